Background: an optimization exercise with open tools, aiming at small area. Do not read the settings as production practice. At most, simulation tests tie the RTL to the original design; equivalence was not proved. Order is by start time. A run may have started before the one above it ended, and the first run may already hold edits. Not every run is shown, and edits may drop behaviour that the tests do not exercise. The RTL of runs 6 to 9, 14 and 15 was laid out without a check of its function.

[design/flow/design.v]
`timescale 1ns / 1ps
module globalCounter(count,clk,rst);
input clk;
input rst;
output [4:0]count;
parameter limit = 21;
reg [4:0]countReg;
always@(posedge clk)
begin
	if(rst)
		countReg <= 0;
	else if(countReg == limit)
		countReg <= 0;
	else
		countReg <= countReg + 1;
end
assign count = countReg;
endmodule
`timescale 1ns / 1ps
module synchronizer(count,
							a11,a12,a13,a14,
							a21,a22,a23,a24,a25,
							a31,a32,a33,a34,a35,a36,
							a41,a42,a43,a44,a45,a46,a47,
								 a52,a53,a54,a55,a56,a57,a58,
									  a63,a64,a65,a66,a67,a68,
										   a74,a75,a76,a77,a78,
												 a85,a86,a87,a88,
							iL1,iL2,iL3,iL4,iL5,iL6,iL7);
input [4:0]count;
input [7:0] a11,a12,a13,a14,
				a21,a22,a23,a24,a25,
				a31,a32,a33,a34,a35,a36,
				a41,a42,a43,a44,a45,a46,a47,
					 a52,a53,a54,a55,a56,a57,a58,
						  a63,a64,a65,a66,a67,a68,
								a74,a75,a76,a77,a78,
									 a85,a86,a87,a88;
output [7:0]iL1,iL2,iL3,iL4,iL5,iL6,iL7;
reg [7:0]iL1Reg;
reg [7:0]iL2Reg;
reg [7:0]iL3Reg;
reg [7:0]iL4Reg;
reg [7:0]iL5Reg;
reg [7:0]iL6Reg;
reg [7:0]iL7Reg;
always@ (*)
begin
	case(count)
	0 : begin
			iL1Reg <= 0;
			iL2Reg <= 0;
			iL3Reg <= 0;
			iL4Reg <= a11;
			iL5Reg <= 0;
			iL6Reg <= 0;
			iL7Reg <= 0;
		  end
	1 : begin
			iL1Reg <= 0;
			iL2Reg <= 0;
			iL3Reg <= 0;
			iL4Reg <= 0;
			iL5Reg <= 0;
			iL6Reg <= 0;
			iL7Reg <= 0;
		  end
	2 : begin
			iL1Reg <= 0;
			iL2Reg <= 0;
			iL3Reg <= a21;
			iL4Reg <= 0;
			iL5Reg <= a12;
			iL6Reg <= 0;
			iL7Reg <= 0;
		  end
	3 : begin
			iL1Reg <= 0;
			iL2Reg <= 0;
			iL3Reg <= 0;
			iL4Reg <= a22;
			iL5Reg <= 0;
			iL6Reg <= 0;
			iL7Reg <= 0;
		  end
	4 : begin
			iL1Reg <= 0;
			iL2Reg <= a31;
			iL3Reg <= 0;
			iL4Reg <= 0;
			iL5Reg <= 0;
			iL6Reg <= a13;
			iL7Reg <= 0;
		  end
	5 : begin
			iL1Reg <= 0;
			iL2Reg <= 0;
			iL3Reg <= a32;
			iL4Reg <= 0;
			iL5Reg <= a23;
			iL6Reg <= 0;
			iL7Reg <= 0;
		  end
	6 : begin
			iL1Reg <= a41;
			iL2Reg <= 0;
			iL3Reg <= 0;
			iL4Reg <= a33;
			iL5Reg <= 0;
			iL6Reg <= 0;
			iL7Reg <= a14;
		  end
	7 : begin
			iL1Reg <= 0;
			iL2Reg <= a42;
			iL3Reg <= 0;
			iL4Reg <= 0;
			iL5Reg <= 0;
			iL6Reg <= a24;
			iL7Reg <= 0;
		  end
	8 : begin
			iL1Reg <= 0;
			iL2Reg <= 0;
			iL3Reg <= a43;
			iL4Reg <= 0;
			iL5Reg <= a34;
			iL6Reg <= 0;
			iL7Reg <= 0;
		  end
	9 : begin
			iL1Reg <= a52;
			iL2Reg <= 0;
			iL3Reg <= 0;
			iL4Reg <= a44;
			iL5Reg <= 0;
			iL6Reg <= 0;
			iL7Reg <= a25;
		  end
	10 : begin
			iL1Reg <= 0;
			iL2Reg <= a53;
			iL3Reg <= 0;
			iL4Reg <= 0;
			iL5Reg <= 0;
			iL6Reg <= a35;
			iL7Reg <= 0;
		  end
	11 : begin
			iL1Reg <= 0;
			iL2Reg <= 0;
			iL3Reg <= a54;
			iL4Reg <= 0;
			iL5Reg <= a45;
			iL6Reg <= 0;
			iL7Reg <= 0;
		  end
	12 : begin
			iL1Reg <= a63;
			iL2Reg <= 0;
			iL3Reg <= 0;
			iL4Reg <= a55;
			iL5Reg <= 0;
			iL6Reg <= 0;
			iL7Reg <= a36;
		  end
	13 : begin
			iL1Reg <= 0;
			iL2Reg <= a64;
			iL3Reg <= 0;
			iL4Reg <= 0;
			iL5Reg <= 0;
			iL6Reg <= a46;
			iL7Reg <= 0;
		  end
	14 : begin
			iL1Reg <= 0;
			iL2Reg <= 0;
			iL3Reg <= a65;
			iL4Reg <= 0;
			iL5Reg <= a56;
			iL6Reg <= 0;
			iL7Reg <= 0;
		  end
	15 : begin
			iL1Reg <= a74;
			iL2Reg <= 0;
			iL3Reg <= 0;
			iL4Reg <= a66;
			iL5Reg <= 0;
			iL6Reg <= 0;
			iL7Reg <= a47;
		  end
	16 : begin
			iL1Reg <= 0;
			iL2Reg <= a75;
			iL3Reg <= 0;
			iL4Reg <= 0;
			iL5Reg <= 0;
			iL6Reg <= a57;
			iL7Reg <= 0;
		  end
	17 : begin
			iL1Reg <= 0;
			iL2Reg <= 0;
			iL3Reg <= a76;
			iL4Reg <= 0;
			iL5Reg <= a67;
			iL6Reg <= 0;
			iL7Reg <= 0;
		  end
	18 : begin
			iL1Reg <= a85;
			iL2Reg <= 0;
			iL3Reg <= 0;
			iL4Reg <= a77;
			iL5Reg <= 0;
			iL6Reg <= 0;
			iL7Reg <= a58;
		  end
	19 : begin
			iL1Reg <= 0;
			iL2Reg <= a86;
			iL3Reg <= 0;
			iL4Reg <= 0;
			iL5Reg <= 0;
			iL6Reg <= a68;
			iL7Reg <= 0;
		  end
	20 : begin
			iL1Reg <= 0;
			iL2Reg <= 0;
			iL3Reg <= a87;
			iL4Reg <= 0;
			iL5Reg <= a78;
			iL6Reg <= 0;
			iL7Reg <= 0;
		  end
	21 : begin
			iL1Reg <= 0;
			iL2Reg <= 0;
			iL3Reg <= 0;
			iL4Reg <= a88;
			iL5Reg <= 0;
			iL6Reg <= 0;
			iL7Reg <= 0;
		  end
	default : begin
			iL1Reg <= 0;
			iL2Reg <= 0;
			iL3Reg <= 0;
			iL4Reg <= 0;
			iL5Reg <= 0;
			iL6Reg <= 0;
			iL7Reg <= 0;
		  end
	endcase
end
assign iL1 = iL1Reg;		  
assign iL2 = iL2Reg;
assign iL3 = iL3Reg;
assign iL4 = iL4Reg;
assign iL5 = iL5Reg;
assign iL6 = iL6Reg;
assign iL7 = iL7Reg;
endmodule
`timescale 1ns / 1ps
module vertexCell(clk,
						x,y,z,
						zOut,rst);
parameter SZ = 8;
parameter mSZ = 16;
input clk;
input rst;
input [SZ-1:0]x,y,z;
output [SZ-1:0]zOut;
reg [SZ-1:0]zReg;
wire [SZ-1:0]c,mS;
wire [mSZ-1:0]m;
assign m = x*y;
assign mS = m[7:0];
assign c = z + mS;	 
always@(posedge clk)
begin
if(rst)
zReg <= 0;
else
zReg <= c;
end
assign zOut = zReg;
endmodule
`timescale 1ns / 1ps
module edgeCell(clk,
					 x,y,z,
					 xOut,zOut,rst);
parameter SZ = 8;
parameter mSZ = 16;
input clk;
input rst;
input [SZ-1:0]x,y,z;
output [SZ-1:0]xOut,zOut;
reg [SZ-1:0]xReg;
reg [SZ-1:0]zReg;
wire [SZ-1:0]c,mS;
wire [mSZ-1:0]m;
assign m = x*y;
assign mS = m[7:0];
assign c = z + mS;	 
always@(posedge clk)
begin
if(rst)
begin
xReg <= 0;
zReg <= 0;
end
else
begin
xReg <= x;
zReg <= c;
end
end
assign xOut = xReg;
assign zOut = zReg;
endmodule
`timescale 1ns / 1ps
module basicCell(clk,
					  x,y,z,
					  xOut,yOut,zOut,rst);
parameter SZ = 8;
parameter mSZ = 16;
input clk;
input rst;
input [SZ-1:0]x,y,z;
output [SZ-1:0]xOut,yOut,zOut;
reg [SZ-1:0]xReg;
reg [SZ-1:0]yReg;
reg [SZ-1:0]zReg;
wire [SZ-1:0]c,mS;
wire [mSZ-1:0]m;
assign m = x*y;
assign mS = m[7:0];
assign c = z + mS;	 
always@(posedge clk)
begin
if(rst)
begin
xReg <= 0;
yReg <= 0;
zReg <= 0;
end
else
begin
xReg <= x;
yReg <= y;
zReg <= c;
end
end
assign xOut = xReg;
assign yOut = yReg;
assign zOut = zReg;
endmodule
`timescale 1ns / 1ps
module negCell(clk,
					x,
					xOut,zOut,rst);
parameter SZ = 8;
input clk;
input rst;
input [SZ-1:0]x;
output [SZ-1:0]xOut,zOut;
reg [SZ-1:0]xReg;
reg [SZ-1:0]zReg;
wire [SZ-1:0]neg;
wire [SZ-1:0]c;
assign neg[0] = ~x[0];
assign neg[1] = ~x[1];
assign neg[2] = ~x[2];
assign neg[3] = ~x[3];
assign neg[4] = ~x[4];
assign neg[5] = ~x[5];
assign neg[6] = ~x[6];
assign neg[7] = ~x[7];
assign c = neg + 8'b00000001;
always@(posedge clk)
begin
	if(rst)
	begin
		xReg <= 0;
		zReg <= 0;
	end
	else
	begin
		xReg <= x;
		zReg <= c;
	end
end
assign xOut = xReg;
assign zOut = zReg;
endmodule
`timescale 1ns / 1ps
module circularCell(clk,
						  x,
						  xInv,xOut,rst);
parameter SZ = 8;
input clk;
input rst;
input [SZ-1:0]x;
output [SZ-1:0]xInv;
output [SZ-1:0]xOut;
reg [SZ-1:0]xReg;
reg [SZ-1:0]xInvReg;
wire [SZ-1:0]I;
assign I = x;
always @(posedge clk)
begin
	if(rst)
	begin
		xReg <= 0;
		xInvReg <= 0;
	end
	else
	begin
		xReg <= x;
		xInvReg <= I;
	end
end
assign xInv = xInvReg;
assign xOut = xReg;
endmodule
`timescale 1ns / 1ps
module systolicArray(iL1,iL2,iL3,iL4,iL5,iL6,iL7,
							lL1,lL2,lL3,
							uL1,uL2,uL3,uL4,
							clk,rst);
parameter iSZ = 8;
parameter oSZ = 16;
input clk;
input rst;
input [iSZ-1:0]iL1,iL2,iL3,iL4,iL5,iL6,iL7;
output [iSZ-1:0]lL1,lL2,lL3;
output [iSZ-1:0]uL1,uL2,uL3,uL4;
wire [iSZ-1:0] x1,x2,x3,x4,x5,x6,x7,x8,x9;
wire [iSZ-1:0] y1,y2,y3,y4,y5,y6,y7,y8,y9,y10,y11;
wire [iSZ-1:0] yInv,pass;
wire [iSZ-1:0] z1,z2,z3,z4,z5,z6,z7,z8,z9;
wire [iSZ-1:0] u2W,u3W,u4W;
vertexCell v1(clk,x1,y1,iL4,z1,rst);
vertexCell v2(clk,iL1,y11,8'b00000000,y3,rst);
edgeCell   e1(clk,y3,x7,iL2,y2,z4,rst);
edgeCell   e2(clk,y2,x4,iL3,y1,z2,rst);
edgeCell	  e3(clk,x2,y4,iL5,x1,z3,rst);
edgeCell   e4(clk,x3,y7,iL6,x2,z6,rst);
edgeCell   e6(clk,y10,z4,8'b00000000,y11,y6,rst);
edgeCell   e7(clk,yInv,z7,8'b00000000,y10,y9,rst);
basicCell b1(clk,x5,y5,z1,x4,y4,z5,rst);
basicCell b2(clk,x8,y6,z2,x7,y5,z7,rst);
basicCell b3(clk,x6,y8,z3,x5,y7,z8,rst);
basicCell b4(clk,x9,y9,z5,x8,y8,z9,rst);
negCell n1(clk,z8,u2W,x9,rst);
negCell n2(clk,z6,u3W,x6,rst);
negCell n3(clk,iL7,u4W,x3,rst);
circularCell c1(clk,z9,yInv,pass,rst);
assign lL1 = y3;
assign lL2 = y6;
assign lL3 = y9;
assign uL1 = pass;
assign uL2 = u2W;
assign uL3 = u3W;
assign uL4 = u4W;
endmodule
`timescale 1ns / 1ps
module luFactorizer(clk,rst,
							a11,a12,a13,a14,
							a21,a22,a23,a24,a25,
							a31,a32,a33,a34,a35,a36,
							a41,a42,a43,a44,a45,a46,a47,
								 a52,a53,a54,a55,a56,a57,a58,
									  a63,a64,a65,a66,a67,a68,
										   a74,a75,a76,a77,a78,
												 a85,a86,a87,a88,
							lL1,lL2,lL3,
							uL1,uL2,uL3,uL4);
parameter iSZ = 8;
input clk;
input rst;
input [iSZ-1:0] a11,a12,a13,a14,
					 a21,a22,a23,a24,a25,
					 a31,a32,a33,a34,a35,a36,
					 a41,a42,a43,a44,a45,a46,a47,
						  a52,a53,a54,a55,a56,a57,a58,
								a63,a64,a65,a66,a67,a68,
									 a74,a75,a76,a77,a78,
										  a85,a86,a87,a88;
output [iSZ-1:0]lL1,lL2,lL3;
output [iSZ-1:0]uL1,uL2,uL3,uL4;
wire [4:0]count;
wire [iSZ-1:0]iL1,iL2,iL3,iL4,iL5,iL6,iL7;
globalCounter g1(count,clk,rst);
synchronizer s1(count,
						a11,a12,a13,a14,
						a21,a22,a23,a24,a25,
						a31,a32,a33,a34,a35,a36,
						a41,a42,a43,a44,a45,a46,a47,
							 a52,a53,a54,a55,a56,a57,a58,
								  a63,a64,a65,a66,a67,a68,
									   a74,a75,a76,a77,a78,
											 a85,a86,a87,a88,
						iL1,iL2,iL3,iL4,iL5,iL6,iL7);
systolicArray a1(iL1,iL2,iL3,iL4,iL5,iL6,iL7,
							lL1,lL2,lL3,
							uL1,uL2,uL3,uL4,
							clk,rst);
endmodule
[design/flow/run.sh]
#!/bin/bash
# synth_recipe.tcl (not shown) runs the flow's synth.tcl, then flattens the netlist and writes it again
# the make line also repeats each setting of config.mk as NAME=value (left out here)
make -C /OpenROAD-flow-scripts/flow DESIGN_CONFIG=/design/flow/config.mk WORK_HOME=/design/flow/orfs CLKGATE_MAP_FILE= SYNTH_SCRIPT=/design/flow/synth_recipe.tcl finish
[design/flow/config.mk]
export PLATFORM = sky130hd
export DESIGN_NAME = luFactorizer
export DESIGN_NICKNAME = luFactorizer
export VERILOG_FILES = /design/flow/design.v
export SDC_FILE = /design/flow/constraint.sdc
export NUM_CORES = 4
export LEC_CHECK = 0
export CAP_MARGIN = 20
export CORE_MARGIN = 2
export CORE_UTILIZATION = 40
export SLEW_MARGIN = 20
[design/flow/constraint.sdc]
create_clock -name core_clock -period 8.0 [get_ports {clk}]
set_input_delay 1.6000 -clock core_clock [delete_from_list [all_inputs] [get_ports {clk}]]
set_output_delay 1.6000 -clock core_clock [all_outputs]
set_load 0.01 [all_outputs]
==> out/qor.yml, run 1 <==
worst_setup_path:
  cp_max_fo: 8
  worstPathArrival_ns: 6.45
  start_kind: "input port"
  critPathCaptureType: "register"
  required_ns: 8.47
  cp_num_buf_inv: 3
  cpMaxStageDelayCell: "fa_1"
  critPathTopFamily: "adder cells"
  crit_chain: "clkdlybuf4s50_1, a222oi_1, o21ai_0, and2_1, fa_1, fa_1, ha_1, inv_1, fa_1, inv_1, ha_1, nor2b_1, o21ai_0, nand2b_1, xnor2_1, xnor3_1, nor2b_1, mux2_4"
  critPathMaxStageDelay_ns: 0.47
  critPathKind: "in2reg"
  critPathMostFrequentCell: "fa_1"
final_layout:
  area.growth.synth_to_final_pct: 27.7
  layout-drive-gt1-share_pct: 3.01
  n_fill_cell: 4827
  fin_area_sq_um: 27300
  multi_input_area_sq_um: 14400
  fin_nets: 3492
  seqCellArea_sq_um: 5330
sta:
  final.setup.worst_slack_ns: 2.02
  setup_tns_ns: 0
  fin_crit_sh_pct: 74.8
  setup_viol: 0
  final_hold_viol_count: 0
  rsz0062_at_grt: "false"
  fmax_ghz: 0.167
  slew_violations: 0
  fin_crit_ns: 5.98
  worst_pin_slew_ns: 1.03
  fin_worst_skew_ns: 0.0222
  slew_headroom_pct: 31.3
yosys:
  syn_nets: 3104
  synth_area_sq_um: 21400
  ys_ff_latch: 266
  synth-edff-count: 0
  ys_async_sr_fraction_pct: 0
  yosysSeqAreaShare_pct: 24.9
  ys_warn_count: 7
  syn_avg_cell_area_sq_um: 9.12
  syn_inst: 2343
  netlist-cell-type-count: 44
  ys.flop_type: "dfxtp_1"
cts:
  clk_pin_slew_ns: 0.06
  clock_latency_ns: 0.58
  cts_num_sinks: 266
  cts_setup_buffers: 0
  cts_tree: "built"
  cts-root-buf: "clkbuf_16"
  cts_buffer_depth: 3
  ctsHoldBuffers: 0
  cts_resized: 0
  numCtsBuffers: 30
  cts.htree.levels: 1
global_routing:
  grt_pass1_vias: 18400
  grt_usage_pct: 24.6
  grt_max_degree: 144
  grt-ovfl-total: 0
  antenna_found_initial: 4
  grt_pass1_wl_um: 108000
routing:
  routed_via_density: 4.97
  postRouteAntennaNets: 0
  drtPass1Iterations: 9
  vias: 17100
  drtIter0Drc: 1101
  wirelength_um: 68000
  drc_errors: 0
  post_drt_wl_per_cell_um: 19.7
floorplanning:
  dieArea_sq_um: 55300
  rows: 84
  num_io_pins: 410
  die_h_um: 235
  core-area_sq_um: 52700
  die_w_um: 235
  initial_core_util_pct: 40.6
place:
  gp_routability_congestion: 0.922
  hpwl_um: 54300
  place_ws_ns: 1.45
  placed_cell_area_sq_um: 26200
  place.port_buffers: 409
run_status:
  status: "no timing/DRC/antenna violations"
job:
  cap_viol_max_count: 0
worst_hold_path:
  hold_class: "reg2reg"
-- cells in the final DEF, fill, tap and decap left out, drive strengths merged, types with 6 or more instances in the layout --
cell type / Yosys / layout
a21o: 24 / 24
dfxtp: 266 / 266
nor3: 6 / 6
xor2: 58 / 58
fa: 198 / 198
and2: 195 / 195
nand2: 257 / 257
clkbuf: 56 / 41
a222oi: 69 / 69
nor2b: 194 / 194
xnor2: 165 / 165
nand2b: 12 / 12
inv: 361 / 362
clkdlybuf4s50: 0 / 408
buf: 15 / 18
and3: 12 / 12
nor2: 92 / 92
nand3: 20 / 20
ha: 209 / 209
clkinvlp: 0 / 6
o21ai: 10 / 10
a22oi: 62 / 62
a21oi: 31 / 31
-- worst reg2reg max path: cells and delay by family (launching register included) --
kind,cells,cell delay [ns]
adders and majority gates,4,1.74
and+or+nand+nor,5,1.51
AOI/OAI and AO/OA,3,0.87
DFF,1,0.73
xor gates and xnor gates,2,0.55
muxes,1,0.26
buffers and inverters,1,0.06
-- cell usage after synthesis, types with 2 or more instances --
| master | n | area share, % |
|---|---|---|
| and4bb_2 | 2 | 0.12 |
| and2_1 | 195 | 5.7 |
| clkbuf_1 | 56 | 0.98 |
| o21a_1 | 4 | 0.14 |
| a21o_1 | 24 | 0.84 |
| o21ai_1 | 4 | 0.094 |
| or2_2 | 2 | 0.059 |
| inv_1 | 361 | 6.3 |
| fa_1 | 198 | 19 |
| xnor3_1 | 2 | 0.21 |
| a21oi_1 | 31 | 0.73 |
| xor2_1 | 58 | 2.4 |
| ha_1 | 209 | 12 |
| nand2b_1 | 12 | 0.35 |
| a222oi_1 | 69 | 3.2 |
| nand3_1 | 20 | 0.47 |
| buf_4 | 4 | 0.14 |
| nor3_1 | 6 | 0.14 |
| dfxtp_1 | 266 | 25 |
| xnor2_1 | 165 | 6.8 |
| nand4bb_1 | 2 | 0.11 |
| a22oi_1 | 62 | 2.2 |
| nor2_1 | 92 | 1.6 |
| and3_1 | 12 | 0.35 |
| nor3b_1 | 4 | 0.14 |
| buf_2 | 5 | 0.12 |
| nor2b_1 | 194 | 5.7 |
| o21ai_0 | 6 | 0.14 |
| a31oi_1 | 2 | 0.059 |
| nand2_1 | 257 | 4.5 |
| buf_1 | 5 | 0.088 |
| a22o_1 | 2 | 0.082 |
-- final timing paths --
check,startpoint,end,slack (ns),depth (start not counted)
max,a74[0],a1.v2.zReg[7]$_SDFF_PP0_,2.02,18
min reg2reg,a1.b4.zReg[5]$_SDFF_PP0_,a1.c1.xInvReg[5]$_SDFF_PP0_,0.44,1
max reg2reg,g1.countReg[2]$_SDFF_PP0_,a1.v2.zReg[7]$_SDFF_PP0_,2.18,16
min,a1.b4.zReg[5]$_SDFF_PP0_,a1.c1.xInvReg[5]$_SDFF_PP0_,0.44,1
-- logic make-up after synthesis --
kind of cell	after synthesis	share of synthesized area, %
AND/OR/NAND/NOR	804	19.5
buffers and inverters	432	7.72
adder cells (fa/ha/maj)	407	30.8
flip-flops	266	24.9
XOR/XNOR	225	9.35
AO/OA/AOI/OAI	208	7.67
multiplexers	1	0.0702
-- area by class of cell --
| class | instances | area share, % |
|---|---|---|
| multi-input combinational | 1645 | 52.8 |
| sequential | 266 | 19.5 |
| timing repair buffer | 427 | 15.5 |
| inverter | 361 | 4.97 |
| tap | 688 | 3.15 |
| clock buffer | 40 | 3.15 |
| clock inverter | 16 | 0.834 |
| antenna | 4 | 0.0367 |
-- metal layers --
layer	track usage, %	part of all wire, %	vias up
met3	2.57	5.1	82
li1	-	-	8180
met1	33.9	46	8346
met5	0	0	-
met2	41.7	47	514
met4	5.35	1.9	0
-- per-stage QoR --
stage	utilization [%]	hold slack, ns	instances
after floorplan	-	0.414	2343
after global placement	49.7	0.428	3387
after detailed placement	49.7	0.425	3387
after CTS	51.8	0.446	3443
after global routing	51.8	0.460	3447
final	51.8	0.441	3447
Power of run 1 is not shown: the default activity estimate is doubtful for this run.
==> inputs of run 2 (changes only) <==
==> design/flow/design.v (replaced) <==
`timescale 1ns / 1ps
module globalCounter(count,clk,rst);
input clk;
input rst;
output [4:0]count;
parameter limit = 21;
reg [4:0]countReg;
always@(posedge clk)
begin
	if(rst)
		countReg <= 0;
	else if(countReg == limit)
		countReg <= 0;
	else
		countReg <= countReg + 1;
end
assign count = countReg;
endmodule
module luFactorizer(clk,rst,a11,a12,a13,a14,a21,a22,a23,a24,a25,a31,a32,a33,a34,a35,a36,a41,a42,a43,a44,a45,a46,a47,a52,a53,a54,a55,a56,a57,a58,a63,a64,a65,a66,a67,a68,a74,a75,a76,a77,a78,a85,a86,a87,a88,lL1,lL2,lL3,uL1,uL2,uL3,uL4);
input clk;
input rst;
input [7:0] a11,a12,a13,a14,a21,a22,a23,a24,a25,a31,a32,a33,a34,a35,a36,a41,a42,a43,a44,a45,a46,a47,a52,a53,a54,a55,a56,a57,a58,a63,a64,a65,a66,a67,a68,a74,a75,a76,a77,a78,a85,a86,a87,a88;
output [7:0] lL1,lL2,lL3,uL1,uL2,uL3,uL4;
wire [4:0] count;
reg first;
globalCounter g1(count,clk,rst);
always @(posedge clk) first <= rst;
wire [5:0] st = {first,count};
reg [7:0] ACC1;
reg [7:0] ACC2;
reg [7:0] ACC3;
reg [7:0] ACC4;
reg [7:0] H7;
reg [7:0] HY3;
reg [7:0] HY6;
reg [7:0] HY9;
reg [7:0] HZ6;
reg [7:0] HZ8;
reg [7:0] HZ9;
reg [7:0] U1_x,U1_y,U1_z; reg U1_s;
always @* begin
  U1_x = HZ8; U1_y = HY9; U1_z = ACC1; U1_s = 1;
  case (st)
    6'd0: begin U1_x = HZ6; U1_y = HY6; end
    6'd7: begin U1_x = HZ6; U1_y = HY6; end
    6'd9: begin U1_x = H7; U1_y = HY3; U1_z = a44; end
    6'd10: begin U1_x = HZ6; U1_y = HY6; end
    6'd12: begin U1_x = H7; U1_y = HY3; U1_z = a55; end
    6'd13: begin U1_x = HZ6; U1_y = HY6; end
    6'd15: begin U1_x = H7; U1_y = HY3; U1_z = a66; end
    6'd16: begin U1_x = HZ6; U1_y = HY6; end
    6'd18: begin U1_x = H7; U1_y = HY3; U1_z = a77; end
    6'd19: begin U1_x = HZ6; U1_y = HY6; end
    6'd21: begin U1_x = H7; U1_y = HY3; U1_z = a88; end
    default: ;
  endcase
end
wire [7:0] U1_p = U1_x * U1_y;
wire [7:0] U1_o = U1_z - U1_p;
reg [7:0] U2_x,U2_y,U2_z; reg U2_s;
always @* begin
  U2_x = HZ9; U2_y = ACC2; U2_z = 8'd0; U2_s = 1;
  case (st)
    6'd0: begin U2_s = 0; end
    6'd4: begin U2_s = 0; end
    6'd6: begin U2_x = HZ8; U2_y = HY6; U2_z = ACC2; end
    6'd7: begin U2_s = 0; end
    6'd8: begin U2_x = HY3; U2_y = HZ6; U2_z = a43; end
    6'd9: begin U2_x = HZ8; U2_y = HY6; U2_z = ACC2; end
    6'd10: begin U2_s = 0; end
    6'd11: begin U2_x = HY3; U2_y = HZ6; U2_z = a54; end
    6'd12: begin U2_x = HZ8; U2_y = HY6; U2_z = ACC2; end
    6'd13: begin U2_s = 0; end
    6'd14: begin U2_x = HY3; U2_y = HZ6; U2_z = a65; end
    6'd15: begin U2_x = HZ8; U2_y = HY6; U2_z = ACC2; end
    6'd16: begin U2_s = 0; end
    6'd17: begin U2_x = HY3; U2_y = HZ6; U2_z = a76; end
    6'd18: begin U2_x = HZ8; U2_y = HY6; U2_z = ACC2; end
    6'd19: begin U2_s = 0; end
    6'd20: begin U2_x = HY3; U2_y = HZ6; U2_z = a87; end
    6'd21: begin U2_x = HZ8; U2_y = HY6; U2_z = ACC2; end
    default: ;
  endcase
end
wire [7:0] U2_p = U2_x * U2_y;
wire [7:0] U2_o = U2_z + (U2_p ^ {8{U2_s}}) + {7'd0,U2_s};
reg [7:0] U3_x,U3_y,U3_z; reg U3_s;
always @* begin
  U3_x = H7; U3_y = HY9; U3_z = ACC3; U3_s = 1;
  case (st)
    6'd6: begin U3_x = HZ6; end
    6'd7: begin U3_z = a24; end
    6'd8: begin U3_y = HY6; U3_z = a34; end
    6'd9: begin U3_x = HZ6; end
    6'd10: begin U3_z = a35; end
    6'd11: begin U3_y = HY6; U3_z = a45; end
    6'd12: begin U3_x = HZ6; end
    6'd13: begin U3_z = a46; end
    6'd14: begin U3_y = HY6; U3_z = a56; end
    6'd15: begin U3_x = HZ6; end
    6'd16: begin U3_z = a57; end
    6'd17: begin U3_y = HY6; U3_z = a67; end
    6'd18: begin U3_x = HZ6; end
    6'd19: begin U3_z = a68; end
    6'd20: begin U3_y = HY6; U3_z = a78; end
    6'd21: begin U3_x = HZ6; end
    default: ;
  endcase
end
wire [7:0] U3_p = U3_x * U3_y;
wire [7:0] U3_o = U3_z - U3_p;
reg [7:0] U4_x,U4_y,U4_z; reg U4_s;
always @* begin
  U4_x = HZ9; U4_y = ACC4; U4_z = 8'd0; U4_s = 0;
  case (st)
    6'd6: begin U4_x = a41; U4_y = HZ9; end
    6'd7: begin U4_x = HY3; U4_y = HZ8; U4_z = a42; U4_s = 1; end
    6'd9: begin U4_x = a52; U4_y = HZ9; end
    6'd10: begin U4_x = HY3; U4_y = HZ8; U4_z = a53; U4_s = 1; end
    6'd12: begin U4_x = a63; U4_y = HZ9; end
    6'd13: begin U4_x = HY3; U4_y = HZ8; U4_z = a64; U4_s = 1; end
    6'd15: begin U4_x = a74; U4_y = HZ9; end
    6'd16: begin U4_x = HY3; U4_y = HZ8; U4_z = a75; U4_s = 1; end
    6'd18: begin U4_x = a85; U4_y = HZ9; end
    6'd19: begin U4_x = HY3; U4_y = HZ8; U4_z = a86; U4_s = 1; end
    default: ;
  endcase
end
wire [7:0] U4_p = U4_x * U4_y;
wire [7:0] U4_o = U4_z + (U4_p ^ {8{U4_s}}) + {7'd0,U4_s};
always @(posedge clk) begin
  case (st)
    6'd2: ACC1 <= HY3;
    6'd3: ACC1 <= a22;
    6'd4: ACC1 <= ACC1;
    6'd6: ACC1 <= a33;
    6'b100000: ACC1 <= 8'd0;
    default: ACC1 <= U1_o;
  endcase
end
always @(posedge clk) begin
  case (st)
    6'd2: ACC2 <= a21;
    6'd3: ACC2 <= ACC2;
    6'd5: ACC2 <= a32;
    default: ACC2 <= U2_o;
  endcase
end
always @(posedge clk) begin
  case (st)
    6'd2: ACC3 <= a12;
    6'd3: ACC3 <= ACC3;
    6'd4: ACC3 <= a13;
    6'd5: ACC3 <= a23;
    default: ACC3 <= U3_o;
  endcase
end
always @(posedge clk) begin
  case (st)
    6'd4: ACC4 <= a31;
    default: ACC4 <= U4_o;
  endcase
end
always @(posedge clk) begin
  case (st)
    6'd6: H7 <= a14;
    6'd9: H7 <= a25;
    6'd12: H7 <= a36;
    6'd15: H7 <= a47;
    6'd18: H7 <= a58;
    default: H7 <= H7;
  endcase
end
always @(posedge clk) begin
  case (st)
    6'd0: HY3 <= a11;
    6'd6: HY3 <= U4_o;
    6'd9: HY3 <= U4_o;
    6'd12: HY3 <= U4_o;
    6'd15: HY3 <= U4_o;
    6'd18: HY3 <= U4_o;
    6'b100000: HY3 <= a11;
    default: HY3 <= HY3;
  endcase
end
always @(posedge clk) begin
  case (st)
    6'd5: HY6 <= U4_o;
    6'd8: HY6 <= U4_o;
    6'd11: HY6 <= U4_o;
    6'd14: HY6 <= U4_o;
    6'd17: HY6 <= U4_o;
    6'd20: HY6 <= U4_o;
    default: HY6 <= HY6;
  endcase
end
always @(posedge clk) begin
  case (st)
    6'd0: HY9 <= U2_o;
    6'd4: HY9 <= U2_o;
    6'd7: HY9 <= U2_o;
    6'd10: HY9 <= U2_o;
    6'd13: HY9 <= U2_o;
    6'd16: HY9 <= U2_o;
    6'd19: HY9 <= U2_o;
    6'b100000: HY9 <= 8'd0;
    default: HY9 <= HY9;
  endcase
end
always @(posedge clk) begin
  case (st)
    6'd5: HZ6 <= ACC3;
    6'd8: HZ6 <= ACC3;
    6'd11: HZ6 <= ACC3;
    6'd14: HZ6 <= ACC3;
    6'd17: HZ6 <= ACC3;
    6'd20: HZ6 <= ACC3;
    default: HZ6 <= HZ6;
  endcase
end
always @(posedge clk) begin
  case (st)
    6'd0: HZ8 <= ACC3;
    6'd4: HZ8 <= ACC3;
    6'd7: HZ8 <= ACC3;
    6'd10: HZ8 <= ACC3;
    6'd13: HZ8 <= ACC3;
    6'd16: HZ8 <= ACC3;
    6'd19: HZ8 <= ACC3;
    6'b100000: HZ8 <= 8'd0;
    default: HZ8 <= HZ8;
  endcase
end
always @(posedge clk) begin
  case (st)
    6'd2: HZ9 <= ACC1;
    6'd3: HZ9 <= ACC1;
    6'd6: HZ9 <= ACC1;
    6'd9: HZ9 <= ACC1;
    6'd12: HZ9 <= ACC1;
    6'd15: HZ9 <= ACC1;
    6'd18: HZ9 <= ACC1;
    6'd21: HZ9 <= ACC1;
    default: HZ9 <= HZ9;
  endcase
end
reg [7:0] lL1_r;
always @* begin
  case (st)
    6'd7, 6'd10, 6'd13, 6'd16, 6'd19: lL1_r = HY3;
    default: lL1_r = 8'd0;
  endcase
end
assign lL1 = lL1_r;
reg [7:0] lL2_r;
always @* begin
  case (st)
    6'd6, 6'd9, 6'd12, 6'd15, 6'd18, 6'd21: lL2_r = HY6;
    default: lL2_r = 8'd0;
  endcase
end
assign lL2 = lL2_r;
reg [7:0] lL3_r;
always @* begin
  case (st)
    6'd1, 6'd5, 6'd8, 6'd11, 6'd14, 6'd17, 6'd20: lL3_r = HY9;
    default: lL3_r = 8'd0;
  endcase
end
assign lL3 = lL3_r;
reg [7:0] uL1_r;
always @* begin
  case (st)
    6'd0, 6'd3, 6'd4, 6'd7, 6'd10, 6'd13, 6'd16, 6'd19: uL1_r = HZ9;
    default: uL1_r = 8'd0;
  endcase
end
assign uL1 = uL1_r;
reg [7:0] uL2_r;
always @* begin
  case (st)
    6'd1, 6'd5, 6'd8, 6'd11, 6'd14, 6'd17, 6'd20: uL2_r = HZ8;
    default: uL2_r = 8'd0;
  endcase
end
assign uL2 = uL2_r;
reg [7:0] uL3_r;
always @* begin
  case (st)
    6'd6, 6'd9, 6'd12, 6'd15, 6'd18, 6'd21: uL3_r = HZ6;
    default: uL3_r = 8'd0;
  endcase
end
assign uL3 = uL3_r;
reg [7:0] uL4_r;
always @* begin
  case (st)
    6'd7, 6'd10, 6'd13, 6'd16, 6'd19: uL4_r = H7;
    default: uL4_r = 8'd0;
  endcase
end
assign uL4 = uL4_r;
endmodule
==> run 2 against run 1 <==
Against the previous run:
- setup slack lost 1.6 ns
- global-route usage grew 8.0 points
- clock skew shrank 0.011 ns
- synthesized cell count shrank 43%
- sequential share of layout area shrank 3.5 points
- synthesized area shrank 44%
- critical endpoint is now HY3[7]$_DFFE_PP_
- largest cell class unchanged
==> out/qor.yml, run 2 <==
worst_setup_path:
  critPathTopFamily: "adder cells"
  required_ns: 8.11
  regToRegSetupSlack_ns: 0.42
  critPathMaxStageDelay_ns: 0.76
  critPathKind: "reg2reg"
  start_kind: "register"
  critPathMostFrequentCell: "fa_1"
  startpoint: "g1.countReg[3]$_SDFF_PP0_"
  cpMaxStageDelayCell: "a211oi_1"
  r2r_cells: 21
  cp_num_buf_inv: 2
  cp.depth: 21
  crit_chain: "mux2_1, a32oi_2, nand2_1, and2_1, a211oi_1, nor2_1, fa_1, inv_1, fa_1, fa_1, fa_1, inv_1, ha_1, a21oi_1, xnor2_1, xnor2_1, xnor2_1, xnor3_1, xnor2_2, xnor2_2, mux2_2"
  worst_r2r_endpoint: "HY3[7]$_DFFE_PP_"
  r2r-start: "g1.countReg[3]$_SDFF_PP0_"
  worstPathArrival_ns: 7.69
  cp_max_fo: 17
  critPathCaptureType: "register"
  crit_end: "HY3[7]$_DFFE_PP_"
yosys:
  synth_area_sq_um: 11900
  synth_top_family_by_area: "compound AO/OA/AOI/OAI gates"
  synth.most_common_cell: "nor2_1"
  yosysSeqAreaShare_pct: 22.6
  synth-edff-count: 80
  ys_ff_latch: 94
  ys.flop_type: "edfxtp_1"
  yosys.area.top_type: "edfxtp_1"
  ys_warn_count: 2
  synthTopCellsByArea: "edfxtp_1 20%, fa_1 9.8%, ha_1 9.3%"
  synth_compound_area_share_pct: 23.5
  synth_xor_area_share_pct: 8.04
  ys_async_sr_fraction_pct: 0
  syn_avg_cell_area_sq_um: 8.91
  synth_mux_area_share_pct: 2.02
  syn_inst: 1335
  yosys-top-cells-count: "121 x nor2_1, 111 x inv_1, 99 x a22oi_1, 99 x nand2_1, 88 x ha_1"
  synth-simple-area-share_pct: 18.4
  synth_top_area_share_pct: 20.2
  syn_nets: 1835
  synth_fa_ha_area_share_pct: 19.0
  netlist-cell-type-count: 89
final_layout:
  layout-drive-gt1-share_pct: 6.97
  seqCellArea_sq_um: 2680
  n_antenna_cell: 0
  multi_input_area_sq_um: 8460
  finalNonFillerCells: 2111
  layout_commonest_cell: "clkdlybuf4s50_1"
  fin_nets: 2216
  area.growth.synth_to_final_pct: 40.5
  mostFrequentLayoutCells: "409 x clkdlybuf4s50_1, 121 x nor2_1, 111 x inv_1"
  n_fill_cell: 2753
place:
  dp.cells: 2095
  hpwl_um: 42900
  place.port_buffers: 409
  gp_routability_congestion: 0.955
floorplanning:
  initial_core_util_pct: 40.3
  core-area_sq_um: 29500
  num_io_pins: 410
  dieArea_sq_um: 31100
  die_w_um: 176
  rows: 63
  die_h_um: 176
cts:
  cts_resized: 0
  cts-root-buf: "clkbuf_16"
  cts_buffer_depth: 2
  clk_pin_slew_ns: 0.07
  cts_setup_buffers: 0
  cts.htree.levels: 3
  cts_num_sinks: 94
  cts_tree: "built"
  clock_latency_ns: 0.36
  ctsHoldBuffers: 0
  numCtsBuffers: 9
global_routing:
  grt_pass1_vias: 12100
  antenna_found_initial: 1
  grt_usage_pct: 32.6
  grt_pass1_wl_um: 75100
  grt_max_degree: 30
  grt-ovfl-total: 0
routing:
  drc_errors: 0
  wirelength_um: 51700
  post_drt_wl_per_cell_um: 24.5
  vias: 12100
  drtPass1Iterations: 5
  postRouteAntennaNets: 0
  routed_via_density: 5.72
  drtIter0Drc: 1017
job:
  cap_viol_max_count: 0
sta:
  fin_worst_skew_ns: 0.0114
  fin_crit_sh_pct: 94.7
  fmax_ghz: 0.132
  fin_crit_ns: 7.58
  worst_pin_slew_ns: 1.00
  slew_headroom_pct: 33.3
  setup_tns_ns: 0
  final_hold_viol_count: 0
  rsz0062_at_grt: "false"
  slew_violations: 0
  setup_viol: 0
worst_hold_path:
  hold_class: "reg2reg"
run_status:
  status: "no timing/DRC/antenna violations"
-- run 2: cell types whose count changed after synthesis, sizes merged, moves of 121 or more --
cell,change
nand2,-158
inv,-250
dfxtp,-252
nor2b,-177
fa,-140
ha,-121
-- run 2: worst register-to-register path: cells and delay by family, from the launching register on --
kind | cells | cell delay (ns)
simple gates | 3 | 0.71
buf+inv | 2 | 0.11
compound gates | 3 | 1.69
fa+ha+maj | 5 | 2.16
xor+xnor | 6 | 1.22
mux | 2 | 0.69
flops | 1 | 0.74
-- run 2: through the flow --
step | setup slack, ns | instance area [sq um] | hold slack [ns] | utilization [%]
final | 0.420 | 16700 | 0.462 | 56.7
after global routing | 0.0939 | 16700 | 0.478 | 56.7
after CTS | 0.505 | 16700 | 0.465 | 56.7
after detailed placement | 0.526 | 16400 | 0.447 | 55.7
after global placement | 0.644 | 16400 | 0.428 | 55.7
after floorplan | 1.40 | 11900 | 0.421 | -
-- run 2: layer usage --
| layer | up-vias | track usage [%] | part of all wire (%) |
|---|---|---|---|
| li1 | 5591 | - | - |
| met1 | 5848 | 41.3 | 41 |
| met2 | 561 | 56.7 | 49 |
| met3 | 69 | 4.82 | 6.8 |
| met4 | 2 | 11.1 | 3.2 |
| met5 | - | 0 | 0.019 |
-- run 2: layout make-up --
class                           instances  area share [%]
Multi-Input combinational cell       1052            50.6
Timing Repair Buffer                  447            26.2
Sequential cell                        94            16.0
Tap cell                              390            2.92
Inverter                              112            2.52
Clock buffer                           11            1.45
Clock inverter                          5           0.247
-- run 2: logic make-up after synthesis --
| kind of cell | after synthesis |
|---|---|
| AO/OA/AOI/OAI | 361 |
| XOR/XNOR | 98 |
| adder cells (fa/ha/maj) | 146 |
| buffers and inverters | 189 |
| flip-flops | 94 |
| multiplexers | 23 |
| AND/OR/NAND/NOR | 424 |
-- run 2: worst min-delay path by stage --
stage,from,to,slack [ns],cells past startpoint
final,ACC3[3]$_DFFE_PP_,HZ6[3]$_DFFE_PP_,0.46,0
after global routing,ACC3[3]$_DFFE_PP_,HZ6[3]$_DFFE_PP_,0.48,0
after CTS,ACC3[3]$_DFFE_PP_,HZ6[3]$_DFFE_PP_,0.46,0
after detailed placement,ACC3[3]$_DFFE_PP_,HZ6[3]$_DFFE_PP_,0.45,0
after global placement,ACC3[3]$_DFFE_PP_,HZ6[3]$_DFFE_PP_,0.43,0
after floorplan,ACC1[0]$_DFFE_PN_,HZ9[0]$_DFFE_PP_,0.42,0
Power of run 2 is not shown: the default activity estimate is doubtful for this run.
==> inputs of run 3 (changes only) <==
==> design/flow/flow/run.sh (new file) <==
#!/bin/bash
set -euo pipefail
cd "$(dirname "$0")/.."
bash standard.sh BUFFER_PORTS_ARGS="-buffer_cell sky130_fd_sc_hd__buf_1" finish > make_finish.log 2>&1
==> design/flow/standard.sh (new file) <==
#!/bin/bash
# synth_recipe.tcl (not shown) runs the flow's synth.tcl, then flattens the netlist and writes it again
# the make line also repeats each setting of config.mk as NAME=value (left out here)
make -C /OpenROAD-flow-scripts/flow DESIGN_CONFIG=/design/flow/config.mk WORK_HOME=/design/flow/orfs CLKGATE_MAP_FILE= SYNTH_SCRIPT=/design/flow/synth_recipe.tcl "${@:-finish}"
removed: design/flow/run.sh
==> run 3 against run 2 <==
Against the previous run:
- setup slack better by 0.36 ns
- count of clock-buffer cells in the layout decreased by 1
- flip-flop and latch count did not move
- critical endpoint unchanged
- largest cell class unchanged
==> out/qor.yml, run 3 <==
yosys:
  ys_warn_count: 2
  syn_avg_cell_area_sq_um: 8.91
  yosys-top-cells-count: "121 x nor2_1, 111 x inv_1, 99 x a22oi_1, 99 x nand2_1, 88 x ha_1"
  ys_async_sr_fraction_pct: 0
  syn_nets: 1835
  netlist-cell-type-count: 89
  synthTopCellsByArea: "edfxtp_1 20%, fa_1 9.8%, ha_1 9.3%"
  ys_ff_latch: 94
  yosys.area.top_type: "edfxtp_1"
  synth-edff-count: 80
  synth.most_common_cell: "nor2_1"
  ys.flop_type: "edfxtp_1"
  syn_inst: 1335
  synth_area_sq_um: 11900
  synth_top_area_share_pct: 20.2
  yosysSeqAreaShare_pct: 22.6
routing:
  post_drt_wl_per_cell_um: 23.7
  drc_errors: 0
  drtPass1Iterations: 7
  wirelength_um: 50200
  postRouteAntennaNets: 0
  routed_via_density: 5.80
  drtIter0Drc: 1209
  vias: 12200
worst_setup_path:
  required_ns: 8.12
  crit_chain: "nor4b_4, o21ai_1, nand2_1, and2_1, a211oi_1, nor2_1, fa_1, inv_1, fa_1, fa_1, fa_1, inv_1, ha_1, a21oi_1, xnor2_1, xnor2_1, xnor2_1, xnor3_1, xnor2_2, xnor2_2, mux2_2"
  worstPathArrival_ns: 7.33
  r2r_cells: 21
  critPathMaxStageDelay_ns: 0.87
  critPathTopFamily: "adder cells"
  cpMaxStageDelayCell: "dfxtp_1"
  start_kind: "register"
  r2r-start: "g1.countReg[2]$_SDFF_PP0_"
  regToRegSetupSlack_ns: 0.78
  critPathKind: "reg2reg"
  cp_num_buf_inv: 2
  critPathCaptureType: "register"
  critPathMostFrequentCell: "fa_1"
  cp_max_fo: 21
  worst_r2r_endpoint: "HY3[7]$_DFFE_PP_"
floorplanning:
  initial_core_util_pct: 40.3
  die_w_um: 176
  die_h_um: 176
  dieArea_sq_um: 31100
  num_io_pins: 410
  core-area_sq_um: 29500
  rows: 63
final_layout:
  area.growth.synth_to_final_pct: 19.2
  fin_area_sq_um: 14200
  layout_commonest_cell: "buf_1"
  mostFrequentLayoutCells: "409 x buf_1, 121 x nor2_1, 111 x inv_1"
  fin_nets: 2217
  layout-drive-gt1-share_pct: 6.97
  n_fill_cell: 2974
cts:
  cts_tree: "built"
  cts_buffer_depth: 2
  ctsHoldBuffers: 0
  cts_num_sinks: 94
  cts-root-buf: "clkbuf_16"
  cts_resized: 0
  numCtsBuffers: 9
  cts_setup_buffers: 0
  clock_latency_ns: 0.37
  cts.htree.levels: 3
  clk_pin_slew_ns: 0.07
global_routing:
  grt_pass1_vias: 11800
  antenna_found_initial: 1
  grt_usage_pct: 31.7
  grt_pass1_wl_um: 73100
  grt_max_degree: 32
  grt-ovfl-total: 0
sta:
  setup_tns_ns: 0
  final_hold_viol_count: 0
  rsz0062_at_grt: "false"
  final.setup.worst_slack_ns: 0.784
  setup_viol: 0
  fin_crit_sh_pct: 90.2
  slew_headroom_pct: 34.8
  worst_pin_slew_ns: 0.972
  fin_crit_ns: 7.22
  fin_worst_skew_ns: 0.0112
  slew_violations: 0
  fmax_ghz: 0.139
worst_hold_path:
  whs_path_depth: 0
  min_to: "HZ6[3]$_DFFE_PP_"
  min_from: "ACC3[3]$_DFFE_PP_"
  hold_class: "reg2reg"
place:
  gp_routability_congestion: 0.980
  hpwl_um: 41300
  place_ws_ns: 0.930
  place.port_buffers: 409
  placed_cell_area_sq_um: 13900
run_status:
  status: "no timing/DRC/antenna violations"
job:
  cap_viol_max_count: 0
==> run 3: cell count changes in the layout (fill, tap and decap cells not counted), sizes merged <==
| cell | delta |
|---|---|
| clkinv | +1 |
| bufinv | +1 |
| clkbuf | -1 |
| clkinvlp | -1 |
| clkdlybuf4s50 | -409 |
| diode | +1 |
| buf | +410 |
==> run 3: metrics by stage <==
step | hold WS [ns] | utilization, % | std cells
floorplan | 0.421 | - | 1335
global placement | 0.433 | 47.1 | 2096
detailed placement | 0.451 | 47.1 | 2096
CTS | 0.468 | 48.1 | 2112
global route | 0.490 | 48.1 | 2113
finish | 0.465 | 48.1 | 2113
==> run 3: final cells by class <==
cell class | count | area [sq um] | share of cell area [%]
antenna | 1 | 2.50 | 0.0176
multi-input combinational | 1052 | 8460 | 59.7
inverter | 112 | 420 | 2.96
timing repair buffer | 448 | 1830 | 12.9
sequential | 94 | 2680 | 18.9
clock buffer | 10 | 229 | 1.61
tap | 390 | 488 | 3.44
clock inverter | 6 | 70.1 | 0.494
==> run 3: logic make-up (layout without fill, tap and decap cells) <==
logic type | count (synthesis) | after routing | synth area share [%]
xor gates and xnor gates | 98 | 98 | 8.04
buffers and inverters | 189 | 576 | 6.50
adders and majority gates | 146 | 146 | 19.0
other | 0 | 1 | 0
muxes | 23 | 23 | 2.02
AOI/OAI and AO/OA | 361 | 361 | 23.5
and+or+nand+nor | 424 | 424 | 18.4
DFF | 94 | 94 | 22.6
==> run 3: how the worst max path moves through the flow <==
| stage | start | to | slack [ns] | depth (start not counted) |
|---|---|---|---|---|
| 2_1_floorplan | a74[0] | HY3[7]$_DFFE_PP_ | 1.40 | 21 |
| 3_3_place_gp | a74[0] | HY3[7]$_DFFE_PP_ | 0.99 | 22 |
| 3_5_place_dp | g1.countReg[2]$_SDFF_PP0_ | HY3[7]$_DFFE_PP_ | 0.93 | 21 |
| 4_1_cts | g1.countReg[2]$_SDFF_PP0_ | HY3[7]$_DFFE_PP_ | 0.90 | 21 |
| 5_1_grt | g1.countReg[2]$_SDFF_PP0_ | HY3[7]$_DFFE_PP_ | 0.31 | 21 |
| 6_report | g1.countReg[2]$_SDFF_PP0_ | HY3[7]$_DFFE_PP_ | 0.78 | 21 |
==> run 3: layer usage <==
layer	up-vias	global-route usage (%)	routed length, um
met5	-	0	0
li1	5600	-	-
met1	5853	41.6	20700
met2	699	53.5	24000
met3	97	2.86	3330
met4	0	13.7	2140
==> run 3: worst reg2reg max path, cell delays in order, from the launching register on <==
cell,delay (ns)
dfxtp_1,0.87
nor4b_4,0.17
o21ai_1,0.57
nand2_1,0.28
and2_1,0.28
a211oi_1,0.67
nor2_1,0.14
fa_1,0.43
inv_1,0.08
fa_1,0.43
fa_1,0.50
fa_1,0.49
inv_1,0.04
ha_1,0.30
a21oi_1,0.18
xnor2_1,0.17
xnor2_1,0.16
xnor2_1,0.14
xnor3_1,0.46
xnor2_2,0.18
xnor2_2,0.16
mux2_2,0.27
Power of run 3 is not shown: the default activity estimate is doubtful for this run.
==> inputs of run 4 (changes only) <==
==> design/flow/design.v (replaced) <==
`timescale 1ns / 1ps
module globalCounter(count,clk,rst);
input clk;
input rst;
output [4:0]count;
parameter limit = 21;
reg [4:0]countReg;
always@(posedge clk)
begin
	if(rst)
		countReg <= 0;
	else if(countReg == limit)
		countReg <= 0;
	else
		countReg <= countReg + 1;
end
assign count = countReg;
endmodule
module luFactorizer(clk,rst,a11,a12,a13,a14,a21,a22,a23,a24,a25,a31,a32,a33,a34,a35,a36,a41,a42,a43,a44,a45,a46,a47,a52,a53,a54,a55,a56,a57,a58,a63,a64,a65,a66,a67,a68,a74,a75,a76,a77,a78,a85,a86,a87,a88,lL1,lL2,lL3,uL1,uL2,uL3,uL4);
input clk;
input rst;
input [7:0] a11,a12,a13,a14,a21,a22,a23,a24,a25,a31,a32,a33,a34,a35,a36,a41,a42,a43,a44,a45,a46,a47,a52,a53,a54,a55,a56,a57,a58,a63,a64,a65,a66,a67,a68,a74,a75,a76,a77,a78,a85,a86,a87,a88;
output [7:0] lL1,lL2,lL3,uL1,uL2,uL3,uL4;
wire [4:0] count;
reg first;
globalCounter g1(count,clk,rst);
always @(posedge clk) first <= rst;
wire [5:0] st = {first,count};
wire s0 = (st == 6'd0) | (st == 6'd10) | (st == 6'd13) | (st == 6'd16) | (st == 6'd19) | (st == 6'd7);
wire s1 = (st == 6'd1) | (st == 6'd11) | (st == 6'd14) | (st == 6'd17) | (st == 6'd20) | (st == 6'd5) | (st == 6'd8);
wire s2 = (st == 6'd12) | (st == 6'd15) | (st == 6'd18) | (st == 6'd21) | (st == 6'd9);
wire s3 = (st == 6'd0) | (st == 6'd1) | (st == 6'd10) | (st == 6'd11) | (st == 6'd13) | (st == 6'd14) | (st == 6'd16) | (st == 6'd17) | (st == 6'd19) | (st == 6'd20) | (st == 6'd5) | (st == 6'd7) | (st == 6'd8);
wire s4 = (st == 6'd9);
wire s5 = (st == 6'd12);
wire s6 = (st == 6'd15);
wire s7 = (st == 6'd18);
wire s8 = (st == 6'd21);
wire s9 = (st == 6'd0) | (st == 6'd10) | (st == 6'd13) | (st == 6'd16) | (st == 6'd19) | (st == 6'd4) | (st == 6'd7);
wire s10 = (st == 6'd12) | (st == 6'd15) | (st == 6'd18) | (st == 6'd21) | (st == 6'd6) | (st == 6'd9);
wire s11 = (st == 6'd11) | (st == 6'd14) | (st == 6'd17) | (st == 6'd20) | (st == 6'd8);
wire s12 = (st == 6'd8);
wire s13 = (st == 6'd11);
wire s14 = (st == 6'd14);
wire s15 = (st == 6'd17);
wire s16 = (st == 6'd20);
wire s17 = (st == 6'd11) | (st == 6'd12) | (st == 6'd14) | (st == 6'd15) | (st == 6'd17) | (st == 6'd18) | (st == 6'd20) | (st == 6'd21) | (st == 6'd6) | (st == 6'd8) | (st == 6'd9);
wire s18 = (st == 6'd10) | (st == 6'd11) | (st == 6'd13) | (st == 6'd14) | (st == 6'd16) | (st == 6'd17) | (st == 6'd19) | (st == 6'd20) | (st == 6'd7) | (st == 6'd8);
wire s19 = (st == 6'd10) | (st == 6'd12) | (st == 6'd13) | (st == 6'd15) | (st == 6'd16) | (st == 6'd18) | (st == 6'd19) | (st == 6'd21) | (st == 6'd6) | (st == 6'd7) | (st == 6'd9);
wire s20 = (st == 6'd7);
wire s21 = (st == 6'd10);
wire s22 = (st == 6'd13);
wire s23 = (st == 6'd16);
wire s24 = (st == 6'd19);
wire s25 = (st == 6'd11) | (st == 6'd14) | (st == 6'd17) | (st == 6'd20) | (st == 6'd5) | (st == 6'd8);
wire s26 = (st == 6'd6);
wire s27 = (st == 6'd10) | (st == 6'd13) | (st == 6'd16) | (st == 6'd19) | (st == 6'd7);
wire s28 = (st == 6'd12) | (st == 6'd15) | (st == 6'd18) | (st == 6'd6) | (st == 6'd9);
wire s29 = (st == 6'd0) | (st == 6'd1) | (st == 6'd10) | (st == 6'd11) | (st == 6'd12) | (st == 6'd13) | (st == 6'd14) | (st == 6'd15) | (st == 6'd16) | (st == 6'd17) | (st == 6'd18) | (st == 6'd19) | (st == 6'd20) | (st == 6'd21) | (st == 6'd5) | (st == 6'd7) | (st == 6'd8) | (st == 6'd9);
wire s30 = (st == 6'd2);
wire s31 = (st == 6'd3);
wire s32 = (st == 6'd0) | (st == 6'b100000) | (st == 6'd1) | (st == 6'd10) | (st == 6'd11) | (st == 6'd12) | (st == 6'd13) | (st == 6'd14) | (st == 6'd15) | (st == 6'd16) | (st == 6'd17) | (st == 6'd18) | (st == 6'd19) | (st == 6'd2) | (st == 6'd20) | (st == 6'd21) | (st == 6'd3) | (st == 6'd5) | (st == 6'd6) | (st == 6'd7) | (st == 6'd8) | (st == 6'd9);
wire s33 = (st == 6'd5);
wire s34 = (st == 6'd11) | (st == 6'd12) | (st == 6'd14) | (st == 6'd15) | (st == 6'd17) | (st == 6'd18) | (st == 6'd2) | (st == 6'd20) | (st == 6'd21) | (st == 6'd5) | (st == 6'd6) | (st == 6'd8) | (st == 6'd9);
wire s35 = (st == 6'd4);
wire s36 = (st == 6'd10) | (st == 6'd11) | (st == 6'd12) | (st == 6'd13) | (st == 6'd14) | (st == 6'd15) | (st == 6'd16) | (st == 6'd17) | (st == 6'd18) | (st == 6'd19) | (st == 6'd20) | (st == 6'd21) | (st == 6'd6) | (st == 6'd7) | (st == 6'd8) | (st == 6'd9);
wire s37 = (st == 6'd10) | (st == 6'd11) | (st == 6'd12) | (st == 6'd13) | (st == 6'd14) | (st == 6'd15) | (st == 6'd16) | (st == 6'd17) | (st == 6'd18) | (st == 6'd19) | (st == 6'd2) | (st == 6'd20) | (st == 6'd21) | (st == 6'd4) | (st == 6'd5) | (st == 6'd6) | (st == 6'd7) | (st == 6'd8) | (st == 6'd9);
wire s38 = (st == 6'd10) | (st == 6'd13) | (st == 6'd16) | (st == 6'd19) | (st == 6'd4) | (st == 6'd7);
wire s39 = (st == 6'd0) | (st == 6'b100000);
wire s40 = (st == 6'd0) | (st == 6'b100000) | (st == 6'd12) | (st == 6'd15) | (st == 6'd18) | (st == 6'd6) | (st == 6'd9);
wire s41 = (st == 6'd0) | (st == 6'b100000) | (st == 6'd10) | (st == 6'd13) | (st == 6'd16) | (st == 6'd19) | (st == 6'd4) | (st == 6'd7);
wire s42 = (st == 6'd12) | (st == 6'd15) | (st == 6'd18) | (st == 6'd2) | (st == 6'd21) | (st == 6'd3) | (st == 6'd6) | (st == 6'd9);
wire s43 = (st == 6'd0) | (st == 6'd10) | (st == 6'd13) | (st == 6'd16) | (st == 6'd19) | (st == 6'd3) | (st == 6'd4) | (st == 6'd7);
reg [7:0] ACC1;
reg [7:0] ACC2;
reg [7:0] ACC3;
reg [7:0] ACC4;
reg [7:0] H7;
reg [7:0] HY3;
reg [7:0] HY6;
reg [7:0] HY9;
reg [7:0] HZ6;
reg [7:0] HZ8;
reg [7:0] HZ9;
wire [7:0] U1_x = ({8{s0}} & HZ6) | ({8{s1}} & HZ8) | ({8{s2}} & H7);
wire [7:0] U1_y = ({8{s0}} & HY6) | ({8{s1}} & HY9) | ({8{s2}} & HY3);
wire [7:0] U1_zi = ({8{s3}} & ~ACC1) | ({8{s4}} & ~a44) | ({8{s5}} & ~a55) | ({8{s6}} & ~a66) | ({8{s7}} & ~a77) | ({8{s8}} & ~a88);
wire U1_n = 1'b1;
wire [7:0] U1_r;
wire U1_w1 = (U1_x[0] & U1_y[0]) ^ U1_zi[0]; wire U1_w2 = (U1_x[0] & U1_y[0]) & U1_zi[0];
assign U1_r[0] = U1_w1;
wire U1_w3 = (U1_x[0] & U1_y[1]) ^ (U1_x[1] & U1_y[0]) ^ U1_zi[1]; wire U1_w4 = ((U1_x[0] & U1_y[1]) & (U1_x[1] & U1_y[0])) | ((U1_x[0] & U1_y[1]) & U1_zi[1]) | ((U1_x[1] & U1_y[0]) & U1_zi[1]);
wire U1_w5 = U1_w2 ^ U1_w3; wire U1_w6 = U1_w2 & U1_w3;
assign U1_r[1] = U1_w5;
wire U1_w7 = (U1_x[0] & U1_y[2]) ^ (U1_x[1] & U1_y[1]) ^ (U1_x[2] & U1_y[0]); wire U1_w8 = ((U1_x[0] & U1_y[2]) & (U1_x[1] & U1_y[1])) | ((U1_x[0] & U1_y[2]) & (U1_x[2] & U1_y[0])) | ((U1_x[1] & U1_y[1]) & (U1_x[2] & U1_y[0]));
wire U1_w9 = U1_zi[2] ^ U1_w4 ^ U1_w6; wire U1_w10 = (U1_zi[2] & U1_w4) | (U1_zi[2] & U1_w6) | (U1_w4 & U1_w6);
wire U1_w11 = U1_w7 ^ U1_w9; wire U1_w12 = U1_w7 & U1_w9;
assign U1_r[2] = U1_w11;
wire U1_w13 = (U1_x[0] & U1_y[3]) ^ (U1_x[1] & U1_y[2]) ^ (U1_x[2] & U1_y[1]); wire U1_w14 = ((U1_x[0] & U1_y[3]) & (U1_x[1] & U1_y[2])) | ((U1_x[0] & U1_y[3]) & (U1_x[2] & U1_y[1])) | ((U1_x[1] & U1_y[2]) & (U1_x[2] & U1_y[1]));
wire U1_w15 = (U1_x[3] & U1_y[0]) ^ U1_zi[3] ^ U1_w8; wire U1_w16 = ((U1_x[3] & U1_y[0]) & U1_zi[3]) | ((U1_x[3] & U1_y[0]) & U1_w8) | (U1_zi[3] & U1_w8);
wire U1_w17 = U1_w10 ^ U1_w12 ^ U1_w13; wire U1_w18 = (U1_w10 & U1_w12) | (U1_w10 & U1_w13) | (U1_w12 & U1_w13);
wire U1_w19 = U1_w15 ^ U1_w17; wire U1_w20 = U1_w15 & U1_w17;
assign U1_r[3] = U1_w19;
wire U1_w21 = (U1_x[0] & U1_y[4]) ^ (U1_x[1] & U1_y[3]) ^ (U1_x[2] & U1_y[2]); wire U1_w22 = ((U1_x[0] & U1_y[4]) & (U1_x[1] & U1_y[3])) | ((U1_x[0] & U1_y[4]) & (U1_x[2] & U1_y[2])) | ((U1_x[1] & U1_y[3]) & (U1_x[2] & U1_y[2]));
wire U1_w23 = (U1_x[3] & U1_y[1]) ^ (U1_x[4] & U1_y[0]) ^ U1_zi[4]; wire U1_w24 = ((U1_x[3] & U1_y[1]) & (U1_x[4] & U1_y[0])) | ((U1_x[3] & U1_y[1]) & U1_zi[4]) | ((U1_x[4] & U1_y[0]) & U1_zi[4]);
wire U1_w25 = U1_w14 ^ U1_w16 ^ U1_w18; wire U1_w26 = (U1_w14 & U1_w16) | (U1_w14 & U1_w18) | (U1_w16 & U1_w18);
wire U1_w27 = U1_w20 ^ U1_w21 ^ U1_w23; wire U1_w28 = (U1_w20 & U1_w21) | (U1_w20 & U1_w23) | (U1_w21 & U1_w23);
wire U1_w29 = U1_w25 ^ U1_w27; wire U1_w30 = U1_w25 & U1_w27;
assign U1_r[4] = U1_w29;
wire U1_w31 = (U1_x[0] & U1_y[5]) ^ (U1_x[1] & U1_y[4]) ^ (U1_x[2] & U1_y[3]); wire U1_w32 = ((U1_x[0] & U1_y[5]) & (U1_x[1] & U1_y[4])) | ((U1_x[0] & U1_y[5]) & (U1_x[2] & U1_y[3])) | ((U1_x[1] & U1_y[4]) & (U1_x[2] & U1_y[3]));
wire U1_w33 = (U1_x[3] & U1_y[2]) ^ (U1_x[4] & U1_y[1]) ^ (U1_x[5] & U1_y[0]); wire U1_w34 = ((U1_x[3] & U1_y[2]) & (U1_x[4] & U1_y[1])) | ((U1_x[3] & U1_y[2]) & (U1_x[5] & U1_y[0])) | ((U1_x[4] & U1_y[1]) & (U1_x[5] & U1_y[0]));
wire U1_w35 = U1_zi[5] ^ U1_w22 ^ U1_w24; wire U1_w36 = (U1_zi[5] & U1_w22) | (U1_zi[5] & U1_w24) | (U1_w22 & U1_w24);
wire U1_w37 = U1_w26 ^ U1_w28 ^ U1_w30; wire U1_w38 = (U1_w26 & U1_w28) | (U1_w26 & U1_w30) | (U1_w28 & U1_w30);
wire U1_w39 = U1_w31 ^ U1_w33 ^ U1_w35; wire U1_w40 = (U1_w31 & U1_w33) | (U1_w31 & U1_w35) | (U1_w33 & U1_w35);
wire U1_w41 = U1_w37 ^ U1_w39; wire U1_w42 = U1_w37 & U1_w39;
assign U1_r[5] = U1_w41;
wire U1_w43 = (U1_x[0] & U1_y[6]) ^ (U1_x[1] & U1_y[5]) ^ (U1_x[2] & U1_y[4]); wire U1_w44 = ((U1_x[0] & U1_y[6]) & (U1_x[1] & U1_y[5])) | ((U1_x[0] & U1_y[6]) & (U1_x[2] & U1_y[4])) | ((U1_x[1] & U1_y[5]) & (U1_x[2] & U1_y[4]));
wire U1_w45 = (U1_x[3] & U1_y[3]) ^ (U1_x[4] & U1_y[2]) ^ (U1_x[5] & U1_y[1]); wire U1_w46 = ((U1_x[3] & U1_y[3]) & (U1_x[4] & U1_y[2])) | ((U1_x[3] & U1_y[3]) & (U1_x[5] & U1_y[1])) | ((U1_x[4] & U1_y[2]) & (U1_x[5] & U1_y[1]));
wire U1_w47 = (U1_x[6] & U1_y[0]) ^ U1_zi[6] ^ U1_w32; wire U1_w48 = ((U1_x[6] & U1_y[0]) & U1_zi[6]) | ((U1_x[6] & U1_y[0]) & U1_w32) | (U1_zi[6] & U1_w32);
wire U1_w49 = U1_w34 ^ U1_w36 ^ U1_w38; wire U1_w50 = (U1_w34 & U1_w36) | (U1_w34 & U1_w38) | (U1_w36 & U1_w38);
wire U1_w51 = U1_w40 ^ U1_w42 ^ U1_w43; wire U1_w52 = (U1_w40 & U1_w42) | (U1_w40 & U1_w43) | (U1_w42 & U1_w43);
wire U1_w53 = U1_w45 ^ U1_w47 ^ U1_w49; wire U1_w54 = (U1_w45 & U1_w47) | (U1_w45 & U1_w49) | (U1_w47 & U1_w49);
wire U1_w55 = U1_w51 ^ U1_w53; wire U1_w56 = U1_w51 & U1_w53;
assign U1_r[6] = U1_w55;
assign U1_r[7] = (U1_x[0] & U1_y[7]) ^ (U1_x[1] & U1_y[6]) ^ (U1_x[2] & U1_y[5]) ^ (U1_x[3] & U1_y[4]) ^ (U1_x[4] & U1_y[3]) ^ (U1_x[5] & U1_y[2]) ^ (U1_x[6] & U1_y[1]) ^ (U1_x[7] & U1_y[0]) ^ U1_zi[7] ^ U1_w44 ^ U1_w46 ^ U1_w48 ^ U1_w50 ^ U1_w52 ^ U1_w54 ^ U1_w56;
wire [7:0] U1_o = U1_r ^ {8{U1_n}};
wire [7:0] U2_x = ({8{s9}} & HZ9) | ({8{s10}} & HZ8) | ({8{s11}} & HY3);
wire [7:0] U2_y = ({8{s9}} & ACC2) | ({8{s10}} & HY6) | ({8{s11}} & HZ6);
wire [7:0] U2_zi = ({8{s10}} & ~ACC2) | ({8{s12}} & ~a43) | ({8{s13}} & ~a54) | ({8{s14}} & ~a65) | ({8{s15}} & ~a76) | ({8{s16}} & ~a87);
wire U2_n = s17;
wire [7:0] U2_r;
wire U2_w1 = (U2_x[0] & U2_y[0]) ^ U2_zi[0]; wire U2_w2 = (U2_x[0] & U2_y[0]) & U2_zi[0];
assign U2_r[0] = U2_w1;
wire U2_w3 = (U2_x[0] & U2_y[1]) ^ (U2_x[1] & U2_y[0]) ^ U2_zi[1]; wire U2_w4 = ((U2_x[0] & U2_y[1]) & (U2_x[1] & U2_y[0])) | ((U2_x[0] & U2_y[1]) & U2_zi[1]) | ((U2_x[1] & U2_y[0]) & U2_zi[1]);
wire U2_w5 = U2_w2 ^ U2_w3; wire U2_w6 = U2_w2 & U2_w3;
assign U2_r[1] = U2_w5;
wire U2_w7 = (U2_x[0] & U2_y[2]) ^ (U2_x[1] & U2_y[1]) ^ (U2_x[2] & U2_y[0]); wire U2_w8 = ((U2_x[0] & U2_y[2]) & (U2_x[1] & U2_y[1])) | ((U2_x[0] & U2_y[2]) & (U2_x[2] & U2_y[0])) | ((U2_x[1] & U2_y[1]) & (U2_x[2] & U2_y[0]));
wire U2_w9 = U2_zi[2] ^ U2_w4 ^ U2_w6; wire U2_w10 = (U2_zi[2] & U2_w4) | (U2_zi[2] & U2_w6) | (U2_w4 & U2_w6);
wire U2_w11 = U2_w7 ^ U2_w9; wire U2_w12 = U2_w7 & U2_w9;
assign U2_r[2] = U2_w11;
wire U2_w13 = (U2_x[0] & U2_y[3]) ^ (U2_x[1] & U2_y[2]) ^ (U2_x[2] & U2_y[1]); wire U2_w14 = ((U2_x[0] & U2_y[3]) & (U2_x[1] & U2_y[2])) | ((U2_x[0] & U2_y[3]) & (U2_x[2] & U2_y[1])) | ((U2_x[1] & U2_y[2]) & (U2_x[2] & U2_y[1]));
wire U2_w15 = (U2_x[3] & U2_y[0]) ^ U2_zi[3] ^ U2_w8; wire U2_w16 = ((U2_x[3] & U2_y[0]) & U2_zi[3]) | ((U2_x[3] & U2_y[0]) & U2_w8) | (U2_zi[3] & U2_w8);
wire U2_w17 = U2_w10 ^ U2_w12 ^ U2_w13; wire U2_w18 = (U2_w10 & U2_w12) | (U2_w10 & U2_w13) | (U2_w12 & U2_w13);
wire U2_w19 = U2_w15 ^ U2_w17; wire U2_w20 = U2_w15 & U2_w17;
assign U2_r[3] = U2_w19;
wire U2_w21 = (U2_x[0] & U2_y[4]) ^ (U2_x[1] & U2_y[3]) ^ (U2_x[2] & U2_y[2]); wire U2_w22 = ((U2_x[0] & U2_y[4]) & (U2_x[1] & U2_y[3])) | ((U2_x[0] & U2_y[4]) & (U2_x[2] & U2_y[2])) | ((U2_x[1] & U2_y[3]) & (U2_x[2] & U2_y[2]));
wire U2_w23 = (U2_x[3] & U2_y[1]) ^ (U2_x[4] & U2_y[0]) ^ U2_zi[4]; wire U2_w24 = ((U2_x[3] & U2_y[1]) & (U2_x[4] & U2_y[0])) | ((U2_x[3] & U2_y[1]) & U2_zi[4]) | ((U2_x[4] & U2_y[0]) & U2_zi[4]);
wire U2_w25 = U2_w14 ^ U2_w16 ^ U2_w18; wire U2_w26 = (U2_w14 & U2_w16) | (U2_w14 & U2_w18) | (U2_w16 & U2_w18);
wire U2_w27 = U2_w20 ^ U2_w21 ^ U2_w23; wire U2_w28 = (U2_w20 & U2_w21) | (U2_w20 & U2_w23) | (U2_w21 & U2_w23);
wire U2_w29 = U2_w25 ^ U2_w27; wire U2_w30 = U2_w25 & U2_w27;
assign U2_r[4] = U2_w29;
wire U2_w31 = (U2_x[0] & U2_y[5]) ^ (U2_x[1] & U2_y[4]) ^ (U2_x[2] & U2_y[3]); wire U2_w32 = ((U2_x[0] & U2_y[5]) & (U2_x[1] & U2_y[4])) | ((U2_x[0] & U2_y[5]) & (U2_x[2] & U2_y[3])) | ((U2_x[1] & U2_y[4]) & (U2_x[2] & U2_y[3]));
wire U2_w33 = (U2_x[3] & U2_y[2]) ^ (U2_x[4] & U2_y[1]) ^ (U2_x[5] & U2_y[0]); wire U2_w34 = ((U2_x[3] & U2_y[2]) & (U2_x[4] & U2_y[1])) | ((U2_x[3] & U2_y[2]) & (U2_x[5] & U2_y[0])) | ((U2_x[4] & U2_y[1]) & (U2_x[5] & U2_y[0]));
wire U2_w35 = U2_zi[5] ^ U2_w22 ^ U2_w24; wire U2_w36 = (U2_zi[5] & U2_w22) | (U2_zi[5] & U2_w24) | (U2_w22 & U2_w24);
wire U2_w37 = U2_w26 ^ U2_w28 ^ U2_w30; wire U2_w38 = (U2_w26 & U2_w28) | (U2_w26 & U2_w30) | (U2_w28 & U2_w30);
wire U2_w39 = U2_w31 ^ U2_w33 ^ U2_w35; wire U2_w40 = (U2_w31 & U2_w33) | (U2_w31 & U2_w35) | (U2_w33 & U2_w35);
wire U2_w41 = U2_w37 ^ U2_w39; wire U2_w42 = U2_w37 & U2_w39;
assign U2_r[5] = U2_w41;
wire U2_w43 = (U2_x[0] & U2_y[6]) ^ (U2_x[1] & U2_y[5]) ^ (U2_x[2] & U2_y[4]); wire U2_w44 = ((U2_x[0] & U2_y[6]) & (U2_x[1] & U2_y[5])) | ((U2_x[0] & U2_y[6]) & (U2_x[2] & U2_y[4])) | ((U2_x[1] & U2_y[5]) & (U2_x[2] & U2_y[4]));
wire U2_w45 = (U2_x[3] & U2_y[3]) ^ (U2_x[4] & U2_y[2]) ^ (U2_x[5] & U2_y[1]); wire U2_w46 = ((U2_x[3] & U2_y[3]) & (U2_x[4] & U2_y[2])) | ((U2_x[3] & U2_y[3]) & (U2_x[5] & U2_y[1])) | ((U2_x[4] & U2_y[2]) & (U2_x[5] & U2_y[1]));
wire U2_w47 = (U2_x[6] & U2_y[0]) ^ U2_zi[6] ^ U2_w32; wire U2_w48 = ((U2_x[6] & U2_y[0]) & U2_zi[6]) | ((U2_x[6] & U2_y[0]) & U2_w32) | (U2_zi[6] & U2_w32);
wire U2_w49 = U2_w34 ^ U2_w36 ^ U2_w38; wire U2_w50 = (U2_w34 & U2_w36) | (U2_w34 & U2_w38) | (U2_w36 & U2_w38);
wire U2_w51 = U2_w40 ^ U2_w42 ^ U2_w43; wire U2_w52 = (U2_w40 & U2_w42) | (U2_w40 & U2_w43) | (U2_w42 & U2_w43);
wire U2_w53 = U2_w45 ^ U2_w47 ^ U2_w49; wire U2_w54 = (U2_w45 & U2_w47) | (U2_w45 & U2_w49) | (U2_w47 & U2_w49);
wire U2_w55 = U2_w51 ^ U2_w53; wire U2_w56 = U2_w51 & U2_w53;
assign U2_r[6] = U2_w55;
assign U2_r[7] = (U2_x[0] & U2_y[7]) ^ (U2_x[1] & U2_y[6]) ^ (U2_x[2] & U2_y[5]) ^ (U2_x[3] & U2_y[4]) ^ (U2_x[4] & U2_y[3]) ^ (U2_x[5] & U2_y[2]) ^ (U2_x[6] & U2_y[1]) ^ (U2_x[7] & U2_y[0]) ^ U2_zi[7] ^ U2_w44 ^ U2_w46 ^ U2_w48 ^ U2_w50 ^ U2_w52 ^ U2_w54 ^ U2_w56;
wire [7:0] U2_o = U2_r ^ {8{U2_n}};
wire [7:0] U3_x = ({8{s10}} & HZ6) | ({8{s18}} & H7);
wire [7:0] U3_y = ({8{s19}} & HY9) | ({8{s11}} & HY6);
wire [7:0] U3_zi = ({8{s10}} & ~ACC3) | ({8{s20}} & ~a24) | ({8{s12}} & ~a34) | ({8{s21}} & ~a35) | ({8{s13}} & ~a45) | ({8{s22}} & ~a46) | ({8{s14}} & ~a56) | ({8{s23}} & ~a57) | ({8{s15}} & ~a67) | ({8{s24}} & ~a68) | ({8{s16}} & ~a78);
wire U3_n = 1'b1;
wire [7:0] U3_r;
wire U3_w1 = (U3_x[0] & U3_y[0]) ^ U3_zi[0]; wire U3_w2 = (U3_x[0] & U3_y[0]) & U3_zi[0];
assign U3_r[0] = U3_w1;
wire U3_w3 = (U3_x[0] & U3_y[1]) ^ (U3_x[1] & U3_y[0]) ^ U3_zi[1]; wire U3_w4 = ((U3_x[0] & U3_y[1]) & (U3_x[1] & U3_y[0])) | ((U3_x[0] & U3_y[1]) & U3_zi[1]) | ((U3_x[1] & U3_y[0]) & U3_zi[1]);
wire U3_w5 = U3_w2 ^ U3_w3; wire U3_w6 = U3_w2 & U3_w3;
assign U3_r[1] = U3_w5;
wire U3_w7 = (U3_x[0] & U3_y[2]) ^ (U3_x[1] & U3_y[1]) ^ (U3_x[2] & U3_y[0]); wire U3_w8 = ((U3_x[0] & U3_y[2]) & (U3_x[1] & U3_y[1])) | ((U3_x[0] & U3_y[2]) & (U3_x[2] & U3_y[0])) | ((U3_x[1] & U3_y[1]) & (U3_x[2] & U3_y[0]));
wire U3_w9 = U3_zi[2] ^ U3_w4 ^ U3_w6; wire U3_w10 = (U3_zi[2] & U3_w4) | (U3_zi[2] & U3_w6) | (U3_w4 & U3_w6);
wire U3_w11 = U3_w7 ^ U3_w9; wire U3_w12 = U3_w7 & U3_w9;
assign U3_r[2] = U3_w11;
wire U3_w13 = (U3_x[0] & U3_y[3]) ^ (U3_x[1] & U3_y[2]) ^ (U3_x[2] & U3_y[1]); wire U3_w14 = ((U3_x[0] & U3_y[3]) & (U3_x[1] & U3_y[2])) | ((U3_x[0] & U3_y[3]) & (U3_x[2] & U3_y[1])) | ((U3_x[1] & U3_y[2]) & (U3_x[2] & U3_y[1]));
wire U3_w15 = (U3_x[3] & U3_y[0]) ^ U3_zi[3] ^ U3_w8; wire U3_w16 = ((U3_x[3] & U3_y[0]) & U3_zi[3]) | ((U3_x[3] & U3_y[0]) & U3_w8) | (U3_zi[3] & U3_w8);
wire U3_w17 = U3_w10 ^ U3_w12 ^ U3_w13; wire U3_w18 = (U3_w10 & U3_w12) | (U3_w10 & U3_w13) | (U3_w12 & U3_w13);
wire U3_w19 = U3_w15 ^ U3_w17; wire U3_w20 = U3_w15 & U3_w17;
assign U3_r[3] = U3_w19;
wire U3_w21 = (U3_x[0] & U3_y[4]) ^ (U3_x[1] & U3_y[3]) ^ (U3_x[2] & U3_y[2]); wire U3_w22 = ((U3_x[0] & U3_y[4]) & (U3_x[1] & U3_y[3])) | ((U3_x[0] & U3_y[4]) & (U3_x[2] & U3_y[2])) | ((U3_x[1] & U3_y[3]) & (U3_x[2] & U3_y[2]));
wire U3_w23 = (U3_x[3] & U3_y[1]) ^ (U3_x[4] & U3_y[0]) ^ U3_zi[4]; wire U3_w24 = ((U3_x[3] & U3_y[1]) & (U3_x[4] & U3_y[0])) | ((U3_x[3] & U3_y[1]) & U3_zi[4]) | ((U3_x[4] & U3_y[0]) & U3_zi[4]);
wire U3_w25 = U3_w14 ^ U3_w16 ^ U3_w18; wire U3_w26 = (U3_w14 & U3_w16) | (U3_w14 & U3_w18) | (U3_w16 & U3_w18);
wire U3_w27 = U3_w20 ^ U3_w21 ^ U3_w23; wire U3_w28 = (U3_w20 & U3_w21) | (U3_w20 & U3_w23) | (U3_w21 & U3_w23);
wire U3_w29 = U3_w25 ^ U3_w27; wire U3_w30 = U3_w25 & U3_w27;
assign U3_r[4] = U3_w29;
wire U3_w31 = (U3_x[0] & U3_y[5]) ^ (U3_x[1] & U3_y[4]) ^ (U3_x[2] & U3_y[3]); wire U3_w32 = ((U3_x[0] & U3_y[5]) & (U3_x[1] & U3_y[4])) | ((U3_x[0] & U3_y[5]) & (U3_x[2] & U3_y[3])) | ((U3_x[1] & U3_y[4]) & (U3_x[2] & U3_y[3]));
wire U3_w33 = (U3_x[3] & U3_y[2]) ^ (U3_x[4] & U3_y[1]) ^ (U3_x[5] & U3_y[0]); wire U3_w34 = ((U3_x[3] & U3_y[2]) & (U3_x[4] & U3_y[1])) | ((U3_x[3] & U3_y[2]) & (U3_x[5] & U3_y[0])) | ((U3_x[4] & U3_y[1]) & (U3_x[5] & U3_y[0]));
wire U3_w35 = U3_zi[5] ^ U3_w22 ^ U3_w24; wire U3_w36 = (U3_zi[5] & U3_w22) | (U3_zi[5] & U3_w24) | (U3_w22 & U3_w24);
wire U3_w37 = U3_w26 ^ U3_w28 ^ U3_w30; wire U3_w38 = (U3_w26 & U3_w28) | (U3_w26 & U3_w30) | (U3_w28 & U3_w30);
wire U3_w39 = U3_w31 ^ U3_w33 ^ U3_w35; wire U3_w40 = (U3_w31 & U3_w33) | (U3_w31 & U3_w35) | (U3_w33 & U3_w35);
wire U3_w41 = U3_w37 ^ U3_w39; wire U3_w42 = U3_w37 & U3_w39;
assign U3_r[5] = U3_w41;
wire U3_w43 = (U3_x[0] & U3_y[6]) ^ (U3_x[1] & U3_y[5]) ^ (U3_x[2] & U3_y[4]); wire U3_w44 = ((U3_x[0] & U3_y[6]) & (U3_x[1] & U3_y[5])) | ((U3_x[0] & U3_y[6]) & (U3_x[2] & U3_y[4])) | ((U3_x[1] & U3_y[5]) & (U3_x[2] & U3_y[4]));
wire U3_w45 = (U3_x[3] & U3_y[3]) ^ (U3_x[4] & U3_y[2]) ^ (U3_x[5] & U3_y[1]); wire U3_w46 = ((U3_x[3] & U3_y[3]) & (U3_x[4] & U3_y[2])) | ((U3_x[3] & U3_y[3]) & (U3_x[5] & U3_y[1])) | ((U3_x[4] & U3_y[2]) & (U3_x[5] & U3_y[1]));
wire U3_w47 = (U3_x[6] & U3_y[0]) ^ U3_zi[6] ^ U3_w32; wire U3_w48 = ((U3_x[6] & U3_y[0]) & U3_zi[6]) | ((U3_x[6] & U3_y[0]) & U3_w32) | (U3_zi[6] & U3_w32);
wire U3_w49 = U3_w34 ^ U3_w36 ^ U3_w38; wire U3_w50 = (U3_w34 & U3_w36) | (U3_w34 & U3_w38) | (U3_w36 & U3_w38);
wire U3_w51 = U3_w40 ^ U3_w42 ^ U3_w43; wire U3_w52 = (U3_w40 & U3_w42) | (U3_w40 & U3_w43) | (U3_w42 & U3_w43);
wire U3_w53 = U3_w45 ^ U3_w47 ^ U3_w49; wire U3_w54 = (U3_w45 & U3_w47) | (U3_w45 & U3_w49) | (U3_w47 & U3_w49);
wire U3_w55 = U3_w51 ^ U3_w53; wire U3_w56 = U3_w51 & U3_w53;
assign U3_r[6] = U3_w55;
assign U3_r[7] = (U3_x[0] & U3_y[7]) ^ (U3_x[1] & U3_y[6]) ^ (U3_x[2] & U3_y[5]) ^ (U3_x[3] & U3_y[4]) ^ (U3_x[4] & U3_y[3]) ^ (U3_x[5] & U3_y[2]) ^ (U3_x[6] & U3_y[1]) ^ (U3_x[7] & U3_y[0]) ^ U3_zi[7] ^ U3_w44 ^ U3_w46 ^ U3_w48 ^ U3_w50 ^ U3_w52 ^ U3_w54 ^ U3_w56;
wire [7:0] U3_o = U3_r ^ {8{U3_n}};
wire [7:0] U4_x = ({8{s25}} & HZ9) | ({8{s26}} & a41) | ({8{s27}} & HY3) | ({8{s4}} & a52) | ({8{s5}} & a63) | ({8{s6}} & a74) | ({8{s7}} & a85);
wire [7:0] U4_y = ({8{s25}} & ACC4) | ({8{s28}} & HZ9) | ({8{s27}} & HZ8);
wire [7:0] U4_zi = ({8{s20}} & ~a42) | ({8{s21}} & ~a53) | ({8{s22}} & ~a64) | ({8{s23}} & ~a75) | ({8{s24}} & ~a86);
wire U4_n = s27;
wire [7:0] U4_r;
wire U4_w1 = (U4_x[0] & U4_y[0]) ^ U4_zi[0]; wire U4_w2 = (U4_x[0] & U4_y[0]) & U4_zi[0];
assign U4_r[0] = U4_w1;
wire U4_w3 = (U4_x[0] & U4_y[1]) ^ (U4_x[1] & U4_y[0]) ^ U4_zi[1]; wire U4_w4 = ((U4_x[0] & U4_y[1]) & (U4_x[1] & U4_y[0])) | ((U4_x[0] & U4_y[1]) & U4_zi[1]) | ((U4_x[1] & U4_y[0]) & U4_zi[1]);
wire U4_w5 = U4_w2 ^ U4_w3; wire U4_w6 = U4_w2 & U4_w3;
assign U4_r[1] = U4_w5;
wire U4_w7 = (U4_x[0] & U4_y[2]) ^ (U4_x[1] & U4_y[1]) ^ (U4_x[2] & U4_y[0]); wire U4_w8 = ((U4_x[0] & U4_y[2]) & (U4_x[1] & U4_y[1])) | ((U4_x[0] & U4_y[2]) & (U4_x[2] & U4_y[0])) | ((U4_x[1] & U4_y[1]) & (U4_x[2] & U4_y[0]));
wire U4_w9 = U4_zi[2] ^ U4_w4 ^ U4_w6; wire U4_w10 = (U4_zi[2] & U4_w4) | (U4_zi[2] & U4_w6) | (U4_w4 & U4_w6);
wire U4_w11 = U4_w7 ^ U4_w9; wire U4_w12 = U4_w7 & U4_w9;
assign U4_r[2] = U4_w11;
wire U4_w13 = (U4_x[0] & U4_y[3]) ^ (U4_x[1] & U4_y[2]) ^ (U4_x[2] & U4_y[1]); wire U4_w14 = ((U4_x[0] & U4_y[3]) & (U4_x[1] & U4_y[2])) | ((U4_x[0] & U4_y[3]) & (U4_x[2] & U4_y[1])) | ((U4_x[1] & U4_y[2]) & (U4_x[2] & U4_y[1]));
wire U4_w15 = (U4_x[3] & U4_y[0]) ^ U4_zi[3] ^ U4_w8; wire U4_w16 = ((U4_x[3] & U4_y[0]) & U4_zi[3]) | ((U4_x[3] & U4_y[0]) & U4_w8) | (U4_zi[3] & U4_w8);
wire U4_w17 = U4_w10 ^ U4_w12 ^ U4_w13; wire U4_w18 = (U4_w10 & U4_w12) | (U4_w10 & U4_w13) | (U4_w12 & U4_w13);
wire U4_w19 = U4_w15 ^ U4_w17; wire U4_w20 = U4_w15 & U4_w17;
assign U4_r[3] = U4_w19;
wire U4_w21 = (U4_x[0] & U4_y[4]) ^ (U4_x[1] & U4_y[3]) ^ (U4_x[2] & U4_y[2]); wire U4_w22 = ((U4_x[0] & U4_y[4]) & (U4_x[1] & U4_y[3])) | ((U4_x[0] & U4_y[4]) & (U4_x[2] & U4_y[2])) | ((U4_x[1] & U4_y[3]) & (U4_x[2] & U4_y[2]));
wire U4_w23 = (U4_x[3] & U4_y[1]) ^ (U4_x[4] & U4_y[0]) ^ U4_zi[4]; wire U4_w24 = ((U4_x[3] & U4_y[1]) & (U4_x[4] & U4_y[0])) | ((U4_x[3] & U4_y[1]) & U4_zi[4]) | ((U4_x[4] & U4_y[0]) & U4_zi[4]);
wire U4_w25 = U4_w14 ^ U4_w16 ^ U4_w18; wire U4_w26 = (U4_w14 & U4_w16) | (U4_w14 & U4_w18) | (U4_w16 & U4_w18);
wire U4_w27 = U4_w20 ^ U4_w21 ^ U4_w23; wire U4_w28 = (U4_w20 & U4_w21) | (U4_w20 & U4_w23) | (U4_w21 & U4_w23);
wire U4_w29 = U4_w25 ^ U4_w27; wire U4_w30 = U4_w25 & U4_w27;
assign U4_r[4] = U4_w29;
wire U4_w31 = (U4_x[0] & U4_y[5]) ^ (U4_x[1] & U4_y[4]) ^ (U4_x[2] & U4_y[3]); wire U4_w32 = ((U4_x[0] & U4_y[5]) & (U4_x[1] & U4_y[4])) | ((U4_x[0] & U4_y[5]) & (U4_x[2] & U4_y[3])) | ((U4_x[1] & U4_y[4]) & (U4_x[2] & U4_y[3]));
wire U4_w33 = (U4_x[3] & U4_y[2]) ^ (U4_x[4] & U4_y[1]) ^ (U4_x[5] & U4_y[0]); wire U4_w34 = ((U4_x[3] & U4_y[2]) & (U4_x[4] & U4_y[1])) | ((U4_x[3] & U4_y[2]) & (U4_x[5] & U4_y[0])) | ((U4_x[4] & U4_y[1]) & (U4_x[5] & U4_y[0]));
wire U4_w35 = U4_zi[5] ^ U4_w22 ^ U4_w24; wire U4_w36 = (U4_zi[5] & U4_w22) | (U4_zi[5] & U4_w24) | (U4_w22 & U4_w24);
wire U4_w37 = U4_w26 ^ U4_w28 ^ U4_w30; wire U4_w38 = (U4_w26 & U4_w28) | (U4_w26 & U4_w30) | (U4_w28 & U4_w30);
wire U4_w39 = U4_w31 ^ U4_w33 ^ U4_w35; wire U4_w40 = (U4_w31 & U4_w33) | (U4_w31 & U4_w35) | (U4_w33 & U4_w35);
wire U4_w41 = U4_w37 ^ U4_w39; wire U4_w42 = U4_w37 & U4_w39;
assign U4_r[5] = U4_w41;
wire U4_w43 = (U4_x[0] & U4_y[6]) ^ (U4_x[1] & U4_y[5]) ^ (U4_x[2] & U4_y[4]); wire U4_w44 = ((U4_x[0] & U4_y[6]) & (U4_x[1] & U4_y[5])) | ((U4_x[0] & U4_y[6]) & (U4_x[2] & U4_y[4])) | ((U4_x[1] & U4_y[5]) & (U4_x[2] & U4_y[4]));
wire U4_w45 = (U4_x[3] & U4_y[3]) ^ (U4_x[4] & U4_y[2]) ^ (U4_x[5] & U4_y[1]); wire U4_w46 = ((U4_x[3] & U4_y[3]) & (U4_x[4] & U4_y[2])) | ((U4_x[3] & U4_y[3]) & (U4_x[5] & U4_y[1])) | ((U4_x[4] & U4_y[2]) & (U4_x[5] & U4_y[1]));
wire U4_w47 = (U4_x[6] & U4_y[0]) ^ U4_zi[6] ^ U4_w32; wire U4_w48 = ((U4_x[6] & U4_y[0]) & U4_zi[6]) | ((U4_x[6] & U4_y[0]) & U4_w32) | (U4_zi[6] & U4_w32);
wire U4_w49 = U4_w34 ^ U4_w36 ^ U4_w38; wire U4_w50 = (U4_w34 & U4_w36) | (U4_w34 & U4_w38) | (U4_w36 & U4_w38);
wire U4_w51 = U4_w40 ^ U4_w42 ^ U4_w43; wire U4_w52 = (U4_w40 & U4_w42) | (U4_w40 & U4_w43) | (U4_w42 & U4_w43);
wire U4_w53 = U4_w45 ^ U4_w47 ^ U4_w49; wire U4_w54 = (U4_w45 & U4_w47) | (U4_w45 & U4_w49) | (U4_w47 & U4_w49);
wire U4_w55 = U4_w51 ^ U4_w53; wire U4_w56 = U4_w51 & U4_w53;
assign U4_r[6] = U4_w55;
assign U4_r[7] = (U4_x[0] & U4_y[7]) ^ (U4_x[1] & U4_y[6]) ^ (U4_x[2] & U4_y[5]) ^ (U4_x[3] & U4_y[4]) ^ (U4_x[4] & U4_y[3]) ^ (U4_x[5] & U4_y[2]) ^ (U4_x[6] & U4_y[1]) ^ (U4_x[7] & U4_y[0]) ^ U4_zi[7] ^ U4_w44 ^ U4_w46 ^ U4_w48 ^ U4_w50 ^ U4_w52 ^ U4_w54 ^ U4_w56;
wire [7:0] U4_o = U4_r ^ {8{U4_n}};
wire [7:0] ACC1_d = ({8{s29}} & U1_o) | ({8{s30}} & HY3) | ({8{s31}} & a22) | ({8{s26}} & a33);
wire ACC1_en = s32;
always @(posedge clk) if (ACC1_en) ACC1 <= ACC1_d;
wire [7:0] ACC2_d = ({8{s30}} & a21) | ({8{s33}} & a32) | ({8{s17}} & U2_o);
wire ACC2_en = s34;
always @(posedge clk) if (ACC2_en) ACC2 <= ACC2_d;
wire [7:0] ACC3_d = ({8{s30}} & a12) | ({8{s35}} & a13) | ({8{s33}} & a23) | ({8{s36}} & U3_o);
wire ACC3_en = s37;
always @(posedge clk) if (ACC3_en) ACC3 <= ACC3_d;
wire [7:0] ACC4_d = ({8{s35}} & a31) | ({8{s27}} & U4_o);
wire ACC4_en = s38;
always @(posedge clk) if (ACC4_en) ACC4 <= ACC4_d;
wire [7:0] H7_d = ({8{s26}} & a14) | ({8{s4}} & a25) | ({8{s5}} & a36) | ({8{s6}} & a47) | ({8{s7}} & a58);
wire H7_en = s28;
always @(posedge clk) if (H7_en) H7 <= H7_d;
wire [7:0] HY3_d = ({8{s39}} & a11) | ({8{s28}} & U4_o);
wire HY3_en = s40;
always @(posedge clk) if (HY3_en) HY3 <= HY3_d;
wire [7:0] HY6_d = ({8{s25}} & U4_o);
wire HY6_en = s25;
always @(posedge clk) if (HY6_en) HY6 <= HY6_d;
wire [7:0] HY9_d = ({8{s9}} & U2_o);
wire HY9_en = s41;
always @(posedge clk) if (HY9_en) HY9 <= HY9_d;
wire [7:0] HZ6_d = ({8{s25}} & ACC3);
wire HZ6_en = s25;
always @(posedge clk) if (HZ6_en) HZ6 <= HZ6_d;
wire [7:0] HZ8_d = ({8{s9}} & ACC3);
wire HZ8_en = s41;
always @(posedge clk) if (HZ8_en) HZ8 <= HZ8_d;
wire [7:0] HZ9_d = ({8{s42}} & ACC1);
wire HZ9_en = s42;
always @(posedge clk) if (HZ9_en) HZ9 <= HZ9_d;
wire [7:0] lL1_w = ({8{s27}} & HY3);
assign lL1 = lL1_w;
wire [7:0] lL2_w = ({8{s10}} & HY6);
assign lL2 = lL2_w;
wire [7:0] lL3_w = ({8{s1}} & HY9);
assign lL3 = lL3_w;
wire [7:0] uL1_w = ({8{s43}} & HZ9);
assign uL1 = uL1_w;
wire [7:0] uL2_w = ({8{s1}} & HZ8);
assign uL2 = uL2_w;
wire [7:0] uL3_w = ({8{s10}} & HZ6);
assign uL3 = uL3_w;
wire [7:0] uL4_w = ({8{s27}} & H7);
assign uL4 = uL4_w;
endmodule
==> run 4 against run 3 <==
Against the previous run:
- now fails the layout checks on negative setup slack
- sequential share of layout area grew 0.65 points
- non-clock buffer count grew 126
- final area about the same
==> out/qor.yml, run 4 <==
yosys:
  syn_avg_cell_area_sq_um: 8.92
  ys.flop_type: "edfxtp_1"
  yosysSeqAreaShare_pct: 26.0
  netlist-cell-type-count: 59
  synth.most_common_cell: "nor2_1"
  syn_nets: 1676
  ys_async_sr_fraction_pct: 0
  synth-edff-count: 88
  ys_warn_count: 2
  synth_top_area_share_pct: 24.9
  synthTopCellsByArea: "edfxtp_1 25%, fa_1 16%, nor2_1 6.2%"
  yosys.area.top_type: "edfxtp_1"
  synth_area_sq_um: 10600
  ys_ff_latch: 94
  syn_inst: 1190
  yosys-top-cells-count: "174 x nor2_1, 132 x inv_1, 88 x edfxtp_1"
final_layout:
  fin_nets: 2196
  area.growth.synth_to_final_pct: 33.4
  fin_util_pct: 54.4
  seqCellArea_sq_um: 2770
  finalNonFillerCells: 2050
  n_fill_cell: 2491
  layout_commonest_cell: "buf_1"
  n_antenna_cell: 0
  mostFrequentLayoutCells: "409 x buf_1, 171 x nor2_1, 159 x buf_4"
  multi_input_area_sq_um: 7350
  layout-drive-gt1-share_pct: 16.8
job:
  cap_viol_max_count: 0
worst_setup_path:
  start_kind: "register"
  worstPathArrival_ns: 8.35
  critPathMostFrequentCell: "ha_2"
  regToRegSetupSlack_ns: -0.12
  cpMaxStageDelayCell: "fa_1"
  required_ns: 8.23
  cp_max_fo: 14
  critPathKind: "reg2reg"
  critPathCaptureType: "register"
  critPathMaxStageDelay_ns: 0.50
cts:
  cts_tree: "built"
  numCtsBuffers: 9
  ctsHoldBuffers: 0
  clk_pin_slew_ns: 0.09
  clock_latency_ns: 0.37
  cts.htree.levels: 3
  cts_buffer_depth: 2
  cts_num_sinks: 94
  cts-root-buf: "clkbuf_16"
global_routing:
  grt_max_degree: 26
  grt-ovfl-total: 0
  grt_pass1_wl_um: 69000
  grt_pass1_vias: 12000
  grt_usage_pct: 32.7
  antenna_found_initial: 1
run_status:
  failed_checks: "negative setup slack"
  status: "finished with violations"
routing:
  wirelength_um: 46700
  drc_errors: 0
  drtIter0Drc: 1360
  vias: 11800
  postRouteAntennaNets: 0
  post_drt_wl_per_cell_um: 22.8
  routed_via_density: 5.73
  drtPass1Iterations: 9
place:
  place.port_buffers: 409
  gp_routability_congestion: 0.982
  dp.cells: 2017
  hpwl_um: 39000
sta:
  slew_headroom_pct: 42.1
  fmax_ghz: 0.123
  fin_worst_skew_ns: 0.0145
  fin_crit_sh_pct: 101
  slew_violations: 0
  fin_crit_ns: 8.12
  setup_viol: 4
  hold_slack_ns: 0.551
  worst_pin_slew_ns: 0.862
  final_hold_viol_count: 0
  rsz0062_at_grt: "true"
  final.setup.worst_slack_ns: -0.119
floorplanning:
  dieArea_sq_um: 27900
  num_io_pins: 410
  core-area_sq_um: 26100
  rows: 59
  initial_core_util_pct: 40.7
  die_w_um: 167
  die_h_um: 167
worst_hold_path:
  hold_class: "reg2reg"
[run 4: metal layers]
| layer | GRT usage (%) | share of wire, % | vias up |
|---|---|---|---|
| li1 | - | - | 5320 |
| met3 | 6.15 | 8.8 | 100 |
| met2 | 55.2 | 48 | 689 |
| met1 | 41.7 | 39 | 5644 |
| met5 | 0 | 0 | - |
| met4 | 12.0 | 3.9 | 0 |
[run 4: final timing paths]
check,depth (start not counted),startpoint,to
max,36,g1.countReg[0]$_SDFF_PP0_,HY3[7]$_DFFE_PP_
min,1,ACC1[0]$_DFFE_PP_,HZ9[0]$_DFFE_PN_
max reg2reg,36,g1.countReg[0]$_SDFF_PP0_,HY3[7]$_DFFE_PP_
min reg2reg,1,ACC1[0]$_DFFE_PP_,HZ9[0]$_DFFE_PN_
[run 4: logic make-up after synthesis]
logic type	synth area share, %
buf+inv	7.45
fa+ha+maj	21.5
compound gates	20.1
simple gates	19.2
flops	26.0
xor+xnor	5.40
mux	0.389
[run 4: through the flow]
step / TNS [ns] / area (sq um) / setup WS (ns)
after floorplan: -0.0562 / 10700 / -0.0451
after detailed placement: -1.44 / 13500 / -0.306
after global routing: -1.90 / 14200 / -0.418
final: -0.294 / 14200 / -0.119
after CTS: -0.107 / 13900 / -0.0779
after global placement: -0.800 / 13500 / -0.237
[run 4: cell type report]
cell class	count	area share, %
sequential	94	19.6
clock buffer	9	1.59
multi-input combinational	897	51.9
tap	335	2.96
inverter	134	3.59
clock inverter	7	0.556
timing repair buffer	574	19.9
[run 4: worst max-delay path: cells and delay by family (launching register included)]
kind | cells | cell delay, ns
adders and majority gates | 14 | 4.49
muxes | 1 | 0.29
AOI/OAI and AO/OA | 3 | 0.73
DFF | 1 | 0.37
and+or+nand+nor | 3 | 0.36
buffers and inverters | 9 | 0.77
xor gates and xnor gates | 6 | 0.98
[run 4: timing repair]
| item | in CTS | in global routing |
|---|---|---|
| endpoints found under the setup margin | 6 | 7 |
| setup buffers | 3 | 14 |
| pin swaps | 4 | 43 |
| gates cloned | 0 | 0 |
| resized for setup | 5 | 48 |
Power of run 4 is not shown: the default activity estimate is doubtful for this run.
==> inputs of run 5 (changes only) <==
==> design/flow/design.v (replaced) <==
`timescale 1ns / 1ps
module globalCounter(count,clk,rst);
input clk;
input rst;
output [4:0]count;
parameter limit = 21;
reg [4:0]countReg;
always@(posedge clk)
begin
	if(rst)
		countReg <= 0;
	else if(countReg == limit)
		countReg <= 0;
	else
		countReg <= countReg + 1;
end
assign count = countReg;
endmodule
module luFactorizer(clk,rst,a11,a12,a13,a14,a21,a22,a23,a24,a25,a31,a32,a33,a34,a35,a36,a41,a42,a43,a44,a45,a46,a47,a52,a53,a54,a55,a56,a57,a58,a63,a64,a65,a66,a67,a68,a74,a75,a76,a77,a78,a85,a86,a87,a88,lL1,lL2,lL3,uL1,uL2,uL3,uL4);
input clk;
input rst;
input [7:0] a11,a12,a13,a14,a21,a22,a23,a24,a25,a31,a32,a33,a34,a35,a36,a41,a42,a43,a44,a45,a46,a47,a52,a53,a54,a55,a56,a57,a58,a63,a64,a65,a66,a67,a68,a74,a75,a76,a77,a78,a85,a86,a87,a88;
output [7:0] lL1,lL2,lL3,uL1,uL2,uL3,uL4;
wire [4:0] count;
reg first;
globalCounter g1(count,clk,rst);
always @(posedge clk) first <= rst;
wire [5:0] st = {first,count};
wire s0 = (st == 6'd0) | (st == 6'd10) | (st == 6'd13) | (st == 6'd16) | (st == 6'd19) | (st == 6'd7);
wire s1 = (st == 6'd1) | (st == 6'd11) | (st == 6'd14) | (st == 6'd17) | (st == 6'd20) | (st == 6'd5) | (st == 6'd8);
wire s2 = (st == 6'd12) | (st == 6'd15) | (st == 6'd18) | (st == 6'd21) | (st == 6'd9);
wire s3 = (st == 6'd0) | (st == 6'd1) | (st == 6'd10) | (st == 6'd11) | (st == 6'd13) | (st == 6'd14) | (st == 6'd16) | (st == 6'd17) | (st == 6'd19) | (st == 6'd20) | (st == 6'd4) | (st == 6'd5) | (st == 6'd7) | (st == 6'd8);
wire s4 = (st == 6'd9);
wire s5 = (st == 6'd12);
wire s6 = (st == 6'd15);
wire s7 = (st == 6'd18);
wire s8 = (st == 6'd21);
wire s9 = (st == 6'd2);
wire s10 = (st == 6'd3);
wire s11 = (st == 6'd6);
wire s12 = (st == 6'b100000);
wire s13 = (st == 6'd0) | (st == 6'd10) | (st == 6'd13) | (st == 6'd16) | (st == 6'd19) | (st == 6'd4) | (st == 6'd7);
wire s14 = (st == 6'd12) | (st == 6'd15) | (st == 6'd18) | (st == 6'd21) | (st == 6'd6) | (st == 6'd9);
wire s15 = (st == 6'd11) | (st == 6'd14) | (st == 6'd17) | (st == 6'd20) | (st == 6'd8);
wire s16 = (st == 6'd12) | (st == 6'd15) | (st == 6'd18) | (st == 6'd21) | (st == 6'd3) | (st == 6'd6) | (st == 6'd9);
wire s17 = (st == 6'd8);
wire s18 = (st == 6'd11);
wire s19 = (st == 6'd14);
wire s20 = (st == 6'd17);
wire s21 = (st == 6'd20);
wire s22 = (st == 6'd5);
wire s23 = (st == 6'd11) | (st == 6'd12) | (st == 6'd14) | (st == 6'd15) | (st == 6'd17) | (st == 6'd18) | (st == 6'd2) | (st == 6'd20) | (st == 6'd21) | (st == 6'd3) | (st == 6'd5) | (st == 6'd6) | (st == 6'd8) | (st == 6'd9);
wire s24 = (st == 6'd10) | (st == 6'd11) | (st == 6'd13) | (st == 6'd14) | (st == 6'd16) | (st == 6'd17) | (st == 6'd19) | (st == 6'd20) | (st == 6'd7) | (st == 6'd8);
wire s25 = (st == 6'd10) | (st == 6'd12) | (st == 6'd13) | (st == 6'd15) | (st == 6'd16) | (st == 6'd18) | (st == 6'd19) | (st == 6'd21) | (st == 6'd6) | (st == 6'd7) | (st == 6'd9);
wire s26 = (st == 6'd7);
wire s27 = (st == 6'd10);
wire s28 = (st == 6'd13);
wire s29 = (st == 6'd16);
wire s30 = (st == 6'd19);
wire s31 = (st == 6'd4);
wire s32 = (st == 6'd11) | (st == 6'd14) | (st == 6'd17) | (st == 6'd20) | (st == 6'd5) | (st == 6'd8);
wire s33 = (st == 6'd10) | (st == 6'd13) | (st == 6'd16) | (st == 6'd19) | (st == 6'd7);
wire s34 = (st == 6'd12) | (st == 6'd15) | (st == 6'd18) | (st == 6'd6) | (st == 6'd9);
wire s35 = (st == 6'd0) | (st == 6'b100000);
wire s36 = (st == 6'd0) | (st == 6'b100000) | (st == 6'd1) | (st == 6'd10) | (st == 6'd11) | (st == 6'd12) | (st == 6'd13) | (st == 6'd14) | (st == 6'd15) | (st == 6'd16) | (st == 6'd17) | (st == 6'd18) | (st == 6'd19) | (st == 6'd2) | (st == 6'd20) | (st == 6'd21) | (st == 6'd3) | (st == 6'd4) | (st == 6'd5) | (st == 6'd6) | (st == 6'd7) | (st == 6'd8) | (st == 6'd9);
wire s37 = (st == 6'd10) | (st == 6'd13) | (st == 6'd16) | (st == 6'd19) | (st == 6'd4) | (st == 6'd7);
wire s38 = (st == 6'd10) | (st == 6'd11) | (st == 6'd12) | (st == 6'd13) | (st == 6'd14) | (st == 6'd15) | (st == 6'd16) | (st == 6'd17) | (st == 6'd18) | (st == 6'd19) | (st == 6'd2) | (st == 6'd20) | (st == 6'd21) | (st == 6'd3) | (st == 6'd4) | (st == 6'd5) | (st == 6'd6) | (st == 6'd7) | (st == 6'd8) | (st == 6'd9);
wire s39 = (st == 6'd0) | (st == 6'b100000) | (st == 6'd12) | (st == 6'd15) | (st == 6'd18) | (st == 6'd6) | (st == 6'd9);
wire s40 = (st == 6'd0) | (st == 6'b100000) | (st == 6'd10) | (st == 6'd13) | (st == 6'd16) | (st == 6'd19) | (st == 6'd4) | (st == 6'd7);
wire s41 = (st == 6'd12) | (st == 6'd15) | (st == 6'd18) | (st == 6'd2) | (st == 6'd21) | (st == 6'd3) | (st == 6'd6) | (st == 6'd9);
wire s42 = (st == 6'd0) | (st == 6'd10) | (st == 6'd13) | (st == 6'd16) | (st == 6'd19) | (st == 6'd3) | (st == 6'd4) | (st == 6'd7);
reg [7:0] ACC1;
reg [7:0] ACC2;
reg [7:0] ACC3;
reg [7:0] H7;
reg [7:0] HY3;
reg [7:0] HY6;
reg [7:0] HY9;
reg [7:0] HZ6;
reg [7:0] HZ8;
reg [7:0] HZ9;
wire [7:0] U1_x = ({8{s0}} & HZ6) | ({8{s1}} & HZ8) | ({8{s2}} & H7);
wire [7:0] U1_y = ({8{s0}} & HY6) | ({8{s1}} & HY9) | ({8{s2}} & HY3);
wire [7:0] U1_zi = ({8{s3}} & ~ACC1) | ({8{s4}} & ~a44) | ({8{s5}} & ~a55) | ({8{s6}} & ~a66) | ({8{s7}} & ~a77) | ({8{s8}} & ~a88) | ({8{s9}} & ~HY3) | ({8{s10}} & ~a22) | ({8{s11}} & ~a33) | ({8{s12}} & 8'hff);
wire U1_n = 1'b1;
wire [7:0] U1_r;
wire U1_w1 = U1_zi[0] ^ (U1_x[0] & U1_y[0]); wire U1_w2 = U1_zi[0] & (U1_x[0] & U1_y[0]);
assign U1_r[0] = U1_w1;
wire U1_w3 = U1_zi[1] ^ (U1_x[0] & U1_y[1]) ^ (U1_x[1] & U1_y[0]); wire U1_w4 = (U1_zi[1] & (U1_x[0] & U1_y[1])) | (U1_zi[1] & (U1_x[1] & U1_y[0])) | ((U1_x[0] & U1_y[1]) & (U1_x[1] & U1_y[0]));
wire U1_w5 = U1_w2 ^ U1_w3; wire U1_w6 = U1_w2 & U1_w3;
assign U1_r[1] = U1_w5;
wire U1_w7 = U1_zi[2] ^ (U1_x[0] & U1_y[2]) ^ (U1_x[1] & U1_y[1]); wire U1_w8 = (U1_zi[2] & (U1_x[0] & U1_y[2])) | (U1_zi[2] & (U1_x[1] & U1_y[1])) | ((U1_x[0] & U1_y[2]) & (U1_x[1] & U1_y[1]));
wire U1_w9 = (U1_x[2] & U1_y[0]) ^ U1_w4 ^ U1_w7; wire U1_w10 = ((U1_x[2] & U1_y[0]) & U1_w4) | ((U1_x[2] & U1_y[0]) & U1_w7) | (U1_w4 & U1_w7);
wire U1_w11 = U1_w6 ^ U1_w9; wire U1_w12 = U1_w6 & U1_w9;
assign U1_r[2] = U1_w11;
wire U1_w13 = U1_zi[3] ^ (U1_x[0] & U1_y[3]) ^ (U1_x[1] & U1_y[2]); wire U1_w14 = (U1_zi[3] & (U1_x[0] & U1_y[3])) | (U1_zi[3] & (U1_x[1] & U1_y[2])) | ((U1_x[0] & U1_y[3]) & (U1_x[1] & U1_y[2]));
wire U1_w15 = (U1_x[2] & U1_y[1]) ^ (U1_x[3] & U1_y[0]) ^ U1_w8; wire U1_w16 = ((U1_x[2] & U1_y[1]) & (U1_x[3] & U1_y[0])) | ((U1_x[2] & U1_y[1]) & U1_w8) | ((U1_x[3] & U1_y[0]) & U1_w8);
wire U1_w17 = U1_w13 ^ U1_w10 ^ U1_w15; wire U1_w18 = (U1_w13 & U1_w10) | (U1_w13 & U1_w15) | (U1_w10 & U1_w15);
wire U1_w19 = U1_w12 ^ U1_w17; wire U1_w20 = U1_w12 & U1_w17;
assign U1_r[3] = U1_w19;
wire U1_w21 = U1_zi[4] ^ (U1_x[0] & U1_y[4]) ^ (U1_x[1] & U1_y[3]); wire U1_w22 = (U1_zi[4] & (U1_x[0] & U1_y[4])) | (U1_zi[4] & (U1_x[1] & U1_y[3])) | ((U1_x[0] & U1_y[4]) & (U1_x[1] & U1_y[3]));
wire U1_w23 = (U1_x[2] & U1_y[2]) ^ (U1_x[3] & U1_y[1]) ^ (U1_x[4] & U1_y[0]); wire U1_w24 = ((U1_x[2] & U1_y[2]) & (U1_x[3] & U1_y[1])) | ((U1_x[2] & U1_y[2]) & (U1_x[4] & U1_y[0])) | ((U1_x[3] & U1_y[1]) & (U1_x[4] & U1_y[0]));
wire U1_w25 = U1_w14 ^ U1_w21 ^ U1_w23; wire U1_w26 = (U1_w14 & U1_w21) | (U1_w14 & U1_w23) | (U1_w21 & U1_w23);
wire U1_w27 = U1_w16 ^ U1_w25 ^ U1_w18; wire U1_w28 = (U1_w16 & U1_w25) | (U1_w16 & U1_w18) | (U1_w25 & U1_w18);
wire U1_w29 = U1_w20 ^ U1_w27; wire U1_w30 = U1_w20 & U1_w27;
assign U1_r[4] = U1_w29;
wire U1_w31 = U1_zi[5] ^ (U1_x[0] & U1_y[5]) ^ (U1_x[1] & U1_y[4]); wire U1_w32 = (U1_zi[5] & (U1_x[0] & U1_y[5])) | (U1_zi[5] & (U1_x[1] & U1_y[4])) | ((U1_x[0] & U1_y[5]) & (U1_x[1] & U1_y[4]));
wire U1_w33 = (U1_x[2] & U1_y[3]) ^ (U1_x[3] & U1_y[2]) ^ (U1_x[4] & U1_y[1]); wire U1_w34 = ((U1_x[2] & U1_y[3]) & (U1_x[3] & U1_y[2])) | ((U1_x[2] & U1_y[3]) & (U1_x[4] & U1_y[1])) | ((U1_x[3] & U1_y[2]) & (U1_x[4] & U1_y[1]));
wire U1_w35 = (U1_x[5] & U1_y[0]) ^ U1_w22 ^ U1_w24; wire U1_w36 = ((U1_x[5] & U1_y[0]) & U1_w22) | ((U1_x[5] & U1_y[0]) & U1_w24) | (U1_w22 & U1_w24);
wire U1_w37 = U1_w31 ^ U1_w33 ^ U1_w26; wire U1_w38 = (U1_w31 & U1_w33) | (U1_w31 & U1_w26) | (U1_w33 & U1_w26);
wire U1_w39 = U1_w35 ^ U1_w37 ^ U1_w28; wire U1_w40 = (U1_w35 & U1_w37) | (U1_w35 & U1_w28) | (U1_w37 & U1_w28);
wire U1_w41 = U1_w30 ^ U1_w39; wire U1_w42 = U1_w30 & U1_w39;
assign U1_r[5] = U1_w41;
wire U1_w43 = U1_zi[6] ^ (U1_x[0] & U1_y[6]) ^ (U1_x[1] & U1_y[5]); wire U1_w44 = (U1_zi[6] & (U1_x[0] & U1_y[6])) | (U1_zi[6] & (U1_x[1] & U1_y[5])) | ((U1_x[0] & U1_y[6]) & (U1_x[1] & U1_y[5]));
wire U1_w45 = (U1_x[2] & U1_y[4]) ^ (U1_x[3] & U1_y[3]) ^ (U1_x[4] & U1_y[2]); wire U1_w46 = ((U1_x[2] & U1_y[4]) & (U1_x[3] & U1_y[3])) | ((U1_x[2] & U1_y[4]) & (U1_x[4] & U1_y[2])) | ((U1_x[3] & U1_y[3]) & (U1_x[4] & U1_y[2]));
wire U1_w47 = (U1_x[5] & U1_y[1]) ^ (U1_x[6] & U1_y[0]) ^ U1_w32; wire U1_w48 = ((U1_x[5] & U1_y[1]) & (U1_x[6] & U1_y[0])) | ((U1_x[5] & U1_y[1]) & U1_w32) | ((U1_x[6] & U1_y[0]) & U1_w32);
wire U1_w49 = U1_w34 ^ U1_w43 ^ U1_w45; wire U1_w50 = (U1_w34 & U1_w43) | (U1_w34 & U1_w45) | (U1_w43 & U1_w45);
wire U1_w51 = U1_w36 ^ U1_w47 ^ U1_w49; wire U1_w52 = (U1_w36 & U1_w47) | (U1_w36 & U1_w49) | (U1_w47 & U1_w49);
wire U1_w53 = U1_w38 ^ U1_w51 ^ U1_w40; wire U1_w54 = (U1_w38 & U1_w51) | (U1_w38 & U1_w40) | (U1_w51 & U1_w40);
wire U1_w55 = U1_w42 ^ U1_w53; wire U1_w56 = U1_w42 & U1_w53;
assign U1_r[6] = U1_w55;
wire U1_w57 = U1_zi[7] ^ (U1_x[0] & U1_y[7]) ^ (U1_x[1] & U1_y[6]);
wire U1_w58 = (U1_x[2] & U1_y[5]) ^ (U1_x[3] & U1_y[4]) ^ (U1_x[4] & U1_y[3]);
wire U1_w59 = (U1_x[5] & U1_y[2]) ^ (U1_x[6] & U1_y[1]) ^ (U1_x[7] & U1_y[0]);
wire U1_w60 = U1_w44 ^ U1_w46 ^ U1_w57;
wire U1_w61 = U1_w58 ^ U1_w59 ^ U1_w48;
wire U1_w62 = U1_w50 ^ U1_w60 ^ U1_w61;
wire U1_w63 = U1_w52 ^ U1_w62 ^ U1_w54;
wire U1_w64 = U1_w56 ^ U1_w63;
assign U1_r[7] = U1_w64;
wire [7:0] U1_o = U1_r ^ {8{U1_n}};
wire [7:0] U2_x = ({8{s13}} & HZ9) | ({8{s14}} & HZ8) | ({8{s15}} & HY3);
wire [7:0] U2_y = ({8{s13}} & ACC2) | ({8{s14}} & HY6) | ({8{s15}} & HZ6);
wire [7:0] U2_zi = ({8{s16}} & ~ACC2) | ({8{s17}} & ~a43) | ({8{s18}} & ~a54) | ({8{s19}} & ~a65) | ({8{s20}} & ~a76) | ({8{s21}} & ~a87) | ({8{s9}} & ~a21) | ({8{s22}} & ~a32);
wire U2_n = s23;
wire [7:0] U2_r;
wire U2_w1 = U2_zi[0] ^ (U2_x[0] & U2_y[0]); wire U2_w2 = U2_zi[0] & (U2_x[0] & U2_y[0]);
assign U2_r[0] = U2_w1;
wire U2_w3 = U2_zi[1] ^ (U2_x[0] & U2_y[1]) ^ (U2_x[1] & U2_y[0]); wire U2_w4 = (U2_zi[1] & (U2_x[0] & U2_y[1])) | (U2_zi[1] & (U2_x[1] & U2_y[0])) | ((U2_x[0] & U2_y[1]) & (U2_x[1] & U2_y[0]));
wire U2_w5 = U2_w2 ^ U2_w3; wire U2_w6 = U2_w2 & U2_w3;
assign U2_r[1] = U2_w5;
wire U2_w7 = U2_zi[2] ^ (U2_x[0] & U2_y[2]) ^ (U2_x[1] & U2_y[1]); wire U2_w8 = (U2_zi[2] & (U2_x[0] & U2_y[2])) | (U2_zi[2] & (U2_x[1] & U2_y[1])) | ((U2_x[0] & U2_y[2]) & (U2_x[1] & U2_y[1]));
wire U2_w9 = (U2_x[2] & U2_y[0]) ^ U2_w4 ^ U2_w7; wire U2_w10 = ((U2_x[2] & U2_y[0]) & U2_w4) | ((U2_x[2] & U2_y[0]) & U2_w7) | (U2_w4 & U2_w7);
wire U2_w11 = U2_w6 ^ U2_w9; wire U2_w12 = U2_w6 & U2_w9;
assign U2_r[2] = U2_w11;
wire U2_w13 = U2_zi[3] ^ (U2_x[0] & U2_y[3]) ^ (U2_x[1] & U2_y[2]); wire U2_w14 = (U2_zi[3] & (U2_x[0] & U2_y[3])) | (U2_zi[3] & (U2_x[1] & U2_y[2])) | ((U2_x[0] & U2_y[3]) & (U2_x[1] & U2_y[2]));
wire U2_w15 = (U2_x[2] & U2_y[1]) ^ (U2_x[3] & U2_y[0]) ^ U2_w8; wire U2_w16 = ((U2_x[2] & U2_y[1]) & (U2_x[3] & U2_y[0])) | ((U2_x[2] & U2_y[1]) & U2_w8) | ((U2_x[3] & U2_y[0]) & U2_w8);
wire U2_w17 = U2_w13 ^ U2_w10 ^ U2_w15; wire U2_w18 = (U2_w13 & U2_w10) | (U2_w13 & U2_w15) | (U2_w10 & U2_w15);
wire U2_w19 = U2_w12 ^ U2_w17; wire U2_w20 = U2_w12 & U2_w17;
assign U2_r[3] = U2_w19;
wire U2_w21 = U2_zi[4] ^ (U2_x[0] & U2_y[4]) ^ (U2_x[1] & U2_y[3]); wire U2_w22 = (U2_zi[4] & (U2_x[0] & U2_y[4])) | (U2_zi[4] & (U2_x[1] & U2_y[3])) | ((U2_x[0] & U2_y[4]) & (U2_x[1] & U2_y[3]));
wire U2_w23 = (U2_x[2] & U2_y[2]) ^ (U2_x[3] & U2_y[1]) ^ (U2_x[4] & U2_y[0]); wire U2_w24 = ((U2_x[2] & U2_y[2]) & (U2_x[3] & U2_y[1])) | ((U2_x[2] & U2_y[2]) & (U2_x[4] & U2_y[0])) | ((U2_x[3] & U2_y[1]) & (U2_x[4] & U2_y[0]));
wire U2_w25 = U2_w14 ^ U2_w21 ^ U2_w23; wire U2_w26 = (U2_w14 & U2_w21) | (U2_w14 & U2_w23) | (U2_w21 & U2_w23);
wire U2_w27 = U2_w16 ^ U2_w25 ^ U2_w18; wire U2_w28 = (U2_w16 & U2_w25) | (U2_w16 & U2_w18) | (U2_w25 & U2_w18);
wire U2_w29 = U2_w20 ^ U2_w27; wire U2_w30 = U2_w20 & U2_w27;
assign U2_r[4] = U2_w29;
wire U2_w31 = U2_zi[5] ^ (U2_x[0] & U2_y[5]) ^ (U2_x[1] & U2_y[4]); wire U2_w32 = (U2_zi[5] & (U2_x[0] & U2_y[5])) | (U2_zi[5] & (U2_x[1] & U2_y[4])) | ((U2_x[0] & U2_y[5]) & (U2_x[1] & U2_y[4]));
wire U2_w33 = (U2_x[2] & U2_y[3]) ^ (U2_x[3] & U2_y[2]) ^ (U2_x[4] & U2_y[1]); wire U2_w34 = ((U2_x[2] & U2_y[3]) & (U2_x[3] & U2_y[2])) | ((U2_x[2] & U2_y[3]) & (U2_x[4] & U2_y[1])) | ((U2_x[3] & U2_y[2]) & (U2_x[4] & U2_y[1]));
wire U2_w35 = (U2_x[5] & U2_y[0]) ^ U2_w22 ^ U2_w24; wire U2_w36 = ((U2_x[5] & U2_y[0]) & U2_w22) | ((U2_x[5] & U2_y[0]) & U2_w24) | (U2_w22 & U2_w24);
wire U2_w37 = U2_w31 ^ U2_w33 ^ U2_w26; wire U2_w38 = (U2_w31 & U2_w33) | (U2_w31 & U2_w26) | (U2_w33 & U2_w26);
wire U2_w39 = U2_w35 ^ U2_w37 ^ U2_w28; wire U2_w40 = (U2_w35 & U2_w37) | (U2_w35 & U2_w28) | (U2_w37 & U2_w28);
wire U2_w41 = U2_w30 ^ U2_w39; wire U2_w42 = U2_w30 & U2_w39;
assign U2_r[5] = U2_w41;
wire U2_w43 = U2_zi[6] ^ (U2_x[0] & U2_y[6]) ^ (U2_x[1] & U2_y[5]); wire U2_w44 = (U2_zi[6] & (U2_x[0] & U2_y[6])) | (U2_zi[6] & (U2_x[1] & U2_y[5])) | ((U2_x[0] & U2_y[6]) & (U2_x[1] & U2_y[5]));
wire U2_w45 = (U2_x[2] & U2_y[4]) ^ (U2_x[3] & U2_y[3]) ^ (U2_x[4] & U2_y[2]); wire U2_w46 = ((U2_x[2] & U2_y[4]) & (U2_x[3] & U2_y[3])) | ((U2_x[2] & U2_y[4]) & (U2_x[4] & U2_y[2])) | ((U2_x[3] & U2_y[3]) & (U2_x[4] & U2_y[2]));
wire U2_w47 = (U2_x[5] & U2_y[1]) ^ (U2_x[6] & U2_y[0]) ^ U2_w32; wire U2_w48 = ((U2_x[5] & U2_y[1]) & (U2_x[6] & U2_y[0])) | ((U2_x[5] & U2_y[1]) & U2_w32) | ((U2_x[6] & U2_y[0]) & U2_w32);
wire U2_w49 = U2_w34 ^ U2_w43 ^ U2_w45; wire U2_w50 = (U2_w34 & U2_w43) | (U2_w34 & U2_w45) | (U2_w43 & U2_w45);
wire U2_w51 = U2_w36 ^ U2_w47 ^ U2_w49; wire U2_w52 = (U2_w36 & U2_w47) | (U2_w36 & U2_w49) | (U2_w47 & U2_w49);
wire U2_w53 = U2_w38 ^ U2_w51 ^ U2_w40; wire U2_w54 = (U2_w38 & U2_w51) | (U2_w38 & U2_w40) | (U2_w51 & U2_w40);
wire U2_w55 = U2_w42 ^ U2_w53; wire U2_w56 = U2_w42 & U2_w53;
assign U2_r[6] = U2_w55;
wire U2_w57 = U2_zi[7] ^ (U2_x[0] & U2_y[7]) ^ (U2_x[1] & U2_y[6]);
wire U2_w58 = (U2_x[2] & U2_y[5]) ^ (U2_x[3] & U2_y[4]) ^ (U2_x[4] & U2_y[3]);
wire U2_w59 = (U2_x[5] & U2_y[2]) ^ (U2_x[6] & U2_y[1]) ^ (U2_x[7] & U2_y[0]);
wire U2_w60 = U2_w44 ^ U2_w46 ^ U2_w57;
wire U2_w61 = U2_w58 ^ U2_w59 ^ U2_w48;
wire U2_w62 = U2_w50 ^ U2_w60 ^ U2_w61;
wire U2_w63 = U2_w52 ^ U2_w62 ^ U2_w54;
wire U2_w64 = U2_w56 ^ U2_w63;
assign U2_r[7] = U2_w64;
wire [7:0] U2_o = U2_r ^ {8{U2_n}};
wire [7:0] U3_x = ({8{s14}} & HZ6) | ({8{s24}} & H7);
wire [7:0] U3_y = ({8{s25}} & HY9) | ({8{s15}} & HY6);
wire [7:0] U3_zi = ({8{s16}} & ~ACC3) | ({8{s26}} & ~a24) | ({8{s17}} & ~a34) | ({8{s27}} & ~a35) | ({8{s18}} & ~a45) | ({8{s28}} & ~a46) | ({8{s19}} & ~a56) | ({8{s29}} & ~a57) | ({8{s20}} & ~a67) | ({8{s30}} & ~a68) | ({8{s21}} & ~a78) | ({8{s9}} & ~a12) | ({8{s31}} & ~a13) | ({8{s22}} & ~a23);
wire U3_n = 1'b1;
wire [7:0] U3_r;
wire U3_w1 = U3_zi[0] ^ (U3_x[0] & U3_y[0]); wire U3_w2 = U3_zi[0] & (U3_x[0] & U3_y[0]);
assign U3_r[0] = U3_w1;
wire U3_w3 = U3_zi[1] ^ (U3_x[0] & U3_y[1]) ^ (U3_x[1] & U3_y[0]); wire U3_w4 = (U3_zi[1] & (U3_x[0] & U3_y[1])) | (U3_zi[1] & (U3_x[1] & U3_y[0])) | ((U3_x[0] & U3_y[1]) & (U3_x[1] & U3_y[0]));
wire U3_w5 = U3_w2 ^ U3_w3; wire U3_w6 = U3_w2 & U3_w3;
assign U3_r[1] = U3_w5;
wire U3_w7 = U3_zi[2] ^ (U3_x[0] & U3_y[2]) ^ (U3_x[1] & U3_y[1]); wire U3_w8 = (U3_zi[2] & (U3_x[0] & U3_y[2])) | (U3_zi[2] & (U3_x[1] & U3_y[1])) | ((U3_x[0] & U3_y[2]) & (U3_x[1] & U3_y[1]));
wire U3_w9 = (U3_x[2] & U3_y[0]) ^ U3_w4 ^ U3_w7; wire U3_w10 = ((U3_x[2] & U3_y[0]) & U3_w4) | ((U3_x[2] & U3_y[0]) & U3_w7) | (U3_w4 & U3_w7);
wire U3_w11 = U3_w6 ^ U3_w9; wire U3_w12 = U3_w6 & U3_w9;
assign U3_r[2] = U3_w11;
wire U3_w13 = U3_zi[3] ^ (U3_x[0] & U3_y[3]) ^ (U3_x[1] & U3_y[2]); wire U3_w14 = (U3_zi[3] & (U3_x[0] & U3_y[3])) | (U3_zi[3] & (U3_x[1] & U3_y[2])) | ((U3_x[0] & U3_y[3]) & (U3_x[1] & U3_y[2]));
wire U3_w15 = (U3_x[2] & U3_y[1]) ^ (U3_x[3] & U3_y[0]) ^ U3_w8; wire U3_w16 = ((U3_x[2] & U3_y[1]) & (U3_x[3] & U3_y[0])) | ((U3_x[2] & U3_y[1]) & U3_w8) | ((U3_x[3] & U3_y[0]) & U3_w8);
wire U3_w17 = U3_w13 ^ U3_w10 ^ U3_w15; wire U3_w18 = (U3_w13 & U3_w10) | (U3_w13 & U3_w15) | (U3_w10 & U3_w15);
wire U3_w19 = U3_w12 ^ U3_w17; wire U3_w20 = U3_w12 & U3_w17;
assign U3_r[3] = U3_w19;
wire U3_w21 = U3_zi[4] ^ (U3_x[0] & U3_y[4]) ^ (U3_x[1] & U3_y[3]); wire U3_w22 = (U3_zi[4] & (U3_x[0] & U3_y[4])) | (U3_zi[4] & (U3_x[1] & U3_y[3])) | ((U3_x[0] & U3_y[4]) & (U3_x[1] & U3_y[3]));
wire U3_w23 = (U3_x[2] & U3_y[2]) ^ (U3_x[3] & U3_y[1]) ^ (U3_x[4] & U3_y[0]); wire U3_w24 = ((U3_x[2] & U3_y[2]) & (U3_x[3] & U3_y[1])) | ((U3_x[2] & U3_y[2]) & (U3_x[4] & U3_y[0])) | ((U3_x[3] & U3_y[1]) & (U3_x[4] & U3_y[0]));
wire U3_w25 = U3_w14 ^ U3_w21 ^ U3_w23; wire U3_w26 = (U3_w14 & U3_w21) | (U3_w14 & U3_w23) | (U3_w21 & U3_w23);
wire U3_w27 = U3_w16 ^ U3_w25 ^ U3_w18; wire U3_w28 = (U3_w16 & U3_w25) | (U3_w16 & U3_w18) | (U3_w25 & U3_w18);
wire U3_w29 = U3_w20 ^ U3_w27; wire U3_w30 = U3_w20 & U3_w27;
assign U3_r[4] = U3_w29;
wire U3_w31 = U3_zi[5] ^ (U3_x[0] & U3_y[5]) ^ (U3_x[1] & U3_y[4]); wire U3_w32 = (U3_zi[5] & (U3_x[0] & U3_y[5])) | (U3_zi[5] & (U3_x[1] & U3_y[4])) | ((U3_x[0] & U3_y[5]) & (U3_x[1] & U3_y[4]));
wire U3_w33 = (U3_x[2] & U3_y[3]) ^ (U3_x[3] & U3_y[2]) ^ (U3_x[4] & U3_y[1]); wire U3_w34 = ((U3_x[2] & U3_y[3]) & (U3_x[3] & U3_y[2])) | ((U3_x[2] & U3_y[3]) & (U3_x[4] & U3_y[1])) | ((U3_x[3] & U3_y[2]) & (U3_x[4] & U3_y[1]));
wire U3_w35 = (U3_x[5] & U3_y[0]) ^ U3_w22 ^ U3_w24; wire U3_w36 = ((U3_x[5] & U3_y[0]) & U3_w22) | ((U3_x[5] & U3_y[0]) & U3_w24) | (U3_w22 & U3_w24);
wire U3_w37 = U3_w31 ^ U3_w33 ^ U3_w26; wire U3_w38 = (U3_w31 & U3_w33) | (U3_w31 & U3_w26) | (U3_w33 & U3_w26);
wire U3_w39 = U3_w35 ^ U3_w37 ^ U3_w28; wire U3_w40 = (U3_w35 & U3_w37) | (U3_w35 & U3_w28) | (U3_w37 & U3_w28);
wire U3_w41 = U3_w30 ^ U3_w39; wire U3_w42 = U3_w30 & U3_w39;
assign U3_r[5] = U3_w41;
wire U3_w43 = U3_zi[6] ^ (U3_x[0] & U3_y[6]) ^ (U3_x[1] & U3_y[5]); wire U3_w44 = (U3_zi[6] & (U3_x[0] & U3_y[6])) | (U3_zi[6] & (U3_x[1] & U3_y[5])) | ((U3_x[0] & U3_y[6]) & (U3_x[1] & U3_y[5]));
wire U3_w45 = (U3_x[2] & U3_y[4]) ^ (U3_x[3] & U3_y[3]) ^ (U3_x[4] & U3_y[2]); wire U3_w46 = ((U3_x[2] & U3_y[4]) & (U3_x[3] & U3_y[3])) | ((U3_x[2] & U3_y[4]) & (U3_x[4] & U3_y[2])) | ((U3_x[3] & U3_y[3]) & (U3_x[4] & U3_y[2]));
wire U3_w47 = (U3_x[5] & U3_y[1]) ^ (U3_x[6] & U3_y[0]) ^ U3_w32; wire U3_w48 = ((U3_x[5] & U3_y[1]) & (U3_x[6] & U3_y[0])) | ((U3_x[5] & U3_y[1]) & U3_w32) | ((U3_x[6] & U3_y[0]) & U3_w32);
wire U3_w49 = U3_w34 ^ U3_w43 ^ U3_w45; wire U3_w50 = (U3_w34 & U3_w43) | (U3_w34 & U3_w45) | (U3_w43 & U3_w45);
wire U3_w51 = U3_w36 ^ U3_w47 ^ U3_w49; wire U3_w52 = (U3_w36 & U3_w47) | (U3_w36 & U3_w49) | (U3_w47 & U3_w49);
wire U3_w53 = U3_w38 ^ U3_w51 ^ U3_w40; wire U3_w54 = (U3_w38 & U3_w51) | (U3_w38 & U3_w40) | (U3_w51 & U3_w40);
wire U3_w55 = U3_w42 ^ U3_w53; wire U3_w56 = U3_w42 & U3_w53;
assign U3_r[6] = U3_w55;
wire U3_w57 = U3_zi[7] ^ (U3_x[0] & U3_y[7]) ^ (U3_x[1] & U3_y[6]);
wire U3_w58 = (U3_x[2] & U3_y[5]) ^ (U3_x[3] & U3_y[4]) ^ (U3_x[4] & U3_y[3]);
wire U3_w59 = (U3_x[5] & U3_y[2]) ^ (U3_x[6] & U3_y[1]) ^ (U3_x[7] & U3_y[0]);
wire U3_w60 = U3_w44 ^ U3_w46 ^ U3_w57;
wire U3_w61 = U3_w58 ^ U3_w59 ^ U3_w48;
wire U3_w62 = U3_w50 ^ U3_w60 ^ U3_w61;
wire U3_w63 = U3_w52 ^ U3_w62 ^ U3_w54;
wire U3_w64 = U3_w56 ^ U3_w63;
assign U3_r[7] = U3_w64;
wire [7:0] U3_o = U3_r ^ {8{U3_n}};
wire [7:0] U4_x = ({8{s32}} & HZ9) | ({8{s11}} & a41) | ({8{s33}} & HY3) | ({8{s4}} & a52) | ({8{s5}} & a63) | ({8{s6}} & a74) | ({8{s7}} & a85);
wire [7:0] U4_y = ({8{s32}} & ACC2) | ({8{s34}} & HZ9) | ({8{s33}} & HZ8);
wire [7:0] U4_zi = ({8{s26}} & ~a42) | ({8{s27}} & ~a53) | ({8{s28}} & ~a64) | ({8{s29}} & ~a75) | ({8{s30}} & ~a86) | ({8{s31}} & a31) | ({8{s35}} & a11);
wire U4_n = s33;
wire [7:0] U4_r;
wire U4_w1 = U4_zi[0] ^ (U4_x[0] & U4_y[0]); wire U4_w2 = U4_zi[0] & (U4_x[0] & U4_y[0]);
assign U4_r[0] = U4_w1;
wire U4_w3 = U4_zi[1] ^ (U4_x[0] & U4_y[1]) ^ (U4_x[1] & U4_y[0]); wire U4_w4 = (U4_zi[1] & (U4_x[0] & U4_y[1])) | (U4_zi[1] & (U4_x[1] & U4_y[0])) | ((U4_x[0] & U4_y[1]) & (U4_x[1] & U4_y[0]));
wire U4_w5 = U4_w2 ^ U4_w3; wire U4_w6 = U4_w2 & U4_w3;
assign U4_r[1] = U4_w5;
wire U4_w7 = U4_zi[2] ^ (U4_x[0] & U4_y[2]) ^ (U4_x[1] & U4_y[1]); wire U4_w8 = (U4_zi[2] & (U4_x[0] & U4_y[2])) | (U4_zi[2] & (U4_x[1] & U4_y[1])) | ((U4_x[0] & U4_y[2]) & (U4_x[1] & U4_y[1]));
wire U4_w9 = (U4_x[2] & U4_y[0]) ^ U4_w4 ^ U4_w7; wire U4_w10 = ((U4_x[2] & U4_y[0]) & U4_w4) | ((U4_x[2] & U4_y[0]) & U4_w7) | (U4_w4 & U4_w7);
wire U4_w11 = U4_w6 ^ U4_w9; wire U4_w12 = U4_w6 & U4_w9;
assign U4_r[2] = U4_w11;
wire U4_w13 = U4_zi[3] ^ (U4_x[0] & U4_y[3]) ^ (U4_x[1] & U4_y[2]); wire U4_w14 = (U4_zi[3] & (U4_x[0] & U4_y[3])) | (U4_zi[3] & (U4_x[1] & U4_y[2])) | ((U4_x[0] & U4_y[3]) & (U4_x[1] & U4_y[2]));
wire U4_w15 = (U4_x[2] & U4_y[1]) ^ (U4_x[3] & U4_y[0]) ^ U4_w8; wire U4_w16 = ((U4_x[2] & U4_y[1]) & (U4_x[3] & U4_y[0])) | ((U4_x[2] & U4_y[1]) & U4_w8) | ((U4_x[3] & U4_y[0]) & U4_w8);
wire U4_w17 = U4_w13 ^ U4_w10 ^ U4_w15; wire U4_w18 = (U4_w13 & U4_w10) | (U4_w13 & U4_w15) | (U4_w10 & U4_w15);
wire U4_w19 = U4_w12 ^ U4_w17; wire U4_w20 = U4_w12 & U4_w17;
assign U4_r[3] = U4_w19;
wire U4_w21 = U4_zi[4] ^ (U4_x[0] & U4_y[4]) ^ (U4_x[1] & U4_y[3]); wire U4_w22 = (U4_zi[4] & (U4_x[0] & U4_y[4])) | (U4_zi[4] & (U4_x[1] & U4_y[3])) | ((U4_x[0] & U4_y[4]) & (U4_x[1] & U4_y[3]));
wire U4_w23 = (U4_x[2] & U4_y[2]) ^ (U4_x[3] & U4_y[1]) ^ (U4_x[4] & U4_y[0]); wire U4_w24 = ((U4_x[2] & U4_y[2]) & (U4_x[3] & U4_y[1])) | ((U4_x[2] & U4_y[2]) & (U4_x[4] & U4_y[0])) | ((U4_x[3] & U4_y[1]) & (U4_x[4] & U4_y[0]));
wire U4_w25 = U4_w14 ^ U4_w21 ^ U4_w23; wire U4_w26 = (U4_w14 & U4_w21) | (U4_w14 & U4_w23) | (U4_w21 & U4_w23);
wire U4_w27 = U4_w16 ^ U4_w25 ^ U4_w18; wire U4_w28 = (U4_w16 & U4_w25) | (U4_w16 & U4_w18) | (U4_w25 & U4_w18);
wire U4_w29 = U4_w20 ^ U4_w27; wire U4_w30 = U4_w20 & U4_w27;
assign U4_r[4] = U4_w29;
wire U4_w31 = U4_zi[5] ^ (U4_x[0] & U4_y[5]) ^ (U4_x[1] & U4_y[4]); wire U4_w32 = (U4_zi[5] & (U4_x[0] & U4_y[5])) | (U4_zi[5] & (U4_x[1] & U4_y[4])) | ((U4_x[0] & U4_y[5]) & (U4_x[1] & U4_y[4]));
wire U4_w33 = (U4_x[2] & U4_y[3]) ^ (U4_x[3] & U4_y[2]) ^ (U4_x[4] & U4_y[1]); wire U4_w34 = ((U4_x[2] & U4_y[3]) & (U4_x[3] & U4_y[2])) | ((U4_x[2] & U4_y[3]) & (U4_x[4] & U4_y[1])) | ((U4_x[3] & U4_y[2]) & (U4_x[4] & U4_y[1]));
wire U4_w35 = (U4_x[5] & U4_y[0]) ^ U4_w22 ^ U4_w24; wire U4_w36 = ((U4_x[5] & U4_y[0]) & U4_w22) | ((U4_x[5] & U4_y[0]) & U4_w24) | (U4_w22 & U4_w24);
wire U4_w37 = U4_w31 ^ U4_w33 ^ U4_w26; wire U4_w38 = (U4_w31 & U4_w33) | (U4_w31 & U4_w26) | (U4_w33 & U4_w26);
wire U4_w39 = U4_w35 ^ U4_w37 ^ U4_w28; wire U4_w40 = (U4_w35 & U4_w37) | (U4_w35 & U4_w28) | (U4_w37 & U4_w28);
wire U4_w41 = U4_w30 ^ U4_w39; wire U4_w42 = U4_w30 & U4_w39;
assign U4_r[5] = U4_w41;
wire U4_w43 = U4_zi[6] ^ (U4_x[0] & U4_y[6]) ^ (U4_x[1] & U4_y[5]); wire U4_w44 = (U4_zi[6] & (U4_x[0] & U4_y[6])) | (U4_zi[6] & (U4_x[1] & U4_y[5])) | ((U4_x[0] & U4_y[6]) & (U4_x[1] & U4_y[5]));
wire U4_w45 = (U4_x[2] & U4_y[4]) ^ (U4_x[3] & U4_y[3]) ^ (U4_x[4] & U4_y[2]); wire U4_w46 = ((U4_x[2] & U4_y[4]) & (U4_x[3] & U4_y[3])) | ((U4_x[2] & U4_y[4]) & (U4_x[4] & U4_y[2])) | ((U4_x[3] & U4_y[3]) & (U4_x[4] & U4_y[2]));
wire U4_w47 = (U4_x[5] & U4_y[1]) ^ (U4_x[6] & U4_y[0]) ^ U4_w32; wire U4_w48 = ((U4_x[5] & U4_y[1]) & (U4_x[6] & U4_y[0])) | ((U4_x[5] & U4_y[1]) & U4_w32) | ((U4_x[6] & U4_y[0]) & U4_w32);
wire U4_w49 = U4_w34 ^ U4_w43 ^ U4_w45; wire U4_w50 = (U4_w34 & U4_w43) | (U4_w34 & U4_w45) | (U4_w43 & U4_w45);
wire U4_w51 = U4_w36 ^ U4_w47 ^ U4_w49; wire U4_w52 = (U4_w36 & U4_w47) | (U4_w36 & U4_w49) | (U4_w47 & U4_w49);
wire U4_w53 = U4_w38 ^ U4_w51 ^ U4_w40; wire U4_w54 = (U4_w38 & U4_w51) | (U4_w38 & U4_w40) | (U4_w51 & U4_w40);
wire U4_w55 = U4_w42 ^ U4_w53; wire U4_w56 = U4_w42 & U4_w53;
assign U4_r[6] = U4_w55;
wire U4_w57 = U4_zi[7] ^ (U4_x[0] & U4_y[7]) ^ (U4_x[1] & U4_y[6]);
wire U4_w58 = (U4_x[2] & U4_y[5]) ^ (U4_x[3] & U4_y[4]) ^ (U4_x[4] & U4_y[3]);
wire U4_w59 = (U4_x[5] & U4_y[2]) ^ (U4_x[6] & U4_y[1]) ^ (U4_x[7] & U4_y[0]);
wire U4_w60 = U4_w44 ^ U4_w46 ^ U4_w57;
wire U4_w61 = U4_w58 ^ U4_w59 ^ U4_w48;
wire U4_w62 = U4_w50 ^ U4_w60 ^ U4_w61;
wire U4_w63 = U4_w52 ^ U4_w62 ^ U4_w54;
wire U4_w64 = U4_w56 ^ U4_w63;
assign U4_r[7] = U4_w64;
wire [7:0] U4_o = U4_r ^ {8{U4_n}};
wire [7:0] ACC1_d = ({8{s36}} & U1_o);
always @(posedge clk) ACC1 <= U1_o;
wire [7:0] ACC2_d = ({8{s23}} & U2_o) | ({8{s37}} & U4_o);
wire ACC2_en = s38;
always @(posedge clk) if (ACC2_en) ACC2 <= ACC2_d;
wire [7:0] ACC3_d = ({8{s38}} & U3_o);
always @(posedge clk) ACC3 <= U3_o;
wire [7:0] H7_d = ({8{s11}} & a14) | ({8{s4}} & a25) | ({8{s5}} & a36) | ({8{s6}} & a47) | ({8{s7}} & a58);
wire H7_en = s34;
always @(posedge clk) if (H7_en) H7 <= H7_d;
wire [7:0] HY3_d = ({8{s39}} & U4_o);
wire HY3_en = s39;
always @(posedge clk) if (HY3_en) HY3 <= HY3_d;
wire [7:0] HY6_d = ({8{s32}} & U4_o);
wire HY6_en = s32;
always @(posedge clk) if (HY6_en) HY6 <= HY6_d;
wire [7:0] HY9_d = ({8{s40}} & U2_o);
wire HY9_en = s40;
always @(posedge clk) if (HY9_en) HY9 <= HY9_d;
wire [7:0] HZ6_d = ({8{s32}} & ACC3);
wire HZ6_en = s32;
always @(posedge clk) if (HZ6_en) HZ6 <= HZ6_d;
wire [7:0] HZ8_d = ({8{s13}} & ACC3);
wire HZ8_en = s40;
always @(posedge clk) if (HZ8_en) HZ8 <= HZ8_d;
wire [7:0] HZ9_d = ({8{s41}} & ACC1);
wire HZ9_en = s41;
always @(posedge clk) if (HZ9_en) HZ9 <= HZ9_d;
wire [7:0] lL1_w = ({8{s33}} & HY3);
assign lL1 = lL1_w;
wire [7:0] lL2_w = ({8{s14}} & HY6);
assign lL2 = lL2_w;
wire [7:0] lL3_w = ({8{s1}} & HY9);
assign lL3 = lL3_w;
wire [7:0] uL1_w = ({8{s42}} & HZ9);
assign uL1 = uL1_w;
wire [7:0] uL2_w = ({8{s1}} & HZ8);
assign uL2 = uL2_w;
wire [7:0] uL3_w = ({8{s14}} & HZ6);
assign uL3 = uL3_w;
wire [7:0] uL4_w = ({8{s33}} & H7);
assign uL4 = uL4_w;
endmodule
==> run 5 against run 4 <==
Against the previous run:
- the run now finishes clean
- non-clock buffer count fell by 108
- largest cell class unchanged
- critical endpoint is now HY6[7]$_DFFE_PN_
- synthesized area decreased by 3.6%
- highest routed layer unchanged
- count of clock-buffer cells in the layout unchanged
- core utilization is 4.0 points lower
- synthesized cell count is 0.17% lower
- flip-flop and latch count decreased by 8
- setup slack better by 0.79 ns
- hold slack worse by 0.060 ns
==> out/qor.yml, run 5 <==
sta:
  setup_tns_ns: 0
  slew_violations: 0
  setup_viol: 0
  fmax_ghz: 0.137
  rsz0062_at_grt: "false"
  final_hold_viol_count: 0
  slew_headroom_pct: 37.0
  worst_pin_slew_ns: 0.945
  fin_crit_sh_pct: 91.5
  fin_crit_ns: 7.32
  fin_worst_skew_ns: 0.0102
routing:
  drtIter0Drc: 1490
  wirelength_um: 48400
  postRouteAntennaNets: 0
  routed_via_density: 6.00
  drtPass1Iterations: 7
  drc_errors: 0
  post_drt_wl_per_cell_um: 25.0
  vias: 11600
yosys:
  synth_top_area_share_pct: 18.8
  syn_inst: 1188
  yosysSeqAreaShare_pct: 23.1
  synth_mux_area_share_pct: 0.440
  yosys.area.top_type: "edfxtp_1"
  yosys-top-cells-count: "136 x nor2_1, 106 x inv_1, 101 x nand2_1"
  synth_fa_ha_area_share_pct: 21.3
  ys_async_sr_fraction_pct: 0
  synth-edff-count: 64
  syn_nets: 1666
  netlist-cell-type-count: 59
  synthTopCellsByArea: "edfxtp_1 19%, fa_1 16%, o22ai_1 6.0%"
  synth_top_family_by_area: "adder cells"
  synth.most_common_cell: "nor2_1"
  ys.flop_type: "edfxtp_1"
  synth_compound_area_share_pct: 21.2
  ys_ff_latch: 86
  synth_xor_area_share_pct: 6.28
  ys_warn_count: 2
  synth-simple-area-share_pct: 21.2
  syn_avg_cell_area_sq_um: 8.62
  synth_area_sq_um: 10200
global_routing:
  grt-ovfl-total: 0
  grt_pass1_vias: 11300
  grt_pass1_wl_um: 69100
  grt_usage_pct: 35.6
  grt_max_degree: 31
  antenna_found_initial: 0
worst_setup_path:
  required_ns: 8.22
  startpoint: "g1.countReg[2]$_SDFF_PP0_"
  crit_end: "HY6[7]$_DFFE_PN_"
  regToRegSetupSlack_ns: 0.68
  critPathMostFrequentCell: "fa_1"
  r2r-start: "g1.countReg[2]$_SDFF_PP0_"
  start_kind: "register"
  r2r_cells: 24
  cp_num_buf_inv: 3
  worst_r2r_endpoint: "HY6[7]$_DFFE_PN_"
  worstPathArrival_ns: 7.54
  cp_max_fo: 30
  crit_chain: "nor2b_1, nand3_1, and3_1, inv_2, buf_12, a22oi_1, nand2_1, nand2_1, fa_1, fa_1, fa_1, fa_1, fa_1, fa_1, inv_1, ha_1, xor2_1, xnor2_1, xnor2_1, xnor2_1, xnor2_1, xnor2_1, xor3_1, nor2_1"
  critPathKind: "reg2reg"
  critPathCaptureType: "register"
  cpMaxStageDelayCell: "dfxtp_1"
  critPathTopFamily: "adder cells"
  cp.depth: 24
  critPathMaxStageDelay_ns: 0.75
cts:
  cts.htree.levels: 3
  cts_buffer_depth: 2
  cts_num_sinks: 86
  cts_setup_buffers: 0
  cts_resized: 0
  numCtsBuffers: 9
  clk_pin_slew_ns: 0.08
  cts_tree: "built"
  clock_latency_ns: 0.37
  ctsHoldBuffers: 0
  cts-root-buf: "clkbuf_16"
floorplanning:
  core-area_sq_um: 25200
  die_h_um: 164
  num_io_pins: 410
  initial_core_util_pct: 40.7
  dieArea_sq_um: 26900
  rows: 58
  die_w_um: 164
job:
  cap_viol_max_count: 0
place:
  place.port_buffers: 409
  hpwl_um: 40000
  gp_routability_congestion: 1.01
final_layout:
  n_fill_cell: 2528
  fin_nets: 2082
  mostFrequentLayoutCells: "409 x buf_1, 136 x nor2_1, 106 x inv_1"
  layout_commonest_cell: "buf_1"
  layout-drive-gt1-share_pct: 6.03
  area.growth.synth_to_final_pct: 24.0
worst_hold_path:
  hold_class: "reg2reg"
run_status:
  status: "no timing/DRC/antenna violations"
-- run 5: cell count changes in the layout (fill, tap and decap cells not counted), moves of 16 or more --
cell,change
and2_1,+23
dfxtp_1,+20
a222oi_1,-35
buf_4,-103
nand2_1,+54
edfxtp_1,-24
nor2_1,-35
ha_1,+16
o21ai_0,-32
inv_1,-18
ha_2,-21
o22ai_1,+19
-- run 5: routing by layer --
| metal | wire [um] | up-vias | GRT usage [%] |
|---|---|---|---|
| met4 | 3260 | 0 | 20.7 |
| met5 | 0 | - | 0 |
| li1 | - | 5107 | - |
| met1 | 18500 | 5524 | 45.7 |
| met2 | 21900 | 855 | 56.7 |
| met3 | 4720 | 158 | 6.09 |
-- run 5: cell families after synthesis --
group | after synthesis
compound gates | 294
xor+xnor | 67
fa+ha+maj | 124
buf+inv | 168
flops | 86
mux | 4
simple gates | 445
-- run 5: worst min path at each step --
stage / from / end / slack [ns] / cells after the start
final: g1.countReg[0]$_SDFF_PP0_ / g1.countReg[0]$_SDFF_PP0_ / 0.49 / 1
after global routing: g1.countReg[0]$_SDFF_PP0_ / g1.countReg[0]$_SDFF_PP0_ / 0.51 / 1
after CTS: g1.countReg[0]$_SDFF_PP0_ / g1.countReg[0]$_SDFF_PP0_ / 0.49 / 1
after detailed placement: g1.countReg[0]$_SDFF_PP0_ / g1.countReg[0]$_SDFF_PP0_ / 0.47 / 1
after global placement: g1.countReg[0]$_SDFF_PP0_ / g1.countReg[0]$_SDFF_PP0_ / 0.46 / 1
after floorplan: g1.countReg[0]$_SDFF_PP0_ / g1.countReg[0]$_SDFF_PP0_ / 0.44 / 1
-- run 5: final cells by class --
type	count	area [sq um]	area share, %
clock inverter	7	81.3	0.641
timing repair buffer	466	1980	15.6
inverter	107	402	3.16
tap	330	413	3.25
sequential	86	2360	18.6
antenna	1	2.50	0.0197
clock buffer	9	225	1.77
multi-input combinational	934	7230	57.0
-- run 5: stage by stage --
| stage | cells | worst slack, ns | util, % | hold WS [ns] | cell area (sq um) |
|---|---|---|---|---|---|
| after floorplan | 1188 | 0.957 | - | 0.444 | 10200 |
| after global placement | 1923 | 0.528 | 49.2 | 0.463 | 12400 |
| after detailed placement | 1923 | 0.511 | 49.2 | 0.474 | 12400 |
| after CTS | 1939 | 0.721 | 50.4 | 0.491 | 12700 |
| after global routing | 1939 | 0.212 | 50.4 | 0.509 | 12700 |
| final | 1940 | 0.676 | 50.4 | 0.490 | 12700 |
Power of run 5 is not shown: the default activity estimate is doubtful for this run.
==> inputs of run 6 (changes only) <==
--- a/design/flow/design.v
+++ b/design/flow/design.v
@@ -41,32 +41,31 @@
 wire s12 = (st == 6'b100000);
-wire s13 = (st == 6'd0) | (st == 6'd10) | (st == 6'd13) | (st == 6'd16) | (st == 6'd19) | (st == 6'd4) | (st == 6'd7);
-wire s14 = (st == 6'd12) | (st == 6'd15) | (st == 6'd18) | (st == 6'd21) | (st == 6'd6) | (st == 6'd9);
-wire s15 = (st == 6'd11) | (st == 6'd14) | (st == 6'd17) | (st == 6'd20) | (st == 6'd8);
-wire s16 = (st == 6'd12) | (st == 6'd15) | (st == 6'd18) | (st == 6'd21) | (st == 6'd3) | (st == 6'd6) | (st == 6'd9);
-wire s17 = (st == 6'd8);
-wire s18 = (st == 6'd11);
-wire s19 = (st == 6'd14);
-wire s20 = (st == 6'd17);
-wire s21 = (st == 6'd20);
-wire s22 = (st == 6'd5);
-wire s23 = (st == 6'd11) | (st == 6'd12) | (st == 6'd14) | (st == 6'd15) | (st == 6'd17) | (st == 6'd18) | (st == 6'd2) | (st == 6'd20) | (st == 6'd21) | (st == 6'd3) | (st == 6'd5) | (st == 6'd6) | (st == 6'd8) | (st == 6'd9);
-wire s24 = (st == 6'd10) | (st == 6'd11) | (st == 6'd13) | (st == 6'd14) | (st == 6'd16) | (st == 6'd17) | (st == 6'd19) | (st == 6'd20) | (st == 6'd7) | (st == 6'd8);
-wire s25 = (st == 6'd10) | (st == 6'd12) | (st == 6'd13) | (st == 6'd15) | (st == 6'd16) | (st == 6'd18) | (st == 6'd19) | (st == 6'd21) | (st == 6'd6) | (st == 6'd7) | (st == 6'd9);
-wire s26 = (st == 6'd7);
-wire s27 = (st == 6'd10);
-wire s28 = (st == 6'd13);
-wire s29 = (st == 6'd16);
-wire s30 = (st == 6'd19);
-wire s31 = (st == 6'd4);
-wire s32 = (st == 6'd11) | (st == 6'd14) | (st == 6'd17) | (st == 6'd20) | (st == 6'd5) | (st == 6'd8);
-wire s33 = (st == 6'd10) | (st == 6'd13) | (st == 6'd16) | (st == 6'd19) | (st == 6'd7);
-wire s34 = (st == 6'd12) | (st == 6'd15) | (st == 6'd18) | (st == 6'd6) | (st == 6'd9);
+wire s13 = (st == 6'd12) | (st == 6'd15) | (st == 6'd18) | (st == 6'd21) | (st == 6'd6) | (st == 6'd9);
+wire s14 = (st == 6'd10) | (st == 6'd11) | (st == 6'd13) | (st == 6'd14) | (st == 6'd16) | (st == 6'd17) | (st == 6'd19) | (st == 6'd20) | (st == 6'd7) | (st == 6'd8);
+wire s15 = (st == 6'd10) | (st == 6'd13) | (st == 6'd16) | (st == 6'd19) | (st == 6'd7);
+wire s16 = (st == 6'd11) | (st == 6'd14) | (st == 6'd17) | (st == 6'd20) | (st == 6'd8);
+wire s17 = (st == 6'd12) | (st == 6'd15) | (st == 6'd18) | (st == 6'd21) | (st == 6'd3) | (st == 6'd6) | (st == 6'd9);
+wire s18 = (st == 6'd7);
+wire s19 = (st == 6'd8);
+wire s20 = (st == 6'd10);
+wire s21 = (st == 6'd11);
+wire s22 = (st == 6'd13);
+wire s23 = (st == 6'd14);
+wire s24 = (st == 6'd16);
+wire s25 = (st == 6'd17);
+wire s26 = (st == 6'd19);
+wire s27 = (st == 6'd20);
+wire s28 = (st == 6'd4);
+wire s29 = (st == 6'd5);
+wire s30 = (st == 6'd10) | (st == 6'd12) | (st == 6'd13) | (st == 6'd15) | (st == 6'd16) | (st == 6'd18) | (st == 6'd19) | (st == 6'd21) | (st == 6'd6) | (st == 6'd7) | (st == 6'd9);
+wire s31 = (st == 6'd0) | (st == 6'd10) | (st == 6'd11) | (st == 6'd13) | (st == 6'd14) | (st == 6'd16) | (st == 6'd17) | (st == 6'd19) | (st == 6'd20) | (st == 6'd4) | (st == 6'd5) | (st == 6'd7) | (st == 6'd8);
+wire s32 = (st == 6'd12) | (st == 6'd15) | (st == 6'd18) | (st == 6'd6) | (st == 6'd9);
+wire s33 = (st == 6'd0) | (st == 6'b100000) | (st == 6'd1) | (st == 6'd10) | (st == 6'd11) | (st == 6'd12) | (st == 6'd13) | (st == 6'd14) | (st == 6'd15) | (st == 6'd16) | (st == 6'd17) | (st == 6'd18) | (st == 6'd19) | (st == 6'd2) | (st == 6'd20) | (st == 6'd21) | (st == 6'd3) | (st == 6'd4) | (st == 6'd5) | (st == 6'd6) | (st == 6'd7) | (st == 6'd8) | (st == 6'd9);
+wire s34 = (st == 6'd10) | (st == 6'd11) | (st == 6'd12) | (st == 6'd13) | (st == 6'd14) | (st == 6'd15) | (st == 6'd16) | (st == 6'd17) | (st == 6'd18) | (st == 6'd19) | (st == 6'd2) | (st == 6'd20) | (st == 6'd21) | (st == 6'd3) | (st == 6'd4) | (st == 6'd5) | (st == 6'd6) | (st == 6'd7) | (st == 6'd8) | (st == 6'd9);
 wire s35 = (st == 6'd0) | (st == 6'b100000);
-wire s36 = (st == 6'd0) | (st == 6'b100000) | (st == 6'd1) | (st == 6'd10) | (st == 6'd11) | (st == 6'd12) | (st == 6'd13) | (st == 6'd14) | (st == 6'd15) | (st == 6'd16) | (st == 6'd17) | (st == 6'd18) | (st == 6'd19) | (st == 6'd2) | (st == 6'd20) | (st == 6'd21) | (st == 6'd3) | (st == 6'd4) | (st == 6'd5) | (st == 6'd6) | (st == 6'd7) | (st == 6'd8) | (st == 6'd9);
-wire s37 = (st == 6'd10) | (st == 6'd13) | (st == 6'd16) | (st == 6'd19) | (st == 6'd4) | (st == 6'd7);
-wire s38 = (st == 6'd10) | (st == 6'd11) | (st == 6'd12) | (st == 6'd13) | (st == 6'd14) | (st == 6'd15) | (st == 6'd16) | (st == 6'd17) | (st == 6'd18) | (st == 6'd19) | (st == 6'd2) | (st == 6'd20) | (st == 6'd21) | (st == 6'd3) | (st == 6'd4) | (st == 6'd5) | (st == 6'd6) | (st == 6'd7) | (st == 6'd8) | (st == 6'd9);
-wire s39 = (st == 6'd0) | (st == 6'b100000) | (st == 6'd12) | (st == 6'd15) | (st == 6'd18) | (st == 6'd6) | (st == 6'd9);
-wire s40 = (st == 6'd0) | (st == 6'b100000) | (st == 6'd10) | (st == 6'd13) | (st == 6'd16) | (st == 6'd19) | (st == 6'd4) | (st == 6'd7);
-wire s41 = (st == 6'd12) | (st == 6'd15) | (st == 6'd18) | (st == 6'd2) | (st == 6'd21) | (st == 6'd3) | (st == 6'd6) | (st == 6'd9);
-wire s42 = (st == 6'd0) | (st == 6'd10) | (st == 6'd13) | (st == 6'd16) | (st == 6'd19) | (st == 6'd3) | (st == 6'd4) | (st == 6'd7);
+wire s36 = (st == 6'd0) | (st == 6'b100000) | (st == 6'd12) | (st == 6'd15) | (st == 6'd18) | (st == 6'd6) | (st == 6'd9);
+wire s37 = (st == 6'd11) | (st == 6'd14) | (st == 6'd17) | (st == 6'd20) | (st == 6'd5) | (st == 6'd8);
+wire s38 = (st == 6'd0) | (st == 6'b100000) | (st == 6'd10) | (st == 6'd13) | (st == 6'd16) | (st == 6'd19) | (st == 6'd4) | (st == 6'd7);
+wire s39 = (st == 6'd0) | (st == 6'd10) | (st == 6'd13) | (st == 6'd16) | (st == 6'd19) | (st == 6'd4) | (st == 6'd7);
+wire s40 = (st == 6'd12) | (st == 6'd15) | (st == 6'd18) | (st == 6'd2) | (st == 6'd21) | (st == 6'd3) | (st == 6'd6) | (st == 6'd9);
+wire s41 = (st == 6'd0) | (st == 6'd10) | (st == 6'd13) | (st == 6'd16) | (st == 6'd19) | (st == 6'd3) | (st == 6'd4) | (st == 6'd7);
 reg [7:0] ACC1;
@@ -83,3 +82,3 @@
 wire [7:0] U1_y = ({8{s0}} & HY6) | ({8{s1}} & HY9) | ({8{s2}} & HY3);
-wire [7:0] U1_zi = ({8{s3}} & ~ACC1) | ({8{s4}} & ~a44) | ({8{s5}} & ~a55) | ({8{s6}} & ~a66) | ({8{s7}} & ~a77) | ({8{s8}} & ~a88) | ({8{s9}} & ~HY3) | ({8{s10}} & ~a22) | ({8{s11}} & ~a33) | ({8{s12}} & 8'hff);
+wire [7:0] U1_zi = ({8{s3}} & ~ACC1) | ({8{s4}} & ~a44) | ({8{s5}} & ~a55) | ({8{s6}} & ~a66) | ({8{s7}} & ~a77) | ({8{s8}} & ~a88) | ({8{s9}} & ~H7) | ({8{s10}} & ~a22) | ({8{s11}} & ~a33) | ({8{s12}} & 8'hff);
 wire U1_n = 1'b1;
@@ -131,6 +130,6 @@
 wire [7:0] U1_o = U1_r ^ {8{U1_n}};
-wire [7:0] U2_x = ({8{s13}} & HZ9) | ({8{s14}} & HZ8) | ({8{s15}} & HY3);
-wire [7:0] U2_y = ({8{s13}} & ACC2) | ({8{s14}} & HY6) | ({8{s15}} & HZ6);
-wire [7:0] U2_zi = ({8{s16}} & ~ACC2) | ({8{s17}} & ~a43) | ({8{s18}} & ~a54) | ({8{s19}} & ~a65) | ({8{s20}} & ~a76) | ({8{s21}} & ~a87) | ({8{s9}} & ~a21) | ({8{s22}} & ~a32);
-wire U2_n = s23;
+wire [7:0] U2_x = ({8{s13}} & HZ8) | ({8{s14}} & HY3);
+wire [7:0] U2_y = ({8{s13}} & HY6) | ({8{s15}} & HZ8) | ({8{s16}} & HZ6);
+wire [7:0] U2_zi = ({8{s17}} & ~ACC2) | ({8{s18}} & ~a42) | ({8{s19}} & ~a43) | ({8{s20}} & ~a53) | ({8{s21}} & ~a54) | ({8{s22}} & ~a64) | ({8{s23}} & ~a65) | ({8{s24}} & ~a75) | ({8{s25}} & ~a76) | ({8{s26}} & ~a86) | ({8{s27}} & ~a87) | ({8{s9}} & ~a21) | ({8{s28}} & ~a31) | ({8{s29}} & ~a32);
+wire U2_n = 1'b1;
 wire [7:0] U2_r;
@@ -181,5 +180,5 @@
 wire [7:0] U2_o = U2_r ^ {8{U2_n}};
-wire [7:0] U3_x = ({8{s14}} & HZ6) | ({8{s24}} & H7);
-wire [7:0] U3_y = ({8{s25}} & HY9) | ({8{s15}} & HY6);
-wire [7:0] U3_zi = ({8{s16}} & ~ACC3) | ({8{s26}} & ~a24) | ({8{s17}} & ~a34) | ({8{s27}} & ~a35) | ({8{s18}} & ~a45) | ({8{s28}} & ~a46) | ({8{s19}} & ~a56) | ({8{s29}} & ~a57) | ({8{s20}} & ~a67) | ({8{s30}} & ~a68) | ({8{s21}} & ~a78) | ({8{s9}} & ~a12) | ({8{s31}} & ~a13) | ({8{s22}} & ~a23);
+wire [7:0] U3_x = ({8{s13}} & HZ6) | ({8{s14}} & H7);
+wire [7:0] U3_y = ({8{s30}} & HY9) | ({8{s16}} & HY6);
+wire [7:0] U3_zi = ({8{s17}} & ~ACC3) | ({8{s18}} & ~a24) | ({8{s19}} & ~a34) | ({8{s20}} & ~a35) | ({8{s21}} & ~a45) | ({8{s22}} & ~a46) | ({8{s23}} & ~a56) | ({8{s24}} & ~a57) | ({8{s25}} & ~a67) | ({8{s26}} & ~a68) | ({8{s27}} & ~a78) | ({8{s9}} & ~a12) | ({8{s28}} & ~a13) | ({8{s29}} & ~a23);
 wire U3_n = 1'b1;
@@ -231,6 +230,6 @@
 wire [7:0] U3_o = U3_r ^ {8{U3_n}};
-wire [7:0] U4_x = ({8{s32}} & HZ9) | ({8{s11}} & a41) | ({8{s33}} & HY3) | ({8{s4}} & a52) | ({8{s5}} & a63) | ({8{s6}} & a74) | ({8{s7}} & a85);
-wire [7:0] U4_y = ({8{s32}} & ACC2) | ({8{s34}} & HZ9) | ({8{s33}} & HZ8);
-wire [7:0] U4_zi = ({8{s26}} & ~a42) | ({8{s27}} & ~a53) | ({8{s28}} & ~a64) | ({8{s29}} & ~a75) | ({8{s30}} & ~a86) | ({8{s31}} & a31) | ({8{s35}} & a11);
-wire U4_n = s33;
+wire [7:0] U4_x = ({8{s31}} & HZ9) | ({8{s11}} & a41) | ({8{s4}} & a52) | ({8{s5}} & a63) | ({8{s6}} & a74) | ({8{s7}} & a85);
+wire [7:0] U4_y = ({8{s31}} & ACC2) | ({8{s32}} & HZ9);
+wire [7:0] U4_zi = 8'd0;
+wire U4_n = 1'b0;
 wire [7:0] U4_r;
@@ -281,33 +280,32 @@
 wire [7:0] U4_o = U4_r ^ {8{U4_n}};
-wire [7:0] ACC1_d = ({8{s36}} & U1_o);
+wire [7:0] ACC1_d = ({8{s33}} & U1_o);
 always @(posedge clk) ACC1 <= U1_o;
-wire [7:0] ACC2_d = ({8{s23}} & U2_o) | ({8{s37}} & U4_o);
-wire ACC2_en = s38;
-always @(posedge clk) if (ACC2_en) ACC2 <= ACC2_d;
-wire [7:0] ACC3_d = ({8{s38}} & U3_o);
+wire [7:0] ACC2_d = ({8{s34}} & U2_o);
+always @(posedge clk) ACC2 <= U2_o;
+wire [7:0] ACC3_d = ({8{s34}} & U3_o);
 always @(posedge clk) ACC3 <= U3_o;
-wire [7:0] H7_d = ({8{s11}} & a14) | ({8{s4}} & a25) | ({8{s5}} & a36) | ({8{s6}} & a47) | ({8{s7}} & a58);
-wire H7_en = s34;
+wire [7:0] H7_d = ({8{s35}} & a11) | ({8{s11}} & a14) | ({8{s4}} & a25) | ({8{s5}} & a36) | ({8{s6}} & a47) | ({8{s7}} & a58);
+wire H7_en = s36;
 always @(posedge clk) if (H7_en) H7 <= H7_d;
-wire [7:0] HY3_d = ({8{s39}} & U4_o);
-wire HY3_en = s39;
+wire [7:0] HY3_d = ({8{s32}} & U4_o);
+wire HY3_en = s32;
 always @(posedge clk) if (HY3_en) HY3 <= HY3_d;
-wire [7:0] HY6_d = ({8{s32}} & U4_o);
-wire HY6_en = s32;
+wire [7:0] HY6_d = ({8{s37}} & U4_o);
+wire HY6_en = s37;
 always @(posedge clk) if (HY6_en) HY6 <= HY6_d;
-wire [7:0] HY9_d = ({8{s40}} & U2_o);
-wire HY9_en = s40;
+wire [7:0] HY9_d = ({8{s38}} & U4_o);
+wire HY9_en = s38;
 always @(posedge clk) if (HY9_en) HY9 <= HY9_d;
-wire [7:0] HZ6_d = ({8{s32}} & ACC3);
-wire HZ6_en = s32;
+wire [7:0] HZ6_d = ({8{s37}} & ACC3);
+wire HZ6_en = s37;
 always @(posedge clk) if (HZ6_en) HZ6 <= HZ6_d;
-wire [7:0] HZ8_d = ({8{s13}} & ACC3);
-wire HZ8_en = s40;
+wire [7:0] HZ8_d = ({8{s39}} & ACC3);
+wire HZ8_en = s38;
 always @(posedge clk) if (HZ8_en) HZ8 <= HZ8_d;
-wire [7:0] HZ9_d = ({8{s41}} & ACC1);
-wire HZ9_en = s41;
+wire [7:0] HZ9_d = ({8{s40}} & ACC1);
+wire HZ9_en = s40;
 always @(posedge clk) if (HZ9_en) HZ9 <= HZ9_d;
-wire [7:0] lL1_w = ({8{s33}} & HY3);
+wire [7:0] lL1_w = ({8{s15}} & HY3);
 assign lL1 = lL1_w;
-wire [7:0] lL2_w = ({8{s14}} & HY6);
+wire [7:0] lL2_w = ({8{s13}} & HY6);
 assign lL2 = lL2_w;
@@ -315,3 +313,3 @@
 assign lL3 = lL3_w;
-wire [7:0] uL1_w = ({8{s42}} & HZ9);
+wire [7:0] uL1_w = ({8{s41}} & HZ9);
 assign uL1 = uL1_w;
@@ -319,5 +317,5 @@
 assign uL2 = uL2_w;
-wire [7:0] uL3_w = ({8{s14}} & HZ6);
+wire [7:0] uL3_w = ({8{s13}} & HZ6);
 assign uL3 = uL3_w;
-wire [7:0] uL4_w = ({8{s33}} & H7);
+wire [7:0] uL4_w = ({8{s15}} & H7);
 assign uL4 = uL4_w;
==> run 6 against run 5 <==
Against the previous run:
- still clean
- sequential share of layout area increased by 0.53 points
- core utilization increased by 0.25 points
- die area decreased by 6.1%
- clock skew about the same
- wire length decreased by 2.6%
- hold slack improved by 0.0035 ns
- flip-flop and latch count unchanged
- register-to-register slack got worse by 0.17 ns
- fmax decreased by 2.3%
- final area decreased by 6.1%
==> out/qor.yml, run 6 <==
place:
  hpwl_um: 39400
  place.port_buffers: 409
  gp_routability_congestion: 0.988
yosys:
  netlist-cell-type-count: 64
  ys.flop_type: "edfxtp_1"
  synth_top_area_share_pct: 17.5
  ys_async_sr_fraction_pct: 0
  synth-simple-area-share_pct: 22.5
  syn_avg_cell_area_sq_um: 8.80
  ys_warn_count: 2
  synth_top_family_by_area: "simple AND/OR/NAND/NOR gates"
  synth_mux_area_share_pct: 0.274
  syn_inst: 1091
  yosysSeqAreaShare_pct: 23.8
  synth_compound_area_share_pct: 20.8
  synth_xor_area_share_pct: 5.93
  yosys-top-cells-count: "133 x nor2_1, 120 x o22ai_1, 95 x inv_1"
  synth_area_sq_um: 9600
  synth-edff-count: 56
  syn_nets: 1554
  yosys.area.top_type: "edfxtp_1"
  synthTopCellsByArea: "edfxtp_1 18%, fa_1 16%, o22ai_1 7.8%"
  synth_fa_ha_area_share_pct: 20.3
  ys_ff_latch: 86
  synth.most_common_cell: "nor2_1"
worst_setup_path:
  critPathCaptureType: "register"
  critPathKind: "reg2reg"
  cp_max_fo: 21
  worstPathArrival_ns: 7.73
  start_kind: "register"
  cpMaxStageDelayCell: "a211oi_2"
  critPathMostFrequentCell: "fa_1"
  crit_chain: "inv_1, ha_1, mux2_4, a32oi_2, nand3_1, a211oi_2, nor2_1, nor4_1, fa_1, inv_1, fa_1, inv_1, fa_1, fa_1, fa_1, fa_1, inv_1, ha_1, xnor2_1, xnor2_1, xnor2_1, xnor3_1, xnor2_1, xnor2_1"
  required_ns: 8.23
  critPathMaxStageDelay_ns: 0.79
cts:
  cts_buffer_depth: 2
  clk_pin_slew_ns: 0.07
  cts-root-buf: "clkbuf_16"
  cts_resized: 0
  ctsHoldBuffers: 0
  cts_setup_buffers: 0
  cts_tree: "built"
  numCtsBuffers: 9
  cts_num_sinks: 86
  clock_latency_ns: 0.36
  cts.htree.levels: 3
routing:
  postRouteAntennaNets: 0
  drtIter0Drc: 945
  post_drt_wl_per_cell_um: 25.9
  drtPass1Iterations: 9
  drc_errors: 0
  vias: 10700
  wirelength_um: 47200
  routed_via_density: 5.86
global_routing:
  grt_usage_pct: 36.8
  grt_max_degree: 35
  grt_pass1_wl_um: 68700
  antenna_found_initial: 0
  grt_pass1_vias: 10900
  grt-ovfl-total: 0
sta:
  fmax_ghz: 0.133
  fin_crit_ns: 7.50
  rsz0062_at_grt: "false"
  fin_crit_sh_pct: 93.7
  slew_violations: 0
  slew_headroom_pct: 35.1
  worst_pin_slew_ns: 0.972
  fin_worst_skew_ns: 0.00971
  final_hold_viol_count: 0
  setup_tns_ns: 0
  setup_viol: 0
floorplanning:
  num_io_pins: 410
  core-area_sq_um: 23500
  die_h_um: 159
  die_w_um: 159
  rows: 56
  initial_core_util_pct: 40.8
  dieArea_sq_um: 25200
worst_hold_path:
  hold_class: "reg2reg"
job:
  cap_viol_max_count: 0
final_layout:
  fin_util_pct: 50.7
  area.growth.synth_to_final_pct: 24.3
  layout-drive-gt1-share_pct: 7.12
  mostFrequentLayoutCells: "409 x buf_1, 133 x nor2_1, 120 x o22ai_1"
  fin_nets: 1960
  n_fill_cell: 2405
  layout_commonest_cell: "buf_1"
run_status:
  status: "no timing/DRC/antenna violations"
-- run 6: metal layers --
| metal | wire, um | track usage (%) | share of wire [%] | vias up |
|---|---|---|---|---|
| met2 | 22500 | 61.9 | 48 | 728 |
| met1 | 17200 | 42.2 | 36 | 5055 |
| met5 | 0 | 0 | 0 | - |
| met4 | 3770 | 25.7 | 8.0 | 0 |
| met3 | 3730 | 6.97 | 7.9 | 163 |
| li1 | - | - | - | 4730 |
-- run 6: critical path, delay by kind of cell, from the launching register on --
kind,cells,cell delay (ns)
flops,1,0.40
mux,1,0.34
simple gates,3,1.02
buf+inv,4,0.27
fa+ha+maj,8,3.09
xor+xnor,6,1.20
compound gates,2,1.04
-- run 6: area by class of cell --
type | count | area, sq um | share of cell area, %
flip-flops and latches | 86 | 2280 | 19.1
repair buffers | 452 | 1860 | 15.6
well taps | 319 | 399 | 3.35
inverters | 96 | 360 | 3.02
diodes | 1 | 2.50 | 0.0210
clock buffers | 10 | 229 | 1.92
clock inverters | 6 | 86.3 | 0.724
multi-input cells | 852 | 6710 | 56.3
-- run 6: cells by family (layout without fill, tap and decap cells) --
logic type / count (synthesis) / after routing
multiplexers: 2 / 2
other: 0 / 1
flip-flops: 86 / 86
adder cells (fa/ha/maj): 109 / 109
AO/OA/AOI/OAI: 273 / 273
buffers and inverters: 153 / 564
AND/OR/NAND/NOR: 414 / 414
XOR/XNOR: 54 / 54
-- run 6: stage by stage --
stage | hold slack [ns] | std cells | setup slack (ns) | area [sq um]
after floorplan | 0.445 | 1091 | 1.32 | 9600
after global placement | 0.463 | 1805 | 0.882 | 11600
after detailed placement | 0.486 | 1805 | 0.631 | 11600
after CTS | 0.500 | 1821 | 0.595 | 11900
after global routing | 0.518 | 1821 | 0.164 | 11900
final | 0.494 | 1822 | 0.503 | 11900
-- run 6: final timing paths --
kind | slack (ns) | depth (start not counted) | end | start
max | 0.50 | 24 | ACC1[7]$_DFF_P_ | g1.countReg[0]$_SDFF_PP0_
max reg2reg | 0.50 | 24 | ACC1[7]$_DFF_P_ | g1.countReg[0]$_SDFF_PP0_
min | 0.49 | 1 | g1.countReg[0]$_SDFF_PP0_ | g1.countReg[0]$_SDFF_PP0_
min reg2reg | 0.49 | 1 | g1.countReg[0]$_SDFF_PP0_ | g1.countReg[0]$_SDFF_PP0_
Power of run 6 is not shown: the default activity estimate is doubtful for this run.
## Run 7: large edit since run 6, in outline
design/flow/design.v: 322 -> 322 lines; modules unchanged: 1
  luFactorizer: edited, 304 -> 304 lines, shown in part
==> module luFactorizer as of run 7, first 24 of 304 lines <==
module luFactorizer(clk,rst,a11,a12,a13,a14,a21,a22,a23,a24,a25,a31,a32,a33,a34,a35,a36,a41,a42,a43,a44,a45,a46,a47,a52,a53,a54,a55,a56,a57,a58,a63,a64,a65,a66,a67,a68,a74,a75,a76,a77,a78,a85,a86,a87,a88,lL1,lL2,lL3,uL1,uL2,uL3,uL4);
input clk;
input rst;
input [7:0] a11,a12,a13,a14,a21,a22,a23,a24,a25,a31,a32,a33,a34,a35,a36,a41,a42,a43,a44,a45,a46,a47,a52,a53,a54,a55,a56,a57,a58,a63,a64,a65,a66,a67,a68,a74,a75,a76,a77,a78,a85,a86,a87,a88;
output [7:0] lL1,lL2,lL3,uL1,uL2,uL3,uL4;
wire [4:0] count;
reg first;
globalCounter g1(count,clk,rst);
always @(posedge clk) first <= rst;
wire [5:0] st = {first,count};
wire s0 = (st == 6'd0) | (st == 6'd10) | (st == 6'd13) | (st == 6'd16) | (st == 6'd19) | (st == 6'd7);
wire s1 = (st == 6'd1) | (st == 6'd11) | (st == 6'd14) | (st == 6'd17) | (st == 6'd20) | (st == 6'd5) | (st == 6'd8);
wire s2 = (st == 6'd12) | (st == 6'd15) | (st == 6'd18) | (st == 6'd21) | (st == 6'd9);
wire s3 = (st == 6'd0) | (st == 6'd1) | (st == 6'd10) | (st == 6'd11) | (st == 6'd13) | (st == 6'd14) | (st == 6'd16) | (st == 6'd17) | (st == 6'd19) | (st == 6'd20) | (st == 6'd4) | (st == 6'd5) | (st == 6'd7) | (st == 6'd8);
wire s4 = (st == 6'd9);
wire s5 = (st == 6'd12);
wire s6 = (st == 6'd15);
wire s7 = (st == 6'd18);
wire s8 = (st == 6'd21);
wire s9 = (st == 6'd2);
wire s10 = (st == 6'd3);
wire s11 = (st == 6'd6);
wire s12 = (st == 6'd12) | (st == 6'd15) | (st == 6'd18) | (st == 6'd21) | (st == 6'd6) | (st == 6'd9);
wire s13 = (st == 6'd10) | (st == 6'd11) | (st == 6'd13) | (st == 6'd14) | (st == 6'd16) | (st == 6'd17) | (st == 6'd19) | (st == 6'd20) | (st == 6'd7) | (st == 6'd8);
==> run 7 against run 6 <==
Against the previous run:
- core utilization down 0.46 points
- global-route usage decreased by 5.2 points
- critical path type unchanged
- register-to-register slack gained 0.64 ns
- setup slack better by 0.64 ns
- via count fell by 4.7%
- sequential share of layout area up 0.35 points
- wire length decreased by 15%
- critical path depth fell by 4
- final area shrank 1.8%
==> out/qor.yml, run 7 <==
run_status:
  status: "no timing/DRC/antenna violations"
global_routing:
  grt_usage_pct: 31.6
  grt_max_degree: 36
  grt-ovfl-total: 0
  grt_pass1_vias: 9680
  grt_pass1_wl_um: 58000
  antenna_found_initial: 1
yosys:
  ys_ff_latch: 86
  netlist-cell-type-count: 64
  syn_avg_cell_area_sq_um: 9.06
  synth_top_area_share_pct: 17.8
  yosys.area.top_type: "edfxtp_1"
  syn_nets: 1504
  ys_async_sr_fraction_pct: 0
  syn_inst: 1041
  ys_warn_count: 2
  ys.flop_type: "edfxtp_1"
  synth_area_sq_um: 9440
  synth.most_common_cell: "nor2_1"
  synthTopCellsByArea: "edfxtp_1 18%, fa_1 17%, a22oi_1 9.8%"
  yosys-top-cells-count: "133 x nor2_1, 123 x a22oi_1, 93 x and2_1"
  yosysSeqAreaShare_pct: 24.2
  synth-edff-count: 56
sta:
  rsz0062_at_grt: "false"
  setup_tns_ns: 0
  slew_headroom_pct: 38.7
  fin_crit_sh_pct: 85.7
  setup_viol: 0
  slew_violations: 0
  fmax_ghz: 0.146
  fin_worst_skew_ns: 0.0146
  final_hold_viol_count: 0
  fin_crit_ns: 6.86
  worst_pin_slew_ns: 0.919
cts:
  cts_resized: 0
  cts.htree.levels: 3
  cts_buffer_depth: 2
  cts-root-buf: "clkbuf_16"
  cts_tree: "built"
  cts_setup_buffers: 0
  ctsHoldBuffers: 0
  clock_latency_ns: 0.36
  numCtsBuffers: 9
  cts_num_sinks: 86
  clk_pin_slew_ns: 0.07
floorplanning:
  num_io_pins: 410
  rows: 56
  core-area_sq_um: 23300
  initial_core_util_pct: 40.4
  die_w_um: 158
  die_h_um: 158
  dieArea_sq_um: 24800
routing:
  met1Wirelength_um: 16800
  drc_errors: 0
  drtPass1Iterations: 11
  drtIter0Drc: 1281
  post_drt_wl_per_cell_um: 22.8
  vias: 10200
  routed_via_density: 5.78
  route.met3.wl_um: 4980
  top_layer: "met4"
  dr_wl_met2_um: 17300
  wirelength_um: 40200
  postRouteAntennaNets: 0
worst_setup_path:
  start_kind: "register"
  r2r-start: "g1.countReg[3]$_SDFF_PP0_"
  cp_max_fo: 21
  cpMaxStageDelayCell: "dfxtp_1"
  critPathMostFrequentCell: "xnor2_1"
  regToRegSetupSlack_ns: 1.14
  critPathTopFamily: "adder cells"
  crit_chain: "mux2_4, a22oi_4, nand4_1, a21oi_1, nor2_1, ha_1, fa_1, inv_1, fa_1, fa_1, fa_1, fa_1, fa_1, xnor2_1, xnor2_1, xnor2_1, xnor2_1, xnor2_1, xnor2_1, xnor2_1"
  cp_num_buf_inv: 1
  required_ns: 8.24
  r2r_cells: 20
  critPathKind: "reg2reg"
  critPathMaxStageDelay_ns: 0.87
  critPathCaptureType: "register"
  worst_r2r_endpoint: "ACC3[7]$_DFF_P_"
  worstPathArrival_ns: 7.10
place:
  dp.cells: 1744
  place.port_buffers: 409
  gp_routability_congestion: 1.01
  hpwl_um: 33000
worst_hold_path:
  hold_class: "reg2reg"
  min_from: "g1.countReg[0]$_SDFF_PP0_"
  min_to: "g1.countReg[0]$_SDFF_PP0_"
  whs_path_depth: 1
final_layout:
  finalNonFillerCells: 1762
  mostFrequentLayoutCells: "409 x buf_1, 129 x nor2_1, 123 x a22oi_1"
  area.growth.synth_to_final_pct: 24.1
  layout-drive-gt1-share_pct: 6.32
  fin_nets: 1899
  layout_commonest_cell: "buf_1"
job:
  cap_viol_max_count: 0
run 7: cell types whose count changed in the layout (fill, tap and decap cells not counted), sizes merged, moves of 22 or more:
cell / delta
o22ai: -120
a22oi: +72
a21oi: +28
nand3: +24
a222oi: +22
nor3: -22
run 7: kinds of logic (layout without fill, tap and decap cells):
group	after synthesis	after routing	share of synthesized area, %
adders and majority gates	109	109	20.7
xor gates and xnor gates	59	59	5.77
DFF	86	86	24.2
buffers and inverters	132	532	5.76
muxes	3	3	0.424
and+or+nand+nor	376	376	20.6
other	0	2	0
AOI/OAI and AO/OA	276	276	22.6
run 7: worst max-delay path by stage:
stage | from | to | cells past startpoint
final | g1.countReg[3]$_SDFF_PP0_ | ACC3[7]$_DFF_P_ | 20
after floorplan | g1.countReg[0]$_SDFF_PP0_ | ACC2[7]$_DFF_P_ | 23
after CTS | g1.countReg[3]$_SDFF_PP0_ | ACC3[7]$_DFF_P_ | 20
after global placement | g1.countReg[3]$_SDFF_PP0_ | ACC3[7]$_DFF_P_ | 20
after global routing | g1.countReg[3]$_SDFF_PP0_ | ACC3[7]$_DFF_P_ | 20
after detailed placement | g1.countReg[3]$_SDFF_PP0_ | ACC3[7]$_DFF_P_ | 20
run 7: per-layer routing:
metal	vias up	GRT usage [%]
met1	4863	45.5
met4	0	8.01
met2	672	46.5
met5	-	0
li1	4573	-
met3	69	9.31
run 7: cell type report:
class	count	area (sq um)
antenna	2	5.00
clock buffer	9	225
clock inverter	7	103
fill	2294	11600
inverter	72	270
multi-input combinational	823	6630
sequential	86	2280
tap	319	399
timing repair buffer	444	1800
run 7: metrics by stage:
| stage | utilization, % | area (sq um) | hold slack, ns | setup WS, ns |
|---|---|---|---|---|
| floorplan | - | 9440 | 0.444 | 1.95 |
| global placement | 48.8 | 11400 | 0.464 | 1.35 |
| detailed placement | 48.8 | 11400 | 0.474 | 1.15 |
| CTS | 50.2 | 11700 | 0.490 | 1.16 |
| global route | 50.2 | 11700 | 0.528 | 0.757 |
| finish | 50.2 | 11700 | 0.492 | 1.14 |
Power of run 7 is not shown: the default activity estimate is doubtful for this run.
==> inputs of run 8 (changes only) <==
--- a/design/flow/design.v
+++ b/design/flow/design.v
@@ -23,49 +23,50 @@
 output [7:0] lL1,lL2,lL3,uL1,uL2,uL3,uL4;
-wire [4:0] count;
+reg [21:0] oh;
 reg first;
-globalCounter g1(count,clk,rst);
+wire [4:0] count;
+always @(posedge clk) oh <= rst ? 22'd1 : {oh[20:0], oh[21]};
 always @(posedge clk) first <= rst;
 wire [5:0] st = {first,count};
-wire s0 = (st == 6'd0) | (st == 6'd10) | (st == 6'd13) | (st == 6'd16) | (st == 6'd19) | (st == 6'd7);
-wire s1 = (st == 6'd1) | (st == 6'd11) | (st == 6'd14) | (st == 6'd17) | (st == 6'd20) | (st == 6'd5) | (st == 6'd8);
-wire s2 = (st == 6'd12) | (st == 6'd15) | (st == 6'd18) | (st == 6'd21) | (st == 6'd9);
-wire s3 = (st == 6'd0) | (st == 6'd1) | (st == 6'd10) | (st == 6'd11) | (st == 6'd13) | (st == 6'd14) | (st == 6'd16) | (st == 6'd17) | (st == 6'd19) | (st == 6'd20) | (st == 6'd4) | (st == 6'd5) | (st == 6'd7) | (st == 6'd8);
-wire s4 = (st == 6'd9);
-wire s5 = (st == 6'd12);
-wire s6 = (st == 6'd15);
-wire s7 = (st == 6'd18);
-wire s8 = (st == 6'd21);
-wire s9 = (st == 6'd2);
-wire s10 = (st == 6'd3);
-wire s11 = (st == 6'd6);
-wire s12 = (st == 6'd12) | (st == 6'd15) | (st == 6'd18) | (st == 6'd21) | (st == 6'd6) | (st == 6'd9);
-wire s13 = (st == 6'd10) | (st == 6'd11) | (st == 6'd13) | (st == 6'd14) | (st == 6'd16) | (st == 6'd17) | (st == 6'd19) | (st == 6'd20) | (st == 6'd7) | (st == 6'd8);
-wire s14 = (st == 6'd10) | (st == 6'd12) | (st == 6'd13) | (st == 6'd15) | (st == 6'd16) | (st == 6'd18) | (st == 6'd19) | (st == 6'd21) | (st == 6'd6) | (st == 6'd7) | (st == 6'd9);
-wire s15 = (st == 6'd11) | (st == 6'd14) | (st == 6'd17) | (st == 6'd20) | (st == 6'd8);
-wire s16 = (st == 6'd12) | (st == 6'd15) | (st == 6'd18) | (st == 6'd21) | (st == 6'd3) | (st == 6'd6) | (st == 6'd9);
-wire s17 = (st == 6'd7);
-wire s18 = (st == 6'd8);
-wire s19 = (st == 6'd10);
-wire s20 = (st == 6'd11);
-wire s21 = (st == 6'd13);
-wire s22 = (st == 6'd14);
-wire s23 = (st == 6'd16);
-wire s24 = (st == 6'd17);
-wire s25 = (st == 6'd19);
-wire s26 = (st == 6'd20);
-wire s27 = (st == 6'd4);
-wire s28 = (st == 6'd5);
-wire s29 = (st == 6'd0) | (st == 6'd10) | (st == 6'd11) | (st == 6'd13) | (st == 6'd14) | (st == 6'd16) | (st == 6'd17) | (st == 6'd19) | (st == 6'd20) | (st == 6'd4) | (st == 6'd5) | (st == 6'd7) | (st == 6'd8);
-wire s30 = (st == 6'd0) | (st == 6'd10) | (st == 6'd11) | (st == 6'd12) | (st == 6'd13) | (st == 6'd14) | (st == 6'd15) | (st == 6'd16) | (st == 6'd17) | (st == 6'd18) | (st == 6'd19) | (st == 6'd20) | (st == 6'd4) | (st == 6'd5) | (st == 6'd6) | (st == 6'd7) | (st == 6'd8) | (st == 6'd9);
-wire s31 = (st == 6'd0) | (st == 6'b100000) | (st == 6'd1) | (st == 6'd10) | (st == 6'd11) | (st == 6'd12) | (st == 6'd13) | (st == 6'd14) | (st == 6'd15) | (st == 6'd16) | (st == 6'd17) | (st == 6'd18) | (st == 6'd19) | (st == 6'd2) | (st == 6'd20) | (st == 6'd21) | (st == 6'd3) | (st == 6'd4) | (st == 6'd5) | (st == 6'd6) | (st == 6'd7) | (st == 6'd8) | (st == 6'd9);
-wire s32 = (st == 6'd10) | (st == 6'd11) | (st == 6'd12) | (st == 6'd13) | (st == 6'd14) | (st == 6'd15) | (st == 6'd16) | (st == 6'd17) | (st == 6'd18) | (st == 6'd19) | (st == 6'd2) | (st == 6'd20) | (st == 6'd21) | (st == 6'd3) | (st == 6'd4) | (st == 6'd5) | (st == 6'd6) | (st == 6'd7) | (st == 6'd8) | (st == 6'd9);
-wire s33 = (st == 6'd0) | (st == 6'b100000);
-wire s34 = (st == 6'd0) | (st == 6'b100000) | (st == 6'd12) | (st == 6'd15) | (st == 6'd18) | (st == 6'd6) | (st == 6'd9);
-wire s35 = (st == 6'd12) | (st == 6'd15) | (st == 6'd18) | (st == 6'd6) | (st == 6'd9);
-wire s36 = (st == 6'd11) | (st == 6'd14) | (st == 6'd17) | (st == 6'd20) | (st == 6'd5) | (st == 6'd8);
-wire s37 = (st == 6'd0) | (st == 6'b100000) | (st == 6'd10) | (st == 6'd13) | (st == 6'd16) | (st == 6'd19) | (st == 6'd4) | (st == 6'd7);
-wire s38 = (st == 6'd0) | (st == 6'd10) | (st == 6'd13) | (st == 6'd16) | (st == 6'd19) | (st == 6'd4) | (st == 6'd7);
-wire s39 = (st == 6'd12) | (st == 6'd15) | (st == 6'd18) | (st == 6'd2) | (st == 6'd21) | (st == 6'd3) | (st == 6'd6) | (st == 6'd9);
-wire s40 = (st == 6'd10) | (st == 6'd13) | (st == 6'd16) | (st == 6'd19) | (st == 6'd7);
-wire s41 = (st == 6'd0) | (st == 6'd10) | (st == 6'd13) | (st == 6'd16) | (st == 6'd19) | (st == 6'd3) | (st == 6'd4) | (st == 6'd7);
+wire s0 = (oh[0] & ~first) | oh[7] | oh[10] | oh[13] | oh[16] | oh[19];
+wire s1 = oh[1] | oh[5] | oh[8] | oh[11] | oh[14] | oh[17] | oh[20];
+wire s2 = oh[9] | oh[12] | oh[15] | oh[18] | oh[21];
+wire s3 = (oh[0] & ~first) | oh[1] | oh[4] | oh[5] | oh[7] | oh[8] | oh[10] | oh[11] | oh[13] | oh[14] | oh[16] | oh[17] | oh[19] | oh[20];
+wire s4 = oh[9];
+wire s5 = oh[12];
+wire s6 = oh[15];
+wire s7 = oh[18];
+wire s8 = oh[21];
+wire s9 = oh[2];
+wire s10 = oh[3];
+wire s11 = oh[6];
+wire s12 = oh[6] | oh[9] | oh[12] | oh[15] | oh[18] | oh[21];
+wire s13 = oh[7] | oh[8] | oh[10] | oh[11] | oh[13] | oh[14] | oh[16] | oh[17] | oh[19] | oh[20];
+wire s14 = oh[6] | oh[7] | oh[9] | oh[10] | oh[12] | oh[13] | oh[15] | oh[16] | oh[18] | oh[19] | oh[21];
+wire s15 = oh[8] | oh[11] | oh[14] | oh[17] | oh[20];
+wire s16 = oh[3] | oh[6] | oh[9] | oh[12] | oh[15] | oh[18] | oh[21];
+wire s17 = oh[7];
+wire s18 = oh[8];
+wire s19 = oh[10];
+wire s20 = oh[11];
+wire s21 = oh[13];
+wire s22 = oh[14];
+wire s23 = oh[16];
+wire s24 = oh[17];
+wire s25 = oh[19];
+wire s26 = oh[20];
+wire s27 = oh[4];
+wire s28 = oh[5];
+wire s29 = (oh[0] & ~first) | oh[4] | oh[5] | oh[7] | oh[8] | oh[10] | oh[11] | oh[13] | oh[14] | oh[16] | oh[17] | oh[19] | oh[20];
+wire s30 = (oh[0] & ~first) | oh[4] | oh[5] | oh[6] | oh[7] | oh[8] | oh[9] | oh[10] | oh[11] | oh[12] | oh[13] | oh[14] | oh[15] | oh[16] | oh[17] | oh[18] | oh[19] | oh[20];
+wire s31 = oh[0] | oh[1] | oh[2] | oh[3] | oh[4] | oh[5] | oh[6] | oh[7] | oh[8] | oh[9] | oh[10] | oh[11] | oh[12] | oh[13] | oh[14] | oh[15] | oh[16] | oh[17] | oh[18] | oh[19] | oh[20] | oh[21];
+wire s32 = oh[2] | oh[3] | oh[4] | oh[5] | oh[6] | oh[7] | oh[8] | oh[9] | oh[10] | oh[11] | oh[12] | oh[13] | oh[14] | oh[15] | oh[16] | oh[17] | oh[18] | oh[19] | oh[20] | oh[21];
+wire s33 = oh[0];
+wire s34 = oh[0] | oh[6] | oh[9] | oh[12] | oh[15] | oh[18];
+wire s35 = oh[6] | oh[9] | oh[12] | oh[15] | oh[18];
+wire s36 = oh[5] | oh[8] | oh[11] | oh[14] | oh[17] | oh[20];
+wire s37 = oh[0] | oh[4] | oh[7] | oh[10] | oh[13] | oh[16] | oh[19];
+wire s38 = (oh[0] & ~first) | oh[4] | oh[7] | oh[10] | oh[13] | oh[16] | oh[19];
+wire s39 = oh[2] | oh[3] | oh[6] | oh[9] | oh[12] | oh[15] | oh[18] | oh[21];
+wire s40 = oh[7] | oh[10] | oh[13] | oh[16] | oh[19];
+wire s41 = (oh[0] & ~first) | oh[3] | oh[4] | oh[7] | oh[10] | oh[13] | oh[16] | oh[19];
 reg [7:0] ACC1;
==> run 8 against run 7 <==
Against the previous run:
- final cell count is 2.4% lower
- global-route usage increased by 0.81 points
- register-to-register slack better by 0.03 ns
- count of clock-buffer cells in the layout stayed put
- clock skew fell by 0.0042 ns
- non-clock buffer count shrank 2
- flip-flop and latch count up 17
- sequential share of layout area rose by 3.2 points
- fmax up 0.45%
- critical path depth decreased by 2
- hold slack got worse by 0.011 ns
- final area fell by 1.1%
==> out/qor.yml, run 8 <==
sta:
  worst_pin_slew_ns: 0.967
  fin_crit_ns: 6.83
  setup_tns_ns: 0
  slew_headroom_pct: 35.5
  setup_viol: 0
  hold_slack_ns: 0.481
  fin_worst_skew_ns: 0.0104
  final_hold_viol_count: 0
  rsz0062_at_grt: "false"
  fin_crit_sh_pct: 85.3
  fmax_ghz: 0.146
  final.setup.worst_slack_ns: 1.17
  slew_violations: 0
worst_hold_path:
  whs_path_depth: 1
  min_from: "oh[1]$_SDFF_PP0_"
  hold_class: "reg2reg"
  min_to: "oh[2]$_SDFF_PP0_"
final_layout:
  largest_register_ffs: 22
  area.growth.synth_to_final_pct: 23.4
  n_antenna_cell: 0
  layout_commonest_cell: "buf_1"
  layout-drive-gt1-share_pct: 5.64
  fin_nets: 1854
  mostFrequentLayoutCells: "409 x buf_1, 136 x nor2_1, 130 x a22oi_1"
  fin_util_pct: 49.8
  largest-register: "oh"
yosys:
  syn_nets: 1470
  synth-edff-count: 56
  syn_inst: 1011
  netlist-cell-type-count: 41
  synth_mux_area_share_pct: 0
  synth_top_area_share_pct: 17.9
  synthTopCellsByArea: "edfxtp_1 18%, fa_1 17%, a22oi_1 10%"
  synth_fa_ha_area_share_pct: 20.2
  synth.most_common_cell: "nor2_1"
  ys_warn_count: 1
  syn_avg_cell_area_sq_um: 9.29
  ys_async_sr_fraction_pct: 0
  synth_top_family_by_area: "compound AO/OA/AOI/OAI gates"
  synth_compound_area_share_pct: 20.8
  yosys-top-cells-count: "136 x nor2_1, 130 x a22oi_1, 78 x fa_1"
  synth-simple-area-share_pct: 19.5
  yosysSeqAreaShare_pct: 27.9
  synth_xor_area_share_pct: 5.62
  ys.flop_type: "edfxtp_1"
  synth_area_sq_um: 9390
  ys_ff_latch: 103
  yosys.area.top_type: "edfxtp_1"
worst_setup_path:
  regToRegSetupSlack_ns: 1.17
  critPathCaptureType: "register"
  cp_max_fo: 33
  cpMaxStageDelayCell: "a222oi_1"
  r2r_cells: 18
  critPathKind: "reg2reg"
  r2r-start: "oh[11]$_SDFF_PP0_"
  critPathMostFrequentCell: "fa_1"
  crit_chain: "nor4_4, nand2_2, or3_1, a222oi_1, nor2_1, fa_1, inv_1, fa_1, fa_1, fa_1, fa_1, fa_1, xor2_1, xnor2_1, xnor2_1, xnor2_1, xnor3_1, xnor2_1"
  worstPathArrival_ns: 7.08
  worst_r2r_endpoint: "ACC1[7]$_DFF_P_"
  required_ns: 8.25
  start_kind: "register"
  critPathMaxStageDelay_ns: 0.91
place:
  gp_routability_congestion: 1.03
  place_ws_ns: 1.19
  hpwl_um: 31800
  place.port_buffers: 409
floorplanning:
  die_h_um: 157
  initial_core_util_pct: 40.4
  die_w_um: 157
  rows: 56
  num_io_pins: 410
  core-area_sq_um: 23300
  dieArea_sq_um: 24700
cts:
  numCtsBuffers: 9
  cts-root-buf: "clkbuf_16"
  cts_setup_buffers: 0
  cts_buffer_depth: 2
  ctsHoldBuffers: 0
  cts.htree.levels: 3
  cts_tree: "built"
  cts_num_sinks: 103
  cts_resized: 0
  clock_latency_ns: 0.37
  clk_pin_slew_ns: 0.07
global_routing:
  antenna_found_initial: 0
  grt_max_degree: 34
  grt_pass1_vias: 9789
  grt-ovfl-total: 0
  grt_usage_pct: 32.4
  grt_pass1_wl_um: 58300
routing:
  drc_errors: 0
  wirelength_um: 40400
  postRouteAntennaNets: 0
  post_drt_wl_per_cell_um: 23.5
  vias: 9870
  drtIter0Drc: 1149
  routed_via_density: 5.74
  drtPass1Iterations: 9
run_status:
  status: "no timing/DRC/antenna violations"
job:
  cap_viol_max_count: 0
## run 8: cell types whose count changed after synthesis, moves of 7 or more
cell	previous run	this run
nand3_1	38	27
a222oi_1	30	40
and2_1	93	47
o21ai_0	10	1
or2_2	12	23
dfxtp_1	30	47
clkbuf_1	38	57
a22oi_1	123	130
nor2b_1	15	68
a21oi_1	38	30
buf_2	14	5
## run 8: area by class of cell
type                    instances  area (sq um)
clock inverters                 7          73.8
flip-flops and latches        103          2620
multi-input cells             768          6210
fillers                      2312         11700
well taps                     319           399
inverters                      71           267
clock buffers                   9           225
repair buffers                442          1780
## run 8: worst max-delay path by stage
stage | start | end | slack, ns | cells past startpoint
after floorplan | oh[10]$_SDFF_PP0_ | ACC1[7]$_DFF_P_ | 1.85 | 20
after global placement | oh[11]$_SDFF_PP0_ | ACC1[7]$_DFF_P_ | 1.24 | 18
after detailed placement | oh[11]$_SDFF_PP0_ | ACC1[7]$_DFF_P_ | 1.19 | 18
after CTS | oh[11]$_SDFF_PP0_ | ACC1[7]$_DFF_P_ | 1.17 | 18
after global routing | oh[14]$_SDFF_PP0_ | ACC1[7]$_DFF_P_ | 0.66 | 18
final | oh[11]$_SDFF_PP0_ | ACC1[7]$_DFF_P_ | 1.17 | 18
## run 8: through the flow
stage / instance area, sq um / std cells
after floorplan: 9390 / 1011
after global routing: 11600 / 1719
after CTS: 11600 / 1719
after global placement: 11300 / 1703
after detailed placement: 11300 / 1703
final: 11600 / 1719
## run 8: metal layers
metal  part of all wire (%)  up-vias  GRT usage, %
li1                       -     4404             -
met2                     47      618          53.2
met1                     41     4772          42.9
met5                      0        -             0
met4                    2.6        0          9.57
met3                    9.9       76          7.38
## run 8: cells by family (layout without fill, tap and decap cells)
| family | Yosys count | after routing |
|---|---|---|
| buf+inv | 140 | 529 |
| xor+xnor | 54 | 54 |
| simple gates | 359 | 359 |
| compound gates | 250 | 250 |
| flops | 103 | 103 |
| fa+ha+maj | 105 | 105 |
## run 8: worst max-delay path: cells and delay by family, from the launching register on
kind,cells,cell delay [ns]
adders and majority gates,6,2.80
DFF,1,0.33
xor gates and xnor gates,6,1.16
AOI/OAI and AO/OA,1,0.91
buffers and inverters,1,0.06
and+or+nand+nor,4,1.45
Power of run 8 is not shown: the default activity estimate is doubtful for this run.
==> inputs of run 9 (changes only) <==
==> design/flow/design.v: back to that of run 7 <==
--- a/design/flow/config.mk
+++ b/design/flow/config.mk
@@ -10,2 +10,3 @@
 export CORE_UTILIZATION = 40
+export CTS_BUF_LIST = sky130_fd_sc_hd__clkbuf_8
 export SLEW_MARGIN = 20
==> run 9 against run 8 <==
Against the previous run:
- wire length decreased by 0.54%
- sequential share of layout area decreased by 3.0 points
- critical path depth increased by 2
- clock skew increased by 0.0084 ns
- via count increased by 2.6%
- register-to-register slack got worse by 0.07 ns
- hold slack improved by 0.018 ns
- synthesized area increased by 0.51%
- highest routed layer unchanged
- fmax decreased by 0.95%
==> out/qor.yml, run 9 <==
worst_hold_path:
  hold_class: "reg2reg"
  min_from: "g1.countReg[0]$_SDFF_PP0_"
yosys:
  yosysSeqAreaShare_pct: 24.2
  synthTopCellsByArea: "edfxtp_1 18%, fa_1 17%, a22oi_1 9.8%"
  synth_area_sq_um: 9440
  syn_inst: 1041
  synth-edff-count: 56
  synth_top_area_share_pct: 17.8
  netlist-cell-type-count: 64
  syn_nets: 1504
  ys_warn_count: 2
  synth.most_common_cell: "nor2_1"
  syn_avg_cell_area_sq_um: 9.06
  ys_async_sr_fraction_pct: 0
  ys.flop_type: "edfxtp_1"
  ys_ff_latch: 86
  yosys-top-cells-count: "133 x nor2_1, 123 x a22oi_1, 93 x and2_1"
  yosys.area.top_type: "edfxtp_1"
worst_setup_path:
  required_ns: 8.29
  crit_chain: "mux2_4, a22oi_4, nand4_1, a21oi_1, nor2_1, ha_1, fa_1, inv_1, fa_1, fa_1, fa_1, fa_1, fa_1, xnor2_1, xnor2_1, xnor2_1, xnor2_1, xnor2_1, xnor2_1, xnor2_1"
  critPathCaptureType: "register"
  start_kind: "register"
  critPathMostFrequentCell: "xnor2_1"
  cp_max_fo: 21
  startpoint: "g1.countReg[3]$_SDFF_PP0_"
  r2r-start: "g1.countReg[3]$_SDFF_PP0_"
  critPathKind: "reg2reg"
  critPathMaxStageDelay_ns: 0.88
  cpMaxStageDelayCell: "dfxtp_1"
  worstPathArrival_ns: 7.18
global_routing:
  grt_max_degree: 36
  grt-ovfl-total: 0
  antenna_found_initial: 1
  grt_usage_pct: 31.5
  grt_pass1_vias: 9679
  grt_pass1_wl_um: 57900
cts:
  cts_buffer_depth: 2
  cts_num_sinks: 86
  cts_setup_buffers: 0
  cts_tree: "built"
  cts-root-buf: "clkbuf_8"
  numCtsBuffers: 9
  cts.htree.levels: 3
  cts_resized: 0
  clock_latency_ns: 0.40
  ctsHoldBuffers: 0
  clk_pin_slew_ns: 0.10
routing:
  drtPass1Iterations: 9
  postRouteAntennaNets: 0
  drtIter0Drc: 1388
  drc_errors: 0
  routed_via_density: 5.75
  vias: 10100
  post_drt_wl_per_cell_um: 22.8
  wirelength_um: 40200
final_layout:
  fin_nets: 1899
  area.growth.synth_to_final_pct: 23.0
  layout-drive-gt1-share_pct: 6.32
  mostFrequentLayoutCells: "409 x buf_1, 129 x nor2_1, 123 x a22oi_1"
  layout_commonest_cell: "buf_1"
sta:
  slew_violations: 0
  worst_pin_slew_ns: 1.01
  fmax_ghz: 0.145
  fin_crit_ns: 6.89
  setup_viol: 0
  fin_worst_skew_ns: 0.0187
  rsz0062_at_grt: "false"
  setup_tns_ns: 0
  fin_crit_sh_pct: 86.2
  slew_headroom_pct: 32.9
  final_hold_viol_count: 0
floorplanning:
  die_w_um: 158
  rows: 56
  num_io_pins: 410
  dieArea_sq_um: 24800
  initial_core_util_pct: 40.4
  core-area_sq_um: 23300
  die_h_um: 158
place:
  place.port_buffers: 409
  hpwl_um: 33000
  gp_routability_congestion: 1.01
run_status:
  status: "no timing/DRC/antenna violations"
job:
  cap_viol_max_count: 0
-- run 9: cell count changes after synthesis, moves of 7 or more --
cell | before | now
nor2b_1 | 68 | 15
and2_1 | 47 | 93
clkbuf_1 | 57 | 38
nand3_1 | 27 | 38
dfxtp_1 | 47 | 30
a222oi_1 | 40 | 30
o21ai_0 | 1 | 10
or2_2 | 23 | 12
buf_2 | 5 | 14
a21oi_1 | 30 | 38
a22oi_1 | 130 | 123
-- run 9: cell families after synthesis --
logic type	Yosys count	share of synthesized area [%]
xor gates and xnor gates	59	5.77
DFF	86	24.2
AOI/OAI and AO/OA	276	22.6
buffers and inverters	132	5.76
adders and majority gates	109	20.7
and+or+nand+nor	376	20.6
muxes	3	0.424
-- run 9: layout make-up --
class	count	area [sq um]
clock buffer	9	124
sequential	86	2280
inverter	72	270
multi-input combinational	823	6630
fill	2316	11700
antenna	1	2.50
clock inverter	7	103
timing repair buffer	444	1800
tap	319	399
-- run 9: path summary, 6_finish.rpt --
check / slack [ns] / depth (start not counted) / end
worst max-delay path: 1.11 / 20 / ACC3[7]$_DFF_P_
worst min-delay path: 0.50 / 1 / g1.countReg[0]$_SDFF_PP0_
worst max register to register: 1.11 / 20 / ACC3[7]$_DFF_P_
worst min register to register: 0.50 / 1 / g1.countReg[0]$_SDFF_PP0_
-- run 9: worst max-delay path: cells and delay by family (launching register included) --
family	cells	cell delay [ns]
buf+inv	1	0.05
compound gates	2	0.99
xor+xnor	7	1.09
mux	1	0.37
flops	1	0.88
fa+ha+maj	7	2.60
simple gates	2	0.80
-- run 9: through the flow --
stage | util, % | worst slack [ns] | instances | hold slack (ns) | instance area [sq um]
after detailed placement | 48.8 | 1.15 | 1744 | 0.474 | 11400
after floorplan | - | 1.95 | 1041 | 0.444 | 9440
after global placement | 48.8 | 1.35 | 1744 | 0.464 | 11400
after CTS | 49.7 | 1.16 | 1760 | 0.497 | 11600
final | 49.8 | 1.11 | 1761 | 0.500 | 11600
after global routing | 49.7 | 0.755 | 1760 | 0.535 | 11600
-- run 9: layer usage --
layer	track usage [%]	part of all wire [%]	vias to the layer above
met5	0	0	-
met4	7.53	2.3	0
met3	9.36	12	66
met2	46.7	44	658
met1	45.2	42	4830
li1	-	-	4572
Power of run 9 is not shown: the default activity estimate is doubtful for this run.
==> inputs of run 10 (changes only) <==
--- a/design/flow/design.v
+++ b/design/flow/design.v
@@ -23,49 +23,52 @@
 output [7:0] lL1,lL2,lL3,uL1,uL2,uL3,uL4;
-wire [4:0] count;
+reg [10:0] jq;
 reg first;
-globalCounter g1(count,clk,rst);
+wire [4:0] count;
+always @(posedge clk) jq <= rst ? 11'd0 : {jq[9:0], ~jq[10]};
 always @(posedge clk) first <= rst;
 wire [5:0] st = {first,count};
-wire s0 = (st == 6'd0) | (st == 6'd10) | (st == 6'd13) | (st == 6'd16) | (st == 6'd19) | (st == 6'd7);
-wire s1 = (st == 6'd1) | (st == 6'd11) | (st == 6'd14) | (st == 6'd17) | (st == 6'd20) | (st == 6'd5) | (st == 6'd8);
-wire s2 = (st == 6'd12) | (st == 6'd15) | (st == 6'd18) | (st == 6'd21) | (st == 6'd9);
-wire s3 = (st == 6'd0) | (st == 6'd1) | (st == 6'd10) | (st == 6'd11) | (st == 6'd13) | (st == 6'd14) | (st == 6'd16) | (st == 6'd17) | (st == 6'd19) | (st == 6'd20) | (st == 6'd4) | (st == 6'd5) | (st == 6'd7) | (st == 6'd8);
-wire s4 = (st == 6'd9);
-wire s5 = (st == 6'd12);
-wire s6 = (st == 6'd15);
-wire s7 = (st == 6'd18);
-wire s8 = (st == 6'd21);
-wire s9 = (st == 6'd2);
-wire s10 = (st == 6'd3);
-wire s11 = (st == 6'd6);
-wire s12 = (st == 6'd12) | (st == 6'd15) | (st == 6'd18) | (st == 6'd21) | (st == 6'd6) | (st == 6'd9);
-wire s13 = (st == 6'd10) | (st == 6'd11) | (st == 6'd13) | (st == 6'd14) | (st == 6'd16) | (st == 6'd17) | (st == 6'd19) | (st == 6'd20) | (st == 6'd7) | (st == 6'd8);
-wire s14 = (st == 6'd10) | (st == 6'd12) | (st == 6'd13) | (st == 6'd15) | (st == 6'd16) | (st == 6'd18) | (st == 6'd19) | (st == 6'd21) | (st == 6'd6) | (st == 6'd7) | (st == 6'd9);
-wire s15 = (st == 6'd11) | (st == 6'd14) | (st == 6'd17) | (st == 6'd20) | (st == 6'd8);
-wire s16 = (st == 6'd12) | (st == 6'd15) | (st == 6'd18) | (st == 6'd21) | (st == 6'd3) | (st == 6'd6) | (st == 6'd9);
-wire s17 = (st == 6'd7);
-wire s18 = (st == 6'd8);
-wire s19 = (st == 6'd10);
-wire s20 = (st == 6'd11);
-wire s21 = (st == 6'd13);
-wire s22 = (st == 6'd14);
-wire s23 = (st == 6'd16);
-wire s24 = (st == 6'd17);
-wire s25 = (st == 6'd19);
-wire s26 = (st == 6'd20);
-wire s27 = (st == 6'd4);
-wire s28 = (st == 6'd5);
-wire s29 = (st == 6'd0) | (st == 6'd10) | (st == 6'd11) | (st == 6'd13) | (st == 6'd14) | (st == 6'd16) | (st == 6'd17) | (st == 6'd19) | (st == 6'd20) | (st == 6'd4) | (st == 6'd5) | (st == 6'd7) | (st == 6'd8);
-wire s30 = (st == 6'd0) | (st == 6'd10) | (st == 6'd11) | (st == 6'd12) | (st == 6'd13) | (st == 6'd14) | (st == 6'd15) | (st == 6'd16) | (st == 6'd17) | (st == 6'd18) | (st == 6'd19) | (st == 6'd20) | (st == 6'd4) | (st == 6'd5) | (st == 6'd6) | (st == 6'd7) | (st == 6'd8) | (st == 6'd9);
-wire s31 = (st == 6'd0) | (st == 6'b100000) | (st == 6'd1) | (st == 6'd10) | (st == 6'd11) | (st == 6'd12) | (st == 6'd13) | (st == 6'd14) | (st == 6'd15) | (st == 6'd16) | (st == 6'd17) | (st == 6'd18) | (st == 6'd19) | (st == 6'd2) | (st == 6'd20) | (st == 6'd21) | (st == 6'd3) | (st == 6'd4) | (st == 6'd5) | (st == 6'd6) | (st == 6'd7) | (st == 6'd8) | (st == 6'd9);
-wire s32 = (st == 6'd10) | (st == 6'd11) | (st == 6'd12) | (st == 6'd13) | (st == 6'd14) | (st == 6'd15) | (st == 6'd16) | (st == 6'd17) | (st == 6'd18) | (st == 6'd19) | (st == 6'd2) | (st == 6'd20) | (st == 6'd21) | (st == 6'd3) | (st == 6'd4) | (st == 6'd5) | (st == 6'd6) | (st == 6'd7) | (st == 6'd8) | (st == 6'd9);
-wire s33 = (st == 6'd0) | (st == 6'b100000);
-wire s34 = (st == 6'd0) | (st == 6'b100000) | (st == 6'd12) | (st == 6'd15) | (st == 6'd18) | (st == 6'd6) | (st == 6'd9);
-wire s35 = (st == 6'd12) | (st == 6'd15) | (st == 6'd18) | (st == 6'd6) | (st == 6'd9);
-wire s36 = (st == 6'd11) | (st == 6'd14) | (st == 6'd17) | (st == 6'd20) | (st == 6'd5) | (st == 6'd8);
-wire s37 = (st == 6'd0) | (st == 6'b100000) | (st == 6'd10) | (st == 6'd13) | (st == 6'd16) | (st == 6'd19) | (st == 6'd4) | (st == 6'd7);
-wire s38 = (st == 6'd0) | (st == 6'd10) | (st == 6'd13) | (st == 6'd16) | (st == 6'd19) | (st == 6'd4) | (st == 6'd7);
-wire s39 = (st == 6'd12) | (st == 6'd15) | (st == 6'd18) | (st == 6'd2) | (st == 6'd21) | (st == 6'd3) | (st == 6'd6) | (st == 6'd9);
-wire s40 = (st == 6'd10) | (st == 6'd13) | (st == 6'd16) | (st == 6'd19) | (st == 6'd7);
-wire s41 = (st == 6'd0) | (st == 6'd10) | (st == 6'd13) | (st == 6'd16) | (st == 6'd19) | (st == 6'd3) | (st == 6'd4) | (st == 6'd7);
+wire s0 = (jq[6] & jq[6]) | (~jq[6] & jq[10]);
+wire s1 = (jq[6] & ~jq[7]) | (jq[9] & ~jq[10]) | (~jq[1] & jq[2]) | (~jq[4] & jq[5]) | (~jq[7] & jq[8]);
+wire s2 = (jq[7] & ~jq[8]) | (jq[10] & jq[0]) | (~jq[2] & jq[3]) | (~jq[5] & jq[6]) | (~jq[8] & jq[9]);
+wire s3 = (jq[8] & ~jq[9]) | (~jq[0] & jq[1]) | (~jq[3] & jq[4]) | (~jq[6] & jq[7]) | (~jq[9] & jq[10]);
+wire s4 = (jq[6] & ~jq[7]);
+wire s5 = (jq[7] & ~jq[8]);
+wire s6 = (jq[8] & ~jq[9]);
+wire s7 = (jq[9] & ~jq[10]);
+wire s8 = (jq[10] & jq[0]);
+wire s9 = (~jq[0] & jq[1]);
+wire s10 = (~jq[1] & jq[2]);
+wire s11 = (~jq[2] & jq[3]);
+wire s12 = (~jq[3] & jq[4]);
+wire s13 = (~jq[4] & jq[5]);
+wire s14 = (~jq[5] & jq[6]);
+wire s15 = (~jq[6] & jq[7]);
+wire s16 = (~jq[7] & jq[8]);
+wire s17 = (~jq[8] & jq[9]);
+wire s18 = (~jq[9] & jq[10]);
+wire s19 = (jq[1] & ~jq[2]);
+wire s20 = (jq[2] & ~jq[3]);
+wire s21 = (jq[3] & ~jq[4]);
+wire s22 = (jq[4] & ~jq[5]);
+wire s23 = (jq[5] & ~jq[6]);
+wire s24 = (jq[0] & ~jq[1]) | (jq[4] & ~jq[5]) | (jq[7] & ~jq[8]) | (jq[10] & jq[0]) | (~jq[2] & jq[3]) | (~jq[5] & jq[6]) | (~jq[8] & jq[9]);
+wire s25 = (jq[5] & ~jq[6]) | (jq[8] & ~jq[9]) | (~jq[0] & jq[1]) | (~jq[3] & jq[4]) | (~jq[6] & jq[7]) | (~jq[9] & jq[10]);
+wire s26 = (jq[0] & ~jq[1]) | (jq[4] & jq[4]) | (~jq[4] & jq[10]);
+wire s27 = (jq[0] & ~jq[1]) | (jq[2] & ~jq[3]) | (jq[4] & ~jq[6]) | (jq[7] & ~jq[9]) | (jq[10] & jq[1]) | (~jq[2] & jq[4]) | (~jq[5] & jq[7]) | (~jq[8] & jq[10]);
+wire s28 = (jq[6] & ~jq[7]) | (jq[9] & ~jq[10]) | (~jq[1] & jq[2]) | (~jq[4] & jq[5]) | (~jq[7] & jq[8]) | ((~jq[10] & ~jq[0]) & ~first);
+wire s29 = (jq[5] & jq[5]) | (~jq[5] & jq[10]) | ((~jq[10] & ~jq[0]) & ~first);
+wire s30 = (jq[2] & ~jq[4]) | (jq[5] & ~jq[7]) | (jq[8] & ~jq[10]) | (~jq[0] & jq[2]) | (~jq[3] & jq[5]) | (~jq[6] & jq[8]) | (~jq[9] & jq[10]) | ((~jq[10] & ~jq[0]) & ~first);
+wire s31 = (jq[3] & ~jq[5]) | (jq[6] & ~jq[8]) | (jq[9] & jq[0]) | (~jq[1] & jq[3]) | (~jq[4] & jq[6]) | (~jq[7] & jq[9]) | ((~jq[10] & ~jq[0]) & ~first);
+wire s32 = (jq[3] & jq[3]) | (~jq[3] & jq[9]) | ((~jq[10] & ~jq[0]) & ~first);
+wire s33 = (jq[1] & jq[1]) | (~jq[1] & jq[10]);
+wire s34 = (jq[0] & jq[0]) | (~jq[0] & jq[10]);
+wire s35 = (jq[1] & jq[1]) | (~jq[1] & ~jq[0]);
+wire s36 = (~jq[10] & ~jq[0]);
+wire s37 = (~jq[10] & ~jq[0]) | (jq[5] & ~jq[6]) | (jq[8] & ~jq[9]) | (~jq[0] & jq[1]) | (~jq[3] & jq[4]) | (~jq[6] & jq[7]);
+wire s38 = (jq[5] & ~jq[6]) | (jq[8] & ~jq[9]) | (~jq[0] & jq[1]) | (~jq[3] & jq[4]) | (~jq[6] & jq[7]);
+wire s39 = (jq[4] & ~jq[5]) | (jq[7] & ~jq[8]) | (jq[10] & jq[0]) | (~jq[2] & jq[3]) | (~jq[5] & jq[6]) | (~jq[8] & jq[9]);
+wire s40 = (~jq[10] & ~jq[0]) | (jq[3] & ~jq[4]) | (jq[6] & ~jq[7]) | (jq[9] & ~jq[10]) | (~jq[1] & jq[2]) | (~jq[4] & jq[5]) | (~jq[7] & jq[8]);
+wire s41 = (jq[3] & ~jq[4]) | (jq[6] & ~jq[7]) | (jq[9] & ~jq[10]) | (~jq[1] & jq[2]) | (~jq[4] & jq[5]) | (~jq[7] & jq[8]) | ((~jq[10] & ~jq[0]) & ~first);
+wire s42 = (jq[1] & ~jq[3]) | (jq[5] & ~jq[6]) | (jq[8] & ~jq[9]) | (~jq[0] & jq[1]) | (~jq[3] & jq[4]) | (~jq[6] & jq[7]) | (~jq[9] & jq[10]);
+wire s43 = (jq[2] & ~jq[4]) | (jq[6] & ~jq[7]) | (jq[9] & ~jq[10]) | (~jq[1] & jq[2]) | (~jq[4] & jq[5]) | (~jq[7] & jq[8]) | ((~jq[10] & ~jq[0]) & ~first);
 reg [7:0] ACC1;
@@ -80,5 +83,5 @@
 reg [7:0] HZ9;
-wire [7:0] U1_x = ({8{s0}} & HZ6) | ({8{s1}} & HZ8) | ({8{s2}} & H7);
-wire [7:0] U1_y = ({8{s0}} & HY6) | ({8{s1}} & HY9) | ({8{s2}} & HY3);
-wire [7:0] U1_zi = ({8{s3}} & ACC1) | ({8{s4}} & a44) | ({8{s5}} & a55) | ({8{s6}} & a66) | ({8{s7}} & a77) | ({8{s8}} & a88) | ({8{s9}} & H7) | ({8{s10}} & a22) | ({8{s11}} & a33);
+wire [7:0] U1_x = ({8{s0}} & H7);
+wire [7:0] U1_y = ({8{s1}} & HY9) | ({8{s2}} & HY6) | ({8{s3}} & HY3);
+wire [7:0] U1_zi = ({8{s4}} & a24) | ({8{s5}} & a34) | ({8{s6}} & a44) | ({8{s7}} & a35) | ({8{s8}} & a45) | ({8{s9}} & a55) | ({8{s10}} & a46) | ({8{s11}} & a56) | ({8{s12}} & a66) | ({8{s13}} & a57) | ({8{s14}} & a67) | ({8{s15}} & a77) | ({8{s16}} & a68) | ({8{s17}} & a78) | ({8{s18}} & a88) | ({8{s19}} & a12) | ({8{s20}} & a22) | ({8{s21}} & a13) | ({8{s22}} & a23) | ({8{s23}} & a33);
 wire U1_n = 1'b0;
@@ -130,5 +133,5 @@
 wire [7:0] U1_o = U1_r;
-wire [7:0] U2_x = ({8{s12}} & HY6) | ({8{s13}} & HY3);
-wire [7:0] U2_y = ({8{s14}} & HZ8) | ({8{s15}} & HZ6);
-wire [7:0] U2_zi = ({8{s16}} & ACC2) | ({8{s17}} & a42) | ({8{s18}} & a43) | ({8{s19}} & a53) | ({8{s20}} & a54) | ({8{s21}} & a64) | ({8{s22}} & a65) | ({8{s23}} & a75) | ({8{s24}} & a76) | ({8{s25}} & a86) | ({8{s26}} & a87) | ({8{s9}} & a21) | ({8{s27}} & a31) | ({8{s28}} & a32);
+wire [7:0] U2_x = ({8{s24}} & HY9) | ({8{s25}} & HY6) | ({8{s1}} & HY3);
+wire [7:0] U2_y = ({8{s26}} & HZ8);
+wire [7:0] U2_zi = ({8{s27}} & ACC3) | ({8{s4}} & a42) | ({8{s7}} & a53) | ({8{s10}} & a64) | ({8{s13}} & a75) | ({8{s16}} & a86) | ({8{s19}} & H7) | ({8{s21}} & a31);
 wire U2_n = 1'b0;
@@ -180,5 +183,5 @@
 wire [7:0] U2_o = U2_r;
-wire [7:0] U3_x = ({8{s12}} & HZ6) | ({8{s13}} & H7);
-wire [7:0] U3_y = ({8{s14}} & HY9) | ({8{s15}} & HY6);
-wire [7:0] U3_zi = ({8{s16}} & ACC3) | ({8{s17}} & a24) | ({8{s18}} & a34) | ({8{s19}} & a35) | ({8{s20}} & a45) | ({8{s21}} & a46) | ({8{s22}} & a56) | ({8{s23}} & a57) | ({8{s24}} & a67) | ({8{s25}} & a68) | ({8{s26}} & a78) | ({8{s9}} & a12) | ({8{s27}} & a13) | ({8{s28}} & a23);
+wire [7:0] U3_x = ({8{s28}} & HY6) | ({8{s25}} & HY9) | ({8{s2}} & HY3);
+wire [7:0] U3_y = ({8{s29}} & HZ6);
+wire [7:0] U3_zi = ({8{s30}} & ACC1) | ({8{s5}} & a43) | ({8{s8}} & a54) | ({8{s11}} & a65) | ({8{s14}} & a76) | ({8{s17}} & a87) | ({8{s19}} & a21) | ({8{s22}} & a32);
 wire U3_n = 1'b0;
@@ -230,92 +233,83 @@
 wire [7:0] U3_o = U3_r;
-wire [7:0] U4_x = ({8{s29}} & ACC2) | ({8{s11}} & a41) | ({8{s4}} & a52) | ({8{s5}} & a63) | ({8{s6}} & a74) | ({8{s7}} & a85);
-wire [7:0] U4_y = ({8{s30}} & HZ9);
-wire [7:0] U4_zi = 8'd0;
+wire [7:0] U4_x = ({8{s31}} & ACC2) | ({8{s23}} & a41) | ({8{s6}} & a52) | ({8{s9}} & a63) | ({8{s12}} & a74) | ({8{s15}} & a85);
+wire [7:0] U4_y = ({8{s32}} & HZ9);
 wire U4_n = 1'b0;
 wire [7:0] U4_r;
-wire U4_w1 = U4_zi[0] ^ (U4_x[0] & U4_y[0]); wire U4_w2 = U4_zi[0] & (U4_x[0] & U4_y[0]);
-assign U4_r[0] = U4_w1;
-wire U4_w3 = U4_zi[1] ^ (U4_x[0] & U4_y[1]) ^ (U4_x[1] & U4_y[0]); wire U4_w4 = (U4_zi[1] & (U4_x[0] & U4_y[1])) | (U4_zi[1] & (U4_x[1] & U4_y[0])) | ((U4_x[0] & U4_y[1]) & (U4_x[1] & U4_y[0]));
-wire U4_w5 = U4_w2 ^ U4_w3; wire U4_w6 = U4_w2 & U4_w3;
-assign U4_r[1] = U4_w5;
-wire U4_w7 = U4_zi[2] ^ (U4_x[0] & U4_y[2]) ^ (U4_x[1] & U4_y[1]); wire U4_w8 = (U4_zi[2] & (U4_x[0] & U4_y[2])) | (U4_zi[2] & (U4_x[1] & U4_y[1])) | ((U4_x[0] & U4_y[2]) & (U4_x[1] & U4_y[1]));
-wire U4_w9 = (U4_x[2] & U4_y[0]) ^ U4_w4 ^ U4_w7; wire U4_w10 = ((U4_x[2] & U4_y[0]) & U4_w4) | ((U4_x[2] & U4_y[0]) & U4_w7) | (U4_w4 & U4_w7);
-wire U4_w11 = U4_w6 ^ U4_w9; wire U4_w12 = U4_w6 & U4_w9;
-assign U4_r[2] = U4_w11;
-wire U4_w13 = U4_zi[3] ^ (U4_x[0] & U4_y[3]) ^ (U4_x[1] & U4_y[2]); wire U4_w14 = (U4_zi[3] & (U4_x[0] & U4_y[3])) | (U4_zi[3] & (U4_x[1] & U4_y[2])) | ((U4_x[0] & U4_y[3]) & (U4_x[1] & U4_y[2]));
-wire U4_w15 = (U4_x[2] & U4_y[1]) ^ (U4_x[3] & U4_y[0]) ^ U4_w8; wire U4_w16 = ((U4_x[2] & U4_y[1]) & (U4_x[3] & U4_y[0])) | ((U4_x[2] & U4_y[1]) & U4_w8) | ((U4_x[3] & U4_y[0]) & U4_w8);
-wire U4_w17 = U4_w13 ^ U4_w10 ^ U4_w15; wire U4_w18 = (U4_w13 & U4_w10) | (U4_w13 & U4_w15) | (U4_w10 & U4_w15);
-wire U4_w19 = U4_w12 ^ U4_w17; wire U4_w20 = U4_w12 & U4_w17;
-assign U4_r[3] = U4_w19;
-wire U4_w21 = U4_zi[4] ^ (U4_x[0] & U4_y[4]) ^ (U4_x[1] & U4_y[3]); wire U4_w22 = (U4_zi[4] & (U4_x[0] & U4_y[4])) | (U4_zi[4] & (U4_x[1] & U4_y[3])) | ((U4_x[0] & U4_y[4]) & (U4_x[1] & U4_y[3]));
-wire U4_w23 = (U4_x[2] & U4_y[2]) ^ (U4_x[3] & U4_y[1]) ^ (U4_x[4] & U4_y[0]); wire U4_w24 = ((U4_x[2] & U4_y[2]) & (U4_x[3] & U4_y[1])) | ((U4_x[2] & U4_y[2]) & (U4_x[4] & U4_y[0])) | ((U4_x[3] & U4_y[1]) & (U4_x[4] & U4_y[0]));
-wire U4_w25 = U4_w14 ^ U4_w21 ^ U4_w23; wire U4_w26 = (U4_w14 & U4_w21) | (U4_w14 & U4_w23) | (U4_w21 & U4_w23);
-wire U4_w27 = U4_w16 ^ U4_w25 ^ U4_w18; wire U4_w28 = (U4_w16 & U4_w25) | (U4_w16 & U4_w18) | (U4_w25 & U4_w18);
-wire U4_w29 = U4_w20 ^ U4_w27; wire U4_w30 = U4_w20 & U4_w27;
-assign U4_r[4] = U4_w29;
-wire U4_w31 = U4_zi[5] ^ (U4_x[0] & U4_y[5]) ^ (U4_x[1] & U4_y[4]); wire U4_w32 = (U4_zi[5] & (U4_x[0] & U4_y[5])) | (U4_zi[5] & (U4_x[1] & U4_y[4])) | ((U4_x[0] & U4_y[5]) & (U4_x[1] & U4_y[4]));
-wire U4_w33 = (U4_x[2] & U4_y[3]) ^ (U4_x[3] & U4_y[2]) ^ (U4_x[4] & U4_y[1]); wire U4_w34 = ((U4_x[2] & U4_y[3]) & (U4_x[3] & U4_y[2])) | ((U4_x[2] & U4_y[3]) & (U4_x[4] & U4_y[1])) | ((U4_x[3] & U4_y[2]) & (U4_x[4] & U4_y[1]));
-wire U4_w35 = (U4_x[5] & U4_y[0]) ^ U4_w22 ^ U4_w24; wire U4_w36 = ((U4_x[5] & U4_y[0]) & U4_w22) | ((U4_x[5] & U4_y[0]) & U4_w24) | (U4_w22 & U4_w24);
-wire U4_w37 = U4_w31 ^ U4_w33 ^ U4_w26; wire U4_w38 = (U4_w31 & U4_w33) | (U4_w31 & U4_w26) | (U4_w33 & U4_w26);
-wire U4_w39 = U4_w35 ^ U4_w37 ^ U4_w28; wire U4_w40 = (U4_w35 & U4_w37) | (U4_w35 & U4_w28) | (U4_w37 & U4_w28);
-wire U4_w41 = U4_w30 ^ U4_w39; wire U4_w42 = U4_w30 & U4_w39;
-assign U4_r[5] = U4_w41;
-wire U4_w43 = U4_zi[6] ^ (U4_x[0] & U4_y[6]) ^ (U4_x[1] & U4_y[5]); wire U4_w44 = (U4_zi[6] & (U4_x[0] & U4_y[6])) | (U4_zi[6] & (U4_x[1] & U4_y[5])) | ((U4_x[0] & U4_y[6]) & (U4_x[1] & U4_y[5]));
-wire U4_w45 = (U4_x[2] & U4_y[4]) ^ (U4_x[3] & U4_y[3]) ^ (U4_x[4] & U4_y[2]); wire U4_w46 = ((U4_x[2] & U4_y[4]) & (U4_x[3] & U4_y[3])) | ((U4_x[2] & U4_y[4]) & (U4_x[4] & U4_y[2])) | ((U4_x[3] & U4_y[3]) & (U4_x[4] & U4_y[2]));
-wire U4_w47 = (U4_x[5] & U4_y[1]) ^ (U4_x[6] & U4_y[0]) ^ U4_w32; wire U4_w48 = ((U4_x[5] & U4_y[1]) & (U4_x[6] & U4_y[0])) | ((U4_x[5] & U4_y[1]) & U4_w32) | ((U4_x[6] & U4_y[0]) & U4_w32);
-wire U4_w49 = U4_w34 ^ U4_w43 ^ U4_w45; wire U4_w50 = (U4_w34 & U4_w43) | (U4_w34 & U4_w45) | (U4_w43 & U4_w45);
-wire U4_w51 = U4_w36 ^ U4_w47 ^ U4_w49; wire U4_w52 = (U4_w36 & U4_w47) | (U4_w36 & U4_w49) | (U4_w47 & U4_w49);
-wire U4_w53 = U4_w38 ^ U4_w51 ^ U4_w40; wire U4_w54 = (U4_w38 & U4_w51) | (U4_w38 & U4_w40) | (U4_w51 & U4_w40);
-wire U4_w55 = U4_w42 ^ U4_w53; wire U4_w56 = U4_w42 & U4_w53;
-assign U4_r[6] = U4_w55;
-wire U4_w57 = U4_zi[7] ^ (U4_x[0] & U4_y[7]) ^ (U4_x[1] & U4_y[6]);
-wire U4_w58 = (U4_x[2] & U4_y[5]) ^ (U4_x[3] & U4_y[4]) ^ (U4_x[4] & U4_y[3]);
-wire U4_w59 = (U4_x[5] & U4_y[2]) ^ (U4_x[6] & U4_y[1]) ^ (U4_x[7] & U4_y[0]);
-wire U4_w60 = U4_w44 ^ U4_w46 ^ U4_w57;
-wire U4_w61 = U4_w58 ^ U4_w59 ^ U4_w48;
-wire U4_w62 = U4_w50 ^ U4_w60 ^ U4_w61;
-wire U4_w63 = U4_w52 ^ U4_w62 ^ U4_w54;
-wire U4_w64 = U4_w56 ^ U4_w63;
-assign U4_r[7] = U4_w64;
-wire [7:0] U4_o = U4_r ^ {8{U4_n}};
-wire [7:0] ACC1_d = ({8{s31}} & U1_o);
+assign U4_r[0] = ~(U4_x[0] & U4_y[0]);
+wire U4_w1 = 1'b1 ^ ~(U4_x[0] & U4_y[1]) ^ ~(U4_x[1] & U4_y[0]); wire U4_w2 = (1'b1 & ~(U4_x[0] & U4_y[1])) | (1'b1 & ~(U4_x[1] & U4_y[0])) | (~(U4_x[0] & U4_y[1]) & ~(U4_x[1] & U4_y[0]));
+assign U4_r[1] = U4_w1;
+wire U4_w3 = 1'b1 ^ ~(U4_x[0] & U4_y[2]) ^ ~(U4_x[1] & U4_y[1]); wire U4_w4 = (1'b1 & ~(U4_x[0] & U4_y[2])) | (1'b1 & ~(U4_x[1] & U4_y[1])) | (~(U4_x[0] & U4_y[2]) & ~(U4_x[1] & U4_y[1]));
+wire U4_w5 = ~(U4_x[2] & U4_y[0]) ^ U4_w2 ^ U4_w3; wire U4_w6 = (~(U4_x[2] & U4_y[0]) & U4_w2) | (~(U4_x[2] & U4_y[0]) & U4_w3) | (U4_w2 & U4_w3);
+assign U4_r[2] = U4_w5;
+wire U4_w7 = 1'b1 ^ ~(U4_x[0] & U4_y[3]) ^ ~(U4_x[1] & U4_y[2]); wire U4_w8 = (1'b1 & ~(U4_x[0] & U4_y[3])) | (1'b1 & ~(U4_x[1] & U4_y[2])) | (~(U4_x[0] & U4_y[3]) & ~(U4_x[1] & U4_y[2]));
+wire U4_w9 = ~(U4_x[2] & U4_y[1]) ^ ~(U4_x[3] & U4_y[0]) ^ U4_w4; wire U4_w10 = (~(U4_x[2] & U4_y[1]) & ~(U4_x[3] & U4_y[0])) | (~(U4_x[2] & U4_y[1]) & U4_w4) | (~(U4_x[3] & U4_y[0]) & U4_w4);
+wire U4_w11 = U4_w7 ^ U4_w6 ^ U4_w9; wire U4_w12 = (U4_w7 & U4_w6) | (U4_w7 & U4_w9) | (U4_w6 & U4_w9);
+assign U4_r[3] = U4_w11;
+wire U4_w13 = 1'b1 ^ ~(U4_x[0] & U4_y[4]) ^ ~(U4_x[1] & U4_y[3]); wire U4_w14 = (1'b1 & ~(U4_x[0] & U4_y[4])) | (1'b1 & ~(U4_x[1] & U4_y[3])) | (~(U4_x[0] & U4_y[4]) & ~(U4_x[1] & U4_y[3]));
+wire U4_w15 = ~(U4_x[2] & U4_y[2]) ^ ~(U4_x[3] & U4_y[1]) ^ ~(U4_x[4] & U4_y[0]); wire U4_w16 = (~(U4_x[2] & U4_y[2]) & ~(U4_x[3] & U4_y[1])) | (~(U4_x[2] & U4_y[2]) & ~(U4_x[4] & U4_y[0])) | (~(U4_x[3] & U4_y[1]) & ~(U4_x[4] & U4_y[0]));
+wire U4_w17 = U4_w8 ^ U4_w13 ^ U4_w15; wire U4_w18 = (U4_w8 & U4_w13) | (U4_w8 & U4_w15) | (U4_w13 & U4_w15);
+wire U4_w19 = U4_w10 ^ U4_w17 ^ U4_w12; wire U4_w20 = (U4_w10 & U4_w17) | (U4_w10 & U4_w12) | (U4_w17 & U4_w12);
+assign U4_r[4] = U4_w19;
+wire U4_w21 = 1'b1 ^ ~(U4_x[0] & U4_y[5]) ^ ~(U4_x[1] & U4_y[4]); wire U4_w22 = (1'b1 & ~(U4_x[0] & U4_y[5])) | (1'b1 & ~(U4_x[1] & U4_y[4])) | (~(U4_x[0] & U4_y[5]) & ~(U4_x[1] & U4_y[4]));
+wire U4_w23 = ~(U4_x[2] & U4_y[3]) ^ ~(U4_x[3] & U4_y[2]) ^ ~(U4_x[4] & U4_y[1]); wire U4_w24 = (~(U4_x[2] & U4_y[3]) & ~(U4_x[3] & U4_y[2])) | (~(U4_x[2] & U4_y[3]) & ~(U4_x[4] & U4_y[1])) | (~(U4_x[3] & U4_y[2]) & ~(U4_x[4] & U4_y[1]));
+wire U4_w25 = ~(U4_x[5] & U4_y[0]) ^ U4_w14 ^ U4_w16; wire U4_w26 = (~(U4_x[5] & U4_y[0]) & U4_w14) | (~(U4_x[5] & U4_y[0]) & U4_w16) | (U4_w14 & U4_w16);
+wire U4_w27 = U4_w21 ^ U4_w23 ^ U4_w18; wire U4_w28 = (U4_w21 & U4_w23) | (U4_w21 & U4_w18) | (U4_w23 & U4_w18);
+wire U4_w29 = U4_w25 ^ U4_w27 ^ U4_w20; wire U4_w30 = (U4_w25 & U4_w27) | (U4_w25 & U4_w20) | (U4_w27 & U4_w20);
+assign U4_r[5] = U4_w29;
+wire U4_w31 = 1'b1 ^ ~(U4_x[0] & U4_y[6]) ^ ~(U4_x[1] & U4_y[5]); wire U4_w32 = (1'b1 & ~(U4_x[0] & U4_y[6])) | (1'b1 & ~(U4_x[1] & U4_y[5])) | (~(U4_x[0] & U4_y[6]) & ~(U4_x[1] & U4_y[5]));
+wire U4_w33 = ~(U4_x[2] & U4_y[4]) ^ ~(U4_x[3] & U4_y[3]) ^ ~(U4_x[4] & U4_y[2]); wire U4_w34 = (~(U4_x[2] & U4_y[4]) & ~(U4_x[3] & U4_y[3])) | (~(U4_x[2] & U4_y[4]) & ~(U4_x[4] & U4_y[2])) | (~(U4_x[3] & U4_y[3]) & ~(U4_x[4] & U4_y[2]));
+wire U4_w35 = ~(U4_x[5] & U4_y[1]) ^ ~(U4_x[6] & U4_y[0]) ^ U4_w22; wire U4_w36 = (~(U4_x[5] & U4_y[1]) & ~(U4_x[6] & U4_y[0])) | (~(U4_x[5] & U4_y[1]) & U4_w22) | (~(U4_x[6] & U4_y[0]) & U4_w22);
+wire U4_w37 = U4_w24 ^ U4_w31 ^ U4_w33; wire U4_w38 = (U4_w24 & U4_w31) | (U4_w24 & U4_w33) | (U4_w31 & U4_w33);
+wire U4_w39 = U4_w26 ^ U4_w35 ^ U4_w37; wire U4_w40 = (U4_w26 & U4_w35) | (U4_w26 & U4_w37) | (U4_w35 & U4_w37);
+wire U4_w41 = U4_w28 ^ U4_w39 ^ U4_w30; wire U4_w42 = (U4_w28 & U4_w39) | (U4_w28 & U4_w30) | (U4_w39 & U4_w30);
+assign U4_r[6] = U4_w41;
+wire U4_w43 = 1'b1 ^ ~(U4_x[0] & U4_y[7]) ^ ~(U4_x[1] & U4_y[6]);
+wire U4_w44 = ~(U4_x[2] & U4_y[5]) ^ ~(U4_x[3] & U4_y[4]) ^ ~(U4_x[4] & U4_y[3]);
+wire U4_w45 = ~(U4_x[5] & U4_y[2]) ^ ~(U4_x[6] & U4_y[1]) ^ ~(U4_x[7] & U4_y[0]);
+wire U4_w46 = U4_w32 ^ U4_w34 ^ U4_w43;
+wire U4_w47 = U4_w44 ^ U4_w45 ^ U4_w36;
+wire U4_w48 = U4_w38 ^ U4_w46 ^ U4_w47;
+wire U4_w49 = U4_w40 ^ U4_w48 ^ U4_w42;
+assign U4_r[7] = U4_w49;
+wire [7:0] U4_o = ~U4_r;
+wire [7:0] ACC1_d = ({8{s33}} & U1_o);
 always @(posedge clk) ACC1 <= U1_o;
-wire [7:0] ACC2_d = ({8{s32}} & U2_o);
+wire [7:0] ACC2_d = ({8{s34}} & U2_o);
 always @(posedge clk) ACC2 <= U2_o;
-wire [7:0] ACC3_d = ({8{s32}} & U3_o);
+wire [7:0] ACC3_d = ({8{s35}} & U3_o);
 always @(posedge clk) ACC3 <= U3_o;
-wire [7:0] H7_d = ({8{s33}} & a11) | ({8{s11}} & a14) | ({8{s4}} & a25) | ({8{s5}} & a36) | ({8{s6}} & a47) | ({8{s7}} & a58);
-wire H7_en = s34;
+wire [7:0] H7_d = ({8{s36}} & a11) | ({8{s23}} & a14) | ({8{s6}} & a25) | ({8{s9}} & a36) | ({8{s12}} & a47) | ({8{s15}} & a58);
+wire H7_en = s37;
 always @(posedge clk) if (H7_en) H7 <= H7_d;
-wire [7:0] HY3_d = ({8{s35}} & U4_o);
-wire HY3_en = s35;
+wire [7:0] HY3_d = ({8{s38}} & U4_o);
+wire HY3_en = s38;
 always @(posedge clk) if (HY3_en) HY3 <= HY3_d;
-wire [7:0] HY6_d = ({8{s36}} & U4_o);
-wire HY6_en = s36;
+wire [7:0] HY6_d = ({8{s39}} & U4_o);
+wire HY6_en = s39;
 always @(posedge clk) if (HY6_en) HY6 <= HY6_d;
-wire [7:0] HY9_d = ({8{s37}} & U4_o);
-wire HY9_en = s37;
+wire [7:0] HY9_d = ({8{s40}} & U4_o);
+wire HY9_en = s40;
 always @(posedge clk) if (HY9_en) HY9 <= HY9_d;
-wire [7:0] HZ6_d = ({8{s36}} & ACC3);
-wire HZ6_en = s36;
+wire [7:0] HZ6_d = ({8{s39}} & ACC1);
+wire HZ6_en = s39;
 always @(posedge clk) if (HZ6_en) HZ6 <= HZ6_d;
-wire [7:0] HZ8_d = ({8{s38}} & ACC3);
-wire HZ8_en = s37;
+wire [7:0] HZ8_d = ({8{s41}} & ACC3);
+wire HZ8_en = s40;
 always @(posedge clk) if (HZ8_en) HZ8 <= HZ8_d;
-wire [7:0] HZ9_d = ({8{s39}} & ACC1);
-wire HZ9_en = s39;
+wire [7:0] HZ9_d = ({8{s42}} & ACC2);
+wire HZ9_en = s42;
 always @(posedge clk) if (HZ9_en) HZ9 <= HZ9_d;
-wire [7:0] lL1_w = ({8{s40}} & HY3);
+wire [7:0] lL1_w = ({8{s1}} & HY3);
 assign lL1 = lL1_w;
-wire [7:0] lL2_w = ({8{s12}} & HY6);
+wire [7:0] lL2_w = ({8{s25}} & HY6);
 assign lL2 = lL2_w;
-wire [7:0] lL3_w = ({8{s1}} & HY9);
+wire [7:0] lL3_w = ({8{s24}} & HY9);
 assign lL3 = lL3_w;
-wire [7:0] uL1_w = ({8{s41}} & HZ9);
+wire [7:0] uL1_w = ({8{s43}} & HZ9);
 assign uL1 = uL1_w;
-wire [7:0] uL2_w = ({8{s1}} & HZ8);
+wire [7:0] uL2_w = ({8{s24}} & HZ8);
 assign uL2 = uL2_w;
-wire [7:0] uL3_w = ({8{s12}} & HZ6);
+wire [7:0] uL3_w = ({8{s25}} & HZ6);
 assign uL3 = uL3_w;
-wire [7:0] uL4_w = ({8{s40}} & H7);
+wire [7:0] uL4_w = ({8{s1}} & H7);
 assign uL4 = uL4_w;
--- a/design/flow/config.mk
+++ b/design/flow/config.mk
@@ -10,3 +10,2 @@
 export CORE_UTILIZATION = 40
-export CTS_BUF_LIST = sky130_fd_sc_hd__clkbuf_8
 export SLEW_MARGIN = 20
==> run 10 against run 9 <==
Against the previous run:
- still clean on timing, DRC and antenna
- flip-flop and latch count up 6
- hold slack better by 0.031 ns
- register-to-register slack got worse by 0.19 ns
- via count up 2.2%
- wire length grew 14%
- critical path depth increased by 1
- die area is essentially flat
- first-iteration DRC count fell by 4.8%
- final cell count is 0.40% higher
- highest routed layer is now met5
==> out/qor.yml, run 10 <==
run_status:
  status: "no timing/DRC/antenna violations"
yosys:
  syn_inst: 1061
  synth-edff-count: 56
  yosys-top-cells-count: "140 x nor2_1, 107 x a22oi_1, 96 x inv_1"
  ys_async_sr_fraction_pct: 0
  synth_area_sq_um: 9430
  ys_warn_count: 1
  netlist-cell-type-count: 54
  syn_nets: 1520
  ys.flop_type: "edfxtp_1"
  yosys.area.top_type: "edfxtp_1"
  synth_top_area_share_pct: 17.8
  synthTopCellsByArea: "edfxtp_1 18%, fa_1 17%, a22oi_1 8.5%"
  syn_avg_cell_area_sq_um: 8.89
  ys_ff_latch: 92
  yosysSeqAreaShare_pct: 25.5
  synth.most_common_cell: "nor2_1"
routing:
  vias: 10300
  wirelength_um: 45900
  drc_errors: 0
  post_drt_wl_per_cell_um: 26.0
  dr_wl_met2_um: 21800
  drtIter0Drc: 1321
  met1Wirelength_um: 17600
  drtPass1Iterations: 9
  routed_via_density: 5.85
  top_layer: "met5"
  route.met3.wl_um: 4450
  postRouteAntennaNets: 0
floorplanning:
  die_w_um: 158
  die_h_um: 158
  dieArea_sq_um: 24800
  num_io_pins: 410
  initial_core_util_pct: 40.4
  core-area_sq_um: 23300
  rows: 56
cts:
  cts_resized: 0
  cts_tree: "built"
  ctsHoldBuffers: 0
  cts.htree.levels: 3
  clk_pin_slew_ns: 0.07
  cts-root-buf: "clkbuf_16"
  cts_setup_buffers: 0
  cts_num_sinks: 92
  clock_latency_ns: 0.35
  numCtsBuffers: 9
  cts_buffer_depth: 2
final_layout:
  seqCellArea_sq_um: 2400
  area.growth.synth_to_final_pct: 23.8
  mostFrequentLayoutCells: "409 x buf_1, 140 x nor2_1, 107 x a22oi_1"
  multi_input_area_sq_um: 6420
  n_fill_cell: 2405
  layout-drive-gt1-share_pct: 5.33
  finalNonFillerCells: 1768
  largest-register: "jq"
  largest_register_ffs: 11
  fin_nets: 1899
  layout_commonest_cell: "buf_1"
sta:
  fin_worst_skew_ns: 0.0105
  worst_pin_slew_ns: 1.13
  slew_violations: 0
  final_hold_viol_count: 0
  fin_crit_sh_pct: 88.5
  setup_viol: 0
  fin_crit_ns: 7.08
  setup_tns_ns: 0
  fmax_ghz: 0.141
  rsz0062_at_grt: "false"
  slew_headroom_pct: 24.7
global_routing:
  antenna_found_initial: 5
  grt-ovfl-total: 0
  grt_pass1_vias: 10300
  grt_pass1_wl_um: 66200
  grt_max_degree: 33
  grt_usage_pct: 36.9
worst_hold_path:
  whs_path_depth: 1
  min_to: "HZ6[0]$_DFFE_PP_"
  hold_class: "reg2reg"
  min_from: "ACC1[0]$_DFF_P_"
worst_setup_path:
  start_kind: "register"
  critPathMaxStageDelay_ns: 0.96
  crit_chain: "nor2b_2, buf_4, or4_1, a222oi_1, nor2_1, fa_1, fa_1, fa_1, inv_1, fa_1, inv_1, fa_1, inv_1, fa_1, xor2_1, xnor2_1, xnor2_1, xnor2_1, xnor3_1, xor2_1, xnor2_1"
  critPathKind: "reg2reg"
  required_ns: 8.25
  r2r_cells: 21
  critPathCaptureType: "register"
  worst_r2r_endpoint: "ACC1[7]$_DFF_P_"
  cpMaxStageDelayCell: "a222oi_1"
  regToRegSetupSlack_ns: 0.92
  worstPathArrival_ns: 7.33
  cp_max_fo: 24
  critPathTopFamily: "adder cells"
  cp_num_buf_inv: 4
  critPathMostFrequentCell: "fa_1"
  r2r-start: "jq[6]$_SDFF_PP0_"
place:
  gp_routability_congestion: 0.970
  dp.cells: 1748
  hpwl_um: 37900
  place.port_buffers: 409
job:
  cap_viol_max_count: 0
-- run 10: logic make-up after synthesis --
group | Yosys count | share of synthesized area (%)
compound gates | 265 | 22.1
simple gates | 385 | 20.1
fa+ha+maj | 105 | 20.1
flops | 92 | 25.5
mux | 3 | 0.332
buf+inv | 165 | 6.87
xor+xnor | 46 | 5.00
-- run 10: layer usage --
layer | track usage (%) | vias to the layer above
met5 | 0 | -
met4 | 14.9 | 2
met3 | 8.09 | 106
met2 | 61.4 | 635
met1 | 46.6 | 5046
li1 | - | 4558
-- run 10: area by class of cell --
class	instances	share of cell area [%]
timing repair buffer	437	15.0
multi-input combinational	804	55.0
tap	319	3.42
clock inverter	6	0.815
clock buffer	10	2.05
antenna	4	0.0857
inverter	96	3.09
sequential	92	20.6
-- run 10: worst max path at each step --
stage	slack, ns	cells past startpoint	to	start
after global placement	1.20	21	ACC1[7]$_DFF_P_	jq[4]$_SDFF_PP0_
after CTS	1.05	21	ACC1[7]$_DFF_P_	jq[4]$_SDFF_PP0_
after floorplan	1.65	24	ACC1[7]$_DFF_P_	jq[0]$_SDFF_PP0_
after detailed placement	1.05	21	ACC1[7]$_DFF_P_	jq[4]$_SDFF_PP0_
final	0.92	21	ACC1[7]$_DFF_P_	jq[6]$_SDFF_PP0_
after global routing	0.57	21	ACC1[7]$_DFF_P_	jq[4]$_SDFF_PP0_
-- run 10: worst reg2reg max path: stages (launching register included) --
cell,delay (ns)
dfxtp_1,0.42
nor2b_2,0.20
buf_4,0.23
or4_1,0.89
a222oi_1,0.96
nor2_1,0.16
fa_1,0.52
fa_1,0.47
fa_1,0.55
inv_1,0.06
fa_1,0.39
inv_1,0.09
fa_1,0.16
inv_1,0.05
fa_1,0.43
xor2_1,0.17
xnor2_1,0.14
xnor2_1,0.25
xnor2_1,0.18
xnor3_1,0.36
xor2_1,0.18
xnor2_1,0.12
-- run 10: per-stage QoR --
stage / cell area, sq um / setup WS [ns] / hold slack [ns] / util, %
after CTS: 11700 / 1.05 / 0.532 / 50.0
after floorplan: 9430 / 1.65 / 0.479 / -
after global routing: 11700 / 0.572 / 0.570 / 50.0
after detailed placement: 11300 / 1.05 / 0.517 / 48.5
after global placement: 11300 / 1.20 / 0.515 / 48.5
final: 11700 / 0.919 / 0.531 / 50.0
Power of run 10 is not shown: the default activity estimate is doubtful for this run.
==> inputs of run 11 (changes only) <==
--- a/design/flow/design.v
+++ b/design/flow/design.v
@@ -30,45 +30,46 @@
 wire s0 = (jq[6] & jq[6]) | (~jq[6] & jq[10]);
-wire s1 = (jq[6] & ~jq[7]) | (jq[9] & ~jq[10]) | (~jq[1] & jq[2]) | (~jq[4] & jq[5]) | (~jq[7] & jq[8]);
-wire s2 = (jq[7] & ~jq[8]) | (jq[10] & jq[0]) | (~jq[2] & jq[3]) | (~jq[5] & jq[6]) | (~jq[8] & jq[9]);
-wire s3 = (jq[8] & ~jq[9]) | (~jq[0] & jq[1]) | (~jq[3] & jq[4]) | (~jq[6] & jq[7]) | (~jq[9] & jq[10]);
-wire s4 = (jq[6] & ~jq[7]);
-wire s5 = (jq[7] & ~jq[8]);
-wire s6 = (jq[8] & ~jq[9]);
-wire s7 = (jq[9] & ~jq[10]);
-wire s8 = (jq[10] & jq[0]);
-wire s9 = (~jq[0] & jq[1]);
-wire s10 = (~jq[1] & jq[2]);
-wire s11 = (~jq[2] & jq[3]);
-wire s12 = (~jq[3] & jq[4]);
-wire s13 = (~jq[4] & jq[5]);
-wire s14 = (~jq[5] & jq[6]);
-wire s15 = (~jq[6] & jq[7]);
-wire s16 = (~jq[7] & jq[8]);
-wire s17 = (~jq[8] & jq[9]);
-wire s18 = (~jq[9] & jq[10]);
-wire s19 = (jq[1] & ~jq[2]);
-wire s20 = (jq[2] & ~jq[3]);
-wire s21 = (jq[3] & ~jq[4]);
-wire s22 = (jq[4] & ~jq[5]);
-wire s23 = (jq[5] & ~jq[6]);
-wire s24 = (jq[0] & ~jq[1]) | (jq[4] & ~jq[5]) | (jq[7] & ~jq[8]) | (jq[10] & jq[0]) | (~jq[2] & jq[3]) | (~jq[5] & jq[6]) | (~jq[8] & jq[9]);
-wire s25 = (jq[5] & ~jq[6]) | (jq[8] & ~jq[9]) | (~jq[0] & jq[1]) | (~jq[3] & jq[4]) | (~jq[6] & jq[7]) | (~jq[9] & jq[10]);
-wire s26 = (jq[0] & ~jq[1]) | (jq[4] & jq[4]) | (~jq[4] & jq[10]);
-wire s27 = (jq[0] & ~jq[1]) | (jq[2] & ~jq[3]) | (jq[4] & ~jq[6]) | (jq[7] & ~jq[9]) | (jq[10] & jq[1]) | (~jq[2] & jq[4]) | (~jq[5] & jq[7]) | (~jq[8] & jq[10]);
-wire s28 = (jq[6] & ~jq[7]) | (jq[9] & ~jq[10]) | (~jq[1] & jq[2]) | (~jq[4] & jq[5]) | (~jq[7] & jq[8]) | ((~jq[10] & ~jq[0]) & ~first);
-wire s29 = (jq[5] & jq[5]) | (~jq[5] & jq[10]) | ((~jq[10] & ~jq[0]) & ~first);
-wire s30 = (jq[2] & ~jq[4]) | (jq[5] & ~jq[7]) | (jq[8] & ~jq[10]) | (~jq[0] & jq[2]) | (~jq[3] & jq[5]) | (~jq[6] & jq[8]) | (~jq[9] & jq[10]) | ((~jq[10] & ~jq[0]) & ~first);
-wire s31 = (jq[3] & ~jq[5]) | (jq[6] & ~jq[8]) | (jq[9] & jq[0]) | (~jq[1] & jq[3]) | (~jq[4] & jq[6]) | (~jq[7] & jq[9]) | ((~jq[10] & ~jq[0]) & ~first);
-wire s32 = (jq[3] & jq[3]) | (~jq[3] & jq[9]) | ((~jq[10] & ~jq[0]) & ~first);
-wire s33 = (jq[1] & jq[1]) | (~jq[1] & jq[10]);
-wire s34 = (jq[0] & jq[0]) | (~jq[0] & jq[10]);
-wire s35 = (jq[1] & jq[1]) | (~jq[1] & ~jq[0]);
-wire s36 = (~jq[10] & ~jq[0]);
-wire s37 = (~jq[10] & ~jq[0]) | (jq[5] & ~jq[6]) | (jq[8] & ~jq[9]) | (~jq[0] & jq[1]) | (~jq[3] & jq[4]) | (~jq[6] & jq[7]);
-wire s38 = (jq[5] & ~jq[6]) | (jq[8] & ~jq[9]) | (~jq[0] & jq[1]) | (~jq[3] & jq[4]) | (~jq[6] & jq[7]);
-wire s39 = (jq[4] & ~jq[5]) | (jq[7] & ~jq[8]) | (jq[10] & jq[0]) | (~jq[2] & jq[3]) | (~jq[5] & jq[6]) | (~jq[8] & jq[9]);
-wire s40 = (~jq[10] & ~jq[0]) | (jq[3] & ~jq[4]) | (jq[6] & ~jq[7]) | (jq[9] & ~jq[10]) | (~jq[1] & jq[2]) | (~jq[4] & jq[5]) | (~jq[7] & jq[8]);
-wire s41 = (jq[3] & ~jq[4]) | (jq[6] & ~jq[7]) | (jq[9] & ~jq[10]) | (~jq[1] & jq[2]) | (~jq[4] & jq[5]) | (~jq[7] & jq[8]) | ((~jq[10] & ~jq[0]) & ~first);
-wire s42 = (jq[1] & ~jq[3]) | (jq[5] & ~jq[6]) | (jq[8] & ~jq[9]) | (~jq[0] & jq[1]) | (~jq[3] & jq[4]) | (~jq[6] & jq[7]) | (~jq[9] & jq[10]);
-wire s43 = (jq[2] & ~jq[4]) | (jq[6] & ~jq[7]) | (jq[9] & ~jq[10]) | (~jq[1] & jq[2]) | (~jq[4] & jq[5]) | (~jq[7] & jq[8]) | ((~jq[10] & ~jq[0]) & ~first);
+wire s1 = (jq[6] & ~jq[7]);
+wire s2 = (jq[7] & ~jq[8]);
+wire s3 = (jq[8] & ~jq[9]);
+wire s4 = (jq[9] & ~jq[10]);
+wire s5 = (jq[10] & jq[0]);
+wire s6 = (~jq[0] & jq[1]);
+wire s7 = (~jq[1] & jq[2]);
+wire s8 = (~jq[2] & jq[3]);
+wire s9 = (~jq[3] & jq[4]);
+wire s10 = (~jq[4] & jq[5]);
+wire s11 = (~jq[5] & jq[6]);
+wire s12 = (~jq[6] & jq[7]);
+wire s13 = (~jq[7] & jq[8]);
+wire s14 = (~jq[8] & jq[9]);
+wire s15 = (~jq[9] & jq[10]);
+wire s16 = (jq[1] & ~jq[2]);
+wire s17 = (jq[2] & ~jq[3]);
+wire s18 = (jq[3] & ~jq[4]);
+wire s19 = (jq[4] & ~jq[5]);
+wire s20 = (jq[5] & ~jq[6]);
+wire s21 = (jq[0] & ~jq[1]) | (jq[4] & jq[4]) | (~jq[4] & jq[10]);
+wire s22 = (jq[0] & ~jq[1]) | (jq[2] & ~jq[3]) | (jq[4] & ~jq[6]) | (jq[7] & ~jq[9]) | (jq[10] & jq[1]) | (~jq[2] & jq[4]) | (~jq[5] & jq[7]) | (~jq[8] & jq[10]);
+wire s23 = (jq[5] & jq[5]) | (~jq[5] & jq[10]) | ((~jq[10] & ~jq[0]) & ~first);
+wire s24 = (jq[2] & ~jq[4]) | (jq[5] & ~jq[7]) | (jq[8] & ~jq[10]) | (~jq[0] & jq[2]) | (~jq[3] & jq[5]) | (~jq[6] & jq[8]) | (~jq[9] & jq[10]) | ((~jq[10] & ~jq[0]) & ~first);
+wire s25 = (jq[3] & ~jq[5]) | (jq[6] & ~jq[8]) | (jq[9] & jq[0]) | (~jq[1] & jq[3]) | (~jq[4] & jq[6]) | (~jq[7] & jq[9]) | ((~jq[10] & ~jq[0]) & ~first);
+wire s26 = (jq[3] & jq[3]) | (~jq[3] & jq[9]) | ((~jq[10] & ~jq[0]) & ~first);
+wire s27 = (jq[1] & jq[1]) | (~jq[1] & jq[10]);
+wire s28 = (jq[0] & jq[0]) | (~jq[0] & jq[10]);
+wire s29 = (jq[1] & jq[1]) | (~jq[1] & ~jq[0]);
+wire s30 = (~jq[10] & ~jq[0]);
+wire s31 = (jq[0] & ~jq[1]) | (jq[6] & ~jq[8]) | (jq[9] & jq[0]) | (~jq[1] & jq[3]) | (~jq[4] & jq[6]) | (~jq[7] & jq[9]);
+wire s32 = (jq[4] & ~jq[5]) | (jq[7] & ~jq[8]) | (jq[10] & jq[0]) | (~jq[2] & jq[3]) | (~jq[5] & jq[6]) | (~jq[8] & jq[9]);
+wire s33 = (jq[5] & ~jq[7]) | (jq[8] & ~jq[10]) | (~jq[0] & jq[2]) | (~jq[3] & jq[5]) | (~jq[6] & jq[8]) | (~jq[9] & jq[10]);
+wire s34 = (jq[3] & ~jq[4]) | (jq[6] & ~jq[7]) | (jq[9] & ~jq[10]) | (~jq[1] & jq[2]) | (~jq[4] & jq[5]) | (~jq[7] & jq[8]) | ((~jq[10] & ~jq[0]) & ~first);
+wire s35 = (jq[4] & ~jq[6]) | (jq[7] & ~jq[9]) | (jq[10] & jq[1]) | (~jq[2] & jq[4]) | (~jq[5] & jq[7]) | (~jq[8] & jq[9]);
+wire s36 = (jq[1] & ~jq[3]) | (jq[5] & ~jq[6]) | (jq[8] & ~jq[9]) | (~jq[0] & jq[1]) | (~jq[3] & jq[4]) | (~jq[6] & jq[7]) | (~jq[9] & jq[10]);
+wire s37 = (jq[3] & ~jq[5]) | (jq[6] & ~jq[8]) | (jq[9] & jq[0]) | (~jq[1] & jq[3]) | (~jq[4] & jq[6]) | (~jq[7] & jq[8]);
+wire s38 = (~jq[10] & ~jq[0]) | (jq[3] & jq[3]) | (~jq[3] & jq[9]);
+wire s39 = (jq[5] & jq[5]) | (~jq[5] & jq[9]);
+wire s40 = (jq[4] & jq[4]) | (~jq[4] & jq[10]);
+wire s41 = (jq[6] & ~jq[7]) | (jq[9] & ~jq[10]) | (~jq[1] & jq[2]) | (~jq[4] & jq[5]) | (~jq[7] & jq[8]);
+wire s42 = (jq[5] & ~jq[6]) | (jq[8] & ~jq[9]) | (~jq[0] & jq[1]) | (~jq[3] & jq[4]) | (~jq[6] & jq[7]) | (~jq[9] & jq[10]);
+wire s43 = (jq[0] & ~jq[1]) | (jq[4] & ~jq[5]) | (jq[7] & ~jq[8]) | (jq[10] & jq[0]) | (~jq[2] & jq[3]) | (~jq[5] & jq[6]) | (~jq[8] & jq[9]);
+wire s44 = (jq[2] & ~jq[4]) | (jq[6] & ~jq[7]) | (jq[9] & ~jq[10]) | (~jq[1] & jq[2]) | (~jq[4] & jq[5]) | (~jq[7] & jq[8]) | ((~jq[10] & ~jq[0]) & ~first);
 reg [7:0] ACC1;
@@ -77,5 +78,2 @@
 reg [7:0] H7;
-reg [7:0] HY3;
-reg [7:0] HY6;
-reg [7:0] HY9;
 reg [7:0] HZ6;
@@ -83,5 +81,8 @@
 reg [7:0] HZ9;
+reg [7:0] YA;
+reg [7:0] YB;
+reg [7:0] YC;
 wire [7:0] U1_x = ({8{s0}} & H7);
-wire [7:0] U1_y = ({8{s1}} & HY9) | ({8{s2}} & HY6) | ({8{s3}} & HY3);
-wire [7:0] U1_zi = ({8{s4}} & a24) | ({8{s5}} & a34) | ({8{s6}} & a44) | ({8{s7}} & a35) | ({8{s8}} & a45) | ({8{s9}} & a55) | ({8{s10}} & a46) | ({8{s11}} & a56) | ({8{s12}} & a66) | ({8{s13}} & a57) | ({8{s14}} & a67) | ({8{s15}} & a77) | ({8{s16}} & a68) | ({8{s17}} & a78) | ({8{s18}} & a88) | ({8{s19}} & a12) | ({8{s20}} & a22) | ({8{s21}} & a13) | ({8{s22}} & a23) | ({8{s23}} & a33);
+wire [7:0] U1_y = ({8{s0}} & YB);
+wire [7:0] U1_zi = ({8{s1}} & a24) | ({8{s2}} & a34) | ({8{s3}} & a44) | ({8{s4}} & a35) | ({8{s5}} & a45) | ({8{s6}} & a55) | ({8{s7}} & a46) | ({8{s8}} & a56) | ({8{s9}} & a66) | ({8{s10}} & a57) | ({8{s11}} & a67) | ({8{s12}} & a77) | ({8{s13}} & a68) | ({8{s14}} & a78) | ({8{s15}} & a88) | ({8{s16}} & a12) | ({8{s17}} & a22) | ({8{s18}} & a13) | ({8{s19}} & a23) | ({8{s20}} & a33);
 wire U1_n = 1'b0;
@@ -133,5 +134,5 @@
 wire [7:0] U1_o = U1_r;
-wire [7:0] U2_x = ({8{s24}} & HY9) | ({8{s25}} & HY6) | ({8{s1}} & HY3);
-wire [7:0] U2_y = ({8{s26}} & HZ8);
-wire [7:0] U2_zi = ({8{s27}} & ACC3) | ({8{s4}} & a42) | ({8{s7}} & a53) | ({8{s10}} & a64) | ({8{s13}} & a75) | ({8{s16}} & a86) | ({8{s19}} & H7) | ({8{s21}} & a31);
+wire [7:0] U2_x = ({8{s21}} & HZ8);
+wire [7:0] U2_y = ({8{s21}} & YA);
+wire [7:0] U2_zi = ({8{s22}} & ACC3) | ({8{s1}} & a42) | ({8{s4}} & a53) | ({8{s7}} & a64) | ({8{s10}} & a75) | ({8{s13}} & a86) | ({8{s16}} & H7) | ({8{s18}} & a31);
 wire U2_n = 1'b0;
@@ -183,5 +184,5 @@
 wire [7:0] U2_o = U2_r;
-wire [7:0] U3_x = ({8{s28}} & HY6) | ({8{s25}} & HY9) | ({8{s2}} & HY3);
-wire [7:0] U3_y = ({8{s29}} & HZ6);
-wire [7:0] U3_zi = ({8{s30}} & ACC1) | ({8{s5}} & a43) | ({8{s8}} & a54) | ({8{s11}} & a65) | ({8{s14}} & a76) | ({8{s17}} & a87) | ({8{s19}} & a21) | ({8{s22}} & a32);
+wire [7:0] U3_x = ({8{s23}} & HZ6);
+wire [7:0] U3_y = ({8{s23}} & YC);
+wire [7:0] U3_zi = ({8{s24}} & ACC1) | ({8{s2}} & a43) | ({8{s5}} & a54) | ({8{s8}} & a65) | ({8{s11}} & a76) | ({8{s14}} & a87) | ({8{s16}} & a21) | ({8{s19}} & a32);
 wire U3_n = 1'b0;
@@ -233,4 +234,4 @@
 wire [7:0] U3_o = U3_r;
-wire [7:0] U4_x = ({8{s31}} & ACC2) | ({8{s23}} & a41) | ({8{s6}} & a52) | ({8{s9}} & a63) | ({8{s12}} & a74) | ({8{s15}} & a85);
-wire [7:0] U4_y = ({8{s32}} & HZ9);
+wire [7:0] U4_x = ({8{s25}} & ACC2) | ({8{s20}} & a41) | ({8{s3}} & a52) | ({8{s6}} & a63) | ({8{s9}} & a74) | ({8{s12}} & a85);
+wire [7:0] U4_y = ({8{s26}} & HZ9);
 wire U4_n = 1'b0;
@@ -274,42 +275,39 @@
 wire [7:0] U4_o = ~U4_r;
-wire [7:0] ACC1_d = ({8{s33}} & U1_o);
+wire [7:0] ACC1_d = ({8{s27}} & U1_o);
 always @(posedge clk) ACC1 <= U1_o;
-wire [7:0] ACC2_d = ({8{s34}} & U2_o);
+wire [7:0] ACC2_d = ({8{s28}} & U2_o);
 always @(posedge clk) ACC2 <= U2_o;
-wire [7:0] ACC3_d = ({8{s35}} & U3_o);
+wire [7:0] ACC3_d = ({8{s29}} & U3_o);
 always @(posedge clk) ACC3 <= U3_o;
-wire [7:0] H7_d = ({8{s36}} & a11) | ({8{s23}} & a14) | ({8{s6}} & a25) | ({8{s9}} & a36) | ({8{s12}} & a47) | ({8{s15}} & a58);
-wire H7_en = s37;
+wire [7:0] H7_d = ({8{s30}} & a11) | ({8{s20}} & a14) | ({8{s3}} & a25) | ({8{s6}} & a36) | ({8{s9}} & a47) | ({8{s12}} & a58);
+wire H7_en = ~s31;
 always @(posedge clk) if (H7_en) H7 <= H7_d;
-wire [7:0] HY3_d = ({8{s38}} & U4_o);
-wire HY3_en = s38;
-always @(posedge clk) if (HY3_en) HY3 <= HY3_d;
-wire [7:0] HY6_d = ({8{s39}} & U4_o);
-wire HY6_en = s39;
-always @(posedge clk) if (HY6_en) HY6 <= HY6_d;
-wire [7:0] HY9_d = ({8{s40}} & U4_o);
-wire HY9_en = s40;
-always @(posedge clk) if (HY9_en) HY9 <= HY9_d;
-wire [7:0] HZ6_d = ({8{s39}} & ACC1);
-wire HZ6_en = s39;
+wire [7:0] HZ6_d = ({8{s32}} & ACC1);
+wire HZ6_en = ~s33;
 always @(posedge clk) if (HZ6_en) HZ6 <= HZ6_d;
-wire [7:0] HZ8_d = ({8{s41}} & ACC3);
-wire HZ8_en = s40;
+wire [7:0] HZ8_d = ({8{s34}} & ACC3);
+wire HZ8_en = ~s35;
 always @(posedge clk) if (HZ8_en) HZ8 <= HZ8_d;
-wire [7:0] HZ9_d = ({8{s42}} & ACC2);
-wire HZ9_en = s42;
+wire [7:0] HZ9_d = ({8{s36}} & ACC2);
+wire HZ9_en = ~s37;
 always @(posedge clk) if (HZ9_en) HZ9 <= HZ9_d;
-wire [7:0] lL1_w = ({8{s1}} & HY3);
+wire [7:0] YA_d = ({8{s38}} & U4_o);
+always @(posedge clk) YA <= U4_o;
+wire [7:0] YB_d = ({8{s39}} & YC);
+always @(posedge clk) YB <= YC;
+wire [7:0] YC_d = ({8{s40}} & YA);
+always @(posedge clk) YC <= YA;
+wire [7:0] lL1_w = ({8{s41}} & YA);
 assign lL1 = lL1_w;
-wire [7:0] lL2_w = ({8{s25}} & HY6);
+wire [7:0] lL2_w = ({8{s42}} & YA);
 assign lL2 = lL2_w;
-wire [7:0] lL3_w = ({8{s24}} & HY9);
+wire [7:0] lL3_w = ({8{s43}} & YA);
 assign lL3 = lL3_w;
-wire [7:0] uL1_w = ({8{s43}} & HZ9);
+wire [7:0] uL1_w = ({8{s44}} & HZ9);
 assign uL1 = uL1_w;
-wire [7:0] uL2_w = ({8{s24}} & HZ8);
+wire [7:0] uL2_w = ({8{s43}} & HZ8);
 assign uL2 = uL2_w;
-wire [7:0] uL3_w = ({8{s25}} & HZ6);
+wire [7:0] uL3_w = ({8{s42}} & HZ6);
 assign uL3 = uL3_w;
-wire [7:0] uL4_w = ({8{s1}} & H7);
+wire [7:0] uL4_w = ({8{s41}} & H7);
 assign uL4 = uL4_w;
==> run 11 against run 10 <==
Against the previous run:
- core utilization grew 0.45 points
- die area shrank 6.6%
- register-to-register slack gained 1.2 ns
- synthesized area shrank 6.8%
- clock skew shrank 0.0038 ns
- hold slack lost 0.13 ns
- count of clock-buffer cells in the layout is the same
- first-iteration DRC count shrank 24%
- flip-flop and latch count is the same
==> out/qor.yml, run 11 <==
yosys:
  yosys.area.top_type: "fa_1"
  synth-simple-area-share_pct: 23.0
  synthTopCellsByArea: "fa_1 18%, dfxtp_1 14%, edfxtp_1 11%"
  syn_avg_cell_area_sq_um: 9.10
  ys_warn_count: 1
  netlist-cell-type-count: 48
  syn_nets: 1425
  synth_area_sq_um: 8790
  synth_compound_area_share_pct: 18.7
  ys_async_sr_fraction_pct: 0
  synth_mux_area_share_pct: 0
  yosys-top-cells-count: "109 x a22oi_1, 82 x and3_1, 79 x and2_1"
  synth-edff-count: 32
  synth.most_common_cell: "a22oi_1"
  synth_fa_ha_area_share_pct: 21.6
  ys.flop_type: "dfxtp_1"
  yosysSeqAreaShare_pct: 24.6
  synth_xor_area_share_pct: 5.95
  syn_inst: 966
  synth_top_family_by_area: "simple AND/OR/NAND/NOR gates"
  ys_ff_latch: 92
  synth_top_area_share_pct: 17.8
routing:
  routed_via_density: 5.95
  postRouteAntennaNets: 0
  post_drt_wl_per_cell_um: 27.6
  wirelength_um: 45300
  drtIter0Drc: 1003
  drtPass1Iterations: 6
  drc_errors: 0
  vias: 9757
cts:
  cts.htree.levels: 3
  cts_resized: 0
  clock_latency_ns: 0.36
  ctsHoldBuffers: 0
  cts_setup_buffers: 0
  clk_pin_slew_ns: 0.07
  cts_num_sinks: 92
  cts_tree: "built"
  numCtsBuffers: 9
  cts-root-buf: "clkbuf_16"
  cts_buffer_depth: 2
final_layout:
  mostFrequentLayoutCells: "409 x buf_1, 109 x a22oi_1, 82 x and3_1"
  largest-register: "jq"
  multi_input_area_sq_um: 6120
  area.growth.synth_to_final_pct: 24.6
  seqCellArea_sq_um: 2160
  layout_commonest_cell: "buf_1"
  largest_register_ffs: 11
  finalNonFillerCells: 1639
  fin_nets: 1804
  n_fill_cell: 2204
  layout-drive-gt1-share_pct: 4.37
  fin_util_pct: 50.5
floorplanning:
  num_io_pins: 410
  core-area_sq_um: 21700
  rows: 54
  die_h_um: 152
  initial_core_util_pct: 40.5
  dieArea_sq_um: 23200
  die_w_um: 152
worst_setup_path:
  regToRegSetupSlack_ns: 2.14
  critPathCaptureType: "register"
  cp_num_buf_inv: 3
  critPathKind: "reg2reg"
  critPathMostFrequentCell: "fa_1"
  cp_max_fo: 11
  critPathMaxStageDelay_ns: 0.75
  start_kind: "register"
  required_ns: 8.29
  cpMaxStageDelayCell: "nor2_1"
  critPathTopFamily: "adder cells"
  crit_chain: "inv_1, nor2_1, a2111oi_2, buf_4, nand2_1, a21oi_1, ha_1, fa_1, inv_1, fa_1, fa_1, fa_1, fa_1, fa_1, xnor2_1, xnor2_1, xnor2_1, xnor2_1, xnor2_1"
  worstPathArrival_ns: 6.15
sta:
  fin_crit_ns: 5.86
  final.setup.worst_slack_ns: 2.14
  fin_worst_skew_ns: 0.00673
  fmax_ghz: 0.171
  fin_crit_sh_pct: 73.3
  rsz0062_at_grt: "false"
  worst_pin_slew_ns: 0.936
  setup_viol: 0
  slew_violations: 0
  setup_tns_ns: 0
  final_hold_viol_count: 0
  slew_headroom_pct: 37.4
global_routing:
  grt_usage_pct: 38.3
  grt_max_degree: 31
  grt_pass1_vias: 9695
  antenna_found_initial: 12
  grt_pass1_wl_um: 65100
  grt-ovfl-total: 0
place:
  place.port_buffers: 409
  place_ws_ns: 1.83
  dp.cells: 1614
  gp_routability_congestion: 0.986
  hpwl_um: 37200
run_status:
  status: "no timing/DRC/antenna violations"
job:
  cap_viol_max_count: 0
worst_hold_path:
  hold_class: "reg2reg"
-- run 11: layer usage --
layer / share of wire [%] / global-route usage [%] / vias to the layer above
met3: 11 / 8.73 / 112
met4: 4.9 / 17.2 / 2
met1: 38 / 49.5 / 4746
met5: 0.029 / 0 / -
met2: 46 / 61.3 / 687
li1: - / - / 4210
-- run 11: worst paths after layout --
check / startpoint / to / depth (start not counted)
max: jq[10]$_SDFF_PP0_ / ACC3[7]$_DFF_P_ / 19
min: YC[7]$_DFF_P_ / YB[7]$_DFF_P_ / 0
min reg2reg: YC[7]$_DFF_P_ / YB[7]$_DFF_P_ / 0
max reg2reg: jq[10]$_SDFF_PP0_ / ACC3[7]$_DFF_P_ / 19
-- run 11: area by class of cell --
type,count,share of cell area (%)
antenna,9,0.206
clock buffer,10,2.29
clock inverter,6,0.617
inverter,77,2.64
multi-input combinational,736,55.9
sequential,92,19.7
tap,280,3.20
timing repair buffer,429,15.4
-- run 11: kinds of logic (layout without fill, tap and decap cells) --
group | Yosys count | in the layout
AND/OR/NAND/NOR | 366 | 366
AO/OA/AOI/OAI | 210 | 210
buffers and inverters | 138 | 522
adder cells (fa/ha/maj) | 105 | 105
flip-flops | 92 | 92
XOR/XNOR | 55 | 55
other | 0 | 9
-- run 11: per-stage QoR --
| step | instance area (sq um) | hold slack, ns |
|---|---|---|
| floorplan | 8790 | 0.331 |
| global placement | 10600 | 0.395 |
| detailed placement | 10600 | 0.380 |
| CTS | 10900 | 0.403 |
| global route | 10900 | 0.412 |
| finish | 10900 | 0.405 |
-- run 11: worst register-to-register path, delay by kind of cell, from the launching register on --
family	cells	cell delay (ns)
buffers and inverters	3	0.42
AND/OR/NAND/NOR	2	1.02
adder cells (fa/ha/maj)	7	2.72
flip-flops	1	0.58
AO/OA/AOI/OAI	2	0.22
XOR/XNOR	5	0.83
Power of run 11 is not shown: the default activity estimate is doubtful for this run.
==> inputs of run 12 (changes only) <==
--- a/design/flow/design.v
+++ b/design/flow/design.v
@@ -45,31 +45,30 @@
 wire s15 = (~jq[9] & jq[10]);
-wire s16 = (jq[1] & ~jq[2]);
-wire s17 = (jq[2] & ~jq[3]);
-wire s18 = (jq[3] & ~jq[4]);
-wire s19 = (jq[4] & ~jq[5]);
-wire s20 = (jq[5] & ~jq[6]);
-wire s21 = (jq[0] & ~jq[1]) | (jq[4] & jq[4]) | (~jq[4] & jq[10]);
-wire s22 = (jq[0] & ~jq[1]) | (jq[2] & ~jq[3]) | (jq[4] & ~jq[6]) | (jq[7] & ~jq[9]) | (jq[10] & jq[1]) | (~jq[2] & jq[4]) | (~jq[5] & jq[7]) | (~jq[8] & jq[10]);
-wire s23 = (jq[5] & jq[5]) | (~jq[5] & jq[10]) | ((~jq[10] & ~jq[0]) & ~first);
-wire s24 = (jq[2] & ~jq[4]) | (jq[5] & ~jq[7]) | (jq[8] & ~jq[10]) | (~jq[0] & jq[2]) | (~jq[3] & jq[5]) | (~jq[6] & jq[8]) | (~jq[9] & jq[10]) | ((~jq[10] & ~jq[0]) & ~first);
-wire s25 = (jq[3] & ~jq[5]) | (jq[6] & ~jq[8]) | (jq[9] & jq[0]) | (~jq[1] & jq[3]) | (~jq[4] & jq[6]) | (~jq[7] & jq[9]) | ((~jq[10] & ~jq[0]) & ~first);
-wire s26 = (jq[3] & jq[3]) | (~jq[3] & jq[9]) | ((~jq[10] & ~jq[0]) & ~first);
-wire s27 = (jq[1] & jq[1]) | (~jq[1] & jq[10]);
+wire s16 = (~jq[10] & ~jq[0]);
+wire s17 = (jq[1] & ~jq[2]);
+wire s18 = (jq[2] & ~jq[3]);
+wire s19 = (jq[3] & ~jq[4]);
+wire s20 = (jq[4] & ~jq[5]);
+wire s21 = (jq[5] & ~jq[6]);
+wire s22 = (jq[0] & ~jq[1]) | (jq[4] & jq[4]) | (~jq[4] & jq[10]);
+wire s23 = (jq[0] & ~jq[3]) | (jq[4] & ~jq[6]) | (jq[7] & ~jq[9]) | (jq[10] & jq[1]) | (~jq[2] & jq[4]) | (~jq[5] & jq[7]) | (~jq[8] & jq[10]);
+wire s24 = (jq[5] & jq[5]) | (~jq[5] & jq[10]) | ((~jq[10] & ~jq[0]) & ~first);
+wire s25 = (jq[0] & ~jq[1]) | (jq[2] & ~jq[4]) | (jq[5] & ~jq[7]) | (jq[8] & ~jq[10]) | (~jq[0] & jq[2]) | (~jq[3] & jq[5]) | (~jq[6] & jq[8]) | (~jq[9] & jq[10]) | ((~jq[10] & ~jq[0]) & ~first);
+wire s26 = (jq[3] & ~jq[5]) | (jq[6] & ~jq[8]) | (jq[9] & jq[0]) | (~jq[1] & jq[3]) | (~jq[4] & jq[6]) | (~jq[7] & jq[9]) | ((~jq[10] & ~jq[0]) & ~first);
+wire s27 = (jq[1] & jq[1]) | (~jq[1] & ~jq[0]);
 wire s28 = (jq[0] & jq[0]) | (~jq[0] & jq[10]);
-wire s29 = (jq[1] & jq[1]) | (~jq[1] & ~jq[0]);
-wire s30 = (~jq[10] & ~jq[0]);
-wire s31 = (jq[0] & ~jq[1]) | (jq[6] & ~jq[8]) | (jq[9] & jq[0]) | (~jq[1] & jq[3]) | (~jq[4] & jq[6]) | (~jq[7] & jq[9]);
-wire s32 = (jq[4] & ~jq[5]) | (jq[7] & ~jq[8]) | (jq[10] & jq[0]) | (~jq[2] & jq[3]) | (~jq[5] & jq[6]) | (~jq[8] & jq[9]);
-wire s33 = (jq[5] & ~jq[7]) | (jq[8] & ~jq[10]) | (~jq[0] & jq[2]) | (~jq[3] & jq[5]) | (~jq[6] & jq[8]) | (~jq[9] & jq[10]);
-wire s34 = (jq[3] & ~jq[4]) | (jq[6] & ~jq[7]) | (jq[9] & ~jq[10]) | (~jq[1] & jq[2]) | (~jq[4] & jq[5]) | (~jq[7] & jq[8]) | ((~jq[10] & ~jq[0]) & ~first);
-wire s35 = (jq[4] & ~jq[6]) | (jq[7] & ~jq[9]) | (jq[10] & jq[1]) | (~jq[2] & jq[4]) | (~jq[5] & jq[7]) | (~jq[8] & jq[9]);
-wire s36 = (jq[1] & ~jq[3]) | (jq[5] & ~jq[6]) | (jq[8] & ~jq[9]) | (~jq[0] & jq[1]) | (~jq[3] & jq[4]) | (~jq[6] & jq[7]) | (~jq[9] & jq[10]);
-wire s37 = (jq[3] & ~jq[5]) | (jq[6] & ~jq[8]) | (jq[9] & jq[0]) | (~jq[1] & jq[3]) | (~jq[4] & jq[6]) | (~jq[7] & jq[8]);
-wire s38 = (~jq[10] & ~jq[0]) | (jq[3] & jq[3]) | (~jq[3] & jq[9]);
-wire s39 = (jq[5] & jq[5]) | (~jq[5] & jq[9]);
-wire s40 = (jq[4] & jq[4]) | (~jq[4] & jq[10]);
-wire s41 = (jq[6] & ~jq[7]) | (jq[9] & ~jq[10]) | (~jq[1] & jq[2]) | (~jq[4] & jq[5]) | (~jq[7] & jq[8]);
-wire s42 = (jq[5] & ~jq[6]) | (jq[8] & ~jq[9]) | (~jq[0] & jq[1]) | (~jq[3] & jq[4]) | (~jq[6] & jq[7]) | (~jq[9] & jq[10]);
-wire s43 = (jq[0] & ~jq[1]) | (jq[4] & ~jq[5]) | (jq[7] & ~jq[8]) | (jq[10] & jq[0]) | (~jq[2] & jq[3]) | (~jq[5] & jq[6]) | (~jq[8] & jq[9]);
-wire s44 = (jq[2] & ~jq[4]) | (jq[6] & ~jq[7]) | (jq[9] & ~jq[10]) | (~jq[1] & jq[2]) | (~jq[4] & jq[5]) | (~jq[7] & jq[8]) | ((~jq[10] & ~jq[0]) & ~first);
+wire s29 = 1'b1;
+wire s30 = (jq[6] & ~jq[8]) | (jq[9] & jq[0]) | (~jq[1] & jq[3]) | (~jq[4] & jq[6]) | (~jq[7] & jq[9]);
+wire s31 = (jq[4] & ~jq[5]) | (jq[7] & ~jq[8]) | (jq[10] & jq[0]) | (~jq[2] & jq[3]) | (~jq[5] & jq[6]) | (~jq[8] & jq[9]);
+wire s32 = (jq[5] & ~jq[7]) | (jq[8] & ~jq[10]) | (~jq[0] & jq[2]) | (~jq[3] & jq[5]) | (~jq[6] & jq[8]) | (~jq[9] & jq[10]);
+wire s33 = (jq[3] & ~jq[4]) | (jq[6] & ~jq[7]) | (jq[9] & ~jq[10]) | (~jq[1] & jq[2]) | (~jq[4] & jq[5]) | (~jq[7] & jq[8]) | ((~jq[10] & ~jq[0]) & ~first);
+wire s34 = (jq[4] & ~jq[6]) | (jq[7] & ~jq[9]) | (jq[10] & jq[1]) | (~jq[2] & jq[4]) | (~jq[5] & jq[7]) | (~jq[8] & jq[9]);
+wire s35 = (jq[1] & ~jq[3]) | (jq[5] & ~jq[6]) | (jq[8] & ~jq[9]) | (~jq[0] & jq[1]) | (~jq[3] & jq[4]) | (~jq[6] & jq[7]) | (~jq[9] & jq[10]);
+wire s36 = (jq[3] & ~jq[5]) | (jq[6] & ~jq[8]) | (jq[9] & jq[0]) | (~jq[1] & jq[3]) | (~jq[4] & jq[6]) | (~jq[7] & jq[8]);
+wire s37 = (~jq[10] & ~jq[0]) | (jq[3] & jq[3]) | (~jq[3] & jq[9]);
+wire s38 = (jq[5] & jq[5]) | (~jq[5] & jq[9]);
+wire s39 = (jq[4] & jq[4]) | (~jq[4] & jq[10]);
+wire s40 = (jq[6] & ~jq[7]) | (jq[9] & ~jq[10]) | (~jq[1] & jq[2]) | (~jq[4] & jq[5]) | (~jq[7] & jq[8]);
+wire s41 = (jq[5] & ~jq[6]) | (jq[8] & ~jq[9]) | (~jq[0] & jq[1]) | (~jq[3] & jq[4]) | (~jq[6] & jq[7]) | (~jq[9] & jq[10]);
+wire s42 = (jq[0] & ~jq[1]) | (jq[4] & ~jq[5]) | (jq[7] & ~jq[8]) | (jq[10] & jq[0]) | (~jq[2] & jq[3]) | (~jq[5] & jq[6]) | (~jq[8] & jq[9]);
+wire s43 = (jq[2] & ~jq[4]) | (jq[6] & ~jq[7]) | (jq[9] & ~jq[10]) | (~jq[1] & jq[2]) | (~jq[4] & jq[5]) | (~jq[7] & jq[8]) | ((~jq[10] & ~jq[0]) & ~first);
 reg [7:0] ACC1;
@@ -85,4 +84,4 @@
 wire [7:0] U1_x = ({8{s0}} & H7);
-wire [7:0] U1_y = ({8{s0}} & YB);
-wire [7:0] U1_zi = ({8{s1}} & a24) | ({8{s2}} & a34) | ({8{s3}} & a44) | ({8{s4}} & a35) | ({8{s5}} & a45) | ({8{s6}} & a55) | ({8{s7}} & a46) | ({8{s8}} & a56) | ({8{s9}} & a66) | ({8{s10}} & a57) | ({8{s11}} & a67) | ({8{s12}} & a77) | ({8{s13}} & a68) | ({8{s14}} & a78) | ({8{s15}} & a88) | ({8{s16}} & a12) | ({8{s17}} & a22) | ({8{s18}} & a13) | ({8{s19}} & a23) | ({8{s20}} & a33);
+wire [7:0] U1_y = YB;
+wire [7:0] U1_zi = ({8{s1}} & a24) | ({8{s2}} & a34) | ({8{s3}} & a44) | ({8{s4}} & a35) | ({8{s5}} & a45) | ({8{s6}} & a55) | ({8{s7}} & a46) | ({8{s8}} & a56) | ({8{s9}} & a66) | ({8{s10}} & a57) | ({8{s11}} & a67) | ({8{s12}} & a77) | ({8{s13}} & a68) | ({8{s14}} & a78) | ({8{s15}} & a88) | ({8{s16}} & a11) | ({8{s17}} & a12) | ({8{s18}} & a22) | ({8{s19}} & a13) | ({8{s20}} & a23) | ({8{s21}} & a33);
 wire U1_n = 1'b0;
@@ -134,5 +133,5 @@
 wire [7:0] U1_o = U1_r;
-wire [7:0] U2_x = ({8{s21}} & HZ8);
-wire [7:0] U2_y = ({8{s21}} & YA);
-wire [7:0] U2_zi = ({8{s22}} & ACC3) | ({8{s1}} & a42) | ({8{s4}} & a53) | ({8{s7}} & a64) | ({8{s10}} & a75) | ({8{s13}} & a86) | ({8{s16}} & H7) | ({8{s18}} & a31);
+wire [7:0] U2_x = ({8{s22}} & HZ8);
+wire [7:0] U2_y = YA;
+wire [7:0] U2_zi = ({8{s23}} & ACC3) | ({8{s1}} & a42) | ({8{s4}} & a53) | ({8{s7}} & a64) | ({8{s10}} & a75) | ({8{s13}} & a86) | ({8{s19}} & a31);
 wire U2_n = 1'b0;
@@ -184,5 +183,5 @@
 wire [7:0] U2_o = U2_r;
-wire [7:0] U3_x = ({8{s23}} & HZ6);
-wire [7:0] U3_y = ({8{s23}} & YC);
-wire [7:0] U3_zi = ({8{s24}} & ACC1) | ({8{s2}} & a43) | ({8{s5}} & a54) | ({8{s8}} & a65) | ({8{s11}} & a76) | ({8{s14}} & a87) | ({8{s16}} & a21) | ({8{s19}} & a32);
+wire [7:0] U3_x = ({8{s24}} & HZ6);
+wire [7:0] U3_y = YC;
+wire [7:0] U3_zi = ({8{s25}} & ACC1) | ({8{s2}} & a43) | ({8{s5}} & a54) | ({8{s8}} & a65) | ({8{s11}} & a76) | ({8{s14}} & a87) | ({8{s17}} & a21) | ({8{s20}} & a32);
 wire U3_n = 1'b0;
@@ -234,4 +233,4 @@
 wire [7:0] U3_o = U3_r;
-wire [7:0] U4_x = ({8{s25}} & ACC2) | ({8{s20}} & a41) | ({8{s3}} & a52) | ({8{s6}} & a63) | ({8{s9}} & a74) | ({8{s12}} & a85);
-wire [7:0] U4_y = ({8{s26}} & HZ9);
+wire [7:0] U4_x = ({8{s26}} & ACC2) | ({8{s21}} & a41) | ({8{s3}} & a52) | ({8{s6}} & a63) | ({8{s9}} & a74) | ({8{s12}} & a85);
+wire [7:0] U4_y = HZ9;
 wire U4_n = 1'b0;
@@ -281,33 +280,33 @@
 always @(posedge clk) ACC3 <= U3_o;
-wire [7:0] H7_d = ({8{s30}} & a11) | ({8{s20}} & a14) | ({8{s3}} & a25) | ({8{s6}} & a36) | ({8{s9}} & a47) | ({8{s12}} & a58);
-wire H7_en = ~s31;
+wire [7:0] H7_d = ({8{s21}} & a14) | ({8{s3}} & a25) | ({8{s6}} & a36) | ({8{s9}} & a47) | ({8{s12}} & a58);
+wire H7_en = ~s30;
 always @(posedge clk) if (H7_en) H7 <= H7_d;
-wire [7:0] HZ6_d = ({8{s32}} & ACC1);
-wire HZ6_en = ~s33;
+wire [7:0] HZ6_d = ({8{s31}} & ACC1);
+wire HZ6_en = ~s32;
 always @(posedge clk) if (HZ6_en) HZ6 <= HZ6_d;
-wire [7:0] HZ8_d = ({8{s34}} & ACC3);
-wire HZ8_en = ~s35;
+wire [7:0] HZ8_d = ({8{s33}} & ACC3);
+wire HZ8_en = ~s34;
 always @(posedge clk) if (HZ8_en) HZ8 <= HZ8_d;
-wire [7:0] HZ9_d = ({8{s36}} & ACC2);
-wire HZ9_en = ~s37;
+wire [7:0] HZ9_d = ({8{s35}} & ACC2);
+wire HZ9_en = ~s36;
 always @(posedge clk) if (HZ9_en) HZ9 <= HZ9_d;
-wire [7:0] YA_d = ({8{s38}} & U4_o);
+wire [7:0] YA_d = ({8{s37}} & U4_o);
 always @(posedge clk) YA <= U4_o;
-wire [7:0] YB_d = ({8{s39}} & YC);
+wire [7:0] YB_d = ({8{s38}} & YC);
 always @(posedge clk) YB <= YC;
-wire [7:0] YC_d = ({8{s40}} & YA);
+wire [7:0] YC_d = ({8{s39}} & YA);
 always @(posedge clk) YC <= YA;
-wire [7:0] lL1_w = ({8{s41}} & YA);
+wire [7:0] lL1_w = ({8{s40}} & YA);
 assign lL1 = lL1_w;
-wire [7:0] lL2_w = ({8{s42}} & YA);
+wire [7:0] lL2_w = ({8{s41}} & YA);
 assign lL2 = lL2_w;
-wire [7:0] lL3_w = ({8{s43}} & YA);
+wire [7:0] lL3_w = ({8{s42}} & YA);
 assign lL3 = lL3_w;
-wire [7:0] uL1_w = ({8{s44}} & HZ9);
+wire [7:0] uL1_w = ({8{s43}} & HZ9);
 assign uL1 = uL1_w;
-wire [7:0] uL2_w = ({8{s43}} & HZ8);
+wire [7:0] uL2_w = ({8{s42}} & HZ8);
 assign uL2 = uL2_w;
-wire [7:0] uL3_w = ({8{s42}} & HZ6);
+wire [7:0] uL3_w = ({8{s41}} & HZ6);
 assign uL3 = uL3_w;
-wire [7:0] uL4_w = ({8{s41}} & H7);
+wire [7:0] uL4_w = ({8{s40}} & H7);
 assign uL4 = uL4_w;
--- a/design/flow/config.mk
+++ b/design/flow/config.mk
@@ -10,2 +10,3 @@
 export CORE_UTILIZATION = 40
+export CTS_BUF_LIST = sky130_fd_sc_hd__clkbuf_8
 export SLEW_MARGIN = 20
==> run 12 against run 11 <==
Against the previous run:
- still clean
- wire length shrank 13%
- core utilization grew 0.26 points
- critical path depth is 2 higher
- register-to-register slack worse by 0.02 ns
- final area is 2.0% lower
- setup slack got worse by 0.022 ns
- first-iteration DRC count shrank 17%
- sequential share of layout area up 0.39 points
- hold slack worse by 0.018 ns
- largest cell class unchanged
==> out/qor.yml, run 12 <==
yosys:
  ys.flop_type: "dfxtp_1"
  yosysSeqAreaShare_pct: 25.0
  ys_warn_count: 1
  synth-edff-count: 32
  synth_top_area_share_pct: 18.0
  synthTopCellsByArea: "fa_1 18%, dfxtp_1 14%, a22oi_1 11%"
  netlist-cell-type-count: 45
  ys_ff_latch: 92
  syn_inst: 958
  syn_nets: 1417
  synth_area_sq_um: 8660
  yosys.area.top_type: "fa_1"
  ys_async_sr_fraction_pct: 0
  synth.most_common_cell: "a22oi_1"
  syn_avg_cell_area_sq_um: 9.04
  yosys-top-cells-count: "132 x a22oi_1, 83 x and3_1, 83 x inv_1"
cts:
  clk_pin_slew_ns: 0.09
  cts_setup_buffers: 0
  clock_latency_ns: 0.38
  cts_resized: 0
  cts-root-buf: "clkbuf_8"
  numCtsBuffers: 9
  cts_tree: "built"
  cts_buffer_depth: 2
  cts.htree.levels: 3
  cts_num_sinks: 92
  ctsHoldBuffers: 0
worst_setup_path:
  critPathCaptureType: "register"
  critPathMostFrequentCell: "fa_1"
  worst_r2r_endpoint: "ACC1[7]$_DFF_P_"
  critPathKind: "reg2reg"
  start_kind: "register"
  required_ns: 8.31
  regToRegSetupSlack_ns: 2.12
  worstPathArrival_ns: 6.20
  crit_chain: "inv_1, nor2_1, buf_4, a22oi_1, nand4_1, nor3_1, ha_1, fa_1, fa_1, fa_1, inv_1, fa_1, inv_1, fa_1, inv_1, fa_1, xor2_1, xnor2_1, xnor2_1, xnor2_1, xnor2_1"
  cpMaxStageDelayCell: "dfxtp_1"
  cp_max_fo: 13
  r2r-start: "jq[3]$_SDFF_PP0_"
  critPathMaxStageDelay_ns: 0.79
  r2r_cells: 21
floorplanning:
  initial_core_util_pct: 40.9
  num_io_pins: 410
  dieArea_sq_um: 22800
  die_w_um: 151
  rows: 53
  die_h_um: 151
  core-area_sq_um: 21200
place:
  place.port_buffers: 409
  gp_routability_congestion: 0.948
  hpwl_um: 31700
sta:
  setup_tns_ns: 0
  fmax_ghz: 0.170
  rsz0062_at_grt: "false"
  fin_crit_ns: 5.88
  final_hold_viol_count: 0
  fin_worst_skew_ns: 0.0141
  slew_violations: 0
  fin_crit_sh_pct: 73.6
  slew_headroom_pct: 29.5
  worst_pin_slew_ns: 1.06
  setup_viol: 0
final_layout:
  mostFrequentLayoutCells: "409 x buf_1, 132 x a22oi_1, 85 x inv_1"
  area.growth.synth_to_final_pct: 23.9
  layout-drive-gt1-share_pct: 3.85
  largest-register: "jq"
  multi_input_area_sq_um: 6030
  seqCellArea_sq_um: 2160
  n_fill_cell: 2140
  largest_register_ffs: 11
  fin_nets: 1803
  layout_commonest_cell: "buf_1"
routing:
  drc_errors: 0
  postRouteAntennaNets: 0
  drtPass1Iterations: 9
  routed_via_density: 5.72
  post_drt_wl_per_cell_um: 24.3
  vias: 9314
  wirelength_um: 39500
  drtIter0Drc: 830
worst_hold_path:
  min_to: "YB[7]$_DFF_P_"
  min_from: "YC[7]$_DFF_P_"
  whs_path_depth: 0
  hold_class: "reg2reg"
global_routing:
  grt_max_degree: 31
  grt-ovfl-total: 0
  grt_pass1_vias: 9237
  antenna_found_initial: 3
  grt_usage_pct: 34.6
  grt_pass1_wl_um: 56900
job:
  cap_viol_max_count: 0
run_status:
  status: "no timing/DRC/antenna violations"
## run 12: changes by cell type after synthesis, moves of 13 or more
cell | previous run | this run
and2_1 | 79 | 58
a22oi_1 | 109 | 132
nor2b_1 | 36 | 59
a221oi_1 | 18 | 5
nor2_1 | 39 | 21
## run 12: cells by family after synthesis
logic type / after synthesis / synth area share (%)
simple gates: 359 / 22.7
xor+xnor: 55 / 6.05
flops: 92 / 25.0
compound gates: 210 / 18.4
fa+ha+maj: 105 / 21.9
buf+inv: 137 / 5.97
## run 12: how the worst max path moves through the flow
stage / startpoint / endpoint / slack (ns) / cells after the start
after floorplan: a66[1] / ACC1[7]$_DFF_P_ / 2.40 / 21
after global placement: a66[1] / ACC1[7]$_DFF_P_ / 1.96 / 22
after detailed placement: a66[1] / ACC1[7]$_DFF_P_ / 1.96 / 22
after CTS: jq[3]$_SDFF_PP0_ / ACC1[7]$_DFF_P_ / 2.16 / 21
after global routing: jq[6]$_SDFF_PP0_ / ACC2[7]$_DFF_P_ / 1.82 / 19
final: jq[3]$_SDFF_PP0_ / ACC1[7]$_DFF_P_ / 2.12 / 21
## run 12: layer usage
metal	global-route usage, %	routed length (um)	vias to the layer above
li1	-	-	4169
met4	13.6	1570	2
met2	59.6	19200	512
met3	8.10	3710	88
met5	0	11	-
met1	41.9	15000	4543
## run 12: final cells by class
class | instances | area share (%)
Multi-Input combinational cell | 729 | 56.2
Sequential cell | 92 | 20.1
Timing Repair Buffer | 429 | 15.7
Tap cell | 275 | 3.21
Inverter | 83 | 2.90
Clock buffer | 9 | 1.15
Clock inverter | 7 | 0.618
Antenna cell | 3 | 0.0699
## run 12: worst max-delay path, delay by kind of cell (launching register included)
family / cells / cell delay, ns
XOR/XNOR: 5 / 0.75
adder cells (fa/ha/maj): 7 / 2.33
AO/OA/AOI/OAI: 1 / 0.11
flip-flops: 1 / 0.79
AND/OR/NAND/NOR: 3 / 0.94
buffers and inverters: 5 / 0.87
## run 12: metrics by stage
step	setup WS (ns)	util [%]	instance area [sq um]	std cells	hold slack, ns
after global placement	1.96	49.7	10500	1608	0.367
after CTS	2.16	50.6	10700	1624	0.381
after global routing	1.82	50.7	10700	1625	0.396
final	2.12	50.7	10700	1627	0.387
after detailed placement	1.96	49.7	10500	1608	0.362
after floorplan	2.40	-	8660	958	0.331
Power of run 12 is not shown: the default activity estimate is doubtful for this run.
==> inputs of run 13 (changes only) <==
--- a/design/flow/config.mk
+++ b/design/flow/config.mk
@@ -7,6 +7,6 @@
 export LEC_CHECK = 0
-export CAP_MARGIN = 20
+export CAP_MARGIN = 10
 export CORE_MARGIN = 2
-export CORE_UTILIZATION = 40
+export CORE_UTILIZATION = 60
 export CTS_BUF_LIST = sky130_fd_sc_hd__clkbuf_8
-export SLEW_MARGIN = 20
+export SLEW_MARGIN = 10
==> run 13 against run 12 <==
Against the previous run:
- wire length up 9.0%
- die area down 33%
- flip-flop and latch count unchanged
- fmax down 1.6%
- synthesized area unchanged
- count of clock-buffer cells in the layout up 2
- largest cell class unchanged
- highest routed layer unchanged
- hold slack better by 0.022 ns
- via count up 11%
- critical path depth down 2
- sequential share of layout area up 0.16 points
- clock skew up 0.0065 ns
==> out/qor.yml, run 13 <==
cts:
  numCtsBuffers: 9
  cts.htree.levels: 3
  cts_num_sinks: 92
  cts_tree: "built"
  cts_setup_buffers: 0
  clk_pin_slew_ns: 0.09
  clock_latency_ns: 0.38
  ctsHoldBuffers: 0
  cts_resized: 0
  cts-root-buf: "clkbuf_8"
  cts_buffer_depth: 2
yosys:
  yosysSeqAreaShare_pct: 25.0
  yosys.area.top_type: "fa_1"
  synth_fa_ha_area_share_pct: 21.9
  syn_avg_cell_area_sq_um: 9.04
  synth_mux_area_share_pct: 0
  ys_async_sr_fraction_pct: 0
  yosys-top-cells-count: "132 x a22oi_1, 83 x and3_1, 83 x inv_1"
  syn_inst: 958
  synth_xor_area_share_pct: 6.05
  netlist-cell-type-count: 45
  synth.most_common_cell: "a22oi_1"
  ys_warn_count: 1
  synth_area_sq_um: 8660
  synthTopCellsByArea: "fa_1 18%, dfxtp_1 14%, a22oi_1 11%"
  synth-edff-count: 32
  ys_ff_latch: 92
  synth_top_family_by_area: "simple AND/OR/NAND/NOR gates"
  synth-simple-area-share_pct: 22.7
  synth_top_area_share_pct: 18.0
  syn_nets: 1417
  synth_compound_area_share_pct: 18.4
  ys.flop_type: "dfxtp_1"
routing:
  postRouteAntennaNets: 0
  drtIter0Drc: 1716
  vias: 10400
  drtPass1Iterations: 10
  wirelength_um: 43100
  post_drt_wl_per_cell_um: 27.8
  routed_via_density: 6.69
  drc_errors: 0
worst_setup_path:
  cp_max_fo: 13
  required_ns: 8.30
  crit_chain: "inv_1, nor2_1, buf_4, a22oi_1, nand4_1, a21oi_1, ha_1, fa_1, inv_1, fa_1, fa_1, fa_1, fa_1, fa_1, xor2_1, xnor2_1, xnor2_1, xnor2_1, xnor2_1"
  r2r_cells: 19
  critPathMostFrequentCell: "fa_1"
  r2r-start: "jq[3]$_SDFF_PP0_"
  critPathCaptureType: "register"
  worstPathArrival_ns: 6.28
  critPathKind: "reg2reg"
  cpMaxStageDelayCell: "dfxtp_1"
  cp_num_buf_inv: 3
  critPathTopFamily: "adder cells"
  critPathMaxStageDelay_ns: 0.71
  regToRegSetupSlack_ns: 2.02
  start_kind: "register"
  worst_r2r_endpoint: "ACC3[7]$_DFF_P_"
final_layout:
  largest-register: "jq"
  fin_nets: 1805
  area.growth.synth_to_final_pct: 23.0
  layout-drive-gt1-share_pct: 3.48
  n_fill_cell: 1053
  mostFrequentLayoutCells: "409 x buf_1, 132 x a22oi_1, 85 x inv_1"
  largest_register_ffs: 11
  layout_commonest_cell: "buf_1"
place:
  hpwl_um: 34000
  gp_routability_congestion: 1.09
  place.port_buffers: 409
floorplanning:
  rows: 43
  dieArea_sq_um: 15400
  core-area_sq_um: 14000
  num_io_pins: 410
  die_w_um: 124
  die_h_um: 124
  initial_core_util_pct: 61.9
run_status:
  status: "no timing/DRC/antenna violations"
sta:
  worst_pin_slew_ns: 1.16
  setup_viol: 0
  setup_tns_ns: 0
  rsz0062_at_grt: "false"
  fin_worst_skew_ns: 0.0206
  fin_crit_sh_pct: 74.8
  fin_crit_ns: 5.98
  slew_headroom_pct: 22.5
  fmax_ghz: 0.167
  final_hold_viol_count: 0
  slew_violations: 0
global_routing:
  grt_usage_pct: 55.9
  grt-ovfl-total: 0
  antenna_found_initial: 16
  grt_pass1_vias: 9924
  grt_max_degree: 31
  grt_pass1_wl_um: 60300
worst_hold_path:
  min_from: "YC[7]$_DFF_P_"
  min_to: "YB[7]$_DFF_P_"
  hold_class: "reg2reg"
  whs_path_depth: 0
job:
  cap_viol_max_count: 0
[run 13: cell counts after synthesis]
No cell type changed its count.
[run 13: through the flow]
step                hold slack, ns  util (%)  instances  setup WS, ns  instance area [sq um]
floorplan                    0.331         -        958          2.40                   8660
global placement             0.376      74.3       1515          2.07                  10400
detailed placement           0.383      74.3       1515          1.90                  10400
CTS                          0.395      75.8       1531          2.24                  10600
global route                 0.413      76.0       1542          1.96                  10600
finish                       0.409      76.1       1550          2.02                  10700
[run 13: kinds of logic after synthesis]
kind of cell,count (synthesis)
flip-flops,92
AO/OA/AOI/OAI,210
buffers and inverters,137
AND/OR/NAND/NOR,359
adder cells (fa/ha/maj),105
XOR/XNOR,55
[run 13: worst max path at each step]
stage	end	cells past startpoint	slack (ns)	from
after floorplan	ACC1[7]$_DFF_P_	21	2.40	a66[1]
after global placement	ACC1[7]$_DFF_P_	22	2.07	a66[1]
after detailed placement	ACC1[7]$_DFF_P_	22	1.90	a66[1]
after CTS	ACC3[7]$_DFF_P_	19	2.24	jq[3]$_SDFF_PP0_
after global routing	ACC3[7]$_DFF_P_	19	1.96	jq[3]$_SDFF_PP0_
final	ACC3[7]$_DFF_P_	19	2.02	jq[3]$_SDFF_PP0_
[run 13: cell type report]
cell class | count | area, sq um | area share, %
flip-flops and latches | 92 | 2160 | 20.3
multi-input cells | 729 | 6000 | 56.3
inverters | 83 | 312 | 2.92
diodes | 19 | 47.5 | 0.446
clock inverters | 5 | 53.8 | 0.505
repair buffers | 431 | 1700 | 16.0
well taps | 180 | 225 | 2.11
clock buffers | 11 | 151 | 1.42
[run 13: worst register-to-register path, cell delays in order (launching register included)]
cell and delay [ns]:
dfxtp_1 0.71, inv_1 0.31, nor2_1 0.59, buf_4 0.37
a22oi_1 0.10, nand4_1 0.13, a21oi_1 0.06, ha_1 0.24
fa_1 0.48, inv_1 0.05, fa_1 0.38, fa_1 0.39
fa_1 0.38, fa_1 0.38, fa_1 0.41, xor2_1 0.22
xnor2_1 0.16, xnor2_1 0.18, xnor2_1 0.18, xnor2_1 0.17
[run 13: layer usage]
| metal | GRT usage, % | wire (um) | vias up |
|---|---|---|---|
| met1 | 64.1 | 13700 | 4777 |
| met5 | 4.51 | 14 | - |
| met2 | 80.7 | 17900 | 1101 |
| met4 | 42.1 | 4230 | 4 |
| li1 | - | - | 4198 |
| met3 | 25.6 | 7300 | 288 |
Power of run 13 is not shown: the default activity estimate is doubtful for this run.
==> inputs of run 14 (changes only) <==
==> design/flow/design.v (replaced) <==
`timescale 1ns / 1ps
module globalCounter(count,clk,rst);
input clk;
input rst;
output [4:0]count;
parameter limit = 21;
reg [4:0]countReg;
always@(posedge clk)
begin
	if(rst)
		countReg <= 0;
	else if(countReg == limit)
		countReg <= 0;
	else
		countReg <= countReg + 1;
end
assign count = countReg;
endmodule
module luFactorizer(clk,rst,a11,a12,a13,a14,a21,a22,a23,a24,a25,a31,a32,a33,a34,a35,a36,a41,a42,a43,a44,a45,a46,a47,a52,a53,a54,a55,a56,a57,a58,a63,a64,a65,a66,a67,a68,a74,a75,a76,a77,a78,a85,a86,a87,a88,lL1,lL2,lL3,uL1,uL2,uL3,uL4);
input clk;
input rst;
input [7:0] a11,a12,a13,a14,a21,a22,a23,a24,a25,a31,a32,a33,a34,a35,a36,a41,a42,a43,a44,a45,a46,a47,a52,a53,a54,a55,a56,a57,a58,a63,a64,a65,a66,a67,a68,a74,a75,a76,a77,a78,a85,a86,a87,a88;
output [7:0] lL1,lL2,lL3,uL1,uL2,uL3,uL4;
reg [10:0] jq;
reg first;
always @(posedge clk) jq <= rst ? 11'd0 : {jq[9:0], ~jq[10]};
always @(posedge clk) first <= rst;
wire s0 = (jq[6] & jq[6]) | (~jq[6] & jq[10]);
wire s1 = (jq[6] & ~jq[7]);
wire s2 = (jq[7] & ~jq[8]);
wire s3 = (jq[8] & ~jq[9]);
wire s4 = (jq[9] & ~jq[10]);
wire s5 = (jq[10] & jq[0]);
wire s6 = (~jq[0] & jq[1]);
wire s7 = (~jq[1] & jq[2]);
wire s8 = (~jq[2] & jq[3]);
wire s9 = (~jq[3] & jq[4]);
wire s10 = (~jq[4] & jq[5]);
wire s11 = (~jq[5] & jq[6]);
wire s12 = (~jq[6] & jq[7]);
wire s13 = (~jq[7] & jq[8]);
wire s14 = (~jq[8] & jq[9]);
wire s15 = (~jq[9] & jq[10]);
wire s16 = (~jq[10] & ~jq[0]);
wire s17 = (jq[1] & ~jq[2]);
wire s18 = (jq[2] & ~jq[3]);
wire s19 = (jq[3] & ~jq[4]);
wire s20 = (jq[4] & ~jq[5]);
wire s21 = (jq[5] & ~jq[6]);
wire s22 = (jq[0] & ~jq[1]) | (jq[4] & jq[4]) | (~jq[4] & jq[10]);
wire s23 = (jq[0] & ~jq[3]) | (jq[4] & ~jq[6]) | (jq[7] & ~jq[9]) | (jq[10] & jq[1]) | (~jq[2] & jq[4]) | (~jq[5] & jq[7]) | (~jq[8] & jq[10]);
wire s24 = (jq[5] & jq[5]) | (~jq[5] & jq[10]) | ((~jq[10] & ~jq[0]) & ~first);
wire s25 = (jq[0] & ~jq[1]) | (jq[2] & ~jq[4]) | (jq[5] & ~jq[7]) | (jq[8] & ~jq[10]) | (~jq[0] & jq[2]) | (~jq[3] & jq[5]) | (~jq[6] & jq[8]) | (~jq[9] & jq[10]) | ((~jq[10] & ~jq[0]) & ~first);
wire s26 = ((~jq[10] & ~jq[0]) & first);
wire s27 = (jq[3] & ~jq[5]) | (jq[6] & ~jq[8]) | (jq[9] & jq[0]) | (~jq[1] & jq[3]) | (~jq[4] & jq[6]) | (~jq[7] & jq[9]) | ((~jq[10] & ~jq[0]) & ~first);
wire s28 = (jq[6] & ~jq[8]) | (jq[9] & jq[0]) | (~jq[1] & jq[3]) | (~jq[4] & jq[6]) | (~jq[7] & jq[9]);
wire s29 = (jq[4] & ~jq[5]) | (jq[7] & ~jq[8]) | (jq[10] & jq[0]) | (~jq[2] & jq[3]) | (~jq[5] & jq[6]) | (~jq[8] & jq[9]);
wire s30 = (jq[5] & ~jq[7]) | (jq[8] & ~jq[10]) | (~jq[0] & jq[2]) | (~jq[3] & jq[5]) | (~jq[6] & jq[8]) | (~jq[9] & jq[10]);
wire s31 = (jq[3] & ~jq[4]) | (jq[6] & ~jq[7]) | (jq[9] & ~jq[10]) | (~jq[1] & jq[2]) | (~jq[4] & jq[5]) | (~jq[7] & jq[8]) | ((~jq[10] & ~jq[0]) & ~first);
wire s32 = (jq[4] & ~jq[6]) | (jq[7] & ~jq[9]) | (jq[10] & jq[1]) | (~jq[2] & jq[4]) | (~jq[5] & jq[7]) | (~jq[8] & jq[9]);
wire s33 = (jq[1] & ~jq[3]) | (jq[5] & ~jq[6]) | (jq[8] & ~jq[9]) | (~jq[0] & jq[1]) | (~jq[3] & jq[4]) | (~jq[6] & jq[7]) | (~jq[9] & jq[10]);
wire s34 = (jq[3] & ~jq[5]) | (jq[6] & ~jq[8]) | (jq[9] & jq[0]) | (~jq[1] & jq[3]) | (~jq[4] & jq[6]) | (~jq[7] & jq[8]);
wire s35 = (jq[6] & ~jq[7]) | (jq[9] & ~jq[10]) | (~jq[1] & jq[2]) | (~jq[4] & jq[5]) | (~jq[7] & jq[8]);
wire s36 = (jq[5] & ~jq[6]) | (jq[8] & ~jq[9]) | (~jq[0] & jq[1]) | (~jq[3] & jq[4]) | (~jq[6] & jq[7]) | (~jq[9] & jq[10]);
wire s37 = (jq[0] & ~jq[1]) | (jq[4] & ~jq[5]) | (jq[7] & ~jq[8]) | (jq[10] & jq[0]) | (~jq[2] & jq[3]) | (~jq[5] & jq[6]) | (~jq[8] & jq[9]);
wire s38 = (jq[2] & ~jq[4]) | (jq[6] & ~jq[7]) | (jq[9] & ~jq[10]) | (~jq[1] & jq[2]) | (~jq[4] & jq[5]) | (~jq[7] & jq[8]) | ((~jq[10] & ~jq[0]) & ~first);
reg [7:0] ACC1;
reg [7:0] ACC2;
reg [7:0] ACC3;
reg [7:0] H7;
reg [7:0] HZ6;
reg [7:0] HZ8;
reg [7:0] HZ9;
reg [7:0] YA;
reg [7:0] YB;
reg [7:0] YC;
wire [7:0] U1_x = ({8{s0}} & H7);
wire [7:0] U1_y = YB;
wire [7:0] U1_zi = ({8{s1}} & ~a24) | ({8{s2}} & ~a34) | ({8{s3}} & ~a44) | ({8{s4}} & ~a35) | ({8{s5}} & ~a45) | ({8{s6}} & ~a55) | ({8{s7}} & ~a46) | ({8{s8}} & ~a56) | ({8{s9}} & ~a66) | ({8{s10}} & ~a57) | ({8{s11}} & ~a67) | ({8{s12}} & ~a77) | ({8{s13}} & ~a68) | ({8{s14}} & ~a78) | ({8{s15}} & ~a88) | ({8{s16}} & ~a11) | ({8{s17}} & ~a12) | ({8{s18}} & ~a22) | ({8{s19}} & ~a13) | ({8{s20}} & ~a23) | ({8{s21}} & ~a33);
wire U1_n = 1'b1;
wire [7:0] U1_r;
wire U1_w1 = U1_zi[0] ^ (U1_x[0] & U1_y[0]); wire U1_w2 = U1_zi[0] & (U1_x[0] & U1_y[0]);
assign U1_r[0] = U1_w1;
wire U1_w3 = U1_zi[1] ^ (U1_x[0] & U1_y[1]) ^ (U1_x[1] & U1_y[0]); wire U1_w4 = (U1_zi[1] & (U1_x[0] & U1_y[1])) | (U1_zi[1] & (U1_x[1] & U1_y[0])) | ((U1_x[0] & U1_y[1]) & (U1_x[1] & U1_y[0]));
wire U1_w5 = U1_w2 ^ U1_w3; wire U1_w6 = U1_w2 & U1_w3;
assign U1_r[1] = U1_w5;
wire U1_w7 = U1_zi[2] ^ (U1_x[0] & U1_y[2]) ^ (U1_x[1] & U1_y[1]); wire U1_w8 = (U1_zi[2] & (U1_x[0] & U1_y[2])) | (U1_zi[2] & (U1_x[1] & U1_y[1])) | ((U1_x[0] & U1_y[2]) & (U1_x[1] & U1_y[1]));
wire U1_w9 = (U1_x[2] & U1_y[0]) ^ U1_w4 ^ U1_w7; wire U1_w10 = ((U1_x[2] & U1_y[0]) & U1_w4) | ((U1_x[2] & U1_y[0]) & U1_w7) | (U1_w4 & U1_w7);
wire U1_w11 = U1_w6 ^ U1_w9; wire U1_w12 = U1_w6 & U1_w9;
assign U1_r[2] = U1_w11;
wire U1_w13 = U1_zi[3] ^ (U1_x[0] & U1_y[3]) ^ (U1_x[1] & U1_y[2]); wire U1_w14 = (U1_zi[3] & (U1_x[0] & U1_y[3])) | (U1_zi[3] & (U1_x[1] & U1_y[2])) | ((U1_x[0] & U1_y[3]) & (U1_x[1] & U1_y[2]));
wire U1_w15 = (U1_x[2] & U1_y[1]) ^ (U1_x[3] & U1_y[0]) ^ U1_w8; wire U1_w16 = ((U1_x[2] & U1_y[1]) & (U1_x[3] & U1_y[0])) | ((U1_x[2] & U1_y[1]) & U1_w8) | ((U1_x[3] & U1_y[0]) & U1_w8);
wire U1_w17 = U1_w13 ^ U1_w10 ^ U1_w15; wire U1_w18 = (U1_w13 & U1_w10) | (U1_w13 & U1_w15) | (U1_w10 & U1_w15);
wire U1_w19 = U1_w12 ^ U1_w17; wire U1_w20 = U1_w12 & U1_w17;
assign U1_r[3] = U1_w19;
wire U1_w21 = U1_zi[4] ^ (U1_x[0] & U1_y[4]) ^ (U1_x[1] & U1_y[3]); wire U1_w22 = (U1_zi[4] & (U1_x[0] & U1_y[4])) | (U1_zi[4] & (U1_x[1] & U1_y[3])) | ((U1_x[0] & U1_y[4]) & (U1_x[1] & U1_y[3]));
wire U1_w23 = (U1_x[2] & U1_y[2]) ^ (U1_x[3] & U1_y[1]) ^ (U1_x[4] & U1_y[0]); wire U1_w24 = ((U1_x[2] & U1_y[2]) & (U1_x[3] & U1_y[1])) | ((U1_x[2] & U1_y[2]) & (U1_x[4] & U1_y[0])) | ((U1_x[3] & U1_y[1]) & (U1_x[4] & U1_y[0]));
wire U1_w25 = U1_w14 ^ U1_w21 ^ U1_w23; wire U1_w26 = (U1_w14 & U1_w21) | (U1_w14 & U1_w23) | (U1_w21 & U1_w23);
wire U1_w27 = U1_w16 ^ U1_w25 ^ U1_w18; wire U1_w28 = (U1_w16 & U1_w25) | (U1_w16 & U1_w18) | (U1_w25 & U1_w18);
wire U1_w29 = U1_w20 ^ U1_w27; wire U1_w30 = U1_w20 & U1_w27;
assign U1_r[4] = U1_w29;
wire U1_w31 = U1_zi[5] ^ (U1_x[0] & U1_y[5]) ^ (U1_x[1] & U1_y[4]); wire U1_w32 = (U1_zi[5] & (U1_x[0] & U1_y[5])) | (U1_zi[5] & (U1_x[1] & U1_y[4])) | ((U1_x[0] & U1_y[5]) & (U1_x[1] & U1_y[4]));
wire U1_w33 = (U1_x[2] & U1_y[3]) ^ (U1_x[3] & U1_y[2]) ^ (U1_x[4] & U1_y[1]); wire U1_w34 = ((U1_x[2] & U1_y[3]) & (U1_x[3] & U1_y[2])) | ((U1_x[2] & U1_y[3]) & (U1_x[4] & U1_y[1])) | ((U1_x[3] & U1_y[2]) & (U1_x[4] & U1_y[1]));
wire U1_w35 = (U1_x[5] & U1_y[0]) ^ U1_w22 ^ U1_w24; wire U1_w36 = ((U1_x[5] & U1_y[0]) & U1_w22) | ((U1_x[5] & U1_y[0]) & U1_w24) | (U1_w22 & U1_w24);
wire U1_w37 = U1_w31 ^ U1_w33 ^ U1_w26; wire U1_w38 = (U1_w31 & U1_w33) | (U1_w31 & U1_w26) | (U1_w33 & U1_w26);
wire U1_w39 = U1_w35 ^ U1_w37 ^ U1_w28; wire U1_w40 = (U1_w35 & U1_w37) | (U1_w35 & U1_w28) | (U1_w37 & U1_w28);
wire U1_w41 = U1_w30 ^ U1_w39; wire U1_w42 = U1_w30 & U1_w39;
assign U1_r[5] = U1_w41;
wire U1_w43 = U1_zi[6] ^ (U1_x[0] & U1_y[6]) ^ (U1_x[1] & U1_y[5]); wire U1_w44 = (U1_zi[6] & (U1_x[0] & U1_y[6])) | (U1_zi[6] & (U1_x[1] & U1_y[5])) | ((U1_x[0] & U1_y[6]) & (U1_x[1] & U1_y[5]));
wire U1_w45 = (U1_x[2] & U1_y[4]) ^ (U1_x[3] & U1_y[3]) ^ (U1_x[4] & U1_y[2]); wire U1_w46 = ((U1_x[2] & U1_y[4]) & (U1_x[3] & U1_y[3])) | ((U1_x[2] & U1_y[4]) & (U1_x[4] & U1_y[2])) | ((U1_x[3] & U1_y[3]) & (U1_x[4] & U1_y[2]));
wire U1_w47 = (U1_x[5] & U1_y[1]) ^ (U1_x[6] & U1_y[0]) ^ U1_w32; wire U1_w48 = ((U1_x[5] & U1_y[1]) & (U1_x[6] & U1_y[0])) | ((U1_x[5] & U1_y[1]) & U1_w32) | ((U1_x[6] & U1_y[0]) & U1_w32);
wire U1_w49 = U1_w34 ^ U1_w43 ^ U1_w45; wire U1_w50 = (U1_w34 & U1_w43) | (U1_w34 & U1_w45) | (U1_w43 & U1_w45);
wire U1_w51 = U1_w36 ^ U1_w47 ^ U1_w49; wire U1_w52 = (U1_w36 & U1_w47) | (U1_w36 & U1_w49) | (U1_w47 & U1_w49);
wire U1_w53 = U1_w38 ^ U1_w51 ^ U1_w40; wire U1_w54 = (U1_w38 & U1_w51) | (U1_w38 & U1_w40) | (U1_w51 & U1_w40);
wire U1_w55 = U1_w42 ^ U1_w53; wire U1_w56 = U1_w42 & U1_w53;
assign U1_r[6] = U1_w55;
wire U1_w57 = U1_zi[7] ^ (U1_x[0] & U1_y[7]) ^ (U1_x[1] & U1_y[6]);
wire U1_w58 = (U1_x[2] & U1_y[5]) ^ (U1_x[3] & U1_y[4]) ^ (U1_x[4] & U1_y[3]);
wire U1_w59 = (U1_x[5] & U1_y[2]) ^ (U1_x[6] & U1_y[1]) ^ (U1_x[7] & U1_y[0]);
wire U1_w60 = U1_w44 ^ U1_w46 ^ U1_w57;
wire U1_w61 = U1_w58 ^ U1_w59 ^ U1_w48;
wire U1_w62 = U1_w50 ^ U1_w60 ^ U1_w61;
wire U1_w63 = U1_w52 ^ U1_w62 ^ U1_w54;
wire U1_w64 = U1_w56 ^ U1_w63;
assign U1_r[7] = U1_w64;
wire [7:0] U1_o = U1_r ^ {8{U1_n}};
wire [7:0] U2_x = ({8{s22}} & HZ8);
wire [7:0] U2_y = YA;
wire [7:0] U2_zi = ({8{s23}} & ~ACC3) | ({8{s1}} & ~a42) | ({8{s4}} & ~a53) | ({8{s7}} & ~a64) | ({8{s10}} & ~a75) | ({8{s13}} & ~a86) | ({8{s19}} & ~a31);
wire U2_n = 1'b1;
wire [7:0] U2_r;
wire U2_w1 = U2_zi[0] ^ (U2_x[0] & U2_y[0]); wire U2_w2 = U2_zi[0] & (U2_x[0] & U2_y[0]);
assign U2_r[0] = U2_w1;
wire U2_w3 = U2_zi[1] ^ (U2_x[0] & U2_y[1]) ^ (U2_x[1] & U2_y[0]); wire U2_w4 = (U2_zi[1] & (U2_x[0] & U2_y[1])) | (U2_zi[1] & (U2_x[1] & U2_y[0])) | ((U2_x[0] & U2_y[1]) & (U2_x[1] & U2_y[0]));
wire U2_w5 = U2_w2 ^ U2_w3; wire U2_w6 = U2_w2 & U2_w3;
assign U2_r[1] = U2_w5;
wire U2_w7 = U2_zi[2] ^ (U2_x[0] & U2_y[2]) ^ (U2_x[1] & U2_y[1]); wire U2_w8 = (U2_zi[2] & (U2_x[0] & U2_y[2])) | (U2_zi[2] & (U2_x[1] & U2_y[1])) | ((U2_x[0] & U2_y[2]) & (U2_x[1] & U2_y[1]));
wire U2_w9 = (U2_x[2] & U2_y[0]) ^ U2_w4 ^ U2_w7; wire U2_w10 = ((U2_x[2] & U2_y[0]) & U2_w4) | ((U2_x[2] & U2_y[0]) & U2_w7) | (U2_w4 & U2_w7);
wire U2_w11 = U2_w6 ^ U2_w9; wire U2_w12 = U2_w6 & U2_w9;
assign U2_r[2] = U2_w11;
wire U2_w13 = U2_zi[3] ^ (U2_x[0] & U2_y[3]) ^ (U2_x[1] & U2_y[2]); wire U2_w14 = (U2_zi[3] & (U2_x[0] & U2_y[3])) | (U2_zi[3] & (U2_x[1] & U2_y[2])) | ((U2_x[0] & U2_y[3]) & (U2_x[1] & U2_y[2]));
wire U2_w15 = (U2_x[2] & U2_y[1]) ^ (U2_x[3] & U2_y[0]) ^ U2_w8; wire U2_w16 = ((U2_x[2] & U2_y[1]) & (U2_x[3] & U2_y[0])) | ((U2_x[2] & U2_y[1]) & U2_w8) | ((U2_x[3] & U2_y[0]) & U2_w8);
wire U2_w17 = U2_w13 ^ U2_w10 ^ U2_w15; wire U2_w18 = (U2_w13 & U2_w10) | (U2_w13 & U2_w15) | (U2_w10 & U2_w15);
wire U2_w19 = U2_w12 ^ U2_w17; wire U2_w20 = U2_w12 & U2_w17;
assign U2_r[3] = U2_w19;
wire U2_w21 = U2_zi[4] ^ (U2_x[0] & U2_y[4]) ^ (U2_x[1] & U2_y[3]); wire U2_w22 = (U2_zi[4] & (U2_x[0] & U2_y[4])) | (U2_zi[4] & (U2_x[1] & U2_y[3])) | ((U2_x[0] & U2_y[4]) & (U2_x[1] & U2_y[3]));
wire U2_w23 = (U2_x[2] & U2_y[2]) ^ (U2_x[3] & U2_y[1]) ^ (U2_x[4] & U2_y[0]); wire U2_w24 = ((U2_x[2] & U2_y[2]) & (U2_x[3] & U2_y[1])) | ((U2_x[2] & U2_y[2]) & (U2_x[4] & U2_y[0])) | ((U2_x[3] & U2_y[1]) & (U2_x[4] & U2_y[0]));
wire U2_w25 = U2_w14 ^ U2_w21 ^ U2_w23; wire U2_w26 = (U2_w14 & U2_w21) | (U2_w14 & U2_w23) | (U2_w21 & U2_w23);
wire U2_w27 = U2_w16 ^ U2_w25 ^ U2_w18; wire U2_w28 = (U2_w16 & U2_w25) | (U2_w16 & U2_w18) | (U2_w25 & U2_w18);
wire U2_w29 = U2_w20 ^ U2_w27; wire U2_w30 = U2_w20 & U2_w27;
assign U2_r[4] = U2_w29;
wire U2_w31 = U2_zi[5] ^ (U2_x[0] & U2_y[5]) ^ (U2_x[1] & U2_y[4]); wire U2_w32 = (U2_zi[5] & (U2_x[0] & U2_y[5])) | (U2_zi[5] & (U2_x[1] & U2_y[4])) | ((U2_x[0] & U2_y[5]) & (U2_x[1] & U2_y[4]));
wire U2_w33 = (U2_x[2] & U2_y[3]) ^ (U2_x[3] & U2_y[2]) ^ (U2_x[4] & U2_y[1]); wire U2_w34 = ((U2_x[2] & U2_y[3]) & (U2_x[3] & U2_y[2])) | ((U2_x[2] & U2_y[3]) & (U2_x[4] & U2_y[1])) | ((U2_x[3] & U2_y[2]) & (U2_x[4] & U2_y[1]));
wire U2_w35 = (U2_x[5] & U2_y[0]) ^ U2_w22 ^ U2_w24; wire U2_w36 = ((U2_x[5] & U2_y[0]) & U2_w22) | ((U2_x[5] & U2_y[0]) & U2_w24) | (U2_w22 & U2_w24);
wire U2_w37 = U2_w31 ^ U2_w33 ^ U2_w26; wire U2_w38 = (U2_w31 & U2_w33) | (U2_w31 & U2_w26) | (U2_w33 & U2_w26);
wire U2_w39 = U2_w35 ^ U2_w37 ^ U2_w28; wire U2_w40 = (U2_w35 & U2_w37) | (U2_w35 & U2_w28) | (U2_w37 & U2_w28);
wire U2_w41 = U2_w30 ^ U2_w39; wire U2_w42 = U2_w30 & U2_w39;
assign U2_r[5] = U2_w41;
wire U2_w43 = U2_zi[6] ^ (U2_x[0] & U2_y[6]) ^ (U2_x[1] & U2_y[5]); wire U2_w44 = (U2_zi[6] & (U2_x[0] & U2_y[6])) | (U2_zi[6] & (U2_x[1] & U2_y[5])) | ((U2_x[0] & U2_y[6]) & (U2_x[1] & U2_y[5]));
wire U2_w45 = (U2_x[2] & U2_y[4]) ^ (U2_x[3] & U2_y[3]) ^ (U2_x[4] & U2_y[2]); wire U2_w46 = ((U2_x[2] & U2_y[4]) & (U2_x[3] & U2_y[3])) | ((U2_x[2] & U2_y[4]) & (U2_x[4] & U2_y[2])) | ((U2_x[3] & U2_y[3]) & (U2_x[4] & U2_y[2]));
wire U2_w47 = (U2_x[5] & U2_y[1]) ^ (U2_x[6] & U2_y[0]) ^ U2_w32; wire U2_w48 = ((U2_x[5] & U2_y[1]) & (U2_x[6] & U2_y[0])) | ((U2_x[5] & U2_y[1]) & U2_w32) | ((U2_x[6] & U2_y[0]) & U2_w32);
wire U2_w49 = U2_w34 ^ U2_w43 ^ U2_w45; wire U2_w50 = (U2_w34 & U2_w43) | (U2_w34 & U2_w45) | (U2_w43 & U2_w45);
wire U2_w51 = U2_w36 ^ U2_w47 ^ U2_w49; wire U2_w52 = (U2_w36 & U2_w47) | (U2_w36 & U2_w49) | (U2_w47 & U2_w49);
wire U2_w53 = U2_w38 ^ U2_w51 ^ U2_w40; wire U2_w54 = (U2_w38 & U2_w51) | (U2_w38 & U2_w40) | (U2_w51 & U2_w40);
wire U2_w55 = U2_w42 ^ U2_w53; wire U2_w56 = U2_w42 & U2_w53;
assign U2_r[6] = U2_w55;
wire U2_w57 = U2_zi[7] ^ (U2_x[0] & U2_y[7]) ^ (U2_x[1] & U2_y[6]);
wire U2_w58 = (U2_x[2] & U2_y[5]) ^ (U2_x[3] & U2_y[4]) ^ (U2_x[4] & U2_y[3]);
wire U2_w59 = (U2_x[5] & U2_y[2]) ^ (U2_x[6] & U2_y[1]) ^ (U2_x[7] & U2_y[0]);
wire U2_w60 = U2_w44 ^ U2_w46 ^ U2_w57;
wire U2_w61 = U2_w58 ^ U2_w59 ^ U2_w48;
wire U2_w62 = U2_w50 ^ U2_w60 ^ U2_w61;
wire U2_w63 = U2_w52 ^ U2_w62 ^ U2_w54;
wire U2_w64 = U2_w56 ^ U2_w63;
assign U2_r[7] = U2_w64;
wire [7:0] U2_o = U2_r ^ {8{U2_n}};
wire [7:0] U3_x = ({8{s24}} & HZ6);
wire [7:0] U3_y = YC;
wire [7:0] U3_zi = ({8{s25}} & ~ACC1) | ({8{s2}} & ~a43) | ({8{s5}} & ~a54) | ({8{s8}} & ~a65) | ({8{s11}} & ~a76) | ({8{s14}} & ~a87) | ({8{s17}} & ~a21) | ({8{s20}} & ~a32) | ({8{s26}} & 8'hff);
wire U3_n = 1'b1;
wire [7:0] U3_r;
wire U3_w1 = U3_zi[0] ^ (U3_x[0] & U3_y[0]); wire U3_w2 = U3_zi[0] & (U3_x[0] & U3_y[0]);
assign U3_r[0] = U3_w1;
wire U3_w3 = U3_zi[1] ^ (U3_x[0] & U3_y[1]) ^ (U3_x[1] & U3_y[0]); wire U3_w4 = (U3_zi[1] & (U3_x[0] & U3_y[1])) | (U3_zi[1] & (U3_x[1] & U3_y[0])) | ((U3_x[0] & U3_y[1]) & (U3_x[1] & U3_y[0]));
wire U3_w5 = U3_w2 ^ U3_w3; wire U3_w6 = U3_w2 & U3_w3;
assign U3_r[1] = U3_w5;
wire U3_w7 = U3_zi[2] ^ (U3_x[0] & U3_y[2]) ^ (U3_x[1] & U3_y[1]); wire U3_w8 = (U3_zi[2] & (U3_x[0] & U3_y[2])) | (U3_zi[2] & (U3_x[1] & U3_y[1])) | ((U3_x[0] & U3_y[2]) & (U3_x[1] & U3_y[1]));
wire U3_w9 = (U3_x[2] & U3_y[0]) ^ U3_w4 ^ U3_w7; wire U3_w10 = ((U3_x[2] & U3_y[0]) & U3_w4) | ((U3_x[2] & U3_y[0]) & U3_w7) | (U3_w4 & U3_w7);
wire U3_w11 = U3_w6 ^ U3_w9; wire U3_w12 = U3_w6 & U3_w9;
assign U3_r[2] = U3_w11;
wire U3_w13 = U3_zi[3] ^ (U3_x[0] & U3_y[3]) ^ (U3_x[1] & U3_y[2]); wire U3_w14 = (U3_zi[3] & (U3_x[0] & U3_y[3])) | (U3_zi[3] & (U3_x[1] & U3_y[2])) | ((U3_x[0] & U3_y[3]) & (U3_x[1] & U3_y[2]));
wire U3_w15 = (U3_x[2] & U3_y[1]) ^ (U3_x[3] & U3_y[0]) ^ U3_w8; wire U3_w16 = ((U3_x[2] & U3_y[1]) & (U3_x[3] & U3_y[0])) | ((U3_x[2] & U3_y[1]) & U3_w8) | ((U3_x[3] & U3_y[0]) & U3_w8);
wire U3_w17 = U3_w13 ^ U3_w10 ^ U3_w15; wire U3_w18 = (U3_w13 & U3_w10) | (U3_w13 & U3_w15) | (U3_w10 & U3_w15);
wire U3_w19 = U3_w12 ^ U3_w17; wire U3_w20 = U3_w12 & U3_w17;
assign U3_r[3] = U3_w19;
wire U3_w21 = U3_zi[4] ^ (U3_x[0] & U3_y[4]) ^ (U3_x[1] & U3_y[3]); wire U3_w22 = (U3_zi[4] & (U3_x[0] & U3_y[4])) | (U3_zi[4] & (U3_x[1] & U3_y[3])) | ((U3_x[0] & U3_y[4]) & (U3_x[1] & U3_y[3]));
wire U3_w23 = (U3_x[2] & U3_y[2]) ^ (U3_x[3] & U3_y[1]) ^ (U3_x[4] & U3_y[0]); wire U3_w24 = ((U3_x[2] & U3_y[2]) & (U3_x[3] & U3_y[1])) | ((U3_x[2] & U3_y[2]) & (U3_x[4] & U3_y[0])) | ((U3_x[3] & U3_y[1]) & (U3_x[4] & U3_y[0]));
wire U3_w25 = U3_w14 ^ U3_w21 ^ U3_w23; wire U3_w26 = (U3_w14 & U3_w21) | (U3_w14 & U3_w23) | (U3_w21 & U3_w23);
wire U3_w27 = U3_w16 ^ U3_w25 ^ U3_w18; wire U3_w28 = (U3_w16 & U3_w25) | (U3_w16 & U3_w18) | (U3_w25 & U3_w18);
wire U3_w29 = U3_w20 ^ U3_w27; wire U3_w30 = U3_w20 & U3_w27;
assign U3_r[4] = U3_w29;
wire U3_w31 = U3_zi[5] ^ (U3_x[0] & U3_y[5]) ^ (U3_x[1] & U3_y[4]); wire U3_w32 = (U3_zi[5] & (U3_x[0] & U3_y[5])) | (U3_zi[5] & (U3_x[1] & U3_y[4])) | ((U3_x[0] & U3_y[5]) & (U3_x[1] & U3_y[4]));
wire U3_w33 = (U3_x[2] & U3_y[3]) ^ (U3_x[3] & U3_y[2]) ^ (U3_x[4] & U3_y[1]); wire U3_w34 = ((U3_x[2] & U3_y[3]) & (U3_x[3] & U3_y[2])) | ((U3_x[2] & U3_y[3]) & (U3_x[4] & U3_y[1])) | ((U3_x[3] & U3_y[2]) & (U3_x[4] & U3_y[1]));
wire U3_w35 = (U3_x[5] & U3_y[0]) ^ U3_w22 ^ U3_w24; wire U3_w36 = ((U3_x[5] & U3_y[0]) & U3_w22) | ((U3_x[5] & U3_y[0]) & U3_w24) | (U3_w22 & U3_w24);
wire U3_w37 = U3_w31 ^ U3_w33 ^ U3_w26; wire U3_w38 = (U3_w31 & U3_w33) | (U3_w31 & U3_w26) | (U3_w33 & U3_w26);
wire U3_w39 = U3_w35 ^ U3_w37 ^ U3_w28; wire U3_w40 = (U3_w35 & U3_w37) | (U3_w35 & U3_w28) | (U3_w37 & U3_w28);
wire U3_w41 = U3_w30 ^ U3_w39; wire U3_w42 = U3_w30 & U3_w39;
assign U3_r[5] = U3_w41;
wire U3_w43 = U3_zi[6] ^ (U3_x[0] & U3_y[6]) ^ (U3_x[1] & U3_y[5]); wire U3_w44 = (U3_zi[6] & (U3_x[0] & U3_y[6])) | (U3_zi[6] & (U3_x[1] & U3_y[5])) | ((U3_x[0] & U3_y[6]) & (U3_x[1] & U3_y[5]));
wire U3_w45 = (U3_x[2] & U3_y[4]) ^ (U3_x[3] & U3_y[3]) ^ (U3_x[4] & U3_y[2]); wire U3_w46 = ((U3_x[2] & U3_y[4]) & (U3_x[3] & U3_y[3])) | ((U3_x[2] & U3_y[4]) & (U3_x[4] & U3_y[2])) | ((U3_x[3] & U3_y[3]) & (U3_x[4] & U3_y[2]));
wire U3_w47 = (U3_x[5] & U3_y[1]) ^ (U3_x[6] & U3_y[0]) ^ U3_w32; wire U3_w48 = ((U3_x[5] & U3_y[1]) & (U3_x[6] & U3_y[0])) | ((U3_x[5] & U3_y[1]) & U3_w32) | ((U3_x[6] & U3_y[0]) & U3_w32);
wire U3_w49 = U3_w34 ^ U3_w43 ^ U3_w45; wire U3_w50 = (U3_w34 & U3_w43) | (U3_w34 & U3_w45) | (U3_w43 & U3_w45);
wire U3_w51 = U3_w36 ^ U3_w47 ^ U3_w49; wire U3_w52 = (U3_w36 & U3_w47) | (U3_w36 & U3_w49) | (U3_w47 & U3_w49);
wire U3_w53 = U3_w38 ^ U3_w51 ^ U3_w40; wire U3_w54 = (U3_w38 & U3_w51) | (U3_w38 & U3_w40) | (U3_w51 & U3_w40);
wire U3_w55 = U3_w42 ^ U3_w53; wire U3_w56 = U3_w42 & U3_w53;
assign U3_r[6] = U3_w55;
wire U3_w57 = U3_zi[7] ^ (U3_x[0] & U3_y[7]) ^ (U3_x[1] & U3_y[6]);
wire U3_w58 = (U3_x[2] & U3_y[5]) ^ (U3_x[3] & U3_y[4]) ^ (U3_x[4] & U3_y[3]);
wire U3_w59 = (U3_x[5] & U3_y[2]) ^ (U3_x[6] & U3_y[1]) ^ (U3_x[7] & U3_y[0]);
wire U3_w60 = U3_w44 ^ U3_w46 ^ U3_w57;
wire U3_w61 = U3_w58 ^ U3_w59 ^ U3_w48;
wire U3_w62 = U3_w50 ^ U3_w60 ^ U3_w61;
wire U3_w63 = U3_w52 ^ U3_w62 ^ U3_w54;
wire U3_w64 = U3_w56 ^ U3_w63;
assign U3_r[7] = U3_w64;
wire [7:0] U3_o = U3_r ^ {8{U3_n}};
wire [7:0] U4_x = ({8{s27}} & ACC2) | ({8{s21}} & a41) | ({8{s3}} & a52) | ({8{s6}} & a63) | ({8{s9}} & a74) | ({8{s12}} & a85);
wire [7:0] U4_y = HZ9;
wire [7:0] U4_r;
assign U4_r[0] = ~(U4_x[0] & U4_y[0]);
wire U4_w1 = 1'b1 ^ ~(U4_x[0] & U4_y[1]) ^ ~(U4_x[1] & U4_y[0]); wire U4_w2 = (1'b1 & ~(U4_x[0] & U4_y[1])) | (1'b1 & ~(U4_x[1] & U4_y[0])) | (~(U4_x[0] & U4_y[1]) & ~(U4_x[1] & U4_y[0]));
assign U4_r[1] = U4_w1;
wire U4_w3 = 1'b1 ^ ~(U4_x[0] & U4_y[2]) ^ ~(U4_x[1] & U4_y[1]); wire U4_w4 = (1'b1 & ~(U4_x[0] & U4_y[2])) | (1'b1 & ~(U4_x[1] & U4_y[1])) | (~(U4_x[0] & U4_y[2]) & ~(U4_x[1] & U4_y[1]));
wire U4_w5 = ~(U4_x[2] & U4_y[0]) ^ U4_w2 ^ U4_w3; wire U4_w6 = (~(U4_x[2] & U4_y[0]) & U4_w2) | (~(U4_x[2] & U4_y[0]) & U4_w3) | (U4_w2 & U4_w3);
assign U4_r[2] = U4_w5;
wire U4_w7 = 1'b1 ^ ~(U4_x[0] & U4_y[3]) ^ ~(U4_x[1] & U4_y[2]); wire U4_w8 = (1'b1 & ~(U4_x[0] & U4_y[3])) | (1'b1 & ~(U4_x[1] & U4_y[2])) | (~(U4_x[0] & U4_y[3]) & ~(U4_x[1] & U4_y[2]));
wire U4_w9 = ~(U4_x[2] & U4_y[1]) ^ ~(U4_x[3] & U4_y[0]) ^ U4_w4; wire U4_w10 = (~(U4_x[2] & U4_y[1]) & ~(U4_x[3] & U4_y[0])) | (~(U4_x[2] & U4_y[1]) & U4_w4) | (~(U4_x[3] & U4_y[0]) & U4_w4);
wire U4_w11 = U4_w7 ^ U4_w6 ^ U4_w9; wire U4_w12 = (U4_w7 & U4_w6) | (U4_w7 & U4_w9) | (U4_w6 & U4_w9);
assign U4_r[3] = U4_w11;
wire U4_w13 = 1'b1 ^ ~(U4_x[0] & U4_y[4]) ^ ~(U4_x[1] & U4_y[3]); wire U4_w14 = (1'b1 & ~(U4_x[0] & U4_y[4])) | (1'b1 & ~(U4_x[1] & U4_y[3])) | (~(U4_x[0] & U4_y[4]) & ~(U4_x[1] & U4_y[3]));
wire U4_w15 = ~(U4_x[2] & U4_y[2]) ^ ~(U4_x[3] & U4_y[1]) ^ ~(U4_x[4] & U4_y[0]); wire U4_w16 = (~(U4_x[2] & U4_y[2]) & ~(U4_x[3] & U4_y[1])) | (~(U4_x[2] & U4_y[2]) & ~(U4_x[4] & U4_y[0])) | (~(U4_x[3] & U4_y[1]) & ~(U4_x[4] & U4_y[0]));
wire U4_w17 = U4_w8 ^ U4_w13 ^ U4_w15; wire U4_w18 = (U4_w8 & U4_w13) | (U4_w8 & U4_w15) | (U4_w13 & U4_w15);
wire U4_w19 = U4_w10 ^ U4_w17 ^ U4_w12; wire U4_w20 = (U4_w10 & U4_w17) | (U4_w10 & U4_w12) | (U4_w17 & U4_w12);
assign U4_r[4] = U4_w19;
wire U4_w21 = 1'b1 ^ ~(U4_x[0] & U4_y[5]) ^ ~(U4_x[1] & U4_y[4]); wire U4_w22 = (1'b1 & ~(U4_x[0] & U4_y[5])) | (1'b1 & ~(U4_x[1] & U4_y[4])) | (~(U4_x[0] & U4_y[5]) & ~(U4_x[1] & U4_y[4]));
wire U4_w23 = ~(U4_x[2] & U4_y[3]) ^ ~(U4_x[3] & U4_y[2]) ^ ~(U4_x[4] & U4_y[1]); wire U4_w24 = (~(U4_x[2] & U4_y[3]) & ~(U4_x[3] & U4_y[2])) | (~(U4_x[2] & U4_y[3]) & ~(U4_x[4] & U4_y[1])) | (~(U4_x[3] & U4_y[2]) & ~(U4_x[4] & U4_y[1]));
wire U4_w25 = ~(U4_x[5] & U4_y[0]) ^ U4_w14 ^ U4_w16; wire U4_w26 = (~(U4_x[5] & U4_y[0]) & U4_w14) | (~(U4_x[5] & U4_y[0]) & U4_w16) | (U4_w14 & U4_w16);
wire U4_w27 = U4_w21 ^ U4_w23 ^ U4_w18; wire U4_w28 = (U4_w21 & U4_w23) | (U4_w21 & U4_w18) | (U4_w23 & U4_w18);
wire U4_w29 = U4_w25 ^ U4_w27 ^ U4_w20; wire U4_w30 = (U4_w25 & U4_w27) | (U4_w25 & U4_w20) | (U4_w27 & U4_w20);
assign U4_r[5] = U4_w29;
wire U4_w31 = 1'b1 ^ ~(U4_x[0] & U4_y[6]) ^ ~(U4_x[1] & U4_y[5]); wire U4_w32 = (1'b1 & ~(U4_x[0] & U4_y[6])) | (1'b1 & ~(U4_x[1] & U4_y[5])) | (~(U4_x[0] & U4_y[6]) & ~(U4_x[1] & U4_y[5]));
wire U4_w33 = ~(U4_x[2] & U4_y[4]) ^ ~(U4_x[3] & U4_y[3]) ^ ~(U4_x[4] & U4_y[2]); wire U4_w34 = (~(U4_x[2] & U4_y[4]) & ~(U4_x[3] & U4_y[3])) | (~(U4_x[2] & U4_y[4]) & ~(U4_x[4] & U4_y[2])) | (~(U4_x[3] & U4_y[3]) & ~(U4_x[4] & U4_y[2]));
wire U4_w35 = ~(U4_x[5] & U4_y[1]) ^ ~(U4_x[6] & U4_y[0]) ^ U4_w22; wire U4_w36 = (~(U4_x[5] & U4_y[1]) & ~(U4_x[6] & U4_y[0])) | (~(U4_x[5] & U4_y[1]) & U4_w22) | (~(U4_x[6] & U4_y[0]) & U4_w22);
wire U4_w37 = U4_w24 ^ U4_w31 ^ U4_w33; wire U4_w38 = (U4_w24 & U4_w31) | (U4_w24 & U4_w33) | (U4_w31 & U4_w33);
wire U4_w39 = U4_w26 ^ U4_w35 ^ U4_w37; wire U4_w40 = (U4_w26 & U4_w35) | (U4_w26 & U4_w37) | (U4_w35 & U4_w37);
wire U4_w41 = U4_w28 ^ U4_w39 ^ U4_w30; wire U4_w42 = (U4_w28 & U4_w39) | (U4_w28 & U4_w30) | (U4_w39 & U4_w30);
assign U4_r[6] = U4_w41;
wire U4_w43 = 1'b1 ^ ~(U4_x[0] & U4_y[7]) ^ ~(U4_x[1] & U4_y[6]);
wire U4_w44 = ~(U4_x[2] & U4_y[5]) ^ ~(U4_x[3] & U4_y[4]) ^ ~(U4_x[4] & U4_y[3]);
wire U4_w45 = ~(U4_x[5] & U4_y[2]) ^ ~(U4_x[6] & U4_y[1]) ^ ~(U4_x[7] & U4_y[0]);
wire U4_w46 = U4_w32 ^ U4_w34 ^ U4_w43;
wire U4_w47 = U4_w44 ^ U4_w45 ^ U4_w36;
wire U4_w48 = U4_w38 ^ U4_w46 ^ U4_w47;
wire U4_w49 = U4_w40 ^ U4_w48 ^ U4_w42;
assign U4_r[7] = U4_w49;
wire [7:0] U4_o = ~U4_r;
always @(posedge clk) ACC1 <= U1_o;
always @(posedge clk) ACC2 <= U2_o;
always @(posedge clk) ACC3 <= U3_o;
wire [7:0] H7_d = ({8{s21}} & a14) | ({8{s3}} & a25) | ({8{s6}} & a36) | ({8{s9}} & a47) | ({8{s12}} & a58);
wire H7_en = ~s28;
always @(posedge clk) if (H7_en) H7 <= H7_d;
wire [7:0] HZ6_d = ({8{s29}} & ACC1);
wire HZ6_en = ~s30;
always @(posedge clk) if (HZ6_en) HZ6 <= HZ6_d;
wire [7:0] HZ8_d = ({8{s31}} & ACC3);
wire HZ8_en = ~s32;
always @(posedge clk) if (HZ8_en) HZ8 <= HZ8_d;
wire [7:0] HZ9_d = ({8{s33}} & ACC2);
wire HZ9_en = ~s34;
always @(posedge clk) if (HZ9_en) HZ9 <= HZ9_d;
always @(posedge clk) YA <= U4_o;
always @(posedge clk) YB <= YC;
always @(posedge clk) YC <= YA;
wire [7:0] lL1_w = ({8{s35}} & YA);
assign lL1 = lL1_w;
wire [7:0] lL2_w = ({8{s36}} & YA);
assign lL2 = lL2_w;
wire [7:0] lL3_w = ({8{s37}} & YA);
assign lL3 = lL3_w;
wire [7:0] uL1_w = ({8{s38}} & HZ9);
assign uL1 = uL1_w;
wire [7:0] uL2_w = ({8{s37}} & HZ8);
assign uL2 = uL2_w;
wire [7:0] uL3_w = ({8{s36}} & HZ6);
assign uL3 = uL3_w;
wire [7:0] uL4_w = ({8{s35}} & H7);
assign uL4 = uL4_w;
endmodule
--- a/design/flow/config.mk
+++ b/design/flow/config.mk
@@ -7,6 +7,6 @@
 export LEC_CHECK = 0
-export CAP_MARGIN = 10
+export CAP_MARGIN = 20
 export CORE_MARGIN = 2
-export CORE_UTILIZATION = 60
+export CORE_UTILIZATION = 40
 export CTS_BUF_LIST = sky130_fd_sc_hd__clkbuf_8
-export SLEW_MARGIN = 10
+export SLEW_MARGIN = 20
==> run 14 against run 13 <==
Against the previous run:
- non-clock buffer count did not move
- clock skew down 0.0090 ns
- sequential share of layout area decreased by 0.12 points
- critical path depth rose by 2
- die area up 49%
- register-to-register slack lost 0.39 ns
- first-iteration DRC count down 54%
==> out/qor.yml, run 14 <==
yosys:
  synth_top_family_by_area: "simple AND/OR/NAND/NOR gates"
  synth_mux_area_share_pct: 0
  ys_async_sr_fraction_pct: 0
  yosys.area.top_type: "fa_1"
  synth_compound_area_share_pct: 15.8
  ys_ff_latch: 92
  yosys-top-cells-count: "118 x o22ai_1, 97 x inv_1, 78 x fa_1"
  synth_xor_area_share_pct: 6.02
  synth_fa_ha_area_share_pct: 21.9
  synth-edff-count: 32
  syn_nets: 1464
  synth-simple-area-share_pct: 24.5
  synth.most_common_cell: "o22ai_1"
  synth_area_sq_um: 8690
  synth_top_area_share_pct: 18.0
  synthTopCellsByArea: "fa_1 18%, dfxtp_1 14%, edfxtp_1 11%"
  syn_inst: 1005
  ys_warn_count: 1
  syn_avg_cell_area_sq_um: 8.64
  yosysSeqAreaShare_pct: 24.9
  netlist-cell-type-count: 49
  ys.flop_type: "dfxtp_1"
routing:
  wirelength_um: 37800
  drtPass1Iterations: 7
  vias: 9300
  drtIter0Drc: 788
  drc_errors: 0
  postRouteAntennaNets: 0
  post_drt_wl_per_cell_um: 22.6
  routed_via_density: 5.56
cts:
  clk_pin_slew_ns: 0.10
  cts.htree.levels: 3
  cts-root-buf: "clkbuf_8"
  cts_num_sinks: 92
  numCtsBuffers: 9
  clock_latency_ns: 0.38
  cts_tree: "built"
  ctsHoldBuffers: 0
  cts_setup_buffers: 0
  cts_buffer_depth: 2
  cts_resized: 0
sta:
  final_hold_viol_count: 0
  fmax_ghz: 0.157
  fin_worst_skew_ns: 0.0116
  rsz0062_at_grt: "false"
  slew_violations: 0
  slew_headroom_pct: 28.3
  fin_crit_sh_pct: 79.6
  setup_tns_ns: 0
  worst_pin_slew_ns: 1.07
  fin_crit_ns: 6.37
  setup_viol: 0
final_layout:
  n_fill_cell: 2189
  layout_commonest_cell: "buf_1"
  fin_nets: 1848
  largest-register: "jq"
  area.growth.synth_to_final_pct: 23.4
  mostFrequentLayoutCells: "409 x buf_1, 118 x o22ai_1, 98 x inv_1"
  largest_register_ffs: 11
  layout-drive-gt1-share_pct: 3.30
worst_setup_path:
  crit_chain: "or2_2, o22ai_1, nor4_1, nand3_1, a2111oi_0, buf_4, fa_1, inv_1, fa_1, inv_1, fa_1, fa_1, fa_1, fa_1, inv_1, ha_1, xor2_1, xnor2_1, xnor2_1, xnor2_1, xnor2_1"
  required_ns: 8.31
  worstPathArrival_ns: 6.68
  critPathCaptureType: "register"
  cp_num_buf_inv: 4
  critPathMostFrequentCell: "fa_1"
  cpMaxStageDelayCell: "dfxtp_1"
  critPathKind: "reg2reg"
  cp_max_fo: 13
  critPathTopFamily: "adder cells"
  critPathMaxStageDelay_ns: 0.73
  start_kind: "register"
place:
  place.port_buffers: 409
  hpwl_um: 29900
  gp_routability_congestion: 0.970
floorplanning:
  die_h_um: 151
  rows: 53
  dieArea_sq_um: 22900
  die_w_um: 151
  initial_core_util_pct: 41.1
  core-area_sq_um: 21200
  num_io_pins: 410
job:
  cap_viol_max_count: 0
global_routing:
  grt-ovfl-total: 0
  grt_max_degree: 31
  grt_pass1_vias: 8811
  grt_pass1_wl_um: 53600
  antenna_found_initial: 5
  grt_usage_pct: 32.5
run_status:
  status: "no timing/DRC/antenna violations"
worst_hold_path:
  hold_class: "reg2reg"
[run 14: path summary, 6_finish.rpt]
| kind | start | to | slack (ns) | cells past startpoint |
|---|---|---|---|---|
| worst min register to register | YC[7]$_DFF_P_ | YB[7]$_DFF_P_ | 0.39 | 0 |
| worst min-delay path | YC[7]$_DFF_P_ | YB[7]$_DFF_P_ | 0.39 | 0 |
| worst max register to register | jq[0]$_SDFF_PP0_ | ACC1[7]$_DFF_P_ | 1.63 | 21 |
| worst max-delay path | jq[0]$_SDFF_PP0_ | ACC1[7]$_DFF_P_ | 1.63 | 21 |
[run 14: metal layers]
layer | wire length, um | GRT usage (%) | vias up
li1 | - | - | 4282
met1 | 15500 | 43.2 | 4391
met2 | 17600 | 52.9 | 553
met3 | 3580 | 6.51 | 70
met4 | 1070 | 10.9 | 4
met5 | 24 | 0 | -
[run 14: final cells by class]
| cell class | instances | area, sq um | area share, % |
|---|---|---|---|
| diodes | 3 | 7.51 | 0.0701 |
| clock inverters | 7 | 56.3 | 0.526 |
| inverters | 97 | 364 | 3.40 |
| multi-input cells | 758 | 5960 | 55.6 |
| clock buffers | 9 | 124 | 1.16 |
| well taps | 275 | 344 | 3.21 |
| flip-flops and latches | 92 | 2160 | 20.2 |
| repair buffers | 431 | 1700 | 15.9 |
[run 14: per-stage QoR]
step	hold slack (ns)	area, sq um	utilization, %	std cells	setup slack [ns]
floorplan	0.329	8690	-	1005	1.82
global placement	0.369	10500	49.7	1653	1.30
detailed placement	0.362	10500	49.7	1653	1.24
CTS	0.392	10700	50.5	1669	1.64
global route	0.399	10700	50.6	1669	1.23
finish	0.391	10700	50.6	1672	1.63
[run 14: logic make-up (layout without fill, tap and decap cells)]
logic type	count (synthesis)	after routing
AO/OA/AOI/OAI	200	200
XOR/XNOR	55	55
adder cells (fa/ha/maj)	105	105
buffers and inverters	155	544
flip-flops	92	92
other	0	3
AND/OR/NAND/NOR	398	398
Power of run 14 is not shown: the default activity estimate is doubtful for this run.
==> inputs of run 15 (changes only) <==
==> design/flow/design.v (replaced) <==
`timescale 1ns / 1ps
module globalCounter(count,clk,rst);
input clk;
input rst;
output [4:0]count;
parameter limit = 21;
reg [4:0]countReg;
always@(posedge clk)
begin
	if(rst)
		countReg <= 0;
	else if(countReg == limit)
		countReg <= 0;
	else
		countReg <= countReg + 1;
end
assign count = countReg;
endmodule
module luFactorizer(clk,rst,a11,a12,a13,a14,a21,a22,a23,a24,a25,a31,a32,a33,a34,a35,a36,a41,a42,a43,a44,a45,a46,a47,a52,a53,a54,a55,a56,a57,a58,a63,a64,a65,a66,a67,a68,a74,a75,a76,a77,a78,a85,a86,a87,a88,lL1,lL2,lL3,uL1,uL2,uL3,uL4);
input clk;
input rst;
input [7:0] a11,a12,a13,a14,a21,a22,a23,a24,a25,a31,a32,a33,a34,a35,a36,a41,a42,a43,a44,a45,a46,a47,a52,a53,a54,a55,a56,a57,a58,a63,a64,a65,a66,a67,a68,a74,a75,a76,a77,a78,a85,a86,a87,a88;
output [7:0] lL1,lL2,lL3,uL1,uL2,uL3,uL4;
reg [10:0] jq;
reg first;
always @(posedge clk) jq <= rst ? 11'd0 : {jq[9:0], ~jq[10]};
always @(posedge clk) first <= rst;
wire s0 = (jq[6] & jq[6]) | (~jq[6] & jq[10]);
wire s1 = (jq[6] & ~jq[7]);
wire s2 = (jq[7] & ~jq[8]);
wire s3 = (jq[8] & ~jq[9]);
wire s4 = (jq[9] & ~jq[10]);
wire s5 = (jq[10] & jq[0]);
wire s6 = (~jq[0] & jq[1]);
wire s7 = (~jq[1] & jq[2]);
wire s8 = (~jq[2] & jq[3]);
wire s9 = (~jq[3] & jq[4]);
wire s10 = (~jq[4] & jq[5]);
wire s11 = (~jq[5] & jq[6]);
wire s12 = (~jq[6] & jq[7]);
wire s13 = (~jq[7] & jq[8]);
wire s14 = (~jq[8] & jq[9]);
wire s15 = (~jq[9] & jq[10]);
wire s16 = (~jq[10] & ~jq[0]);
wire s17 = (jq[1] & ~jq[2]);
wire s18 = (jq[2] & ~jq[3]);
wire s19 = (jq[3] & ~jq[4]);
wire s20 = (jq[4] & ~jq[5]);
wire s21 = (jq[5] & ~jq[6]);
wire s22 = (jq[0] & ~jq[1]) | (jq[4] & jq[4]) | (~jq[4] & jq[10]);
wire s23 = (jq[0] & ~jq[3]) | (jq[4] & ~jq[6]) | (jq[7] & ~jq[9]) | (jq[10] & jq[1]) | (~jq[2] & jq[4]) | (~jq[5] & jq[7]) | (~jq[8] & jq[10]);
wire s24 = (jq[5] & jq[5]) | (~jq[5] & jq[10]) | ((~jq[10] & ~jq[0]) & ~first);
wire s25 = (jq[0] & ~jq[1]) | (jq[2] & ~jq[4]) | (jq[5] & ~jq[7]) | (jq[8] & ~jq[10]) | (~jq[0] & jq[2]) | (~jq[3] & jq[5]) | (~jq[6] & jq[8]) | (~jq[9] & jq[10]) | ((~jq[10] & ~jq[0]) & ~first);
wire s26 = (jq[3] & ~jq[5]) | (jq[6] & ~jq[8]) | (jq[9] & jq[0]) | (~jq[1] & jq[3]) | (~jq[4] & jq[6]) | (~jq[7] & jq[9]) | ((~jq[10] & ~jq[0]) & ~first);
wire s27 = (jq[6] & ~jq[8]) | (jq[9] & jq[0]) | (~jq[1] & jq[3]) | (~jq[4] & jq[6]) | (~jq[7] & jq[9]);
wire s28 = (jq[4] & ~jq[5]) | (jq[7] & ~jq[8]) | (jq[10] & jq[0]) | (~jq[2] & jq[3]) | (~jq[5] & jq[6]) | (~jq[8] & jq[9]);
wire s29 = (jq[5] & ~jq[7]) | (jq[8] & ~jq[10]) | (~jq[0] & jq[2]) | (~jq[3] & jq[5]) | (~jq[6] & jq[8]) | (~jq[9] & jq[10]);
wire s30 = (jq[3] & ~jq[4]) | (jq[6] & ~jq[7]) | (jq[9] & ~jq[10]) | (~jq[1] & jq[2]) | (~jq[4] & jq[5]) | (~jq[7] & jq[8]) | ((~jq[10] & ~jq[0]) & ~first);
wire s31 = (jq[4] & ~jq[6]) | (jq[7] & ~jq[9]) | (jq[10] & jq[1]) | (~jq[2] & jq[4]) | (~jq[5] & jq[7]) | (~jq[8] & jq[9]);
wire s32 = (jq[1] & ~jq[3]) | (jq[5] & ~jq[6]) | (jq[8] & ~jq[9]) | (~jq[0] & jq[1]) | (~jq[3] & jq[4]) | (~jq[6] & jq[7]) | (~jq[9] & jq[10]);
wire s33 = (jq[3] & ~jq[5]) | (jq[6] & ~jq[8]) | (jq[9] & jq[0]) | (~jq[1] & jq[3]) | (~jq[4] & jq[6]) | (~jq[7] & jq[8]);
wire s34 = (jq[6] & ~jq[7]) | (jq[9] & ~jq[10]) | (~jq[1] & jq[2]) | (~jq[4] & jq[5]) | (~jq[7] & jq[8]);
wire s35 = (jq[5] & ~jq[6]) | (jq[8] & ~jq[9]) | (~jq[0] & jq[1]) | (~jq[3] & jq[4]) | (~jq[6] & jq[7]) | (~jq[9] & jq[10]);
wire s36 = (jq[0] & ~jq[1]) | (jq[4] & ~jq[5]) | (jq[7] & ~jq[8]) | (jq[10] & jq[0]) | (~jq[2] & jq[3]) | (~jq[5] & jq[6]) | (~jq[8] & jq[9]);
wire s37 = (jq[2] & ~jq[4]) | (jq[6] & ~jq[7]) | (jq[9] & ~jq[10]) | (~jq[1] & jq[2]) | (~jq[4] & jq[5]) | (~jq[7] & jq[8]) | ((~jq[10] & ~jq[0]) & ~first);
reg [7:0] ACC1;
reg [7:0] ACC2;
reg [7:0] ACC3;
reg [7:0] H7;
reg [7:0] HZ6;
reg [7:0] HZ8;
reg [7:0] HZ9;
reg [7:0] YA;
reg [7:0] YB;
reg [7:0] YC;
wire [7:0] U1_x = ({8{s0}} & H7);
wire [7:0] U1_y = YB;
wire [7:0] U1_zi = ({8{s1}} & a24) | ({8{s2}} & a34) | ({8{s3}} & a44) | ({8{s4}} & a35) | ({8{s5}} & a45) | ({8{s6}} & a55) | ({8{s7}} & a46) | ({8{s8}} & a56) | ({8{s9}} & a66) | ({8{s10}} & a57) | ({8{s11}} & a67) | ({8{s12}} & a77) | ({8{s13}} & a68) | ({8{s14}} & a78) | ({8{s15}} & a88) | ({8{s16}} & a11) | ({8{s17}} & a12) | ({8{s18}} & a22) | ({8{s19}} & a13) | ({8{s20}} & a23) | ({8{s21}} & a33);
wire [7:0] U1_r;
wire U1_w1 = 1'b1 ^ U1_zi[0] ^ ~(U1_x[0] & U1_y[0]); wire U1_w2 = (1'b1 & U1_zi[0]) | (1'b1 & ~(U1_x[0] & U1_y[0])) | (U1_zi[0] & ~(U1_x[0] & U1_y[0]));
assign U1_r[0] = U1_w1;
wire U1_w3 = 1'b1 ^ U1_zi[1] ^ ~(U1_x[0] & U1_y[1]); wire U1_w4 = (1'b1 & U1_zi[1]) | (1'b1 & ~(U1_x[0] & U1_y[1])) | (U1_zi[1] & ~(U1_x[0] & U1_y[1]));
wire U1_w5 = ~(U1_x[1] & U1_y[0]) ^ U1_w2 ^ U1_w3; wire U1_w6 = (~(U1_x[1] & U1_y[0]) & U1_w2) | (~(U1_x[1] & U1_y[0]) & U1_w3) | (U1_w2 & U1_w3);
assign U1_r[1] = U1_w5;
wire U1_w7 = 1'b1 ^ U1_zi[2] ^ ~(U1_x[0] & U1_y[2]); wire U1_w8 = (1'b1 & U1_zi[2]) | (1'b1 & ~(U1_x[0] & U1_y[2])) | (U1_zi[2] & ~(U1_x[0] & U1_y[2]));
wire U1_w9 = ~(U1_x[1] & U1_y[1]) ^ ~(U1_x[2] & U1_y[0]) ^ U1_w4; wire U1_w10 = (~(U1_x[1] & U1_y[1]) & ~(U1_x[2] & U1_y[0])) | (~(U1_x[1] & U1_y[1]) & U1_w4) | (~(U1_x[2] & U1_y[0]) & U1_w4);
wire U1_w11 = U1_w7 ^ U1_w6 ^ U1_w9; wire U1_w12 = (U1_w7 & U1_w6) | (U1_w7 & U1_w9) | (U1_w6 & U1_w9);
assign U1_r[2] = U1_w11;
wire U1_w13 = 1'b1 ^ U1_zi[3] ^ ~(U1_x[0] & U1_y[3]); wire U1_w14 = (1'b1 & U1_zi[3]) | (1'b1 & ~(U1_x[0] & U1_y[3])) | (U1_zi[3] & ~(U1_x[0] & U1_y[3]));
wire U1_w15 = ~(U1_x[1] & U1_y[2]) ^ ~(U1_x[2] & U1_y[1]) ^ ~(U1_x[3] & U1_y[0]); wire U1_w16 = (~(U1_x[1] & U1_y[2]) & ~(U1_x[2] & U1_y[1])) | (~(U1_x[1] & U1_y[2]) & ~(U1_x[3] & U1_y[0])) | (~(U1_x[2] & U1_y[1]) & ~(U1_x[3] & U1_y[0]));
wire U1_w17 = U1_w8 ^ U1_w13 ^ U1_w15; wire U1_w18 = (U1_w8 & U1_w13) | (U1_w8 & U1_w15) | (U1_w13 & U1_w15);
wire U1_w19 = U1_w10 ^ U1_w17 ^ U1_w12; wire U1_w20 = (U1_w10 & U1_w17) | (U1_w10 & U1_w12) | (U1_w17 & U1_w12);
assign U1_r[3] = U1_w19;
wire U1_w21 = 1'b1 ^ U1_zi[4] ^ ~(U1_x[0] & U1_y[4]); wire U1_w22 = (1'b1 & U1_zi[4]) | (1'b1 & ~(U1_x[0] & U1_y[4])) | (U1_zi[4] & ~(U1_x[0] & U1_y[4]));
wire U1_w23 = ~(U1_x[1] & U1_y[3]) ^ ~(U1_x[2] & U1_y[2]) ^ ~(U1_x[3] & U1_y[1]); wire U1_w24 = (~(U1_x[1] & U1_y[3]) & ~(U1_x[2] & U1_y[2])) | (~(U1_x[1] & U1_y[3]) & ~(U1_x[3] & U1_y[1])) | (~(U1_x[2] & U1_y[2]) & ~(U1_x[3] & U1_y[1]));
wire U1_w25 = ~(U1_x[4] & U1_y[0]) ^ U1_w14 ^ U1_w16; wire U1_w26 = (~(U1_x[4] & U1_y[0]) & U1_w14) | (~(U1_x[4] & U1_y[0]) & U1_w16) | (U1_w14 & U1_w16);
wire U1_w27 = U1_w21 ^ U1_w23 ^ U1_w18; wire U1_w28 = (U1_w21 & U1_w23) | (U1_w21 & U1_w18) | (U1_w23 & U1_w18);
wire U1_w29 = U1_w25 ^ U1_w27 ^ U1_w20; wire U1_w30 = (U1_w25 & U1_w27) | (U1_w25 & U1_w20) | (U1_w27 & U1_w20);
assign U1_r[4] = U1_w29;
wire U1_w31 = 1'b1 ^ U1_zi[5] ^ ~(U1_x[0] & U1_y[5]); wire U1_w32 = (1'b1 & U1_zi[5]) | (1'b1 & ~(U1_x[0] & U1_y[5])) | (U1_zi[5] & ~(U1_x[0] & U1_y[5]));
wire U1_w33 = ~(U1_x[1] & U1_y[4]) ^ ~(U1_x[2] & U1_y[3]) ^ ~(U1_x[3] & U1_y[2]); wire U1_w34 = (~(U1_x[1] & U1_y[4]) & ~(U1_x[2] & U1_y[3])) | (~(U1_x[1] & U1_y[4]) & ~(U1_x[3] & U1_y[2])) | (~(U1_x[2] & U1_y[3]) & ~(U1_x[3] & U1_y[2]));
wire U1_w35 = ~(U1_x[4] & U1_y[1]) ^ ~(U1_x[5] & U1_y[0]) ^ U1_w22; wire U1_w36 = (~(U1_x[4] & U1_y[1]) & ~(U1_x[5] & U1_y[0])) | (~(U1_x[4] & U1_y[1]) & U1_w22) | (~(U1_x[5] & U1_y[0]) & U1_w22);
wire U1_w37 = U1_w24 ^ U1_w31 ^ U1_w33; wire U1_w38 = (U1_w24 & U1_w31) | (U1_w24 & U1_w33) | (U1_w31 & U1_w33);
wire U1_w39 = U1_w26 ^ U1_w35 ^ U1_w37; wire U1_w40 = (U1_w26 & U1_w35) | (U1_w26 & U1_w37) | (U1_w35 & U1_w37);
wire U1_w41 = U1_w28 ^ U1_w39 ^ U1_w30; wire U1_w42 = (U1_w28 & U1_w39) | (U1_w28 & U1_w30) | (U1_w39 & U1_w30);
assign U1_r[5] = U1_w41;
wire U1_w43 = 1'b1 ^ U1_zi[6] ^ ~(U1_x[0] & U1_y[6]); wire U1_w44 = (1'b1 & U1_zi[6]) | (1'b1 & ~(U1_x[0] & U1_y[6])) | (U1_zi[6] & ~(U1_x[0] & U1_y[6]));
wire U1_w45 = ~(U1_x[1] & U1_y[5]) ^ ~(U1_x[2] & U1_y[4]) ^ ~(U1_x[3] & U1_y[3]); wire U1_w46 = (~(U1_x[1] & U1_y[5]) & ~(U1_x[2] & U1_y[4])) | (~(U1_x[1] & U1_y[5]) & ~(U1_x[3] & U1_y[3])) | (~(U1_x[2] & U1_y[4]) & ~(U1_x[3] & U1_y[3]));
wire U1_w47 = ~(U1_x[4] & U1_y[2]) ^ ~(U1_x[5] & U1_y[1]) ^ ~(U1_x[6] & U1_y[0]); wire U1_w48 = (~(U1_x[4] & U1_y[2]) & ~(U1_x[5] & U1_y[1])) | (~(U1_x[4] & U1_y[2]) & ~(U1_x[6] & U1_y[0])) | (~(U1_x[5] & U1_y[1]) & ~(U1_x[6] & U1_y[0]));
wire U1_w49 = U1_w32 ^ U1_w34 ^ U1_w43; wire U1_w50 = (U1_w32 & U1_w34) | (U1_w32 & U1_w43) | (U1_w34 & U1_w43);
wire U1_w51 = U1_w45 ^ U1_w47 ^ U1_w36; wire U1_w52 = (U1_w45 & U1_w47) | (U1_w45 & U1_w36) | (U1_w47 & U1_w36);
wire U1_w53 = U1_w38 ^ U1_w49 ^ U1_w51; wire U1_w54 = (U1_w38 & U1_w49) | (U1_w38 & U1_w51) | (U1_w49 & U1_w51);
wire U1_w55 = U1_w40 ^ U1_w53 ^ U1_w42; wire U1_w56 = (U1_w40 & U1_w53) | (U1_w40 & U1_w42) | (U1_w53 & U1_w42);
assign U1_r[6] = U1_w55;
wire U1_w57 = 1'b1 ^ U1_zi[7] ^ ~(U1_x[0] & U1_y[7]);
wire U1_w58 = ~(U1_x[1] & U1_y[6]) ^ ~(U1_x[2] & U1_y[5]) ^ ~(U1_x[3] & U1_y[4]);
wire U1_w59 = ~(U1_x[4] & U1_y[3]) ^ ~(U1_x[5] & U1_y[2]) ^ ~(U1_x[6] & U1_y[1]);
wire U1_w60 = ~(U1_x[7] & U1_y[0]) ^ U1_w44 ^ U1_w46;
wire U1_w61 = U1_w48 ^ U1_w57 ^ U1_w58;
wire U1_w62 = U1_w59 ^ U1_w50 ^ U1_w60;
wire U1_w63 = U1_w61 ^ U1_w52 ^ U1_w62;
wire U1_w64 = U1_w54 ^ U1_w63 ^ U1_w56;
assign U1_r[7] = U1_w64;
wire [7:0] U1_o = U1_r;
wire [7:0] U2_x = ({8{s22}} & HZ8);
wire [7:0] U2_y = YA;
wire [7:0] U2_zi = ({8{s23}} & ACC3) | ({8{s1}} & a42) | ({8{s4}} & a53) | ({8{s7}} & a64) | ({8{s10}} & a75) | ({8{s13}} & a86) | ({8{s19}} & a31);
wire [7:0] U2_r;
wire U2_w1 = 1'b1 ^ U2_zi[0] ^ ~(U2_x[0] & U2_y[0]); wire U2_w2 = (1'b1 & U2_zi[0]) | (1'b1 & ~(U2_x[0] & U2_y[0])) | (U2_zi[0] & ~(U2_x[0] & U2_y[0]));
assign U2_r[0] = U2_w1;
wire U2_w3 = 1'b1 ^ U2_zi[1] ^ ~(U2_x[0] & U2_y[1]); wire U2_w4 = (1'b1 & U2_zi[1]) | (1'b1 & ~(U2_x[0] & U2_y[1])) | (U2_zi[1] & ~(U2_x[0] & U2_y[1]));
wire U2_w5 = ~(U2_x[1] & U2_y[0]) ^ U2_w2 ^ U2_w3; wire U2_w6 = (~(U2_x[1] & U2_y[0]) & U2_w2) | (~(U2_x[1] & U2_y[0]) & U2_w3) | (U2_w2 & U2_w3);
assign U2_r[1] = U2_w5;
wire U2_w7 = 1'b1 ^ U2_zi[2] ^ ~(U2_x[0] & U2_y[2]); wire U2_w8 = (1'b1 & U2_zi[2]) | (1'b1 & ~(U2_x[0] & U2_y[2])) | (U2_zi[2] & ~(U2_x[0] & U2_y[2]));
wire U2_w9 = ~(U2_x[1] & U2_y[1]) ^ ~(U2_x[2] & U2_y[0]) ^ U2_w4; wire U2_w10 = (~(U2_x[1] & U2_y[1]) & ~(U2_x[2] & U2_y[0])) | (~(U2_x[1] & U2_y[1]) & U2_w4) | (~(U2_x[2] & U2_y[0]) & U2_w4);
wire U2_w11 = U2_w7 ^ U2_w6 ^ U2_w9; wire U2_w12 = (U2_w7 & U2_w6) | (U2_w7 & U2_w9) | (U2_w6 & U2_w9);
assign U2_r[2] = U2_w11;
wire U2_w13 = 1'b1 ^ U2_zi[3] ^ ~(U2_x[0] & U2_y[3]); wire U2_w14 = (1'b1 & U2_zi[3]) | (1'b1 & ~(U2_x[0] & U2_y[3])) | (U2_zi[3] & ~(U2_x[0] & U2_y[3]));
wire U2_w15 = ~(U2_x[1] & U2_y[2]) ^ ~(U2_x[2] & U2_y[1]) ^ ~(U2_x[3] & U2_y[0]); wire U2_w16 = (~(U2_x[1] & U2_y[2]) & ~(U2_x[2] & U2_y[1])) | (~(U2_x[1] & U2_y[2]) & ~(U2_x[3] & U2_y[0])) | (~(U2_x[2] & U2_y[1]) & ~(U2_x[3] & U2_y[0]));
wire U2_w17 = U2_w8 ^ U2_w13 ^ U2_w15; wire U2_w18 = (U2_w8 & U2_w13) | (U2_w8 & U2_w15) | (U2_w13 & U2_w15);
wire U2_w19 = U2_w10 ^ U2_w17 ^ U2_w12; wire U2_w20 = (U2_w10 & U2_w17) | (U2_w10 & U2_w12) | (U2_w17 & U2_w12);
assign U2_r[3] = U2_w19;
wire U2_w21 = 1'b1 ^ U2_zi[4] ^ ~(U2_x[0] & U2_y[4]); wire U2_w22 = (1'b1 & U2_zi[4]) | (1'b1 & ~(U2_x[0] & U2_y[4])) | (U2_zi[4] & ~(U2_x[0] & U2_y[4]));
wire U2_w23 = ~(U2_x[1] & U2_y[3]) ^ ~(U2_x[2] & U2_y[2]) ^ ~(U2_x[3] & U2_y[1]); wire U2_w24 = (~(U2_x[1] & U2_y[3]) & ~(U2_x[2] & U2_y[2])) | (~(U2_x[1] & U2_y[3]) & ~(U2_x[3] & U2_y[1])) | (~(U2_x[2] & U2_y[2]) & ~(U2_x[3] & U2_y[1]));
wire U2_w25 = ~(U2_x[4] & U2_y[0]) ^ U2_w14 ^ U2_w16; wire U2_w26 = (~(U2_x[4] & U2_y[0]) & U2_w14) | (~(U2_x[4] & U2_y[0]) & U2_w16) | (U2_w14 & U2_w16);
wire U2_w27 = U2_w21 ^ U2_w23 ^ U2_w18; wire U2_w28 = (U2_w21 & U2_w23) | (U2_w21 & U2_w18) | (U2_w23 & U2_w18);
wire U2_w29 = U2_w25 ^ U2_w27 ^ U2_w20; wire U2_w30 = (U2_w25 & U2_w27) | (U2_w25 & U2_w20) | (U2_w27 & U2_w20);
assign U2_r[4] = U2_w29;
wire U2_w31 = 1'b1 ^ U2_zi[5] ^ ~(U2_x[0] & U2_y[5]); wire U2_w32 = (1'b1 & U2_zi[5]) | (1'b1 & ~(U2_x[0] & U2_y[5])) | (U2_zi[5] & ~(U2_x[0] & U2_y[5]));
wire U2_w33 = ~(U2_x[1] & U2_y[4]) ^ ~(U2_x[2] & U2_y[3]) ^ ~(U2_x[3] & U2_y[2]); wire U2_w34 = (~(U2_x[1] & U2_y[4]) & ~(U2_x[2] & U2_y[3])) | (~(U2_x[1] & U2_y[4]) & ~(U2_x[3] & U2_y[2])) | (~(U2_x[2] & U2_y[3]) & ~(U2_x[3] & U2_y[2]));
wire U2_w35 = ~(U2_x[4] & U2_y[1]) ^ ~(U2_x[5] & U2_y[0]) ^ U2_w22; wire U2_w36 = (~(U2_x[4] & U2_y[1]) & ~(U2_x[5] & U2_y[0])) | (~(U2_x[4] & U2_y[1]) & U2_w22) | (~(U2_x[5] & U2_y[0]) & U2_w22);
wire U2_w37 = U2_w24 ^ U2_w31 ^ U2_w33; wire U2_w38 = (U2_w24 & U2_w31) | (U2_w24 & U2_w33) | (U2_w31 & U2_w33);
wire U2_w39 = U2_w26 ^ U2_w35 ^ U2_w37; wire U2_w40 = (U2_w26 & U2_w35) | (U2_w26 & U2_w37) | (U2_w35 & U2_w37);
wire U2_w41 = U2_w28 ^ U2_w39 ^ U2_w30; wire U2_w42 = (U2_w28 & U2_w39) | (U2_w28 & U2_w30) | (U2_w39 & U2_w30);
assign U2_r[5] = U2_w41;
wire U2_w43 = 1'b1 ^ U2_zi[6] ^ ~(U2_x[0] & U2_y[6]); wire U2_w44 = (1'b1 & U2_zi[6]) | (1'b1 & ~(U2_x[0] & U2_y[6])) | (U2_zi[6] & ~(U2_x[0] & U2_y[6]));
wire U2_w45 = ~(U2_x[1] & U2_y[5]) ^ ~(U2_x[2] & U2_y[4]) ^ ~(U2_x[3] & U2_y[3]); wire U2_w46 = (~(U2_x[1] & U2_y[5]) & ~(U2_x[2] & U2_y[4])) | (~(U2_x[1] & U2_y[5]) & ~(U2_x[3] & U2_y[3])) | (~(U2_x[2] & U2_y[4]) & ~(U2_x[3] & U2_y[3]));
wire U2_w47 = ~(U2_x[4] & U2_y[2]) ^ ~(U2_x[5] & U2_y[1]) ^ ~(U2_x[6] & U2_y[0]); wire U2_w48 = (~(U2_x[4] & U2_y[2]) & ~(U2_x[5] & U2_y[1])) | (~(U2_x[4] & U2_y[2]) & ~(U2_x[6] & U2_y[0])) | (~(U2_x[5] & U2_y[1]) & ~(U2_x[6] & U2_y[0]));
wire U2_w49 = U2_w32 ^ U2_w34 ^ U2_w43; wire U2_w50 = (U2_w32 & U2_w34) | (U2_w32 & U2_w43) | (U2_w34 & U2_w43);
wire U2_w51 = U2_w45 ^ U2_w47 ^ U2_w36; wire U2_w52 = (U2_w45 & U2_w47) | (U2_w45 & U2_w36) | (U2_w47 & U2_w36);
wire U2_w53 = U2_w38 ^ U2_w49 ^ U2_w51; wire U2_w54 = (U2_w38 & U2_w49) | (U2_w38 & U2_w51) | (U2_w49 & U2_w51);
wire U2_w55 = U2_w40 ^ U2_w53 ^ U2_w42; wire U2_w56 = (U2_w40 & U2_w53) | (U2_w40 & U2_w42) | (U2_w53 & U2_w42);
assign U2_r[6] = U2_w55;
wire U2_w57 = 1'b1 ^ U2_zi[7] ^ ~(U2_x[0] & U2_y[7]);
wire U2_w58 = ~(U2_x[1] & U2_y[6]) ^ ~(U2_x[2] & U2_y[5]) ^ ~(U2_x[3] & U2_y[4]);
wire U2_w59 = ~(U2_x[4] & U2_y[3]) ^ ~(U2_x[5] & U2_y[2]) ^ ~(U2_x[6] & U2_y[1]);
wire U2_w60 = ~(U2_x[7] & U2_y[0]) ^ U2_w44 ^ U2_w46;
wire U2_w61 = U2_w48 ^ U2_w57 ^ U2_w58;
wire U2_w62 = U2_w59 ^ U2_w50 ^ U2_w60;
wire U2_w63 = U2_w61 ^ U2_w52 ^ U2_w62;
wire U2_w64 = U2_w54 ^ U2_w63 ^ U2_w56;
assign U2_r[7] = U2_w64;
wire [7:0] U2_o = U2_r;
wire [7:0] U3_x = ({8{s24}} & HZ6);
wire [7:0] U3_y = YC;
wire [7:0] U3_zi = ({8{s25}} & ACC1) | ({8{s2}} & a43) | ({8{s5}} & a54) | ({8{s8}} & a65) | ({8{s11}} & a76) | ({8{s14}} & a87) | ({8{s17}} & a21) | ({8{s20}} & a32);
wire [7:0] U3_r;
wire U3_w1 = 1'b1 ^ U3_zi[0] ^ ~(U3_x[0] & U3_y[0]); wire U3_w2 = (1'b1 & U3_zi[0]) | (1'b1 & ~(U3_x[0] & U3_y[0])) | (U3_zi[0] & ~(U3_x[0] & U3_y[0]));
assign U3_r[0] = U3_w1;
wire U3_w3 = 1'b1 ^ U3_zi[1] ^ ~(U3_x[0] & U3_y[1]); wire U3_w4 = (1'b1 & U3_zi[1]) | (1'b1 & ~(U3_x[0] & U3_y[1])) | (U3_zi[1] & ~(U3_x[0] & U3_y[1]));
wire U3_w5 = ~(U3_x[1] & U3_y[0]) ^ U3_w2 ^ U3_w3; wire U3_w6 = (~(U3_x[1] & U3_y[0]) & U3_w2) | (~(U3_x[1] & U3_y[0]) & U3_w3) | (U3_w2 & U3_w3);
assign U3_r[1] = U3_w5;
wire U3_w7 = 1'b1 ^ U3_zi[2] ^ ~(U3_x[0] & U3_y[2]); wire U3_w8 = (1'b1 & U3_zi[2]) | (1'b1 & ~(U3_x[0] & U3_y[2])) | (U3_zi[2] & ~(U3_x[0] & U3_y[2]));
wire U3_w9 = ~(U3_x[1] & U3_y[1]) ^ ~(U3_x[2] & U3_y[0]) ^ U3_w4; wire U3_w10 = (~(U3_x[1] & U3_y[1]) & ~(U3_x[2] & U3_y[0])) | (~(U3_x[1] & U3_y[1]) & U3_w4) | (~(U3_x[2] & U3_y[0]) & U3_w4);
wire U3_w11 = U3_w7 ^ U3_w6 ^ U3_w9; wire U3_w12 = (U3_w7 & U3_w6) | (U3_w7 & U3_w9) | (U3_w6 & U3_w9);
assign U3_r[2] = U3_w11;
wire U3_w13 = 1'b1 ^ U3_zi[3] ^ ~(U3_x[0] & U3_y[3]); wire U3_w14 = (1'b1 & U3_zi[3]) | (1'b1 & ~(U3_x[0] & U3_y[3])) | (U3_zi[3] & ~(U3_x[0] & U3_y[3]));
wire U3_w15 = ~(U3_x[1] & U3_y[2]) ^ ~(U3_x[2] & U3_y[1]) ^ ~(U3_x[3] & U3_y[0]); wire U3_w16 = (~(U3_x[1] & U3_y[2]) & ~(U3_x[2] & U3_y[1])) | (~(U3_x[1] & U3_y[2]) & ~(U3_x[3] & U3_y[0])) | (~(U3_x[2] & U3_y[1]) & ~(U3_x[3] & U3_y[0]));
wire U3_w17 = U3_w8 ^ U3_w13 ^ U3_w15; wire U3_w18 = (U3_w8 & U3_w13) | (U3_w8 & U3_w15) | (U3_w13 & U3_w15);
wire U3_w19 = U3_w10 ^ U3_w17 ^ U3_w12; wire U3_w20 = (U3_w10 & U3_w17) | (U3_w10 & U3_w12) | (U3_w17 & U3_w12);
assign U3_r[3] = U3_w19;
wire U3_w21 = 1'b1 ^ U3_zi[4] ^ ~(U3_x[0] & U3_y[4]); wire U3_w22 = (1'b1 & U3_zi[4]) | (1'b1 & ~(U3_x[0] & U3_y[4])) | (U3_zi[4] & ~(U3_x[0] & U3_y[4]));
wire U3_w23 = ~(U3_x[1] & U3_y[3]) ^ ~(U3_x[2] & U3_y[2]) ^ ~(U3_x[3] & U3_y[1]); wire U3_w24 = (~(U3_x[1] & U3_y[3]) & ~(U3_x[2] & U3_y[2])) | (~(U3_x[1] & U3_y[3]) & ~(U3_x[3] & U3_y[1])) | (~(U3_x[2] & U3_y[2]) & ~(U3_x[3] & U3_y[1]));
wire U3_w25 = ~(U3_x[4] & U3_y[0]) ^ U3_w14 ^ U3_w16; wire U3_w26 = (~(U3_x[4] & U3_y[0]) & U3_w14) | (~(U3_x[4] & U3_y[0]) & U3_w16) | (U3_w14 & U3_w16);
wire U3_w27 = U3_w21 ^ U3_w23 ^ U3_w18; wire U3_w28 = (U3_w21 & U3_w23) | (U3_w21 & U3_w18) | (U3_w23 & U3_w18);
wire U3_w29 = U3_w25 ^ U3_w27 ^ U3_w20; wire U3_w30 = (U3_w25 & U3_w27) | (U3_w25 & U3_w20) | (U3_w27 & U3_w20);
assign U3_r[4] = U3_w29;
wire U3_w31 = 1'b1 ^ U3_zi[5] ^ ~(U3_x[0] & U3_y[5]); wire U3_w32 = (1'b1 & U3_zi[5]) | (1'b1 & ~(U3_x[0] & U3_y[5])) | (U3_zi[5] & ~(U3_x[0] & U3_y[5]));
wire U3_w33 = ~(U3_x[1] & U3_y[4]) ^ ~(U3_x[2] & U3_y[3]) ^ ~(U3_x[3] & U3_y[2]); wire U3_w34 = (~(U3_x[1] & U3_y[4]) & ~(U3_x[2] & U3_y[3])) | (~(U3_x[1] & U3_y[4]) & ~(U3_x[3] & U3_y[2])) | (~(U3_x[2] & U3_y[3]) & ~(U3_x[3] & U3_y[2]));
wire U3_w35 = ~(U3_x[4] & U3_y[1]) ^ ~(U3_x[5] & U3_y[0]) ^ U3_w22; wire U3_w36 = (~(U3_x[4] & U3_y[1]) & ~(U3_x[5] & U3_y[0])) | (~(U3_x[4] & U3_y[1]) & U3_w22) | (~(U3_x[5] & U3_y[0]) & U3_w22);
wire U3_w37 = U3_w24 ^ U3_w31 ^ U3_w33; wire U3_w38 = (U3_w24 & U3_w31) | (U3_w24 & U3_w33) | (U3_w31 & U3_w33);
wire U3_w39 = U3_w26 ^ U3_w35 ^ U3_w37; wire U3_w40 = (U3_w26 & U3_w35) | (U3_w26 & U3_w37) | (U3_w35 & U3_w37);
wire U3_w41 = U3_w28 ^ U3_w39 ^ U3_w30; wire U3_w42 = (U3_w28 & U3_w39) | (U3_w28 & U3_w30) | (U3_w39 & U3_w30);
assign U3_r[5] = U3_w41;
wire U3_w43 = 1'b1 ^ U3_zi[6] ^ ~(U3_x[0] & U3_y[6]); wire U3_w44 = (1'b1 & U3_zi[6]) | (1'b1 & ~(U3_x[0] & U3_y[6])) | (U3_zi[6] & ~(U3_x[0] & U3_y[6]));
wire U3_w45 = ~(U3_x[1] & U3_y[5]) ^ ~(U3_x[2] & U3_y[4]) ^ ~(U3_x[3] & U3_y[3]); wire U3_w46 = (~(U3_x[1] & U3_y[5]) & ~(U3_x[2] & U3_y[4])) | (~(U3_x[1] & U3_y[5]) & ~(U3_x[3] & U3_y[3])) | (~(U3_x[2] & U3_y[4]) & ~(U3_x[3] & U3_y[3]));
wire U3_w47 = ~(U3_x[4] & U3_y[2]) ^ ~(U3_x[5] & U3_y[1]) ^ ~(U3_x[6] & U3_y[0]); wire U3_w48 = (~(U3_x[4] & U3_y[2]) & ~(U3_x[5] & U3_y[1])) | (~(U3_x[4] & U3_y[2]) & ~(U3_x[6] & U3_y[0])) | (~(U3_x[5] & U3_y[1]) & ~(U3_x[6] & U3_y[0]));
wire U3_w49 = U3_w32 ^ U3_w34 ^ U3_w43; wire U3_w50 = (U3_w32 & U3_w34) | (U3_w32 & U3_w43) | (U3_w34 & U3_w43);
wire U3_w51 = U3_w45 ^ U3_w47 ^ U3_w36; wire U3_w52 = (U3_w45 & U3_w47) | (U3_w45 & U3_w36) | (U3_w47 & U3_w36);
wire U3_w53 = U3_w38 ^ U3_w49 ^ U3_w51; wire U3_w54 = (U3_w38 & U3_w49) | (U3_w38 & U3_w51) | (U3_w49 & U3_w51);
wire U3_w55 = U3_w40 ^ U3_w53 ^ U3_w42; wire U3_w56 = (U3_w40 & U3_w53) | (U3_w40 & U3_w42) | (U3_w53 & U3_w42);
assign U3_r[6] = U3_w55;
wire U3_w57 = 1'b1 ^ U3_zi[7] ^ ~(U3_x[0] & U3_y[7]);
wire U3_w58 = ~(U3_x[1] & U3_y[6]) ^ ~(U3_x[2] & U3_y[5]) ^ ~(U3_x[3] & U3_y[4]);
wire U3_w59 = ~(U3_x[4] & U3_y[3]) ^ ~(U3_x[5] & U3_y[2]) ^ ~(U3_x[6] & U3_y[1]);
wire U3_w60 = ~(U3_x[7] & U3_y[0]) ^ U3_w44 ^ U3_w46;
wire U3_w61 = U3_w48 ^ U3_w57 ^ U3_w58;
wire U3_w62 = U3_w59 ^ U3_w50 ^ U3_w60;
wire U3_w63 = U3_w61 ^ U3_w52 ^ U3_w62;
wire U3_w64 = U3_w54 ^ U3_w63 ^ U3_w56;
assign U3_r[7] = U3_w64;
wire [7:0] U3_o = U3_r;
wire [7:0] U4_x = ({8{s26}} & ACC2) | ({8{s21}} & a41) | ({8{s3}} & a52) | ({8{s6}} & a63) | ({8{s9}} & a74) | ({8{s12}} & a85);
wire [7:0] U4_y = HZ9;
wire [7:0] U4_zi = 8'd0;
wire U4_n = 1'b0;
wire [7:0] U4_r;
wire U4_w1 = U4_zi[0] ^ (U4_x[0] & U4_y[0]); wire U4_w2 = U4_zi[0] & (U4_x[0] & U4_y[0]);
assign U4_r[0] = U4_w1;
wire U4_w3 = U4_zi[1] ^ (U4_x[0] & U4_y[1]) ^ (U4_x[1] & U4_y[0]); wire U4_w4 = (U4_zi[1] & (U4_x[0] & U4_y[1])) | (U4_zi[1] & (U4_x[1] & U4_y[0])) | ((U4_x[0] & U4_y[1]) & (U4_x[1] & U4_y[0]));
wire U4_w5 = U4_w2 ^ U4_w3; wire U4_w6 = U4_w2 & U4_w3;
assign U4_r[1] = U4_w5;
wire U4_w7 = U4_zi[2] ^ (U4_x[0] & U4_y[2]) ^ (U4_x[1] & U4_y[1]); wire U4_w8 = (U4_zi[2] & (U4_x[0] & U4_y[2])) | (U4_zi[2] & (U4_x[1] & U4_y[1])) | ((U4_x[0] & U4_y[2]) & (U4_x[1] & U4_y[1]));
wire U4_w9 = (U4_x[2] & U4_y[0]) ^ U4_w4 ^ U4_w7; wire U4_w10 = ((U4_x[2] & U4_y[0]) & U4_w4) | ((U4_x[2] & U4_y[0]) & U4_w7) | (U4_w4 & U4_w7);
wire U4_w11 = U4_w6 ^ U4_w9; wire U4_w12 = U4_w6 & U4_w9;
assign U4_r[2] = U4_w11;
wire U4_w13 = U4_zi[3] ^ (U4_x[0] & U4_y[3]) ^ (U4_x[1] & U4_y[2]); wire U4_w14 = (U4_zi[3] & (U4_x[0] & U4_y[3])) | (U4_zi[3] & (U4_x[1] & U4_y[2])) | ((U4_x[0] & U4_y[3]) & (U4_x[1] & U4_y[2]));
wire U4_w15 = (U4_x[2] & U4_y[1]) ^ (U4_x[3] & U4_y[0]) ^ U4_w8; wire U4_w16 = ((U4_x[2] & U4_y[1]) & (U4_x[3] & U4_y[0])) | ((U4_x[2] & U4_y[1]) & U4_w8) | ((U4_x[3] & U4_y[0]) & U4_w8);
wire U4_w17 = U4_w13 ^ U4_w10 ^ U4_w15; wire U4_w18 = (U4_w13 & U4_w10) | (U4_w13 & U4_w15) | (U4_w10 & U4_w15);
wire U4_w19 = U4_w12 ^ U4_w17; wire U4_w20 = U4_w12 & U4_w17;
assign U4_r[3] = U4_w19;
wire U4_w21 = U4_zi[4] ^ (U4_x[0] & U4_y[4]) ^ (U4_x[1] & U4_y[3]); wire U4_w22 = (U4_zi[4] & (U4_x[0] & U4_y[4])) | (U4_zi[4] & (U4_x[1] & U4_y[3])) | ((U4_x[0] & U4_y[4]) & (U4_x[1] & U4_y[3]));
wire U4_w23 = (U4_x[2] & U4_y[2]) ^ (U4_x[3] & U4_y[1]) ^ (U4_x[4] & U4_y[0]); wire U4_w24 = ((U4_x[2] & U4_y[2]) & (U4_x[3] & U4_y[1])) | ((U4_x[2] & U4_y[2]) & (U4_x[4] & U4_y[0])) | ((U4_x[3] & U4_y[1]) & (U4_x[4] & U4_y[0]));
wire U4_w25 = U4_w14 ^ U4_w21 ^ U4_w23; wire U4_w26 = (U4_w14 & U4_w21) | (U4_w14 & U4_w23) | (U4_w21 & U4_w23);
wire U4_w27 = U4_w16 ^ U4_w25 ^ U4_w18; wire U4_w28 = (U4_w16 & U4_w25) | (U4_w16 & U4_w18) | (U4_w25 & U4_w18);
wire U4_w29 = U4_w20 ^ U4_w27; wire U4_w30 = U4_w20 & U4_w27;
assign U4_r[4] = U4_w29;
wire U4_w31 = U4_zi[5] ^ (U4_x[0] & U4_y[5]) ^ (U4_x[1] & U4_y[4]); wire U4_w32 = (U4_zi[5] & (U4_x[0] & U4_y[5])) | (U4_zi[5] & (U4_x[1] & U4_y[4])) | ((U4_x[0] & U4_y[5]) & (U4_x[1] & U4_y[4]));
wire U4_w33 = (U4_x[2] & U4_y[3]) ^ (U4_x[3] & U4_y[2]) ^ (U4_x[4] & U4_y[1]); wire U4_w34 = ((U4_x[2] & U4_y[3]) & (U4_x[3] & U4_y[2])) | ((U4_x[2] & U4_y[3]) & (U4_x[4] & U4_y[1])) | ((U4_x[3] & U4_y[2]) & (U4_x[4] & U4_y[1]));
wire U4_w35 = (U4_x[5] & U4_y[0]) ^ U4_w22 ^ U4_w24; wire U4_w36 = ((U4_x[5] & U4_y[0]) & U4_w22) | ((U4_x[5] & U4_y[0]) & U4_w24) | (U4_w22 & U4_w24);
wire U4_w37 = U4_w31 ^ U4_w33 ^ U4_w26; wire U4_w38 = (U4_w31 & U4_w33) | (U4_w31 & U4_w26) | (U4_w33 & U4_w26);
wire U4_w39 = U4_w35 ^ U4_w37 ^ U4_w28; wire U4_w40 = (U4_w35 & U4_w37) | (U4_w35 & U4_w28) | (U4_w37 & U4_w28);
wire U4_w41 = U4_w30 ^ U4_w39; wire U4_w42 = U4_w30 & U4_w39;
assign U4_r[5] = U4_w41;
wire U4_w43 = U4_zi[6] ^ (U4_x[0] & U4_y[6]) ^ (U4_x[1] & U4_y[5]); wire U4_w44 = (U4_zi[6] & (U4_x[0] & U4_y[6])) | (U4_zi[6] & (U4_x[1] & U4_y[5])) | ((U4_x[0] & U4_y[6]) & (U4_x[1] & U4_y[5]));
wire U4_w45 = (U4_x[2] & U4_y[4]) ^ (U4_x[3] & U4_y[3]) ^ (U4_x[4] & U4_y[2]); wire U4_w46 = ((U4_x[2] & U4_y[4]) & (U4_x[3] & U4_y[3])) | ((U4_x[2] & U4_y[4]) & (U4_x[4] & U4_y[2])) | ((U4_x[3] & U4_y[3]) & (U4_x[4] & U4_y[2]));
wire U4_w47 = (U4_x[5] & U4_y[1]) ^ (U4_x[6] & U4_y[0]) ^ U4_w32; wire U4_w48 = ((U4_x[5] & U4_y[1]) & (U4_x[6] & U4_y[0])) | ((U4_x[5] & U4_y[1]) & U4_w32) | ((U4_x[6] & U4_y[0]) & U4_w32);
wire U4_w49 = U4_w34 ^ U4_w43 ^ U4_w45; wire U4_w50 = (U4_w34 & U4_w43) | (U4_w34 & U4_w45) | (U4_w43 & U4_w45);
wire U4_w51 = U4_w36 ^ U4_w47 ^ U4_w49; wire U4_w52 = (U4_w36 & U4_w47) | (U4_w36 & U4_w49) | (U4_w47 & U4_w49);
wire U4_w53 = U4_w38 ^ U4_w51 ^ U4_w40; wire U4_w54 = (U4_w38 & U4_w51) | (U4_w38 & U4_w40) | (U4_w51 & U4_w40);
wire U4_w55 = U4_w42 ^ U4_w53; wire U4_w56 = U4_w42 & U4_w53;
assign U4_r[6] = U4_w55;
wire U4_w57 = U4_zi[7] ^ (U4_x[0] & U4_y[7]) ^ (U4_x[1] & U4_y[6]);
wire U4_w58 = (U4_x[2] & U4_y[5]) ^ (U4_x[3] & U4_y[4]) ^ (U4_x[4] & U4_y[3]);
wire U4_w59 = (U4_x[5] & U4_y[2]) ^ (U4_x[6] & U4_y[1]) ^ (U4_x[7] & U4_y[0]);
wire U4_w60 = U4_w44 ^ U4_w46 ^ U4_w57;
wire U4_w61 = U4_w58 ^ U4_w59 ^ U4_w48;
wire U4_w62 = U4_w50 ^ U4_w60 ^ U4_w61;
wire U4_w63 = U4_w52 ^ U4_w62 ^ U4_w54;
wire U4_w64 = U4_w56 ^ U4_w63;
assign U4_r[7] = U4_w64;
wire [7:0] U4_o = U4_r ^ {8{U4_n}};
always @(posedge clk) ACC1 <= U1_o;
always @(posedge clk) ACC2 <= U2_o;
always @(posedge clk) ACC3 <= U3_o;
wire [7:0] H7_d = ({8{s21}} & a14) | ({8{s3}} & a25) | ({8{s6}} & a36) | ({8{s9}} & a47) | ({8{s12}} & a58);
wire H7_en = ~s27;
always @(posedge clk) if (H7_en) H7 <= H7_d;
wire [7:0] HZ6_d = ({8{s28}} & ACC1);
wire HZ6_en = ~s29;
always @(posedge clk) if (HZ6_en) HZ6 <= HZ6_d;
wire [7:0] HZ8_d = ({8{s30}} & ACC3);
wire HZ8_en = ~s31;
always @(posedge clk) if (HZ8_en) HZ8 <= HZ8_d;
wire [7:0] HZ9_d = ({8{s32}} & ACC2);
wire HZ9_en = ~s33;
always @(posedge clk) if (HZ9_en) HZ9 <= HZ9_d;
always @(posedge clk) YA <= U4_o;
always @(posedge clk) YB <= YC;
always @(posedge clk) YC <= YA;
wire [7:0] lL1_w = ({8{s34}} & YA);
assign lL1 = lL1_w;
wire [7:0] lL2_w = ({8{s35}} & YA);
assign lL2 = lL2_w;
wire [7:0] lL3_w = ({8{s36}} & YA);
assign lL3 = lL3_w;
wire [7:0] uL1_w = ({8{s37}} & HZ9);
assign uL1 = uL1_w;
wire [7:0] uL2_w = ({8{s36}} & HZ8);
assign uL2 = uL2_w;
wire [7:0] uL3_w = ({8{s35}} & HZ6);
assign uL3 = uL3_w;
wire [7:0] uL4_w = ({8{s34}} & H7);
assign uL4 = uL4_w;
endmodule
==> run 15 against run 14 <==
Against the previous run:
- hold slack got worse by 0.017 ns
- count of clock-buffer cells in the layout unchanged
- final area increased by 0.69%
- die area decreased by 0.14%
- critical endpoint is now YA[7]$_DFF_P_
- largest cell class unchanged
==> out/qor.yml, run 15 <==
run_status:
  status: "no timing/DRC/antenna violations"
sta:
  setup_tns_ns: 0
  setup_viol: 0
  fin_crit_sh_pct: 75.1
  slew_violations: 0
  final.setup.worst_slack_ns: 1.99
  fin_crit_ns: 6.01
  final_hold_viol_count: 0
  fmax_ghz: 0.167
  fin_worst_skew_ns: 0.0159
  slew_headroom_pct: 27.9
  rsz0062_at_grt: "false"
  worst_pin_slew_ns: 1.08
worst_setup_path:
  critPathCaptureType: "register"
  cp_max_fo: 11
  worstPathArrival_ns: 6.28
  start_kind: "register"
  required_ns: 8.27
  startpoint: "jq[4]$_SDFF_PP0_"
  r2r-start: "jq[4]$_SDFF_PP0_"
  critPathKind: "reg2reg"
job:
  cap_viol_max_count: 0
global_routing:
  grt_max_degree: 31
  grt_pass1_vias: 9132
  grt_usage_pct: 33.9
  antenna_found_initial: 5
  grt-ovfl-total: 0
  grt_pass1_wl_um: 55700
yosys:
  ys_warn_count: 1
  yosys-top-cells-count: "123 x a22oi_1, 82 x and3_1, 78 x fa_1, 78 x inv_1, 68 x nor2b_1"
  ys.flop_type: "dfxtp_1"
  synth_area_sq_um: 8670
  syn_nets: 1407
  synth-edff-count: 32
  synth.most_common_cell: "a22oi_1"
  netlist-cell-type-count: 49
  yosys.area.top_type: "fa_1"
  syn_inst: 948
  yosysSeqAreaShare_pct: 24.9
  synth_top_area_share_pct: 18.0
  ys_ff_latch: 92
  syn_avg_cell_area_sq_um: 9.15
  synthTopCellsByArea: "fa_1 18%, dfxtp_1 14%, edfxtp_1 11%"
  ys_async_sr_fraction_pct: 0
final_layout:
  finalNonFillerCells: 1625
  fin_nets: 1801
  largest-register: "jq"
  area.growth.synth_to_final_pct: 24.4
  fin_area_sq_um: 10800
  mostFrequentLayoutCells: "409 x buf_1, 123 x a22oi_1, 82 x and3_1"
  layout_commonest_cell: "buf_1"
  layout-drive-gt1-share_pct: 5.05
  largest_register_ffs: 11
routing:
  wirelength_um: 38900
  postRouteAntennaNets: 0
  vias: 9230
  drtIter0Drc: 891
  post_drt_wl_per_cell_um: 24.0
  drtPass1Iterations: 6
  routed_via_density: 5.68
  drc_errors: 0
cts:
  cts_tree: "built"
  cts.htree.levels: 3
  ctsHoldBuffers: 0
  clock_latency_ns: 0.39
  clk_pin_slew_ns: 0.11
  cts_resized: 0
  numCtsBuffers: 9
  cts_setup_buffers: 0
  cts-root-buf: "clkbuf_8"
  cts_buffer_depth: 2
  cts_num_sinks: 92
floorplanning:
  num_io_pins: 410
  die_w_um: 151
  dieArea_sq_um: 22900
  core-area_sq_um: 21200
  rows: 53
  initial_core_util_pct: 41.0
  die_h_um: 151
worst_hold_path:
  min_from: "YC[7]$_DFF_P_"
  hold_class: "reg2reg"
place:
  gp_routability_congestion: 0.952
  placed_cell_area_sq_um: 10600
  dp.cells: 1606
  place_ws_ns: 1.89
  hpwl_um: 31800
  place.port_buffers: 409
[run 15: cell types whose count changed after synthesis, sizes merged, moves of 20 or more]
cell,previous run,this run
a22oi,27,123
and3,49,82
nor2,52,27
o22ai,118,2
nand2,72,52
[run 15: worst paths after layout]
kind	to	cells after the start	slack [ns]
max	YA[7]$_DFF_P_	15	1.99
min	YB[7]$_DFF_P_	0	0.37
max reg2reg	YA[7]$_DFF_P_	15	1.99
min reg2reg	YB[7]$_DFF_P_	0	0.37
[run 15: final cells by class]
type	instances	area [sq um]
Fill cell	2171	10400
Clock buffer	9	124
Multi-Input combinational cell	723	6040
Timing Repair Buffer	436	1740
Sequential cell	92	2160
Inverter	80	300
Tap cell	275	344
Clock inverter	7	75.1
Antenna cell	3	7.51
[run 15: routing by layer]
layer	part of all wire (%)	global-route usage, %	up-vias	wire, um
met5	0.10	0	-	40
met4	4.1	13.6	6	1620
met3	9.5	8.86	87	3690
met2	47	55.4	540	18400
met1	39	42.7	4432	15200
li1	-	-	4165	-
[run 15: metrics by stage]
step	hold WS, ns	utilization, %
global route	0.393	51.0
CTS	0.384	50.9
floorplan	0.331	-
finish	0.374	51.0
detailed placement	0.365	50.0
global placement	0.365	50.0
[run 15: critical path, cell delays in order, from the launching register on]
cell	delay [ns]
dfxtp_1	0.63
a21boi_1	0.21
a2111oi_4	0.95
nand2_4	0.17
a21oi_1	0.42
and2b_1	0.25
fa_1	0.56
fa_1	0.44
fa_1	0.42
fa_1	0.40
fa_1	0.39
xnor2_1	0.20
xnor2_1	0.15
xnor2_1	0.15
xnor2_1	0.14
xnor3_1	0.40
[run 15: kinds of logic (layout without fill, tap and decap cells)]
| logic type | count (synthesis) | count (layout) | share of synthesized area, % |
|---|---|---|---|
| buffers and inverters | 133 | 532 | 5.96 |
| AO/OA/AOI/OAI | 208 | 208 | 18.3 |
| flip-flops | 92 | 92 | 24.9 |
| XOR/XNOR | 55 | 55 | 6.03 |
| AND/OR/NAND/NOR | 355 | 355 | 22.9 |
| other | 0 | 3 | 0 |
| adder cells (fa/ha/maj) | 105 | 105 | 21.9 |
Power of run 15 is not shown: the default activity estimate is doubtful for this run.
==> inputs of run 16 (changes only) <==
==> design/flow/design.v: back to that of run 12 <==
==> design/flow/flow/run.sh (replaced) <==
#!/bin/bash
set -euo pipefail
cd "$(dirname "$0")/.."
R="$PWD/orfs/results/sky130hd/luFactorizer/base"
bash standard.sh BUFFER_PORTS_ARGS="-buffer_cell sky130_fd_sc_hd__buf_1" synth > make_synth.log 2>&1
cp "$R/1_2_yosys.v" "$PWD/synth_standard.v"
if python3 flow/fapol.py "$PWD/synth_standard.v" "$PWD/synth_fapol.v" > fapol.log 2>&1; then
  cp "$PWD/synth_fapol.v" "$R/1_2_yosys.v"
  rm -f "$R/1_synth.odb" "$R/1_synth.sdc"
fi
bash standard.sh BUFFER_PORTS_ARGS="-buffer_cell sky130_fd_sc_hd__buf_1" finish > make_finish.log 2>&1
==> design/flow/flow/fapol.py (new file) <==
#!/usr/bin/env python3
"""Flip the polarity of full-adder cells (FA(~a,~b,~c) = ~FA(a,b,c)) in a Yosys-written gate netlist
where that lowers the number of inverters; rewrites the netlist in place. Registers are untouched."""
import re, sys, collections, random
src, dst = sys.argv[1], sys.argv[2]
txt = open(src).read()
OUTP = {'X', 'Y', 'Q', 'Q_N', 'SUM', 'COUT'}
cell_re = re.compile(r'^  (sky130_fd_sc_hd__\w+) (\S+(?: )?) \(\n(.*?)\n  \);\n', re.S | re.M)
cells = []
for m in cell_re.finditer(txt):
    t, n, body = m.group(1), m.group(2), m.group(3)
    pins = re.findall(r'^\s+\.(\w+)\((.*)\),?$', body, re.M)
    cells.append({'type': t, 'name': n, 'pins': [(p, v.strip()) for p, v in pins], 'span': m.span()})
isinv = lambda c: re.match(r'sky130_fd_sc_hd__(clk)?inv_\d+$', c['type'])
isfa = lambda c: re.match(r'sky130_fd_sc_hd__fa_\d+$', c['type'])
drv = {}
for i, c in enumerate(cells):
    for p, v in c['pins']:
        if p in OUTP: drv[v] = (i, p)
# nets referenced outside cells (ports, assigns): treat as fixed sinks of their own polarity
body_wo_cells = cell_re.sub('', txt)
ext = set(re.findall(r'assign\s+(\S+)\s*=\s*(\S+?)\s*;', body_wo_cells))
portnames = set()
hdr = re.search(r'module\s+\w+\s*\((.*?)\);', txt, re.S).group(1)
for p in hdr.replace('\n', ' ').split(','): portnames.add(p.strip())
outports = set(re.findall(r'^\s*output\s+(?:\[\d+:\d+\]\s*)?(\w+);', txt, re.M))
def is_outport_net(v):
    b = re.sub(r'\[\d+\]$', '', v.strip())
    return b in outports
def root(v):
    pol = 0
    while v in drv and isinv(cells[drv[v][0]]):
        c = cells[drv[v][0]]
        v = dict(c['pins'])['A']; pol ^= 1
    return v, pol
# sinks: (cell index, pin, root, pol) for non-inverter cells
sinks = collections.defaultdict(list)
for i, c in enumerate(cells):
    if isinv(c): continue
    for p, v in c['pins']:
        if p in OUTP: continue
        r, pol = root(v)
        sinks[r].append((i, p, pol))
fixed_roots = set()
for v in list(drv):
    if is_outport_net(v): fixed_roots.add(root(v)[0])
fa = [i for i, c in enumerate(cells) if isfa(c)]
faout = {}
for i in fa:
    for p, v in cells[i]['pins']:
        if p in OUTP: faout[v] = i
# forbid flipping FAs whose outputs feed ports through inverters or directly
forbid = set(faout[r] for r in fixed_roots if r in faout)
flip = {}
def cost_root(r):
    prov = flip.get(faout[r], 0) if r in faout else 0
    need = set()
    for i, p, pol in sinks.get(r, []):
        need.add(pol ^ (flip.get(i, 0) if i in flip or isfa(cells[i]) else 0) ^ prov)
    return 1 if 1 in need else 0
def touched(i):
    rs = set()
    for p, v in cells[i]['pins']:
        rs.add(root(v)[0] if p not in OUTP else v)
    return rs
roots_of = {i: touched(i) for i in fa}
def total():
    return sum(cost_root(r) for r in sinks)
base = total()
best = base
random.seed(1)
order = [i for i in fa if i not in forbid]
for sweep in range(20):
    improved = False
    random.shuffle(order)
    for i in order:
        rs = roots_of[i]
        before = sum(cost_root(r) for r in rs)
        flip[i] = 1 - flip.get(i, 0)
        after = sum(cost_root(r) for r in rs)
        if after < before: improved = True
        else: flip[i] = 1 - flip[i]
    if not improved: break
flipped = [i for i in fa if flip.get(i, 0)]
final = total()
sys.stderr.write('fapol: inverter roots needed %d -> %d, flipped %d of %d full adders\n' % (base, final, len(flipped), len(fa)))
# ---- rebuild ----
affected = set()
for i in flipped:
    affected |= roots_of[i]
newwires = []
cnt = [0]
def newnet(prefix):
    cnt[0] += 1
    n = '_fapol_%s%d_' % (prefix, cnt[0]); newwires.append(n); return n
# flipped FA outputs drive new nets carrying the complement
provnet = {}   # root -> net carrying root value in provided polarity
provpol = {}
for r in affected:
    if r in faout and flip.get(faout[r], 0):
        provnet[r] = newnet('n'); provpol[r] = 1
    else:
        provnet[r] = r; provpol[r] = 0
invnet = {}
newcells = []
def get_pol(r, want):
    if want == provpol[r]: return provnet[r]
    if r not in invnet:
        invnet[r] = newnet('i')
        newcells.append(('sky130_fd_sc_hd__inv_1', '_fapol_inv%d_' % cnt[0], [('A', provnet[r]), ('Y', invnet[r])]))
    return invnet[r]
# rewrite pins
removed_inv = set()
for i, c in enumerate(cells):
    if isinv(c): continue
    newpins = []
    for p, v in c['pins']:
        if p in OUTP:
            if isfa(c) and flip.get(i, 0): v = provnet[v]
            newpins.append((p, v)); continue
        r, pol = root(v)
        if r in affected:
            want = pol ^ (1 if (isfa(c) and flip.get(i, 0)) else 0)
            v = get_pol(r, want)
        newpins.append((p, v))
    c['pins'] = newpins
# original inverters whose root is affected: drop them if their outputs are no longer used
used = collections.Counter()
for c in cells:
    for p, v in c['pins']:
        if p not in OUTP: used[v] += 1
for t, n, pins in newcells:
    for p, v in pins:
        if p not in OUTP: used[v] += 1
changed = True
keep = [True] * len(cells)
while changed:
    changed = False
    for i, c in enumerate(cells):
        if not keep[i] or not isinv(c): continue
        y = dict(c['pins'])['Y']; a = dict(c['pins'])['A']
        if used[y] == 0 and not is_outport_net(y) and root(y)[0] in affected:
            keep[i] = False; used[a] -= 1; changed = True
# original (unflipped-name) FA output nets that are no longer driven must not be loaded
out = []
pos = 0
def fmt(t, n, pins):
    esc = lambda v: v + ' ' if v.startswith('\\') else v
    return '  %s %s (\n%s\n  );\n' % (t, n, ',\n'.join('    .%s(%s)' % (p, esc(v)) for p, v in pins))
for i, c in enumerate(cells):
    s, e = c['span']
    out.append(txt[pos:s]); pos = e
    if keep[i]: out.append(fmt(c['type'], c['name'], c['pins']))
rest = txt[pos:]
idx = rest.rfind('endmodule')
out.append(rest[:idx])
for t, n, pins in newcells: out.append(fmt(t, n, pins))
out.append(rest[idx:])
res = ''.join(out)
# declare new wires after the module header's last declaration
decl = ''.join('  wire %s;\n' % w for w in newwires)
m = re.search(r'\);\n', res)
res = res[:m.end()] + decl + res[m.end():]
# drop declarations of nets that are no longer referenced by any cell
refs = collections.Counter(re.findall(r'\.\w+\(([^()]*)\)', res))
refs = set(v.strip() for v in refs)
def keepdecl(m):
    n = m.group(1).strip()
    return m.group(0) if (n in refs or not n.startswith('_')) else ''
res = re.sub(r'^  wire (\S+(?: )?);\n', keepdecl, res, flags=re.M)
open(dst, 'w').write(res)
kept_inv = sum(1 for i, c in enumerate(cells) if keep[i] and isinv(c)) + len(newcells)
sys.stderr.write('fapol: inverters %d -> %d\n' % (sum(1 for c in cells if isinv(c)), kept_inv))
==> run 16 against run 15 <==
Against the previous run:
- synthesized area decreased by 1.9%
- wire length decreased by 0.73%
- sequential share of layout area increased by 0.36 points
- hold slack improved by 0.024 ns
- still clean
==> out/qor.yml, run 16 <==
run_status:
  status: "no timing/DRC/antenna violations"
routing:
  drc_errors: 0
  drtIter0Drc: 761
  postRouteAntennaNets: 0
  post_drt_wl_per_cell_um: 24.4
  routed_via_density: 5.79
  wirelength_um: 38700
  vias: 9188
  drtPass1Iterations: 6
floorplanning:
  num_io_pins: 410
  core-area_sq_um: 21000
  die_h_um: 150
  initial_core_util_pct: 40.6
  dieArea_sq_um: 22500
  die_w_um: 150
  rows: 53
final_layout:
  mostFrequentLayoutCells: "409 x buf_1, 132 x a22oi_1, 83 x and3_1"
  finalNonFillerCells: 1586
  fin_nets: 1763
  multi_input_area_sq_um: 6040
  largest-register: "jq"
  n_fill_cell: 2158
  largest_register_ffs: 11
  seqCellArea_sq_um: 2160
  layout-drive-gt1-share_pct: 4.13
  area.growth.synth_to_final_pct: 24.5
  layout_commonest_cell: "buf_1"
yosys:
  syn_nets: 1377
  ys_warn_count: 1
  syn_inst: 918
  synth_area_sq_um: 8510
  syn_avg_cell_area_sq_um: 9.27
sta:
  final.setup.worst_slack_ns: 1.97
  slew_headroom_pct: 31.2
  worst_pin_slew_ns: 1.03
  fin_crit_sh_pct: 75.4
  fin_crit_ns: 6.03
  rsz0062_at_grt: "false"
  hold_slack_ns: 0.398
  setup_tns_ns: 0
  setup_viol: 0
  slew_violations: 0
  fmax_ghz: 0.166
  fin_worst_skew_ns: 0.0158
  final_hold_viol_count: 0
worst_hold_path:
  hold_class: "reg2reg"
  min_from: "YC[7]$_DFF_P_"
  min_to: "YB[7]$_DFF_P_"
  whs_path_depth: 0
cts:
  ctsHoldBuffers: 0
  cts_setup_buffers: 0
  cts_buffer_depth: 2
  cts_num_sinks: 92
  cts_resized: 0
  clock_latency_ns: 0.39
  clk_pin_slew_ns: 0.10
  numCtsBuffers: 9
  cts.htree.levels: 3
  cts_tree: "built"
  cts-root-buf: "clkbuf_8"
global_routing:
  grt_usage_pct: 33.9
  antenna_found_initial: 2
  grt-ovfl-total: 0
  grt_pass1_vias: 9081
  grt_max_degree: 31
  grt_pass1_wl_um: 55500
worst_setup_path:
  start_kind: "register"
  critPathKind: "reg2reg"
  cp_max_fo: 16
  worstPathArrival_ns: 6.31
  required_ns: 8.28
  r2r-start: "jq[4]$_SDFF_PP0_"
  regToRegSetupSlack_ns: 1.97
  worst_r2r_endpoint: "YA[7]$_DFF_P_"
  critPathCaptureType: "register"
  r2r_cells: 16
place:
  hpwl_um: 31100
  place_ws_ns: 1.55
  dp.cells: 1568
  place.port_buffers: 409
  gp_routability_congestion: 0.953
job:
  cap_viol_max_count: 0
[run 16: per-stage QoR]
step	instance area [sq um]	util [%]
finish	10600	50.6
global route	10600	50.5
CTS	10600	50.5
detailed placement	10400	49.5
global placement	10400	49.5
floorplan	8510	-
[run 16: how the worst max path moves through the flow]
stage / from / end / slack (ns)
6_report: jq[4]$_SDFF_PP0_ / YA[7]$_DFF_P_ / 1.97
4_1_cts: jq[4]$_SDFF_PP0_ / YA[7]$_DFF_P_ / 1.95
5_1_grt: a66[1] / ACC1[7]$_DFF_P_ / 1.66
3_3_place_gp: a66[1] / ACC1[7]$_DFF_P_ / 1.55
2_1_floorplan: a66[1] / ACC1[7]$_DFF_P_ / 2.06
3_5_place_dp: a66[1] / ACC1[7]$_DFF_P_ / 1.55
[run 16: cell type report]
type                            instances  area share [%]
Clock buffer                            9            1.17
Multi-Input combinational cell        729            57.0
Antenna cell                            2          0.0472
Inverter                               43            1.52
Timing Repair Buffer                  429            15.9
Sequential cell                        92            20.4
Tap cell                              275            3.25
Clock inverter                          7           0.720
[run 16: worst max-delay path: stages (launching register included)]
cell and delay (ns):
dfxtp_1 0.82, a21boi_2 0.17, a2111o_1 0.50, or2_4 0.33
a21o_1 0.26, and2_1 0.19, ha_1 0.21, fa_1 0.52
fa_1 0.46, fa_1 0.46, fa_1 0.47, fa_1 0.45
xnor2_1 0.19, xnor2_1 0.11, xnor2_1 0.21, xnor2_1 0.15
xnor3_1 0.41
[run 16: per-layer routing]
metal	routed length [um]	track usage (%)
met1	14700	41.9
met2	19400	60.2
met3	3500	6.62
met4	1070	9.39
met5	0	0
Power of run 16 is not shown: the default activity estimate is doubtful for this run.
==> inputs of run 17 (changes only) <==
--- a/design/flow/flow/run.sh
+++ b/design/flow/flow/run.sh
@@ -2,2 +2,3 @@
 set -euo pipefail
+export CTS_ARGS="-sink_clustering_enable -repair_clock_nets -buf_list sky130_fd_sc_hd__clkbuf_8 -dont_use_dummy_load"
 cd "$(dirname "$0")/.."
--- a/design/flow/flow/fapol.py
+++ b/design/flow/flow/fapol.py
@@ -69,16 +69,21 @@
 base = total()
-best = base
-random.seed(1)
-order = [i for i in fa if i not in forbid]
-for sweep in range(20):
-    improved = False
-    random.shuffle(order)
-    for i in order:
-        rs = roots_of[i]
-        before = sum(cost_root(r) for r in rs)
-        flip[i] = 1 - flip.get(i, 0)
-        after = sum(cost_root(r) for r in rs)
-        if after < before: improved = True
-        else: flip[i] = 1 - flip[i]
-    if not improved: break
+best = None
+for seed in range(1, 11):
+    random.seed(seed)
+    flip = {}
+    order = [i for i in fa if i not in forbid]
+    for sweep in range(20):
+        improved = False
+        random.shuffle(order)
+        for i in order:
+            rs = roots_of[i]
+            before = sum(cost_root(r) for r in rs)
+            flip[i] = 1 - flip.get(i, 0)
+            after = sum(cost_root(r) for r in rs)
+            if after < before: improved = True
+            else: flip[i] = 1 - flip[i]
+        if not improved: break
+    t = total()
+    if best is None or t < best[0]: best = (t, dict(flip))
+flip = best[1]
 flipped = [i for i in fa if flip.get(i, 0)]
==> run 17 against run 16 <==
Against the previous run:
- still clean on timing, DRC and antenna
- setup slack gained 0.029 ns
- flip-flop and latch count is the same
- count of clock-buffer cells in the layout is the same
- hold slack lost 0.047 ns
- core utilization shrank 0.44 points
- synthesized area is essentially flat
- synthesized cell count shrank 0.22%
- critical path depth grew 2
- sequential share of layout area grew 0.18 points
- critical path type is now in2reg
- largest cell class unchanged
==> out/qor.yml, run 17 <==
run_status:
  status: "no timing/DRC/antenna violations"
final_layout:
  fin_util_pct: 50.1
  layout_commonest_cell: "buf_1"
  mostFrequentLayoutCells: "409 x buf_1, 132 x a22oi_1, 83 x and3_1"
  fin_area_sq_um: 10500
  layout-drive-gt1-share_pct: 3.77
  largest_register_ffs: 11
  fin_nets: 1762
  area.growth.synth_to_final_pct: 23.5
  largest-register: "jq"
floorplanning:
  core-area_sq_um: 21000
  rows: 53
  initial_core_util_pct: 40.6
  dieArea_sq_um: 22400
  num_io_pins: 410
  die_w_um: 150
  die_h_um: 150
sta:
  fin_worst_skew_ns: 0.0164
  fin_crit_ns: 6.00
  setup_tns_ns: 0
  fmax_ghz: 0.167
  final_hold_viol_count: 0
  worst_pin_slew_ns: 1.10
  setup_viol: 0
  slew_headroom_pct: 26.7
  fin_crit_sh_pct: 75.1
  rsz0062_at_grt: "false"
  slew_violations: 0
cts:
  cts_resized: 0
  clock_latency_ns: 0.37
  clk_pin_slew_ns: 0.08
  cts_tree: "built"
  cts_setup_buffers: 0
  cts-root-buf: "clkbuf_8"
  cts_buffer_depth: 2
  ctsHoldBuffers: 0
  cts.htree.levels: 3
  cts_num_sinks: 92
  numCtsBuffers: 9
routing:
  postRouteAntennaNets: 0
  vias: 9103
  drc_errors: 0
  wirelength_um: 39000
  drtPass1Iterations: 6
  post_drt_wl_per_cell_um: 24.7
  drtIter0Drc: 819
  routed_via_density: 5.77
job:
  cap_viol_max_count: 0
worst_hold_path:
  hold_class: "reg2reg"
worst_setup_path:
  critPathKind: "in2reg"
  crit_chain: "buf_1, a22o_1, a222oi_1, o21ai_0, nor3_1, ha_1, fa_1, fa_1, fa_1, fa_1, fa_1, fa_1, inv_1, xor2_1, xnor2_1, xnor2_1, xnor2_1, xnor2_1"
  worstPathArrival_ns: 6.30
  critPathMostFrequentCell: "fa_1"
  cp_num_buf_inv: 2
  critPathMaxStageDelay_ns: 0.46
  cpMaxStageDelayCell: "fa_1"
  cp_max_fo: 1
  critPathCaptureType: "register"
  critPathTopFamily: "adder cells"
  start_kind: "input port"
  required_ns: 8.29
place:
  gp_routability_congestion: 0.945
  place.port_buffers: 409
  placed_cell_area_sq_um: 10400
  hpwl_um: 31600
global_routing:
  grt_pass1_wl_um: 56400
  grt_max_degree: 31
  grt_usage_pct: 34.5
  grt-ovfl-total: 0
  grt_pass1_vias: 9112
  antenna_found_initial: 2
yosys:
  syn_nets: 1375
  synth_area_sq_um: 8500
  syn_avg_cell_area_sq_um: 9.28
  ys_warn_count: 1
  syn_inst: 916
-- run 17: layout make-up --
| cell class | instances | area [sq um] |
|---|---|---|
| flip-flops and latches | 92 | 2160 |
| repair buffers | 430 | 1690 |
| inverters | 41 | 154 |
| well taps | 275 | 344 |
| diodes | 1 | 2.50 |
| fillers | 2170 | 10500 |
| clock buffers | 9 | 124 |
| multi-input cells | 729 | 6020 |
-- run 17: through the flow --
stage          setup slack, ns  hold slack, ns  instances
2_1_floorplan             2.06           0.331        916
3_3_place_gp              1.71           0.339       1567
3_5_place_dp              1.62           0.343       1567
4_1_cts                   2.00           0.352       1576
5_1_grt                   1.71           0.374       1576
6_report                  2.00           0.351       1577
-- run 17: final timing paths --
check | end | slack [ns] | cells past startpoint | from
max | ACC1[7]$_DFF_P_ | 2.00 | 18 | a66[1]
min | YB[7]$_DFF_P_ | 0.35 | 0 | YC[7]$_DFF_P_
max reg2reg | ACC3[7]$_DFF_P_ | 2.05 | 19 | jq[10]$_SDFF_PP0_
min reg2reg | YB[7]$_DFF_P_ | 0.35 | 0 | YC[7]$_DFF_P_
-- run 17: metal layers --
layer,vias to the layer above,global-route usage [%],wire [um]
met5,-,0,13
met4,2,13.5,1460
met3,72,7.62,3220
met2,512,59.3,19300
met1,4429,42.0,15000
li1,4088,-,-
Power of run 17 is not shown: the default activity estimate is doubtful for this run.
==> inputs of run 18 (changes only) <==
--- a/design/flow/config.mk
+++ b/design/flow/config.mk
@@ -7,3 +7,3 @@
 export LEC_CHECK = 0
-export CAP_MARGIN = 20
+export CAP_MARGIN = 5
 export CORE_MARGIN = 2
@@ -11,2 +11,3 @@
 export CTS_BUF_LIST = sky130_fd_sc_hd__clkbuf_8
-export SLEW_MARGIN = 20
+export GPL_TIMING_DRIVEN = 0
+export SLEW_MARGIN = 5
==> run 18 against run 17 <==
Against the previous run:
- final cell count rose by 2.2%
- global-route usage rose by 0.63 points
- setup slack got worse by 1.0 ns
- first-iteration DRC count rose by 3.3%
- flip-flop and latch count did not move
- fmax fell by 14%
- count of clock-buffer cells in the layout did not move
- register-to-register slack got worse by 1.1 ns
- wire length rose by 2.0%
==> out/qor.yml, run 18 <==
cts:
  ctsHoldBuffers: 0
  cts_resized: 0
  cts.htree.levels: 3
  numCtsBuffers: 9
  cts_buffer_depth: 2
  cts-root-buf: "clkbuf_8"
  cts_tree: "built"
  cts_setup_buffers: 0
  clk_pin_slew_ns: 0.11
  clock_latency_ns: 0.38
  cts_num_sinks: 92
yosys:
  ys_warn_count: 1
  syn_avg_cell_area_sq_um: 9.28
  syn_inst: 916
  synth_area_sq_um: 8500
  syn_nets: 1375
routing:
  wirelength_um: 39800
  routed_via_density: 5.78
  post_drt_wl_per_cell_um: 24.7
  drtPass1Iterations: 7
  drc_errors: 0
  vias: 9316
  drtIter0Drc: 846
  postRouteAntennaNets: 0
final_layout:
  fin_nets: 1796
  largest-register: "jq"
  area.growth.synth_to_final_pct: 23.8
  layout-drive-gt1-share_pct: 1.50
  largest_register_ffs: 11
  mostFrequentLayoutCells: "410 x buf_1, 132 x a22oi_1, 83 x and3_1"
  layout_commonest_cell: "buf_1"
global_routing:
  grt_pass1_wl_um: 57300
  grt_usage_pct: 35.1
  grt_pass1_vias: 9200
  grt_max_degree: 18
  antenna_found_initial: 0
  grt-ovfl-total: 0
worst_setup_path:
  cp_num_buf_inv: 4
  critPathMaxStageDelay_ns: 0.84
  critPathCaptureType: "register"
  crit_chain: "clkbuf_1, nor2b_1, clkbuf_1, clkbuf_1, a22oi_1, nand4_1, nor3_1, ha_1, fa_1, fa_1, fa_1, fa_1, fa_1, fa_1, inv_1, xor2_1, xnor2_1, xnor2_1, xnor2_1, xnor2_1"
  start_kind: "register"
  r2r_cells: 20
  startpoint: "jq[6]$_SDFF_PP0_"
  worstPathArrival_ns: 7.30
  cp_max_fo: 10
  critPathKind: "reg2reg"
  cpMaxStageDelayCell: "clkbuf_1"
  regToRegSetupSlack_ns: 0.99
  worst_r2r_endpoint: "ACC1[7]$_DFF_P_"
  r2r-start: "jq[6]$_SDFF_PP0_"
  required_ns: 8.29
  critPathMostFrequentCell: "fa_1"
  critPathTopFamily: "adder cells"
sta:
  fmax_ghz: 0.143
  fin_worst_skew_ns: 0.0290
  fin_crit_sh_pct: 87.6
  fin_crit_ns: 7.01
  slew_headroom_pct: 21.5
  setup_viol: 0
  setup_tns_ns: 0
  worst_pin_slew_ns: 1.17
  rsz0062_at_grt: "false"
  slew_violations: 0
  final_hold_viol_count: 0
floorplanning:
  initial_core_util_pct: 40.6
  rows: 53
  core-area_sq_um: 21000
  die_w_um: 150
  die_h_um: 150
  dieArea_sq_um: 22400
  num_io_pins: 410
place:
  gp_routability_congestion: 0.981
  hpwl_um: 32800
  place.port_buffers: 409
worst_hold_path:
  whs_path_depth: 0
  min_from: "YA[0]$_DFF_P_"
  hold_class: "reg2reg"
  min_to: "YC[0]$_DFF_P_"
job:
  cap_viol_max_count: 0
run_status:
  status: "no timing/DRC/antenna violations"
-- run 18: metrics by stage --
step                      cells  hold WS [ns]  util, %  area [sq um]  worst slack, ns
after CTS                  1610         0.410     50.2         10500             1.02
after global routing       1610         0.423     50.2         10500            0.708
after global placement     1600         0.377     49.6         10400            0.993
after floorplan             916         0.331        -          8500             2.06
final                      1611         0.413     50.2         10500            0.990
after detailed placement   1601         0.367     49.6         10400             1.07
-- run 18: per-layer routing --
metal	vias to the layer above	track usage (%)	part of all wire (%)
li1	4157	-	-
met1	4513	44.7	39
met2	555	58.8	48
met3	91	6.31	9.0
met4	0	14.6	4.5
met5	-	0	0
-- run 18: worst max-delay path by stage --
stage	end	slack [ns]	cells past startpoint
2_1_floorplan	ACC1[7]$_DFF_P_	2.06	17
3_3_place_gp	ACC3[7]$_DFF_P_	0.99	19
4_1_cts	ACC1[7]$_DFF_P_	1.02	20
6_report	ACC1[7]$_DFF_P_	0.99	20
5_1_grt	ACC1[7]$_DFF_P_	0.71	20
3_5_place_dp	ACC1[7]$_DFF_P_	1.07	20
-- run 18: layout make-up --
class                      instances  area (sq um)
buffer                            54           205
tap                              275           344
clock buffer                       9           124
sequential                        92          2160
fill                            2183         10400
antenna                            1          2.50
multi-input combinational        729          6000
inverter                          41           154
timing repair buffer             410          1540
-- run 18: worst reg2reg max path, stage by stage (launching register included) --
cell and delay, ns:
dfxtp_1 0.44, clkbuf_1 0.50, nor2b_1 0.20, clkbuf_1 0.47, clkbuf_1 0.85, a22oi_1 0.22, nand4_1 0.30, nor3_1 0.13
ha_1 0.32, fa_1 0.45, fa_1 0.44, fa_1 0.46, fa_1 0.45, fa_1 0.41, fa_1 0.37, inv_1 0.09
xor2_1 0.18, xnor2_1 0.11, xnor2_1 0.24, xnor2_1 0.16, xnor2_1 0.14
Power of run 18 is not shown: the default activity estimate is doubtful for this run.
==> inputs of run 19 (changes only) <==
--- a/design/flow/config.mk
+++ b/design/flow/config.mk
@@ -7,3 +7,3 @@
 export LEC_CHECK = 0
-export CAP_MARGIN = 5
+export CAP_MARGIN = 20
 export CORE_MARGIN = 2
@@ -12,2 +12,2 @@
 export GPL_TIMING_DRIVEN = 0
-export SLEW_MARGIN = 5
+export SLEW_MARGIN = 20
==> run 19 against run 18 <==
Against the previous run:
- wire length increased by 1.5%
- critical path depth is the same
- global-route usage rose by 0.35 points
- via count about the same
- critical path type unchanged
==> out/qor.yml, run 19 <==
run_status:
  status: "no timing/DRC/antenna violations"
worst_setup_path:
  critPathCaptureType: "register"
  critPathKind: "reg2reg"
  worstPathArrival_ns: 7.30
  required_ns: 8.29
  start_kind: "register"
  cp_max_fo: 10
final_layout:
  layout-drive-gt1-share_pct: 1.65
  fin_nets: 1797
  seqCellArea_sq_um: 2160
  layout_commonest_cell: "buf_1"
  largest_register_ffs: 11
  multi_input_area_sq_um: 6000
  area.growth.synth_to_final_pct: 24.0
  mostFrequentLayoutCells: "410 x buf_1, 132 x a22oi_1, 83 x and3_1"
  largest-register: "jq"
  fin_area_sq_um: 10500
  n_fill_cell: 2204
cts:
  cts_setup_buffers: 0
  ctsHoldBuffers: 0
  clk_pin_slew_ns: 0.10
  cts_tree: "built"
  cts_num_sinks: 92
  cts_resized: 0
  clock_latency_ns: 0.39
  cts.htree.levels: 3
  cts-root-buf: "clkbuf_8"
  cts_buffer_depth: 2
  numCtsBuffers: 9
floorplanning:
  core-area_sq_um: 21000
  die_h_um: 150
  initial_core_util_pct: 40.6
  die_w_um: 150
  num_io_pins: 410
  dieArea_sq_um: 22400
  rows: 53
global_routing:
  grt_pass1_wl_um: 57600
  grt-ovfl-total: 0
  grt_pass1_vias: 9340
  grt_usage_pct: 35.5
  grt_max_degree: 18
  antenna_found_initial: 2
sta:
  setup_tns_ns: 0
  slew_violations: 0
  hold_slack_ns: 0.370
  final_hold_viol_count: 0
  fin_worst_skew_ns: 0.0269
  fin_crit_sh_pct: 87.6
  fin_crit_ns: 7.01
  slew_headroom_pct: 19.5
  rsz0062_at_grt: "false"
  fmax_ghz: 0.143
  setup_viol: 0
  worst_pin_slew_ns: 1.20
routing:
  vias: 9323
  post_drt_wl_per_cell_um: 25.0
  drtIter0Drc: 833
  drtPass1Iterations: 6
  drc_errors: 0
  wirelength_um: 40400
  routed_via_density: 5.78
  postRouteAntennaNets: 0
worst_hold_path:
  hold_class: "reg2reg"
yosys:
  ys_warn_count: 1
  syn_nets: 1375
  synth_area_sq_um: 8500
  syn_inst: 916
  syn_avg_cell_area_sq_um: 9.28
place:
  place.port_buffers: 409
  placed_cell_area_sq_um: 10400
  hpwl_um: 33200
  gp_routability_congestion: 0.979
job:
  cap_viol_max_count: 0
-- run 19: changes by cell type in the layout (fill, tap and decap cells not counted), sizes merged --
cell	delta
buf	+1
diode	+2
-- run 19: routing by layer --
metal | wire length, um | track usage, %
met1 | 15400 | 43.5
met2 | 19600 | 60.5
met3 | 3700 | 8.26
met4 | 1680 | 13.7
met5 | 0 | 0
-- run 19: area by class of cell --
cell class	count	share of cell area (%)
clock buffers	9	1.17
repair buffers	411	14.7
multi-input cells	729	56.9
well taps	275	3.26
diodes	3	0.0712
plain buffers	54	1.95
flip-flops and latches	92	20.5
inverters	41	1.46
-- run 19: path summary, 6_finish.rpt --
check	startpoint	to	slack [ns]	cells past startpoint
worst max register to register	jq[6]$_SDFF_PP0_	ACC1[7]$_DFF_P_	0.99	20
worst min register to register	YC[7]$_DFF_P_	YB[7]$_DFF_P_	0.37	0
worst min-delay path	YC[7]$_DFF_P_	YB[7]$_DFF_P_	0.37	0
worst max-delay path	jq[6]$_SDFF_PP0_	ACC1[7]$_DFF_P_	0.99	20
-- run 19: stage by stage --
stage	std cells	worst slack, ns	utilization (%)
5_1_grt	1612	0.819	50.3
6_report	1614	0.993	50.3
3_5_place_dp	1602	1.15	49.7
4_1_cts	1611	1.09	50.3
2_1_floorplan	916	2.06	-
3_3_place_gp	1600	0.998	49.6
-- run 19: worst max-delay path, stage by stage, from the launching register on --
cell and delay [ns]:
dfxtp_1 0.44, clkbuf_1 0.50, nor2b_1 0.20, clkbuf_1 0.44
clkbuf_1 0.84, a22oi_1 0.21, nand4_1 0.32, nor3_1 0.13
ha_1 0.33, fa_1 0.45, fa_1 0.44, fa_1 0.46
fa_1 0.45, fa_1 0.41, fa_1 0.37, inv_1 0.09
xor2_1 0.18, xnor2_1 0.11, xnor2_1 0.24, xnor2_1 0.16
xnor2_1 0.13
Power of run 19 is not shown: the default activity estimate is doubtful for this run.
==> inputs of run 20 (changes only) <==
--- a/design/flow/flow/run.sh
+++ b/design/flow/flow/run.sh
@@ -2,3 +2,3 @@
 set -euo pipefail
-export CTS_ARGS="-sink_clustering_enable -repair_clock_nets -buf_list sky130_fd_sc_hd__clkbuf_8 -dont_use_dummy_load"
+export CTS_ARGS="-sink_clustering_enable -repair_clock_nets -sink_clustering_size 20 -buf_list sky130_fd_sc_hd__clkbuf_8 -dont_use_dummy_load"
 cd "$(dirname "$0")/.."
--- a/design/flow/config.mk
+++ b/design/flow/config.mk
@@ -11,3 +11,2 @@
 export CTS_BUF_LIST = sky130_fd_sc_hd__clkbuf_8
-export GPL_TIMING_DRIVEN = 0
 export SLEW_MARGIN = 20
==> run 20 against run 19 <==
Against the previous run:
- still clean on timing, DRC and antenna
- critical path depth fell by 1
- non-clock buffer count fell by 35
- fmax rose by 16%
- clock skew fell by 0.013 ns
- first-iteration DRC count fell by 11%
- flip-flop and latch count did not move
- wire length fell by 2.8%
- register-to-register slack improved by 0.99 ns
- largest cell class unchanged
- highest routed layer is now met5
==> out/qor.yml, run 20 <==
cts:
  numCtsBuffers: 9
  ctsHoldBuffers: 0
  cts_resized: 0
  cts_tree: "built"
  clock_latency_ns: 0.38
  cts.htree.levels: 3
  cts-root-buf: "clkbuf_8"
  cts_setup_buffers: 0
  cts_buffer_depth: 2
  clk_pin_slew_ns: 0.08
  cts_num_sinks: 92
final_layout:
  largest_register_ffs: 11
  layout_commonest_cell: "buf_1"
  largest-register: "jq"
  multi_input_area_sq_um: 6020
  n_fill_cell: 2140
  fin_util_pct: 50.1
  fin_area_sq_um: 10500
  seqCellArea_sq_um: 2160
  area.growth.synth_to_final_pct: 23.6
  mostFrequentLayoutCells: "409 x buf_1, 132 x a22oi_1, 83 x and3_1"
  layout-drive-gt1-share_pct: 3.77
  fin_nets: 1762
routing:
  post_drt_wl_per_cell_um: 24.9
  wirelength_um: 39200
  drtPass1Iterations: 8
  drc_errors: 0
  drtIter0Drc: 741
  routed_via_density: 5.76
  vias: 9089
  postRouteAntennaNets: 0
place:
  gp_routability_congestion: 0.937
  hpwl_um: 31700
  placed_cell_area_sq_um: 10400
  place_ws_ns: 1.60
  place.port_buffers: 409
sta:
  fmax_ghz: 0.166
  slew_headroom_pct: 27.8
  setup_viol: 0
  worst_pin_slew_ns: 1.07
  rsz0062_at_grt: "false"
  setup_tns_ns: 0
  slew_violations: 0
  fin_crit_sh_pct: 75.2
  fin_worst_skew_ns: 0.0140
  final.setup.worst_slack_ns: 1.98
  fin_crit_ns: 6.02
  final_hold_viol_count: 0
global_routing:
  grt_usage_pct: 34.6
  top_usage_layer: "met2"
  met2_usage_pct: 59.6
  antenna_found_initial: 3
  grt_pass1_wl_um: 56200
  met1_usage_pct: 41.7
  grt_max_degree: 31
  grt-ovfl-total: 0
  use_met3_pct: 8.48
  grt_pass1_vias: 9065
worst_setup_path:
  worstPathArrival_ns: 6.32
  r2r-start: "jq[10]$_SDFF_PP0_"
  critPathKind: "reg2reg"
  start_kind: "register"
  regToRegSetupSlack_ns: 1.98
  startpoint: "jq[10]$_SDFF_PP0_"
  cp_max_fo: 12
  critPathCaptureType: "register"
  required_ns: 8.30
  r2r_cells: 19
floorplanning:
  core-area_sq_um: 21000
  rows: 53
  dieArea_sq_um: 22400
  initial_core_util_pct: 40.6
  die_h_um: 150
  die_w_um: 150
  num_io_pins: 410
worst_hold_path:
  min_from: "YC[7]$_DFF_P_"
  whs_path_depth: 0
  hold_class: "reg2reg"
job:
  cap_viol_max_count: 0
yosys:
  syn_avg_cell_area_sq_um: 9.28
  syn_inst: 916
  syn_nets: 1375
  synth_area_sq_um: 8500
  ys_warn_count: 1
run_status:
  status: "no timing/DRC/antenna violations"
## run 20: per-stage QoR
step	hold slack, ns	std cells
detailed placement	0.339	1567
floorplan	0.331	916
finish	0.363	1579
global route	0.378	1577
global placement	0.339	1567
CTS	0.363	1576
## run 20: layer usage
| metal | wire (um) | vias to the layer above | part of all wire, % |
|---|---|---|---|
| met2 | 19400 | 532 | 49 |
| met5 | 13 | - | 0.033 |
| met3 | 3670 | 82 | 9.3 |
| met4 | 1420 | 2 | 3.6 |
| met1 | 14800 | 4389 | 38 |
| li1 | - | 4084 | - |
## run 20: worst max-delay path: stages (launching register included)
cell	delay [ns]
dfxtp_1	0.61
inv_1	0.14
nor2_1	0.75
a211oi_1	0.15
buf_4	0.24
nand2_1	0.23
a21oi_1	0.13
ha_1	0.33
fa_1	0.46
fa_1	0.46
fa_1	0.40
fa_1	0.40
fa_1	0.40
fa_1	0.38
inv_1	0.08
xor2_1	0.17
xnor2_1	0.15
xnor2_1	0.15
xnor2_1	0.15
xnor2_1	0.13
## run 20: worst paths after layout
path,to
setup / recovery,ACC3[7]$_DFF_P_
hold / removal,YB[7]$_DFF_P_
setup reg to reg,ACC3[7]$_DFF_P_
hold reg to reg,YB[7]$_DFF_P_
## run 20: area by class of cell
type,instances,area share [%]
Multi-Input combinational cell,729,57.3
Sequential cell,92,20.6
Timing Repair Buffer,430,16.1
Clock buffer,9,1.18
Tap cell,275,3.27
Inverter,41,1.46
Antenna cell,3,0.0714
Power of run 20 is not shown: the default activity estimate is doubtful for this run.
==> inputs of run 21 (changes only) <==
--- a/design/flow/flow/run.sh
+++ b/design/flow/flow/run.sh
@@ -2,3 +2,3 @@
 set -euo pipefail
-export CTS_ARGS="-sink_clustering_enable -repair_clock_nets -sink_clustering_size 20 -buf_list sky130_fd_sc_hd__clkbuf_8 -dont_use_dummy_load"
+export CTS_ARGS="-sink_clustering_enable -repair_clock_nets -sink_clustering_size 30 -buf_list sky130_fd_sc_hd__clkbuf_16 -dont_use_dummy_load"
 cd "$(dirname "$0")/.."
==> run 21 against run 20 <==
Against the previous run:
- register-to-register slack better by 0.07 ns
- non-clock buffer count unchanged
- critical path depth down 1
- still clean on timing, DRC and antenna
- via count increased by 0.55%
- largest cell class unchanged
- fmax decreased by 0.31%
- clock skew decreased by 0.0032 ns
- die area stayed put
==> out/qor.yml, run 21 <==
sta:
  fin_crit_sh_pct: 75.4
  rsz0062_at_grt: "false"
  slew_headroom_pct: 30.4
  final_hold_viol_count: 0
  setup_tns_ns: 0
  fin_worst_skew_ns: 0.0108
  fmax_ghz: 0.166
  slew_violations: 0
  setup_viol: 0
  worst_pin_slew_ns: 1.04
  fin_crit_ns: 6.04
global_routing:
  grt_pass1_vias: 9208
  antenna_found_initial: 6
  grt_max_degree: 31
  grt_pass1_wl_um: 56500
  grt-ovfl-total: 0
  grt_usage_pct: 34.8
final_layout:
  n_fill_cell: 2134
  largest_register_ffs: 11
  area.growth.synth_to_final_pct: 24.7
  multi_input_area_sq_um: 6020
  largest-register: "jq"
  mostFrequentLayoutCells: "409 x buf_1, 132 x a22oi_1, 83 x and3_1"
  fin_nets: 1762
  layout_commonest_cell: "buf_1"
  layout-drive-gt1-share_pct: 3.77
  seqCellArea_sq_um: 2160
routing:
  drtIter0Drc: 693
  drtPass1Iterations: 8
  vias: 9139
  postRouteAntennaNets: 0
  wirelength_um: 39100
  drc_errors: 0
  post_drt_wl_per_cell_um: 24.8
  routed_via_density: 5.79
worst_setup_path:
  critPathMostFrequentCell: "fa_1"
  crit_chain: "buf_1, a22o_1, a222oi_1, o21ai_0, nor3_1, ha_1, fa_1, fa_1, fa_1, fa_1, fa_1, fa_1, inv_1, xor2_1, xnor2_1, xnor2_1, xnor2_1, xnor2_1"
  required_ns: 8.27
  critPathKind: "in2reg"
  cpMaxStageDelayCell: "fa_1"
  worstPathArrival_ns: 6.30
  start_kind: "input port"
  cp_max_fo: 1
  critPathCaptureType: "register"
  critPathMaxStageDelay_ns: 0.48
cts:
  cts_buffer_depth: 2
  cts-root-buf: "clkbuf_16"
  cts_tree: "built"
  cts_num_sinks: 92
  cts.htree.levels: 3
  clock_latency_ns: 0.35
  cts_setup_buffers: 0
  clk_pin_slew_ns: 0.06
  numCtsBuffers: 9
  ctsHoldBuffers: 0
  cts_resized: 0
yosys:
  synth_area_sq_um: 8500
  ys_warn_count: 1
  syn_avg_cell_area_sq_um: 9.28
  syn_inst: 916
  syn_nets: 1375
place:
  place.port_buffers: 409
  gp_routability_congestion: 0.938
  hpwl_um: 31700
floorplanning:
  die_w_um: 150
  core-area_sq_um: 21000
  initial_core_util_pct: 40.6
  num_io_pins: 410
  die_h_um: 150
  rows: 53
  dieArea_sq_um: 22400
job:
  cap_viol_max_count: 0
run_status:
  status: "no timing/DRC/antenna violations"
worst_hold_path:
  hold_class: "reg2reg"
run 21: per-stage QoR:
stage / worst slack (ns) / std cells / hold slack, ns / utilization (%) / cell area (sq um)
global route: 1.70 / 1576 / 0.371 / 50.6 / 10600
CTS: 1.95 / 1576 / 0.350 / 50.6 / 10600
global placement: 1.71 / 1567 / 0.339 / 49.5 / 10400
detailed placement: 1.60 / 1567 / 0.343 / 49.5 / 10400
finish: 1.96 / 1578 / 0.352 / 50.6 / 10600
floorplan: 2.06 / 916 / 0.331 / - / 8500
run 21: final cells by class:
type,count,share of cell area [%]
antenna,2,0.0472
tap,275,3.24
inverter,41,1.45
clock buffer,9,2.12
multi-input combinational,729,56.8
timing repair buffer,430,16.0
sequential,92,20.4
run 21: worst max-delay path, delay by kind of cell:
family | cells | cell delay, ns
adders and majority gates | 7 | 2.89
xor gates and xnor gates | 5 | 0.78
AOI/OAI and AO/OA | 3 | 0.67
and+or+nand+nor | 1 | 0.23
buffers and inverters | 2 | 0.14
run 21: path summary, 6_finish.rpt:
kind | end | depth (start not counted) | slack, ns | from
max | ACC1[7]$_DFF_P_ | 18 | 1.96 | a66[1]
min reg2reg | YB[7]$_DFF_P_ | 0 | 0.35 | YC[7]$_DFF_P_
min | YB[7]$_DFF_P_ | 0 | 0.35 | YC[7]$_DFF_P_
max reg2reg | YA[7]$_DFF_P_ | 16 | 2.05 | jq[4]$_SDFF_PP0_
run 21: layer usage:
layer / routed length, um / track usage (%) / up-vias
li1: - / - / 4083
met4: 1660 / 12.7 / 10
met1: 14800 / 41.2 / 4424
met5: 65 / 0 / -
met2: 19000 / 59.6 / 523
met3: 3530 / 10.3 / 99
Power of run 21 is not shown: the default activity estimate is doubtful for this run.
==> inputs of run 22 (changes only) <==
--- a/design/flow/design.v
+++ b/design/flow/design.v
@@ -25,6 +25,4 @@
 reg first;
-wire [4:0] count;
 always @(posedge clk) jq <= rst ? 11'd0 : {jq[9:0], ~jq[10]};
 always @(posedge clk) first <= rst;
-wire [5:0] st = {first,count};
 wire s0 = (jq[6] & jq[6]) | (~jq[6] & jq[10]);
@@ -56,19 +54,13 @@
 wire s26 = (jq[3] & ~jq[5]) | (jq[6] & ~jq[8]) | (jq[9] & jq[0]) | (~jq[1] & jq[3]) | (~jq[4] & jq[6]) | (~jq[7] & jq[9]) | ((~jq[10] & ~jq[0]) & ~first);
-wire s27 = (jq[1] & jq[1]) | (~jq[1] & ~jq[0]);
-wire s28 = (jq[0] & jq[0]) | (~jq[0] & jq[10]);
-wire s29 = 1'b1;
-wire s30 = (jq[6] & ~jq[8]) | (jq[9] & jq[0]) | (~jq[1] & jq[3]) | (~jq[4] & jq[6]) | (~jq[7] & jq[9]);
-wire s31 = (jq[4] & ~jq[5]) | (jq[7] & ~jq[8]) | (jq[10] & jq[0]) | (~jq[2] & jq[3]) | (~jq[5] & jq[6]) | (~jq[8] & jq[9]);
-wire s32 = (jq[5] & ~jq[7]) | (jq[8] & ~jq[10]) | (~jq[0] & jq[2]) | (~jq[3] & jq[5]) | (~jq[6] & jq[8]) | (~jq[9] & jq[10]);
-wire s33 = (jq[3] & ~jq[4]) | (jq[6] & ~jq[7]) | (jq[9] & ~jq[10]) | (~jq[1] & jq[2]) | (~jq[4] & jq[5]) | (~jq[7] & jq[8]) | ((~jq[10] & ~jq[0]) & ~first);
-wire s34 = (jq[4] & ~jq[6]) | (jq[7] & ~jq[9]) | (jq[10] & jq[1]) | (~jq[2] & jq[4]) | (~jq[5] & jq[7]) | (~jq[8] & jq[9]);
-wire s35 = (jq[1] & ~jq[3]) | (jq[5] & ~jq[6]) | (jq[8] & ~jq[9]) | (~jq[0] & jq[1]) | (~jq[3] & jq[4]) | (~jq[6] & jq[7]) | (~jq[9] & jq[10]);
-wire s36 = (jq[3] & ~jq[5]) | (jq[6] & ~jq[8]) | (jq[9] & jq[0]) | (~jq[1] & jq[3]) | (~jq[4] & jq[6]) | (~jq[7] & jq[8]);
-wire s37 = (~jq[10] & ~jq[0]) | (jq[3] & jq[3]) | (~jq[3] & jq[9]);
-wire s38 = (jq[5] & jq[5]) | (~jq[5] & jq[9]);
-wire s39 = (jq[4] & jq[4]) | (~jq[4] & jq[10]);
-wire s40 = (jq[6] & ~jq[7]) | (jq[9] & ~jq[10]) | (~jq[1] & jq[2]) | (~jq[4] & jq[5]) | (~jq[7] & jq[8]);
-wire s41 = (jq[5] & ~jq[6]) | (jq[8] & ~jq[9]) | (~jq[0] & jq[1]) | (~jq[3] & jq[4]) | (~jq[6] & jq[7]) | (~jq[9] & jq[10]);
-wire s42 = (jq[0] & ~jq[1]) | (jq[4] & ~jq[5]) | (jq[7] & ~jq[8]) | (jq[10] & jq[0]) | (~jq[2] & jq[3]) | (~jq[5] & jq[6]) | (~jq[8] & jq[9]);
-wire s43 = (jq[2] & ~jq[4]) | (jq[6] & ~jq[7]) | (jq[9] & ~jq[10]) | (~jq[1] & jq[2]) | (~jq[4] & jq[5]) | (~jq[7] & jq[8]) | ((~jq[10] & ~jq[0]) & ~first);
+wire s27 = (jq[6] & ~jq[8]) | (jq[9] & jq[0]) | (~jq[1] & jq[3]) | (~jq[4] & jq[6]) | (~jq[7] & jq[9]);
+wire s28 = (jq[4] & ~jq[5]) | (jq[7] & ~jq[8]) | (jq[10] & jq[0]) | (~jq[2] & jq[3]) | (~jq[5] & jq[6]) | (~jq[8] & jq[9]);
+wire s29 = (jq[5] & ~jq[7]) | (jq[8] & ~jq[10]) | (~jq[0] & jq[2]) | (~jq[3] & jq[5]) | (~jq[6] & jq[8]) | (~jq[9] & jq[10]);
+wire s30 = (jq[3] & ~jq[4]) | (jq[6] & ~jq[7]) | (jq[9] & ~jq[10]) | (~jq[1] & jq[2]) | (~jq[4] & jq[5]) | (~jq[7] & jq[8]) | ((~jq[10] & ~jq[0]) & ~first);
+wire s31 = (jq[4] & ~jq[6]) | (jq[7] & ~jq[9]) | (jq[10] & jq[1]) | (~jq[2] & jq[4]) | (~jq[5] & jq[7]) | (~jq[8] & jq[9]);
+wire s32 = (jq[1] & ~jq[3]) | (jq[5] & ~jq[6]) | (jq[8] & ~jq[9]) | (~jq[0] & jq[1]) | (~jq[3] & jq[4]) | (~jq[6] & jq[7]) | (~jq[9] & jq[10]);
+wire s33 = (jq[3] & ~jq[5]) | (jq[6] & ~jq[8]) | (jq[9] & jq[0]) | (~jq[1] & jq[3]) | (~jq[4] & jq[6]) | (~jq[7] & jq[8]);
+wire s34 = (jq[6] & ~jq[7]) | (jq[9] & ~jq[10]) | (~jq[1] & jq[2]) | (~jq[4] & jq[5]) | (~jq[7] & jq[8]);
+wire s35 = (jq[5] & ~jq[6]) | (jq[8] & ~jq[9]) | (~jq[0] & jq[1]) | (~jq[3] & jq[4]) | (~jq[6] & jq[7]) | (~jq[9] & jq[10]);
+wire s36 = (jq[0] & ~jq[1]) | (jq[4] & ~jq[5]) | (jq[7] & ~jq[8]) | (jq[10] & jq[0]) | (~jq[2] & jq[3]) | (~jq[5] & jq[6]) | (~jq[8] & jq[9]);
+wire s37 = (jq[2] & ~jq[4]) | (jq[6] & ~jq[7]) | (jq[9] & ~jq[10]) | (~jq[1] & jq[2]) | (~jq[4] & jq[5]) | (~jq[7] & jq[8]) | ((~jq[10] & ~jq[0]) & ~first);
 reg [7:0] ACC1;
@@ -86,3 +78,2 @@
 wire [7:0] U1_zi = ({8{s1}} & a24) | ({8{s2}} & a34) | ({8{s3}} & a44) | ({8{s4}} & a35) | ({8{s5}} & a45) | ({8{s6}} & a55) | ({8{s7}} & a46) | ({8{s8}} & a56) | ({8{s9}} & a66) | ({8{s10}} & a57) | ({8{s11}} & a67) | ({8{s12}} & a77) | ({8{s13}} & a68) | ({8{s14}} & a78) | ({8{s15}} & a88) | ({8{s16}} & a11) | ({8{s17}} & a12) | ({8{s18}} & a22) | ({8{s19}} & a13) | ({8{s20}} & a23) | ({8{s21}} & a33);
-wire U1_n = 1'b0;
 wire [7:0] U1_r;
@@ -136,3 +127,2 @@
 wire [7:0] U2_zi = ({8{s23}} & ACC3) | ({8{s1}} & a42) | ({8{s4}} & a53) | ({8{s7}} & a64) | ({8{s10}} & a75) | ({8{s13}} & a86) | ({8{s19}} & a31);
-wire U2_n = 1'b0;
 wire [7:0] U2_r;
@@ -186,3 +176,2 @@
 wire [7:0] U3_zi = ({8{s25}} & ACC1) | ({8{s2}} & a43) | ({8{s5}} & a54) | ({8{s8}} & a65) | ({8{s11}} & a76) | ({8{s14}} & a87) | ({8{s17}} & a21) | ({8{s20}} & a32);
-wire U3_n = 1'b0;
 wire [7:0] U3_r;
@@ -235,3 +224,2 @@
 wire [7:0] U4_y = HZ9;
-wire U4_n = 1'b0;
 wire [7:0] U4_r;
@@ -274,39 +262,33 @@
 wire [7:0] U4_o = ~U4_r;
-wire [7:0] ACC1_d = ({8{s27}} & U1_o);
 always @(posedge clk) ACC1 <= U1_o;
-wire [7:0] ACC2_d = ({8{s28}} & U2_o);
 always @(posedge clk) ACC2 <= U2_o;
-wire [7:0] ACC3_d = ({8{s29}} & U3_o);
 always @(posedge clk) ACC3 <= U3_o;
 wire [7:0] H7_d = ({8{s21}} & a14) | ({8{s3}} & a25) | ({8{s6}} & a36) | ({8{s9}} & a47) | ({8{s12}} & a58);
-wire H7_en = ~s30;
-always @(posedge clk) if (H7_en) H7 <= H7_d;
-wire [7:0] HZ6_d = ({8{s31}} & ACC1);
-wire HZ6_en = ~s32;
-always @(posedge clk) if (HZ6_en) HZ6 <= HZ6_d;
-wire [7:0] HZ8_d = ({8{s33}} & ACC3);
-wire HZ8_en = ~s34;
-always @(posedge clk) if (HZ8_en) HZ8 <= HZ8_d;
-wire [7:0] HZ9_d = ({8{s35}} & ACC2);
-wire HZ9_en = ~s36;
-always @(posedge clk) if (HZ9_en) HZ9 <= HZ9_d;
-wire [7:0] YA_d = ({8{s37}} & U4_o);
+wire H7_en = ~s27;
+always @(posedge clk) H7 <= H7_d | ({8{~H7_en}} & H7);
+wire [7:0] HZ6_d = ({8{s28}} & ACC1);
+wire HZ6_en = ~s29;
+always @(posedge clk) HZ6 <= HZ6_d | ({8{~HZ6_en}} & HZ6);
+wire [7:0] HZ8_d = ({8{s30}} & ACC3);
+wire HZ8_en = ~s31;
+always @(posedge clk) HZ8 <= HZ8_d | ({8{~HZ8_en}} & HZ8);
+wire [7:0] HZ9_d = ({8{s32}} & ACC2);
+wire HZ9_en = ~s33;
+always @(posedge clk) HZ9 <= HZ9_d | ({8{~HZ9_en}} & HZ9);
 always @(posedge clk) YA <= U4_o;
-wire [7:0] YB_d = ({8{s38}} & YC);
 always @(posedge clk) YB <= YC;
-wire [7:0] YC_d = ({8{s39}} & YA);
 always @(posedge clk) YC <= YA;
-wire [7:0] lL1_w = ({8{s40}} & YA);
+wire [7:0] lL1_w = ({8{s34}} & YA);
 assign lL1 = lL1_w;
-wire [7:0] lL2_w = ({8{s41}} & YA);
+wire [7:0] lL2_w = ({8{s35}} & YA);
 assign lL2 = lL2_w;
-wire [7:0] lL3_w = ({8{s42}} & YA);
+wire [7:0] lL3_w = ({8{s36}} & YA);
 assign lL3 = lL3_w;
-wire [7:0] uL1_w = ({8{s43}} & HZ9);
+wire [7:0] uL1_w = ({8{s37}} & HZ9);
 assign uL1 = uL1_w;
-wire [7:0] uL2_w = ({8{s42}} & HZ8);
+wire [7:0] uL2_w = ({8{s36}} & HZ8);
 assign uL2 = uL2_w;
-wire [7:0] uL3_w = ({8{s41}} & HZ6);
+wire [7:0] uL3_w = ({8{s35}} & HZ6);
 assign uL3 = uL3_w;
-wire [7:0] uL4_w = ({8{s40}} & H7);
+wire [7:0] uL4_w = ({8{s34}} & H7);
 assign uL4 = uL4_w;
--- a/design/flow/flow/run.sh
+++ b/design/flow/flow/run.sh
@@ -2,3 +2,3 @@
 set -euo pipefail
-export CTS_ARGS="-sink_clustering_enable -repair_clock_nets -sink_clustering_size 30 -buf_list sky130_fd_sc_hd__clkbuf_16 -dont_use_dummy_load"
+export CTS_ARGS="-sink_clustering_enable -repair_clock_nets -buf_list sky130_fd_sc_hd__clkbuf_8 -dont_use_dummy_load"
 cd "$(dirname "$0")/.."
==> run 22 against run 21 <==
Against the previous run:
- setup slack lost 0.13 ns
- core utilization down 0.11 points
- register-to-register slack got worse by 0.21 ns
- die area is 2.0% lower
- critical path depth grew 2
- non-clock buffer count increased by 2
- final cell count up 0.13%
- fmax is 2.1% lower
- synthesized area is 2.0% lower
- critical path type is now reg2reg
- critical endpoint is now ACC2[7]$_DFF_P_
- largest cell class unchanged
- highest routed layer unchanged
==> out/qor.yml, run 22 <==
global_routing:
  grt_max_degree: 32
  grt_pass1_vias: 9468
  antenna_found_initial: 5
  grt-ovfl-total: 0
  grt_pass1_wl_um: 57900
  grt_usage_pct: 35.5
worst_setup_path:
  critPathCaptureType: "register"
  startpoint: "jq[9]$_SDFF_PP0_"
  cp_max_fo: 10
  critPathKind: "reg2reg"
  start_kind: "register"
  worstPathArrival_ns: 6.46
  required_ns: 8.30
  r2r-start: "jq[9]$_SDFF_PP0_"
cts:
  cts_buffer_depth: 2
  cts_setup_buffers: 0
  cts-root-buf: "clkbuf_8"
  cts.htree.levels: 3
  ctsHoldBuffers: 0
  cts_tree: "built"
  clock_latency_ns: 0.38
  cts_resized: 0
  numCtsBuffers: 9
  clk_pin_slew_ns: 0.10
  cts_num_sinks: 92
final_layout:
  area.growth.synth_to_final_pct: 23.5
  layout-drive-gt1-share_pct: 3.97
  seqCellArea_sq_um: 1840
  finalNonFillerCells: 1580
  fin_nets: 1770
  largest-register: "jq"
  multi_input_area_sq_um: 6120
  n_fill_cell: 2057
  largest_register_ffs: 11
  layout_commonest_cell: "buf_1"
  mostFrequentLayoutCells: "409 x buf_1, 129 x a22oi_1, 92 x dfxtp_1"
sta:
  setup_viol: 0
  fin_worst_skew_ns: 0.0289
  final_hold_viol_count: 0
  worst_pin_slew_ns: 1.21
  rsz0062_at_grt: "false"
  setup_tns_ns: 0
  fin_crit_ns: 6.16
  fmax_ghz: 0.162
  slew_headroom_pct: 18.8
  slew_violations: 0
  fin_crit_sh_pct: 77.0
place:
  place.port_buffers: 409
  hpwl_um: 31500
  dp.cells: 1570
  gp_routability_congestion: 0.930
floorplanning:
  rows: 52
  initial_core_util_pct: 40.9
  num_io_pins: 410
  core-area_sq_um: 20400
  dieArea_sq_um: 22000
  die_w_um: 148
  die_h_um: 148
worst_hold_path:
  min_from: "YC[7]$_DFF_P_"
  hold_class: "reg2reg"
routing:
  postRouteAntennaNets: 0
  wirelength_um: 39400
  routed_via_density: 5.91
  drc_errors: 0
  post_drt_wl_per_cell_um: 25.0
  drtIter0Drc: 1001
  drtPass1Iterations: 9
  vias: 9332
run_status:
  status: "no timing/DRC/antenna violations"
yosys:
  syn_nets: 1389
  ys_warn_count: 1
  synth_area_sq_um: 8330
  syn_inst: 930
  syn_avg_cell_area_sq_um: 8.96
job:
  cap_viol_max_count: 0
[run 22: changes by cell type in the layout (fill, tap and decap cells not counted), sizes merged, moves of 6 or more]
cell	delta
dfxtp	+32
edfxtp	-32
a22o	+21
and2	-18
nor3	-8
o21ai	+8
nand4	+7
o211ai	-6
[run 22: worst paths after layout]
check | cells after the start | end | slack, ns
hold / removal | 0 | YB[7]$_DFF_P_ | 0.34
hold reg to reg | 0 | YB[7]$_DFF_P_ | 0.34
setup reg to reg | 20 | ACC2[7]$_DFF_P_ | 1.84
setup / recovery | 20 | ACC2[7]$_DFF_P_ | 1.84
[run 22: worst max-delay path, stage by stage, from the launching register on]
cell and delay [ns]:
dfxtp_1 0.61, clkinv_1 0.42, nor2_1 0.65, buf_4 0.38, a22oi_1 0.13, nand3_1 0.14, a21oi_1 0.07, ha_1 0.26
fa_1 0.43, fa_1 0.41, fa_1 0.39, fa_1 0.38, fa_1 0.40, fa_1 0.37, inv_1 0.07, xor2_1 0.19
xnor2_1 0.16, xnor2_1 0.17, xnor2_1 0.17, xnor2_1 0.16, xnor2_1 0.13
[run 22: area by class of cell]
cell class                 count  share of cell area, %
antenna                        1                 0.0243
timing repair buffer         432                   16.6
sequential                    92                   17.9
multi-input combinational    736                   59.5
tap                          270                   3.28
inverter                      40                   1.46
clock buffer                   9                   1.20
[run 22: per-layer routing]
metal  up-vias  GRT usage [%]  routed length (um)
met4         8           11.0                1180
met1      4519           47.2               16100
met3        83           9.36                4210
met2       580           56.6               17900
met5         -              0                  54
li1       4142              -                   -
[run 22: stage by stage]
step | hold WS [ns] | worst slack (ns) | util (%) | instance area (sq um)
after global placement | 0.361 | 1.58 | 49.9 | 10200
after global routing | 0.344 | 1.54 | 50.5 | 10300
after detailed placement | 0.358 | 1.51 | 49.9 | 10200
after floorplan | 0.331 | 2.02 | - | 8330
final | 0.335 | 1.84 | 50.5 | 10300
after CTS | 0.336 | 1.92 | 50.5 | 10300
Power of run 22 is not shown: the default activity estimate is doubtful for this run.

[re-timing with driven ports]
In the flow no input, the clock included, has a driving cell. The finished layouts below were timed again as built, in two steps. Step 1 sets driving cells, clkbuf_16 on the clock port and buf_2 on the other inputs (assumed; they add their load-dependent delay and slew). Step 2 times the ports against the registers' clock, not the clock port: input delays grow and output delays shrink by t, the midpoint of the rising clock arrivals with the driver on. a / b / c = ideal / step 1 / step 2; a / b = the first two.
| run | shift t [ns] | setup slack, ns | latest minus earliest clock arrival (ns) | worst data-port slew with drivers (ns) |
|---|---|---|---|---|
| run 1 | 0.625 | 2.019 / 2.040 / 1.416 | 0.025 / 0.025 | 0.09 |
| run 2 | 0.410 | 0.420 / 0.420 / 0.420 | 0.011 / 0.011 | 0.06 |
| run 3 | 0.417 | 0.784 / 0.784 / 0.784 | 0.013 / 0.013 | 0.07 |
| run 4 | 0.407 | -0.119 / -0.119 / -0.386 | 0.016 / 0.016 | 0.06 |
| run 5 | 0.406 | 0.676 / 0.676 / 0.468 | 0.010 / 0.010 | 0.08 |
| run 6 | 0.397 | 0.503 / 0.503 / 0.503 | 0.010 / 0.010 | 0.12 |
| run 7 | 0.400 | 1.141 / 1.141 / 1.141 | 0.015 / 0.014 | 0.14 |
| run 8 | 0.414 | 1.172 / 1.172 / 1.172 | 0.010 / 0.010 | 0.08 |
| run 9 | 0.432 | 1.106 / 1.106 / 1.106 | 0.019 / 0.019 | 0.14 |
| run 10 | 0.389 | 0.919 / 0.919 / 0.919 | 0.011 / 0.010 | 0.13 |
| run 11 | 0.400 | 2.138 / 2.138 / 1.802 | 0.007 / 0.007 | 0.14 |
| run 12 | 0.418 | 2.116 / 2.116 / 1.904 | 0.014 / 0.015 | 0.14 |
| run 13 | 0.413 | 2.020 / 2.020 / 1.796 | 0.021 / 0.021 | 0.17 |
| run 14 | 0.417 | 1.633 / 1.633 / 1.250 | 0.013 / 0.013 | 0.15 |
| run 15 | 0.420 | 1.994 / 1.994 / 1.907 | 0.018 / 0.017 | 0.16 |
| run 16 | 0.426 | 1.966 / 1.966 / 1.576 | 0.016 / 0.016 | 0.11 |
| run 17 | 0.408 | 1.995 / 2.018 / 1.610 | 0.016 / 0.016 | 0.13 |
| run 18 | 0.413 | 0.990 / 0.990 / 0.990 | 0.030 / 0.029 | 0.13 |
| run 19 | 0.419 | 0.993 / 0.993 / 0.993 | 0.027 / 0.027 | 0.13 |
| run 20 | 0.416 | 1.983 / 1.983 / 1.610 | 0.014 / 0.014 | 0.14 |
| run 21 | 0.391 | 1.964 / 1.989 / 1.599 | 0.011 / 0.011 | 0.14 |
| run 22 | 0.403 | 1.837 / 1.837 / 1.510 | 0.030 / 0.030 | 0.09 |
The setup slack of run 1, which loses most, moves by +0.021 ns with the drivers and by -0.603 ns with both steps.
